What follows belongs to an exercise in optimizing a design on an open flow for small area, a short achievable clock period and few clock cycles per item; a production flow would make more cautious choices. At most, simulation tests tie the RTL to the original design; equivalence was not proved. The runs stand in the order in which they began. Some may have run side by side, so a run need not build on the results above it, and the first need not be the original design. Not every run is shown, and edits may drop behaviour that the tests do not exercise. For runs 8, 20, 26 and 30, only the layout was checked, not whether the RTL still works. Power is estimated from default activity; no workload was simulated.

$ cat flow/run.sh
#!/bin/bash
# synth_recipe.tcl (not shown) runs the flow's synth.tcl, then flattens the netlist and writes it again
# the make line also repeats each setting of config.mk as NAME=value (left out here)
make -C /OpenROAD-flow-scripts/flow DESIGN_CONFIG=/design/flow/config.mk WORK_HOME=/design/flow/orfs CLKGATE_MAP_FILE= SYNTH_SCRIPT=/design/flow/synth_recipe.tcl finish
$ cat flow/config.mk
export PLATFORM = sky130hd
export DESIGN_NAME = func
export DESIGN_NICKNAME = func
export VERILOG_FILES = /design/flow/design.v
export SDC_FILE = /design/flow/constraint.sdc
export NUM_CORES = 4
export LEC_CHECK = 0
export CAP_MARGIN = 20
export CORE_MARGIN = 2
export CORE_UTILIZATION = 40
export SLEW_MARGIN = 20
$ cat flow/constraint.sdc
create_clock -name core_clock -period 5.0 [get_ports {clk_i}]
set_input_delay 1.0000 -clock core_clock [delete_from_list [all_inputs] [get_ports {clk_i}]]
set_output_delay 1.0000 -clock core_clock [all_outputs]
set_load 0.01 [all_outputs]
$ cat flow/design.v
`timescale 1ns / 1ps
module mult(
  input clk_i,
  input rst_i,
  input [15:0] a_bi,
  input [7:0] b_bi,
  input start_i,
  output busy_o,
  output reg [23:0] y_bo 
);
  localparam IDLE = 1'b0, WORK = 1'b1;
  reg [2:0] ctr;
  wire [2:0] end_step;
  wire [23:0] part_sum;
  wire [23:0] shifted_part_sum;
  reg [7:0] b;
  reg [15:0] a;
  reg [23:0] part_res;
  reg state;
  assign part_sum = a&{16{b[ctr]}};
  assign shifted_part_sum=part_sum<<ctr;
  assign end_step=(ctr==3'h7);
  assign busy_o=state;
  always @(posedge clk_i)
	if (rst_i) begin
		ctr <= 0 ;
		part_res <= 0 ;
		y_bo <= 0 ;
		state <= IDLE;
	end else begin
		case (state)
			IDLE:
				if (start_i) begin
					state <= WORK;
					a <= a_bi;
					b <= b_bi;
					ctr <= 0;
					part_res <= 0;
				end
			WORK:
				begin
					if (end_step) begin
						state <= IDLE;
						y_bo <= part_res+shifted_part_sum;
					end else begin
					   part_res <= part_res+shifted_part_sum;
					   ctr <= ctr+1;
					end
				end
		endcase
	end
endmodule
`timescale 1ns / 1ps
module cube (
  input clk_i,
  input rst_i,
  input [7:0] x_bi,
  input start_i,
  output [1:0] busy_o,
  output reg [23:0] y_bo 
);
  localparam IDLE = 2'b00, FIRST_WORK = 2'b01, SECOND_WORK = 2'b10;
  reg [15:0] a;
  reg [7:0] b;
  wire [23:0] result;
  wire mult_busy;
  reg [1:0] state;
  reg start;
  reg start_end;
  assign busy_o=state;
  mult multiple(
    .clk_i(clk_i),
    .rst_i(rst_i),
    .a_bi(a),
    .b_bi(b),
    .start_i(start),
    .busy_o(mult_busy),
    .y_bo(result)
  );
  always @(posedge clk_i)
    if (rst_i) begin
      y_bo <= 0;
      start <= 0;
      start_end <= 0;
      state <= IDLE;
    end else begin
      case (state)
		IDLE:
			if (start_i) begin
					state <= FIRST_WORK;
					a <= {8'b0,x_bi};
					b <= x_bi;
					start <= 1;
					start_end <= 0;
			end
		FIRST_WORK:
			begin
				if (start_end==0) begin
					start_end <= 1;
				end else begin
					start <= 0;
				end
				if (mult_busy==0 && start==0) begin
					state <= SECOND_WORK;
					a <= result[15:0];
					b <= x_bi;
					start <= 1;
					start_end <= 0;
				end
			end
		SECOND_WORK:
			begin
				if (start_end==0) begin
					start_end <= 1;
				end else begin
					start <= 0;
				end
				if (mult_busy==0 && start==0) begin
                    state <= IDLE;
                    y_bo <= result;
				end
			end
	  endcase
    end
endmodule
`timescale 1ns / 1ps
module sqrt(
  input clk_i,
  input rst_i,
  input start_i,
  input [7:0] x_i,
  output [1:0] busy_o,
  output reg [3:0] y_o 
);
  localparam IDLE = 2'b00, Y_WORK = 2'b01, X_WORK = 2'b10;
  reg [6:0] m,y,b;
  reg [7:0] x;
  wire x_above_b,end_step;
  reg [1:0] state;
  assign busy_o=state;
  assign x_above_b=(x>=b);
  assign end_step=(m==0);
  always @(posedge clk_i)
    if (rst_i) begin
      y_o <= 0;
      state <= IDLE;
    end else begin
      case (state)
		IDLE:
			if (start_i) begin
				x <= x_i;
				m <= 7'b1000000;
				y <= 0;
				state <= Y_WORK;
			end
		Y_WORK:
			if (!end_step) begin
				b <= y|m;
				y <= y>>1;
				state <= X_WORK;
			end else begin
				y_o <= y;
				state <= IDLE;
			end
		X_WORK:
			begin
				if (x_above_b) begin
					x <= x-b;
					y <= y|m;
				end
				m <= m>>2;
				state <= Y_WORK;
			end
	  endcase
    end   
endmodule
`timescale 1ns / 1ps
module func(
	input clk_i,
	input rst_i,
	input start_i,
	input [7:0] a_i,
	input [7:0] b_i,
	input change_mode,
	output [1:0] busy_o,
	output [15:0] y_o
);
  localparam IDLE = 2'b00, WORK=2'b10, UNSET_START=2'b01;
  wire [1:0] busy_cube, busy_sqrt;
  reg start_cube,start_sqrt;
  reg [1:0] state;
  reg [23:0] part_result;
  reg mode;
  wire [23:0] result_cube;
  wire [3:0] result_sqrt;
  reg [7:0] a,b;
  wire done;
  cube cube1(
	.clk_i(clk_i),
	.rst_i(rst_i),
	.x_bi(a),
	.start_i(start_cube),
	.busy_o(busy_cube),
	.y_bo(result_cube)
  );
  sqrt sqrt1(
	.clk_i(clk_i),
	.rst_i(rst_i),
	.x_i(b),
	.start_i(start_sqrt),
	.busy_o(busy_sqrt),
	.y_o(result_sqrt)
  );
  assign busy_o = state;
  assign done = (busy_sqrt==0 && busy_cube==0 && (result_cube!=0 && a!=0 || result_cube==0 && a==0) && (result_sqrt!=0 && b!=0 || result_sqrt==0 && b==0));  
  assign y_o[7:0]=mode? part_result[23:16]:part_result[7:0];
  assign y_o[15:8]=mode? 0:part_result[15:8];
  always @(posedge clk_i) begin
    if (rst_i) mode <= 1'b0;
    else if (change_mode) mode <= ~mode;
    if (rst_i) begin
      part_result <= 0;
      start_cube <= 0;
      start_sqrt <= 0;
      state <= IDLE;
    end else begin
      case (state)
		IDLE:
			if (start_i) begin
			    part_result <= 0;
				a <= a_i;
				b <= b_i;
				start_cube <= 1;
				start_sqrt <= 1;
				state <= UNSET_START;
			end
	    UNSET_START:
	       begin
	           if (busy_cube) begin
	               start_cube <= 0;
	           end
	           if (busy_sqrt) begin
	               start_sqrt <= 0;
	           end
	           if (start_cube==0 && start_sqrt==0) begin
	               state <= WORK;
	           end
	       end
		WORK:
			begin
				if (done) begin
					part_result <= result_cube+result_sqrt;
					state <= IDLE;
				end
			end
	  endcase
      end
    end
endmodule
==> notes.md, run 1 <==
Detailed Route WL: 25,560 µm
total power: 5.259 mW
grt peak-use layer: met2
fmax: 248.5 MHz
Die X: 166.7 µm
final worst slack: 0.9758 ns
Synth Flop Type: dfxtp_1
Initial DRC Count: 455
met1 Use GR: 25.19%
RSZ-0062 raised after global routing: false
DRT antenna net count: 0
clock skew: 0.01014 ns
critical path launch point: cube1.multiple.ctr[1]$_SDFFE_PP0P_
endpoint class of the critical path: flop
Mapped Area: 0.01059 mm²
proportion of layout cells with a drive suffix above 1: 7.713%
detailed placement HPWL: 18,300 µm
PortBufs: 37
CTS sink cnt: 205
area delta synth->final: 13.01%
fill count: 2,489
crit start category: flop
Pre-Repair DR Iteration Count: 5
pin count of the biggest net entering global routing: 62
Mean Syn Cell Area: 9.514 µm²
H-tree depth: 1
CP max FO: 14
top-area cell type share of the netlist area: 25.52%
WL per Instance: 17.32 µm
Initial Utilization: 40.63%
final routed DRC violation total: 0
Crit Path Class: reg -> reg
worst hold path type: reg -> reg
n_diodes: 0
Global Route Usage Sum: 18.16%
most numerous cell in the Yosys netlist: nand2_1
normalized max-slew margin: 35.59%
GP Congestion: 0.8922
post-CTS sizing: 0
drt via density: 5.439
Die Y-Extent: 166.7 µm
TritonCTS clock tree: built
vias in the first global route: 7,847
met2 Use GR: 29.25%
top cells by area, synth: edfxtp_1 (26%), dfxtp_1 (22%), nand2_1 (5.9%), ha_1 (5.7%), a21oi_1 (4.7%)
Max-Cap Viols: 0
area occupied by multi-input gates: 0.005180 mm²
cells after synthesis: 1,113
I/O pins: 38
post-synthesis register bit count: 205
first-pass GRT wire length: 41,410 µm
WP data arrival: 4.42 ns
Clock Root Buffer: clkbuf_16
hold path depth: 0
Ys Warns: 4
# rows: 59
status: timing/DRC/antenna clean
pins over their slew limit: 0
Least-Margin Pin Slew: 0.9573 ns
met3 Use GR: 2.828%
initial antenna violation count: 0
DR vias: 8,028
Post CTS Setup Buffer Count: 0
Worst R2R Start: cube1.multiple.ctr[1]$_SDFFE_PP0P_
Fin. Hold Viols: 0
register area share after synthesis: 47.26%
dpl cells: 1,435
crit path time final: 4.024 ns
LEAKAGE: 4.336 nW
Core ar.: 0.02606 mm²
clk latency of the worst-skew pair: 0.51 ns
reg2reg path depth: 12
Sequential Area: 0.005005 mm²
DP Worst Slack: 1.002 ns
EDFF count, synth: 90
Max clock buf depth: 3
CTS Buf Count: 23
die area: 0.02779 mm²
Final TNS setup: 0 ns
GRT overflow: 0
area leader, netlist: edfxtp_1
Distinct cells, synth: 68
final setup vio count: 0
Clock transition at path regs: 0.06 ns
Final Net Count: 1,197
final cell count without fillers: 1,476
min-delay src: cube1.a[15]$_SDFFCE_PN0P_
Worst VDD drop: 0.3284 mV
fin crit share: 80.48%
Hold Buf Count CTS: 0
r2r setup slk: 0.98 ns
Post-synth ARST share: 0%
CP required: 5.39 ns
PD cells: 439.5 mW/mm²
Post-synth top cells: nand2_1 (167), dfxtp_1 (115), a21oi_1 (100)
[metrics by stage]
step           cell area [µm²]  hold slack [ns]  util, %
2_1_floorplan            10590           0.4003        -
3_3_place_gp             11170           0.4011    42.85
3_5_place_dp             11170           0.4054    42.85
4_1_cts                  11960           0.4162    45.88
5_1_grt                  11970           0.4193    45.92
6_report                 11970           0.4175    45.92
[path summary, 6_finish.rpt]
| path | end |
|---|---|
| setup / recovery | cube1.multiple.y_bo[17]$_SDFFE_PP0P_ |
| hold reg to reg | cube1.multiple.a[15]$_DFFE_PP_ |
| setup reg to reg | cube1.multiple.y_bo[17]$_SDFFE_PP0P_ |
| hold / removal | cube1.multiple.a[15]$_DFFE_PP_ |
[layout make-up]
cell class | instances | area share (%)
Timing Repair Buffer | 48 | 3.795
Clock inverter | 13 | 1.401
Inverter | 32 | 1.004
Sequential cell | 205 | 41.82
Clock buffer | 27 | 5.186
Tap cell | 335 | 3.503
Multi-Input combinational cell | 816 | 43.29
[metal layers]
metal	routed length, µm	up-vias
met5	0	-
met1	12110	3821
met4	720	0
li1	-	3979
met3	1187	47
met2	11540	181
[kinds of logic (layout without fill, tap and decap cells)]
kind of cell               after synthesis  in the layout  share of synthesized area [%]
and+or+nand+nor                        427            427                          19.04
muxes                                   56             56                          6.133
adders and majority gates               51             51                          6.239
DFF                                    205            205                          47.26
xor gates and xnor gates                45             45                          3.722
AOI/OAI and AO/OA                      237            237                          13.68
buffers and inverters                   92            120                          3.923
[cell usage in the layout (no fill, tap or decap), types with 5 or more instances in the layout]
cell and instances:
a211oi_1 8, a21boi_0 7, a21o_1 11, a21oi_1 100
a22oi_1 8, a31oi_1 10, and2_1 32, and3_1 8
buf_4 11, clkbuf_16 23, clkdlybuf4s50_1 36, clkinv_1 5
dfxtp_1 115, edfxtp_1 90, ha_1 48, inv_1 30
mux2_2 21, mux2i_1 30, mux4_2 5, nand2_1 167
nand2b_1 5, nand3_1 50, nand3b_1 5, nand4_1 12
nor2_1 82, nor2b_1 25, nor3_1 8, nor4_1 12
o211ai_1 6, o21ai_0 49, or2_2 5, xnor2_1 21
xor2_1 24
[registers in the layout, summed over array words and instances, names as in the netlist, 7 cells and up]
name,count
a,8
b,8
cube1.a,16
cube1.b,8
cube1.multiple.a,16
cube1.multiple.b,8
cube1.multiple.part_res,24
cube1.multiple.y_bo,24
cube1.y_bo,24
part_result,24
sqrt1.b,7
sqrt1.x,8
sqrt1.y,7
[power by group]
group          leakage, nW  total (mW)  switching, mW  internal [mW]
sequential            1.76        2.18          0.141           2.04
combinational         2.19        1.31          0.831          0.482
clock                0.388        1.77          0.679           1.09
[critical path, stage by stage (launching register included)]
cell and delay [ns]:
dfxtp_1 0.61, mux4_2 0.41, nand2b_1 0.17, and2_1 0.46
a21oi_1 0.10, ha_1 0.35, a21oi_1 0.36, o2111ai_1 0.26
a21boi_1 0.32, o221ai_2 0.23, and2_1 0.20, mux2i_1 0.11
a311o_1 0.32
Testbench counts, summed over its fixed seeds: cycles 36,800, items 1,600.
==> inputs of run 2 (changes only) <==
==> flow/design.v (replaced) <==
`timescale 1ns / 1ps
module csa_fa (
  input a, b, c,
  output s, co
);
  assign s = a ^ b ^ c;
  assign co = (a & b) | (a & c) | (b & c);
endmodule
module csa_ha (
  input a, b,
  output s, co
);
  assign s = a ^ b;
  assign co = a & b;
endmodule
`timescale 1ns / 1ps
module cube (
  input [7:0] x_bi,
  input [3:0] s_i,
  output [23:0] r1_o,
  output [16:0] r2_o,
  output cin_o
);
  wire [3:0] h = x_bi[7:4];
  wire [3:0] l = x_bi[3:0];
  wire [11:0] h3, l3;
  wire [9:0] h2x3, l2x3;
  assign h3[0] = h[0];
  assign h3[1] = (h[1] & h[0]);
  assign h3[2] = (h[2] & h[0]);
  assign h3[3] = (h[1] & ~h[0]) | (~h[3] & ~h[2] & h[1]) | (h[3] & h[2] & h[1]) | (~h[3] & h[2] & ~h[1] & h[0]) | (h[3] & ~h[2] & ~h[1] & h[0]);
  assign h3[4] = (h[3] & ~h[2] & h[0]) | (~h[3] & h[2] & h[1]) | (h[2] & ~h[1] & h[0]) | (~h[2] & h[1] & h[0]) | (h[2] & h[1] & ~h[0]);
  assign h3[5] = (h[3] & h[1]) | (~h[3] & h[2] & ~h[1] & h[0]);
  assign h3[6] = (~h[3] & h[2]) | (h[2] & ~h[1] & ~h[0]) | (h[3] & ~h[2] & h[1] & ~h[0]) | (h[3] & ~h[2] & ~h[1] & h[0]);
  assign h3[7] = (h[2] & h[1] & ~h[0]) | (h[3] & ~h[1] & h[0]) | (h[3] & h[1] & ~h[0]) | (h[3] & h[2] & ~h[0]);
  assign h3[8] = (h[2] & h[1] & h[0]) | (h[3] & ~h[2] & h[1]);
  assign h3[9] = (h[3] & ~h[0]) | (h[3] & ~h[2] & ~h[1]);
  assign h3[10] = (h[3] & h[1] & h[0]) | (h[3] & h[2] & ~h[1] & ~h[0]);
  assign h3[11] = (h[3] & h[2] & h[1]) | (h[3] & h[2] & h[0]);
  assign l3[0] = l[0];
  assign l3[1] = (l[1] & l[0]);
  assign l3[2] = (l[2] & l[0]);
  assign l3[3] = (l[1] & ~l[0]) | (~l[3] & ~l[2] & l[1]) | (l[3] & l[2] & l[1]) | (~l[3] & l[2] & ~l[1] & l[0]) | (l[3] & ~l[2] & ~l[1] & l[0]);
  assign l3[4] = (l[3] & ~l[2] & l[0]) | (~l[3] & l[2] & l[1]) | (l[2] & ~l[1] & l[0]) | (~l[2] & l[1] & l[0]) | (l[2] & l[1] & ~l[0]);
  assign l3[5] = (l[3] & l[1]) | (~l[3] & l[2] & ~l[1] & l[0]);
  assign l3[6] = (~l[3] & l[2]) | (l[2] & ~l[1] & ~l[0]) | (l[3] & ~l[2] & l[1] & ~l[0]) | (l[3] & ~l[2] & ~l[1] & l[0]);
  assign l3[7] = (l[2] & l[1] & ~l[0]) | (l[3] & ~l[1] & l[0]) | (l[3] & l[1] & ~l[0]) | (l[3] & l[2] & ~l[0]);
  assign l3[8] = (l[2] & l[1] & l[0]) | (l[3] & ~l[2] & l[1]);
  assign l3[9] = (l[3] & ~l[0]) | (l[3] & ~l[2] & ~l[1]);
  assign l3[10] = (l[3] & l[1] & l[0]) | (l[3] & l[2] & ~l[1] & ~l[0]);
  assign l3[11] = (l[3] & l[2] & l[1]) | (l[3] & l[2] & l[0]);
  assign h2x3[0] = h[0];
  assign h2x3[1] = h[0];
  assign h2x3[2] = (h[1] & ~h[0]);
  assign h2x3[3] = (h[1] & ~h[0]) | (~h[2] & h[1]) | (h[2] & ~h[1] & h[0]);
  assign h2x3[4] = (h[3] & ~h[1] & h[0]) | (h[2] & ~h[1] & ~h[0]) | (~h[3] & h[1] & h[0]);
  assign h2x3[5] = (h[3] & h[0]) | (~h[3] & h[2] & ~h[0]) | (h[3] & ~h[2] & h[1]) | (h[2] & ~h[1] & ~h[0]);
  assign h2x3[6] = (h[2] & h[1] & ~h[0]) | (h[3] & ~h[2] & ~h[1]) | (h[2] & ~h[1] & h[0]) | (h[3] & ~h[2] & h[0]);
  assign h2x3[7] = (h[3] & ~h[1]) | (h[2] & h[1] & h[0]);
  assign h2x3[8] = (h[3] & h[2] & ~h[1]) | (h[3] & ~h[2] & h[1]);
  assign h2x3[9] = (h[3] & h[2] & h[1]);
  assign l2x3[0] = l[0];
  assign l2x3[1] = l[0];
  assign l2x3[2] = (l[1] & ~l[0]);
  assign l2x3[3] = (l[1] & ~l[0]) | (~l[2] & l[1]) | (l[2] & ~l[1] & l[0]);
  assign l2x3[4] = (l[3] & ~l[1] & l[0]) | (l[2] & ~l[1] & ~l[0]) | (~l[3] & l[1] & l[0]);
  assign l2x3[5] = (l[3] & l[0]) | (~l[3] & l[2] & ~l[0]) | (l[3] & ~l[2] & l[1]) | (l[2] & ~l[1] & ~l[0]);
  assign l2x3[6] = (l[2] & l[1] & ~l[0]) | (l[3] & ~l[2] & ~l[1]) | (l[2] & ~l[1] & l[0]) | (l[3] & ~l[2] & l[0]);
  assign l2x3[7] = (l[3] & ~l[1]) | (l[2] & l[1] & l[0]);
  assign l2x3[8] = (l[3] & l[2] & ~l[1]) | (l[3] & ~l[2] & l[1]);
  assign l2x3[9] = (l[3] & l[2] & l[1]);
  wire hs0, hc0;
  csa_ha ha0 (.a(l3[9]), .b(h2x3[0] & l[1]), .s(hs0), .co(hc0));
  wire fs0, fc0;
  csa_fa fa0 (.a(l3[10]), .b(h2x3[0] & l[2]), .c(h2x3[1] & l[1]), .s(fs0), .co(fc0));
  wire hs1, hc1;
  csa_ha ha1 (.a(h2x3[2] & l[0]), .b(l2x3[3] & h[3]), .s(hs1), .co(hc1));
  wire fs1, fc1;
  csa_fa fa1 (.a(l3[11]), .b(h2x3[0] & l[3]), .c(h2x3[1] & l[2]), .s(fs1), .co(fc1));
  wire fs2, fc2;
  csa_fa fa2 (.a(h2x3[2] & l[1]), .b(h2x3[3] & l[0]), .c(l2x3[4] & h[3]), .s(fs2), .co(fc2));
  wire hs2, hc2;
  csa_ha ha2 (.a(l2x3[5] & h[2]), .b(l2x3[6] & h[1]), .s(hs2), .co(hc2));
  wire fs3, fc3;
  csa_fa fa3 (.a(h3[0]), .b(h2x3[1] & l[3]), .c(h2x3[2] & l[2]), .s(fs3), .co(fc3));
  wire fs4, fc4;
  csa_fa fa4 (.a(h2x3[3] & l[1]), .b(h2x3[4] & l[0]), .c(l2x3[5] & h[3]), .s(fs4), .co(fc4));
  wire fs5, fc5;
  csa_fa fa5 (.a(l2x3[6] & h[2]), .b(l2x3[7] & h[1]), .c(l2x3[8] & h[0]), .s(fs5), .co(fc5));
  wire fs6, fc6;
  csa_fa fa6 (.a(h3[1]), .b(h2x3[2] & l[3]), .c(h2x3[3] & l[2]), .s(fs6), .co(fc6));
  wire fs7, fc7;
  csa_fa fa7 (.a(h2x3[4] & l[1]), .b(h2x3[5] & l[0]), .c(l2x3[6] & h[3]), .s(fs7), .co(fc7));
  wire fs8, fc8;
  csa_fa fa8 (.a(l2x3[7] & h[2]), .b(l2x3[8] & h[1]), .c(l2x3[9] & h[0]), .s(fs8), .co(fc8));
  wire fs9, fc9;
  csa_fa fa9 (.a(h3[2]), .b(h2x3[3] & l[3]), .c(h2x3[4] & l[2]), .s(fs9), .co(fc9));
  wire fs10, fc10;
  csa_fa fa10 (.a(h2x3[5] & l[1]), .b(h2x3[6] & l[0]), .c(l2x3[7] & h[3]), .s(fs10), .co(fc10));
  wire hs3, hc3;
  csa_ha ha3 (.a(l2x3[8] & h[2]), .b(l2x3[9] & h[1]), .s(hs3), .co(hc3));
  wire fs11, fc11;
  csa_fa fa11 (.a(h3[3]), .b(h2x3[4] & l[3]), .c(h2x3[5] & l[2]), .s(fs11), .co(fc11));
  wire fs12, fc12;
  csa_fa fa12 (.a(h2x3[6] & l[1]), .b(h2x3[7] & l[0]), .c(l2x3[8] & h[3]), .s(fs12), .co(fc12));
  wire fs13, fc13;
  csa_fa fa13 (.a(h3[4]), .b(h2x3[5] & l[3]), .c(h2x3[6] & l[2]), .s(fs13), .co(fc13));
  wire hs4, hc4;
  csa_ha ha4 (.a(l3[7]), .b(l2x3[0] & h[3]), .s(hs4), .co(hc4));
  wire fs14, fc14;
  csa_fa fa14 (.a(l3[8]), .b(h2x3[0] & l[0]), .c(l2x3[1] & h[3]), .s(fs14), .co(fc14));
  wire hs5, hc5;
  csa_ha ha5 (.a(l2x3[2] & h[2]), .b(l2x3[3] & h[1]), .s(hs5), .co(hc5));
  wire fs15, fc15;
  csa_fa fa15 (.a(h2x3[1] & l[0]), .b(l2x3[2] & h[3]), .c(l2x3[3] & h[2]), .s(fs15), .co(fc15));
  wire fs16, fc16;
  csa_fa fa16 (.a(l2x3[4] & h[1]), .b(l2x3[5] & h[0]), .c(hs0), .s(fs16), .co(fc16));
  wire fs17, fc17;
  csa_fa fa17 (.a(l2x3[4] & h[2]), .b(l2x3[5] & h[1]), .c(l2x3[6] & h[0]), .s(fs17), .co(fc17));
  wire fs18, fc18;
  csa_fa fa18 (.a(hc0), .b(hs1), .c(fs0), .s(fs18), .co(fc18));
  wire fs19, fc19;
  csa_fa fa19 (.a(l2x3[7] & h[0]), .b(hc1), .c(hs2), .s(fs19), .co(fc19));
  wire fs20, fc20;
  csa_fa fa20 (.a(fc0), .b(fs1), .c(fs2), .s(fs20), .co(fc20));
  wire fs21, fc21;
  csa_fa fa21 (.a(hc2), .b(fc1), .c(fc2), .s(fs21), .co(fc21));
  wire fs22, fc22;
  csa_fa fa22 (.a(fs3), .b(fs4), .c(fs5), .s(fs22), .co(fc22));
  wire fs23, fc23;
  csa_fa fa23 (.a(fc3), .b(fc4), .c(fc5), .s(fs23), .co(fc23));
  wire fs24, fc24;
  csa_fa fa24 (.a(fs6), .b(fs7), .c(fs8), .s(fs24), .co(fc24));
  wire fs25, fc25;
  csa_fa fa25 (.a(hs3), .b(fc6), .c(fc7), .s(fs25), .co(fc25));
  wire fs26, fc26;
  csa_fa fa26 (.a(fc8), .b(fs10), .c(fs9), .s(fs26), .co(fc26));
  wire fs27, fc27;
  csa_fa fa27 (.a(l2x3[9] & h[2]), .b(hc3), .c(fc10), .s(fs27), .co(fc27));
  wire fs28, fc28;
  csa_fa fa28 (.a(fc9), .b(fs11), .c(fs12), .s(fs28), .co(fc28));
  wire fs29, fc29;
  csa_fa fa29 (.a(h2x3[7] & l[1]), .b(h2x3[8] & l[0]), .c(l2x3[9] & h[3]), .s(fs29), .co(fc29));
  wire fs30, fc30;
  csa_fa fa30 (.a(fc11), .b(fc12), .c(fs13), .s(fs30), .co(fc30));
  wire fs31, fc31;
  csa_fa fa31 (.a(h3[5]), .b(h2x3[6] & l[3]), .c(h2x3[7] & l[2]), .s(fs31), .co(fc31));
  wire fs32, fc32;
  csa_fa fa32 (.a(h2x3[8] & l[1]), .b(h2x3[9] & l[0]), .c(fc13), .s(fs32), .co(fc32));
  wire fs33, fc33;
  csa_fa fa33 (.a(h3[6]), .b(h2x3[7] & l[3]), .c(h2x3[8] & l[2]), .s(fs33), .co(fc33));
  wire hs6, hc6;
  csa_ha ha6 (.a(l3[6]), .b(l2x3[0] & h[2]), .s(hs6), .co(hc6));
  wire fs34, fc34;
  csa_fa fa34 (.a(l2x3[1] & h[2]), .b(l2x3[2] & h[1]), .c(l2x3[3] & h[0]), .s(fs34), .co(fc34));
  wire fs35, fc35;
  csa_fa fa35 (.a(l2x3[4] & h[0]), .b(hc4), .c(hs5), .s(fs35), .co(fc35));
  wire fs36, fc36;
  csa_fa fa36 (.a(hc5), .b(fc14), .c(fs15), .s(fs36), .co(fc36));
  wire fs37, fc37;
  csa_fa fa37 (.a(fc15), .b(fs17), .c(fc16), .s(fs37), .co(fc37));
  wire fs38, fc38;
  csa_fa fa38 (.a(fc17), .b(fs19), .c(fc18), .s(fs38), .co(fc38));
  wire fs39, fc39;
  csa_fa fa39 (.a(fc19), .b(fs21), .c(fc20), .s(fs39), .co(fc39));
  wire fs40, fc40;
  csa_fa fa40 (.a(fc21), .b(fs23), .c(fc22), .s(fs40), .co(fc40));
  wire fs41, fc41;
  csa_fa fa41 (.a(fc23), .b(fs25), .c(fc24), .s(fs41), .co(fc41));
  wire fs42, fc42;
  csa_fa fa42 (.a(fc25), .b(fs27), .c(fc26), .s(fs42), .co(fc42));
  wire fs43, fc43;
  csa_fa fa43 (.a(fs29), .b(fc27), .c(fc28), .s(fs43), .co(fc43));
  wire fs44, fc44;
  csa_fa fa44 (.a(fc29), .b(fs31), .c(fs32), .s(fs44), .co(fc44));
  wire fs45, fc45;
  csa_fa fa45 (.a(h2x3[9] & l[1]), .b(fc31), .c(fs33), .s(fs45), .co(fc45));
  wire fs46, fc46;
  csa_fa fa46 (.a(h3[7]), .b(h2x3[8] & l[3]), .c(h2x3[9] & l[2]), .s(fs46), .co(fc46));
  wire hs7, hc7;
  csa_ha ha7 (.a(l3[5]), .b(l2x3[0] & h[1]), .s(hs7), .co(hc7));
  wire fs47, fc47;
  csa_fa fa47 (.a(l2x3[1] & h[1]), .b(l2x3[2] & h[0]), .c(hs6), .s(fs47), .co(fc47));
  wire fs48, fc48;
  csa_fa fa48 (.a(hc6), .b(hs4), .c(fs34), .s(fs48), .co(fc48));
  wire fs49, fc49;
  csa_fa fa49 (.a(fc34), .b(fs14), .c(fs35), .s(fs49), .co(fc49));
  wire fs50, fc50;
  csa_fa fa50 (.a(fc35), .b(fs16), .c(fs36), .s(fs50), .co(fc50));
  wire fs51, fc51;
  csa_fa fa51 (.a(fc36), .b(fs18), .c(fs37), .s(fs51), .co(fc51));
  wire fs52, fc52;
  csa_fa fa52 (.a(fs20), .b(fc37), .c(fs38), .s(fs52), .co(fc52));
  wire fs53, fc53;
  csa_fa fa53 (.a(fs22), .b(fc38), .c(fs39), .s(fs53), .co(fc53));
  wire fs54, fc54;
  csa_fa fa54 (.a(fs24), .b(fc39), .c(fs40), .s(fs54), .co(fc54));
  wire fs55, fc55;
  csa_fa fa55 (.a(fs26), .b(fc40), .c(fs41), .s(fs55), .co(fc55));
  wire fs56, fc56;
  csa_fa fa56 (.a(fs28), .b(fc41), .c(fs42), .s(fs56), .co(fc56));
  wire fs57, fc57;
  csa_fa fa57 (.a(fs30), .b(fc42), .c(fs43), .s(fs57), .co(fc57));
  wire fs58, fc58;
  csa_fa fa58 (.a(fc30), .b(fc43), .c(fs44), .s(fs58), .co(fc58));
  wire fs59, fc59;
  csa_fa fa59 (.a(fc32), .b(fs45), .c(fc44), .s(fs59), .co(fc59));
  wire fs60, fc60;
  csa_fa fa60 (.a(fc33), .b(fs46), .c(fc45), .s(fs60), .co(fc60));
  wire fs61, fc61;
  csa_fa fa61 (.a(h3[8]), .b(h2x3[9] & l[3]), .c(fc46), .s(fs61), .co(fc61));
  wire hs8, hc8;
  csa_ha ha8 (.a(l3[0]), .b(s_i[0]), .s(hs8), .co(hc8));
  wire fs62, fc62;
  csa_fa fa62 (.a(s_i[1]), .b(hc8), .c(l3[1]), .s(fs62), .co(fc62));
  wire fs63, fc63;
  csa_fa fa63 (.a(s_i[2]), .b(l3[2]), .c(fc62), .s(fs63), .co(fc63));
  wire fs64, fc64;
  csa_fa fa64 (.a(s_i[3]), .b(l3[3]), .c(fc63), .s(fs64), .co(fc64));
  wire fs65, fc65;
  csa_fa fa65 (.a(l3[4]), .b(l2x3[0] & h[0]), .c(fc64), .s(fs65), .co(fc65));
  assign r1_o = {h3[11], h3[10], h3[9], fs61, fs60, fc58, fc57, fc56, fc55, fc54, fc53, fc52, fc51, fc50, fc49, fc48, fc47, hc7, l2x3[1] & h[0], fs65, fs64, fs63, fs62, hs8};
  assign r2_o = {fc61, fc60, fc59, fs59, fs58, fs57, fs56, fs55, fs54, fs53, fs52, fs51, fs50, fs49, fs48, fs47, hs7};
  assign cin_o = fc65;
endmodule
`timescale 1ns / 1ps
module sqrt(
  input [7:0] x_i,
  output reg [3:0] y_o
);
  integer k;
  always @(*) begin
    y_o = 4'd0;
    for (k = 1; k < 16; k = k + 1)
      if (x_i >= k * k) y_o = k;
  end
endmodule
`timescale 1ns / 1ps
module func(
	input clk_i,
	input rst_i,
	input start_i,
	input [7:0] a_i,
	input [7:0] b_i,
	input change_mode,
	output [1:0] busy_o,
	output [15:0] y_o
);
  reg [7:0] a;
  reg [3:0] root;
  reg busy;
  reg mode;
  reg cleared;
  reg [23:0] row1;
  reg [16:0] row2;
  reg row_c;
  wire next_c;
  wire [3:0] result_sqrt;
  wire [23:0] next1;
  wire [16:0] next2;
  wire [23:0] part_result;
  wire accept = start_i & ~busy;
  sqrt sqrt1(.x_i(b_i), .y_o(result_sqrt));
  cube cube1(.x_bi(a), .s_i(root), .r1_o(next1), .r2_o(next2), .cin_o(next_c));
  assign part_result = cleared ? 24'd0 : {row1[23:5] + {1'b0, 1'b0, row2[16], row2[15], row2[14], row2[13], row2[12], row2[11], row2[10], row2[9], row2[8], row2[7], row2[6], row2[5], row2[4], row2[3], row2[2], row2[1], row2[0]} + row_c, row1[4:0]};
  assign busy_o = {1'b0, busy};
  assign y_o[7:0] = mode ? part_result[23:16] : part_result[7:0];
  assign y_o[15:8] = mode ? 8'h00 : part_result[15:8];
  always @(posedge clk_i) begin
    row1 <= next1;
    row2 <= next2;
    row_c <= next_c;
    if (accept) begin
      a <= a_i;
      root <= result_sqrt;
    end
    if (rst_i) begin
      mode <= 1'b0;
      busy <= 1'b0;
      cleared <= 1'b1;
    end else begin
      if (change_mode) mode <= ~mode;
      busy <= accept;
      if (accept) cleared <= 1'b0;
    end
  end
endmodule
--- a/flow/config.mk
+++ b/flow/config.mk
@@ -10,2 +10,3 @@
 export CORE_UTILIZATION = 40
+export SETUP_SLACK_MARGIN = 2.2
 export SLEW_MARGIN = 20
==> run 2 against run 1 <==
  * Largest power group is now combinational logic
  * Worst setup slack gained 0.30 ns
  * Critical path depth is 1 lower
  * Largest cell class unchanged
  * Power decreased by 43%
  * Area after synthesis is 51% lower
==> notes.md, run 2 <==
WL per Instance: 16.57 µm
crit path time final: 3.728 ns
n_diodes: 0
WP data arrival: 2.73 ns
Worst R2R Start: a[5]$_DFFE_PP_
RSZ-0062 raised after global routing: true
fmax: 268.2 MHz
fill count: 1,028
worst hold path type: reg -> reg
Clock Root Buffer: clkbuf_16
met1 Use GR: 26.91%
pins over their slew limit: 0
Final TNS setup: 0 ns
cells after synthesis: 585
Ys Warns: 2
EDFF count, synth: 12
Final Net Count: 798
reg2reg path depth: 12
Clk pwr share: 22.0%
Hold Buf Count CTS: 0
PortBufs: 36
end point of the critical path: y_o[2]
Pre-Repair DR Iteration Count: 5
share of power burned in registers: 21.8%
LEAKAGE: 3.263 nW
Fin. Hold Viols: 0
max FFs per register: 24
die area: 0.01377 mm²
CP max FO: 3
clock skew: 0.009583 ns
endpoint class of the critical path: output pin
post-synthesis register bit count: 57
Sequential Area: 0.001265 mm²
Die Y-Extent: 117.3 µm
I/O pins: 38
Max-Cap Viols: 0
area leader, netlist: fa_1
hold path depth: 1
final routed DRC violation total: 0
Mapped Area: 0.005139 mm²
biggest regs: row1: 24 flops, row2: 17 flops, a: 8 flops
vias in the first global route: 4,513
critical path launch point: row_c$_DFF_P_
Crit Path Class: reg -> out
area post-placement: 0.005851 mm²
Max clock buf depth: 2
Initial DRC Count: 250
Worst VDD drop: 0.1960 mV
final setup vio count: 0
grt peak-use layer: met2
area occupied by multi-input gates: 0.004038 mm²
Post-synth ARST share: 0%
detailed placement HPWL: 9646 µm
H-tree depth: 3
most numerous cell in the Yosys netlist: inv_1
status: timing/DRC/antenna clean
Reg with most FFs: row1
sw frac: 40.35%
met3 Use GR: 3.988%
Distinct cells, synth: 58
Synth Flop Type: dfxtp_1
P_sw: 1.204 mW
DR vias: 4,456
Mean Syn Cell Area: 8.784 µm²
GP Congestion: 0.8654
met2 Use GR: 36.18%
fin area: 0.007237 mm²
proportion of layout cells with a drive suffix above 1: 38.49%
Die X: 117.3 µm
TritonCTS clock tree: built
Core ar.: 0.01257 mm²
area delta synth->final: 40.83%
combinational fraction of design power: 56.2%
pin count of the biggest net entering global routing: 21
GRT overflow: 0
crit start category: flop
commonest non-fill, non-tap cell in the layout: inv_1
Internal: 1.779 mW
Clock transition at path regs: 0.06 ns
FF-to-FF End: row2[12]$_DFF_P_
clk latency of the worst-skew pair: 0.33 ns
DRT antenna net count: 0
CTS Buf Count: 9
top-area cell type share of the netlist area: 26.10%
PD cells: 412.2 mW/mm²
first-pass GRT wire length: 23,050 µm
Detailed Route WL: 14,300 µm
initial antenna violation count: 0
r2r setup slk: 1.74 ns
top cells by area, synth: fa_1 (26%), dfxtp_1 (18%), inv_1 (7.2%), edfxtp_1 (7.0%), ha_1 (6.1%)
Initial Utilization: 40.89%
Post-synth top cells: inv_1 (98), nand2_1 (73), fa_1 (67)
CP required: 4.00 ns
# rows: 41
drt via density: 5.163
register area share after synthesis: 24.54%
CTS sink cnt: 57
Global Route Usage Sum: 21.09%
fin crit share: 74.56%
commonest cells after routing, fill and taps aside: inv_1 (75), buf_4 (54), nand2_1 (48)
-- run 2: per-stage QoR --
stage          utilization, %  cells  worst slack, ns  power [mW]  hold WS (ns)
5_1_grt                 57.58    863            1.149       3.182        0.5639
6_report                57.58    863            1.272       2.983        0.5399
2_1_floorplan               -    585            1.809       1.543        0.4369
3_3_place_gp            46.55    772            1.284       1.881        0.5035
3_5_place_dp            46.55    772            1.251       1.897        0.5155
4_1_cts                 54.76    850            1.245       2.798        0.5393
-- run 2: critical path, stage by stage (launching register included) --
cell and delay (ns):
dfxtp_2 0.32, fa_2 0.42, buf_6 0.14, a211oi_4 0.23
buf_4 0.15, o21ai_4 0.07, buf_6 0.15, a21boi_2 0.13
nor3b_1 0.06, or3_1 0.36, a22o_1 0.22, buf_2 0.14
-- run 2: cells by family after synthesis --
kind of cell               count (synthesis)  synth area share, %
AOI/OAI and AO/OA                         88                11.20
xor gates and xnor gates                  21                3.579
adders and majority gates                 92                32.19
buffers and inverters                    125                9.301
DFF                                       57                24.54
muxes                                      6                1.242
other                                      1              0.07298
and+or+nand+nor                          195                17.87
-- run 2: worst min-delay path by stage --
stage                 endpoint  slack (ns)                  start
2_1_floorplan  row1[0]$_DFF_P_        0.44  root[0]$_SDFFCE_PP1P_
5_1_grt        row1[0]$_DFF_P_        0.56  root[0]$_SDFFCE_PP1P_
4_1_cts        row1[0]$_DFF_P_        0.54  root[0]$_SDFFCE_PP1P_
6_report       row1[0]$_DFF_P_        0.54  root[0]$_SDFFCE_PP1P_
3_3_place_gp   row1[0]$_DFF_P_        0.50  root[0]$_SDFFCE_PP1P_
3_5_place_dp   row1[0]$_DFF_P_        0.52  root[0]$_SDFFCE_PP1P_
-- run 2: final cells by class --
type                       instances  area share (%)
tap                              172           2.974
sequential                        57           17.48
inverter                          99           5.308
clock buffer                      10           3.458
multi-input combinational        403           55.79
timing repair buffer             116           13.99
clock inverter                     6           1.003
-- run 2: layer usage --
metal | wire length, µm | vias to the layer above
li1 | - | 2085
met1 | 6124 | 2209
met2 | 7187 | 143
met3 | 775 | 19
met4 | 210 | 0
met5 | 0 | -
-- run 2: timing repair --
| action | CTS | global route |
|---|---|---|
| gates resized for setup | 138 | 72 |
| pin swaps | 59 | 48 |
| gates cloned | 0 | 0 |
| endpoints found under the setup margin | 41 | 39 |
| setup buffers | 62 | 13 |
-- run 2: power by group through the flow --
stage,combinational (mW),sequential [mW],clock [mW]
CTS,1.48,0.651,0.663
global placement,1.22,0.662,0
detailed placement,1.23,0.663,0
finish,1.68,0.652,0.655
floorplan,0.914,0.630,0
global route,1.83,0.663,0.686
Testbench counts for the RTL of run 2, summed over its fixed seeds: cycles 3,200, items 1,600.
==> inputs of run 3 (changes only) <==
--- a/flow/config.mk
+++ b/flow/config.mk
@@ -10,3 +10,3 @@
 export CORE_UTILIZATION = 40
-export SETUP_SLACK_MARGIN = 2.2
+export SETUP_SLACK_MARGIN = 1.5
 export SLEW_MARGIN = 20
==> run 3 against run 2 <==
  * Combinational power is 14% lower
  * Via count is 8.8% lower
  * Register-to-register slack worse by 0.10 ns
  * Largest power group unchanged
  * Critical endpoint is now y_o[7]
  * Critical path type unchanged
  * Hold slack worse by 0.036 ns
  * Die area stayed put
==> notes.md, run 3 <==
Distinct cells, synth: 58
Crit Path Class: reg -> out
register area share after synthesis: 24.54%
top-area cell type share of the netlist area: 26.10%
post-synthesis register bit count: 57
CP max FO: 6
PortBufs: 36
Core ar.: 0.01257 mm²
most numerous cell in the Yosys netlist: inv_1
dpl cells: 773
share of power burned in registers: 24.2%
Ys Warns: 2
H-tree depth: 3
endpoint class of the critical path: output pin
cells after synthesis: 585
Die Y-Extent: 117.3 µm
RSZ-0062 raised after global routing: true
area delta synth->final: 23.30%
Layout Utilization: 50.41%
Least-Margin Pin Slew: 0.5015 ns
Post-synth ARST share: 0%
Max clock buf depth: 2
final setup vio count: 0
crit path time final: 3.725 ns
Initial Utilization: 40.89%
pins over their slew limit: 0
n_diodes: 0
combinational fraction of design power: 53.7%
Mapped Area: 0.005139 mm²
Worst VDD drop: 0.1491 mV
Clock Root Buffer: clkbuf_16
area leader, netlist: fa_1
Detailed Route WL: 12,690 µm
GRT overflow: 0
final cell count without fillers: 813
Internal: 1.561 mW
Max-Cap Viols: 0
P_sw: 1.115 mW
WP data arrival: 2.73 ns
PD cells: 422.4 mW/mm²
vias in the first global route: 4,191
Fin. Hold Viols: 0
fmax: 268.4 MHz
LEAKAGE: 2.904 nW
commonest non-fill, non-tap cell in the layout: inv_1
TritonCTS clock tree: built
status: timing/DRC/antenna clean
final worst slack: 1.275 ns
normalized max-slew margin: 66.53%
Die X: 117.3 µm
Final Net Count: 748
Reg with most FFs: row1
crit start category: flop
# rows: 41
Synth Flop Type: dfxtp_1
final routed DRC violation total: 0
CP required: 4.00 ns
top cells by area, synth: fa_1 (26%), dfxtp_1 (18%), inv_1 (7.2%), edfxtp_1 (7.0%), ha_1 (6.1%)
Clock transition at path regs: 0.06 ns
die area: 0.01377 mm²
Initial DRC Count: 245
DRT antenna net count: 0
initial antenna violation count: 0
CTS sink cnt: 57
clk latency of the worst-skew pair: 0.34 ns
DR vias: 4,063
Clk pwr share: 22.1%
clock skew: 0.008097 ns
CTS Buf Count: 9
drt via density: 4.998
Mean Syn Cell Area: 8.784 µm²
Final TNS setup: 0 ns
proportion of layout cells with a drive suffix above 1: 16.69%
Pre-Repair DR Iteration Count: 4
I/O pins: 38
pin count of the biggest net entering global routing: 24
fin crit share: 74.51%
EDFF count, synth: 12
biggest regs: row1: 24 flops, row2: 17 flops, a: 8 flops
max FFs per register: 24
sw frac: 41.68%
commonest cells after routing, fill and taps aside: inv_1 (93), nand2_1 (70), fa_1 (63)
first-pass GRT wire length: 20,620 µm
Global Route Usage Sum: 18.84%
DP Worst Slack: 1.105 ns
detailed placement HPWL: 9524 µm
GP Congestion: 0.8904
WL per Instance: 15.61 µm
Post-synth top cells: inv_1 (98), nand2_1 (73), fa_1 (67)
worst hold path type: reg -> reg
==> run 3: repair_timing <==
action / 4_1_cts / 5_1_grt
setup buffers: 7 / 16
hold buffers: 0 / 0
cloned: 0 / 1
setup endpoints to repair: 29 / 24
pin swaps: 9 / 20
endpoints found under the hold margin: 0 / 0
gates resized for setup: 56 / 44
==> run 3: cells by family (layout without fill, tap and decap cells) <==
family | after synthesis | in the layout | synth area share (%)
compound gates | 88 | 88 | 11.20
xor+xnor | 21 | 21 | 3.579
fa+ha+maj | 92 | 92 | 32.19
buf+inv | 125 | 181 | 9.301
flops | 57 | 57 | 24.54
mux | 6 | 6 | 1.242
other cells | 1 | 1 | 0.07298
simple gates | 195 | 195 | 17.87
==> run 3: stage by stage <==
step | area (µm²) | hold WS, ns | total power [mW]
floorplan | 5139 | 0.4369 | 1.489
global placement | 5653 | 0.4721 | 1.833
detailed placement | 5653 | 0.4847 | 1.854
CTS | 6066 | 0.5035 | 2.560
global route | 6336 | 0.5094 | 2.879
finish | 6336 | 0.5040 | 2.677
==> run 3: worst paths after layout <==
kind	start	to	slack [ns]	cells past startpoint
setup / recovery	row_c$_DFF_P_	y_o[7]	1.27	10
hold / removal	root[0]$_SDFFCE_PP1P_	row1[0]$_DFF_P_	0.50	1
hold reg to reg	root[0]$_SDFFCE_PP1P_	row1[0]$_DFF_P_	0.50	1
setup reg to reg	a[1]$_DFFE_PP_	row2[8]$_DFF_P_	1.64	11
==> run 3: power groups by stage <==
| stage | registers (mW) | logic (mW) | clock network [mW] |
|---|---|---|---|
| after floorplan | 0.628 | 0.861 | 0 |
| after global placement | 0.655 | 1.18 | 0 |
| after detailed placement | 0.657 | 1.20 | 0 |
| after CTS | 0.645 | 1.31 | 0.602 |
| after global routing | 0.659 | 1.60 | 0.622 |
| final | 0.647 | 1.44 | 0.592 |
==> run 3: area by class of cell <==
class	count	area [µm²]
fillers	1179	6232
multi-input cells	403	3603
flip-flops and latches	57	1264
repair buffers	66	593.1
inverters	99	375.4
clock buffers	9	225.2
well taps	172	215.2
clock inverters	7	60.06
==> run 3: layer usage <==
metal	wire length [µm]	track usage [%]
met4	312	7.756
met1	5720	24.11
met3	602	3.696
met5	0	0
met2	6053	31.29
==> run 3: worst max-delay path, cell delays in order, from the launching register on <==
cell and delay, ns:
dfxtp_2 0.32, fa_2 0.41, inv_2 0.07, fa_2 0.23, nor2b_4 0.05, o2111a_1 0.25
or3_4 0.37, nor4bb_2 0.19, a311oi_1 0.26, o31ai_1 0.09, buf_2 0.15
==> inputs of run 4 (changes only) <==
--- a/flow/config.mk
+++ b/flow/config.mk
@@ -9,3 +9,4 @@
 export CORE_MARGIN = 2
-export CORE_UTILIZATION = 40
+export CORE_UTILIZATION = 65
+export PLACE_DENSITY = 0.75
 export SETUP_SLACK_MARGIN = 1.5
==> run 4 against run 3 <==
  * Register-to-register slack lost 0.12 ns
  * Final area shrank 1.9%
  * Hold slack lost 0.0055 ns
  * Core utilization grew 30 points
  * Still clean on timing, DRC and antenna
  * Combinational power grew 4%
  * Area after synthesis is the same
  * Sequential share of layout area grew 0.36 points
  * Non-clock buffer count grew 8
  * Global-route usage grew 13 points
  * Sequential power grew 2%
==> notes.md, run 4 <==
status: timing/DRC/antenna clean
WP data arrival: 2.69 ns
pins over their slew limit: 0
GP Congestion: 0.9242
biggest regs: row1: 24 flops, row2: 17 flops, a: 8 flops
sw frac: 43.35%
crit path time final: 3.688 ns
Detailed Route WL: 13,000 µm
share of power burned in registers: 25.4%
clock skew: 0.01727 ns
n_diodes: 0
CTS sink cnt: 57
H-tree depth: 3
Initial DRC Count: 312
final worst slack: 1.312 ns
Mapped Area: 0.005139 mm²
Reg with most FFs: row1
Die Y-Extent: 92.92 µm
Internal: 1.474 mW
CP required: 4.00 ns
area delta synth->final: 21.01%
initial antenna violation count: 0
Pre-Repair DR Iteration Count: 5
I/O pins: 38
Clk pwr share: 17.1%
top cells by area, synth: fa_1 (26%), dfxtp_1 (18%), inv_1 (7.2%), edfxtp_1 (7.0%), ha_1 (6.1%)
crit start category: flop
Clock Root Buffer: clkbuf_8
drt via density: 5.779
P_sw: 1.128 mW
commonest cells after routing, fill and taps aside: inv_1 (97), nand2_1 (72), fa_1 (65)
detailed placement HPWL: 8924 µm
Die X: 92.92 µm
pin count of the biggest net entering global routing: 23
GRT overflow: 0
cells after synthesis: 585
fin crit share: 73.76%
area leader, netlist: fa_1
top-area cell type share of the netlist area: 26.10%
LEAKAGE: 2.937 nW
most numerous cell in the Yosys netlist: inv_1
DR vias: 4,340
Post-synth ARST share: 0%
fmax: 271.2 MHz
die area: 0.008633 mm²
CTS Buf Count: 9
post-synthesis register bit count: 57
first-pass GRT wire length: 21,100 µm
final setup vio count: 0
Hold Buf Count CTS: 0
PD cells: 418.5 mW/mm²
Final Net Count: 756
DP Worst Slack: 1.144 ns
Post-synth top cells: inv_1 (98), nand2_1 (73), fa_1 (67)
register area share after synthesis: 24.54%
Synth Flop Type: dfxtp_1
WL per Instance: 17.30 µm
Worst VDD drop: 0.1776 mV
Clock transition at path regs: 0.08 ns
max FFs per register: 24
worst hold slack: 0.4985 ns
Final TNS setup: 0 ns
CP max FO: 3
Max clock buf depth: 2
clk latency of the worst-skew pair: 0.34 ns
Distinct cells, synth: 58
Fin. Hold Viols: 0
TritonCTS clock tree: built
Initial Utilization: 66.85%
RSZ-0062 raised after global routing: true
Max-Cap Viols: 0
# rows: 32
Mean Syn Cell Area: 8.784 µm²
Global Route Usage Sum: 31.92%
DRT antenna net count: 0
worst hold path type: reg -> reg
EDFF count, synth: 12
Crit Path Class: reg -> out
vias in the first global route: 4,290
commonest non-fill, non-tap cell in the layout: inv_1
final routed DRC violation total: 0
combinational fraction of design power: 57.5%
Ys Warns: 2
endpoint class of the critical path: output pin
Core ar.: 0.007687 mm²
PortBufs: 36
proportion of layout cells with a drive suffix above 1: 16.80%
==> run 4: cell counts after synthesis <==
No cell type changed its count.
==> run 4: per-stage QoR <==
step | utilization, % | cells | area, µm² | total power [mW]
after floorplan | - | 585 | 5139 | 1.489
after global placement | 72.20 | 701 | 5550 | 1.804
after detailed placement | 72.20 | 701 | 5550 | 1.834
after CTS | 77.73 | 733 | 5976 | 2.463
after global routing | 80.89 | 751 | 6218 | 2.775
final | 80.89 | 751 | 6218 | 2.603
==> run 4: cells by family after synthesis <==
logic type	share of synthesized area, %
other cells	0.07298
fa+ha+maj	32.19
xor+xnor	3.579
mux	1.242
flops	24.54
compound gates	11.20
simple gates	17.87
buf+inv	9.301
==> run 4: routing by layer <==
metal | vias to the layer above | wire [µm] | global-route usage [%]
met5 | - | 0 | 0
met1 | 2062 | 5166 | 41.23
met2 | 239 | 6300 | 53.38
li1 | 1989 | - | -
met4 | 0 | 496 | 11.40
met3 | 50 | 1031 | 6.753
==> run 4: power groups by stage <==
| stage | registers, mW | clock network [mW] | logic, mW |
|---|---|---|---|
| after floorplan | 0.628 | 0 | 0.861 |
| after CTS | 0.663 | 0.447 | 1.35 |
| after global placement | 0.665 | 0 | 1.14 |
| after detailed placement | 0.669 | 0 | 1.17 |
| final | 0.661 | 0.445 | 1.50 |
| after global routing | 0.669 | 0.472 | 1.63 |
==> run 4: layout make-up <==
class / count / area (µm²)
Multi-Input combinational cell: 403 / 3622
Fill cell: 467 / 1469
Sequential cell: 57 / 1262
Timing Repair Buffer: 74 / 633.1
Inverter: 99 / 372.9
Tap cell: 102 / 127.6
Clock buffer: 9 / 123.9
Clock inverter: 7 / 76.32
==> run 4: final timing paths <==
| check | start | endpoint | slack [ns] | depth (start not counted) |
|---|---|---|---|---|
| max | row_c$_DFF_P_ | y_o[2] | 1.31 | 10 |
| min | root[0]$_SDFFCE_PP1P_ | row1[0]$_DFF_P_ | 0.50 | 1 |
| max reg2reg | a[1]$_DFFE_PP_ | row2[7]$_DFF_P_ | 1.52 | 12 |
| min reg2reg | root[0]$_SDFFCE_PP1P_ | row1[0]$_DFF_P_ | 0.50 | 1 |
==> run 4: worst max-delay path, stage by stage (launching register included) <==
cell      delay (ns)
dfxtp_2         0.33
fa_2            0.40
buf_4           0.16
a211oi_4        0.28
o21ai_2         0.15
buf_6           0.16
a21boi_4        0.14
nor3b_2         0.06
or3_4           0.33
a22o_1          0.21
buf_2           0.14
==> run 4: repair_timing <==
item,4_1_cts,5_1_grt
resized for setup,67,24
setup buffers,16,18
endpoints found under the setup margin,29,25
pin swaps,13,9
==> inputs of run 5 (changes only) <==
--- a/flow/config.mk
+++ b/flow/config.mk
@@ -9,4 +9,6 @@
 export CORE_MARGIN = 2
-export CORE_UTILIZATION = 65
-export PLACE_DENSITY = 0.75
+export CORE_UTILIZATION = 40
+export CTS_BUF_LIST = sky130_fd_sc_hd__clkbuf_8
+export CTS_CLUSTER_DIAMETER = 100
+export CTS_CLUSTER_SIZE = 30
 export SETUP_SLACK_MARGIN = 1.5
==> run 5 against run 4 <==
  * Final area up 0.10%
  * Die area up 59%
  * Fmax down 1.5%
  * Combinational power down 3%
  * First-iteration DRC count down 7.4%
  * Clock-buffer cell count unchanged
  * Hold slack better by 0.023 ns
  * Sequential power down 2%
  * Critical path type unchanged
  * Largest power group unchanged
  * Highest routed layer unchanged
==> notes.md, run 5 <==
CTS sink cnt: 57
detailed placement HPWL: 9524 µm
Die X: 117.3 µm
worst hold path type: reg -> reg
top-area cell type share of the netlist area: 26.10%
clk latency of the worst-skew pair: 0.35 ns
crit path time final: 3.744 ns
commonest cells after routing, fill and taps aside: inv_1 (93), nand2_1 (70), fa_1 (63)
Clock transition at path regs: 0.08 ns
GRT overflow: 0
CP peak stage delay: 0.41 ns
area delta synth->final: 21.13%
post-synthesis register bit count: 57
initial antenna violation count: 0
H-tree depth: 3
clock skew: 0.01412 ns
Crit Path Class: reg -> out
fmax: 267.1 MHz
CTS Buf Count: 9
endpoint class of the critical path: output pin
most numerous cell in the Yosys netlist: inv_1
mux cell area share after synthesis: 1.242%
max FFs per register: 24
Fin. Hold Viols: 0
status: timing/DRC/antenna clean
drt via density: 4.989
Least-Margin Pin Slew: 0.5136 ns
Max-Cap Viols: 0
final routed DRC violation total: 0
TritonCTS clock tree: built
CP most frequent cell: fa_2
WP data arrival: 2.74 ns
final cell count without fillers: 811
Initial DRC Count: 289
WL per Instance: 15.59 µm
pins over their slew limit: 0
commonest non-fill, non-tap cell in the layout: inv_1
PD cells: 404.3 mW/mm²
die area: 0.01377 mm²
I/O pins: 38
fin crit share: 74.88%
Initial Utilization: 40.89%
PortBufs: 36
Mean Syn Cell Area: 8.784 µm²
Max clock buf depth: 2
Synth Area in Simple Gates: 17.87%
r2r setup slk: 1.62 ns
Die Y-Extent: 117.3 µm
Post-synth ARST share: 0%
Pre-Repair DR Iteration Count: 7
Synth Area in Compound Gates: 11.20%
CP max FO: 6
RSZ-0062 raised after global routing: true
Hold Buf Count CTS: 0
xor/xnor share of the synthesized area: 3.579%
register area share after synthesis: 24.54%
Distinct cells, synth: 58
combinational family with the most area after synthesis: adder cells
final setup vio count: 0
vias in the first global route: 4,232
Mapped Area: 0.005139 mm²
cells after synthesis: 585
Synth Flop Type: dfxtp_1
Final Net Count: 746
normalized max-slew margin: 65.72%
GP Congestion: 0.8904
dpl cells: 773
top cells by area, synth: fa_1 (26%), dfxtp_1 (18%), inv_1 (7.2%), edfxtp_1 (7.0%), ha_1 (6.1%)
Clock Root Buffer: clkbuf_8
Final TNS setup: 0 ns
CP max stage cell: fa_2
proportion of layout cells with a drive suffix above 1: 16.59%
adder-cell share of the synthesized area: 32.19%
Global Route Usage Sum: 18.78%
CP required: 4.00 ns
pin count of the biggest net entering global routing: 24
biggest regs: row1: 24 flops, row2: 17 flops, a: 8 flops
cell family with most CP delay: adder cells
area leader, netlist: fa_1
# rows: 41
Ys Warns: 2
LEAKAGE: 2.854 nW
first-pass GRT wire length: 20,630 µm
crit start category: flop
Core ar.: 0.01257 mm²
Post-synth top cells: inv_1 (98), nand2_1 (73), fa_1 (67)
EDFF count, synth: 12
DR vias: 4,046
CP cell instances: fa_2 -> inv_2 -> fa_2 -> nor2b_4 -> o2111a_1 -> or3_4 -> nor4bb_2 -> a311oi_1 -> o31ai_1 -> buf_2
Worst VDD drop: 0.1447 mV
n_diodes: 0
DRT antenna net count: 0
Detailed Route WL: 12,650 µm
CP Buf/Inv Count: 2
Reg with most FFs: row1
[run 5: power breakdown]
part           internal (mW)  leakage [nW]  switching [mW]  total [mW]
clock                  0.189        0.0931           0.222       0.411
sequential             0.591         0.490          0.0597       0.650
combinational          0.642          2.27           0.813        1.46
total                   1.42          2.85            1.09        2.52
[run 5: timing repair]
item                       CTS  global route
gates resized for setup     60            42
gates cloned                 0             1
pin swaps                   10            18
setup buffers                7            14
setup endpoints to repair   29            23
[run 5: worst paths after layout]
kind                              start               end  depth (start not counted)
hold reg to reg   root[0]$_SDFFCE_PP1P_   row1[0]$_DFF_P_                          1
hold / removal    root[0]$_SDFFCE_PP1P_   row1[0]$_DFF_P_                          1
setup reg to reg         a[6]$_DFFE_PP_  row2[10]$_DFF_P_                         10
setup / recovery          row_c$_DFF_P_            y_o[7]                         10
[run 5: area by class of cell]
class,instances,area [µm²]
inverter,99,372.9
clock inverter,7,60.06
clock buffer,9,123.9
sequential,57,1264
timing repair buffer,64,573.1
fill,1181,6344
tap,172,215.2
multi-input combinational,403,3616
[run 5: through the flow]
step / power, mW / utilization [%] / hold WS (ns) / setup WS, ns / instance area [µm²]
finish: 2.516 / 49.53 / 0.5215 / 1.256 / 6225
global route: 2.722 / 49.53 / 0.5137 / 1.128 / 6225
CTS: 2.394 / 47.61 / 0.5085 / 1.265 / 5983
detailed placement: 1.854 / 44.98 / 0.4847 / 1.105 / 5653
global placement: 1.833 / 44.98 / 0.4721 / 1.174 / 5653
floorplan: 1.489 / - / 0.4369 / 1.684 / 5139
[run 5: kinds of logic (layout without fill, tap and decap cells)]
kind of cell,Yosys count,count (layout)
flip-flops,57,57
adder cells (fa/ha/maj),92,92
multiplexers,6,6
AO/OA/AOI/OAI,88,88
AND/OR/NAND/NOR,195,195
XOR/XNOR,21,21
other,1,1
buffers and inverters,125,179
[run 5: metal layers]
metal  routed length [µm]  GRT usage [%]
met1                 5670          23.93
met2                 6038          31.18
met3                  591          3.745
met4                  344          7.907
met5                    0              0
==> inputs of run 6 (changes only) <==
--- a/flow/config.mk
+++ b/flow/config.mk
@@ -9,3 +9,3 @@
 export CORE_MARGIN = 2
-export CORE_UTILIZATION = 40
+export CORE_UTILIZATION = 65
 export CTS_BUF_LIST = sky130_fd_sc_hd__clkbuf_8
@@ -13,2 +13,3 @@
 export CTS_CLUSTER_SIZE = 30
+export PLACE_DENSITY = 0.75
 export SETUP_SLACK_MARGIN = 1.5
==> run 6 against run 5 <==
  * Still clean on timing, DRC and antenna
  * Fmax increased by 1.5%
  * Register-to-register slack got worse by 0.10 ns
  * Clock skew increased by 0.0032 ns
  * Global-route usage increased by 13 points
  * Cell count decreased by 7.4%
  * Synthesized cell count unchanged
  * Die area decreased by 37%
  * Critical path depth unchanged
  * Critical path type unchanged
==> notes.md, run 6 <==
top-area cell type share of the netlist area: 26.10%
commonest non-fill, non-tap cell in the layout: inv_1
cell family with most CP delay: compound AO/OA/AOI/OAI gates
CTS sink cnt: 57
critical path launch point: row_c$_DFF_P_
final routed DRC violation total: 0
cells after synthesis: 585
Worst VDD drop: 0.1776 mV
pin count of the biggest net entering global routing: 23
Die X: 92.92 µm
TritonCTS clock tree: built
biggest regs: row1: 24 flops, row2: 17 flops, a: 8 flops
DRT antenna net count: 0
fill count: 467
M1 wire length: 5166 µm
DR vias: 4,340
Worst R2R Start: a[1]$_DFFE_PP_
drt via density: 5.779
area delta synth->final: 21.01%
min-delay src: root[0]$_SDFFCE_PP1P_
crit start category: flop
crit path time final: 3.688 ns
Hold Buf Count CTS: 0
Synth Flop Type: dfxtp_1
initial antenna violation count: 0
Final Net Count: 756
Max-Cap Viols: 0
die area: 0.008633 mm²
Global Route Usage Sum: 31.92%
area leader, netlist: fa_1
Final TNS setup: 0 ns
area occupied by multi-input gates: 0.003622 mm²
Distinct cells, synth: 58
status: timing/DRC/antenna clean
CP cell instances: fa_2 -> buf_4 -> a211oi_4 -> o21ai_2 -> buf_6 -> a21boi_4 -> nor3b_2 -> or3_4 -> a22o_1 -> buf_2
Fin. Hold Viols: 0
CP max stage cell: fa_2
pins over their slew limit: 0
GRT overflow: 0
Max clock buf depth: 2
PD cells: 418.5 mW/mm²
commonest cells after routing, fill and taps aside: inv_1 (97), nand2_1 (72), fa_1 (65)
top cells by area, synth: fa_1 (26%), dfxtp_1 (18%), inv_1 (7.2%), edfxtp_1 (7.0%), ha_1 (6.1%)
RSZ-0062 raised after global routing: true
LEAKAGE: 2.937 nW
WL per Instance: 17.30 µm
Ys Warns: 2
CP max FO: 3
# rows: 32
H-tree depth: 3
Mapped Area: 0.005139 mm²
Post-synth ARST share: 0%
CP required: 4.00 ns
Reg with most FFs: row1
clock skew: 0.01727 ns
detailed placement HPWL: 8924 µm
DR top layer: met4
PortBufs: 36
final setup vio count: 0
Sequential Area: 0.001262 mm²
Post-synth top cells: inv_1 (98), nand2_1 (73), fa_1 (67)
Mean Syn Cell Area: 8.784 µm²
Layout Utilization: 80.89%
metal3 WL: 1031 µm
post-synthesis register bit count: 57
worst hold path type: reg -> reg
WP data arrival: 2.69 ns
Clock transition at path regs: 0.08 ns
max FFs per register: 24
first-pass GRT wire length: 21,100 µm
CTS Buf Count: 9
Detailed Route WL: 13,000 µm
CP Buf/Inv Count: 3
GP Congestion: 0.9242
Initial Utilization: 66.85%
vias in the first global route: 4,290
n_diodes: 0
Crit Path Class: reg -> out
met2 wire length: 6300 µm
Clock Root Buffer: clkbuf_8
CP peak stage delay: 0.40 ns
Die Y-Extent: 92.92 µm
endpoint class of the critical path: output pin
fin crit share: 73.76%
Initial DRC Count: 312
EDFF count, synth: 12
most numerous cell in the Yosys netlist: inv_1
register area share after synthesis: 24.54%
Core ar.: 0.007687 mm²
clk latency of the worst-skew pair: 0.34 ns
fmax: 271.2 MHz
I/O pins: 38
proportion of layout cells with a drive suffix above 1: 16.80%
Pre-Repair DR Iteration Count: 5
-- run 6: per-layer routing --
metal | GRT usage (%) | up-vias
li1 | - | 1989
met1 | 41.23 | 2062
met2 | 53.38 | 239
met3 | 6.753 | 50
met4 | 11.40 | 0
met5 | 0 | -
-- run 6: repair_timing --
item / in CTS / in global routing
pin swaps: 13 / 9
gates resized for setup: 67 / 24
endpoints found under the setup margin: 29 / 25
gates cloned: 0 / 0
buffers inserted: 16 / 18
-- run 6: worst paths after layout --
check / to / slack (ns) / cells after the start
min: row1[0]$_DFF_P_ / 0.50 / 1
min reg2reg: row1[0]$_DFF_P_ / 0.50 / 1
max: y_o[2] / 1.31 / 10
max reg2reg: row2[7]$_DFF_P_ / 1.52 / 12
-- run 6: layout make-up --
class                      count  area share (%)
clock buffer                   9           1.992
clock inverter                 7           1.227
inverter                      99           5.996
multi-input combinational    403           58.25
sequential                    57           20.30
tap                          102           2.052
timing repair buffer          74           10.18
-- run 6: kinds of logic (layout without fill, tap and decap cells) --
family          count (synthesis)  after routing  share of synthesized area, %
compound gates                 88             88                         11.20
xor+xnor                       21             21                         3.579
fa+ha+maj                      92             92                         32.19
buf+inv                       125            189                         9.301
flops                          57             57                         24.54
mux                             6              6                         1.242
other cells                     1              1                       0.07298
simple gates                  195            195                         17.87
-- run 6: worst register-to-register path, cell delays in order, from the launching register on --
cell and delay (ns):
edfxtp_1 0.48, nor2_1 0.25, inv_1 0.13, a21oi_1 0.25
a311oi_2 0.07, buf_4 0.17, and2_1 0.15, ha_1 0.22
fa_1 0.55, inv_1 0.06, fa_1 0.50, inv_1 0.05
fa_1 0.45
-- run 6: metrics by stage --
step                cells  instance area, µm²  worst slack, ns  hold slack (ns)  total power, mW
finish                751                6218            1.312           0.4985            2.603
global route          751                6218            1.202           0.5091            2.775
CTS                   733                5976            1.329           0.4892            2.463
detailed placement    701                5550            1.144           0.4637            1.834
global placement      701                5550            1.199           0.4748            1.804
floorplan             585                5139            1.684           0.4369            1.489
-- run 6: where the power goes --
group	switching [mW]	internal [mW]	leakage (nW)
sequential	0.0701	0.591	0.490
combinational	0.847	0.650	2.35
clock	0.211	0.234	0.101
total	1.13	1.47	2.94
==> inputs of run 7 (changes only) <==
--- a/flow/config.mk
+++ b/flow/config.mk
@@ -16 +16,3 @@
 export SLEW_MARGIN = 20
+export SYNTH_HIERARCHICAL = 1
+export SYNTH_MINIMUM_KEEP_SIZE = 0
==> run 7 against run 6 <==
  * Largest power group unchanged
  * Via count down 2.9%
  * Clock-buffer cell count is 1 higher
  * Die area is 6.1% higher
  * Wire length is 1.9% higher
  * Critical path type unchanged
  * Critical path depth fell by 1
  * Area after synthesis up 6.4%
  * Power increased by 1.3%
  * Sequential share of layout area increased by 0.30 points
  * Sequential power shrank 2%
  * First-iteration DRC count shrank 38%
  * Global-route usage shrank 1.4 points
==> notes.md, run 7 <==
DRT antenna net count: 0
Worst VDD drop: 0.2020 mV
met1 Use GR: 39.48%
pins over their slew limit: 0
I/O pins: 38
Reg with most FFs: row1
crit path time final: 3.883 ns
Clock Root Buffer: clkbuf_8
Global Route Usage Sum: 30.55%
Internal: 1.567 mW
Post-synth ARST share: 0%
Clk pwr share: 20.6%
Mapped Area: 0.005466 mm²
Distinct cells, synth: 65
RSZ-0062 raised after global routing: true
# rows: 33
CP required: 4.00 ns
most numerous cell in the Yosys netlist: fa_1
Detailed Route WL: 13,240 µm
clock skew: 0.01078 ns
clk latency of the worst-skew pair: 0.34 ns
pin count of the biggest net entering global routing: 18
H-tree depth: 3
first-pass GRT wire length: 20,820 µm
CP max FO: 2
DR vias: 4,213
combinational fraction of design power: 54.8%
status: timing/DRC/antenna clean
adder-cell share of the synthesized area: 30.62%
sw frac: 40.54%
PD cells: 429.8 mW/mm²
LEAKAGE: 2.663 nW
WL per Instance: 19.30 µm
Mean Syn Cell Area: 9.641 µm²
Crit Path Class: reg -> out
normalized max-slew margin: 52.58%
area delta synth->final: 12.20%
commonest non-fill, non-tap cell in the layout: fa_1
register area share after synthesis: 23.07%
worst hold path type: reg -> reg
die area: 0.009159 mm²
share of power burned in registers: 24.6%
max FFs per register: 24
Clock transition at path regs: 0.07 ns
TritonCTS clock tree: built
drt via density: 6.141
initial antenna violation count: 0
GRT overflow: 0
Initial Utilization: 66.87%
Final TNS setup: 0 ns
fin crit share: 77.66%
top cells by area, synth: fa_1 (25%), dfxtp_1 (16%), edfxtp_1 (6.6%), buf_4 (6.5%), ha_1 (5.7%)
Least-Margin Pin Slew: 0.7098 ns
area post-placement: 0.005475 mm²
PortBufs: 36
Max clock buf depth: 2
Die Y-Extent: 95.71 µm
GP Congestion: 0.9548
Core ar.: 0.008175 mm²
met3 Use GR: 4.777%
grt peak-use layer: met2
commonest cells after routing, fill and taps aside: fa_1 (66), dfxtp_1 (43), and2_1 (37)
Die X: 95.71 µm
final setup vio count: 0
WP data arrival: 2.88 ns
vias in the first global route: 4,087
final routed DRC violation total: 0
Post-synth top cells: fa_1 (68), buf_4 (47), dfxtp_1 (45)
Synth Flop Type: dfxtp_1
Ys Warns: 8
n_diodes: 0
top-area cell type share of the netlist area: 24.90%
CTS sink cnt: 57
Synth Area in Simple Gates: 17.92%
met2 Use GR: 51.28%
proportion of layout cells with a drive suffix above 1: 17.73%
Max-Cap Viols: 0
Final Net Count: 689
area leader, netlist: fa_1
biggest regs: row1: 24 flops, row2: 17 flops, a: 8 flops
P_sw: 1.069 mW
EDFF count, synth: 12
fin area: 0.006133 mm²
post-synthesis register bit count: 57
total power: 2.636 mW
Synth Area in Compound Gates: 14.95%
detailed placement HPWL: 9333 µm
Initial DRC Count: 192
cells after synthesis: 567
mux cell area share after synthesis: 0.5493%
Pre-Repair DR Iteration Count: 5
endpoint class of the critical path: output pin
Fin. Hold Viols: 0
combinational family with the most area after synthesis: adder cells
crit start category: flop
CTS Buf Count: 9
fmax: 257.5 MHz
xor/xnor share of the synthesized area: 2.884%
fill count: 565
-- run 7: final cells by class --
type                    instances  area [µm²]  share of cell area (%)
clock buffers                  10       137.6                   2.244
clock inverters                 6       105.1                   1.714
inverters                      14       56.30                  0.9180
multi-input cells             422        3819                   62.26
flip-flops and latches         57        1264                   20.60
well taps                     105       131.4                   2.142
repair buffers                 72       620.6                   10.12
-- run 7: kinds of logic (layout without fill, tap and decap cells) --
logic type | count (synthesis) | after routing
buffers and inverters | 88 | 102
adders and majority gates | 93 | 93
DFF | 57 | 57
other | 1 | 1
muxes | 3 | 3
and+or+nand+nor | 186 | 186
xor gates and xnor gates | 18 | 18
AOI/OAI and AO/OA | 121 | 121
-- run 7: power by group through the flow --
stage	sequential, mW	clock [mW]	combinational (mW)
6_report	0.648	0.544	1.44
5_1_grt	0.658	0.571	1.58
4_1_cts	0.652	0.554	1.34
3_5_place_dp	0.660	0	1.20
3_3_place_gp	0.658	0	1.17
2_1_floorplan	0.629	0	1.08
-- run 7: path summary, 6_finish.rpt --
| check | end | slack [ns] | cells after the start | startpoint |
|---|---|---|---|---|
| min | row1[0]$_DFF_P_ | 0.48 | 1 | root[0]$_DFFE_PP_ |
| min reg2reg | row1[0]$_DFF_P_ | 0.48 | 1 | root[0]$_DFFE_PP_ |
| max | y_o[7] | 1.12 | 9 | row1[5]$_DFF_P_ |
| max reg2reg | row2[11]$_DFF_P_ | 1.66 | 7 | a[5]$_DFFE_PP_ |
-- run 7: what timing repair did --
action	CTS	global route
hold buffers	0	0
buffers inserted	17	18
pin swaps	14	10
gates resized for setup	64	20
setup endpoints to repair	26	17
-- run 7: worst max-delay path, cell delays in order (launching register included) --
cell and delay (ns):
dfxtp_2 0.33, fa_2 0.40, fa_2 0.36, a21o_1 0.20
a221oi_4 0.30, buf_4 0.17, o32ai_2 0.09, or3_1 0.32
a32o_1 0.24, buf_2 0.13
-- run 7: layer usage --
layer / routed length, µm / vias to the layer above
met3: 937 / 39
met1: 5558 / 2020
met5: 0 / -
li1: - / 1937
met4: 393 / 0
met2: 6352 / 217
-- run 7: stage by stage --
step	instances	setup slack, ns	utilization [%]	hold slack [ns]
CTS	668	1.068	72.45	0.4794
global route	686	1.060	75.02	0.4936
floorplan	567	1.632	-	0.4780
detailed placement	635	1.054	66.97	0.4674
global placement	635	1.076	66.97	0.4794
finish	686	1.117	75.02	0.4828
-- run 7: Yosys stat by module (local to each module, per instance) --
module | cell area, µm² | times used | cells
csa_fa | 20.02 | 66 | 1
cube | 1299 | 1 | 212
csa_ha | 12.51 | 9 | 1
sqrt | 202.7 | 1 | 35
func | 2531 | 1 | 245
==> inputs of run 8 (changes only) <==
--- a/flow/design.v
+++ b/flow/design.v
@@ -221,4 +221,38 @@
   csa_fa fa65 (.a(l3[4]), .b(l2x3[0] & h[0]), .c(fc64), .s(fs65), .co(fc65));
-  assign r1_o = {h3[11], h3[10], h3[9], fs61, fs60, fc58, fc57, fc56, fc55, fc54, fc53, fc52, fc51, fc50, fc49, fc48, fc47, hc7, l2x3[1] & h[0], fs65, fs64, fs63, fs62, hs8};
-  assign r2_o = {fc61, fc60, fc59, fs59, fs58, fs57, fs56, fs55, fs54, fs53, fs52, fs51, fs50, fs49, fs48, fs47, hs7};
+  wire pp5 = l2x3[1] & h[0] ^ hs7;
+  wire gg5 = l2x3[1] & h[0] & hs7;
+  wire pp6 = hc7 ^ fs47;
+  wire gg6 = hc7 & fs47;
+  wire pp7 = fc47 ^ fs48;
+  wire gg7 = fc47 & fs48;
+  wire pp8 = fc48 ^ fs49;
+  wire gg8 = fc48 & fs49;
+  wire pp9 = fc49 ^ fs50;
+  wire gg9 = fc49 & fs50;
+  wire pp10 = fc50 ^ fs51;
+  wire gg10 = fc50 & fs51;
+  wire pp11 = fc51 ^ fs52;
+  wire gg11 = fc51 & fs52;
+  wire pp12 = fc52 ^ fs53;
+  wire gg12 = fc52 & fs53;
+  wire pp13 = fc53 ^ fs54;
+  wire gg13 = fc53 & fs54;
+  wire pp14 = fc54 ^ fs55;
+  wire gg14 = fc54 & fs55;
+  wire pp15 = fc55 ^ fs56;
+  wire gg15 = fc55 & fs56;
+  wire pp16 = fc56 ^ fs57;
+  wire gg16 = fc56 & fs57;
+  wire pp17 = fc57 ^ fs58;
+  wire gg17 = fc57 & fs58;
+  wire pp18 = fc58 ^ fs59;
+  wire gg18 = fc58 & fs59;
+  wire pp19 = fs60 ^ fc59;
+  wire gg19 = fs60 & fc59;
+  wire pp20 = fs61 ^ fc60;
+  wire gg20 = fs61 & fc60;
+  wire pp21 = h3[9] ^ fc61;
+  wire gg21 = h3[9] & fc61;
+  assign r1_o = {h3[11], h3[10], pp21, pp20, pp19, pp18, pp17, pp16, pp15, pp14, pp13, pp12, pp11, pp10, pp9, pp8, pp7, pp6, pp5, fs65, fs64, fs63, fs62, hs8};
+  assign r2_o = {gg21, gg20, gg19, gg18, gg17, gg16, gg15, gg14, gg13, gg12, gg11, gg10, gg9, gg8, gg7, gg6, gg5};
   assign cin_o = fc65;
@@ -257,2 +291,63 @@
   wire next_c;
+  wire [18:0] P = row1[23:5];
+  wire [18:0] G = {1'b0, 1'b0, row2[16], row2[15], row2[14], row2[13], row2[12], row2[11], row2[10], row2[9], row2[8], row2[7], row2[6], row2[5], row2[4], row2[3], row2[2], row2[1], row2[0]};
+  wire g_in = G[0] | (P[0] & row_c);
+  wire g0_1 = G[1] | (P[1] & g_in);
+  wire g0_3 = G[3] | (P[3] & G[2]);
+  wire p0_3 = P[3] & P[2];
+  wire g0_5 = G[5] | (P[5] & G[4]);
+  wire p0_5 = P[5] & P[4];
+  wire g0_7 = G[7] | (P[7] & G[6]);
+  wire p0_7 = P[7] & P[6];
+  wire g0_9 = G[9] | (P[9] & G[8]);
+  wire p0_9 = P[9] & P[8];
+  wire g0_11 = G[11] | (P[11] & G[10]);
+  wire p0_11 = P[11] & P[10];
+  wire g0_13 = G[13] | (P[13] & G[12]);
+  wire p0_13 = P[13] & P[12];
+  wire g0_15 = G[15] | (P[15] & G[14]);
+  wire p0_15 = P[15] & P[14];
+  wire g0_17 = G[17] | (P[17] & G[16]);
+  wire p0_17 = P[17] & P[16];
+  wire g1_2 = G[2] | (P[2] & g0_1);
+  wire g1_3 = g0_3 | (p0_3 & g0_1);
+  wire g1_6 = G[6] | (P[6] & g0_5);
+  wire p1_6 = P[6] & p0_5;
+  wire g1_7 = g0_7 | (p0_7 & g0_5);
+  wire p1_7 = p0_7 & p0_5;
+  wire g1_10 = G[10] | (P[10] & g0_9);
+  wire p1_10 = P[10] & p0_9;
+  wire g1_11 = g0_11 | (p0_11 & g0_9);
+  wire p1_11 = p0_11 & p0_9;
+  wire g1_14 = G[14] | (P[14] & g0_13);
+  wire p1_14 = P[14] & p0_13;
+  wire g1_15 = g0_15 | (p0_15 & g0_13);
+  wire p1_15 = p0_15 & p0_13;
+  wire g1_18 = G[18] | (P[18] & g0_17);
+  wire p1_18 = P[18] & p0_17;
+  wire g2_4 = G[4] | (P[4] & g1_3);
+  wire g2_5 = g0_5 | (p0_5 & g1_3);
+  wire g2_6 = g1_6 | (p1_6 & g1_3);
+  wire g2_7 = g1_7 | (p1_7 & g1_3);
+  wire g2_12 = G[12] | (P[12] & g1_11);
+  wire p2_12 = P[12] & p1_11;
+  wire g2_13 = g0_13 | (p0_13 & g1_11);
+  wire p2_13 = p0_13 & p1_11;
+  wire g2_14 = g1_14 | (p1_14 & g1_11);
+  wire p2_14 = p1_14 & p1_11;
+  wire g2_15 = g1_15 | (p1_15 & g1_11);
+  wire p2_15 = p1_15 & p1_11;
+  wire g3_8 = G[8] | (P[8] & g2_7);
+  wire g3_9 = g0_9 | (p0_9 & g2_7);
+  wire g3_10 = g1_10 | (p1_10 & g2_7);
+  wire g3_11 = g1_11 | (p1_11 & g2_7);
+  wire g3_12 = g2_12 | (p2_12 & g2_7);
+  wire g3_13 = g2_13 | (p2_13 & g2_7);
+  wire g3_14 = g2_14 | (p2_14 & g2_7);
+  wire g3_15 = g2_15 | (p2_15 & g2_7);
+  wire g4_16 = G[16] | (P[16] & g3_15);
+  wire g4_17 = g0_17 | (p0_17 & g3_15);
+  wire g4_18 = g1_18 | (p1_18 & g3_15);
+  wire [18:0] CY = {g4_17, g4_16, g3_15, g3_14, g3_13, g3_12, g3_11, g3_10, g3_9, g3_8, g2_7, g2_6, g2_5, g2_4, g1_3, g1_2, g0_1, g_in, row_c};
+  wire [18:0] S = P ^ CY;
   wire [3:0] result_sqrt;
@@ -264,3 +359,3 @@
   cube cube1(.x_bi(a), .s_i(root), .r1_o(next1), .r2_o(next2), .cin_o(next_c));
-  assign part_result = cleared ? 24'd0 : {row1[23:5] + {1'b0, 1'b0, row2[16], row2[15], row2[14], row2[13], row2[12], row2[11], row2[10], row2[9], row2[8], row2[7], row2[6], row2[5], row2[4], row2[3], row2[2], row2[1], row2[0]} + row_c, row1[4:0]};
+  assign part_result = cleared ? 24'd0 : {S, row1[4:0]};
   assign busy_o = {1'b0, busy};
--- a/flow/config.mk
+++ b/flow/config.mk
@@ -16,3 +16 @@
 export SLEW_MARGIN = 20
-export SYNTH_HIERARCHICAL = 1
-export SYNTH_MINIMUM_KEEP_SIZE = 0
==> run 8 against run 7 <==
  * Critical path type is now reg -> reg
  * Fmax is 0.33% lower
  * Clock skew is 0.0052 ns higher
  * Area after synthesis shrank 8.7%
  * Clock-buffer cell count unchanged
  * Cell count increased by 12%
  * Sequential cell count unchanged
  * Worst setup slack worse by 0.013 ns
  * Non-clock buffer count up 59
  * Die area shrank 8.4%
  * Critical path depth is 4 higher
==> notes.md, run 8 <==
DRT antenna net count: 0
CTS Buf Count: 9
pins over their slew limit: 0
CP peak stage delay: 0.65 ns
H-tree depth: 3
met2 Use GR: 59.19%
status: timing/DRC/antenna clean
r2r setup slk: 1.10 ns
final setup vio count: 0
final cell count without fillers: 770
commonest cells after routing, fill and taps aside: inv_1 (83), buf_4 (69), fa_1 (48)
CTS sink cnt: 57
Initial Utilization: 68.05%
CP most frequent cell: fa_1
CP Buf/Inv Count: 6
clk latency of the worst-skew pair: 0.37 ns
endpoint class of the critical path: flop
EDFF count, synth: 12
cells after synthesis: 550
fin crit share: 77.91%
WP data arrival: 4.20 ns
Ys Warns: 2
grt peak-use layer: met2
dpl cells: 663
WL per Instance: 26.29 µm
n_diodes: 0
PortBufs: 36
GP Congestion: 0.9294
DP Worst Slack: 0.8895 ns
Initial DRC Count: 891
pin count of the biggest net entering global routing: 17
Pre-Repair DR Iteration Count: 9
biggest regs: row1: 24 flops, row2: 17 flops, a: 8 flops
top cells by area, synth: fa_1 (26%), dfxtp_1 (18%), ha_1 (8.0%), inv_1 (7.5%), edfxtp_1 (7.2%)
detailed placement HPWL: 8367 µm
Global Route Usage Sum: 35.51%
proportion of layout cells with a drive suffix above 1: 36.81%
# rows: 31
crit start category: flop
Post-synth top cells: inv_1 (100), fa_1 (65), nand2_1 (57)
Least-Margin Pin Slew: 0.7306 ns
fmax: 256.7 MHz
PD cells: 359.8 mW/mm²
DR vias: 5,158
CP cell instances: buf_4 -> clkinvlp_4 -> buf_8 -> xnor2_4 -> nand2_2 -> fa_1 -> inv_1 -> fa_2 -> inv_2 -> fa_1 -> fa_1 -> inv_1 -> ha_2
Clock Root Buffer: clkbuf_8
Worst R2R Start: a[5]$_DFFE_PP_
first-pass GRT wire length: 22,600 µm
end point of the critical path: row1[14]$_DFF_P_
Worst VDD drop: 0.3149 mV
final worst slack: 1.104 ns
Final Net Count: 783
area leader, netlist: fa_1
FF-to-FF End: row1[14]$_DFF_P_
final routed DRC violation total: 0
crit path time final: 3.896 ns
WP depth: 13
clock skew: 0.01597 ns
vias in the first global route: 4,515
I/O pins: 38
Max-Cap Viols: 0
CP max stage cell: fa_1
Mapped Area: 0.004989 mm²
worst hold path type: reg -> reg
area delta synth->final: 37.27%
TritonCTS clock tree: built
LEAKAGE: 3.214 nW
register area share after synthesis: 25.28%
GRT overflow: 0
CP max FO: 4
initial antenna violation count: 0
post-synthesis register bit count: 57
Detailed Route WL: 20,250 µm
critical path launch point: a[5]$_DFFE_PP_
reg2reg path depth: 13
Clock transition at path regs: 0.08 ns
Fin. Hold Viols: 0
most numerous cell in the Yosys netlist: inv_1
met3 Use GR: 9.046%
Die Y-Extent: 91.61 µm
RSZ-0062 raised after global routing: true
Die X: 91.61 µm
max FFs per register: 24
Distinct cells, synth: 50
Reg with most FFs: row1
Synth Flop Type: dfxtp_1
Max clock buf depth: 2
cell family with most CP delay: adder cells
Crit Path Class: reg -> reg
Final TNS setup: 0 ns
drt via density: 6.699
normalized max-slew margin: 51.12%
CP required: 5.30 ns
die area: 0.008391 mm²
Post-synth ARST share: 0%
Mean Syn Cell Area: 9.070 µm²
top-area cell type share of the netlist area: 26.08%
Core ar.: 0.007331 mm²
commonest non-fill, non-tap cell in the layout: inv_1
met1 Use GR: 41.84%
run 8: changes by cell type in the layout (fill, tap and decap cells not counted), sizes merged, moves of 5 or more:
cell | before | now
inv | 15 | 100
buf | 42 | 105
nand2 | 33 | 57
and2 | 37 | 15
a21oi | 30 | 18
nor2b | 15 | 6
ha | 25 | 32
nor3 | 14 | 8
o21a | 8 | 3
o21ai | 28 | 23
o22ai | 7 | 2
run 8: layout make-up:
cell class	instances	area, µm²
Multi-Input combinational cell	365	3709
Sequential cell	57	1262
Timing Repair Buffer	131	1135
Fill cell	209	483.0
Inverter	101	391.6
Clock buffer	10	137.6
Tap cell	99	123.9
Clock inverter	6	83.83
Timing Repair inverter	1	5.005
run 8: cell families after synthesis:
logic type | after synthesis | share of synthesized area, %
fa+ha+maj | 97 | 34.11
other cells | 1 | 0.07517
xor+xnor | 17 | 2.985
compound gates | 76 | 10.38
buf+inv | 128 | 9.957
simple gates | 167 | 15.78
flops | 57 | 25.28
mux | 7 | 1.430
run 8: where the power goes:
| part | switching (mW) | internal, mW | total [mW] |
|---|---|---|---|
| clock | 0.214 | 0.291 | 0.506 |
| sequential | 0.130 | 0.594 | 0.723 |
| combinational | 0.691 | 0.544 | 1.23 |
run 8: worst min-delay path by stage:
stage / slack (ns) / startpoint / endpoint / cells after the start
after floorplan: 0.44 / root[0]$_SDFFCE_PP1P_ / row1[0]$_DFF_P_ / 1
after global placement: 0.48 / root[0]$_SDFFCE_PP1P_ / row1[0]$_DFF_P_ / 1
after detailed placement: 0.48 / root[0]$_SDFFCE_PP1P_ / row1[0]$_DFF_P_ / 1
after CTS: 0.50 / root[0]$_SDFFCE_PP1P_ / row1[0]$_DFF_P_ / 1
after global routing: 0.59 / root[0]$_SDFFCE_PP1P_ / row1[0]$_DFF_P_ / 1
final: 0.59 / cleared$_SDFFE_PP1P_ / cleared$_SDFFE_PP1P_ / 1
run 8: timing repair:
item                       4_1_cts  5_1_grt
hold endpoints to repair         0        0
gates cloned                     1        2
pin swaps                       51       47
setup buffers                   49       39
hold buffers                     0        0
resized for setup              116      103
setup endpoints to repair       35       31
run 8: layer usage:
layer	up-vias	share of wire (%)	wire length [µm]
met1	2392	31	6301
met3	254	14	2843
met4	0	11	2316
met5	-	0	0
met2	548	43	8783
li1	1964	-	-
run 8: metrics by stage:
stage,hold WS (ns),total power [mW],cell area [µm²],utilization [%]
2_1_floorplan,0.4369,1.281,4991,-
3_3_place_gp,0.4848,1.503,5393,73.56
3_5_place_dp,0.4755,1.545,5393,73.56
4_1_cts,0.4998,2.121,6243,85.17
5_1_grt,0.5874,2.573,6848,93.41
6_report,0.5911,2.464,6848,93.41
==> inputs of run 9 (changes only) <==
==> flow/design.v: back to that of run 2 <==
--- a/flow/config.mk
+++ b/flow/config.mk
@@ -10,7 +10,4 @@
 export CORE_UTILIZATION = 65
-export CTS_BUF_LIST = sky130_fd_sc_hd__clkbuf_8
-export CTS_CLUSTER_DIAMETER = 100
-export CTS_CLUSTER_SIZE = 30
 export PLACE_DENSITY = 0.75
-export SETUP_SLACK_MARGIN = 1.5
+export SETUP_SLACK_MARGIN = 1.8
 export SLEW_MARGIN = 20
==> run 9 against run 8 <==
  * Largest cell class unchanged
  * Area after synthesis up 3.0%
  * Critical path type is now reg -> out
  * Global-route usage about the same
  * Sequential power decreased by 5.9%
  * Sequential cell count stayed put
  * Clock power is 16% lower
  * Clock-buffer cell count down 1
==> notes.md, run 9 <==
Global Route Usage Sum: 35.50%
final routed DRC violation total: 0
PD cells: 408.4 mW/mm²
CTS Buf Count: 9
status: timing/DRC/antenna clean
GRT overflow: 0
worst hold slack: 0.4782 ns
max FFs per register: 24
top cells by area, synth: fa_1 (26%), dfxtp_1 (18%), inv_1 (7.2%), edfxtp_1 (7.0%), ha_1 (6.1%)
cells after synthesis: 585
DRT antenna net count: 0
crit start category: flop
P_sw: 1.272 mW
final setup vio count: 0
Worst VDD drop: 0.2117 mV
Internal: 1.535 mW
# rows: 32
vias in the first global route: 4,717
CP peak stage delay: 0.41 ns
Clk pwr share: 15.1%
crit path time final: 3.783 ns
detailed placement HPWL: 9236 µm
proportion of layout cells with a drive suffix above 1: 32.11%
die area: 0.008633 mm²
Hold Buf Count CTS: 0
Post-synth ARST share: 0%
Final Net Count: 786
Mapped Area: 0.005139 mm²
cell family with most CP delay: adder cells
H-tree depth: 3
TritonCTS clock tree: built
DR vias: 4,990
fill count: 316
Synth Flop Type: dfxtp_1
share of power burned in registers: 24.2%
CP required: 4.00 ns
CP cell instances: fa_2 -> inv_2 -> fa_2 -> nor2b_4 -> o2111a_1 -> or3_4 -> buf_6 -> nand4_1 -> a211oi_2 -> o31ai_2 -> buf_2
Detailed Route WL: 18,310 µm
Initial Utilization: 66.85%
drt via density: 6.389
CTS sink cnt: 57
EDFF count, synth: 12
Pre-Repair DR Iteration Count: 5
WL per Instance: 23.44 µm
most numerous cell in the Yosys netlist: inv_1
post-synthesis register bit count: 57
CP Buf/Inv Count: 3
Die Y-Extent: 92.92 µm
I/O pins: 38
fmax: 264.3 MHz
Reg with most FFs: row1
clk latency of the worst-skew pair: 0.36 ns
Post-synth top cells: inv_1 (98), nand2_1 (73), fa_1 (67)
clock skew: 0.01122 ns
Die X: 92.92 µm
pins over their slew limit: 0
commonest non-fill, non-tap cell in the layout: inv_1
Max-Cap Viols: 0
top-area cell type share of the netlist area: 26.10%
endpoint class of the critical path: output pin
CP max stage cell: fa_2
Clock transition at path regs: 0.08 ns
initial antenna violation count: 0
combinational fraction of design power: 60.7%
Crit Path Class: reg -> out
Mean Syn Cell Area: 8.784 µm²
Core ar.: 0.007687 mm²
Distinct cells, synth: 58
Initial DRC Count: 456
Max clock buf depth: 2
commonest cells after routing, fill and taps aside: inv_1 (80), nand2_1 (57), buf_4 (53)
n_diodes: 0
pin count of the biggest net entering global routing: 16
RSZ-0062 raised after global routing: true
sw frac: 45.31%
PortBufs: 36
register area share after synthesis: 24.54%
dpl cells: 702
area leader, netlist: fa_1
GP Congestion: 0.8640
first-pass GRT wire length: 23,310 µm
normalized max-slew margin: 65.14%
Ys Warns: 2
area delta synth->final: 33.77%
biggest regs: row1: 24 flops, row2: 17 flops, a: 8 flops
WP data arrival: 2.78 ns
Clock Root Buffer: clkbuf_8
final cell count without fillers: 781
CP max FO: 5
fin crit share: 75.66%
Final TNS setup: 0 ns
Fin. Hold Viols: 0
worst hold path type: reg -> reg
CP most frequent cell: fa_2
Least-Margin Pin Slew: 0.5174 ns
LEAKAGE: 3.155 nW
[run 9: routing by layer]
layer | track usage (%) | up-vias | wire length, µm
li1 | - | 2050 | -
met1 | 43.40 | 2374 | 6311
met2 | 59.36 | 425 | 8718
met3 | 6.916 | 141 | 1812
met4 | 19.12 | 0 | 1463
met5 | 0 | - | 0
[run 9: kinds of logic (layout without fill, tap and decap cells)]
family                   count (synthesis)  in the layout  share of synthesized area [%]
adder cells (fa/ha/maj)                 92             92                          32.19
AND/OR/NAND/NOR                        195            195                          17.87
XOR/XNOR                                21             21                          3.579
multiplexers                             6              6                          1.242
AO/OA/AOI/OAI                           88             88                          11.20
buffers and inverters                  125            219                          9.301
other                                    1              1                        0.07298
flip-flops                              57             57                          24.54
[run 9: timing repair]
| action | CTS | global route |
|---|---|---|
| endpoints found under the setup margin | 34 | 31 |
| pin swaps | 32 | 58 |
| resized for setup | 118 | 92 |
| setup buffers | 36 | 25 |
| cloned | 2 | 0 |
| endpoints found under the hold margin | 0 | 0 |
[run 9: final timing paths]
| check | depth (start not counted) | to | slack [ns] | start |
|---|---|---|---|---|
| min reg2reg | 1 | row1[0]$_DFF_P_ | 0.48 | root[0]$_SDFFCE_PP1P_ |
| max | 11 | y_o[7] | 1.22 | row_c$_DFF_P_ |
| max reg2reg | 13 | row2[12]$_DFF_P_ | 1.67 | a[6]$_DFFE_PP_ |
| min | 1 | row1[0]$_DFF_P_ | 0.48 | root[0]$_SDFFCE_PP1P_ |
[run 9: power groups by stage]
| stage | registers [mW] | logic [mW] | clock network, mW |
|---|---|---|---|
| final | 0.680 | 1.71 | 0.423 |
| after global routing | 0.686 | 1.82 | 0.441 |
| after CTS | 0.668 | 1.45 | 0.414 |
| after detailed placement | 0.665 | 1.17 | 0 |
| after global placement | 0.661 | 1.14 | 0 |
| after floorplan | 0.628 | 0.863 | 0 |
[run 9: layout make-up]
type	count	area, µm²	area share, %
Sequential cell	57	1267	18.44
Timing Repair Buffer	104	942.2	13.71
Clock buffer	9	123.9	1.802
Multi-Input combinational cell	403	3963	57.64
Tap cell	102	127.6	1.857
Clock inverter	7	62.56	0.9101
Inverter	99	387.9	5.643
[run 9: through the flow]
step	utilization (%)	power (mW)	worst slack (ns)	area, µm²
detailed placement	72.44	1.836	1.217	5569
floorplan	-	1.491	1.809	5150
global route	89.42	2.944	1.109	6874
finish	89.42	2.808	1.217	6874
global placement	72.44	1.796	1.296	5569
CTS	83.14	2.534	1.190	6391
Testbench counts for the RTL of run 9, summed over its fixed seeds: cycles 3,200, items 1,600.
==> inputs of run 10 (changes only) <==
--- a/flow/design.v
+++ b/flow/design.v
@@ -257,2 +257,3 @@
   wire next_c;
+  wire [19:0] hi_sum = {row1[23:5], 1'b1} + {1'b0, 1'b0, row2[16], row2[15], row2[14], row2[13], row2[12], row2[11], row2[10], row2[9], row2[8], row2[7], row2[6], row2[5], row2[4], row2[3], row2[2], row2[1], row2[0], row_c};
   wire [3:0] result_sqrt;
@@ -264,3 +265,3 @@
   cube cube1(.x_bi(a), .s_i(root), .r1_o(next1), .r2_o(next2), .cin_o(next_c));
-  assign part_result = cleared ? 24'd0 : {row1[23:5] + {1'b0, 1'b0, row2[16], row2[15], row2[14], row2[13], row2[12], row2[11], row2[10], row2[9], row2[8], row2[7], row2[6], row2[5], row2[4], row2[3], row2[2], row2[1], row2[0]} + row_c, row1[4:0]};
+  assign part_result = cleared ? 24'd0 : {hi_sum[19:1], row1[4:0]};
   assign busy_o = {1'b0, busy};
--- a/flow/config.mk
+++ b/flow/config.mk
@@ -11,3 +11,3 @@
 export PLACE_DENSITY = 0.75
-export SETUP_SLACK_MARGIN = 1.8
+export SETUP_SLACK_MARGIN = 1.9
 export SLEW_MARGIN = 20
==> run 10 against run 9 <==
  * Clock-buffer cell count rose by 4
  * Wire length rose by 14%
  * Fmax up 0.62%
  * Non-clock buffer count up 17
  * Global-route usage increased by 4.4 points
  * Largest cell class unchanged
  * Cell count rose by 0.64%
  * Highest routed layer unchanged
  * Sequential cell count did not move
  * Largest power group unchanged
  * Still clean
==> notes.md, run 10 <==
post-synthesis register bit count: 57
Least-Margin Pin Slew: 0.5857 ns
Initial DRC Count: 617
normalized max-slew margin: 60.91%
Clock Root Buffer: clkbuf_8
CP required: 4.00 ns
PD cells: 425.2 mW/mm²
clock skew: 0.009750 ns
die area: 0.008629 mm²
Final Net Count: 792
Mapped Area: 0.005136 mm²
top-area cell type share of the netlist area: 25.72%
GP Congestion: 0.9669
crit start category: flop
fin crit share: 75.20%
Fin. Hold Viols: 0
endpoint class of the critical path: output pin
CP max FO: 3
Core ar.: 0.007687 mm²
Pre-Repair DR Iteration Count: 6
first-pass GRT wire length: 25,850 µm
commonest cells after routing, fill and taps aside: inv_1 (74), buf_4 (62), nand2_1 (52)
Max clock buf depth: 2
initial antenna violation count: 0
fmax: 266.0 MHz
Worst R2R Start: a[1]$_DFFE_PP_
area delta synth->final: 38.08%
reg2reg path depth: 11
Mean Syn Cell Area: 8.902 µm²
WP depth: 8
proportion of layout cells with a drive suffix above 1: 38.16%
critical path launch point: row1[6]$_DFF_P_
Crit Path Class: reg -> out
cells after synthesis: 577
CTS Buf Count: 9
vias in the first global route: 4,956
crit path time final: 3.760 ns
pin count of the biggest net entering global routing: 16
pins over their slew limit: 0
worst hold path type: reg -> reg
# rows: 32
Synth Flop Type: dfxtp_1
drt via density: 6.865
Die Y-Extent: 92.89 µm
EDFF count, synth: 12
Initial Utilization: 66.81%
Post-synth ARST share: 0%
clk latency of the worst-skew pair: 0.36 ns
Distinct cells, synth: 59
WP data arrival: 2.76 ns
DRT antenna net count: 0
Clock transition at path regs: 0.07 ns
Hold Buf Count CTS: 0
detailed placement HPWL: 8841 µm
H-tree depth: 3
final routed DRC violation total: 0
commonest non-fill, non-tap cell in the layout: inv_1
CP peak stage delay: 0.40 ns
register area share after synthesis: 24.56%
n_diodes: 0
GRT overflow: 0
CP max stage cell: or3b_4
max FFs per register: 24
Max-Cap Viols: 0
CP cell instances: ha_4 -> a21oi_4 -> or3b_4 -> a211o_4 -> buf_6 -> a311o_1 -> o311ai_1 -> buf_2
fin area: 0.007092 mm²
Final TNS setup: 0 ns
Reg with most FFs: row1
RSZ-0062 raised after global routing: true
WL per Instance: 26.45 µm
I/O pins: 38
Post-synth top cells: inv_1 (92), nand2_1 (68), fa_1 (66)
biggest regs: row1: 24 flops, row2: 17 flops, a: 8 flops
TritonCTS clock tree: built
status: timing/DRC/antenna clean
worst hold slack: 0.5949 ns
final setup vio count: 0
Detailed Route WL: 20,790 µm
PortBufs: 36
Global Route Usage Sum: 39.90%
r2r setup slk: 1.39 ns
most numerous cell in the Yosys netlist: inv_1
Ys Warns: 2
DR vias: 5,396
top cells by area, synth: fa_1 (26%), dfxtp_1 (18%), edfxtp_1 (7.0%), inv_1 (6.7%), ha_1 (6.3%)
Die X: 92.89 µm
CTS sink cnt: 57
area post-placement: 0.005585 mm²
CP Buf/Inv Count: 2
FF-to-FF End: row2[9]$_DFF_P_
area leader, netlist: fa_1
cell family with most CP delay: compound AO/OA/AOI/OAI gates
LEAKAGE: 3.170 nW
Worst VDD drop: 0.2469 mV
end point of the critical path: y_o[4]
==> run 10: report_power, final <==
part / leakage [nW] / internal, mW / total (mW) / switching (mW)
sequential: 0.494 / 0.597 / 0.697 / 0.0994
clock: 0.100 / 0.233 / 0.428 / 0.195
combinational: 2.58 / 0.865 / 1.89 / 1.03
==> run 10: through the flow <==
stage	instances	worst slack, ns	utilization, %	total power, mW
4_1_cts	762	1.443	86.20	2.537
6_report	786	1.240	92.25	3.016
3_5_place_dp	690	1.253	72.66	1.774
5_1_grt	786	1.199	92.25	3.103
2_1_floorplan	577	1.867	-	1.462
3_3_place_gp	690	1.305	72.66	1.739
==> run 10: worst min-delay path by stage <==
stage                                 end                   from  slack (ns)  cells after the start
after global routing      row1[0]$_DFF_P_  root[0]$_SDFFCE_PP1P_        0.59                      1
after CTS                 row1[0]$_DFF_P_  root[0]$_SDFFCE_PP1P_        0.55                      1
after detailed placement  row1[0]$_DFF_P_  root[0]$_SDFFCE_PP1P_        0.54                      1
final                     row1[0]$_DFF_P_  root[0]$_SDFFCE_PP1P_        0.59                      1
after floorplan           row1[0]$_DFF_P_  root[0]$_SDFFCE_PP1P_        0.44                      1
after global placement    row1[0]$_DFF_P_  root[0]$_SDFFCE_PP1P_        0.55                      1
==> run 10: layer usage <==
layer  global-route usage, %  wire [µm]  vias to the layer above
li1                        -          -                     2082
met4                   23.90       2587                        0
met2                   66.30       9423                      561
met1                   47.61       6465                     2488
met5                       0          0                        -
met3                   8.462       2312                      265
==> run 10: cell type report <==
cell class,count,area (µm²)
clock buffers,13,180.2
clock inverters,2,10.01
fillers,274,595.6
inverters,93,367.9
multi-input cells,398,4076
flip-flops and latches,57,1285
well taps,102,127.6
repair buffers,121,1045
==> run 10: timing repair <==
item                       4_1_cts  5_1_grt
setup buffers                   57       24
pin swaps                       66       65
setup endpoints to repair       38       32
gates resized for setup        178       88
==> run 10: cells by family after synthesis <==
logic type / share of synthesized area (%)
flops: 24.56
xor+xnor: 3.070
fa+ha+maj: 32.06
other cells: 0.07301
compound gates: 12.40
simple gates: 17.39
buf+inv: 9.208
mux: 1.242
Testbench counts for the RTL of run 10, summed over its fixed seeds: cycles 3,200, items 1,600.
==> inputs of run 11 (changes only) <==
--- a/flow/config.mk
+++ b/flow/config.mk
@@ -11,3 +11,5 @@
 export PLACE_DENSITY = 0.75
-export SETUP_SLACK_MARGIN = 1.9
+export SETUP_SLACK_MARGIN = 1.5
 export SLEW_MARGIN = 20
+export SYNTH_HIERARCHICAL = 1
+export SYNTH_MINIMUM_KEEP_SIZE = 0
==> run 11 against run 10 <==
  * Critical endpoint is now y_o[2]
  * Sequential share of layout area grew 3.3 points
  * Sequential power is 7.6% lower
  * Clock skew up 0.0020 ns
  * Still clean on timing, DRC and antenna
  * Via count fell by 26%
  * First-iteration DRC count decreased by 59%
  * Highest routed layer unchanged
  * Die area grew 3.7%
  * Cell count down 14%
  * Register-to-register slack gained 0.21 ns
==> notes.md, run 11 <==
Least-Margin Pin Slew: 0.5220 ns
Post-synth top cells: fa_1 (67), nor2_1 (50), buf_4 (47)
final routed DRC violation total: 0
Worst VDD drop: 0.2045 mV
Reg with most FFs: row1
CP required: 4.00 ns
LEAKAGE: 2.672 nW
Die Y-Extent: 94.61 µm
initial antenna violation count: 0
sw frac: 41.51%
top cells by area, synth: fa_1 (25%), dfxtp_1 (17%), edfxtp_1 (6.8%), buf_4 (6.6%), ha_1 (6.1%)
TritonCTS clock tree: built
cell family with most CP delay: compound AO/OA/AOI/OAI gates
Die X: 94.61 µm
Ys Warns: 8
# rows: 33
Initial DRC Count: 253
area leader, netlist: fa_1
GRT overflow: 0
worst hold path type: reg -> reg
P_sw: 1.023 mW
combinational fraction of design power: 56.3%
Final Net Count: 677
H-tree depth: 3
CP max FO: 4
CP peak stage delay: 0.43 ns
most numerous cell in the Yosys netlist: fa_1
PortBufs: 36
fin crit share: 74.60%
crit start category: flop
Core ar.: 0.008093 mm²
pin count of the biggest net entering global routing: 26
CP Buf/Inv Count: 1
share of power burned in registers: 26.1%
n_diodes: 0
CP most frequent cell: a21o_1
clock skew: 0.01178 ns
Internal: 1.441 mW
DR vias: 4,015
pins over their slew limit: 0
Crit Path Class: reg -> out
commonest cells after routing, fill and taps aside: fa_1 (66), nor2_1 (49), dfxtp_1 (42)
status: timing/DRC/antenna clean
final setup vio count: 0
Clock Root Buffer: clkbuf_8
RSZ-0062 raised after global routing: true
total power: 2.464 mW
CTS Buf Count: 9
CP max stage cell: a2111o_1
top-area cell type share of the netlist area: 25.13%
DRT antenna net count: 0
Mean Syn Cell Area: 9.685 µm²
Max-Cap Viols: 0
Global Route Usage Sum: 29.90%
Initial Utilization: 65.94%
post-synthesis register bit count: 57
cells after synthesis: 551
CP cell instances: fa_2 -> a21o_1 -> a21o_1 -> a2111o_1 -> a41o_1 -> a21oi_2 -> mux2i_1 -> nand2_1 -> clkdlybuf4s15_2
Synth Flop Type: dfxtp_1
register area share after synthesis: 23.63%
Clock transition at path regs: 0.07 ns
clk latency of the worst-skew pair: 0.34 ns
Detailed Route WL: 12,570 µm
crit path time final: 3.730 ns
I/O pins: 38
area delta synth->final: 10.53%
detailed placement HPWL: 9172 µm
biggest regs: row1: 24 flops, row2: 17 flops, a: 8 flops
Pre-Repair DR Iteration Count: 6
Clk pwr share: 17.6%
die area: 0.008950 mm²
Max clock buf depth: 2
Fin. Hold Viols: 0
Post-synth ARST share: 0%
drt via density: 5.957
normalized max-slew margin: 65.20%
WP data arrival: 2.73 ns
EDFF count, synth: 12
CTS sink cnt: 57
Mapped Area: 0.005336 mm²
commonest non-fill, non-tap cell in the layout: fa_1
PD cells: 417.8 mW/mm²
GP Congestion: 0.9321
fmax: 268.1 MHz
endpoint class of the critical path: output pin
Distinct cells, synth: 63
max FFs per register: 24
first-pass GRT wire length: 20,240 µm
proportion of layout cells with a drive suffix above 1: 15.47%
Final TNS setup: 0 ns
WL per Instance: 18.65 µm
vias in the first global route: 4,136
[run 11: changes by cell type after synthesis, moves of 6 or more]
cell,delta
inv_1,-78
and2_1,+22
nor3_1,-7
buf_2,+10
nand3_1,-6
nand2_1,-38
clkbuf_1,-18
nor2b_1,+6
buf_4,+45
nor2_1,+21
[run 11: layout make-up]
cell class / instances / area (µm²)
Clock buffer: 10 / 127.6
Clock inverter: 6 / 66.31
Fill cell: 639 / 2195
Inverter: 17 / 63.81
Multi-Input combinational cell: 412 / 3677
Sequential cell: 57 / 1265
Tap cell: 105 / 131.4
Timing Repair Buffer: 67 / 566.8
[run 11: power by group through the flow]
| stage | Clock [mW] | Sequential, mW | Combinational [mW] |
|---|---|---|---|
| finish | 0.433 | 0.644 | 1.39 |
| CTS | 0.437 | 0.649 | 1.30 |
| floorplan | 0 | 0.629 | 1.03 |
| global placement | 0 | 0.662 | 1.14 |
| detailed placement | 0 | 0.664 | 1.16 |
| global route | 0.458 | 0.656 | 1.52 |
[run 11: kinds of logic (layout without fill, tap and decap cells)]
kind of cell / after synthesis / after routing / share of synthesized area (%)
xor+xnor: 21 / 21 / 3.447
other cells: 1 / 1 / 0.07027
mux: 5 / 5 / 0.9379
fa+ha+maj: 93 / 93 / 31.23
compound gates: 111 / 111 / 13.65
buf+inv: 82 / 100 / 9.472
flops: 57 / 57 / 23.63
simple gates: 181 / 181 / 17.56
[run 11: final timing paths]
check | startpoint | end | slack (ns) | depth (start not counted)
setup / recovery | row_c$_DFF_P_ | y_o[2] | 1.27 | 9
hold / removal | root[0]$_DFFE_PP_ | row1[0]$_DFF_P_ | 0.49 | 1
setup reg to reg | a[4]$_DFFE_PP_ | row2[10]$_DFF_P_ | 1.60 | 8
hold reg to reg | root[0]$_DFFE_PP_ | row1[0]$_DFF_P_ | 0.49 | 1
[run 11: Yosys stat by module (local to each module, per instance)]
module | cells | copies in the design
csa_fa | 1 | 66
cube | 212 | 1
csa_ha | 1 | 9
func | 229 | 1
sqrt | 35 | 1
[run 11: worst reg2reg max path: cells and delay by family, from the launching register on]
family | cells | cell delay, ns
buf+inv | 1 | 0.23
compound gates | 1 | 0.31
flops | 1 | 0.56
xor+xnor | 1 | 0.13
fa+ha+maj | 4 | 1.81
simple gates | 1 | 0.21
[run 11: repair_timing]
action,in CTS,in global routing
hold buffers,0,0
gates resized for setup,56,6
pin swaps,14,2
setup buffers,17,13
setup endpoints to repair,25,25
[run 11: routing by layer]
layer	share of wire, %	GRT usage (%)	vias to the layer above
met1	43	39.79	1940
met5	0	0	-
met3	6.3	5.347	41
met4	3.8	13.04	0
met2	47	48.17	181
li1	-	-	1853
[run 11: through the flow]
step / util, % / cells / instance area (µm²) / setup slack (ns) / hold slack [ns]
finish: 72.88 / 674 / 5898 / 1.270 / 0.4919
global route: 72.88 / 674 / 5898 / 1.203 / 0.5118
CTS: 71.41 / 661 / 5779 / 1.299 / 0.5031
detailed placement: 66.65 / 628 / 5394 / 1.163 / 0.4835
global placement: 66.65 / 628 / 5394 / 1.221 / 0.4877
floorplan: - / 551 / 5336 / 1.751 / 0.5111
==> inputs of run 12 (changes only) <==
--- a/flow/config.mk
+++ b/flow/config.mk
@@ -13,3 +13 @@
 export SLEW_MARGIN = 20
-export SYNTH_HIERARCHICAL = 1
-export SYNTH_MINIMUM_KEEP_SIZE = 0
==> run 12 against run 11 <==
  * Still clean on timing, DRC and antenna
  * Non-clock buffer count up 7
  * Wire length grew 4.9%
  * Critical path depth grew 1
  * Combinational power is 4% higher
  * Core utilization grew 7.9 points
  * Fmax rose by 6.2%
  * Critical path type unchanged
  * Largest power group unchanged
==> notes.md, run 12 <==
vias in the first global route: 4,294
CP peak stage delay: 0.33 ns
final cell count without fillers: 740
LEAKAGE: 2.895 nW
max FFs per register: 24
Clock Root Buffer: clkbuf_8
# rows: 32
first-pass GRT wire length: 20,380 µm
RSZ-0062 raised after global routing: true
Clock transition at path regs: 0.07 ns
Mean Syn Cell Area: 8.902 µm²
cells after synthesis: 577
PD cells: 403.2 mW/mm²
DRT antenna net count: 0
GRT overflow: 0
n_diodes: 0
post-synthesis register bit count: 57
cell family with most CP delay: buffers and inverters
Crit Path Class: reg -> out
Max clock buf depth: 2
Pre-Repair DR Iteration Count: 5
clk latency of the worst-skew pair: 0.34 ns
Synth Flop Type: dfxtp_1
Initial DRC Count: 240
Max-Cap Viols: 0
TritonCTS clock tree: built
clock skew: 0.009365 ns
Global Route Usage Sum: 30.77%
pin count of the biggest net entering global routing: 19
area delta synth->final: 20.93%
Detailed Route WL: 13,190 µm
commonest cells after routing, fill and taps aside: inv_1 (92), nand2_1 (66), fa_1 (65)
WL per Instance: 17.83 µm
normalized max-slew margin: 54.35%
Worst R2R Start: a[1]$_DFFE_PP_
top-area cell type share of the netlist area: 25.72%
H-tree depth: 3
FF-to-FF End: row2[8]$_DFF_P_
Mapped Area: 0.005136 mm²
CTS sink cnt: 57
Sequential Area: 0.001271 mm²
area leader, netlist: fa_1
fill count: 511
pins over their slew limit: 0
CP max FO: 4
Post-synth ARST share: 0%
proportion of layout cells with a drive suffix above 1: 18.03%
final setup vio count: 0
crit path time final: 3.512 ns
reg2reg path depth: 11
biggest regs: row1: 24 flops, row2: 17 flops, a: 8 flops
Final Net Count: 745
worst hold slack: 0.5448 ns
dpl cells: 691
Least-Margin Pin Slew: 0.6824 ns
worst hold path type: reg -> reg
Fin. Hold Viols: 0
die area: 0.008629 mm²
Worst VDD drop: 0.2157 mV
Post-synth top cells: inv_1 (92), nand2_1 (68), fa_1 (66)
fmax: 284.7 MHz
DP Worst Slack: 1.049 ns
Initial Utilization: 66.81%
EDFF count, synth: 12
Die Y-Extent: 92.89 µm
CP Buf/Inv Count: 3
DR vias: 4,339
Ys Warns: 2
CP required: 4.00 ns
CP cell instances: ha_4 -> nand4_1 -> buf_6 -> nor4_4 -> o41ai_4 -> buf_4 -> a21oi_2 -> xnor2_1 -> o21ai_0 -> buf_2
register area share after synthesis: 24.56%
CP max stage cell: dfxtp_1
WP data arrival: 2.51 ns
PortBufs: 36
min-delay src: root[0]$_SDFFCE_PP1P_
Core ar.: 0.007687 mm²
endpoint class of the critical path: output pin
r2r setup slk: 1.57 ns
detailed placement HPWL: 9168 µm
GP Congestion: 0.9131
final routed DRC violation total: 0
fin crit share: 70.25%
total power: 2.504 mW
initial antenna violation count: 0
Final TNS setup: 0 ns
commonest non-fill, non-tap cell in the layout: inv_1
area occupied by multi-input gates: 0.003680 mm²
Distinct cells, synth: 59
crit start category: flop
I/O pins: 38
final worst slack: 1.488 ns
top cells by area, synth: fa_1 (26%), dfxtp_1 (18%), edfxtp_1 (7.0%), inv_1 (6.7%), ha_1 (6.3%)
Reg with most FFs: row1
most numerous cell in the Yosys netlist: inv_1
drt via density: 5.864
Die X: 92.89 µm
status: timing/DRC/antenna clean
hold path depth: 1
Hold Crit Endpoint: row1[0]$_DFF_P_
CTS Buf Count: 9
run 12: where the power goes:
| part | internal, mW | switching, mW |
|---|---|---|
| clock | 0.204 | 0.185 |
| combinational | 0.677 | 0.770 |
| sequential | 0.592 | 0.0757 |
| total | 1.47 | 1.03 |
run 12: repair_timing:
item	CTS	global route
setup endpoints to repair	27	22
pin swaps	14	15
gates resized for setup	77	26
buffers inserted	17	16
hold buffers	0	0
run 12: kinds of logic (layout without fill, tap and decap cells):
logic type               after synthesis  in the layout  synth area share, %
adder cells (fa/ha/maj)               92             92                32.06
AO/OA/AOI/OAI                         97             97                12.40
AND/OR/NAND/NOR                      184            184                17.39
flip-flops                            57             57                24.56
other                                  1              1              0.07301
buffers and inverters                122            183                9.208
XOR/XNOR                              18             18                3.070
multiplexers                           6              6                1.242
run 12: worst max path at each step:
stage	startpoint	to	depth (start not counted)
after floorplan	a[5]$_DFFE_PP_	row2[10]$_DFF_P_	10
after global placement	row1[11]$_DFF_P_	y_o[7]	8
after detailed placement	a[4]$_DFFE_PP_	row2[9]$_DFF_P_	11
after CTS	row1[9]$_DFF_P_	y_o[4]	7
after global routing	row2[6]$_DFF_P_	y_o[3]	10
final	row2[6]$_DFF_P_	y_o[3]	10
run 12: per-stage QoR:
stage	instance area (µm²)	util (%)
final	6211	80.79
after global routing	6211	80.79
after CTS	6023	78.35
after detailed placement	5538	72.04
after global placement	5538	72.04
after floorplan	5136	-
run 12: area by class of cell:
| cell class | instances | share of cell area [%] |
|---|---|---|
| Multi-Input combinational cell | 398 | 59.25 |
| Sequential cell | 57 | 20.47 |
| Timing Repair Buffer | 74 | 9.710 |
| Inverter | 93 | 5.620 |
| Clock buffer | 11 | 2.438 |
| Tap cell | 102 | 2.055 |
| Clock inverter | 5 | 0.4633 |
run 12: layer usage:
metal	global-route usage [%]	up-vias	part of all wire, %
met5	0	-	0
met4	11.76	0	3.1
met3	5.696	44	8.0
met2	50.91	244	49
met1	40.42	2067	40
li1	-	1984	-
==> inputs of run 13 (changes only) <==
--- a/flow/design.v
+++ b/flow/design.v
@@ -252,3 +252,5 @@
   reg mode;
-  reg cleared;
+  reg show_hi, show_lo;
+  wire cleared = ~(show_hi | show_lo);
+  wire next_mode = mode ^ change_mode;
   reg [23:0] row1;
@@ -265,6 +267,6 @@
   cube cube1(.x_bi(a), .s_i(root), .r1_o(next1), .r2_o(next2), .cin_o(next_c));
-  assign part_result = cleared ? 24'd0 : {hi_sum[19:1], row1[4:0]};
+  assign part_result = {hi_sum[19:1], row1[4:0]};
   assign busy_o = {1'b0, busy};
-  assign y_o[7:0] = mode ? part_result[23:16] : part_result[7:0];
-  assign y_o[15:8] = mode ? 8'h00 : part_result[15:8];
+  assign y_o[7:0] = ({8{show_hi}} & part_result[23:16]) | ({8{show_lo}} & part_result[7:0]);
+  assign y_o[15:8] = {8{show_lo}} & part_result[15:8];
   always @(posedge clk_i) begin
@@ -280,7 +282,9 @@
       busy <= 1'b0;
-      cleared <= 1'b1;
+      show_hi <= 1'b0;
+      show_lo <= 1'b0;
     end else begin
-      if (change_mode) mode <= ~mode;
+      mode <= next_mode;
       busy <= accept;
-      if (accept) cleared <= 1'b0;
+      show_hi <= next_mode & (accept | ~cleared);
+      show_lo <= ~next_mode & (accept | ~cleared);
     end
==> run 13 against run 12 <==
  * Sequential cell count grew 1
  * Highest routed layer unchanged
  * Global-route usage decreased by 0.38 points
  * Clock-buffer cell count fell by 1
  * Via count fell by 2.8%
  * Core utilization increased by 1.1 points
  * Wire length is 5.2% lower
  * Still clean on timing, DRC and antenna
  * Sequential share of layout area shrank 0.092 points
  * Power rose by 6.4%
==> notes.md, run 13 <==
pins over their slew limit: 0
LEAKAGE: 2.967 nW
Worst R2R Start: a[5]$_DFFE_PP_
CP most frequent cell: buf_4
TritonCTS clock tree: built
Core ar.: 0.007727 mm²
WP data arrival: 2.61 ns
I/O pins: 38
Least-Margin Pin Slew: 0.5195 ns
FF-to-FF End: row2[10]$_DFF_P_
Synth Flop Type: dfxtp_1
fin area: 0.006331 mm²
grt peak-use layer: met2
# rows: 32
status: timing/DRC/antenna clean
CP max stage cell: fa_2
worst hold path type: reg -> reg
post-synthesis register bit count: 58
Max clock buf depth: 2
cell family with most CP delay: buffers and inverters
Detailed Route WL: 12,500 µm
WL per Instance: 16.96 µm
top-area cell type share of the netlist area: 25.37%
Post-synth top cells: inv_1 (93), fa_1 (66), nand2_1 (63)
commonest non-fill, non-tap cell in the layout: inv_1
min-delay src: root[0]$_SDFFCE_PP1P_
reg2reg path depth: 9
initial antenna violation count: 0
cells after synthesis: 569
Max-Cap Viols: 0
met1 Use GR: 39.58%
Die Y-Extent: 93.52 µm
clk latency of the worst-skew pair: 0.34 ns
biggest regs: row1: 24 flops, row2: 17 flops, a: 8 flops
drt via density: 5.722
CP cell instances: fa_2 -> a21oi_4 -> nand4b_1 -> buf_4 -> a211oi_4 -> buf_4 -> buf_6 -> nor3b_4 -> nand2_1 -> o211ai_1 -> buf_2
Final TNS setup: 0 ns
Crit Path Class: reg -> out
Mean Syn Cell Area: 9.154 µm²
Hold Buf Count CTS: 0
Hold Crit Endpoint: row1[0]$_DFF_P_
RSZ-0062 raised after global routing: true
register area share after synthesis: 24.60%
proportion of layout cells with a drive suffix above 1: 16.69%
PD cells: 420.8 mW/mm²
endpoint class of the critical path: output pin
WP depth: 11
crit start category: flop
H-tree depth: 3
met3 Use GR: 6.124%
final routed DRC violation total: 0
area post-placement: 0.005605 mm²
area delta synth->final: 21.55%
fill count: 477
CP Buf/Inv Count: 4
CP required: 4.00 ns
Final Net Count: 742
r2r setup slk: 1.58 ns
GP Congestion: 0.9145
Reg with most FFs: row1
CP max FO: 2
PortBufs: 36
Pre-Repair DR Iteration Count: 4
detailed placement HPWL: 8757 µm
area leader, netlist: fa_1
Initial DRC Count: 264
n_diodes: 0
vias in the first global route: 4,173
Initial Utilization: 67.41%
Global Route Usage Sum: 30.39%
commonest cells after routing, fill and taps aside: inv_1 (93), fa_1 (65), nand2_1 (63)
Fin. Hold Viols: 0
CP peak stage delay: 0.41 ns
final setup vio count: 0
clock skew: 0.02120 ns
most numerous cell in the Yosys netlist: inv_1
DRT antenna net count: 0
DR vias: 4,217
Worst VDD drop: 0.2364 mV
EDFF count, synth: 12
dpl cells: 684
CTS Buf Count: 9
Clock Root Buffer: clkbuf_8
Post-synth ARST share: 0%
GRT overflow: 0
hold path depth: 1
met2 Use GR: 50.60%
first-pass GRT wire length: 20,150 µm
Die X: 93.52 µm
top cells by area, synth: fa_1 (25%), dfxtp_1 (18%), edfxtp_1 (6.9%), inv_1 (6.7%), ha_1 (6.2%)
Distinct cells, synth: 58
final cell count without fillers: 737
fmax: 276.8 MHz
pin count of the biggest net entering global routing: 30
Ys Warns: 2
normalized max-slew margin: 65.36%
CTS sink cnt: 58
max FFs per register: 24
die area: 0.008745 mm²
Clock transition at path regs: 0.07 ns
fin crit share: 72.24%
crit path time final: 3.612 ns
Mapped Area: 0.005209 mm²
-- run 13: cell types whose count changed in the layout (fill, tap and decap cells not counted), sizes merged, moves of 5 or more --
cell / delta
nor3: -9
dlygate4sd2: +5
and2: +7
nand2: -5
a21oi: -5
nor2: -5
-- run 13: timing repair --
| action | CTS | global route |
|---|---|---|
| resized for setup | 44 | 38 |
| setup endpoints to repair | 27 | 23 |
| setup buffers | 17 | 20 |
| pin swaps | 13 | 12 |
-- run 13: stage by stage --
stage                     hold WS [ns]  utilization, %  power, mW  worst slack, ns
after detailed placement        0.4914           72.54      1.888            1.060
final                           0.4990           81.93      2.664            1.388
after floorplan                 0.4369               -      1.563            1.728
after global routing            0.5059           81.93      2.851            1.290
after global placement          0.4779           72.54      1.854            1.221
after CTS                       0.5044           78.34      2.480            1.338
-- run 13: worst reg2reg max path: stages (launching register included) --
cell	delay, ns
edfxtp_1	0.42
buf_6	0.21
nor2b_2	0.20
a221oi_2	0.40
nand2_1	0.16
fa_1	0.48
fa_1	0.47
fa_1	0.51
inv_1	0.05
fa_1	0.41
-- run 13: area by class of cell --
| class | count | area (µm²) | share of cell area (%) |
|---|---|---|---|
| tap | 102 | 127.6 | 2.016 |
| sequential | 58 | 1290 | 20.38 |
| clock buffer | 10 | 127.6 | 2.016 |
| multi-input combinational | 391 | 3705 | 58.52 |
| timing repair buffer | 76 | 646.9 | 10.22 |
| clock inverter | 6 | 81.33 | 1.285 |
| inverter | 94 | 352.8 | 5.573 |
-- run 13: logic make-up (layout without fill, tap and decap cells) --
group           after synthesis  count (layout)  synth area share [%]
flops                        58              58                 24.60
fa+ha+maj                    93              93                 31.80
simple gates                174             174                 16.74
mux                           6               6                 1.177
compound gates               95              95                 12.95
xor+xnor                     22              22                 3.699
other cells                   1               1               0.07199
buf+inv                     120             186                 8.959
-- run 13: how the worst max path moves through the flow --
stage / startpoint / to / slack, ns
6_report: row1[5]$_DFF_P_ / y_o[4] / 1.39
5_1_grt: row1[5]$_DFF_P_ / y_o[4] / 1.29
4_1_cts: row2[12]$_DFF_P_ / y_o[6] / 1.34
3_5_place_dp: a[2]$_DFFE_PP_ / row2[8]$_DFF_P_ / 1.06
3_3_place_gp: a[4]$_DFFE_PP_ / row2[9]$_DFF_P_ / 1.22
2_1_floorplan: a[0]$_DFFE_PP_ / row2[8]$_DFF_P_ / 1.73
-- run 13: metal layers --
layer / vias up / wire [µm] / part of all wire (%)
met5: - / 0 / 0
met4: 0 / 461 / 3.7
met3: 42 / 795 / 6.4
met2: 171 / 6182 / 49
met1: 2045 / 5062 / 40
li1: 1959 / - / -
-- run 13: where the power goes --
group	total (mW)	internal [mW]	switching [mW]
clock network	0.476	0.278	0.198
registers	0.679	0.602	0.0770
logic	1.51	0.687	0.823
total	2.66	1.57	1.10
Testbench counts for the RTL of run 13, summed over its fixed seeds: cycles 3,200, items 1,600.
==> inputs of run 14 (changes only) <==
--- a/flow/config.mk
+++ b/flow/config.mk
@@ -10,2 +10,5 @@
 export CORE_UTILIZATION = 65
+export CTS_BUF_LIST = sky130_fd_sc_hd__clkbuf_16
+export CTS_CLUSTER_DIAMETER = 500
+export CTS_CLUSTER_SIZE = 100
 export PLACE_DENSITY = 0.75
@@ -13 +16,3 @@
 export SLEW_MARGIN = 20
+export SYNTH_HIERARCHICAL = 1
+export SYNTH_MINIMUM_KEEP_SIZE = 0
==> run 14 against run 13 <==
  * Still clean
  * Final area is 3.4% lower
  * Fmax up 2.5%
  * Sequential power barely moved
  * Wire length fell by 0.89%
  * Critical endpoint is now y_o[1]
==> notes.md, run 14 <==
status: timing/DRC/antenna clean
Max clock buf depth: 2
Fin. Hold Viols: 0
biggest regs: row1: 24 flops, row2: 17 flops, a: 8 flops
RSZ-0062 raised after global routing: true
Pre-Repair DR Iteration Count: 5
TritonCTS clock tree: built
Die X: 94.44 µm
Mean Syn Cell Area: 10.09 µm²
Final Net Count: 657
vias in the first global route: 3,972
Detailed Route WL: 12,390 µm
Hold Buf Count CTS: 0
H-tree depth: 3
DR vias: 3,855
Reg with most FFs: row1
top-area cell type share of the netlist area: 25.23%
crit start category: flop
commonest non-fill, non-tap cell in the layout: fa_1
die area: 0.008918 mm²
CTS Buf Count: 9
post-synthesis register bit count: 58
drt via density: 5.922
Ys Warns: 8
most numerous cell in the Yosys netlist: fa_1
area leader, netlist: fa_1
Worst VDD drop: 0.2449 mV
proportion of layout cells with a drive suffix above 1: 19.13%
CP peak stage delay: 0.33 ns
Clock Root Buffer: clkbuf_16
CP max FO: 4
# rows: 32
worst hold path type: reg -> reg
final routed DRC violation total: 0
Die Y-Extent: 94.44 µm
Initial Utilization: 68.09%
CP max stage cell: dfxtp_1
GP Congestion: 0.9463
Initial DRC Count: 204
Max-Cap Viols: 0
n_diodes: 0
Core ar.: 0.007807 mm²
DRT antenna net count: 0
endpoint class of the critical path: output pin
Final TNS setup: 0 ns
CP required: 4.00 ns
WP data arrival: 2.52 ns
EDFF count, synth: 12
PD cells: 432.1 mW/mm²
pins over their slew limit: 0
Post-synth ARST share: 0%
WL per Instance: 19.03 µm
Crit Path Class: reg -> out
GRT overflow: 0
PortBufs: 36
Distinct cells, synth: 69
clk latency of the worst-skew pair: 0.33 ns
normalized max-slew margin: 60.88%
top cells by area, synth: fa_1 (25%), dfxtp_1 (17%), edfxtp_1 (6.8%), buf_4 (6.5%), ha_1 (6.1%)
I/O pins: 38
Least-Margin Pin Slew: 0.5860 ns
commonest cells after routing, fill and taps aside: fa_1 (66), dfxtp_1 (43), and2_1 (42)
total power: 2.644 mW
register area share after synthesis: 24.10%
CTS sink cnt: 58
CP cell instances: ha_4 -> o211ai_1 -> o211ai_2 -> nand4_1 -> a21oi_1 -> or3_1 -> a32o_1 -> dlygate4sd2_1
initial antenna violation count: 0
Clock transition at path regs: 0.06 ns
Mapped Area: 0.005316 mm²
first-pass GRT wire length: 19,710 µm
cells after synthesis: 527
Post-synth top cells: fa_1 (67), buf_4 (46), dfxtp_1 (46)
detailed placement HPWL: 8765 µm
max FFs per register: 24
final setup vio count: 0
Synth Flop Type: dfxtp_1
clock skew: 0.01023 ns
fin crit share: 70.49%
fmax: 283.7 MHz
LEAKAGE: 2.648 nW
area delta synth->final: 15.09%
Global Route Usage Sum: 29.53%
pin count of the biggest net entering global routing: 24
crit path time final: 3.525 ns
## run 14: cell count changes after synthesis, sizes merged, moves of 11 or more
cell    before  now
and2        20   43
buf          8   56
nand2       63   30
inv         93   12
clkbuf      18    7
## run 14: layout make-up
| type | instances | area (µm²) |
|---|---|---|
| clock buffer | 10 | 250.2 |
| clock inverter | 6 | 47.55 |
| fill | 514 | 1689 |
| inverter | 13 | 52.55 |
| multi-input combinational | 393 | 3759 |
| sequential | 58 | 1287 |
| tap | 102 | 127.6 |
| timing repair buffer | 69 | 594.3 |
## run 14: kinds of logic after synthesis
logic type	after synthesis	share of synthesized area, %
buffers and inverters	76	8.990
other	1	0.07054
adders and majority gates	94	31.56
muxes	6	1.130
DFF	58	24.10
AOI/OAI and AO/OA	103	13.18
and+or+nand+nor	164	16.85
xor gates and xnor gates	25	4.119
## run 14: per-module statistics from Yosys (local to each module, per instance)
| module | flops+latches | area [µm²] | times used |
|---|---|---|---|
| func | 58 | 2421 | 1 |
| cube | 0 | 1299 | 1 |
| sqrt | 0 | 162.7 | 1 |
| csa_fa | 0 | 20.02 | 66 |
| csa_ha | 0 | 12.51 | 9 |
## run 14: routing by layer
layer / part of all wire [%] / wire [µm] / GRT usage (%) / up-vias
met4: 3.9 / 484 / 14.13 / 0
met5: 0 / 0 / 0 / -
met3: 7.4 / 912 / 7.023 / 36
met1: 41 / 5065 / 37.30 / 1865
li1: - / - / - / 1783
met2: 48 / 5927 / 48.10 / 171
## run 14: metrics by stage
step	util [%]	cells	instance area, µm²	hold WS (ns)	setup slack, ns
2_1_floorplan	-	527	5316	0.4837	1.849
3_3_place_gp	68.94	603	5383	0.4429	1.291
3_5_place_dp	68.94	603	5383	0.4752	1.310
4_1_cts	76.51	634	5973	0.4854	1.432
5_1_grt	78.37	651	6118	0.4976	1.352
6_report	78.37	651	6118	0.4791	1.475
## run 14: path summary, 6_finish.rpt
path / from / to / slack, ns / cells after the start
max reg2reg: a[5]$_DFFE_PP_ / row2[9]$_DFF_P_ / 1.59 / 8
min: root[0]$_DFFE_PP_ / row1[0]$_DFF_P_ / 0.48 / 1
max: row1[6]$_DFF_P_ / y_o[1] / 1.48 / 8
min reg2reg: root[0]$_DFFE_PP_ / row1[0]$_DFF_P_ / 0.48 / 1
## run 14: timing repair
action,in CTS,in global routing
resized for setup,43,13
endpoints found under the setup margin,24,21
setup buffers,15,17
pin swaps,18,11
## run 14: report_power, final
part / total [mW] / switching (mW) / internal (mW)
combinational: 1.37 / 0.727 / 0.646
clock: 0.591 / 0.223 / 0.368
sequential: 0.679 / 0.0796 / 0.600
## run 14: critical path, delay by kind of cell (launching register included)
family	cells	cell delay, ns
AOI/OAI and AO/OA	4	0.84
and+or+nand+nor	2	0.47
DFF	1	0.33
buffers and inverters	1	0.29
adders and majority gates	1	0.27
==> inputs of run 15 (changes only) <==
--- a/flow/config.mk
+++ b/flow/config.mk
@@ -10,5 +10,2 @@
 export CORE_UTILIZATION = 65
-export CTS_BUF_LIST = sky130_fd_sc_hd__clkbuf_16
-export CTS_CLUSTER_DIAMETER = 500
-export CTS_CLUSTER_SIZE = 100
 export PLACE_DENSITY = 0.75
==> run 15 against run 14 <==
  * First-iteration DRC count down 22%
  * Non-clock buffer count is 2 higher
  * Sequential share of layout area grew 0.081 points
  * Final area fell by 0.29%
  * Core utilization shrank 0.22 points
  * Fmax shrank 0.83%
  * Sequential power grew 0.6%
  * Register-to-register slack barely moved
  * Die area stayed put
  * Cell count rose by 0.31%
  * Critical endpoint is now y_o[2]
  * Largest cell class unchanged
  * Largest power group unchanged
==> notes.md, run 15 <==
area leader, netlist: fa_1
P_sw: 1.046 mW
CP required: 4.00 ns
Layout Utilization: 78.14%
GRT overflow: 0
TritonCTS clock tree: built
post-synthesis register bit count: 58
Mean Syn Cell Area: 10.09 µm²
detailed placement HPWL: 8765 µm
Clock transition at path regs: 0.08 ns
reg2reg path depth: 8
dpl cells: 603
Clk pwr share: 16.2%
LEAKAGE: 2.651 nW
Ys Warns: 8
cell family with most CP delay: compound AO/OA/AOI/OAI gates
DR vias: 3,909
Die Y-Extent: 94.44 µm
CP cell instances: ha_4 -> nand3_1 -> nor3b_2 -> nor2_2 -> o31a_1 -> buf_4 -> xnor2_2 -> a22o_1 -> dlygate4sd2_1
status: timing/DRC/antenna clean
PortBufs: 36
endpoint class of the critical path: output pin
Pre-Repair DR Iteration Count: 4
final routed DRC violation total: 0
CP Buf/Inv Count: 2
fin area: 0.006101 mm²
hold path depth: 1
most numerous cell in the Yosys netlist: fa_1
max FFs per register: 24
Core ar.: 0.007807 mm²
final setup vio count: 0
RSZ-0062 raised after global routing: true
CTS sink cnt: 58
Detailed Route WL: 12,490 µm
Clock Root Buffer: clkbuf_8
Post-synth top cells: fa_1 (67), buf_4 (46), dfxtp_1 (46)
Max clock buf depth: 2
proportion of layout cells with a drive suffix above 1: 20.33%
Hold Buf Count CTS: 0
DRT antenna net count: 0
fin crit share: 71.08%
pins over their slew limit: 0
Fin. Hold Viols: 0
initial antenna violation count: 0
Post-synth ARST share: 0%
fill count: 520
Die X: 94.44 µm
Final TNS setup: 0 ns
Least-Margin Pin Slew: 0.5963 ns
Synth Flop Type: dfxtp_1
normalized max-slew margin: 60.19%
area delta synth->final: 14.76%
PD cells: 416.9 mW/mm²
EDFF count, synth: 12
share of power burned in registers: 26.9%
n_diodes: 0
fmax: 281.4 MHz
Reg with most FFs: row1
Worst VDD drop: 0.1995 mV
combinational fraction of design power: 56.9%
Hold Crit Endpoint: row1[0]$_DFF_P_
H-tree depth: 3
clk latency of the worst-skew pair: 0.34 ns
pin count of the biggest net entering global routing: 19
# rows: 32
CP max stage cell: dfxtp_1
CP max FO: 5
crit path time final: 3.554 ns
Mapped Area: 0.005316 mm²
min-delay src: root[0]$_DFFE_PP_
drt via density: 5.986
area post-placement: 0.005383 mm²
Crit Path Class: reg -> out
WP data arrival: 2.55 ns
Worst R2R Start: a[5]$_DFFE_PP_
clock skew: 0.01563 ns
register area share after synthesis: 24.10%
biggest regs: row1: 24 flops, row2: 17 flops, a: 8 flops
top cells by area, synth: fa_1 (25%), dfxtp_1 (17%), edfxtp_1 (6.8%), buf_4 (6.5%), ha_1 (6.1%)
vias in the first global route: 4,008
Global Route Usage Sum: 29.88%
die area: 0.008918 mm²
Initial Utilization: 68.09%
worst hold path type: reg -> reg
CTS Buf Count: 9
sw frac: 41.13%
commonest non-fill, non-tap cell in the layout: fa_1
first-pass GRT wire length: 19,890 µm
Internal: 1.497 mW
FF-to-FF End: row2[9]$_DFF_P_
Distinct cells, synth: 69
WL per Instance: 19.13 µm
top-area cell type share of the netlist area: 25.23%
cells after synthesis: 527
Max-Cap Viols: 0
Final Net Count: 659
commonest cells after routing, fill and taps aside: fa_1 (66), and2_1 (42), dfxtp_1 (42)
I/O pins: 38
r2r setup slk: 1.60 ns
CP peak stage delay: 0.34 ns
crit start category: flop
final cell count without fillers: 653
Initial DRC Count: 159
GP Congestion: 0.9463
## run 15: cell count changes in the layout (fill, tap and decap cells not counted), sizes merged
cell	before	now
clkbuf	11	12
dlymetal6s2s	1	3
clkdlybuf4s50	26	24
buf	34	36
dlygate4sd2	6	5
## run 15: how the worst max path moves through the flow
stage | from | to | slack (ns) | depth (start not counted)
3_5_place_dp | row1[5]$_DFF_P_ | y_o[3] | 1.31 | 8
5_1_grt | row2[14]$_DFF_P_ | y_o[7] | 1.36 | 8
4_1_cts | row2[0]$_DFF_P_ | y_o[3] | 1.46 | 9
6_report | row2[5]$_DFF_P_ | y_o[2] | 1.45 | 9
3_3_place_gp | row1[5]$_DFF_P_ | y_o[3] | 1.29 | 8
2_1_floorplan | a[0]$_DFFE_PP_ | row2[8]$_DFF_P_ | 1.85 | 9
## run 15: routing by layer
metal	up-vias	wire (µm)	global-route usage [%]
met5	-	0	0
met4	0	492	16.18
met3	37	821	5.028
met2	182	6025	48.99
met1	1900	5153	38.01
li1	1790	-	-
## run 15: cell type report
cell class,instances,area [µm²],share of cell area (%)
Clock buffer,10,148.9,2.441
Clock inverter,6,47.55,0.7793
Inverter,13,52.55,0.8614
Multi-Input combinational cell,393,3826,62.72
Sequential cell,58,1289,21.12
Tap cell,102,127.6,2.092
Timing Repair Buffer,71,609.3,9.988
## run 15: metrics by stage
stage	setup slack, ns	hold slack, ns	power (mW)
2_1_floorplan	1.849	0.4837	1.674
3_3_place_gp	1.291	0.4429	1.809
3_5_place_dp	1.310	0.4752	1.834
4_1_cts	1.459	0.4898	2.471
5_1_grt	1.365	0.5015	2.725
6_report	1.446	0.4809	2.543
## run 15: Yosys stat by module (local to each module, per instance)
module | flops+latches | copies in the design | area, µm² | cells inside
sqrt | 0 | 1 | 162.7 | 24
csa_ha | 0 | 9 | 12.51 | 1
csa_fa | 0 | 66 | 20.02 | 1
cube | 0 | 1 | 1299 | 212
func | 58 | 1 | 2421 | 216
## run 15: cell families after synthesis
logic type | count (synthesis) | share of synthesized area, %
XOR/XNOR | 25 | 4.119
other | 1 | 0.07054
AND/OR/NAND/NOR | 164 | 16.85
buffers and inverters | 76 | 8.990
adder cells (fa/ha/maj) | 94 | 31.56
multiplexers | 6 | 1.130
flip-flops | 58 | 24.10
AO/OA/AOI/OAI | 103 | 13.18
## run 15: timing repair
item                                    CTS  global route
pin swaps                                19            10
endpoints found under the setup margin   24            18
resized for setup                        52            19
setup buffers                            17            17
## run 15: power by group through the flow
| stage | sequential [mW] | combinational [mW] | clock (mW) |
|---|---|---|---|
| final | 0.683 | 1.45 | 0.413 |
| after global routing | 0.691 | 1.59 | 0.446 |
| after CTS | 0.684 | 1.37 | 0.422 |
| after detailed placement | 0.679 | 1.15 | 0 |
| after global placement | 0.673 | 1.14 | 0 |
| after floorplan | 0.638 | 1.04 | 0 |
## run 15: worst register-to-register path, cell delays in order, from the launching register on
cell      delay [ns]
edfxtp_1        0.59
buf_4           0.23
xor2_1          0.15
a22o_1          0.23
and2_1          0.19
fa_1            0.43
fa_1            0.47
fa_1            0.55
fa_1            0.43
==> inputs of run 16 (changes only) <==
--- a/flow/config.mk
+++ b/flow/config.mk
@@ -11,3 +11,3 @@
 export PLACE_DENSITY = 0.75
-export SETUP_SLACK_MARGIN = 1.5
+export SETUP_SLACK_MARGIN = 1.65
 export SLEW_MARGIN = 20
==> run 16 against run 15 <==
  * Still clean
  * Core utilization is 0.83 points higher
  * Register-to-register slack improved by 0.11 ns
  * Wire length up 2.9%
==> notes.md, run 16 <==
LEAKAGE: 2.674 nW
proportion of layout cells with a drive suffix above 1: 23.60%
initial antenna violation count: 0
detailed placement HPWL: 8765 µm
Ys Warns: 8
end point of the critical path: y_o[3]
final routed DRC violation total: 0
Post-synth ARST share: 0%
reg2reg path depth: 8
WL per Instance: 19.57 µm
DR vias: 3,903
biggest regs: row1: 24 flops, row2: 17 flops, a: 8 flops
pin count of the biggest net entering global routing: 19
Core ar.: 0.007807 mm²
PortBufs: 36
Worst VDD drop: 0.1851 mV
Least-Margin Pin Slew: 0.5852 ns
# rows: 32
pins over their slew limit: 0
Die Y-Extent: 94.44 µm
WP data arrival: 2.41 ns
vias in the first global route: 4,100
Initial DRC Count: 191
Max-Cap Viols: 0
clk latency of the worst-skew pair: 0.35 ns
Detailed Route WL: 12,860 µm
GRT overflow: 0
CP max stage cell: dfxtp_2
Fin. Hold Viols: 0
crit start category: flop
FF-to-FF End: row2[9]$_DFF_P_
post-synthesis register bit count: 58
cells after synthesis: 527
CTS Buf Count: 9
endpoint class of the critical path: output pin
Mapped Area: 0.005316 mm²
RSZ-0062 raised after global routing: true
CP peak stage delay: 0.34 ns
Worst R2R Start: a[7]$_DFFE_PP_
Final Net Count: 663
Die X: 94.44 µm
final cell count without fillers: 657
Pre-Repair DR Iteration Count: 7
Clock transition at path regs: 0.08 ns
CTS sink cnt: 58
fin crit share: 68.29%
CP max FO: 4
final worst slack: 1.586 ns
commonest cells after routing, fill and taps aside: fa_1 (66), and2_1 (42), dfxtp_1 (39)
most numerous cell in the Yosys netlist: fa_1
final setup vio count: 0
first-pass GRT wire length: 20,300 µm
area leader, netlist: fa_1
fmax: 292.9 MHz
die area: 0.008918 mm²
Post-synth top cells: fa_1 (67), buf_4 (46), dfxtp_1 (46)
H-tree depth: 3
critical path launch point: row1[6]$_DFF_P_
dpl cells: 603
Distinct cells, synth: 69
total power: 2.603 mW
GP Congestion: 0.9463
TritonCTS clock tree: built
PD cells: 422.2 mW/mm²
crit path time final: 3.414 ns
max FFs per register: 24
area delta synth->final: 15.98%
top-area cell type share of the netlist area: 25.23%
EDFF count, synth: 12
Layout Utilization: 78.97%
I/O pins: 38
r2r setup slk: 1.71 ns
Crit Path Class: reg -> out
DRT antenna net count: 0
n_diodes: 0
CP required: 4.00 ns
top cells by area, synth: fa_1 (25%), dfxtp_1 (17%), edfxtp_1 (6.8%), buf_4 (6.5%), ha_1 (6.1%)
Max clock buf depth: 2
Clock Root Buffer: clkbuf_8
drt via density: 5.941
normalized max-slew margin: 60.94%
Final TNS setup: 0 ns
Synth Flop Type: dfxtp_1
Hold Buf Count CTS: 0
CP cell instances: ha_4 -> o211ai_1 -> o211ai_2 -> a21boi_2 -> o221ai_2 -> buf_4 -> xor2_4 -> a22o_1 -> clkbuf_2
Initial Utilization: 68.09%
Reg with most FFs: row1
register area share after synthesis: 24.10%
Global Route Usage Sum: 30.62%
commonest non-fill, non-tap cell in the layout: fa_1
status: timing/DRC/antenna clean
DP Worst Slack: 1.310 ns
Mean Syn Cell Area: 10.09 µm²
clock skew: 0.01193 ns
worst hold path type: reg -> reg
run 16: cell counts after synthesis:
No cell type changed its count.
run 16: routing by layer:
metal	vias up	track usage [%]	routed length, µm
li1	1792	-	-
met1	1895	38.11	5162
met2	183	51.55	6316
met3	33	5.108	891
met4	0	15.82	488
met5	-	0	0
run 16: final cells by class:
| type | count | area (µm²) |
|---|---|---|
| tap | 102 | 127.6 |
| timing repair buffer | 75 | 638.1 |
| clock buffer | 10 | 148.9 |
| clock inverter | 6 | 47.55 |
| fill | 490 | 1642 |
| inverter | 13 | 50.05 |
| multi-input combinational | 393 | 3856 |
| sequential | 58 | 1297 |
run 16: kinds of logic after synthesis:
logic type / Yosys count / share of synthesized area, %
flip-flops: 58 / 24.10
buffers and inverters: 76 / 8.990
adder cells (fa/ha/maj): 94 / 31.56
other: 1 / 0.07054
AND/OR/NAND/NOR: 164 / 16.85
multiplexers: 6 / 1.130
AO/OA/AOI/OAI: 103 / 13.18
XOR/XNOR: 25 / 4.119
run 16: Yosys stat by module (local to each module, per instance):
module  cells inside  area [µm²]  flops+latches  copies in the design
csa_fa             1       20.02              0                    66
csa_ha             1       12.51              0                     9
cube             212        1299              0                     1
func             216        2421             58                     1
sqrt              24       162.7              0                     1
run 16: critical path, delay by kind of cell, from the launching register on:
kind	cells	cell delay, ns
AOI/OAI and AO/OA	5	0.97
xor gates and xnor gates	1	0.19
adders and majority gates	1	0.26
buffers and inverters	2	0.30
DFF	1	0.34
run 16: where the power goes:
group | internal, mW | switching [mW]
Sequential | 0.600 | 0.0791
Combinational | 0.720 | 0.785
Clock | 0.213 | 0.206
run 16: what timing repair did:
item,CTS,global route
buffers inserted,28,10
pin swaps,27,19
endpoints found under the setup margin,31,23
gates resized for setup,82,24
run 16: worst min path at each step:
stage | slack (ns) | endpoint | depth (start not counted) | startpoint
after floorplan | 0.48 | mode$_SDFF_PP0_ | 2 | mode$_SDFF_PP0_
after global placement | 0.44 | row1[0]$_DFF_P_ | 1 | root[0]$_DFFE_PP_
after detailed placement | 0.48 | row1[0]$_DFF_P_ | 1 | root[0]$_DFFE_PP_
after CTS | 0.49 | row1[0]$_DFF_P_ | 1 | root[0]$_DFFE_PP_
after global routing | 0.50 | row1[0]$_DFF_P_ | 1 | root[0]$_DFFE_PP_
final | 0.49 | row1[0]$_DFF_P_ | 1 | root[0]$_DFFE_PP_
run 16: stage by stage:
stage	instance area, µm²	hold WS [ns]
floorplan	5316	0.4837
global placement	5383	0.4429
detailed placement	5383	0.4752
CTS	6047	0.4898
global route	6166	0.5046
finish	6166	0.4906
==> inputs of run 17 (changes only) <==
--- a/flow/config.mk
+++ b/flow/config.mk
@@ -9,5 +9,5 @@
 export CORE_MARGIN = 2
-export CORE_UTILIZATION = 65
-export PLACE_DENSITY = 0.75
-export SETUP_SLACK_MARGIN = 1.65
+export CORE_UTILIZATION = 80
+export PLACE_DENSITY = 0.85
+export SETUP_SLACK_MARGIN = 1.5
 export SLEW_MARGIN = 20
==> run 17 against run 16 <==
  * Die area shrank 18%
  * Clock power shrank 3%
  * Area after synthesis is the same
  * Hold slack gained 0.033 ns
  * Fmax shrank 11%
  * Via count grew 23%
  * Critical path type unchanged
  * Sequential power grew 3.2%
  * Register-to-register slack lost 0.33 ns
  * Worst setup slack lost 0.44 ns
  * Sequential share of layout area grew 0.15 points
  * Largest power group unchanged
  * Non-clock buffer count shrank 3
  * Final area shrank 1.3%
  * Critical endpoint is now y_o[6]
==> notes.md, run 17 <==
status: timing/DRC/antenna clean
clock skew: 0.007663 ns
reg2reg path depth: 8
Final Net Count: 660
vias in the first global route: 4,374
GP Congestion: 0.9981
proportion of layout cells with a drive suffix above 1: 22.64%
DRT antenna net count: 0
crit path time final: 3.851 ns
final routed DRC violation total: 0
Least-Margin Pin Slew: 0.9254 ns
RSZ-0062 raised after global routing: true
Internal: 1.579 mW
pin count of the biggest net entering global routing: 25
DP Worst Slack: 1.276 ns
Synth Flop Type: dfxtp_1
Core ar.: 0.006386 mm²
combinational fraction of design power: 63.6%
share of power burned in registers: 23.0%
P_sw: 1.464 mW
Worst R2R Start: a[4]$_DFFE_PP_
final worst slack: 1.149 ns
area leader, netlist: fa_1
PortBufs: 36
# rows: 29
area delta synth->final: 14.47%
commonest non-fill, non-tap cell in the layout: fa_1
WP data arrival: 2.85 ns
Pre-Repair DR Iteration Count: 8
drt via density: 7.594
fill count: 161
normalized max-slew margin: 37.65%
Hold Buf Count CTS: 0
CP Buf/Inv Count: 2
Layout Utilization: 95.30%
fmax: 259.7 MHz
CP max stage cell: o21ai_0
worst hold path type: reg -> reg
DR vias: 4,784
Post-synth top cells: fa_1 (67), buf_4 (46), dfxtp_1 (46)
Ys Warns: 8
Mean Syn Cell Area: 10.09 µm²
Die Y-Extent: 85.52 µm
Max-Cap Viols: 0
Die X: 85.52 µm
I/O pins: 38
Clock Root Buffer: clkbuf_8
Detailed Route WL: 19,170 µm
r2r setup slk: 1.38 ns
Mapped Area: 0.005316 mm²
post-synthesis register bit count: 58
PD cells: 500.0 mW/mm²
detailed placement HPWL: 9118 µm
first-pass GRT wire length: 22,980 µm
CTS sink cnt: 58
most numerous cell in the Yosys netlist: fa_1
top cells by area, synth: fa_1 (25%), dfxtp_1 (17%), edfxtp_1 (6.8%), buf_4 (6.5%), ha_1 (6.1%)
Global Route Usage Sum: 41.68%
Fin. Hold Viols: 0
top-area cell type share of the netlist area: 25.23%
Clk pwr share: 13.4%
CTS Buf Count: 9
Reg with most FFs: row1
CP peak stage delay: 0.42 ns
TritonCTS clock tree: built
H-tree depth: 3
WP depth: 9
dpl cells: 578
EDFF count, synth: 12
LEAKAGE: 2.631 nW
FF-to-FF End: row2[10]$_DFF_P_
Initial Utilization: 83.25%
fin crit share: 77.02%
clk latency of the worst-skew pair: 0.35 ns
sw frac: 48.11%
end point of the critical path: y_o[6]
die area: 0.007314 mm²
Initial DRC Count: 726
Final TNS setup: 0 ns
max FFs per register: 24
GRT overflow: 0
Worst VDD drop: 0.5214 mV
Post-synth ARST share: 0%
biggest regs: row1: 24 flops, row2: 17 flops, a: 8 flops
initial antenna violation count: 2
Distinct cells, synth: 69
Crit Path Class: reg -> out
cells after synthesis: 527
final cell count without fillers: 630
pins over their slew limit: 0
register area share after synthesis: 24.10%
CP cell instances: ha_2 -> and3_2 -> a221oi_4 -> buf_4 -> nand4_1 -> o21ai_0 -> a41oi_1 -> o311ai_1 -> clkbuf_2
Clock transition at path regs: 0.08 ns
crit start category: flop
critical path launch point: row1[21]$_DFF_P_
CP max FO: 5
CP required: 4.00 ns
cell family with most CP delay: compound AO/OA/AOI/OAI gates
WL per Instance: 30.43 µm
Max clock buf depth: 2
final setup vio count: 0
endpoint class of the critical path: output pin
commonest cells after routing, fill and taps aside: fa_1 (66), and2_1 (42), dfxtp_1 (41)
-- run 17: changes by cell type in the layout (fill, tap and decap cells not counted), sizes merged --
cell / before / now
clkdlybuf4s50: 21 / 24
inv: 13 / 14
clkbuf: 14 / 15
dlygate4sd2: 2 / 3
buf: 45 / 37
dlymetal6s2s: 2 / 1
diode: 0 / 1
-- run 17: layout make-up --
type                            instances  area (µm²)  area share [%]
Inverter                               13       48.80          0.8018
Tap cell                               77       96.34           1.583
Sequential cell                        58        1290           21.20
Clock inverter                          7       53.80          0.8840
Multi-Input combinational cell        393        3864           63.49
Timing Repair Buffer                   72       606.8           9.971
Antenna cell                            1       2.502         0.04112
Clock buffer                            9       123.9           2.035
-- run 17: kinds of logic (layout without fill, tap and decap cells) --
kind of cell    count (synthesis)  after routing  share of synthesized area, %
mux                             6              6                         1.130
fa+ha+maj                      94             94                         31.56
simple gates                  164            164                         16.85
other cells                     1              2                       0.07054
compound gates                103            103                         13.18
xor+xnor                       25             25                         4.119
buf+inv                        76            101                         8.990
flops                          58             58                         24.10
-- run 17: per-module statistics from Yosys, one instance, submodules excluded --
module,flops+latches,cells,times used
func,58,216,1
cube,0,212,1
csa_fa,0,1,66
csa_ha,0,1,9
sqrt,0,24,1
-- run 17: timing repair --
item	in CTS	in global routing
pin swaps	22	21
buffers inserted	17	18
gates resized for setup	48	38
setup endpoints to repair	26	28
-- run 17: power by group through the flow --
| stage | registers, mW | logic (mW) | clock network (mW) |
|---|---|---|---|
| floorplan | 0.638 | 1.04 | 0 |
| global placement | 0.671 | 1.10 | 0 |
| detailed placement | 0.680 | 1.15 | 0 |
| CTS | 0.681 | 1.35 | 0.391 |
| global route | 0.699 | 1.98 | 0.417 |
| finish | 0.701 | 1.94 | 0.406 |
-- run 17: layer usage --
layer  share of wire (%)  track usage (%)  routed length (µm)  up-vias
li1                    -                -                   -     1790
met5                0.30                0                  57        -
met1                  30            51.35                5790     2169
met2                  42            70.81                8135      578
met4                  11            19.19                2096        4
met3                  16            8.855                3093      243
-- run 17: worst min-delay path by stage --
stage                 endpoint               from  slack (ns)  depth (start not counted)
6_report       row1[0]$_DFF_P_  root[0]$_DFFE_PP_        0.52                          1
4_1_cts        row1[0]$_DFF_P_  root[0]$_DFFE_PP_        0.49                          1
5_1_grt        row1[0]$_DFF_P_  root[0]$_DFFE_PP_        0.52                          1
2_1_floorplan  mode$_SDFF_PP0_    mode$_SDFF_PP0_        0.48                          2
3_3_place_gp   row1[0]$_DFF_P_  root[0]$_DFFE_PP_        0.47                          1
3_5_place_dp   row1[0]$_DFF_P_  root[0]$_DFFE_PP_        0.47                          1
-- run 17: worst register-to-register path: stages, from the launching register on --
cell	delay, ns
edfxtp_1	0.55
buf_4	0.23
xnor2_1	0.35
o22ai_1	0.23
and2_1	0.26
fa_1	0.50
fa_1	0.43
fa_1	0.53
fa_1	0.43
-- run 17: per-stage QoR --
step           hold slack, ns  cell area, µm²  total power, mW
2_1_floorplan          0.4837            5316            1.674
5_1_grt                0.5186            6086            3.095
3_3_place_gp           0.4708            5351            1.773
6_report               0.5236            6086            3.043
3_5_place_dp           0.4718            5351            1.834
4_1_cts                0.4926            5827            2.427
==> inputs of run 18 (changes only) <==
--- a/flow/design.v
+++ b/flow/design.v
@@ -20,3 +20,3 @@
   output [23:0] r1_o,
-  output [16:0] r2_o,
+  output [13:0] r2_o,
   output cin_o
@@ -211,15 +211,6 @@
   csa_fa fa61 (.a(h3[8]), .b(h2x3[9] & l[3]), .c(fc46), .s(fs61), .co(fc61));
-  wire hs8, hc8;
-  csa_ha ha8 (.a(l3[0]), .b(s_i[0]), .s(hs8), .co(hc8));
-  wire fs62, fc62;
-  csa_fa fa62 (.a(s_i[1]), .b(hc8), .c(l3[1]), .s(fs62), .co(fc62));
-  wire fs63, fc63;
-  csa_fa fa63 (.a(s_i[2]), .b(l3[2]), .c(fc62), .s(fs63), .co(fc63));
-  wire fs64, fc64;
-  csa_fa fa64 (.a(s_i[3]), .b(l3[3]), .c(fc63), .s(fs64), .co(fc64));
-  wire fs65, fc65;
-  csa_fa fa65 (.a(l3[4]), .b(l2x3[0] & h[0]), .c(fc64), .s(fs65), .co(fc65));
-  assign r1_o = {h3[11], h3[10], h3[9], fs61, fs60, fc58, fc57, fc56, fc55, fc54, fc53, fc52, fc51, fc50, fc49, fc48, fc47, hc7, l2x3[1] & h[0], fs65, fs64, fs63, fs62, hs8};
-  assign r2_o = {fc61, fc60, fc59, fs59, fs58, fs57, fs56, fs55, fs54, fs53, fs52, fs51, fs50, fs49, fs48, fs47, hs7};
-  assign cin_o = fc65;
+  wire [8:0] lo_sum = {1'b0, fc47, hc7, hs7, l3[4], s_i[3], s_i[2], s_i[1], l3[0]} + {1'b0, fs48, fs47, l2x3[1] & h[0], l2x3[0] & h[0], l3[3], l3[2], l3[1], s_i[0]};
+  assign r1_o = {h3[11], h3[10], h3[9], fs61, fs60, fc58, fc57, fc56, fc55, fc54, fc53, fc52, fc51, fc50, fc49, fc48, lo_sum[7], lo_sum[6], lo_sum[5], lo_sum[4], lo_sum[3], lo_sum[2], lo_sum[1], lo_sum[0]};
+  assign r2_o = {fc61, fc60, fc59, fs59, fs58, fs57, fs56, fs55, fs54, fs53, fs52, fs51, fs50, fs49};
+  assign cin_o = lo_sum[8];
 endmodule
@@ -256,9 +247,9 @@
   reg [23:0] row1;
-  reg [16:0] row2;
+  reg [13:0] row2;
   reg row_c;
   wire next_c;
-  wire [19:0] hi_sum = {row1[23:5], 1'b1} + {1'b0, 1'b0, row2[16], row2[15], row2[14], row2[13], row2[12], row2[11], row2[10], row2[9], row2[8], row2[7], row2[6], row2[5], row2[4], row2[3], row2[2], row2[1], row2[0], row_c};
+  wire [16:0] hi_sum = {row1[23:8], 1'b1} + {1'b0, 1'b0, row2[13], row2[12], row2[11], row2[10], row2[9], row2[8], row2[7], row2[6], row2[5], row2[4], row2[3], row2[2], row2[1], row2[0], row_c};
   wire [3:0] result_sqrt;
   wire [23:0] next1;
-  wire [16:0] next2;
+  wire [13:0] next2;
   wire [23:0] part_result;
@@ -267,3 +258,3 @@
   cube cube1(.x_bi(a), .s_i(root), .r1_o(next1), .r2_o(next2), .cin_o(next_c));
-  assign part_result = {hi_sum[19:1], row1[4:0]};
+  assign part_result = {hi_sum[16:1], row1[7:0]};
   assign busy_o = {1'b0, busy};
--- a/flow/config.mk
+++ b/flow/config.mk
@@ -9,5 +9,5 @@
 export CORE_MARGIN = 2
-export CORE_UTILIZATION = 80
-export PLACE_DENSITY = 0.85
-export SETUP_SLACK_MARGIN = 1.5
+export CORE_UTILIZATION = 65
+export PLACE_DENSITY = 0.75
+export SETUP_SLACK_MARGIN = 1.65
 export SLEW_MARGIN = 20
==> run 18 against run 17 <==
  * First-iteration DRC count decreased by 66%
  * Non-clock buffer count increased by 8
  * Clock skew increased by 0.014 ns
  * Sequential share of layout area decreased by 1.4 points
  * Still clean
==> notes.md, run 18 <==
Hold Buf Count CTS: 0
Hold Crit Endpoint: mode$_SDFF_PP0_
Synth Flop Type: dfxtp_1
RSZ-0062 raised after global routing: true
commonest non-fill, non-tap cell in the layout: fa_1
CP required: 4.00 ns
PortBufs: 36
Sequential Area: 0.001226 mm²
clk latency of the worst-skew pair: 0.32 ns
Crit Path Class: reg -> out
vias in the first global route: 4,077
normalized max-slew margin: 62.56%
crit start category: flop
post-synthesis register bit count: 55
Post-synth top cells: fa_1 (64), and2_1 (58), dfxtp_1 (43)
Max clock buf depth: 2
register area share after synthesis: 22.47%
crit path time final: 3.395 ns
pin count of the biggest net entering global routing: 20
Max-Cap Viols: 0
Distinct cells, synth: 74
Clock Root Buffer: clkbuf_8
LEAKAGE: 2.663 nW
Fin. Hold Viols: 0
Detailed Route WL: 12,850 µm
Mapped Area: 0.005434 mm²
area delta synth->final: 14.05%
critical path launch point: row1[8]$_DFF_P_
area post-placement: 0.005533 mm²
worst hold slack: 0.5318 ns
Initial Utilization: 66.47%
CTS Buf Count: 5
endpoint class of the critical path: output pin
min-delay src: mode$_SDFF_PP0_
fin area: 0.006197 mm²
Initial DRC Count: 250
fmax: 294.6 MHz
Die X: 95.43 µm
Least-Margin Pin Slew: 0.5609 ns
top-area cell type share of the netlist area: 23.58%
I/O pins: 38
Ys Warns: 8
top cells by area, synth: fa_1 (24%), dfxtp_1 (16%), ha_1 (6.9%), and2_1 (6.7%), edfxtp_1 (6.6%)
CP most frequent cell: buf_4
die area: 0.009107 mm²
reg2reg path depth: 10
Final TNS setup: 0 ns
biggest regs: row1: 24 flops, row2: 14 flops, a: 8 flops
H-tree depth: 2
final routed DRC violation total: 0
Pre-Repair DR Iteration Count: 5
initial antenna violation count: 0
DRT antenna net count: 0
drt via density: 6.108
first-pass GRT wire length: 20,070 µm
n_diodes: 0
Die Y-Extent: 95.43 µm
Global Route Usage Sum: 29.23%
final setup vio count: 0
GP Congestion: 0.9219
max FFs per register: 24
CP max FO: 4
Mean Syn Cell Area: 9.756 µm²
clock skew: 0.02121 ns
EDFF count, synth: 12
Worst VDD drop: 0.1509 mV
Clock transition at path regs: 0.10 ns
WL per Instance: 18.54 µm
CP cell instances: inv_1 -> fa_2 -> nor2b_4 -> o211ai_1 -> buf_4 -> a21oi_4 -> buf_4 -> a311o_1 -> nand3_1 -> dlygate4sd2_1
worst hold path type: reg -> reg
Reg with most FFs: row1
hold path depth: 2
Core ar.: 0.008175 mm²
GRT overflow: 0
DR vias: 4,233
FF-to-FF End: row2[7]$_DFF_P_
pins over their slew limit: 0
Worst R2R Start: a[4]$_DFFE_PP_
final cell count without fillers: 693
CP max stage cell: fa_2
commonest cells after routing, fill and taps aside: fa_1 (60), and2_1 (56), buf_4 (42)
PD cells: 382.4 mW/mm²
TritonCTS clock tree: built
WP data arrival: 2.39 ns
most numerous cell in the Yosys netlist: fa_1
dpl cells: 641
cells after synthesis: 557
Final Net Count: 701
proportion of layout cells with a drive suffix above 1: 19.90%
r2r setup slk: 1.70 ns
Layout Utilization: 75.80%
fin crit share: 67.90%
CP peak stage delay: 0.42 ns
detailed placement HPWL: 9330 µm
area occupied by multi-input gates: 0.003974 mm²
CTS sink cnt: 55
status: timing/DRC/antenna clean
area leader, netlist: fa_1
Post-synth ARST share: 0%
fill count: 571
# rows: 33
==> run 18: cell count changes after synthesis, sizes merged, moves of 5 or more <==
cell | previous run | this run
inv | 12 | 19
nor2 | 32 | 37
nand2 | 30 | 35
a22o | 6 | 0
nor3 | 4 | 14
and2 | 43 | 60
nor2b | 15 | 10
buf | 56 | 47
==> run 18: what timing repair did <==
item                       CTS  global route
setup endpoints to repair   28            19
pin swaps                   10             7
buffers inserted            32            12
resized for setup           42            34
==> run 18: worst max-delay path by stage <==
stage                     slack (ns)              end
final                           1.61           y_o[3]
after global routing            1.51           y_o[3]
after CTS                       1.57           y_o[2]
after detailed placement        1.26  row2[5]$_DFF_P_
after global placement          1.37  row2[5]$_DFF_P_
after floorplan                 1.84  row2[7]$_DFF_P_
==> run 18: stage by stage <==
step                setup WS [ns]  total power, mW
floorplan                   1.835            1.680
global placement            1.370            1.781
detailed placement          1.256            1.828
CTS                         1.571            2.279
global route                1.506            2.549
finish                      1.605            2.370
==> run 18: routing by layer <==
metal  global-route usage (%)  share of wire, %  routed length [µm]
met1                    37.59                41                5217
met2                    50.06                49                6292
met3                    3.715               6.1                 790
met4                    12.14               4.3                 552
met5                        0                 0                   0
==> run 18: final cells by class <==
type,instances,share of cell area (%)
clock inverter,3,0.4240
multi-input combinational,424,64.12
inverter,21,1.454
sequential,55,19.79
timing repair buffer,80,10.98
clock buffer,5,1.110
tap,105,2.120
==> run 18: per-module statistics from Yosys (local to each module, per instance) <==
module	flops+latches	cells inside	copies in the design
sqrt	0	29	1
func	55	216	1
csa_ha	0	1	8
cube	0	242	1
csa_fa	0	1	62
==> run 18: critical path: cells and delay by family (launching register included) <==
kind	cells	cell delay, ns
flops	1	0.35
buf+inv	4	0.67
compound gates	3	0.46
fa+ha+maj	1	0.42
simple gates	2	0.19
==> run 18: power by group <==
part	switching (mW)	total [mW]	internal, mW
logic	0.757	1.44	0.681
registers	0.0907	0.671	0.580
clock network	0.157	0.261	0.103
total	1.01	2.37	1.36
==> run 18: logic make-up (layout without fill, tap and decap cells) <==
logic type,Yosys count,count (layout),synth area share [%]
fa+ha+maj,94,94,30.49
buf+inv,78,109,8.680
flops,55,55,22.47
simple gates,193,193,19.62
compound gates,113,113,14.53
xor+xnor,19,19,3.408
mux,4,4,0.7368
other cells,1,1,0.06901
Testbench counts for the RTL of run 18, summed over its fixed seeds: cycles 3,200, items 1,600.
==> inputs of run 19 (changes only) <==
--- a/flow/config.mk
+++ b/flow/config.mk
@@ -11,3 +11,3 @@
 export PLACE_DENSITY = 0.75
-export SETUP_SLACK_MARGIN = 1.65
+export SETUP_SLACK_MARGIN = 1.8
 export SLEW_MARGIN = 20
==> run 19 against run 18 <==
  * Hold slack better by 0.0016 ns
  * Worst setup slack improved by 0.072 ns
  * Clock-buffer cell count unchanged
  * Die area unchanged
  * Power increased by 7.8%
  * Fmax grew 2.2%
  * Largest power group unchanged
  * Highest routed layer unchanged
==> notes.md, run 19 <==
drt via density: 6.228
Post-synth ARST share: 0%
proportion of layout cells with a drive suffix above 1: 31.19%
Synth Flop Type: dfxtp_1
fin area: 0.006565 mm²
total power: 2.556 mW
pin count of the biggest net entering global routing: 20
TritonCTS clock tree: built
Initial DRC Count: 368
Global Route Usage Sum: 30.13%
Clock Root Buffer: clkbuf_8
crit start category: flop
Internal: 1.458 mW
CP required: 4.00 ns
status: timing/DRC/antenna clean
final setup vio count: 0
Pre-Repair DR Iteration Count: 5
RSZ-0062 raised after global routing: true
met2 Use GR: 51.41%
Core ar.: 0.008175 mm²
PortBufs: 36
FF-to-FF End: row2[7]$_DFF_P_
CP cell instances: ha_4 -> a211oi_4 -> buf_4 -> o211ai_1 -> buf_4 -> a41oi_2 -> o31a_1 -> o311ai_1 -> buf_2
endpoint class of the critical path: output pin
grt peak-use layer: met2
clock skew: 0.01972 ns
Final Net Count: 719
DP Worst Slack: 1.256 ns
area leader, netlist: fa_1
worst hold path type: reg -> reg
first-pass GRT wire length: 20,690 µm
Max-Cap Viols: 0
CP max stage cell: dfxtp_4
GRT overflow: 0
fin crit share: 66.45%
hold path depth: 2
commonest non-fill, non-tap cell in the layout: buf_4
final cell count without fillers: 711
top-area cell type share of the netlist area: 23.58%
critical path launch point: row1[8]$_DFF_P_
end point of the critical path: y_o[6]
detailed placement HPWL: 9330 µm
die area: 0.009107 mm²
CP most frequent cell: buf_4
WP data arrival: 2.32 ns
final routed DRC violation total: 0
Least-Margin Pin Slew: 0.5764 ns
CP peak stage delay: 0.37 ns
combinational family with the most area after synthesis: adder cells
met3 Use GR: 4.111%
GP Congestion: 0.9219
combinational fraction of design power: 63.0%
Clock transition at path regs: 0.10 ns
Synth Area in Simple Gates: 19.62%
Die Y-Extent: 95.43 µm
initial antenna violation count: 0
reg2reg path depth: 8
area delta synth->final: 20.82%
Hold Buf Count CTS: 0
Synth Area in Compound Gates: 14.53%
cell family with most CP delay: compound AO/OA/AOI/OAI gates
Post-synth top cells: fa_1 (64), and2_1 (58), dfxtp_1 (43)
pins over their slew limit: 0
area post-placement: 0.005533 mm²
Detailed Route WL: 14,550 µm
sw frac: 42.94%
max FFs per register: 24
Mean Syn Cell Area: 9.756 µm²
biggest regs: row1: 24 flops, row2: 14 flops, a: 8 flops
worst hold slack: 0.5334 ns
cells after synthesis: 557
xor/xnor share of the synthesized area: 3.408%
n_diodes: 0
clk latency of the worst-skew pair: 0.32 ns
Die X: 95.43 µm
Worst VDD drop: 0.1894 mV
CP Buf/Inv Count: 3
H-tree depth: 2
register area share after synthesis: 22.47%
PD cells: 389.3 mW/mm²
vias in the first global route: 4,195
share of power burned in registers: 26.8%
normalized max-slew margin: 61.52%
commonest cells after routing, fill and taps aside: buf_4 (52), fa_1 (47), and2_1 (46)
Final TNS setup: 0 ns
LEAKAGE: 2.781 nW
Layout Utilization: 80.30%
DRT antenna net count: 0
Worst R2R Start: a[6]$_DFFE_PP_
Reg with most FFs: row1
P_sw: 1.097 mW
EDFF count, synth: 12
top cells by area, synth: fa_1 (24%), dfxtp_1 (16%), ha_1 (6.9%), and2_1 (6.7%), edfxtp_1 (6.6%)
crit path time final: 3.323 ns
most numerous cell in the Yosys netlist: fa_1
r2r setup slk: 1.72 ns
CTS Buf Count: 5
WP depth: 9
fmax: 301.0 MHz
dpl cells: 641
CP max FO: 2
Max clock buf depth: 2
Ys Warns: 8
mux cell area share after synthesis: 0.7368%
CTS sink cnt: 55
I/O pins: 38
final worst slack: 1.677 ns
Clk pwr share: 10.2%
met1 Use GR: 38.18%
WL per Instance: 20.46 µm
Crit Path Class: reg -> out
adder-cell share of the synthesized area: 30.49%
Fin. Hold Viols: 0
Mapped Area: 0.005434 mm²
Initial Utilization: 66.47%
post-synthesis register bit count: 55
# rows: 33
Distinct cells, synth: 74
DR vias: 4,428
==> run 19: cell counts after synthesis <==
No cell type changed its count.
==> run 19: kinds of logic after synthesis <==
kind of cell	count (synthesis)
xor+xnor	19
simple gates	193
fa+ha+maj	94
mux	4
other cells	1
flops	55
compound gates	113
buf+inv	78
==> run 19: power groups by stage <==
stage / Combinational, mW / Clock, mW / Sequential, mW
2_1_floorplan: 1.06 / 0 / 0.618
6_report: 1.61 / 0.261 / 0.686
3_5_place_dp: 1.16 / 0 / 0.663
4_1_cts: 1.43 / 0.267 / 0.674
5_1_grt: 1.75 / 0.286 / 0.696
3_3_place_gp: 1.12 / 0 / 0.662
==> run 19: routing by layer <==
metal	share of wire, %	up-vias	wire length [µm]
met2	50	241	7316
met1	39	2157	5623
li1	-	1971	-
met5	0	-	0
met3	5.9	59	863
met4	5.1	0	744
==> run 19: worst min-delay path by stage <==
stage	to	start
CTS	row1[0]$_DFF_P_	root[0]$_DFFE_PP_
floorplan	row1[0]$_DFF_P_	root[0]$_DFFE_PP_
detailed placement	row1[0]$_DFF_P_	root[0]$_DFFE_PP_
global route	row1[0]$_DFF_P_	root[0]$_DFFE_PP_
global placement	row1[0]$_DFF_P_	root[0]$_DFFE_PP_
finish	mode$_SDFF_PP0_	mode$_SDFF_PP0_
==> run 19: cell type report <==
type                    instances  area [µm²]
clock buffers                   5       68.82
clock inverters                 3       26.28
fillers                       488        1610
inverters                      21       88.84
multi-input cells             424        4207
flip-flops and latches         55        1237
well taps                     105       131.4
repair buffers                 98       805.8
==> run 19: repair_timing <==
| item | 4_1_cts | 5_1_grt |
|---|---|---|
| hold endpoints to repair | 0 | 0 |
| pin swaps | 13 | 31 |
| buffers inserted | 39 | 23 |
| resized for setup | 86 | 81 |
| endpoints found under the setup margin | 34 | 23 |
==> run 19: worst min-delay path: cells and delay by family, from the launching register on <==
family | cells | cell delay [ns]
and+or+nand+nor | 1 | 0.08
xor gates and xnor gates | 1 | 0.09
DFF | 1 | 0.34
==> run 19: Yosys stat by module (local to each module, per instance) <==
module	cells	flops+latches	copies in the design	area, µm²
cube	242	0	1	1588
csa_fa	1	0	62	20.02
csa_ha	1	0	8	12.51
sqrt	29	0	1	171.4
func	216	55	1	2333
==> inputs of run 20 (changes only) <==
--- a/flow/design.v
+++ b/flow/design.v
@@ -72,49 +72,49 @@
   wire hs0, hc0;
-  csa_ha ha0 (.a(l3[9]), .b(h2x3[0] & l[1]), .s(hs0), .co(hc0));
+  csa_fa ha0 (.a(~l3[9]), .b(~(h2x3[0] & l[1])), .c(1'b1), .s(hs0), .co(hc0));
   wire fs0, fc0;
-  csa_fa fa0 (.a(l3[10]), .b(h2x3[0] & l[2]), .c(h2x3[1] & l[1]), .s(fs0), .co(fc0));
+  csa_fa fa0 (.a(~l3[10]), .b(~(h2x3[0] & l[2])), .c(~(h2x3[1] & l[1])), .s(fs0), .co(fc0));
   wire hs1, hc1;
-  csa_ha ha1 (.a(h2x3[2] & l[0]), .b(l2x3[3] & h[3]), .s(hs1), .co(hc1));
+  csa_fa ha1 (.a(~(h2x3[2] & l[0])), .b(~(l2x3[3] & h[3])), .c(1'b1), .s(hs1), .co(hc1));
   wire fs1, fc1;
-  csa_fa fa1 (.a(l3[11]), .b(h2x3[0] & l[3]), .c(h2x3[1] & l[2]), .s(fs1), .co(fc1));
+  csa_fa fa1 (.a(~l3[11]), .b(~(h2x3[0] & l[3])), .c(~(h2x3[1] & l[2])), .s(fs1), .co(fc1));
   wire fs2, fc2;
-  csa_fa fa2 (.a(h2x3[2] & l[1]), .b(h2x3[3] & l[0]), .c(l2x3[4] & h[3]), .s(fs2), .co(fc2));
+  csa_fa fa2 (.a(~(h2x3[2] & l[1])), .b(~(h2x3[3] & l[0])), .c(~(l2x3[4] & h[3])), .s(fs2), .co(fc2));
   wire hs2, hc2;
-  csa_ha ha2 (.a(l2x3[5] & h[2]), .b(l2x3[6] & h[1]), .s(hs2), .co(hc2));
+  csa_fa ha2 (.a(~(l2x3[5] & h[2])), .b(~(l2x3[6] & h[1])), .c(1'b1), .s(hs2), .co(hc2));
   wire fs3, fc3;
-  csa_fa fa3 (.a(h3[0]), .b(h2x3[1] & l[3]), .c(h2x3[2] & l[2]), .s(fs3), .co(fc3));
+  csa_fa fa3 (.a(~h3[0]), .b(~(h2x3[1] & l[3])), .c(~(h2x3[2] & l[2])), .s(fs3), .co(fc3));
   wire fs4, fc4;
-  csa_fa fa4 (.a(h2x3[3] & l[1]), .b(h2x3[4] & l[0]), .c(l2x3[5] & h[3]), .s(fs4), .co(fc4));
+  csa_fa fa4 (.a(~(h2x3[3] & l[1])), .b(~(h2x3[4] & l[0])), .c(~(l2x3[5] & h[3])), .s(fs4), .co(fc4));
   wire fs5, fc5;
-  csa_fa fa5 (.a(l2x3[6] & h[2]), .b(l2x3[7] & h[1]), .c(l2x3[8] & h[0]), .s(fs5), .co(fc5));
+  csa_fa fa5 (.a(~(l2x3[6] & h[2])), .b(~(l2x3[7] & h[1])), .c(~(l2x3[8] & h[0])), .s(fs5), .co(fc5));
   wire fs6, fc6;
-  csa_fa fa6 (.a(h3[1]), .b(h2x3[2] & l[3]), .c(h2x3[3] & l[2]), .s(fs6), .co(fc6));
+  csa_fa fa6 (.a(~h3[1]), .b(~(h2x3[2] & l[3])), .c(~(h2x3[3] & l[2])), .s(fs6), .co(fc6));
   wire fs7, fc7;
-  csa_fa fa7 (.a(h2x3[4] & l[1]), .b(h2x3[5] & l[0]), .c(l2x3[6] & h[3]), .s(fs7), .co(fc7));
+  csa_fa fa7 (.a(~(h2x3[4] & l[1])), .b(~(h2x3[5] & l[0])), .c(~(l2x3[6] & h[3])), .s(fs7), .co(fc7));
   wire fs8, fc8;
-  csa_fa fa8 (.a(l2x3[7] & h[2]), .b(l2x3[8] & h[1]), .c(l2x3[9] & h[0]), .s(fs8), .co(fc8));
+  csa_fa fa8 (.a(~(l2x3[7] & h[2])), .b(~(l2x3[8] & h[1])), .c(~(l2x3[9] & h[0])), .s(fs8), .co(fc8));
   wire fs9, fc9;
-  csa_fa fa9 (.a(h3[2]), .b(h2x3[3] & l[3]), .c(h2x3[4] & l[2]), .s(fs9), .co(fc9));
+  csa_fa fa9 (.a(~h3[2]), .b(~(h2x3[3] & l[3])), .c(~(h2x3[4] & l[2])), .s(fs9), .co(fc9));
   wire fs10, fc10;
-  csa_fa fa10 (.a(h2x3[5] & l[1]), .b(h2x3[6] & l[0]), .c(l2x3[7] & h[3]), .s(fs10), .co(fc10));
+  csa_fa fa10 (.a(~(h2x3[5] & l[1])), .b(~(h2x3[6] & l[0])), .c(~(l2x3[7] & h[3])), .s(fs10), .co(fc10));
   wire hs3, hc3;
-  csa_ha ha3 (.a(l2x3[8] & h[2]), .b(l2x3[9] & h[1]), .s(hs3), .co(hc3));
+  csa_fa ha3 (.a(~(l2x3[8] & h[2])), .b(~(l2x3[9] & h[1])), .c(1'b1), .s(hs3), .co(hc3));
   wire fs11, fc11;
-  csa_fa fa11 (.a(h3[3]), .b(h2x3[4] & l[3]), .c(h2x3[5] & l[2]), .s(fs11), .co(fc11));
+  csa_fa fa11 (.a(~h3[3]), .b(~(h2x3[4] & l[3])), .c(~(h2x3[5] & l[2])), .s(fs11), .co(fc11));
   wire fs12, fc12;
-  csa_fa fa12 (.a(h2x3[6] & l[1]), .b(h2x3[7] & l[0]), .c(l2x3[8] & h[3]), .s(fs12), .co(fc12));
+  csa_fa fa12 (.a(~(h2x3[6] & l[1])), .b(~(h2x3[7] & l[0])), .c(~(l2x3[8] & h[3])), .s(fs12), .co(fc12));
   wire fs13, fc13;
-  csa_fa fa13 (.a(h3[4]), .b(h2x3[5] & l[3]), .c(h2x3[6] & l[2]), .s(fs13), .co(fc13));
+  csa_fa fa13 (.a(~h3[4]), .b(~(h2x3[5] & l[3])), .c(~(h2x3[6] & l[2])), .s(fs13), .co(fc13));
   wire hs4, hc4;
-  csa_ha ha4 (.a(l3[7]), .b(l2x3[0] & h[3]), .s(hs4), .co(hc4));
+  csa_fa ha4 (.a(~l3[7]), .b(~(l2x3[0] & h[3])), .c(1'b1), .s(hs4), .co(hc4));
   wire fs14, fc14;
-  csa_fa fa14 (.a(l3[8]), .b(h2x3[0] & l[0]), .c(l2x3[1] & h[3]), .s(fs14), .co(fc14));
+  csa_fa fa14 (.a(~l3[8]), .b(~(h2x3[0] & l[0])), .c(~(l2x3[1] & h[3])), .s(fs14), .co(fc14));
   wire hs5, hc5;
-  csa_ha ha5 (.a(l2x3[2] & h[2]), .b(l2x3[3] & h[1]), .s(hs5), .co(hc5));
+  csa_fa ha5 (.a(~(l2x3[2] & h[2])), .b(~(l2x3[3] & h[1])), .c(1'b1), .s(hs5), .co(hc5));
   wire fs15, fc15;
-  csa_fa fa15 (.a(h2x3[1] & l[0]), .b(l2x3[2] & h[3]), .c(l2x3[3] & h[2]), .s(fs15), .co(fc15));
+  csa_fa fa15 (.a(~(h2x3[1] & l[0])), .b(~(l2x3[2] & h[3])), .c(~(l2x3[3] & h[2])), .s(fs15), .co(fc15));
   wire fs16, fc16;
-  csa_fa fa16 (.a(l2x3[4] & h[1]), .b(l2x3[5] & h[0]), .c(hs0), .s(fs16), .co(fc16));
+  csa_fa fa16 (.a(~(l2x3[4] & h[1])), .b(~(l2x3[5] & h[0])), .c(hs0), .s(fs16), .co(fc16));
   wire fs17, fc17;
-  csa_fa fa17 (.a(l2x3[4] & h[2]), .b(l2x3[5] & h[1]), .c(l2x3[6] & h[0]), .s(fs17), .co(fc17));
+  csa_fa fa17 (.a(~(l2x3[4] & h[2])), .b(~(l2x3[5] & h[1])), .c(~(l2x3[6] & h[0])), .s(fs17), .co(fc17));
   wire fs18, fc18;
@@ -122,3 +122,3 @@
   wire fs19, fc19;
-  csa_fa fa19 (.a(l2x3[7] & h[0]), .b(hc1), .c(hs2), .s(fs19), .co(fc19));
+  csa_fa fa19 (.a(~(l2x3[7] & h[0])), .b(hc1), .c(hs2), .s(fs19), .co(fc19));
   wire fs20, fc20;
@@ -138,3 +138,3 @@
   wire fs27, fc27;
-  csa_fa fa27 (.a(l2x3[9] & h[2]), .b(hc3), .c(fc10), .s(fs27), .co(fc27));
+  csa_fa fa27 (.a(~(l2x3[9] & h[2])), .b(hc3), .c(fc10), .s(fs27), .co(fc27));
   wire fs28, fc28;
@@ -142,3 +142,3 @@
   wire fs29, fc29;
-  csa_fa fa29 (.a(h2x3[7] & l[1]), .b(h2x3[8] & l[0]), .c(l2x3[9] & h[3]), .s(fs29), .co(fc29));
+  csa_fa fa29 (.a(~(h2x3[7] & l[1])), .b(~(h2x3[8] & l[0])), .c(~(l2x3[9] & h[3])), .s(fs29), .co(fc29));
   wire fs30, fc30;
@@ -146,13 +146,13 @@
   wire fs31, fc31;
-  csa_fa fa31 (.a(h3[5]), .b(h2x3[6] & l[3]), .c(h2x3[7] & l[2]), .s(fs31), .co(fc31));
+  csa_fa fa31 (.a(~h3[5]), .b(~(h2x3[6] & l[3])), .c(~(h2x3[7] & l[2])), .s(fs31), .co(fc31));
   wire fs32, fc32;
-  csa_fa fa32 (.a(h2x3[8] & l[1]), .b(h2x3[9] & l[0]), .c(fc13), .s(fs32), .co(fc32));
+  csa_fa fa32 (.a(~(h2x3[8] & l[1])), .b(~(h2x3[9] & l[0])), .c(fc13), .s(fs32), .co(fc32));
   wire fs33, fc33;
-  csa_fa fa33 (.a(h3[6]), .b(h2x3[7] & l[3]), .c(h2x3[8] & l[2]), .s(fs33), .co(fc33));
+  csa_fa fa33 (.a(~h3[6]), .b(~(h2x3[7] & l[3])), .c(~(h2x3[8] & l[2])), .s(fs33), .co(fc33));
   wire hs6, hc6;
-  csa_ha ha6 (.a(l3[6]), .b(l2x3[0] & h[2]), .s(hs6), .co(hc6));
+  csa_fa ha6 (.a(~l3[6]), .b(~(l2x3[0] & h[2])), .c(1'b1), .s(hs6), .co(hc6));
   wire fs34, fc34;
-  csa_fa fa34 (.a(l2x3[1] & h[2]), .b(l2x3[2] & h[1]), .c(l2x3[3] & h[0]), .s(fs34), .co(fc34));
+  csa_fa fa34 (.a(~(l2x3[1] & h[2])), .b(~(l2x3[2] & h[1])), .c(~(l2x3[3] & h[0])), .s(fs34), .co(fc34));
   wire fs35, fc35;
-  csa_fa fa35 (.a(l2x3[4] & h[0]), .b(hc4), .c(hs5), .s(fs35), .co(fc35));
+  csa_fa fa35 (.a(~(l2x3[4] & h[0])), .b(hc4), .c(hs5), .s(fs35), .co(fc35));
   wire fs36, fc36;
@@ -176,9 +176,9 @@
   wire fs45, fc45;
-  csa_fa fa45 (.a(h2x3[9] & l[1]), .b(fc31), .c(fs33), .s(fs45), .co(fc45));
+  csa_fa fa45 (.a(~(h2x3[9] & l[1])), .b(fc31), .c(fs33), .s(fs45), .co(fc45));
   wire fs46, fc46;
-  csa_fa fa46 (.a(h3[7]), .b(h2x3[8] & l[3]), .c(h2x3[9] & l[2]), .s(fs46), .co(fc46));
+  csa_fa fa46 (.a(~h3[7]), .b(~(h2x3[8] & l[3])), .c(~(h2x3[9] & l[2])), .s(fs46), .co(fc46));
   wire hs7, hc7;
-  csa_ha ha7 (.a(l3[5]), .b(l2x3[0] & h[1]), .s(hs7), .co(hc7));
+  csa_fa ha7 (.a(~l3[5]), .b(~(l2x3[0] & h[1])), .c(1'b1), .s(hs7), .co(hc7));
   wire fs47, fc47;
-  csa_fa fa47 (.a(l2x3[1] & h[1]), .b(l2x3[2] & h[0]), .c(hs6), .s(fs47), .co(fc47));
+  csa_fa fa47 (.a(~(l2x3[1] & h[1])), .b(~(l2x3[2] & h[0])), .c(hs6), .s(fs47), .co(fc47));
   wire fs48, fc48;
@@ -210,7 +210,10 @@
   wire fs61, fc61;
-  csa_fa fa61 (.a(h3[8]), .b(h2x3[9] & l[3]), .c(fc46), .s(fs61), .co(fc61));
-  wire [8:0] lo_sum = {1'b0, fc47, hc7, hs7, l3[4], s_i[3], s_i[2], s_i[1], l3[0]} + {1'b0, fs48, fs47, l2x3[1] & h[0], l2x3[0] & h[0], l3[3], l3[2], l3[1], s_i[0]};
-  assign r1_o = {h3[11], h3[10], h3[9], fs61, fs60, fc58, fc57, fc56, fc55, fc54, fc53, fc52, fc51, fc50, fc49, fc48, lo_sum[7], lo_sum[6], lo_sum[5], lo_sum[4], lo_sum[3], lo_sum[2], lo_sum[1], lo_sum[0]};
+  csa_fa fa61 (.a(~h3[8]), .b(~(h2x3[9] & l[3])), .c(fc46), .s(fs61), .co(fc61));
+  wire [7:0] lo_a = ~{fc47, hc7, hs7, ~l3[4], ~s_i[3], ~s_i[2], ~s_i[1], ~l3[0]};
+  wire [7:0] lo_b = ~{fs48, fs47, ~(l2x3[1] & h[0]), ~(l2x3[0] & h[0]), ~l3[3], ~l3[2], ~l3[1], ~s_i[0]};
+  wire [8:0] lo_sum = {1'b0, lo_a} + {1'b0, lo_b};
+  wire lo_carry_n = ~lo_sum[8];
+  assign r1_o = {~h3[11], ~h3[10], ~h3[9], fs61, fs60, fc58, fc57, fc56, fc55, fc54, fc53, fc52, fc51, fc50, fc49, fc48, lo_sum[7], lo_sum[6], lo_sum[5], lo_sum[4], lo_sum[3], lo_sum[2], lo_sum[1], lo_sum[0]};
   assign r2_o = {fc61, fc60, fc59, fs59, fs58, fs57, fs56, fs55, fs54, fs53, fs52, fs51, fs50, fs49};
-  assign cin_o = lo_sum[8];
+  assign cin_o = lo_carry_n;
 endmodule
@@ -250,3 +253,3 @@
   wire next_c;
-  wire [16:0] hi_sum = {row1[23:8], 1'b1} + {1'b0, 1'b0, row2[13], row2[12], row2[11], row2[10], row2[9], row2[8], row2[7], row2[6], row2[5], row2[4], row2[3], row2[2], row2[1], row2[0], row_c};
+  wire [16:0] hi_sum = {row1[23:8], 1'b1} + {1'b1, 1'b1, row2[13], row2[12], row2[11], row2[10], row2[9], row2[8], row2[7], row2[6], row2[5], row2[4], row2[3], row2[2], row2[1], row2[0], row_c};
   wire [3:0] result_sqrt;
@@ -258,3 +261,3 @@
   cube cube1(.x_bi(a), .s_i(root), .r1_o(next1), .r2_o(next2), .cin_o(next_c));
-  assign part_result = {hi_sum[16:1], row1[7:0]};
+  assign part_result = {~hi_sum[16:1], row1[7:0]};
   assign busy_o = {1'b0, busy};
--- a/flow/config.mk
+++ b/flow/config.mk
@@ -11,3 +11,3 @@
 export PLACE_DENSITY = 0.75
-export SETUP_SLACK_MARGIN = 1.8
+export SETUP_SLACK_MARGIN = 1.5
 export SLEW_MARGIN = 20
==> run 20 against run 19 <==
  * Clock power is 3% lower
  * Hold slack worse by 0.0012 ns
  * Final area is 10% lower
  * Register-to-register slack worse by 0.14 ns
  * Critical endpoint is now y_o[4]
==> notes.md, run 20 <==
Mean Syn Cell Area: 9.300 µm²
initial antenna violation count: 0
PortBufs: 36
PD cells: 428.1 mW/mm²
# rows: 32
detailed placement HPWL: 8662 µm
Die X: 93.83 µm
CP cell instances: ha_4 -> a21o_1 -> a31oi_4 -> a21boi_1 -> a2111oi_1 -> mux2i_1 -> nand3_1 -> clkdlybuf4s50_1
Final Net Count: 704
endpoint class of the critical path: output pin
Max-Cap Viols: 0
commonest cells after routing, fill and taps aside: nand2_1 (100), fa_1 (72), dfxtp_1 (37)
Max clock buf depth: 2
H-tree depth: 2
max FFs per register: 24
first-pass GRT wire length: 18,930 µm
LEAKAGE: 2.285 nW
area delta synth->final: 12.43%
DP Worst Slack: 1.328 ns
Distinct cells, synth: 59
DRT antenna net count: 0
cells after synthesis: 564
Ys Warns: 8
CP max stage cell: clkdlybuf4s50_1
Fin. Hold Viols: 0
top cells by area, synth: fa_1 (27%), dfxtp_1 (16%), nand2_1 (7.2%), edfxtp_1 (6.9%), ha_1 (5.2%)
most numerous cell in the Yosys netlist: nand2_1
status: timing/DRC/antenna clean
fmax: 280.9 MHz
worst hold path type: reg -> reg
crit path time final: 3.560 ns
Worst R2R Start: a[2]$_DFFE_PP_
die area: 0.008804 mm²
GP Congestion: 0.9316
TritonCTS clock tree: built
Core ar.: 0.007767 mm²
EDFF count, synth: 12
Post-synth ARST share: 0%
total power: 2.525 mW
RSZ-0062 raised after global routing: true
Detailed Route WL: 11,910 µm
vias in the first global route: 3,898
clk latency of the worst-skew pair: 0.32 ns
biggest regs: row1: 24 flops, row2: 14 flops, a: 8 flops
clock skew: 0.02135 ns
Clock Root Buffer: clkbuf_8
Initial Utilization: 67.53%
Mapped Area: 0.005245 mm²
min-delay src: root[0]$_DFFE_PP_
Worst VDD drop: 0.2353 mV
Hold Buf Count CTS: 0
pin count of the biggest net entering global routing: 27
CP peak stage delay: 0.53 ns
Pre-Repair DR Iteration Count: 5
drt via density: 5.900
n_diodes: 0
Final TNS setup: 0 ns
final setup vio count: 0
crit start category: flop
Clock transition at path regs: 0.11 ns
CP required: 4.00 ns
top-area cell type share of the netlist area: 27.48%
WP data arrival: 2.56 ns
final worst slack: 1.440 ns
Global Route Usage Sum: 27.94%
WL per Instance: 17.19 µm
I/O pins: 38
critical path launch point: row1[11]$_DFF_P_
final routed DRC violation total: 0
CTS Buf Count: 5
Initial DRC Count: 237
Crit Path Class: reg -> out
CTS sink cnt: 55
post-synthesis register bit count: 55
Post-synth top cells: nand2_1 (101), fa_1 (72), dfxtp_1 (43)
worst hold slack: 0.5322 ns
GRT overflow: 0
proportion of layout cells with a drive suffix above 1: 13.71%
DR vias: 4,089
Synth Flop Type: dfxtp_1
commonest non-fill, non-tap cell in the layout: nand2_1
Layout Utilization: 75.92%
Die Y-Extent: 93.83 µm
CP max FO: 5
Reg with most FFs: row1
area leader, netlist: fa_1
register area share after synthesis: 23.28%
pins over their slew limit: 0
fin crit share: 71.20%
==> run 20: per-layer routing <==
layer | up-vias | wire (µm) | global-route usage (%)
met1 | 1948 | 5076 | 38.58
met5 | - | 0 | 0
met2 | 184 | 5537 | 43.63
li1 | 1924 | - | -
met4 | 0 | 475 | 11.47
met3 | 33 | 823 | 5.377
==> run 20: kinds of logic after synthesis <==
group           after synthesis  share of synthesized area [%]
xor+xnor                     18                          3.006
fa+ha+maj                    94                          32.73
mux                           6                          1.145
other cells                   2                         0.1432
simple gates                194                          16.67
compound gates              115                          14.46
flops                        55                          23.28
buf+inv                      80                          8.564
==> run 20: report_power, final <==
| group | total (mW) | switching (mW) | internal (mW) |
|---|---|---|---|
| Sequential | 0.671 | 0.0814 | 0.589 |
| Combinational | 1.60 | 0.857 | 0.743 |
| Clock | 0.254 | 0.151 | 0.103 |
==> run 20: area by class of cell <==
class / count / area [µm²]
multi-input combinational: 436 / 3755
fill: 573 / 1871
sequential: 55 / 1229
timing repair buffer: 69 / 600.6
tap: 102 / 127.6
inverter: 23 / 90.09
clock buffer: 5 / 68.82
clock inverter: 3 / 26.28
==> run 20: timing repair <==
item | CTS | global route
setup buffers | 10 | 20
setup endpoints to repair | 25 | 28
pin swaps | 5 | 8
resized for setup | 30 | 36
==> run 20: final timing paths <==
kind / to / slack, ns / cells past startpoint
worst max register to register: row2[6]$_DFF_P_ / 1.58 / 7
worst max-delay path: y_o[4] / 1.44 / 8
worst min-delay path: row1[0]$_DFF_P_ / 0.53 / 1
worst min register to register: row1[0]$_DFF_P_ / 0.53 / 1
==> run 20: critical path, delay by kind of cell, from the launching register on <==
family                   cells  cell delay (ns)
AO/OA/AOI/OAI                4             0.89
adder cells (fa/ha/maj)      1             0.27
buffers and inverters        1             0.53
flip-flops                   1             0.34
multiplexers                 1             0.12
AND/OR/NAND/NOR              1             0.10
==> run 20: per-stage QoR <==
stage | instances | area, µm²
global route | 693 | 5897
CTS | 673 | 5652
detailed placement | 655 | 5419
floorplan | 571 | 5271
global placement | 655 | 5419
finish | 693 | 5897
==> run 20: Yosys stat by module (local to each module, per instance) <==
module,cell area [µm²],copies in the design
sqrt,210.2,1
func,2247,1
csa_fa,20.02,70
cube,1386,1
==> inputs of run 21 (changes only) <==
==> flow/design.v: back to that of run 18 <==
==> run 21 against run 20 <==
  * First-iteration DRC count shrank 14%
  * Clock power grew 2%
  * Cell count is 2.5% lower
  * Core utilization fell by 3.4 points
  * Fmax rose by 2.7%
  * Power shrank 11%
  * Wire length rose by 2.4%
  * Non-clock buffer count shrank 6
  * Register-to-register slack better by 0.08 ns
  * Critical endpoint is now y_o[0]
==> notes.md, run 21 <==
Die X: 95.43 µm
Synth Flop Type: dfxtp_1
DP Worst Slack: 1.256 ns
Layout Utilization: 72.56%
area leader, netlist: fa_1
max FFs per register: 24
RSZ-0062 raised after global routing: true
GRT overflow: 0
DRT antenna net count: 0
proportion of layout cells with a drive suffix above 1: 13.84%
Mean Syn Cell Area: 9.756 µm²
final setup vio count: 0
pins over their slew limit: 0
area post-placement: 0.005533 mm²
CP required: 4.00 ns
DR vias: 4,018
crit start category: flop
clock skew: 0.01846 ns
clk latency of the worst-skew pair: 0.33 ns
# rows: 33
Reg with most FFs: row1
Max-Cap Viols: 0
Final TNS setup: 0 ns
worst hold slack: 0.5253 ns
drt via density: 5.944
cells after synthesis: 557
n_diodes: 0
Post-synth top cells: fa_1 (64), and2_1 (58), dfxtp_1 (43)
die area: 0.009107 mm²
fill count: 620
fin crit share: 69.32%
normalized max-slew margin: 62.12%
fmax: 288.5 MHz
Clock Root Buffer: clkbuf_8
Sequential Area: 0.001230 mm²
Core ar.: 0.008175 mm²
CP max FO: 4
post-synthesis register bit count: 55
Die Y-Extent: 95.43 µm
Least-Margin Pin Slew: 0.5674 ns
TritonCTS clock tree: built
endpoint class of the critical path: output pin
area occupied by multi-input gates: 0.003824 mm²
top cells by area, synth: fa_1 (24%), dfxtp_1 (16%), ha_1 (6.9%), and2_1 (6.7%), edfxtp_1 (6.6%)
Fin. Hold Viols: 0
top-area cell type share of the netlist area: 23.58%
final worst slack: 1.534 ns
Mapped Area: 0.005434 mm²
crit path time final: 3.466 ns
I/O pins: 38
Global Route Usage Sum: 28.41%
WP data arrival: 2.47 ns
vias in the first global route: 3,901
final routed DRC violation total: 0
commonest cells after routing, fill and taps aside: fa_1 (63), and2_1 (58), dfxtp_1 (38)
most numerous cell in the Yosys netlist: fa_1
Final Net Count: 684
total power: 2.240 mW
first-pass GRT wire length: 19,390 µm
H-tree depth: 2
CTS sink cnt: 55
Detailed Route WL: 12,190 µm
CTS Buf Count: 5
dpl cells: 641
EDFF count, synth: 12
Worst VDD drop: 0.1391 mV
CP peak stage delay: 0.55 ns
Hold Buf Count CTS: 0
fin area: 0.005932 mm²
final cell count without fillers: 676
area delta synth->final: 9.164%
Initial Utilization: 66.47%
GP Congestion: 0.9219
status: timing/DRC/antenna clean
Crit Path Class: reg -> out
Post-synth ARST share: 0%
biggest regs: row1: 24 flops, row2: 14 flops, a: 8 flops
Ys Warns: 8
WL per Instance: 18.04 µm
CP max stage cell: clkdlybuf4s50_1
Initial DRC Count: 205
Pre-Repair DR Iteration Count: 4
PortBufs: 36
worst hold path type: reg -> reg
CP cell instances: ha_1 -> a211oi_4 -> o21ai_4 -> a41oi_1 -> xor2_1 -> o21ai_1 -> clkdlybuf4s50_1
commonest non-fill, non-tap cell in the layout: fa_1
initial antenna violation count: 0
detailed placement HPWL: 9330 µm
pin count of the biggest net entering global routing: 20
LEAKAGE: 2.601 nW
Clock transition at path regs: 0.11 ns
PD cells: 377.6 mW/mm²
Max clock buf depth: 2
register area share after synthesis: 22.47%
Distinct cells, synth: 74
## run 21: cell count changes after synthesis, moves of 6 or more
| cell | delta |
|---|---|
| fa_1 | -8 |
| and2_1 | +49 |
| nand3_1 | -7 |
| ha_1 | +8 |
| nor2_1 | +6 |
| nand2_1 | -68 |
| o21ai_0 | -6 |
## run 21: timing repair
action / 4_1_cts / 5_1_grt
cloned: 0 / 0
pin swaps: 7 / 8
setup endpoints to repair: 23 / 21
gates resized for setup: 18 / 21
buffers inserted: 13 / 14
## run 21: per-module statistics from Yosys, one instance, submodules excluded
module	flops+latches	cell area (µm²)	cells	copies in the design
func	55	2333	216	1
csa_ha	0	12.51	1	8
sqrt	0	171.4	29	1
cube	0	1588	242	1
csa_fa	0	20.02	1	62
## run 21: cell type report
| cell class | instances | share of cell area, % |
|---|---|---|
| Clock buffer | 5 | 1.160 |
| Clock inverter | 3 | 0.4429 |
| Inverter | 21 | 1.392 |
| Multi-Input combinational cell | 424 | 64.46 |
| Sequential cell | 55 | 20.73 |
| Tap cell | 105 | 2.215 |
| Timing Repair Buffer | 63 | 9.597 |
## run 21: kinds of logic (layout without fill, tap and decap cells)
kind of cell,Yosys count,count (layout),synth area share [%]
mux,4,4,0.7368
simple gates,193,193,19.62
flops,55,55,22.47
fa+ha+maj,94,94,30.49
compound gates,113,113,14.53
xor+xnor,19,19,3.408
other cells,1,1,0.06901
buf+inv,78,92,8.680
## run 21: final timing paths
kind                                   startpoint               to  slack, ns  cells past startpoint
worst max-delay path              row2[0]$_DFF_P_           y_o[0]       1.53                      7
worst min-delay path            root[0]$_DFFE_PP_  row1[0]$_DFF_P_       0.53                      1
worst max register to register     a[4]$_DFFE_PP_  row2[8]$_DFF_P_       1.66                      8
worst min register to register  root[0]$_DFFE_PP_  row1[0]$_DFF_P_       0.53                      1
## run 21: routing by layer
metal  wire length (µm)  track usage, %
met4                367           10.83
met2               6018           48.24
met3                592           3.953
met5                  0               0
met1               5215           37.10
## run 21: power breakdown
part	leakage [nW]	total (mW)	internal, mW	switching (mW)
clock network	0.0491	0.260	0.103	0.157
registers	0.475	0.647	0.580	0.0669
logic	2.08	1.33	0.598	0.735
## run 21: critical path: cells and delay by family (launching register included)
kind / cells / cell delay, ns
adders and majority gates: 1 / 0.33
xor gates and xnor gates: 1 / 0.10
DFF: 1 / 0.35
buffers and inverters: 1 / 0.55
AOI/OAI and AO/OA: 4 / 0.80
Testbench counts for the RTL of run 21, summed over its fixed seeds: cycles 3,200, items 1,600.
==> inputs of run 22 (changes only) <==
==> flow/flow/run.sh (new file) <==
#!/bin/bash
# The standard layout, with plain buffers on the ports: the outputs get
# buf_4 (ORFS would pick a delay cell), the inputs buf_1 (added just before,
# in the global placement step's PRE hook). Everything else is standard.sh.
set -euo pipefail
here=$(pwd)
bash standard.sh \
  "BUFFER_PORTS_ARGS=-outputs -buffer_cell sky130_fd_sc_hd__buf_4" \
  "PRE_GLOBAL_PLACE_TCL=$here/flow/inbuf.tcl" \
  finish > "$here/standard_flow.log" 2>&1
==> flow/flow/inbuf.tcl (new file) <==
# a buffer on every input port but the clock, as ORFS's buffer_ports does
buffer_ports -inputs -buffer_cell sky130_fd_sc_hd__buf_1
==> flow/standard.sh (new file) <==
#!/bin/bash
# synth_recipe.tcl (not shown) runs the flow's synth.tcl, then flattens the netlist and writes it again
# the make line also repeats each setting of config.mk as NAME=value (left out here)
make -C /OpenROAD-flow-scripts/flow DESIGN_CONFIG=/design/flow/config.mk WORK_HOME=/design/flow/orfs CLKGATE_MAP_FILE= SYNTH_SCRIPT=/design/flow/synth_recipe.tcl "${@:-finish}"
removed: flow/run.sh
==> run 22 against run 21 <==
  * Worst setup slack improved by 0.13 ns
  * Area after synthesis did not move
  * Still clean
  * Synthesized cell count unchanged
  * Sequential cell count is the same
  * Largest power group unchanged
  * Critical path depth up 1
  * Core utilization is 4.0 points lower
  * Fmax grew 3.9%
  * Via count fell by 1.7%
  * Power is 7.1% lower
==> notes.md, run 22 <==
status: timing/DRC/antenna clean
metal3 WL: 607 µm
Mapped Area: 0.005434 mm²
worst hold path type: reg -> reg
final routed DRC violation total: 0
H-tree depth: 2
Die Y-Extent: 95.43 µm
endpoint class of the critical path: output pin
GRT overflow: 0
top cells by area, synth: fa_1 (24%), dfxtp_1 (16%), ha_1 (6.9%), and2_1 (6.7%), edfxtp_1 (6.6%)
total power: 2.082 mW
WP data arrival: 2.34 ns
Fin. Hold Viols: 0
Global Route Usage Sum: 26.86%
Reg with most FFs: row1
die area: 0.009107 mm²
fill count: 645
Distinct cells, synth: 74
proportion of layout cells with a drive suffix above 1: 14.03%
Core ar.: 0.008175 mm²
commonest non-fill, non-tap cell in the layout: fa_1
RSZ-0062 raised after global routing: false
CTS sink cnt: 55
Worst VDD drop: 0.1665 mV
Final Net Count: 662
most numerous cell in the Yosys netlist: fa_1
final setup vio count: 0
fmax: 299.7 MHz
Clock Root Buffer: clkbuf_8
top-area cell type share of the netlist area: 23.58%
Final TNS setup: 0 ns
clock skew: 0.02017 ns
cell family with most CP delay: compound AO/OA/AOI/OAI gates
PD cells: 371.4 mW/mm²
PortBufs: 34
detailed placement HPWL: 8909 µm
TritonCTS clock tree: built
WP depth: 8
Crit Path Class: reg -> out
I/O pins: 38
fin crit share: 66.73%
Synth Flop Type: dfxtp_1
vias in the first global route: 3,759
Die X: 95.43 µm
Clock transition at path regs: 0.10 ns
Post-synth ARST share: 0%
Max clock buf depth: 2
reg2reg path depth: 8
GP Congestion: 0.9236
first-pass GRT wire length: 18,420 µm
normalized max-slew margin: 60.58%
CTS Buf Count: 5
# rows: 33
Initial DRC Count: 222
Max-Cap Viols: 0
post-synthesis register bit count: 55
Detailed Route WL: 11,460 µm
CP required: 4.00 ns
CP max stage cell: fa_2
DR top layer: met4
CP max FO: 4
area leader, netlist: fa_1
CP peak stage delay: 0.42 ns
Least-Margin Pin Slew: 0.5905 ns
crit path time final: 3.337 ns
crit start category: flop
Pre-Repair DR Iteration Count: 5
Hold Buf Count CTS: 0
EDFF count, synth: 12
biggest regs: row1: 24 flops, row2: 14 flops, a: 8 flops
Mean Syn Cell Area: 9.756 µm²
commonest cells after routing, fill and taps aside: fa_1 (63), and2_1 (58), dfxtp_1 (43)
Layout Utilization: 68.58%
hold path depth: 2
area delta synth->final: 3.178%
LEAKAGE: 2.469 nW
Initial Utilization: 66.47%
M1 wire length: 5069 µm
DR vias: 3,951
drt via density: 6.041
WL per Instance: 17.52 µm
Post-synth top cells: fa_1 (64), and2_1 (58), dfxtp_1 (43)
DRT antenna net count: 0
n_diodes: 0
met2 wire length: 5317 µm
Ys Warns: 8
pins over their slew limit: 0
initial antenna violation count: 0
pin count of the biggest net entering global routing: 20
register area share after synthesis: 22.47%
cells after synthesis: 557
max FFs per register: 24
CP cell instances: inv_1 -> fa_2 -> nor2b_4 -> o211ai_1 -> a211oi_2 -> o21ai_0 -> a32o_1 -> buf_4
clk latency of the worst-skew pair: 0.32 ns
CP Buf/Inv Count: 2
run 22: cell types whose count changed in the layout (fill, tap and decap cells not counted), moves of 2 or more:
cell	delta
clkdlybuf4s50_1	-28
buf_4	+12
dfxtp_1	+5
ha_1	+5
dfxtp_2	-4
dlymetal6s2s_1	-4
ha_2	-4
o21ai_0	+4
o21ai_1	-4
dlygate4sd2_1	-3
a211oi_2	+2
a211oi_4	-2
run 22: power by group:
part           leakage, nW  switching [mW]  total [mW]  internal [mW]
Clock               0.0495           0.155       0.257          0.103
Sequential           0.474          0.0631       0.640          0.577
Combinational         1.95           0.675        1.18          0.509
run 22: metal layers:
layer / global-route usage, % / up-vias
met5: 0 / -
met4: 12.50 / 0
met3: 2.372 / 30
met2: 43.60 / 163
met1: 36.81 / 1898
li1: - / 1860
run 22: logic make-up after synthesis:
logic type	synth area share, %
xor+xnor	3.408
other cells	0.06901
simple gates	19.62
compound gates	14.53
mux	0.7368
buf+inv	8.680
fa+ha+maj	30.49
flops	22.47
run 22: cell type report:
type                            count  area, µm²  area share, %
Multi-Input combinational cell    424       3765          67.15
Clock inverter                      3      23.77         0.4240
Timing Repair Buffer               41      317.8          5.668
Sequential cell                    55       1221          21.78
Tap cell                          105      131.4          2.343
Clock buffer                        5      68.82          1.227
Inverter                           21      78.83          1.406
run 22: worst paths after layout:
| kind | start | endpoint | slack (ns) |
|---|---|---|---|
| max | row1[8]$_DFF_P_ | y_o[1] | 1.66 |
| min | mode$_SDFF_PP0_ | mode$_SDFF_PP0_ | 0.54 |
| max reg2reg | a[4]$_DFFE_PP_ | row2[6]$_DFF_P_ | 1.72 |
| min reg2reg | mode$_SDFF_PP0_ | mode$_SDFF_PP0_ | 0.54 |
run 22: through the flow:
stage	setup slack (ns)	area [µm²]	hold slack, ns	std cells
3_5_place_dp	1.363	5300	0.5121	622
6_report	1.663	5607	0.5363	654
5_1_grt	1.470	5607	0.5579	654
2_1_floorplan	1.835	5434	0.4369	557
3_3_place_gp	1.449	5300	0.4977	622
4_1_cts	1.513	5458	0.5417	639
run 22: modules after synthesis, one instance, submodules excluded:
module / flops+latches / times used
cube: 0 / 1
csa_ha: 0 / 8
sqrt: 0 / 1
csa_fa: 0 / 62
func: 55 / 1
run 22: worst register-to-register path: cells and delay by family (launching register included):
kind	cells	cell delay [ns]
simple gates	2	0.38
flops	1	0.44
compound gates	1	0.22
buf+inv	1	0.32
fa+ha+maj	4	1.79
run 22: timing repair:
item | 4_1_cts | 5_1_grt
buffers inserted | 9 | 15
gates cloned | 0 | 0
pin swaps | 0 | 2
endpoints found under the setup margin | 12 | 14
resized for setup | 0 | 4
==> inputs of run 23 (changes only) <==
==> flow/flow/run.sh (replaced) <==
#!/bin/bash
# The standard layout (standard.sh), with plain buffers on the ports in
# place of ORFS's delay cells: buf_4 on the outputs (global placement's own
# buffer_ports step), buf_1 on the inputs (added by flow/inbuf.tcl at the start
# of the resize step, after global placement has removed synthesis buffers).
set -euo pipefail
here=$(pwd)
bash standard.sh \
  "BUFFER_PORTS_ARGS=-outputs -buffer_cell sky130_fd_sc_hd__buf_4" \
  "PRE_RESIZE_TCL=$here/flow/inbuf.tcl" \
  finish > "$here/standard_flow.log" 2>&1
==> run 23 against run 22 <==
  * Area after synthesis unchanged
  * Synthesized cell count unchanged
  * First-iteration DRC count down 14%
  * Critical path depth down 1
  * Worst setup slack worse by 0.062 ns
  * Combinational power about the same
  * Sequential cell count unchanged
  * Final area up 0.69%
  * Wire length about the same
  * Fmax down 1.8%
  * Sequential share of layout area down 0.15 points
  * Register-to-register slack worse by 0.11 ns
  * Largest power group unchanged
==> notes.md, run 23 <==
status: timing/DRC/antenna clean
cells after synthesis: 557
combinational fraction of design power: 56.7%
post-synthesis register bit count: 55
Fin. Hold Viols: 0
DRT antenna net count: 0
Mapped Area: 0.005434 mm²
final cell count without fillers: 672
Global Route Usage Sum: 27.39%
DP Worst Slack: 1.406 ns
proportion of layout cells with a drive suffix above 1: 13.23%
fmax: 294.2 MHz
first-pass GRT wire length: 18,910 µm
Clock transition at path regs: 0.12 ns
final routed DRC violation total: 0
# rows: 33
top-area cell type share of the netlist area: 23.58%
EDFF count, synth: 12
share of power burned in registers: 30.7%
GRT overflow: 0
Least-Margin Pin Slew: 0.6526 ns
met2 wire length: 5348 µm
pins over their slew limit: 0
Distinct cells, synth: 74
Mean Syn Cell Area: 9.756 µm²
CTS Buf Count: 5
area post-placement: 0.005371 mm²
area delta synth->final: 3.891%
final worst slack: 1.601 ns
biggest regs: row1: 24 flops, row2: 14 flops, a: 8 flops
register area share after synthesis: 22.47%
Synth Flop Type: dfxtp_1
Reg with most FFs: row1
commonest non-fill, non-tap cell in the layout: fa_1
Final TNS setup: 0 ns
I/O pins: 38
initial antenna violation count: 0
Die Y-Extent: 95.43 µm
H-tree depth: 2
die area: 0.009107 mm²
Initial Utilization: 66.47%
clk latency of the worst-skew pair: 0.32 ns
crit path time final: 3.399 ns
Ys Warns: 8
crit start category: flop
Die X: 95.43 µm
DR vias: 4,022
fin area: 0.005645 mm²
Post-synth ARST share: 0%
TritonCTS clock tree: built
CP required: 4.00 ns
Clk pwr share: 12.6%
Max-Cap Viols: 0
metal3 WL: 553 µm
top cells by area, synth: fa_1 (24%), dfxtp_1 (16%), ha_1 (6.9%), and2_1 (6.7%), edfxtp_1 (6.6%)
vias in the first global route: 3,879
RSZ-0062 raised after global routing: false
pin count of the biggest net entering global routing: 20
n_diodes: 0
Internal: 1.180 mW
CTS sink cnt: 55
Clock Root Buffer: clkbuf_8
max FFs per register: 24
Core ar.: 0.008175 mm²
normalized max-slew margin: 56.49%
Pre-Repair DR Iteration Count: 5
WP data arrival: 2.40 ns
final setup vio count: 0
worst hold path type: reg -> reg
Worst VDD drop: 0.1510 mV
M1 wire length: 5076 µm
dpl cells: 641
commonest cells after routing, fill and taps aside: fa_1 (64), and2_1 (58), dfxtp_1 (43)
CP max FO: 4
P_sw: 900.3 µW
Final Net Count: 680
fin crit share: 67.98%
most numerous cell in the Yosys netlist: fa_1
Post-synth top cells: fa_1 (64), and2_1 (58), dfxtp_1 (43)
Max clock buf depth: 2
area leader, netlist: fa_1
sw frac: 43.29%
GP Congestion: 0.9224
Initial DRC Count: 191
Crit Path Class: reg -> out
DR top layer: met4
endpoint class of the critical path: output pin
detailed placement HPWL: 8822 µm
PD cells: 368.4 mW/mm²
LEAKAGE: 2.483 nW
clock skew: 0.02275 ns
PortBufs: 17
Detailed Route WL: 11,460 µm
WL per Instance: 17.06 µm
drt via density: 5.985
## run 23: cell counts after synthesis
Identical to the previous run, type by type.
## run 23: cell families (layout without fill, tap and decap cells)
family	Yosys count	in the layout	share of synthesized area (%)
xor+xnor	19	19	3.408
compound gates	113	113	14.53
simple gates	193	193	19.62
mux	4	4	0.7368
flops	55	55	22.47
buf+inv	78	88	8.680
fa+ha+maj	94	94	30.49
other cells	1	1	0.06901
## run 23: modules after synthesis, one instance, submodules excluded
module  times used  cell area (µm²)
func             1             2333
cube             1             1588
sqrt             1            171.4
csa_fa          62            20.02
csa_ha           8            12.51
## run 23: path summary, 6_finish.rpt
| kind | depth (start not counted) | end | slack [ns] | startpoint |
|---|---|---|---|---|
| min reg2reg | 2 | mode$_SDFF_PP0_ | 0.54 | mode$_SDFF_PP0_ |
| max | 7 | y_o[1] | 1.60 | row1[9]$_DFF_P_ |
| max reg2reg | 7 | row2[5]$_DFF_P_ | 1.61 | a[1]$_DFFE_PP_ |
| min | 2 | mode$_SDFF_PP0_ | 0.54 | mode$_SDFF_PP0_ |
## run 23: what timing repair did
item | in CTS | in global routing
buffers inserted | 7 | 16
resized for setup | 1 | 2
setup endpoints to repair | 12 | 16
hold buffers | 0 | 0
hold endpoints to repair | 0 | 0
## run 23: critical path, cell delays in order, from the launching register on
cell and delay [ns]:
dfxtp_1 0.33, ha_1 0.35, nor2b_4 0.16, o211ai_1 0.36
a211oi_2 0.14, or3_1 0.32, a32o_1 0.27, buf_4 0.15
## run 23: routing by layer
layer	vias up	GRT usage, %
met4	0	12.02
met2	139	44.37
met3	30	3.004
met1	1955	37.57
met5	-	0
li1	1898	-
## run 23: area by class of cell
type / count / area (µm²)
Multi-Input combinational cell: 424 / 3750
Fill cell: 652 / 2530
Sequential cell: 55 / 1221
Timing Repair Buffer: 59 / 369.1
Tap cell: 105 / 131.4
Inverter: 21 / 78.83
Clock buffer: 5 / 68.82
Clock inverter: 3 / 26.28
## run 23: metrics by stage
step	utilization [%]	total power [mW]	hold WS, ns
detailed placement	65.70	1.791	0.5018
floorplan	-	1.680	0.4369
global route	69.05	2.265	0.5746
CTS	67.48	2.057	0.5456
finish	69.05	2.080	0.5397
global placement	64.83	1.745	0.4987
## run 23: power by group through the flow
stage                     sequential, mW  combinational, mW  clock, mW
after global placement             0.660               1.08          0
after floorplan                    0.618               1.06          0
final                              0.639               1.18      0.262
after CTS                          0.646               1.15      0.265
after detailed placement           0.663               1.13          0
after global routing               0.653               1.33      0.279
==> inputs of run 24 (changes only) <==
==> flow/flow/run.sh (replaced) <==
#!/bin/bash
# The standard layout (standard.sh), with plain buffers on the ports in
# place of ORFS's delay cells: buf_2 on the outputs (global placement's own
# buffer_ports step), buf_1 on the inputs (added by flow/inbuf.tcl at the start
# of the resize step, after global placement has removed synthesis buffers).
set -euo pipefail
here=$(pwd)
bash standard.sh \
  "BUFFER_PORTS_ARGS=-outputs -buffer_cell sky130_fd_sc_hd__buf_2" \
  "PRE_RESIZE_TCL=$here/flow/inbuf.tcl" \
  finish > "$here/standard_flow.log" 2>&1
--- a/flow/config.mk
+++ b/flow/config.mk
@@ -11,3 +11,3 @@
 export PLACE_DENSITY = 0.75
-export SETUP_SLACK_MARGIN = 1.5
+export SETUP_SLACK_MARGIN = 1.7
 export SLEW_MARGIN = 20
==> run 24 against run 23 <==
  * First-iteration DRC count increased by 27%
  * Register-to-register slack better by 0.07 ns
  * Sequential cell count did not move
  * Largest power group unchanged
==> notes.md, run 24 <==
status: timing/DRC/antenna clean
Fin. Hold Viols: 0
Clock Root Buffer: clkbuf_8
TritonCTS clock tree: built
total power: 2.196 mW
cells after synthesis: 557
Mapped Area: 0.005434 mm²
PD cells: 376.6 mW/mm²
register area share after synthesis: 22.47%
area leader, netlist: fa_1
CP max FO: 5
Final TNS setup: 0 ns
final routed DRC violation total: 0
final worst slack: 1.685 ns
vias in the first global route: 3,926
clk latency of the worst-skew pair: 0.33 ns
proportion of layout cells with a drive suffix above 1: 19.79%
Detailed Route WL: 12,580 µm
pins over their slew limit: 0
Reg with most FFs: row1
PortBufs: 17
final cell count without fillers: 686
I/O pins: 38
area post-placement: 0.005329 mm²
post-synthesis register bit count: 55
# rows: 33
Max-Cap Viols: 0
Least-Margin Pin Slew: 0.5850 ns
top-area cell type share of the netlist area: 23.58%
n_diodes: 0
Die X: 95.43 µm
first-pass GRT wire length: 19,240 µm
min-delay src: root[0]$_DFFE_PP_
biggest regs: row1: 24 flops, row2: 14 flops, a: 8 flops
commonest non-fill, non-tap cell in the layout: fa_1
Final Net Count: 694
Clock transition at path regs: 0.11 ns
DP Worst Slack: 1.351 ns
LEAKAGE: 2.558 nW
top cells by area, synth: fa_1 (24%), dfxtp_1 (16%), ha_1 (6.9%), and2_1 (6.7%), edfxtp_1 (6.6%)
fin area: 0.005832 mm²
Core ar.: 0.008175 mm²
FF-to-FF End: row2[6]$_DFF_P_
worst hold path type: reg -> reg
CP required: 5.20 ns
Post-synth ARST share: 0%
Worst R2R Start: a[0]$_DFFE_PP_
Mean Syn Cell Area: 9.756 µm²
commonest cells after routing, fill and taps aside: fa_1 (61), and2_1 (58), dfxtp_1 (38)
WL per Instance: 18.33 µm
crit start category: flop
Pre-Repair DR Iteration Count: 5
final setup vio count: 0
die area: 0.009107 mm²
r2r setup slk: 1.68 ns
CTS Buf Count: 5
H-tree depth: 2
Worst VDD drop: 0.1690 mV
Die Y-Extent: 95.43 µm
EDFF count, synth: 12
GP Congestion: 0.8965
endpoint class of the critical path: flop
reg2reg path depth: 10
fin crit share: 66.30%
DRT antenna net count: 0
Distinct cells, synth: 74
worst hold slack: 0.5473 ns
Max clock buf depth: 2
Layout Utilization: 71.33%
max FFs per register: 24
pin count of the biggest net entering global routing: 21
most numerous cell in the Yosys netlist: fa_1
DR vias: 4,210
CTS sink cnt: 55
Global Route Usage Sum: 27.88%
hold path depth: 1
RSZ-0062 raised after global routing: true
Hold Crit Endpoint: row1[0]$_DFF_P_
Ys Warns: 8
GRT overflow: 0
Initial DRC Count: 242
Initial Utilization: 66.47%
fmax: 301.6 MHz
detailed placement HPWL: 9031 µm
Crit Path Class: reg -> reg
area delta synth->final: 7.322%
dpl cells: 641
Synth Flop Type: dfxtp_1
normalized max-slew margin: 60.95%
WP data arrival: 3.51 ns
crit path time final: 3.315 ns
initial antenna violation count: 0
Post-synth top cells: fa_1 (64), and2_1 (58), dfxtp_1 (43)
clock skew: 0.01899 ns
drt via density: 6.137
## run 24: Yosys stat by module (local to each module, per instance)
module,copies in the design,cell area [µm²],cells inside
csa_fa,62,20.02,1
csa_ha,8,12.51,1
cube,1,1588,242
func,1,2333,216
sqrt,1,171.4,29
## run 24: cell families after synthesis
family,count (synthesis),share of synthesized area (%)
multiplexers,4,0.7368
other,1,0.06901
buffers and inverters,78,8.680
AND/OR/NAND/NOR,193,19.62
flip-flops,55,22.47
adder cells (fa/ha/maj),94,30.49
AO/OA/AOI/OAI,113,14.53
XOR/XNOR,19,3.408
## run 24: report_power, final
| part | total, mW | switching, mW | internal [mW] |
|---|---|---|---|
| logic | 1.29 | 0.736 | 0.554 |
| clock network | 0.266 | 0.160 | 0.106 |
| registers | 0.641 | 0.0610 | 0.580 |
| total | 2.20 | 0.957 | 1.24 |
## run 24: layer usage
layer	GRT usage (%)	vias to the layer above	routed length (µm)
li1	-	1923	-
met5	0	-	0
met1	36.25	2039	5193
met3	2.767	49	715
met2	48.30	199	6119
met4	10.83	0	548
## run 24: layout make-up
cell class / instances / area [µm²]
clock buffers: 5 / 68.82
clock inverters: 3 / 33.78
fillers: 598 / 2344
inverters: 21 / 86.33
multi-input cells: 424 / 3847
flip-flops and latches: 55 / 1227
well taps: 105 / 131.4
repair buffers: 73 / 436.7
## run 24: worst max-delay path: stages, from the launching register on
cell	delay, ns
edfxtp_1	0.44
buf_4	0.16
nand2_2	0.10
inv_1	0.10
nand2_1	0.15
o21ai_1	0.17
and2_1	0.23
fa_1	0.52
fa_1	0.40
fa_1	0.51
fa_1	0.40
## run 24: how the worst max path moves through the flow
stage	from	slack (ns)	end	cells after the start
6_report	a[0]$_DFFE_PP_	1.68	row2[6]$_DFF_P_	10
3_5_place_dp	a[1]$_DFFE_PP_	1.35	row2[5]$_DFF_P_	7
5_1_grt	a[0]$_DFFE_PP_	1.60	row2[7]$_DFF_P_	10
2_1_floorplan	a[5]$_DFFE_PP_	1.84	row2[7]$_DFF_P_	10
4_1_cts	row2[10]$_DFF_P_	1.70	y_o[4]	6
3_3_place_gp	a[1]$_DFFE_PP_	1.43	row2[5]$_DFF_P_	7
## run 24: repair_timing
| action | CTS | global route |
|---|---|---|
| setup buffers | 25 | 12 |
| pin swaps | 1 | 13 |
| hold buffers | 0 | 0 |
| resized for setup | 9 | 30 |
| setup endpoints to repair | 26 | 19 |
| endpoints found under the hold margin | 0 | 0 |
==> inputs of run 25 (changes only) <==
--- a/flow/config.mk
+++ b/flow/config.mk
@@ -11,3 +11,3 @@
 export PLACE_DENSITY = 0.75
-export SETUP_SLACK_MARGIN = 1.7
+export SETUP_SLACK_MARGIN = 1.9
 export SLEW_MARGIN = 20
==> run 25 against run 24 <==
  * Wire length up 6.3%
  * Hold slack got worse by 0.015 ns
  * Clock-buffer cell count unchanged
  * Synthesized cell count did not move
  * Critical path type is now reg -> out
  * Largest cell class unchanged
  * Largest power group unchanged
==> notes.md, run 25 <==
Clock transition at path regs: 0.10 ns
combinational fraction of design power: 61.7%
n_diodes: 0
TritonCTS clock tree: built
pin count of the biggest net entering global routing: 20
Crit Path Class: reg -> out
Hold Buf Count CTS: 0
LEAKAGE: 2.667 nW
met2 Use GR: 49.53%
crit start category: flop
min-delay src: mode$_SDFF_PP0_
Global Route Usage Sum: 29.14%
Mapped Area: 0.005434 mm²
hold path depth: 2
Pre-Repair DR Iteration Count: 4
PortBufs: 17
met3 Use GR: 3.083%
Mean Syn Cell Area: 9.756 µm²
Initial DRC Count: 252
fin crit share: 64.80%
most numerous cell in the Yosys netlist: fa_1
P_sw: 1.064 mW
met1 Use GR: 37.58%
Clk pwr share: 10.8%
DR vias: 4,318
cells after synthesis: 557
Worst R2R Start: a[6]$_DFFE_PP_
EDFF count, synth: 12
Post-synth top cells: fa_1 (64), and2_1 (58), dfxtp_1 (43)
Ys Warns: 8
pins over their slew limit: 0
DRT antenna net count: 0
I/O pins: 38
Die X: 95.43 µm
CP required: 4.00 ns
normalized max-slew margin: 58.36%
clk latency of the worst-skew pair: 0.34 ns
Clock Root Buffer: clkbuf_8
Layout Utilization: 77.46%
worst hold path type: reg -> reg
grt peak-use layer: met2
clock skew: 0.01600 ns
sw frac: 43.22%
Least-Margin Pin Slew: 0.6238 ns
share of power burned in registers: 27.5%
Reg with most FFs: row1
max FFs per register: 24
vias in the first global route: 4,045
detailed placement HPWL: 9086 µm
Die Y-Extent: 95.43 µm
die area: 0.009107 mm²
commonest non-fill, non-tap cell in the layout: and2_1
WP data arrival: 2.24 ns
Worst VDD drop: 0.1494 mV
PD cells: 388.9 mW/mm²
Fin. Hold Viols: 0
status: timing/DRC/antenna clean
Core ar.: 0.008175 mm²
# rows: 33
GRT overflow: 0
final setup vio count: 0
r2r setup slk: 1.81 ns
top cells by area, synth: fa_1 (24%), dfxtp_1 (16%), ha_1 (6.9%), and2_1 (6.7%), edfxtp_1 (6.6%)
CTS Buf Count: 5
Initial Utilization: 66.47%
final routed DRC violation total: 0
Max-Cap Viols: 0
CP max FO: 2
Hold Crit Endpoint: mode$_SDFF_PP0_
CTS sink cnt: 55
endpoint class of the critical path: output pin
first-pass GRT wire length: 19,990 µm
register area share after synthesis: 22.47%
RSZ-0062 raised after global routing: true
fmax: 308.6 MHz
Max clock buf depth: 2
drt via density: 6.177
post-synthesis register bit count: 55
FF-to-FF End: row2[8]$_DFF_P_
Detailed Route WL: 13,370 µm
proportion of layout cells with a drive suffix above 1: 32.83%
Synth Flop Type: dfxtp_1
Final TNS setup: 0 ns
reg2reg path depth: 9
area leader, netlist: fa_1
area delta synth->final: 16.53%
initial antenna violation count: 0
Post-synth ARST share: 0%
biggest regs: row1: 24 flops, row2: 14 flops, a: 8 flops
Distinct cells, synth: 74
GP Congestion: 0.9783
commonest cells after routing, fill and taps aside: and2_1 (47), fa_1 (43), buf_4 (39)
Final Net Count: 707
top-area cell type share of the netlist area: 23.58%
H-tree depth: 2
crit path time final: 3.240 ns
WL per Instance: 19.13 µm
Internal: 1.398 mW
[run 25: area by class of cell]
cell class	count	area, µm²
clock buffer	5	68.82
clock inverter	3	26.28
fill	509	1843
inverter	21	90.09
multi-input combinational	424	4203
sequential	55	1231
tap	105	131.4
timing repair buffer	86	581.8
[run 25: metal layers]
metal,share of wire [%],vias to the layer above
li1,-,1962
met1,41,2110
met2,49,200
met3,5.2,46
met4,4.3,0
met5,0,-
[run 25: cell families after synthesis]
logic type	Yosys count	share of synthesized area, %
AND/OR/NAND/NOR	193	19.62
AO/OA/AOI/OAI	113	14.53
buffers and inverters	78	8.680
flip-flops	55	22.47
adder cells (fa/ha/maj)	94	30.49
multiplexers	4	0.7368
XOR/XNOR	19	3.408
other	1	0.06901
[run 25: critical path: stages, from the launching register on]
cell and delay, ns:
dfxtp_2 0.35, inv_2 0.04, fa_2 0.41, nor2b_4 0.13, o211ai_1 0.11, buf_4 0.16, a211oi_2 0.21, o21ai_1 0.09
a32o_2 0.30, buf_6 0.12
[run 25: per-module statistics from Yosys, one instance, submodules excluded]
module | cells | flip-flops and latches | times used | cell area [µm²]
func | 216 | 55 | 1 | 2333
csa_ha | 1 | 0 | 8 | 12.51
cube | 242 | 0 | 1 | 1588
sqrt | 29 | 0 | 1 | 171.4
csa_fa | 1 | 0 | 62 | 20.02
[run 25: what timing repair did]
item / 4_1_cts / 5_1_grt
resized for setup: 61 / 66
setup buffers: 42 / 8
pin swaps: 24 / 44
setup endpoints to repair: 31 / 26
[run 25: how the worst max path moves through the flow]
stage	endpoint	slack [ns]	startpoint
2_1_floorplan	row2[7]$_DFF_P_	1.91	a[5]$_DFFE_PP_
3_3_place_gp	row2[5]$_DFF_P_	1.39	a[2]$_DFFE_PP_
3_5_place_dp	row2[5]$_DFF_P_	1.33	a[2]$_DFFE_PP_
4_1_cts	y_o[15]	1.77	row_c$_DFF_P_
5_1_grt	y_o[15]	1.68	row1[8]$_DFF_P_
6_report	y_o[1]	1.76	row1[8]$_DFF_P_
[run 25: power by group through the flow]
| stage | combinational [mW] | sequential [mW] | clock, mW |
|---|---|---|---|
| floorplan | 1.07 | 0.618 | 0 |
| global placement | 1.06 | 0.661 | 0 |
| detailed placement | 1.11 | 0.666 | 0 |
| CTS | 1.36 | 0.664 | 0.270 |
| global route | 1.65 | 0.685 | 0.286 |
| finish | 1.52 | 0.677 | 0.266 |
[run 25: per-stage QoR]
step                      setup slack [ns]  hold slack, ns  power, mW  cells  instance area, µm²
after global placement               1.386          0.4960      1.725    622                5279
final                                1.760          0.5319      2.463    699                6332
after floorplan                      1.907          0.4369      1.683    557                5455
after global routing                 1.684          0.5385      2.620    699                6332
after detailed placement             1.326          0.5028      1.778    641                5350
after CTS                            1.771          0.5341      2.291    691                6028
==> inputs of run 26 (changes only) <==
==> flow/design.v: back to that of run 20 <==
--- a/flow/config.mk
+++ b/flow/config.mk
@@ -11,3 +11,3 @@
 export PLACE_DENSITY = 0.75
-export SETUP_SLACK_MARGIN = 1.9
+export SETUP_SLACK_MARGIN = 1.5
 export SLEW_MARGIN = 20
==> run 26 against run 25 <==
  * Core utilization decreased by 4.2 points
  * Synthesized cell count grew 1.3%
  * Hold slack improved by 0.010 ns
  * Still clean on timing, DRC and antenna
  * Power grew 0.75%
  * Area after synthesis down 3.5%
  * Die area is 3.3% lower
  * Clock-buffer cell count unchanged
==> notes.md, run 26 <==
status: timing/DRC/antenna clean
CTS Buf Count: 5
Fin. Hold Viols: 0
worst hold path type: reg -> reg
fin crit share: 70.50%
initial antenna violation count: 0
Worst VDD drop: 0.2148 mV
crit start category: flop
Post-synth ARST share: 0%
area delta synth->final: 8.540%
biggest regs: row1: 24 flops, row2: 14 flops, a: 8 flops
n_diodes: 0
final cell count without fillers: 693
DRT antenna net count: 0
fill count: 580
proportion of layout cells with a drive suffix above 1: 15.57%
most numerous cell in the Yosys netlist: nand2_1
register area share after synthesis: 23.28%
H-tree depth: 2
detailed placement HPWL: 8752 µm
pin count of the biggest net entering global routing: 25
FF-to-FF End: row2[8]$_DFF_P_
EDFF count, synth: 12
fmax: 283.7 MHz
max FFs per register: 24
top-area cell type share of the netlist area: 27.48%
Max-Cap Viols: 0
GP Congestion: 0.9655
WP data arrival: 3.72 ns
Crit Path Class: reg -> reg
RSZ-0062 raised after global routing: true
Clock transition at path regs: 0.12 ns
Max clock buf depth: 2
r2r setup slk: 1.48 ns
Final TNS setup: 0 ns
final setup vio count: 0
reg2reg path depth: 9
Mapped Area: 0.005245 mm²
Core ar.: 0.007767 mm²
Die Y-Extent: 93.83 µm
DR vias: 4,222
LEAKAGE: 2.185 nW
total power: 2.481 mW
TritonCTS clock tree: built
Mean Syn Cell Area: 9.300 µm²
drt via density: 6.092
Clock Root Buffer: clkbuf_8
WL per Instance: 17.55 µm
top cells by area, synth: fa_1 (27%), dfxtp_1 (16%), nand2_1 (7.2%), edfxtp_1 (6.9%), ha_1 (5.2%)
commonest cells after routing, fill and taps aside: nand2_1 (100), fa_1 (71), dfxtp_1 (37)
Initial Utilization: 67.53%
end point of the critical path: row2[8]$_DFF_P_
Initial DRC Count: 320
endpoint class of the critical path: flop
area leader, netlist: fa_1
area occupied by multi-input gates: 0.003745 mm²
critical path launch point: a[6]$_DFFE_PP_
pins over their slew limit: 0
first-pass GRT wire length: 19,020 µm
post-synthesis register bit count: 55
Global Route Usage Sum: 28.03%
Reg with most FFs: row1
Die X: 93.83 µm
Worst R2R Start: a[6]$_DFFE_PP_
CP max FO: 8
Synth Flop Type: dfxtp_1
Pre-Repair DR Iteration Count: 7
Final Net Count: 704
PortBufs: 17
crit path time final: 3.525 ns
Distinct cells, synth: 59
# rows: 32
Detailed Route WL: 12,160 µm
dpl cells: 654
I/O pins: 38
Sequential Area: 0.001229 mm²
PD cells: 435.8 mW/mm²
commonest non-fill, non-tap cell in the layout: nand2_1
final routed DRC violation total: 0
die area: 0.008804 mm²
CTS sink cnt: 55
clock skew: 0.01874 ns
vias in the first global route: 3,869
CP required: 5.19 ns
Ys Warns: 8
Post-synth top cells: nand2_1 (101), fa_1 (72), dfxtp_1 (43)
GRT overflow: 0
clk latency of the worst-skew pair: 0.33 ns
cells after synthesis: 564
run 26: power by group:
| part | internal (mW) | switching (mW) | total (mW) |
|---|---|---|---|
| clock | 0.104 | 0.164 | 0.268 |
| sequential | 0.589 | 0.0766 | 0.666 |
| combinational | 0.697 | 0.850 | 1.55 |
run 26: cell type report:
| type | instances | share of cell area [%] |
|---|---|---|
| inverter | 23 | 1.516 |
| sequential | 55 | 21.58 |
| clock inverter | 3 | 0.5055 |
| clock buffer | 5 | 1.209 |
| tap | 102 | 2.242 |
| multi-input combinational | 436 | 65.78 |
| timing repair buffer | 69 | 7.165 |
run 26: stage by stage:
step	utilization, %	area (µm²)	setup slack (ns)	hold WS (ns)
after floorplan	-	5271	1.723	0.4369
after global placement	66.12	5136	1.414	0.5045
after detailed placement	67.04	5207	1.333	0.5168
after CTS	69.28	5381	1.511	0.5452
after global routing	73.29	5693	1.422	0.5756
final	73.29	5693	1.475	0.5421
run 26: modules after synthesis (local to each module, per instance):
module  flip-flops and latches  cell area, µm²
cube                         0            1386
func                        55            2247
csa_fa                       0           20.02
sqrt                         0           210.2
run 26: worst min-delay path by stage:
stage / startpoint / end / cells past startpoint
after global placement: mode$_SDFF_PP0_ / mode$_SDFF_PP0_ / 2
final: mode$_SDFF_PP0_ / mode$_SDFF_PP0_ / 2
after detailed placement: mode$_SDFF_PP0_ / mode$_SDFF_PP0_ / 2
after global routing: mode$_SDFF_PP0_ / mode$_SDFF_PP0_ / 2
after CTS: mode$_SDFF_PP0_ / mode$_SDFF_PP0_ / 2
after floorplan: root[0]$_DFFE_PP_ / row1[0]$_DFF_P_ / 1
run 26: what timing repair did:
action	in CTS	in global routing
resized for setup	6	29
pin swaps	4	10
buffers inserted	8	23
setup endpoints to repair	18	24
hold buffers	0	0
run 26: routing by layer:
| metal | track usage, % | vias to the layer above | part of all wire [%] | wire (µm) |
|---|---|---|---|---|
| met5 | 0 | - | 0 | 0 |
| met1 | 38.75 | 1991 | 41 | 4989 |
| li1 | - | 1927 | - | - |
| met2 | 43.87 | 256 | 45 | 5528 |
| met4 | 12.20 | 0 | 5.1 | 615 |
| met3 | 4.735 | 48 | 8.4 | 1026 |
run 26: kinds of logic after synthesis:
group                    synth area share (%)
other                                  0.1432
buffers and inverters                   8.564
adder cells (fa/ha/maj)                 32.73
AND/OR/NAND/NOR                         16.67
XOR/XNOR                                3.006
flip-flops                              23.28
multiplexers                            1.145
AO/OA/AOI/OAI                           14.46
run 26: worst max-delay path: stages (launching register included):
cell and delay, ns:
edfxtp_1 0.55, buf_4 0.21, inv_1 0.10, nor2_1 0.08
o21ai_0 0.35, xor2_1 0.27, fa_1 0.46, fa_1 0.42
fa_1 0.51, fa_1 0.44
==> inputs of run 27 (changes only) <==
==> flow/design.v: back to that of run 18 <==
==> run 27 against run 26 <==
  * Critical path type is now reg -> out
  * Sequential power fell by 4.7%
  * Via count shrank 4.7%
  * Clock skew rose by 0.0014 ns
  * Non-clock buffer count fell by 10
  * Register-to-register slack improved by 0.21 ns
  * Critical path depth decreased by 1
==> notes.md, run 27 <==
status: timing/DRC/antenna clean
Global Route Usage Sum: 27.11%
WP data arrival: 2.44 ns
CP max stage cell: fa_1
Max clock buf depth: 2
I/O pins: 38
vias in the first global route: 3,857
Crit Path Class: reg -> out
Fin. Hold Viols: 0
detailed placement HPWL: 9031 µm
pins over their slew limit: 0
first-pass GRT wire length: 18,610 µm
CP cell instances: inv_1 -> fa_1 -> nor2b_4 -> o211ai_1 -> a21oi_1 -> a311o_1 -> nand3_1 -> buf_2
Post-synth top cells: fa_1 (64), and2_1 (58), dfxtp_1 (43)
GRT overflow: 0
area leader, netlist: fa_1
n_diodes: 0
Pre-Repair DR Iteration Count: 5
Clock transition at path regs: 0.11 ns
Mapped Area: 0.005434 mm²
top-area cell type share of the netlist area: 23.58%
DRT antenna net count: 0
WL per Instance: 17.18 µm
commonest cells after routing, fill and taps aside: fa_1 (64), and2_1 (58), dfxtp_1 (43)
PD cells: 366.8 mW/mm²
Clock Root Buffer: clkbuf_8
CTS Buf Count: 5
sw frac: 43.32%
top cells by area, synth: fa_1 (24%), dfxtp_1 (16%), ha_1 (6.9%), and2_1 (6.7%), edfxtp_1 (6.6%)
Sequential Area: 0.001221 mm²
fmax: 291.0 MHz
Worst VDD drop: 0.1597 mV
crit start category: flop
crit path time final: 3.437 ns
clk latency of the worst-skew pair: 0.33 ns
Max-Cap Viols: 0
share of power burned in registers: 30.9%
cells after synthesis: 557
final setup vio count: 0
Die Y-Extent: 95.43 µm
Ys Warns: 8
CP required: 4.00 ns
commonest non-fill, non-tap cell in the layout: fa_1
fill count: 642
Die X: 95.43 µm
pin count of the biggest net entering global routing: 21
Internal: 1.164 mW
Post-synth ARST share: 0%
die area: 0.009107 mm²
TritonCTS clock tree: built
fin crit share: 68.74%
H-tree depth: 2
worst hold slack: 0.5488 ns
Reg with most FFs: row1
area delta synth->final: 3.085%
Final TNS setup: 0 ns
proportion of layout cells with a drive suffix above 1: 12.87%
Initial DRC Count: 224
max FFs per register: 24
initial antenna violation count: 0
Initial Utilization: 66.47%
register area share after synthesis: 22.47%
CTS sink cnt: 55
Final Net Count: 680
normalized max-slew margin: 64.15%
endpoint class of the critical path: output pin
CP max FO: 5
Hold Buf Count CTS: 0
EDFF count, synth: 12
# rows: 33
GP Congestion: 0.8965
most numerous cell in the Yosys netlist: fa_1
post-synthesis register bit count: 55
Mean Syn Cell Area: 9.756 µm²
combinational fraction of design power: 56.2%
worst hold path type: reg -> reg
Core ar.: 0.008175 mm²
DR vias: 4,024
Least-Margin Pin Slew: 0.5371 ns
Distinct cells, synth: 74
Synth Flop Type: dfxtp_1
biggest regs: row1: 24 flops, row2: 14 flops, a: 8 flops
final routed DRC violation total: 0
P_sw: 890.2 µW
Clk pwr share: 12.9%
RSZ-0062 raised after global routing: true
Detailed Route WL: 11,540 µm
clock skew: 0.02018 ns
PortBufs: 17
LEAKAGE: 2.482 nW
CP peak stage delay: 0.49 ns
drt via density: 5.988
area occupied by multi-input gates: 0.003741 mm²
run 27: worst paths after layout:
check	slack (ns)	start	endpoint	cells after the start
worst max-delay path	1.56	row1[8]$_DFF_P_	y_o[3]	8
worst min-delay path	0.55	root[0]$_DFFE_PP_	row1[0]$_DFF_P_	1
worst max register to register	1.69	a[6]$_DFFE_PP_	row2[8]$_DFF_P_	9
worst min register to register	0.55	root[0]$_DFFE_PP_	row1[0]$_DFF_P_	1
run 27: power groups by stage:
| stage | combinational (mW) | sequential, mW | clock, mW |
|---|---|---|---|
| 3_3_place_gp | 1.06 | 0.660 | 0 |
| 4_1_cts | 1.13 | 0.644 | 0.268 |
| 6_report | 1.15 | 0.635 | 0.265 |
| 2_1_floorplan | 1.06 | 0.618 | 0 |
| 3_5_place_dp | 1.11 | 0.662 | 0 |
| 5_1_grt | 1.29 | 0.647 | 0.283 |
run 27: layout make-up:
type | count | area share [%]
inverters | 21 | 1.407
multi-input cells | 424 | 66.79
clock inverters | 3 | 0.6031
flip-flops and latches | 55 | 21.80
clock buffers | 5 | 1.229
well taps | 105 | 2.345
repair buffers | 59 | 5.830
run 27: logic make-up (layout without fill, tap and decap cells):
logic type	count (synthesis)	in the layout	synth area share (%)
adders and majority gates	94	94	30.49
buffers and inverters	78	88	8.680
DFF	55	55	22.47
other	1	1	0.06901
AOI/OAI and AO/OA	113	113	14.53
muxes	4	4	0.7368
and+or+nand+nor	193	193	19.62
xor gates and xnor gates	19	19	3.408
run 27: worst max-delay path, delay by kind of cell, from the launching register on:
kind	cells	cell delay (ns)
adder cells (fa/ha/maj)	1	0.49
AND/OR/NAND/NOR	2	0.23
AO/OA/AOI/OAI	3	0.83
buffers and inverters	2	0.21
flip-flops	1	0.36
run 27: modules after synthesis (local to each module, per instance):
| module | cells inside | copies in the design |
|---|---|---|
| sqrt | 29 | 1 |
| cube | 242 | 1 |
| csa_fa | 1 | 62 |
| csa_ha | 1 | 8 |
| func | 216 | 1 |
run 27: timing repair:
| action | 4_1_cts | 5_1_grt |
|---|---|---|
| gates resized for setup | 1 | 0 |
| pin swaps | 0 | 0 |
| setup endpoints to repair | 14 | 15 |
| buffers inserted | 8 | 15 |
| endpoints found under the hold margin | 0 | 0 |
run 27: metal layers:
layer	share of wire, %	track usage, %
met1	43	34.94
met2	48	45.77
met3	5.7	3.636
met4	3.6	12.26
met5	0	0
run 27: metrics by stage:
step / utilization (%) / area, µm² / cells / setup WS [ns] / power [mW]
global route: 68.52 / 5602 / 672 / 1.418 / 2.225
CTS: 67.14 / 5489 / 657 / 1.532 / 2.043
floorplan: - / 5434 / 557 / 1.835 / 1.680
detailed placement: 65.18 / 5329 / 641 / 1.351 / 1.771
global placement: 64.31 / 5258 / 622 / 1.433 / 1.723
finish: 68.52 / 5602 / 672 / 1.563 / 2.055
Testbench counts for the RTL of run 27, summed over its fixed seeds: cycles 3,200, items 1,600.
==> inputs of run 28 (changes only) <==
--- a/flow/config.mk
+++ b/flow/config.mk
@@ -9,4 +9,4 @@
 export CORE_MARGIN = 2
-export CORE_UTILIZATION = 65
-export PLACE_DENSITY = 0.75
+export CORE_UTILIZATION = 72
+export PLACE_DENSITY = 0.8
 export SETUP_SLACK_MARGIN = 1.5
==> run 28 against run 27 <==
  * Hold slack about the same
  * Still clean
  * Sequential share of layout area about the same
  * Critical path depth unchanged
  * Clock-buffer cell count up 2
  * Largest cell class unchanged
  * Core utilization up 8.4 points
  * Fmax up 1.2%
==> notes.md, run 28 <==
Mean Syn Cell Area: 9.756 µm²
drt via density: 5.980
commonest cells after routing, fill and taps aside: fa_1 (64), and2_1 (58), dfxtp_1 (43)
end point of the critical path: y_o[3]
die area: 0.008258 mm²
first-pass GRT wire length: 18,920 µm
Sequential Area: 0.001221 mm²
DRT antenna net count: 0
final cell count without fillers: 664
CTS sink cnt: 55
post-synthesis register bit count: 55
final setup vio count: 0
cell family with most CP delay: compound AO/OA/AOI/OAI gates
Initial Utilization: 74.52%
TritonCTS clock tree: built
worst hold path type: reg -> reg
fmax: 294.5 MHz
CP required: 4.00 ns
combinational family with the most area after synthesis: adder cells
PD cells: 377.5 mW/mm²
Pre-Repair DR Iteration Count: 4
final routed DRC violation total: 0
CP max stage cell: fa_1
max FFs per register: 24
LEAKAGE: 2.483 nW
CP peak stage delay: 0.48 ns
CTS Buf Count: 5
biggest regs: row1: 24 flops, row2: 14 flops, a: 8 flops
Crit Path Class: reg -> out
# rows: 31
H-tree depth: 2
CP Buf/Inv Count: 2
critical path launch point: row1[8]$_DFF_P_
Reg with most FFs: row1
proportion of layout cells with a drive suffix above 1: 12.74%
EDFF count, synth: 12
GP Congestion: 0.9242
Max clock buf depth: 2
Detailed Route WL: 11,420 µm
initial antenna violation count: 0
Worst VDD drop: 0.2080 mV
Clock transition at path regs: 0.09 ns
pin count of the biggest net entering global routing: 20
commonest non-fill, non-tap cell in the layout: fa_1
Die X: 90.88 µm
adder-cell share of the synthesized area: 30.49%
Initial DRC Count: 209
xor/xnor share of the synthesized area: 3.408%
Clock Root Buffer: clkbuf_8
area delta synth->final: 3.178%
Synth Flop Type: dfxtp_1
fin crit share: 67.90%
WL per Instance: 17.20 µm
vias in the first global route: 3,904
crit path time final: 3.395 ns
most numerous cell in the Yosys netlist: fa_1
RSZ-0062 raised after global routing: true
reg2reg path depth: 7
Ys Warns: 8
crit start category: flop
area leader, netlist: fa_1
Final Net Count: 678
I/O pins: 38
area occupied by multi-input gates: 0.003742 mm²
Global Route Usage Sum: 29.20%
min-delay src: mode$_SDFF_PP0_
fill count: 527
dpl cells: 635
GRT overflow: 0
Core ar.: 0.007292 mm²
DR vias: 3,971
FF-to-FF End: row2[5]$_DFF_P_
normalized max-slew margin: 60.55%
n_diodes: 0
register area share after synthesis: 22.47%
Post-synth ARST share: 0%
top-area cell type share of the netlist area: 23.58%
Distinct cells, synth: 74
status: timing/DRC/antenna clean
r2r setup slk: 1.63 ns
mux cell area share after synthesis: 0.7368%
PortBufs: 17
Die Y-Extent: 90.88 µm
clock skew: 0.008674 ns
Worst R2R Start: a[1]$_DFFE_PP_
WP data arrival: 2.40 ns
Least-Margin Pin Slew: 0.5917 ns
pins over their slew limit: 0
Mapped Area: 0.005434 mm²
clk latency of the worst-skew pair: 0.30 ns
endpoint class of the critical path: output pin
WP depth: 8
CP cell instances: inv_1 -> fa_1 -> nor2b_4 -> o211ai_1 -> a21oi_1 -> a311o_1 -> nand3_1 -> buf_2
Final TNS setup: 0 ns
CP max FO: 5
Fin. Hold Viols: 0
detailed placement HPWL: 9079 µm
Post-synth top cells: fa_1 (64), and2_1 (58), dfxtp_1 (43)
Synth Area in Compound Gates: 14.53%
cells after synthesis: 557
Max-Cap Viols: 0
top cells by area, synth: fa_1 (24%), dfxtp_1 (16%), ha_1 (6.9%), and2_1 (6.7%), edfxtp_1 (6.6%)
Synth Area in Simple Gates: 19.62%
Hold Buf Count CTS: 0
[run 28: area by class of cell]
cell class / count / share of cell area, %
clock buffers: 7 / 1.741
clock inverters: 1 / 0.5356
inverters: 21 / 1.473
multi-input cells: 424 / 66.75
flip-flops and latches: 55 / 21.78
well taps: 99 / 2.209
repair buffers: 57 / 5.512
[run 28: power by group]
group | total, mW | switching, mW | internal (mW)
combinational | 1.16 | 0.677 | 0.485
sequential | 0.640 | 0.0626 | 0.577
clock | 0.315 | 0.135 | 0.180
[run 28: metrics by stage]
stage	util, %	cell area (µm²)	power, mW	setup WS, ns	hold WS, ns
global route	76.89	5607	2.298	1.476	0.5641
detailed placement	72.98	5321	1.784	1.325	0.5262
floorplan	-	5434	1.680	1.835	0.4369
global placement	72.00	5250	1.738	1.392	0.4999
CTS	75.27	5489	2.104	1.539	0.5472
finish	76.89	5607	2.117	1.605	0.5484
[run 28: metal layers]
metal	track usage [%]	vias up	wire [µm]
met5	0	-	0
met2	47.64	144	5311
met4	12.63	0	451
met1	39.02	1903	5004
li1	-	1897	-
met3	4.508	27	650
[run 28: repair_timing]
action | 4_1_cts | 5_1_grt
setup buffers | 6 | 15
gates resized for setup | 1 | 2
pin swaps | 0 | 0
setup endpoints to repair | 12 | 15
[run 28: cells by family after synthesis]
family,count (synthesis)
compound gates,113
xor+xnor,19
flops,55
other cells,1
fa+ha+maj,94
buf+inv,78
simple gates,193
mux,4
[run 28: how the worst min path moves through the flow]
| stage | endpoint | slack (ns) | cells past startpoint |
|---|---|---|---|
| 2_1_floorplan | row1[0]$_DFF_P_ | 0.44 | 1 |
| 3_3_place_gp | mode$_SDFF_PP0_ | 0.50 | 2 |
| 3_5_place_dp | mode$_SDFF_PP0_ | 0.53 | 2 |
| 4_1_cts | mode$_SDFF_PP0_ | 0.55 | 2 |
| 5_1_grt | row1[0]$_DFF_P_ | 0.56 | 1 |
| 6_report | mode$_SDFF_PP0_ | 0.55 | 2 |
[run 28: modules after synthesis, one instance, submodules excluded]
module  times used  cells inside
csa_ha           8             1
func             1           216
cube             1           242
sqrt             1            29
csa_fa          62             1
[run 28: worst register-to-register path: stages (launching register included)]
cell and delay (ns):
edfxtp_1 0.65, xnor2_4 0.27, o221a_1 0.30, and2_1 0.19, fa_1 0.44, fa_1 0.47
fa_1 0.53, fa_1 0.40
==> inputs of run 29 (changes only) <==
--- a/flow/config.mk
+++ b/flow/config.mk
@@ -9,4 +9,4 @@
 export CORE_MARGIN = 2
-export CORE_UTILIZATION = 72
-export PLACE_DENSITY = 0.8
+export CORE_UTILIZATION = 55
+export PLACE_DENSITY = 0.7
 export SETUP_SLACK_MARGIN = 1.5
==> run 29 against run 28 <==
  * Clock power fell by 17%
  * Wire length barely moved
  * Register-to-register slack got worse by 0.02 ns
  * Highest routed layer unchanged
  * Fmax barely moved
  * Clock skew rose by 0.0054 ns
  * Global-route usage fell by 6.0 points
  * Critical endpoint is now row2[5]$_DFF_P_
  * Critical path type is now reg -> reg
  * Largest power group unchanged
  * Still clean on timing, DRC and antenna
  * Hold slack got worse by 0.014 ns
==> notes.md, run 29 <==
status: timing/DRC/antenna clean
WL per Instance: 16.39 µm
drt via density: 5.568
EDFF count, synth: 12
Core ar.: 0.009684 mm²
post-synthesis register bit count: 55
top-area cell type share of the netlist area: 23.58%
top cells by area, synth: fa_1 (24%), dfxtp_1 (16%), ha_1 (6.9%), and2_1 (6.7%), edfxtp_1 (6.6%)
CTS sink cnt: 55
Ys Warns: 8
Post-synth top cells: fa_1 (64), and2_1 (58), dfxtp_1 (43)
dpl cells: 669
GP Congestion: 0.9003
WP data arrival: 3.59 ns
H-tree depth: 2
final worst slack: 1.607 ns
crit start category: flop
commonest cells after routing, fill and taps aside: fa_1 (64), and2_1 (58), dfxtp_1 (43)
clock skew: 0.01410 ns
DP Worst Slack: 1.350 ns
endpoint class of the critical path: flop
met3 Use GR: 2.419%
Reg with most FFs: row1
most numerous cell in the Yosys netlist: fa_1
TritonCTS clock tree: built
final routed DRC violation total: 0
CP max FO: 15
Initial DRC Count: 192
proportion of layout cells with a drive suffix above 1: 12.77%
# rows: 36
die area: 0.01069 mm²
Die X: 103.4 µm
CP required: 5.19 ns
pins over their slew limit: 0
clk latency of the worst-skew pair: 0.32 ns
Final Net Count: 677
CTS Buf Count: 5
LEAKAGE: 2.467 nW
PortBufs: 17
fmax: 294.7 MHz
Max-Cap Viols: 0
vias in the first global route: 3,749
detailed placement HPWL: 9141 µm
Mean Syn Cell Area: 9.756 µm²
worst hold slack: 0.5348 ns
Fin. Hold Viols: 0
Clock Root Buffer: clkbuf_8
fin crit share: 67.87%
Least-Margin Pin Slew: 0.5980 ns
crit path time final: 3.393 ns
final cell count without fillers: 697
DRT antenna net count: 0
first-pass GRT wire length: 18,910 µm
Crit Path Class: reg -> reg
commonest non-fill, non-tap cell in the layout: fa_1
Pre-Repair DR Iteration Count: 5
pin count of the biggest net entering global routing: 20
DR vias: 3,881
normalized max-slew margin: 60.08%
Detailed Route WL: 11,420 µm
Global Route Usage Sum: 23.20%
PD cells: 368.1 mW/mm²
GRT overflow: 0
Worst VDD drop: 0.1527 mV
final setup vio count: 0
Max clock buf depth: 2
grt peak-use layer: met2
Initial Utilization: 56.11%
Mapped Area: 0.005434 mm²
Post-synth ARST share: 0%
met1 Use GR: 32.65%
register area share after synthesis: 22.47%
area delta synth->final: 3.339%
met2 Use GR: 37.52%
area leader, netlist: fa_1
Final TNS setup: 0 ns
initial antenna violation count: 0
Clock transition at path regs: 0.11 ns
max FFs per register: 24
worst hold path type: reg -> reg
Die Y-Extent: 103.4 µm
n_diodes: 0
I/O pins: 38
biggest regs: row1: 24 flops, row2: 14 flops, a: 8 flops
Synth Flop Type: dfxtp_1
cells after synthesis: 557
RSZ-0062 raised after global routing: true
Distinct cells, synth: 74
## run 29: cell counts after synthesis
No cell type changed its count.
## run 29: worst paths after layout
| path | from | endpoint | slack (ns) | depth (start not counted) |
|---|---|---|---|---|
| worst min register to register | mode$_SDFF_PP0_ | mode$_SDFF_PP0_ | 0.53 | 2 |
| worst max-delay path | a[1]$_DFFE_PP_ | row2[5]$_DFF_P_ | 1.61 | 7 |
| worst max register to register | a[1]$_DFFE_PP_ | row2[5]$_DFF_P_ | 1.61 | 7 |
| worst min-delay path | mode$_SDFF_PP0_ | mode$_SDFF_PP0_ | 0.53 | 2 |
## run 29: critical path, cell delays in order (launching register included)
cell and delay, ns:
edfxtp_1 0.67, and2_1 0.29, o22ai_1 0.30, and2_1 0.21
fa_1 0.45, fa_1 0.43, fa_1 0.51, fa_1 0.41
## run 29: kinds of logic (layout without fill, tap and decap cells)
kind of cell / after synthesis / after routing / share of synthesized area, %
DFF: 55 / 55 / 22.47
buffers and inverters: 78 / 85 / 8.680
and+or+nand+nor: 193 / 193 / 19.62
muxes: 4 / 4 / 0.7368
AOI/OAI and AO/OA: 113 / 113 / 14.53
adders and majority gates: 94 / 94 / 30.49
other: 1 / 1 / 0.06901
xor gates and xnor gates: 19 / 19 / 3.408
## run 29: final cells by class
type	instances	area, µm²
fill	848	4069
clock inverter	3	26.28
inverter	21	78.83
multi-input combinational	424	3750
tap	133	166.4
sequential	55	1221
clock buffer	5	68.82
timing repair buffer	56	304.0
## run 29: what timing repair did
action,in CTS,in global routing
hold buffers,0,0
endpoints found under the setup margin,14,13
gates cloned,0,0
hold endpoints to repair,0,0
resized for setup,1,2
buffers inserted,8,12
## run 29: per-layer routing
| metal | share of wire [%] | vias up |
|---|---|---|
| met2 | 46 | 141 |
| met5 | 0 | - |
| met4 | 3.3 | 0 |
| li1 | - | 1883 |
| met3 | 4.5 | 22 |
| met1 | 46 | 1835 |
## run 29: metrics by stage
stage          cell area (µm²)  total power, mW  util (%)
2_1_floorplan             5434            1.680         -
3_3_place_gp              5293            1.741     54.65
3_5_place_dp              5364            1.783     55.39
4_1_cts                   5517            2.057     56.96
5_1_grt                   5615            2.253     57.98
6_report                  5615            2.067     57.98
## run 29: power breakdown
part | switching [mW] | internal [mW] | total [mW]
Sequential | 0.0611 | 0.577 | 0.638
Combinational | 0.679 | 0.488 | 1.17
Clock | 0.158 | 0.104 | 0.262
## run 29: Yosys stat by module (local to each module, per instance)
module	flops+latches	cells	area (µm²)	copies in the design
csa_fa	0	1	20.02	62
csa_ha	0	1	12.51	8
cube	0	242	1588	1
func	55	216	2333	1
sqrt	0	29	171.4	1
==> inputs of run 30 (changes only) <==
--- a/flow/design.v
+++ b/flow/design.v
@@ -18,2 +18,3 @@
   input [7:0] x_bi,
+  input [7:0] xn_bi,
   input [3:0] s_i,
@@ -25,2 +26,4 @@
   wire [3:0] l = x_bi[3:0];
+  wire [3:0] hn = xn_bi[7:4];
+  wire [3:0] ln = xn_bi[3:0];
   wire [11:0] h3, l3;
@@ -72,49 +75,49 @@
   wire hs0, hc0;
-  csa_ha ha0 (.a(l3[9]), .b(h2x3[0] & l[1]), .s(hs0), .co(hc0));
+  csa_ha ha0 (.a(l3[9]), .b(h2x3[0] & ~ln[1]), .s(hs0), .co(hc0));
   wire fs0, fc0;
-  csa_fa fa0 (.a(l3[10]), .b(h2x3[0] & l[2]), .c(h2x3[1] & l[1]), .s(fs0), .co(fc0));
+  csa_fa fa0 (.a(l3[10]), .b(h2x3[0] & ~ln[2]), .c(h2x3[1] & ~ln[1]), .s(fs0), .co(fc0));
   wire hs1, hc1;
-  csa_ha ha1 (.a(h2x3[2] & l[0]), .b(l2x3[3] & h[3]), .s(hs1), .co(hc1));
+  csa_ha ha1 (.a(h2x3[2] & ~ln[0]), .b(l2x3[3] & ~hn[3]), .s(hs1), .co(hc1));
   wire fs1, fc1;
-  csa_fa fa1 (.a(l3[11]), .b(h2x3[0] & l[3]), .c(h2x3[1] & l[2]), .s(fs1), .co(fc1));
+  csa_fa fa1 (.a(l3[11]), .b(h2x3[0] & ~ln[3]), .c(h2x3[1] & ~ln[2]), .s(fs1), .co(fc1));
   wire fs2, fc2;
-  csa_fa fa2 (.a(h2x3[2] & l[1]), .b(h2x3[3] & l[0]), .c(l2x3[4] & h[3]), .s(fs2), .co(fc2));
+  csa_fa fa2 (.a(h2x3[2] & ~ln[1]), .b(h2x3[3] & ~ln[0]), .c(l2x3[4] & ~hn[3]), .s(fs2), .co(fc2));
   wire hs2, hc2;
-  csa_ha ha2 (.a(l2x3[5] & h[2]), .b(l2x3[6] & h[1]), .s(hs2), .co(hc2));
+  csa_ha ha2 (.a(l2x3[5] & ~hn[2]), .b(l2x3[6] & ~hn[1]), .s(hs2), .co(hc2));
   wire fs3, fc3;
-  csa_fa fa3 (.a(h3[0]), .b(h2x3[1] & l[3]), .c(h2x3[2] & l[2]), .s(fs3), .co(fc3));
+  csa_fa fa3 (.a(h3[0]), .b(h2x3[1] & ~ln[3]), .c(h2x3[2] & ~ln[2]), .s(fs3), .co(fc3));
   wire fs4, fc4;
-  csa_fa fa4 (.a(h2x3[3] & l[1]), .b(h2x3[4] & l[0]), .c(l2x3[5] & h[3]), .s(fs4), .co(fc4));
+  csa_fa fa4 (.a(h2x3[3] & ~ln[1]), .b(h2x3[4] & ~ln[0]), .c(l2x3[5] & ~hn[3]), .s(fs4), .co(fc4));
   wire fs5, fc5;
-  csa_fa fa5 (.a(l2x3[6] & h[2]), .b(l2x3[7] & h[1]), .c(l2x3[8] & h[0]), .s(fs5), .co(fc5));
+  csa_fa fa5 (.a(l2x3[6] & ~hn[2]), .b(l2x3[7] & ~hn[1]), .c(l2x3[8] & ~hn[0]), .s(fs5), .co(fc5));
   wire fs6, fc6;
-  csa_fa fa6 (.a(h3[1]), .b(h2x3[2] & l[3]), .c(h2x3[3] & l[2]), .s(fs6), .co(fc6));
+  csa_fa fa6 (.a(h3[1]), .b(h2x3[2] & ~ln[3]), .c(h2x3[3] & ~ln[2]), .s(fs6), .co(fc6));
   wire fs7, fc7;
-  csa_fa fa7 (.a(h2x3[4] & l[1]), .b(h2x3[5] & l[0]), .c(l2x3[6] & h[3]), .s(fs7), .co(fc7));
+  csa_fa fa7 (.a(h2x3[4] & ~ln[1]), .b(h2x3[5] & ~ln[0]), .c(l2x3[6] & ~hn[3]), .s(fs7), .co(fc7));
   wire fs8, fc8;
-  csa_fa fa8 (.a(l2x3[7] & h[2]), .b(l2x3[8] & h[1]), .c(l2x3[9] & h[0]), .s(fs8), .co(fc8));
+  csa_fa fa8 (.a(l2x3[7] & ~hn[2]), .b(l2x3[8] & ~hn[1]), .c(l2x3[9] & ~hn[0]), .s(fs8), .co(fc8));
   wire fs9, fc9;
-  csa_fa fa9 (.a(h3[2]), .b(h2x3[3] & l[3]), .c(h2x3[4] & l[2]), .s(fs9), .co(fc9));
+  csa_fa fa9 (.a(h3[2]), .b(h2x3[3] & ~ln[3]), .c(h2x3[4] & ~ln[2]), .s(fs9), .co(fc9));
   wire fs10, fc10;
-  csa_fa fa10 (.a(h2x3[5] & l[1]), .b(h2x3[6] & l[0]), .c(l2x3[7] & h[3]), .s(fs10), .co(fc10));
+  csa_fa fa10 (.a(h2x3[5] & ~ln[1]), .b(h2x3[6] & ~ln[0]), .c(l2x3[7] & ~hn[3]), .s(fs10), .co(fc10));
   wire hs3, hc3;
-  csa_ha ha3 (.a(l2x3[8] & h[2]), .b(l2x3[9] & h[1]), .s(hs3), .co(hc3));
+  csa_ha ha3 (.a(l2x3[8] & ~hn[2]), .b(l2x3[9] & ~hn[1]), .s(hs3), .co(hc3));
   wire fs11, fc11;
-  csa_fa fa11 (.a(h3[3]), .b(h2x3[4] & l[3]), .c(h2x3[5] & l[2]), .s(fs11), .co(fc11));
+  csa_fa fa11 (.a(h3[3]), .b(h2x3[4] & ~ln[3]), .c(h2x3[5] & ~ln[2]), .s(fs11), .co(fc11));
   wire fs12, fc12;
-  csa_fa fa12 (.a(h2x3[6] & l[1]), .b(h2x3[7] & l[0]), .c(l2x3[8] & h[3]), .s(fs12), .co(fc12));
+  csa_fa fa12 (.a(h2x3[6] & ~ln[1]), .b(h2x3[7] & ~ln[0]), .c(l2x3[8] & ~hn[3]), .s(fs12), .co(fc12));
   wire fs13, fc13;
-  csa_fa fa13 (.a(h3[4]), .b(h2x3[5] & l[3]), .c(h2x3[6] & l[2]), .s(fs13), .co(fc13));
+  csa_fa fa13 (.a(h3[4]), .b(h2x3[5] & ~ln[3]), .c(h2x3[6] & ~ln[2]), .s(fs13), .co(fc13));
   wire hs4, hc4;
-  csa_ha ha4 (.a(l3[7]), .b(l2x3[0] & h[3]), .s(hs4), .co(hc4));
+  csa_ha ha4 (.a(l3[7]), .b(l2x3[0] & ~hn[3]), .s(hs4), .co(hc4));
   wire fs14, fc14;
-  csa_fa fa14 (.a(l3[8]), .b(h2x3[0] & l[0]), .c(l2x3[1] & h[3]), .s(fs14), .co(fc14));
+  csa_fa fa14 (.a(l3[8]), .b(h2x3[0] & ~ln[0]), .c(l2x3[1] & ~hn[3]), .s(fs14), .co(fc14));
   wire hs5, hc5;
-  csa_ha ha5 (.a(l2x3[2] & h[2]), .b(l2x3[3] & h[1]), .s(hs5), .co(hc5));
+  csa_ha ha5 (.a(l2x3[2] & ~hn[2]), .b(l2x3[3] & ~hn[1]), .s(hs5), .co(hc5));
   wire fs15, fc15;
-  csa_fa fa15 (.a(h2x3[1] & l[0]), .b(l2x3[2] & h[3]), .c(l2x3[3] & h[2]), .s(fs15), .co(fc15));
+  csa_fa fa15 (.a(h2x3[1] & ~ln[0]), .b(l2x3[2] & ~hn[3]), .c(l2x3[3] & ~hn[2]), .s(fs15), .co(fc15));
   wire fs16, fc16;
-  csa_fa fa16 (.a(l2x3[4] & h[1]), .b(l2x3[5] & h[0]), .c(hs0), .s(fs16), .co(fc16));
+  csa_fa fa16 (.a(l2x3[4] & ~hn[1]), .b(l2x3[5] & ~hn[0]), .c(hs0), .s(fs16), .co(fc16));
   wire fs17, fc17;
-  csa_fa fa17 (.a(l2x3[4] & h[2]), .b(l2x3[5] & h[1]), .c(l2x3[6] & h[0]), .s(fs17), .co(fc17));
+  csa_fa fa17 (.a(l2x3[4] & ~hn[2]), .b(l2x3[5] & ~hn[1]), .c(l2x3[6] & ~hn[0]), .s(fs17), .co(fc17));
   wire fs18, fc18;
@@ -122,3 +125,3 @@
   wire fs19, fc19;
-  csa_fa fa19 (.a(l2x3[7] & h[0]), .b(hc1), .c(hs2), .s(fs19), .co(fc19));
+  csa_fa fa19 (.a(l2x3[7] & ~hn[0]), .b(hc1), .c(hs2), .s(fs19), .co(fc19));
   wire fs20, fc20;
@@ -138,3 +141,3 @@
   wire fs27, fc27;
-  csa_fa fa27 (.a(l2x3[9] & h[2]), .b(hc3), .c(fc10), .s(fs27), .co(fc27));
+  csa_fa fa27 (.a(l2x3[9] & ~hn[2]), .b(hc3), .c(fc10), .s(fs27), .co(fc27));
   wire fs28, fc28;
@@ -142,3 +145,3 @@
   wire fs29, fc29;
-  csa_fa fa29 (.a(h2x3[7] & l[1]), .b(h2x3[8] & l[0]), .c(l2x3[9] & h[3]), .s(fs29), .co(fc29));
+  csa_fa fa29 (.a(h2x3[7] & ~ln[1]), .b(h2x3[8] & ~ln[0]), .c(l2x3[9] & ~hn[3]), .s(fs29), .co(fc29));
   wire fs30, fc30;
@@ -146,13 +149,13 @@
   wire fs31, fc31;
-  csa_fa fa31 (.a(h3[5]), .b(h2x3[6] & l[3]), .c(h2x3[7] & l[2]), .s(fs31), .co(fc31));
+  csa_fa fa31 (.a(h3[5]), .b(h2x3[6] & ~ln[3]), .c(h2x3[7] & ~ln[2]), .s(fs31), .co(fc31));
   wire fs32, fc32;
-  csa_fa fa32 (.a(h2x3[8] & l[1]), .b(h2x3[9] & l[0]), .c(fc13), .s(fs32), .co(fc32));
+  csa_fa fa32 (.a(h2x3[8] & ~ln[1]), .b(h2x3[9] & ~ln[0]), .c(fc13), .s(fs32), .co(fc32));
   wire fs33, fc33;
-  csa_fa fa33 (.a(h3[6]), .b(h2x3[7] & l[3]), .c(h2x3[8] & l[2]), .s(fs33), .co(fc33));
+  csa_fa fa33 (.a(h3[6]), .b(h2x3[7] & ~ln[3]), .c(h2x3[8] & ~ln[2]), .s(fs33), .co(fc33));
   wire hs6, hc6;
-  csa_ha ha6 (.a(l3[6]), .b(l2x3[0] & h[2]), .s(hs6), .co(hc6));
+  csa_ha ha6 (.a(l3[6]), .b(l2x3[0] & ~hn[2]), .s(hs6), .co(hc6));
   wire fs34, fc34;
-  csa_fa fa34 (.a(l2x3[1] & h[2]), .b(l2x3[2] & h[1]), .c(l2x3[3] & h[0]), .s(fs34), .co(fc34));
+  csa_fa fa34 (.a(l2x3[1] & ~hn[2]), .b(l2x3[2] & ~hn[1]), .c(l2x3[3] & ~hn[0]), .s(fs34), .co(fc34));
   wire fs35, fc35;
-  csa_fa fa35 (.a(l2x3[4] & h[0]), .b(hc4), .c(hs5), .s(fs35), .co(fc35));
+  csa_fa fa35 (.a(l2x3[4] & ~hn[0]), .b(hc4), .c(hs5), .s(fs35), .co(fc35));
   wire fs36, fc36;
@@ -176,9 +179,9 @@
   wire fs45, fc45;
-  csa_fa fa45 (.a(h2x3[9] & l[1]), .b(fc31), .c(fs33), .s(fs45), .co(fc45));
+  csa_fa fa45 (.a(h2x3[9] & ~ln[1]), .b(fc31), .c(fs33), .s(fs45), .co(fc45));
   wire fs46, fc46;
-  csa_fa fa46 (.a(h3[7]), .b(h2x3[8] & l[3]), .c(h2x3[9] & l[2]), .s(fs46), .co(fc46));
+  csa_fa fa46 (.a(h3[7]), .b(h2x3[8] & ~ln[3]), .c(h2x3[9] & ~ln[2]), .s(fs46), .co(fc46));
   wire hs7, hc7;
-  csa_ha ha7 (.a(l3[5]), .b(l2x3[0] & h[1]), .s(hs7), .co(hc7));
+  csa_ha ha7 (.a(l3[5]), .b(l2x3[0] & ~hn[1]), .s(hs7), .co(hc7));
   wire fs47, fc47;
-  csa_fa fa47 (.a(l2x3[1] & h[1]), .b(l2x3[2] & h[0]), .c(hs6), .s(fs47), .co(fc47));
+  csa_fa fa47 (.a(l2x3[1] & ~hn[1]), .b(l2x3[2] & ~hn[0]), .c(hs6), .s(fs47), .co(fc47));
   wire fs48, fc48;
@@ -210,4 +213,4 @@
   wire fs61, fc61;
-  csa_fa fa61 (.a(h3[8]), .b(h2x3[9] & l[3]), .c(fc46), .s(fs61), .co(fc61));
-  wire [8:0] lo_sum = {1'b0, fc47, hc7, hs7, l3[4], s_i[3], s_i[2], s_i[1], l3[0]} + {1'b0, fs48, fs47, l2x3[1] & h[0], l2x3[0] & h[0], l3[3], l3[2], l3[1], s_i[0]};
+  csa_fa fa61 (.a(h3[8]), .b(h2x3[9] & ~ln[3]), .c(fc46), .s(fs61), .co(fc61));
+  wire [8:0] lo_sum = {1'b0, fc47, hc7, hs7, l3[4], s_i[3], s_i[2], s_i[1], l3[0]} + {1'b0, fs48, fs47, l2x3[1] & ~hn[0], l2x3[0] & ~hn[0], l3[3], l3[2], l3[1], s_i[0]};
   assign r1_o = {h3[11], h3[10], h3[9], fs61, fs60, fc58, fc57, fc56, fc55, fc54, fc53, fc52, fc51, fc50, fc49, fc48, lo_sum[7], lo_sum[6], lo_sum[5], lo_sum[4], lo_sum[3], lo_sum[2], lo_sum[1], lo_sum[0]};
@@ -240,2 +243,3 @@
   reg [7:0] a;
+  reg [7:0] a_n;
   reg [3:0] root;
@@ -257,3 +261,3 @@
   sqrt sqrt1(.x_i(b_i), .y_o(result_sqrt));
-  cube cube1(.x_bi(a), .s_i(root), .r1_o(next1), .r2_o(next2), .cin_o(next_c));
+  cube cube1(.x_bi(a), .xn_bi(a_n), .s_i(root), .r1_o(next1), .r2_o(next2), .cin_o(next_c));
   assign part_result = {hi_sum[16:1], row1[7:0]};
@@ -268,2 +272,3 @@
       a <= a_i;
+      a_n <= ~a_i;
       root <= result_sqrt;
==> run 30 against run 29 <==
  * Still clean
  * Clock power rose by 96%
  * Area after synthesis rose by 1.8%
  * Clock-buffer cell count up 4
  * Sequential cell count grew 8
  * Fmax shrank 1.1%
  * Non-clock buffer count rose by 4
==> notes.md, run 30 <==
Mean Syn Cell Area: 9.673 µm²
min-delay src: mode$_SDFF_PP0_
Mapped Area: 0.005533 mm²
DRT antenna net count: 0
Die X: 104.3 µm
critical path launch point: a[1]$_DFFE_PP_
DR vias: 4,041
Synth Flop Type: dfxtp_1
status: timing/DRC/antenna clean
RSZ-0062 raised after global routing: false
fill count: 827
Detailed Route WL: 11,410 µm
proportion of layout cells with a drive suffix above 1: 13.03%
endpoint class of the critical path: flop
CTS sink cnt: 63
Core ar.: 0.009774 mm²
WP data arrival: 3.66 ns
Final TNS setup: 0 ns
Least-Margin Pin Slew: 0.6959 ns
DP Worst Slack: 1.357 ns
Max-Cap Viols: 0
pin count of the biggest net entering global routing: 21
EDFF count, synth: 20
CTS Buf Count: 9
Post-synth ARST share: 0%
final cell count without fillers: 724
M1 wire length: 5322 µm
Worst VDD drop: 0.1845 mV
WL per Instance: 15.76 µm
vias in the first global route: 3,880
cells after synthesis: 572
normalized max-slew margin: 53.55%
Ys Warns: 8
n_diodes: 0
biggest regs: row1: 24 flops, row2: 14 flops
most numerous cell in the Yosys netlist: nor2_1
Final Net Count: 700
Clock transition at path regs: 0.08 ns
PD cells: 401.0 mW/mm²
CP max FO: 9
Layout Utilization: 60.54%
CP required: 5.23 ns
clock skew: 0.02014 ns
detailed placement HPWL: 8981 µm
crit path time final: 3.431 ns
post-synthesis register bit count: 63
Initial Utilization: 56.61%
# rows: 36
fmax: 291.5 MHz
Fin. Hold Viols: 0
TritonCTS clock tree: built
Clock Root Buffer: clkbuf_8
Distinct cells, synth: 70
crit start category: flop
drt via density: 5.581
I/O pins: 38
dpl cells: 684
initial antenna violation count: 0
Post-synth top cells: nor2_1 (88), fa_1 (64), dfxtp_1 (43)
GRT overflow: 0
final setup vio count: 0
first-pass GRT wire length: 18,620 µm
pins over their slew limit: 0
commonest non-fill, non-tap cell in the layout: nor2_1
PortBufs: 17
met2 wire length: 5451 µm
register area share after synthesis: 26.41%
top-area cell type share of the netlist area: 23.16%
clk latency of the worst-skew pair: 0.36 ns
die area: 0.01088 mm²
Hold Buf Count CTS: 0
final worst slack: 1.569 ns
metal3 WL: 510 µm
Crit Path Class: reg -> reg
worst hold path type: reg -> reg
area delta synth->final: 6.942%
LEAKAGE: 2.618 nW
Global Route Usage Sum: 21.52%
Initial DRC Count: 276
Worst R2R Start: a[1]$_DFFE_PP_
top cells by area, synth: fa_1 (23%), dfxtp_1 (16%), edfxtp_1 (11%), ha_1 (6.8%), nor2_1 (6.0%)
GP Congestion: 0.8892
DR top layer: met4
fin crit share: 68.62%
area leader, netlist: fa_1
max FFs per register: 24
Pre-Repair DR Iteration Count: 5
Max clock buf depth: 2
Die Y-Extent: 104.3 µm
final routed DRC violation total: 0
H-tree depth: 3
Reg with most FFs: row1
commonest cells after routing, fill and taps aside: nor2_1 (88), fa_1 (64), dfxtp_1 (43)
==> run 30: path summary, 6_finish.rpt <==
path | endpoint | slack [ns] | cells past startpoint
setup reg to reg | row2[5]$_DFF_P_ | 1.57 | 8
hold / removal | mode$_SDFF_PP0_ | 0.55 | 2
setup / recovery | row2[5]$_DFF_P_ | 1.57 | 8
hold reg to reg | mode$_SDFF_PP0_ | 0.55 | 2
==> run 30: metrics by stage <==
stage	hold slack [ns]	power (mW)	cell area [µm²]
floorplan	0.4369	1.720	5533
global placement	0.4993	1.774	5419
detailed placement	0.5209	1.823	5490
CTS	0.5378	2.338	5758
global route	0.5581	2.558	5917
finish	0.5471	2.373	5917
==> run 30: metal layers <==
layer  vias to the layer above  GRT usage, %
met3                        11         3.947
li1                       1957             -
met5                         -             0
met1                      1944         29.51
met2                       129         35.53
met4                         0         5.116
==> run 30: per-module statistics from Yosys, one instance, submodules excluded <==
module,area (µm²),cells inside,flip-flops and latches
func,2552,226,63
cube,1410,242,0
sqrt,229.0,34,0
csa_fa,20.02,1,0
csa_ha,12.51,1,0
==> run 30: final cells by class <==
cell class / count / area [µm²] / share of cell area (%)
Clock inverter: 7 / 101.3 / 1.713
Tap cell: 133 / 166.4 / 2.812
Sequential cell: 63 / 1461 / 24.70
Inverter: 26 / 97.59 / 1.649
Multi-Input combinational cell: 426 / 3632 / 61.39
Clock buffer: 9 / 123.9 / 2.093
Timing Repair Buffer: 60 / 334.1 / 5.646
==> run 30: logic make-up after synthesis <==
group / count (synthesis) / synth area share (%)
AO/OA/AOI/OAI: 119 / 14.93
XOR/XNOR: 19 / 3.008
buffers and inverters: 83 / 8.367
flip-flops: 63 / 26.41
adder cells (fa/ha/maj): 94 / 29.94
multiplexers: 4 / 0.7237
AND/OR/NAND/NOR: 189 / 16.55
other: 1 / 0.06778
==> run 30: what timing repair did <==
item	4_1_cts	5_1_grt
resized for setup	0	5
buffers inserted	6	18
pin swaps	0	0
hold endpoints to repair	0	0
endpoints found under the setup margin	6	15
==> run 30: critical path, stage by stage, from the launching register on <==
cell      delay, ns
edfxtp_1       0.53
buf_4          0.23
a21o_1         0.18
a32oi_1        0.35
nor2_1         0.12
fa_1           0.50
fa_1           0.44
fa_1           0.54
fa_1           0.41
==> run 30: where the power goes <==
group | internal [mW] | total [mW] | switching, mW
Sequential | 0.656 | 0.722 | 0.0660
Clock | 0.288 | 0.513 | 0.225
Combinational | 0.477 | 1.14 | 0.660
==> inputs of run 31 (changes only) <==
==> flow/design.v: back to that of run 18 <==
--- a/flow/config.mk
+++ b/flow/config.mk
@@ -9,4 +9,4 @@
 export CORE_MARGIN = 2
-export CORE_UTILIZATION = 55
-export PLACE_DENSITY = 0.7
+export CORE_UTILIZATION = 50
+export PLACE_DENSITY = 0.65
 export SETUP_SLACK_MARGIN = 1.5
==> run 31 against run 30 <==
  * Still clean
  * Largest cell class unchanged
  * Critical path depth shrank 1
  * Cell count down 2.2%
  * Sequential power decreased by about 10%
  * Area after synthesis is 1.8% lower
  * Clock-buffer cell count is 4 lower
  * Highest routed layer unchanged
  * Worst setup slack improved by 0.034 ns
  * Register-to-register slack gained 0.03 ns
  * Via count shrank 2.2%
  * Global-route usage increased by 0.40 points
==> notes.md, run 31 <==
n_diodes: 0
LEAKAGE: 2.493 nW
register area share after synthesis: 22.47%
Final Net Count: 681
CP max FO: 15
drt via density: 5.581
met2 wire length: 5813 µm
pin count of the biggest net entering global routing: 20
Initial Utilization: 50.80%
Core ar.: 0.01070 mm²
dpl cells: 676
area leader, netlist: fa_1
initial antenna violation count: 0
M1 wire length: 5673 µm
# rows: 38
hold path depth: 2
Ys Warns: 8
reg2reg path depth: 7
combinational fraction of design power: 56.5%
RSZ-0062 raised after global routing: true
Fin. Hold Viols: 0
TritonCTS clock tree: built
crit path time final: 3.397 ns
P_sw: 919.2 µW
sw frac: 43.81%
max FFs per register: 24
Mean Syn Cell Area: 9.756 µm²
FF-to-FF End: row2[6]$_DFF_P_
top-area cell type share of the netlist area: 23.58%
detailed placement HPWL: 9588 µm
DRT antenna net count: 0
Clk pwr share: 12.7%
biggest regs: row1: 24 flops, row2: 14 flops, a: 8 flops
pins over their slew limit: 0
Clock Root Buffer: clkbuf_8
GP Congestion: 0.8618
first-pass GRT wire length: 19,600 µm
Crit Path Class: reg -> reg
H-tree depth: 2
GRT overflow: 0
normalized max-slew margin: 59.46%
proportion of layout cells with a drive suffix above 1: 13.73%
Clock transition at path regs: 0.12 ns
Internal: 1.179 mW
I/O pins: 38
Max-Cap Viols: 0
worst hold path type: reg -> reg
commonest cells after routing, fill and taps aside: fa_1 (63), and2_1 (58), dfxtp_1 (42)
endpoint class of the critical path: flop
DR vias: 3,951
Die X: 108.3 µm
post-synthesis register bit count: 55
share of power burned in registers: 30.8%
CP required: 5.19 ns
Final TNS setup: 0 ns
vias in the first global route: 3,803
Detailed Route WL: 12,260 µm
clk latency of the worst-skew pair: 0.32 ns
CTS Buf Count: 5
Max clock buf depth: 2
commonest non-fill, non-tap cell in the layout: fa_1
fmax: 294.4 MHz
Mapped Area: 0.005434 mm²
PD cells: 369.1 mW/mm²
final setup vio count: 0
Hold Crit Endpoint: mode$_SDFF_PP0_
total power: 2.098 mW
clock skew: 0.02179 ns
most numerous cell in the Yosys netlist: fa_1
final routed DRC violation total: 0
crit start category: flop
Post-synth ARST share: 0%
r2r setup slk: 1.60 ns
Global Route Usage Sum: 21.92%
cells after synthesis: 557
Distinct cells, synth: 74
PortBufs: 17
status: timing/DRC/antenna clean
CTS sink cnt: 55
DR top layer: met4
min-delay src: mode$_SDFF_PP0_
final cell count without fillers: 708
die area: 0.01172 mm²
Worst VDD drop: 0.1965 mV
Pre-Repair DR Iteration Count: 5
Worst R2R Start: a[1]$_DFFE_PP_
fin crit share: 67.94%
area delta synth->final: 4.628%
WL per Instance: 17.32 µm
Synth Flop Type: dfxtp_1
Post-synth top cells: fa_1 (64), and2_1 (58), dfxtp_1 (43)
Reg with most FFs: row1
Hold Buf Count CTS: 0
Least-Margin Pin Slew: 0.6080 ns
Die Y-Extent: 108.3 µm
Initial DRC Count: 192
EDFF count, synth: 12
top cells by area, synth: fa_1 (24%), dfxtp_1 (16%), ha_1 (6.9%), and2_1 (6.7%), edfxtp_1 (6.6%)
metal3 WL: 557 µm
WP data arrival: 3.58 ns
[run 31: cell types whose count changed after synthesis, moves of 4 or more]
cell      change
nor2_1       -51
inv_1         -5
nand2b_1      -5
buf_6         +4
nand2_1       +5
edfxtp_1      -8
o211ai_1      -4
clkbuf_1      +4
buf_1         -6
and2_1       +48
nor3_1        +6
nand3_1       -4
[run 31: timing repair]
item	CTS	global route
setup buffers	14	10
pin swaps	0	2
setup endpoints to repair	16	17
gates resized for setup	0	5
[run 31: cell families after synthesis]
group	Yosys count	synth area share (%)
AND/OR/NAND/NOR	193	19.62
XOR/XNOR	19	3.408
buffers and inverters	78	8.680
flip-flops	55	22.47
multiplexers	4	0.7368
AO/OA/AOI/OAI	113	14.53
adder cells (fa/ha/maj)	94	30.49
other	1	0.06901
[run 31: power by group through the flow]
stage	Clock, mW	Sequential (mW)	Combinational, mW
final	0.266	0.647	1.19
after global routing	0.290	0.656	1.33
after global placement	0	0.666	1.08
after floorplan	0	0.618	1.06
after detailed placement	0	0.668	1.12
after CTS	0.273	0.648	1.15
[run 31: metal layers]
metal | vias to the layer above | global-route usage, %
met2 | 120 | 36.43
met1 | 1923 | 30.85
met4 | 0 | 5.678
met3 | 12 | 2.170
li1 | 1896 | -
met5 | - | 0
[run 31: worst max-delay path by stage]
stage,from,end,cells after the start
after floorplan,a[5]$_DFFE_PP_,row2[7]$_DFF_P_,10
after global placement,a[2]$_DFFE_PP_,row2[5]$_DFF_P_,8
after detailed placement,a[2]$_DFFE_PP_,row2[5]$_DFF_P_,8
after CTS,a[3]$_DFFE_PP_,row2[5]$_DFF_P_,7
after global routing,a[1]$_DFFE_PP_,row2[5]$_DFF_P_,7
final,a[1]$_DFFE_PP_,row2[6]$_DFF_P_,7
[run 31: stage by stage]
| stage | cell area (µm²) | setup WS [ns] | hold slack [ns] | util [%] |
|---|---|---|---|---|
| 2_1_floorplan | 5434 | 1.835 | 0.4369 | - |
| 3_3_place_gp | 5301 | 1.344 | 0.4963 | 49.56 |
| 3_5_place_dp | 5373 | 1.309 | 0.5265 | 50.22 |
| 4_1_cts | 5585 | 1.520 | 0.5592 | 52.21 |
| 5_1_grt | 5685 | 1.486 | 0.5773 | 53.15 |
| 6_report | 5685 | 1.603 | 0.5612 | 53.15 |
[run 31: layout make-up]
type / count / area [µm²]
clock buffer: 5 / 68.82
clock inverter: 3 / 26.28
fill: 995 / 5012
inverter: 21 / 78.83
multi-input combinational: 424 / 3765
sequential: 55 / 1222
tap: 140 / 175.2
timing repair buffer: 60 / 349.1
[run 31: critical path, cell delays in order, from the launching register on]
cell and delay [ns]:
edfxtp_1 0.67, xnor2_4 0.26, o221a_1 0.30, and2_1 0.19
fa_1 0.44, fa_1 0.42, fa_1 0.57, fa_1 0.41
[run 31: Yosys stat by module (local to each module, per instance)]
module  times used  cells  area (µm²)  flops+latches
csa_fa          62      1       20.02              0
cube             1    242        1588              0
csa_ha           8      1       12.51              0
sqrt             1     29       171.4              0
func             1    216        2333             55
Testbench counts for the RTL of run 31, summed over its fixed seeds: cycles 3,200, items 1,600.
==> inputs of run 32 (changes only) <==
--- a/flow/config.mk
+++ b/flow/config.mk
@@ -9,5 +9,5 @@
 export CORE_MARGIN = 2
-export CORE_UTILIZATION = 50
-export PLACE_DENSITY = 0.65
-export SETUP_SLACK_MARGIN = 1.5
+export CORE_UTILIZATION = 55
+export PLACE_DENSITY = 0.7
+export SETUP_SLACK_MARGIN = 1.4
 export SLEW_MARGIN = 20
==> run 32 against run 31 <==
  * Still clean on timing, DRC and antenna
  * Critical path depth unchanged
  * Synthesized cell count unchanged
  * Sequential cell count is the same
  * Final area decreased by 1.5%
  * Clock skew decreased by 0.0083 ns
  * Critical endpoint is now row2[5]$_DFF_P_
==> notes.md, run 32 <==
pin count of the biggest net entering global routing: 24
I/O pins: 38
crit start category: flop
CP required: 5.19 ns
top-area cell type share of the netlist area: 23.58%
LEAKAGE: 2.454 nW
H-tree depth: 2
register area share after synthesis: 22.47%
Hold Buf Count CTS: 0
die area: 0.01069 mm²
DP Worst Slack: 1.350 ns
Initial Utilization: 56.11%
GRT overflow: 0
Mean Syn Cell Area: 9.756 µm²
Worst VDD drop: 0.1416 mV
cells after synthesis: 557
Final TNS setup: 0 ns
TritonCTS clock tree: built
final routed DRC violation total: 0
Reg with most FFs: row1
CP max FO: 15
WP data arrival: 3.59 ns
Distinct cells, synth: 74
area leader, netlist: fa_1
Initial DRC Count: 199
Post-synth ARST share: 0%
Crit Path Class: reg -> reg
max FFs per register: 24
final worst slack: 1.602 ns
post-synthesis register bit count: 55
GP Congestion: 0.9003
# rows: 36
Least-Margin Pin Slew: 0.5916 ns
Ys Warns: 8
n_diodes: 0
Synth Flop Type: dfxtp_1
Global Route Usage Sum: 23.03%
crit path time final: 3.398 ns
fin crit share: 67.97%
drt via density: 5.617
EDFF count, synth: 12
Post-synth top cells: fa_1 (64), and2_1 (58), dfxtp_1 (43)
Clock Root Buffer: clkbuf_8
first-pass GRT wire length: 18,750 µm
area delta synth->final: 3.016%
fmax: 294.3 MHz
Clock transition at path regs: 0.11 ns
RSZ-0062 raised after global routing: false
Max-Cap Viols: 0
PD cells: 367.7 mW/mm²
vias in the first global route: 3,717
proportion of layout cells with a drive suffix above 1: 12.10%
PortBufs: 17
detailed placement HPWL: 9141 µm
Pre-Repair DR Iteration Count: 5
top cells by area, synth: fa_1 (24%), dfxtp_1 (16%), ha_1 (6.9%), and2_1 (6.7%), edfxtp_1 (6.6%)
clk latency of the worst-skew pair: 0.32 ns
CTS Buf Count: 5
Fin. Hold Viols: 0
status: timing/DRC/antenna clean
initial antenna violation count: 0
clock skew: 0.01351 ns
DR vias: 3,904
Die Y-Extent: 103.4 µm
commonest non-fill, non-tap cell in the layout: fa_1
normalized max-slew margin: 60.56%
worst hold path type: reg -> reg
worst hold slack: 0.5354 ns
Mapped Area: 0.005434 mm²
Detailed Route WL: 11,440 µm
commonest cells after routing, fill and taps aside: fa_1 (64), and2_1 (58), dfxtp_1 (43)
final setup vio count: 0
Die X: 103.4 µm
biggest regs: row1: 24 flops, row2: 14 flops, a: 8 flops
WL per Instance: 16.46 µm
Max clock buf depth: 2
Core ar.: 0.009684 mm²
most numerous cell in the Yosys netlist: fa_1
Final Net Count: 675
DRT antenna net count: 0
endpoint class of the critical path: flop
CTS sink cnt: 55
pins over their slew limit: 0
-- run 32: cell counts after synthesis --
Identical to the previous run, type by type.
-- run 32: report_power, final --
| part | internal (mW) | switching, mW | total, mW |
|---|---|---|---|
| clock | 0.104 | 0.158 | 0.261 |
| combinational | 0.485 | 0.673 | 1.16 |
| sequential | 0.577 | 0.0625 | 0.640 |
-- run 32: logic make-up after synthesis --
| group | share of synthesized area (%) |
|---|---|
| buffers and inverters | 8.680 |
| AOI/OAI and AO/OA | 14.53 |
| adders and majority gates | 30.49 |
| and+or+nand+nor | 19.62 |
| xor gates and xnor gates | 3.408 |
| muxes | 0.7368 |
| other | 0.06901 |
| DFF | 22.47 |
-- run 32: critical path, cell delays in order (launching register included) --
cell and delay, ns:
edfxtp_1 0.66, and2_1 0.29, o22ai_1 0.31, and2_1 0.21, fa_1 0.45, fa_1 0.43, fa_1 0.51, fa_1 0.41
-- run 32: Yosys stat by module, one instance, submodules excluded --
module,cell area [µm²],flip-flops and latches,cells
csa_fa,20.02,0,1
csa_ha,12.51,0,1
cube,1588,0,242
func,2333,55,216
sqrt,171.4,0,29
-- run 32: final timing paths --
kind	cells after the start	startpoint	end	slack, ns
setup reg to reg	7	a[1]$_DFFE_PP_	row2[5]$_DFF_P_	1.60
hold reg to reg	2	mode$_SDFF_PP0_	mode$_SDFF_PP0_	0.54
setup / recovery	7	a[1]$_DFFE_PP_	row2[5]$_DFF_P_	1.60
hold / removal	2	mode$_SDFF_PP0_	mode$_SDFF_PP0_	0.54
-- run 32: timing repair --
item	in CTS	in global routing
setup buffers	4	14
setup endpoints to repair	5	11
resized for setup	0	1
-- run 32: layout make-up --
| type | instances | area [µm²] |
|---|---|---|
| clock buffer | 5 | 68.82 |
| clock inverter | 3 | 26.28 |
| fill | 838 | 4086 |
| inverter | 21 | 82.58 |
| multi-input combinational | 424 | 3741 |
| sequential | 55 | 1221 |
| tap | 133 | 166.4 |
| timing repair buffer | 54 | 291.5 |
-- run 32: metal layers --
| layer | share of wire, % | track usage [%] | routed length, µm | vias to the layer above |
|---|---|---|---|---|
| li1 | - | - | - | 1880 |
| met4 | 3.1 | 7.996 | 359 | 0 |
| met1 | 46 | 32.43 | 5236 | 1837 |
| met2 | 46 | 37.37 | 5218 | 167 |
| met3 | 5.5 | 2.419 | 630 | 20 |
| met5 | 0 | 0 | 0 | - |
-- run 32: through the flow --
step           utilization [%]  instance area (µm²)  cells  power [mW]
2_1_floorplan                -                 5434    557       1.680
3_3_place_gp             54.65                 5293    650       1.741
3_5_place_dp             55.39                 5364    669       1.783
4_1_cts                  56.68                 5489    681       2.054
5_1_grt                  57.80                 5598    695       2.241
6_report                 57.80                 5598    695       2.059

## separate check: timing with driven ports
In the flow no input, the clock included, has a driving cell. The finished layouts below were timed again as built, in two steps.
Step 1 (the two cells are an assumption about what drives the block):
set clk [get_ports {clk_i}]
set_driving_cell -lib_cell sky130_fd_sc_hd__clkbuf_16 $clk
set_driving_cell -lib_cell sky130_fd_sc_hd__buf_2 [delete_from_list [all_inputs] $clk]
Step 2 moves the port delays by t, midway between the first and last clock arrival at a register: inputs arrive t later, outputs are due t later. That takes back most of the time a late clock gives input paths.
Slacks: ideal / step 1 / step 2; pairs: ideal / step 1.
| run | shift t [ns] | setup slack, ns | hold slack, ns | latest minus earliest clock arrival (ns) | worst data-port slew with drivers (ns) |
|---|---|---|---|---|---|
| run 1 | 0.556 | 0.976 / 0.976 / 0.976 | 0.417 / 0.417 / 0.417 | 0.011 / 0.011 | 0.03 |
| run 2 | 0.366 | 1.272 / 1.234 / 1.600 | 0.540 / 0.540 / 0.540 | 0.010 / 0.010 | 0.03 |
| run 3 | 0.372 | 1.275 / 1.237 / 1.609 | 0.504 / 0.504 / 0.504 | 0.008 / 0.009 | 0.03 |
| run 4 | 0.371 | 1.312 / 1.275 / 1.522 | 0.499 / 0.499 / 0.499 | 0.017 / 0.017 | 0.04 |
| run 5 | 0.375 | 1.256 / 1.223 / 1.598 | 0.522 / 0.522 / 0.522 | 0.014 / 0.014 | 0.03 |
| run 6 | 0.371 | 1.312 / 1.275 / 1.522 | 0.499 / 0.499 / 0.499 | 0.017 / 0.017 | 0.04 |
| run 7 | 0.371 | 1.117 / 1.083 / 1.454 | 0.483 / 0.483 / 0.483 | 0.013 / 0.014 | 0.03 |
| run 8 | 0.397 | 1.104 / 1.104 / 1.104 | 0.591 / 0.591 / 0.591 | 0.016 / 0.016 | 0.08 |
| run 9 | 0.389 | 1.217 / 1.183 / 1.572 | 0.478 / 0.478 / 0.478 | 0.011 / 0.011 | 0.04 |
| run 10 | 0.384 | 1.240 / 1.207 / 1.394 | 0.595 / 0.595 / 0.595 | 0.011 / 0.011 | 0.04 |
| run 11 | 0.371 | 1.270 / 1.237 / 1.603 | 0.492 / 0.492 / 0.492 | 0.012 / 0.012 | 0.04 |
| run 12 | 0.364 | 1.488 / 1.454 / 1.567 | 0.545 / 0.545 / 0.545 | 0.009 / 0.009 | 0.04 |
| run 13 | 0.367 | 1.388 / 1.354 / 1.577 | 0.499 / 0.499 / 0.499 | 0.022 / 0.021 | 0.04 |
| run 14 | 0.361 | 1.475 / 1.437 / 1.593 | 0.479 / 0.479 / 0.479 | 0.011 / 0.011 | 0.03 |
| run 15 | 0.367 | 1.446 / 1.413 / 1.602 | 0.481 / 0.481 / 0.481 | 0.016 / 0.016 | 0.03 |
| run 16 | 0.375 | 1.586 / 1.551 / 1.708 | 0.491 / 0.491 / 0.491 | 0.011 / 0.012 | 0.03 |
| run 17 | 0.382 | 1.149 / 1.116 / 1.378 | 0.524 / 0.524 / 0.524 | 0.008 / 0.008 | 0.04 |
| run 18 | 0.344 | 1.605 / 1.571 / 1.697 | 0.532 / 0.532 / 0.532 | 0.021 / 0.022 | 0.03 |
| run 19 | 0.349 | 1.677 / 1.641 / 1.717 | 0.533 / 0.533 / 0.533 | 0.020 / 0.019 | 0.04 |
| run 20 | 0.341 | 1.440 / 1.407 / 1.584 | 0.532 / 0.532 / 0.532 | 0.021 / 0.022 | 0.03 |
| run 21 | 0.353 | 1.534 / 1.500 / 1.655 | 0.525 / 0.525 / 0.525 | 0.019 / 0.019 | 0.03 |
| run 22 | 0.341 | 1.663 / 1.634 / 1.720 | 0.536 / 0.536 / 0.536 | 0.021 / 0.020 | 0.14 |
| run 23 | 0.340 | 1.601 / 1.569 / 1.608 | 0.540 / 0.540 / 0.540 | 0.023 / 0.023 | 0.03 |
| run 24 | 0.351 | 1.685 / 1.672 / 1.685 | 0.547 / 0.547 / 0.547 | 0.019 / 0.019 | 0.03 |
| run 25 | 0.357 | 1.760 / 1.730 / 1.815 | 0.532 / 0.532 / 0.532 | 0.016 / 0.016 | 0.03 |
| run 26 | 0.352 | 1.475 / 1.475 / 1.475 | 0.542 / 0.542 / 0.542 | 0.019 / 0.019 | 0.03 |
| run 27 | 0.345 | 1.563 / 1.534 / 1.688 | 0.549 / 0.549 / 0.549 | 0.020 / 0.020 | 0.03 |
| run 28 | 0.333 | 1.605 / 1.572 / 1.633 | 0.548 / 0.548 / 0.548 | 0.009 / 0.009 | 0.03 |
| run 29 | 0.341 | 1.607 / 1.607 / 1.607 | 0.535 / 0.535 / 0.535 | 0.014 / 0.014 | 0.03 |
| run 30 | 0.378 | 1.569 / 1.569 / 1.569 | 0.547 / 0.547 / 0.547 | 0.020 / 0.020 | 0.03 |
| run 31 | 0.346 | 1.603 / 1.603 / 1.603 | 0.561 / 0.561 / 0.561 | 0.022 / 0.021 | 0.03 |
| run 32 | 0.341 | 1.602 / 1.581 / 1.602 | 0.535 / 0.535 / 0.535 | 0.013 / 0.013 | 0.03 |
After both steps setup and hold are still met in every run listed.
